Source: an optimization exercise on an open RTL-to-GDS flow (aim: small area and a short achievable clock period). Production flows keep margins and buffers that such runs may drop. Where RTL was checked, it was by simulation tests only, not by an equivalence proof against the original. Order is by start time. A run may have started before the one above it ended, and the first run may already hold edits. Not every run is shown, and edits may drop behaviour that the tests do not exercise. For runs 1 to 4, 8, 9, 13, 19 to 22, 24 to 27, 30, 31 and 35 to 40, only the layout was checked, not whether the RTL still works. Power and IR drop assume default switching activity.

`config.mk`:
```
export PLATFORM = sky130hd
export DESIGN_NAME = fpm
export DESIGN_NICKNAME = fpm
export VERILOG_FILES = /design/flow/design.v
export SDC_FILE = /design/flow/constraint.sdc
export NUM_CORES = 4
export LEC_CHECK = 0
export CAP_MARGIN = 20
export CORE_MARGIN = 2
export CORE_UTILIZATION = 35
export SLEW_MARGIN = 20
```
`run.sh`:
```
#!/bin/bash
# synth_recipe.tcl (not shown) runs the flow's synth.tcl, then flattens the netlist and writes it again
# the make line also repeats each setting of config.mk as NAME=value (left out here)
make -C /OpenROAD-flow-scripts/flow DESIGN_CONFIG=/design/flow/config.mk WORK_HOME=/design/flow/orfs CLKGATE_MAP_FILE= SYNTH_SCRIPT=/design/flow/synth_recipe.tcl finish
```
`constraint.sdc`:
```
create_clock -name core_clock -period 5.0 [get_ports {clk}]
set_input_delay 1.0000 -clock core_clock [delete_from_list [all_inputs] [get_ports {clk}]]
set_output_delay 1.0000 -clock core_clock [all_outputs]
set_load 0.01 [all_outputs]
```
`design.v`:
```
module fpm(
    input [32:1] a,
    input [32:1] b,
    input clk,
    input rst,
    input in_valid,
    output [32:1] c,
    output out_valid
    );
reg [2:0] vld;
always @(posedge clk)
    if (!rst)
        vld <= 0;
    else
        vld <= {vld[1:0], in_valid};
assign out_valid = vld[2];
wire one1;
wire two2;
wire neg3;
wire bp4;
wire bp5;
wire bp6;
wire bp7;
wire bp8;
wire bp9;
wire bp10;
wire bp11;
wire bp12;
wire bp13;
wire bp14;
wire bp15;
wire bp16;
wire bp17;
wire bp18;
wire bp19;
wire bp20;
wire bp21;
wire bp22;
wire bp23;
wire bp24;
wire bp25;
wire bp26;
wire bp27;
wire bp28;
wire nn29;
wire one30;
wire two31;
wire neg32;
wire bp33;
wire bp34;
wire bp35;
wire bp36;
wire bp37;
wire bp38;
wire bp39;
wire bp40;
wire bp41;
wire bp42;
wire bp43;
wire bp44;
wire bp45;
wire bp46;
wire bp47;
wire bp48;
wire bp49;
wire bp50;
wire bp51;
wire bp52;
wire bp53;
wire bp54;
wire bp55;
wire bp56;
wire bp57;
wire nn58;
wire one59;
wire two60;
wire neg61;
wire bp62;
wire bp63;
wire bp64;
wire bp65;
wire bp66;
wire bp67;
wire bp68;
wire bp69;
wire bp70;
wire bp71;
wire bp72;
wire bp73;
wire bp74;
wire bp75;
wire bp76;
wire bp77;
wire bp78;
wire bp79;
wire bp80;
wire bp81;
wire bp82;
wire bp83;
wire bp84;
wire bp85;
wire bp86;
wire nn87;
wire one88;
wire two89;
wire neg90;
wire bp91;
wire bp92;
wire bp93;
wire bp94;
wire bp95;
wire bp96;
wire bp97;
wire bp98;
wire bp99;
wire bp100;
wire bp101;
wire bp102;
wire bp103;
wire bp104;
wire bp105;
wire bp106;
wire bp107;
wire bp108;
wire bp109;
wire bp110;
wire bp111;
wire bp112;
wire bp113;
wire bp114;
wire bp115;
wire nn116;
wire one117;
wire two118;
wire neg119;
wire bp120;
wire bp121;
wire bp122;
wire bp123;
wire bp124;
wire bp125;
wire bp126;
wire bp127;
wire bp128;
wire bp129;
wire bp130;
wire bp131;
wire bp132;
wire bp133;
wire bp134;
wire bp135;
wire bp136;
wire bp137;
wire bp138;
wire bp139;
wire bp140;
wire bp141;
wire bp142;
wire bp143;
wire bp144;
wire nn145;
wire one146;
wire two147;
wire neg148;
wire bp149;
wire bp150;
wire bp151;
wire bp152;
wire bp153;
wire bp154;
wire bp155;
wire bp156;
wire bp157;
wire bp158;
wire bp159;
wire bp160;
wire bp161;
wire bp162;
wire bp163;
wire bp164;
wire bp165;
wire bp166;
wire bp167;
wire bp168;
wire bp169;
wire bp170;
wire bp171;
wire bp172;
wire bp173;
wire nn174;
wire one175;
wire two176;
wire neg177;
wire bp178;
wire bp179;
wire bp180;
wire bp181;
wire bp182;
wire bp183;
wire bp184;
wire bp185;
wire bp186;
wire bp187;
wire bp188;
wire bp189;
wire bp190;
wire bp191;
wire bp192;
wire bp193;
wire bp194;
wire bp195;
wire bp196;
wire bp197;
wire bp198;
wire bp199;
wire bp200;
wire bp201;
wire bp202;
wire nn203;
wire one204;
wire two205;
wire neg206;
wire bp207;
wire bp208;
wire bp209;
wire bp210;
wire bp211;
wire bp212;
wire bp213;
wire bp214;
wire bp215;
wire bp216;
wire bp217;
wire bp218;
wire bp219;
wire bp220;
wire bp221;
wire bp222;
wire bp223;
wire bp224;
wire bp225;
wire bp226;
wire bp227;
wire bp228;
wire bp229;
wire bp230;
wire bp231;
wire nn232;
wire one233;
wire two234;
wire neg235;
wire bp236;
wire bp237;
wire bp238;
wire bp239;
wire bp240;
wire bp241;
wire bp242;
wire bp243;
wire bp244;
wire bp245;
wire bp246;
wire bp247;
wire bp248;
wire bp249;
wire bp250;
wire bp251;
wire bp252;
wire bp253;
wire bp254;
wire bp255;
wire bp256;
wire bp257;
wire bp258;
wire bp259;
wire bp260;
wire nn261;
wire one262;
wire two263;
wire neg264;
wire bp265;
wire bp266;
wire bp267;
wire bp268;
wire bp269;
wire bp270;
wire bp271;
wire bp272;
wire bp273;
wire bp274;
wire bp275;
wire bp276;
wire bp277;
wire bp278;
wire bp279;
wire bp280;
wire bp281;
wire bp282;
wire bp283;
wire bp284;
wire bp285;
wire bp286;
wire bp287;
wire bp288;
wire bp289;
wire nn290;
wire one291;
wire two292;
wire neg293;
wire bp294;
wire bp295;
wire bp296;
wire bp297;
wire bp298;
wire bp299;
wire bp300;
wire bp301;
wire bp302;
wire bp303;
wire bp304;
wire bp305;
wire bp306;
wire bp307;
wire bp308;
wire bp309;
wire bp310;
wire bp311;
wire bp312;
wire bp313;
wire bp314;
wire bp315;
wire bp316;
wire bp317;
wire bp318;
wire nn319;
wire one320;
wire two321;
wire neg322;
wire bp323;
wire bp324;
wire bp325;
wire bp326;
wire bp327;
wire bp328;
wire bp329;
wire bp330;
wire bp331;
wire bp332;
wire bp333;
wire bp334;
wire bp335;
wire bp336;
wire bp337;
wire bp338;
wire bp339;
wire bp340;
wire bp341;
wire bp342;
wire bp343;
wire bp344;
wire bp345;
wire bp346;
wire bp347;
wire nn348;
wire s349;
wire c350;
wire s351;
wire c352;
wire s353;
wire c354;
wire s355;
wire c356;
wire s357;
wire c358;
wire s359;
wire c360;
wire s361;
wire c362;
wire s363;
wire c364;
wire s365;
wire c366;
wire s367;
wire c368;
wire s369;
wire c370;
wire s371;
wire c372;
wire s373;
wire c374;
wire s375;
wire c376;
wire s377;
wire c378;
wire s379;
wire c380;
wire s381;
wire c382;
wire s383;
wire c384;
wire s385;
wire c386;
wire s387;
wire c388;
wire s389;
wire c390;
wire s391;
wire c392;
wire s393;
wire c394;
wire s395;
wire c396;
wire s397;
wire c398;
wire s399;
wire c400;
wire s401;
wire c402;
wire s403;
wire c404;
wire s405;
wire c406;
wire s407;
wire c408;
wire s409;
wire c410;
wire s411;
wire c412;
wire s413;
wire c414;
wire s415;
wire c416;
wire s417;
wire c418;
wire s419;
wire c420;
wire s421;
wire c422;
wire s423;
wire c424;
wire s425;
wire c426;
wire s427;
wire c428;
wire s429;
wire c430;
wire s431;
wire c432;
wire s433;
wire c434;
wire s435;
wire c436;
wire s437;
wire c438;
wire s439;
wire c440;
wire s441;
wire c442;
wire s443;
wire c444;
wire s445;
wire c446;
wire s447;
wire c448;
wire s449;
wire c450;
wire s451;
wire c452;
wire s453;
wire c454;
wire s455;
wire c456;
wire s457;
wire c458;
wire s459;
wire c460;
wire s461;
wire c462;
wire s463;
wire c464;
wire s465;
wire c466;
wire s467;
wire c468;
wire s469;
wire c470;
wire s471;
wire c472;
wire s473;
wire c474;
wire s475;
wire c476;
wire s477;
wire c478;
wire s479;
wire c480;
wire s481;
wire c482;
wire s483;
wire c484;
wire s485;
wire c486;
wire s487;
wire c488;
wire s489;
wire c490;
wire s491;
wire c492;
wire s493;
wire c494;
wire s495;
wire c496;
wire s497;
wire c498;
wire s499;
wire c500;
wire s501;
wire c502;
wire s503;
wire c504;
wire s505;
wire c506;
wire s507;
wire c508;
wire s509;
wire c510;
wire s511;
wire c512;
wire s513;
wire c514;
wire s515;
wire c516;
wire s517;
wire c518;
wire s519;
wire c520;
wire s521;
wire c522;
wire s523;
wire c524;
wire s525;
wire c526;
wire s527;
wire c528;
wire s529;
wire c530;
wire s531;
wire c532;
wire s533;
wire c534;
wire s535;
wire c536;
wire s537;
wire c538;
wire s539;
wire c540;
wire s541;
wire c542;
wire s543;
wire c544;
wire s545;
wire c546;
wire s547;
wire c548;
wire s549;
wire c550;
wire s551;
wire c552;
wire s553;
wire c554;
wire s555;
wire c556;
wire s557;
wire c558;
wire s559;
wire c560;
wire s561;
wire c562;
wire s563;
wire c564;
wire s565;
wire c566;
wire s567;
wire c568;
wire s569;
wire c570;
wire s571;
wire c572;
wire s573;
wire c574;
wire s575;
wire c576;
wire s577;
wire c578;
wire s579;
wire c580;
wire s581;
wire c582;
wire s583;
wire c584;
wire s585;
wire c586;
wire s587;
wire c588;
wire s589;
wire c590;
wire s591;
wire c592;
wire s593;
wire c594;
wire s595;
wire c596;
wire s597;
wire c598;
wire s599;
wire c600;
wire s601;
wire c602;
wire s603;
wire c604;
wire s605;
wire c606;
wire s607;
wire c608;
wire s609;
wire c610;
wire s611;
wire c612;
wire s613;
wire c614;
wire s615;
wire c616;
wire s617;
wire c618;
wire s619;
wire c620;
wire s621;
wire c622;
wire s623;
wire c624;
wire s625;
wire c626;
wire s627;
wire c628;
wire s629;
wire c630;
wire s631;
wire c632;
wire s633;
wire c634;
wire x635;
wire o636;
wire s637;
wire c638;
wire s639;
wire c640;
wire s641;
wire c642;
wire s643;
wire c644;
wire s645;
wire c646;
wire s647;
wire c648;
wire s649;
wire c650;
wire s651;
wire c652;
wire s653;
wire c654;
wire s655;
wire c656;
wire s657;
wire c658;
wire x659;
wire o660;
wire s661;
wire c662;
wire s663;
wire c664;
wire s665;
wire c666;
wire s667;
wire c668;
wire s669;
wire c670;
wire s671;
wire c672;
wire s673;
wire c674;
wire s675;
wire c676;
wire s677;
wire c678;
wire s679;
wire c680;
wire s681;
wire c682;
wire s683;
wire c684;
wire s685;
wire c686;
wire s687;
wire c688;
wire s689;
wire c690;
wire s691;
wire c692;
wire s693;
wire c694;
wire s695;
wire c696;
wire s697;
wire c698;
wire s699;
wire c700;
wire s701;
wire c702;
wire s703;
wire c704;
wire x705;
wire o706;
wire s707;
wire c708;
wire s709;
wire c710;
wire s711;
wire c712;
wire s713;
wire c714;
wire s715;
wire c716;
wire s717;
wire c718;
wire s719;
wire c720;
wire s721;
wire c722;
wire s723;
wire c724;
wire s725;
wire c726;
wire s727;
wire c728;
wire s729;
wire c730;
wire s731;
wire c732;
wire s733;
wire c734;
wire s735;
wire c736;
wire s737;
wire c738;
wire s739;
wire c740;
wire s741;
wire c742;
wire s743;
wire c744;
wire s745;
wire c746;
wire x747;
wire o748;
wire s749;
wire c750;
wire s751;
wire c752;
wire s753;
wire c754;
wire s755;
wire c756;
wire s757;
wire c758;
wire s759;
wire c760;
wire s761;
wire c762;
wire s763;
wire c764;
wire s765;
wire c766;
wire s767;
wire c768;
wire s769;
wire c770;
wire s771;
wire c772;
wire s773;
wire c774;
wire s775;
wire c776;
wire s777;
wire c778;
wire s779;
wire c780;
wire s781;
wire c782;
wire s783;
wire c784;
wire x785;
wire o786;
wire s787;
wire c788;
wire s789;
wire c790;
wire s791;
wire c792;
wire s793;
wire c794;
wire s795;
wire c796;
wire s797;
wire c798;
wire s799;
wire c800;
wire s801;
wire c802;
wire s803;
wire c804;
wire s805;
wire c806;
wire s807;
wire c808;
wire s809;
wire c810;
wire s811;
wire c812;
wire s813;
wire c814;
wire s815;
wire c816;
wire s817;
wire c818;
wire x819;
wire o820;
wire s821;
wire c822;
wire s823;
wire c824;
wire s825;
wire c826;
wire s827;
wire c828;
wire s829;
wire c830;
wire s831;
wire c832;
wire s833;
wire c834;
wire s835;
wire c836;
wire s837;
wire c838;
wire s839;
wire c840;
wire s841;
wire c842;
wire s843;
wire c844;
wire s845;
wire c846;
wire s847;
wire c848;
wire x849;
wire o850;
wire s851;
wire c852;
wire s853;
wire c854;
wire s855;
wire c856;
wire s857;
wire c858;
wire s859;
wire c860;
wire s861;
wire c862;
wire s863;
wire c864;
wire s865;
wire c866;
wire s867;
wire c868;
wire s869;
wire c870;
wire s871;
wire c872;
wire s873;
wire c874;
wire x875;
wire o876;
wire s877;
wire c878;
wire s879;
wire c880;
wire s881;
wire c882;
wire s883;
wire c884;
wire s885;
wire c886;
wire s887;
wire c888;
wire s889;
wire c890;
wire s891;
wire c892;
wire s893;
wire c894;
wire s895;
wire c896;
wire x897;
wire o898;
wire s899;
wire c900;
wire s901;
wire c902;
wire s903;
wire c904;
wire s905;
wire c906;
wire s907;
wire c908;
wire s909;
wire c910;
wire s911;
wire c912;
wire s913;
wire c914;
wire x915;
wire o916;
wire s917;
wire c918;
wire s919;
wire c920;
wire s921;
wire c922;
wire s923;
wire c924;
wire s925;
wire c926;
wire s927;
wire c928;
wire x929;
wire o930;
wire s931;
wire c932;
wire s933;
wire c934;
wire s935;
wire c936;
wire s937;
wire c938;
wire x939;
wire o940;
wire s941;
wire c942;
wire x943;
wire o944;
wire g945;
wire pp946;
wire g947;
wire pp948;
wire g949;
wire pp950;
wire g951;
wire pp952;
wire g953;
wire pp954;
wire g955;
wire pp956;
wire g957;
wire pp958;
wire g959;
wire pp960;
wire g961;
wire pp962;
wire g963;
wire pp964;
wire g965;
wire pp966;
wire g967;
wire pp968;
wire g969;
wire pp970;
wire g971;
wire pp972;
wire g973;
wire pp974;
wire g975;
wire pp976;
wire g977;
wire pp978;
wire g979;
wire pp980;
wire g981;
wire pp982;
wire g983;
wire pp984;
wire g985;
wire pp986;
wire g987;
wire pp988;
wire g989;
wire pp990;
wire g991;
wire pp992;
wire g993;
wire pp994;
wire g995;
wire pp996;
wire g997;
wire pp998;
wire g999;
wire pp1000;
wire g1001;
wire pp1002;
wire g1003;
wire pp1004;
wire g1005;
wire pp1006;
wire g1007;
wire pp1008;
wire g1009;
wire pp1010;
wire g1011;
wire pp1012;
wire g1013;
wire pp1014;
wire g1015;
wire pp1016;
wire g1017;
wire pp1018;
wire g1019;
wire pp1020;
wire g1021;
wire pp1022;
wire g1023;
wire pp1024;
wire g1025;
wire pp1026;
wire g1027;
wire pp1028;
wire g1029;
wire pp1030;
wire g1031;
wire pp1032;
wire g1033;
wire pp1034;
wire g1035;
wire pp1036;
wire g1037;
wire pp1038;
wire G1039;
wire P1040;
wire G1041;
wire P1042;
wire G1043;
wire P1044;
wire G1045;
wire P1046;
wire G1047;
wire P1048;
wire G1049;
wire P1050;
wire G1051;
wire P1052;
wire G1053;
wire P1054;
wire G1055;
wire P1056;
wire G1057;
wire P1058;
wire G1059;
wire P1060;
wire G1061;
wire P1062;
wire G1063;
wire P1064;
wire G1065;
wire P1066;
wire G1067;
wire P1068;
wire G1069;
wire P1070;
wire G1071;
wire P1072;
wire G1073;
wire P1074;
wire G1075;
wire P1076;
wire G1077;
wire P1078;
wire G1079;
wire P1080;
wire G1081;
wire P1082;
wire G1083;
wire P1084;
wire G1085;
wire P1086;
wire G1087;
wire P1088;
wire G1089;
wire P1090;
wire G1091;
wire P1092;
wire G1093;
wire P1094;
wire G1095;
wire P1096;
wire G1097;
wire P1098;
wire G1099;
wire P1100;
wire G1101;
wire P1102;
wire G1103;
wire P1104;
wire G1105;
wire P1106;
wire G1107;
wire P1108;
wire G1109;
wire P1110;
wire G1111;
wire P1112;
wire G1113;
wire P1114;
wire G1115;
wire P1116;
wire G1117;
wire P1118;
wire G1119;
wire P1120;
wire G1121;
wire P1122;
wire G1123;
wire P1124;
wire G1125;
wire P1126;
wire G1127;
wire P1128;
wire G1129;
wire P1130;
wire G1131;
wire P1132;
wire G1133;
wire P1134;
wire G1135;
wire P1136;
wire G1137;
wire P1138;
wire G1139;
wire P1140;
wire G1141;
wire P1142;
wire G1143;
wire P1144;
wire G1145;
wire P1146;
wire G1147;
wire P1148;
wire G1149;
wire P1150;
wire G1151;
wire P1152;
wire G1153;
wire P1154;
wire G1155;
wire P1156;
wire G1157;
wire P1158;
wire G1159;
wire P1160;
wire G1161;
wire P1162;
wire G1163;
wire P1164;
wire G1165;
wire P1166;
wire G1167;
wire P1168;
wire G1169;
wire P1170;
wire G1171;
wire P1172;
wire G1173;
wire P1174;
wire G1175;
wire P1176;
wire G1177;
wire P1178;
wire G1179;
wire P1180;
wire G1181;
wire P1182;
wire G1183;
wire P1184;
wire G1185;
wire P1186;
wire G1187;
wire P1188;
wire G1189;
wire P1190;
wire G1191;
wire P1192;
wire G1193;
wire P1194;
wire G1195;
wire P1196;
wire G1197;
wire P1198;
wire G1199;
wire P1200;
wire G1201;
wire P1202;
wire G1203;
wire P1204;
wire G1205;
wire P1206;
wire G1207;
wire P1208;
wire G1209;
wire P1210;
wire G1211;
wire P1212;
wire G1213;
wire P1214;
wire G1215;
wire P1216;
wire G1217;
wire P1218;
wire G1219;
wire P1220;
wire G1221;
wire P1222;
wire G1223;
wire P1224;
wire G1225;
wire P1226;
wire G1227;
wire P1228;
wire G1229;
wire P1230;
wire G1231;
wire P1232;
wire G1233;
wire P1234;
wire G1235;
wire P1236;
wire G1237;
wire P1238;
wire G1239;
wire P1240;
wire G1241;
wire P1242;
wire G1243;
wire P1244;
wire G1245;
wire P1246;
wire G1247;
wire P1248;
wire G1249;
wire P1250;
wire G1251;
wire P1252;
wire G1253;
wire P1254;
wire G1255;
wire P1256;
wire G1257;
wire P1258;
wire G1259;
wire P1260;
wire G1261;
wire P1262;
wire G1263;
wire P1264;
wire G1265;
wire P1266;
wire G1267;
wire P1268;
wire G1269;
wire P1270;
wire G1271;
wire P1272;
wire G1273;
wire P1274;
wire G1275;
wire P1276;
wire G1277;
wire P1278;
wire G1279;
wire P1280;
wire G1281;
wire P1282;
wire G1283;
wire P1284;
wire G1285;
wire P1286;
wire G1287;
wire P1288;
wire G1289;
wire P1290;
wire G1291;
wire P1292;
wire G1293;
wire P1294;
wire P1295;
wire P1296;
wire P1297;
wire P1298;
wire P1299;
wire P1300;
wire P1301;
wire P1302;
wire P1303;
wire P1304;
wire P1305;
wire P1306;
wire P1307;
wire P1308;
wire P1309;
wire P1310;
wire P1311;
wire P1312;
wire P1313;
wire P1314;
wire P1315;
wire P1316;
wire P1317;
wire P1318;
wire P1319;
wire w_sgn;
wire w_fz;
wire w_e255;
wire [8:0] w_S0;
reg q1_a_1;
reg q1_a_2;
reg q1_a_3;
reg q1_a_4;
reg q1_a_5;
reg q1_a_6;
reg q1_a_7;
reg q1_a_8;
reg q1_a_9;
reg q1_a_10;
reg q1_a_11;
reg q1_a_12;
reg q1_a_13;
reg q1_a_14;
reg q1_a_15;
reg q1_a_16;
reg q1_a_17;
reg q1_a_18;
reg q1_a_19;
reg q1_a_20;
reg q1_a_21;
reg q1_a_22;
reg q1_a_23;
reg q1_b_1;
reg q1_b_2;
reg q1_b_3;
reg q1_b_4;
reg q1_b_5;
reg q1_b_6;
reg q1_b_7;
reg q1_b_8;
reg q1_b_9;
reg q1_b_10;
reg q1_b_11;
reg q1_b_12;
reg q1_b_13;
reg q1_b_14;
reg q1_b_15;
reg q1_b_16;
reg q1_b_17;
reg q1_b_18;
reg q1_b_19;
reg q1_b_20;
reg q1_b_21;
reg q1_b_22;
reg q1_b_23;
reg q2_c490;
reg q2_s507;
reg q2_c508;
reg q2_s525;
reg q2_c526;
reg q2_s545;
reg q2_c546;
reg q2_s565;
reg q2_c566;
reg q2_s587;
reg q2_c588;
reg q2_s609;
reg q2_s629;
reg q2_c610;
reg q2_s631;
reg q2_c632;
reg q2_s655;
reg q2_c656;
reg q2_s679;
reg q2_s699;
reg q2_c680;
reg q2_s701;
reg q2_c702;
reg q2_s723;
reg q2_s741;
reg q2_c724;
reg q2_s743;
reg q2_c744;
reg q2_s763;
reg q2_c762;
reg q2_s781;
reg q2_c764;
reg q2_c782;
reg q2_s799;
reg q2_c798;
reg q2_s815;
reg q2_c800;
reg q2_c432;
reg q2_s445;
reg q2_c446;
reg q2_s459;
reg q2_c460;
reg q2_s475;
reg q2_c476;
reg q2_s491;
reg q2_c492;
reg q2_s833;
reg q2_c834;
reg q2_s847;
reg q2_c848;
reg q2_s861;
reg q2_c862;
reg q2_s873;
reg q2_c874;
reg q2_s885;
reg q2_c886;
reg q2_s895;
reg q2_g969;
reg q2_pp970;
reg q2_g967;
reg q2_pp968;
reg q2_g1025;
reg q2_pp1026;
reg q2_g1023;
reg q2_pp1024;
reg q2_G1049;
reg q2_P1050;
reg q2_G1047;
reg q2_P1048;
reg q2_g1027;
reg q2_pp1028;
reg q2_G1081;
reg q2_P1082;
reg q2_g1031;
reg q2_pp1032;
reg q2_G1083;
reg q2_P1084;
reg q2_G1131;
reg q2_P1132;
reg q2_G1133;
reg q2_P1134;
reg q2_g959;
reg q2_pp960;
reg q2_G1141;
reg q2_G1095;
reg q2_P1096;
reg q2_P1142;
reg q2_pp1030;
reg q2_pp1034;
reg q2_pp1036;
reg q2_pp1038;
reg q1_w_S0_0;
reg q2_w_S0_0;
reg q1_w_S0_1;
reg q2_w_S0_1;
reg q1_w_S0_2;
reg q2_w_S0_2;
reg q1_w_S0_3;
reg q2_w_S0_3;
reg q1_w_S0_4;
reg q2_w_S0_4;
reg q1_w_S0_5;
reg q2_w_S0_5;
reg q1_w_S0_6;
reg q2_w_S0_6;
reg q1_w_S0_7;
reg q2_w_S0_7;
reg q1_w_S0_8;
reg q2_w_S0_8;
reg q1_w_fz;
reg q2_w_fz;
reg q1_w_e255;
reg q2_w_e255;
reg q1_w_sgn;
reg q2_w_sgn;
reg [31:0] q_c;
assign one1 = q1_b_1 ^ 1'b0;
assign two2 = (q1_b_2 & ~q1_b_1 & ~1'b0) | (~q1_b_2 & q1_b_1 & 1'b0);
assign neg3 = q1_b_2;
assign bp4 = ((one1 & q1_a_1) | (two2 & 1'b0)) ^ neg3;
assign bp5 = ((one1 & q1_a_2) | (two2 & q1_a_1)) ^ neg3;
assign bp6 = ((one1 & q1_a_3) | (two2 & q1_a_2)) ^ neg3;
assign bp7 = ((one1 & q1_a_4) | (two2 & q1_a_3)) ^ neg3;
assign bp8 = ((one1 & q1_a_5) | (two2 & q1_a_4)) ^ neg3;
assign bp9 = ((one1 & q1_a_6) | (two2 & q1_a_5)) ^ neg3;
assign bp10 = ((one1 & q1_a_7) | (two2 & q1_a_6)) ^ neg3;
assign bp11 = ((one1 & q1_a_8) | (two2 & q1_a_7)) ^ neg3;
assign bp12 = ((one1 & q1_a_9) | (two2 & q1_a_8)) ^ neg3;
assign bp13 = ((one1 & q1_a_10) | (two2 & q1_a_9)) ^ neg3;
assign bp14 = ((one1 & q1_a_11) | (two2 & q1_a_10)) ^ neg3;
assign bp15 = ((one1 & q1_a_12) | (two2 & q1_a_11)) ^ neg3;
assign bp16 = ((one1 & q1_a_13) | (two2 & q1_a_12)) ^ neg3;
assign bp17 = ((one1 & q1_a_14) | (two2 & q1_a_13)) ^ neg3;
assign bp18 = ((one1 & q1_a_15) | (two2 & q1_a_14)) ^ neg3;
assign bp19 = ((one1 & q1_a_16) | (two2 & q1_a_15)) ^ neg3;
assign bp20 = ((one1 & q1_a_17) | (two2 & q1_a_16)) ^ neg3;
assign bp21 = ((one1 & q1_a_18) | (two2 & q1_a_17)) ^ neg3;
assign bp22 = ((one1 & q1_a_19) | (two2 & q1_a_18)) ^ neg3;
assign bp23 = ((one1 & q1_a_20) | (two2 & q1_a_19)) ^ neg3;
assign bp24 = ((one1 & q1_a_21) | (two2 & q1_a_20)) ^ neg3;
assign bp25 = ((one1 & q1_a_22) | (two2 & q1_a_21)) ^ neg3;
assign bp26 = ((one1 & q1_a_23) | (two2 & q1_a_22)) ^ neg3;
assign bp27 = ((one1 & 1'b1) | (two2 & q1_a_23)) ^ neg3;
assign bp28 = ((one1 & 1'b0) | (two2 & 1'b1)) ^ neg3;
assign nn29 = ~neg3;
assign one30 = q1_b_3 ^ q1_b_2;
assign two31 = (q1_b_4 & ~q1_b_3 & ~q1_b_2) | (~q1_b_4 & q1_b_3 & q1_b_2);
assign neg32 = q1_b_4;
assign bp33 = ((one30 & q1_a_1) | (two31 & 1'b0)) ^ neg32;
assign bp34 = ((one30 & q1_a_2) | (two31 & q1_a_1)) ^ neg32;
assign bp35 = ((one30 & q1_a_3) | (two31 & q1_a_2)) ^ neg32;
assign bp36 = ((one30 & q1_a_4) | (two31 & q1_a_3)) ^ neg32;
assign bp37 = ((one30 & q1_a_5) | (two31 & q1_a_4)) ^ neg32;
assign bp38 = ((one30 & q1_a_6) | (two31 & q1_a_5)) ^ neg32;
assign bp39 = ((one30 & q1_a_7) | (two31 & q1_a_6)) ^ neg32;
assign bp40 = ((one30 & q1_a_8) | (two31 & q1_a_7)) ^ neg32;
assign bp41 = ((one30 & q1_a_9) | (two31 & q1_a_8)) ^ neg32;
assign bp42 = ((one30 & q1_a_10) | (two31 & q1_a_9)) ^ neg32;
assign bp43 = ((one30 & q1_a_11) | (two31 & q1_a_10)) ^ neg32;
assign bp44 = ((one30 & q1_a_12) | (two31 & q1_a_11)) ^ neg32;
assign bp45 = ((one30 & q1_a_13) | (two31 & q1_a_12)) ^ neg32;
assign bp46 = ((one30 & q1_a_14) | (two31 & q1_a_13)) ^ neg32;
assign bp47 = ((one30 & q1_a_15) | (two31 & q1_a_14)) ^ neg32;
assign bp48 = ((one30 & q1_a_16) | (two31 & q1_a_15)) ^ neg32;
assign bp49 = ((one30 & q1_a_17) | (two31 & q1_a_16)) ^ neg32;
assign bp50 = ((one30 & q1_a_18) | (two31 & q1_a_17)) ^ neg32;
assign bp51 = ((one30 & q1_a_19) | (two31 & q1_a_18)) ^ neg32;
assign bp52 = ((one30 & q1_a_20) | (two31 & q1_a_19)) ^ neg32;
assign bp53 = ((one30 & q1_a_21) | (two31 & q1_a_20)) ^ neg32;
assign bp54 = ((one30 & q1_a_22) | (two31 & q1_a_21)) ^ neg32;
assign bp55 = ((one30 & q1_a_23) | (two31 & q1_a_22)) ^ neg32;
assign bp56 = ((one30 & 1'b1) | (two31 & q1_a_23)) ^ neg32;
assign bp57 = ((one30 & 1'b0) | (two31 & 1'b1)) ^ neg32;
assign nn58 = ~neg32;
assign one59 = q1_b_5 ^ q1_b_4;
assign two60 = (q1_b_6 & ~q1_b_5 & ~q1_b_4) | (~q1_b_6 & q1_b_5 & q1_b_4);
assign neg61 = q1_b_6;
assign bp62 = ((one59 & q1_a_1) | (two60 & 1'b0)) ^ neg61;
assign bp63 = ((one59 & q1_a_2) | (two60 & q1_a_1)) ^ neg61;
assign bp64 = ((one59 & q1_a_3) | (two60 & q1_a_2)) ^ neg61;
assign bp65 = ((one59 & q1_a_4) | (two60 & q1_a_3)) ^ neg61;
assign bp66 = ((one59 & q1_a_5) | (two60 & q1_a_4)) ^ neg61;
assign bp67 = ((one59 & q1_a_6) | (two60 & q1_a_5)) ^ neg61;
assign bp68 = ((one59 & q1_a_7) | (two60 & q1_a_6)) ^ neg61;
assign bp69 = ((one59 & q1_a_8) | (two60 & q1_a_7)) ^ neg61;
assign bp70 = ((one59 & q1_a_9) | (two60 & q1_a_8)) ^ neg61;
assign bp71 = ((one59 & q1_a_10) | (two60 & q1_a_9)) ^ neg61;
assign bp72 = ((one59 & q1_a_11) | (two60 & q1_a_10)) ^ neg61;
assign bp73 = ((one59 & q1_a_12) | (two60 & q1_a_11)) ^ neg61;
assign bp74 = ((one59 & q1_a_13) | (two60 & q1_a_12)) ^ neg61;
assign bp75 = ((one59 & q1_a_14) | (two60 & q1_a_13)) ^ neg61;
assign bp76 = ((one59 & q1_a_15) | (two60 & q1_a_14)) ^ neg61;
assign bp77 = ((one59 & q1_a_16) | (two60 & q1_a_15)) ^ neg61;
assign bp78 = ((one59 & q1_a_17) | (two60 & q1_a_16)) ^ neg61;
assign bp79 = ((one59 & q1_a_18) | (two60 & q1_a_17)) ^ neg61;
assign bp80 = ((one59 & q1_a_19) | (two60 & q1_a_18)) ^ neg61;
assign bp81 = ((one59 & q1_a_20) | (two60 & q1_a_19)) ^ neg61;
assign bp82 = ((one59 & q1_a_21) | (two60 & q1_a_20)) ^ neg61;
assign bp83 = ((one59 & q1_a_22) | (two60 & q1_a_21)) ^ neg61;
assign bp84 = ((one59 & q1_a_23) | (two60 & q1_a_22)) ^ neg61;
assign bp85 = ((one59 & 1'b1) | (two60 & q1_a_23)) ^ neg61;
assign bp86 = ((one59 & 1'b0) | (two60 & 1'b1)) ^ neg61;
assign nn87 = ~neg61;
assign one88 = q1_b_7 ^ q1_b_6;
assign two89 = (q1_b_8 & ~q1_b_7 & ~q1_b_6) | (~q1_b_8 & q1_b_7 & q1_b_6);
assign neg90 = q1_b_8;
assign bp91 = ((one88 & q1_a_1) | (two89 & 1'b0)) ^ neg90;
assign bp92 = ((one88 & q1_a_2) | (two89 & q1_a_1)) ^ neg90;
assign bp93 = ((one88 & q1_a_3) | (two89 & q1_a_2)) ^ neg90;
assign bp94 = ((one88 & q1_a_4) | (two89 & q1_a_3)) ^ neg90;
assign bp95 = ((one88 & q1_a_5) | (two89 & q1_a_4)) ^ neg90;
assign bp96 = ((one88 & q1_a_6) | (two89 & q1_a_5)) ^ neg90;
assign bp97 = ((one88 & q1_a_7) | (two89 & q1_a_6)) ^ neg90;
assign bp98 = ((one88 & q1_a_8) | (two89 & q1_a_7)) ^ neg90;
assign bp99 = ((one88 & q1_a_9) | (two89 & q1_a_8)) ^ neg90;
assign bp100 = ((one88 & q1_a_10) | (two89 & q1_a_9)) ^ neg90;
assign bp101 = ((one88 & q1_a_11) | (two89 & q1_a_10)) ^ neg90;
assign bp102 = ((one88 & q1_a_12) | (two89 & q1_a_11)) ^ neg90;
assign bp103 = ((one88 & q1_a_13) | (two89 & q1_a_12)) ^ neg90;
assign bp104 = ((one88 & q1_a_14) | (two89 & q1_a_13)) ^ neg90;
assign bp105 = ((one88 & q1_a_15) | (two89 & q1_a_14)) ^ neg90;
assign bp106 = ((one88 & q1_a_16) | (two89 & q1_a_15)) ^ neg90;
assign bp107 = ((one88 & q1_a_17) | (two89 & q1_a_16)) ^ neg90;
assign bp108 = ((one88 & q1_a_18) | (two89 & q1_a_17)) ^ neg90;
assign bp109 = ((one88 & q1_a_19) | (two89 & q1_a_18)) ^ neg90;
assign bp110 = ((one88 & q1_a_20) | (two89 & q1_a_19)) ^ neg90;
assign bp111 = ((one88 & q1_a_21) | (two89 & q1_a_20)) ^ neg90;
assign bp112 = ((one88 & q1_a_22) | (two89 & q1_a_21)) ^ neg90;
assign bp113 = ((one88 & q1_a_23) | (two89 & q1_a_22)) ^ neg90;
assign bp114 = ((one88 & 1'b1) | (two89 & q1_a_23)) ^ neg90;
assign bp115 = ((one88 & 1'b0) | (two89 & 1'b1)) ^ neg90;
assign nn116 = ~neg90;
assign one117 = q1_b_9 ^ q1_b_8;
assign two118 = (q1_b_10 & ~q1_b_9 & ~q1_b_8) | (~q1_b_10 & q1_b_9 & q1_b_8);
assign neg119 = q1_b_10;
assign bp120 = ((one117 & q1_a_1) | (two118 & 1'b0)) ^ neg119;
assign bp121 = ((one117 & q1_a_2) | (two118 & q1_a_1)) ^ neg119;
assign bp122 = ((one117 & q1_a_3) | (two118 & q1_a_2)) ^ neg119;
assign bp123 = ((one117 & q1_a_4) | (two118 & q1_a_3)) ^ neg119;
assign bp124 = ((one117 & q1_a_5) | (two118 & q1_a_4)) ^ neg119;
assign bp125 = ((one117 & q1_a_6) | (two118 & q1_a_5)) ^ neg119;
assign bp126 = ((one117 & q1_a_7) | (two118 & q1_a_6)) ^ neg119;
assign bp127 = ((one117 & q1_a_8) | (two118 & q1_a_7)) ^ neg119;
assign bp128 = ((one117 & q1_a_9) | (two118 & q1_a_8)) ^ neg119;
assign bp129 = ((one117 & q1_a_10) | (two118 & q1_a_9)) ^ neg119;
assign bp130 = ((one117 & q1_a_11) | (two118 & q1_a_10)) ^ neg119;
assign bp131 = ((one117 & q1_a_12) | (two118 & q1_a_11)) ^ neg119;
assign bp132 = ((one117 & q1_a_13) | (two118 & q1_a_12)) ^ neg119;
assign bp133 = ((one117 & q1_a_14) | (two118 & q1_a_13)) ^ neg119;
assign bp134 = ((one117 & q1_a_15) | (two118 & q1_a_14)) ^ neg119;
assign bp135 = ((one117 & q1_a_16) | (two118 & q1_a_15)) ^ neg119;
assign bp136 = ((one117 & q1_a_17) | (two118 & q1_a_16)) ^ neg119;
assign bp137 = ((one117 & q1_a_18) | (two118 & q1_a_17)) ^ neg119;
assign bp138 = ((one117 & q1_a_19) | (two118 & q1_a_18)) ^ neg119;
assign bp139 = ((one117 & q1_a_20) | (two118 & q1_a_19)) ^ neg119;
assign bp140 = ((one117 & q1_a_21) | (two118 & q1_a_20)) ^ neg119;
assign bp141 = ((one117 & q1_a_22) | (two118 & q1_a_21)) ^ neg119;
assign bp142 = ((one117 & q1_a_23) | (two118 & q1_a_22)) ^ neg119;
assign bp143 = ((one117 & 1'b1) | (two118 & q1_a_23)) ^ neg119;
assign bp144 = ((one117 & 1'b0) | (two118 & 1'b1)) ^ neg119;
assign nn145 = ~neg119;
assign one146 = q1_b_11 ^ q1_b_10;
assign two147 = (q1_b_12 & ~q1_b_11 & ~q1_b_10) | (~q1_b_12 & q1_b_11 & q1_b_10);
assign neg148 = q1_b_12;
assign bp149 = ((one146 & q1_a_1) | (two147 & 1'b0)) ^ neg148;
assign bp150 = ((one146 & q1_a_2) | (two147 & q1_a_1)) ^ neg148;
assign bp151 = ((one146 & q1_a_3) | (two147 & q1_a_2)) ^ neg148;
assign bp152 = ((one146 & q1_a_4) | (two147 & q1_a_3)) ^ neg148;
assign bp153 = ((one146 & q1_a_5) | (two147 & q1_a_4)) ^ neg148;
assign bp154 = ((one146 & q1_a_6) | (two147 & q1_a_5)) ^ neg148;
assign bp155 = ((one146 & q1_a_7) | (two147 & q1_a_6)) ^ neg148;
assign bp156 = ((one146 & q1_a_8) | (two147 & q1_a_7)) ^ neg148;
assign bp157 = ((one146 & q1_a_9) | (two147 & q1_a_8)) ^ neg148;
assign bp158 = ((one146 & q1_a_10) | (two147 & q1_a_9)) ^ neg148;
assign bp159 = ((one146 & q1_a_11) | (two147 & q1_a_10)) ^ neg148;
assign bp160 = ((one146 & q1_a_12) | (two147 & q1_a_11)) ^ neg148;
assign bp161 = ((one146 & q1_a_13) | (two147 & q1_a_12)) ^ neg148;
assign bp162 = ((one146 & q1_a_14) | (two147 & q1_a_13)) ^ neg148;
assign bp163 = ((one146 & q1_a_15) | (two147 & q1_a_14)) ^ neg148;
assign bp164 = ((one146 & q1_a_16) | (two147 & q1_a_15)) ^ neg148;
assign bp165 = ((one146 & q1_a_17) | (two147 & q1_a_16)) ^ neg148;
assign bp166 = ((one146 & q1_a_18) | (two147 & q1_a_17)) ^ neg148;
assign bp167 = ((one146 & q1_a_19) | (two147 & q1_a_18)) ^ neg148;
assign bp168 = ((one146 & q1_a_20) | (two147 & q1_a_19)) ^ neg148;
assign bp169 = ((one146 & q1_a_21) | (two147 & q1_a_20)) ^ neg148;
assign bp170 = ((one146 & q1_a_22) | (two147 & q1_a_21)) ^ neg148;
assign bp171 = ((one146 & q1_a_23) | (two147 & q1_a_22)) ^ neg148;
assign bp172 = ((one146 & 1'b1) | (two147 & q1_a_23)) ^ neg148;
assign bp173 = ((one146 & 1'b0) | (two147 & 1'b1)) ^ neg148;
assign nn174 = ~neg148;
assign one175 = q1_b_13 ^ q1_b_12;
assign two176 = (q1_b_14 & ~q1_b_13 & ~q1_b_12) | (~q1_b_14 & q1_b_13 & q1_b_12);
assign neg177 = q1_b_14;
assign bp178 = ((one175 & q1_a_1) | (two176 & 1'b0)) ^ neg177;
assign bp179 = ((one175 & q1_a_2) | (two176 & q1_a_1)) ^ neg177;
assign bp180 = ((one175 & q1_a_3) | (two176 & q1_a_2)) ^ neg177;
assign bp181 = ((one175 & q1_a_4) | (two176 & q1_a_3)) ^ neg177;
assign bp182 = ((one175 & q1_a_5) | (two176 & q1_a_4)) ^ neg177;
assign bp183 = ((one175 & q1_a_6) | (two176 & q1_a_5)) ^ neg177;
assign bp184 = ((one175 & q1_a_7) | (two176 & q1_a_6)) ^ neg177;
assign bp185 = ((one175 & q1_a_8) | (two176 & q1_a_7)) ^ neg177;
assign bp186 = ((one175 & q1_a_9) | (two176 & q1_a_8)) ^ neg177;
assign bp187 = ((one175 & q1_a_10) | (two176 & q1_a_9)) ^ neg177;
assign bp188 = ((one175 & q1_a_11) | (two176 & q1_a_10)) ^ neg177;
assign bp189 = ((one175 & q1_a_12) | (two176 & q1_a_11)) ^ neg177;
assign bp190 = ((one175 & q1_a_13) | (two176 & q1_a_12)) ^ neg177;
assign bp191 = ((one175 & q1_a_14) | (two176 & q1_a_13)) ^ neg177;
assign bp192 = ((one175 & q1_a_15) | (two176 & q1_a_14)) ^ neg177;
assign bp193 = ((one175 & q1_a_16) | (two176 & q1_a_15)) ^ neg177;
assign bp194 = ((one175 & q1_a_17) | (two176 & q1_a_16)) ^ neg177;
assign bp195 = ((one175 & q1_a_18) | (two176 & q1_a_17)) ^ neg177;
assign bp196 = ((one175 & q1_a_19) | (two176 & q1_a_18)) ^ neg177;
assign bp197 = ((one175 & q1_a_20) | (two176 & q1_a_19)) ^ neg177;
assign bp198 = ((one175 & q1_a_21) | (two176 & q1_a_20)) ^ neg177;
assign bp199 = ((one175 & q1_a_22) | (two176 & q1_a_21)) ^ neg177;
assign bp200 = ((one175 & q1_a_23) | (two176 & q1_a_22)) ^ neg177;
assign bp201 = ((one175 & 1'b1) | (two176 & q1_a_23)) ^ neg177;
assign bp202 = ((one175 & 1'b0) | (two176 & 1'b1)) ^ neg177;
assign nn203 = ~neg177;
assign one204 = q1_b_15 ^ q1_b_14;
assign two205 = (q1_b_16 & ~q1_b_15 & ~q1_b_14) | (~q1_b_16 & q1_b_15 & q1_b_14);
assign neg206 = q1_b_16;
assign bp207 = ((one204 & q1_a_1) | (two205 & 1'b0)) ^ neg206;
assign bp208 = ((one204 & q1_a_2) | (two205 & q1_a_1)) ^ neg206;
assign bp209 = ((one204 & q1_a_3) | (two205 & q1_a_2)) ^ neg206;
assign bp210 = ((one204 & q1_a_4) | (two205 & q1_a_3)) ^ neg206;
assign bp211 = ((one204 & q1_a_5) | (two205 & q1_a_4)) ^ neg206;
assign bp212 = ((one204 & q1_a_6) | (two205 & q1_a_5)) ^ neg206;
assign bp213 = ((one204 & q1_a_7) | (two205 & q1_a_6)) ^ neg206;
assign bp214 = ((one204 & q1_a_8) | (two205 & q1_a_7)) ^ neg206;
assign bp215 = ((one204 & q1_a_9) | (two205 & q1_a_8)) ^ neg206;
assign bp216 = ((one204 & q1_a_10) | (two205 & q1_a_9)) ^ neg206;
assign bp217 = ((one204 & q1_a_11) | (two205 & q1_a_10)) ^ neg206;
assign bp218 = ((one204 & q1_a_12) | (two205 & q1_a_11)) ^ neg206;
assign bp219 = ((one204 & q1_a_13) | (two205 & q1_a_12)) ^ neg206;
assign bp220 = ((one204 & q1_a_14) | (two205 & q1_a_13)) ^ neg206;
assign bp221 = ((one204 & q1_a_15) | (two205 & q1_a_14)) ^ neg206;
assign bp222 = ((one204 & q1_a_16) | (two205 & q1_a_15)) ^ neg206;
assign bp223 = ((one204 & q1_a_17) | (two205 & q1_a_16)) ^ neg206;
assign bp224 = ((one204 & q1_a_18) | (two205 & q1_a_17)) ^ neg206;
assign bp225 = ((one204 & q1_a_19) | (two205 & q1_a_18)) ^ neg206;
assign bp226 = ((one204 & q1_a_20) | (two205 & q1_a_19)) ^ neg206;
assign bp227 = ((one204 & q1_a_21) | (two205 & q1_a_20)) ^ neg206;
assign bp228 = ((one204 & q1_a_22) | (two205 & q1_a_21)) ^ neg206;
assign bp229 = ((one204 & q1_a_23) | (two205 & q1_a_22)) ^ neg206;
assign bp230 = ((one204 & 1'b1) | (two205 & q1_a_23)) ^ neg206;
assign bp231 = ((one204 & 1'b0) | (two205 & 1'b1)) ^ neg206;
assign nn232 = ~neg206;
assign one233 = q1_b_17 ^ q1_b_16;
assign two234 = (q1_b_18 & ~q1_b_17 & ~q1_b_16) | (~q1_b_18 & q1_b_17 & q1_b_16);
assign neg235 = q1_b_18;
assign bp236 = ((one233 & q1_a_1) | (two234 & 1'b0)) ^ neg235;
assign bp237 = ((one233 & q1_a_2) | (two234 & q1_a_1)) ^ neg235;
assign bp238 = ((one233 & q1_a_3) | (two234 & q1_a_2)) ^ neg235;
assign bp239 = ((one233 & q1_a_4) | (two234 & q1_a_3)) ^ neg235;
assign bp240 = ((one233 & q1_a_5) | (two234 & q1_a_4)) ^ neg235;
assign bp241 = ((one233 & q1_a_6) | (two234 & q1_a_5)) ^ neg235;
assign bp242 = ((one233 & q1_a_7) | (two234 & q1_a_6)) ^ neg235;
assign bp243 = ((one233 & q1_a_8) | (two234 & q1_a_7)) ^ neg235;
assign bp244 = ((one233 & q1_a_9) | (two234 & q1_a_8)) ^ neg235;
assign bp245 = ((one233 & q1_a_10) | (two234 & q1_a_9)) ^ neg235;
assign bp246 = ((one233 & q1_a_11) | (two234 & q1_a_10)) ^ neg235;
assign bp247 = ((one233 & q1_a_12) | (two234 & q1_a_11)) ^ neg235;
assign bp248 = ((one233 & q1_a_13) | (two234 & q1_a_12)) ^ neg235;
assign bp249 = ((one233 & q1_a_14) | (two234 & q1_a_13)) ^ neg235;
assign bp250 = ((one233 & q1_a_15) | (two234 & q1_a_14)) ^ neg235;
assign bp251 = ((one233 & q1_a_16) | (two234 & q1_a_15)) ^ neg235;
assign bp252 = ((one233 & q1_a_17) | (two234 & q1_a_16)) ^ neg235;
assign bp253 = ((one233 & q1_a_18) | (two234 & q1_a_17)) ^ neg235;
assign bp254 = ((one233 & q1_a_19) | (two234 & q1_a_18)) ^ neg235;
assign bp255 = ((one233 & q1_a_20) | (two234 & q1_a_19)) ^ neg235;
assign bp256 = ((one233 & q1_a_21) | (two234 & q1_a_20)) ^ neg235;
assign bp257 = ((one233 & q1_a_22) | (two234 & q1_a_21)) ^ neg235;
assign bp258 = ((one233 & q1_a_23) | (two234 & q1_a_22)) ^ neg235;
assign bp259 = ((one233 & 1'b1) | (two234 & q1_a_23)) ^ neg235;
assign bp260 = ((one233 & 1'b0) | (two234 & 1'b1)) ^ neg235;
assign nn261 = ~neg235;
assign one262 = q1_b_19 ^ q1_b_18;
assign two263 = (q1_b_20 & ~q1_b_19 & ~q1_b_18) | (~q1_b_20 & q1_b_19 & q1_b_18);
assign neg264 = q1_b_20;
assign bp265 = ((one262 & q1_a_1) | (two263 & 1'b0)) ^ neg264;
assign bp266 = ((one262 & q1_a_2) | (two263 & q1_a_1)) ^ neg264;
assign bp267 = ((one262 & q1_a_3) | (two263 & q1_a_2)) ^ neg264;
assign bp268 = ((one262 & q1_a_4) | (two263 & q1_a_3)) ^ neg264;
assign bp269 = ((one262 & q1_a_5) | (two263 & q1_a_4)) ^ neg264;
assign bp270 = ((one262 & q1_a_6) | (two263 & q1_a_5)) ^ neg264;
assign bp271 = ((one262 & q1_a_7) | (two263 & q1_a_6)) ^ neg264;
assign bp272 = ((one262 & q1_a_8) | (two263 & q1_a_7)) ^ neg264;
assign bp273 = ((one262 & q1_a_9) | (two263 & q1_a_8)) ^ neg264;
assign bp274 = ((one262 & q1_a_10) | (two263 & q1_a_9)) ^ neg264;
assign bp275 = ((one262 & q1_a_11) | (two263 & q1_a_10)) ^ neg264;
assign bp276 = ((one262 & q1_a_12) | (two263 & q1_a_11)) ^ neg264;
assign bp277 = ((one262 & q1_a_13) | (two263 & q1_a_12)) ^ neg264;
assign bp278 = ((one262 & q1_a_14) | (two263 & q1_a_13)) ^ neg264;
assign bp279 = ((one262 & q1_a_15) | (two263 & q1_a_14)) ^ neg264;
assign bp280 = ((one262 & q1_a_16) | (two263 & q1_a_15)) ^ neg264;
assign bp281 = ((one262 & q1_a_17) | (two263 & q1_a_16)) ^ neg264;
assign bp282 = ((one262 & q1_a_18) | (two263 & q1_a_17)) ^ neg264;
assign bp283 = ((one262 & q1_a_19) | (two263 & q1_a_18)) ^ neg264;
assign bp284 = ((one262 & q1_a_20) | (two263 & q1_a_19)) ^ neg264;
assign bp285 = ((one262 & q1_a_21) | (two263 & q1_a_20)) ^ neg264;
assign bp286 = ((one262 & q1_a_22) | (two263 & q1_a_21)) ^ neg264;
assign bp287 = ((one262 & q1_a_23) | (two263 & q1_a_22)) ^ neg264;
assign bp288 = ((one262 & 1'b1) | (two263 & q1_a_23)) ^ neg264;
assign bp289 = ((one262 & 1'b0) | (two263 & 1'b1)) ^ neg264;
assign nn290 = ~neg264;
assign one291 = q1_b_21 ^ q1_b_20;
assign two292 = (q1_b_22 & ~q1_b_21 & ~q1_b_20) | (~q1_b_22 & q1_b_21 & q1_b_20);
assign neg293 = q1_b_22;
assign bp294 = ((one291 & q1_a_1) | (two292 & 1'b0)) ^ neg293;
assign bp295 = ((one291 & q1_a_2) | (two292 & q1_a_1)) ^ neg293;
assign bp296 = ((one291 & q1_a_3) | (two292 & q1_a_2)) ^ neg293;
assign bp297 = ((one291 & q1_a_4) | (two292 & q1_a_3)) ^ neg293;
assign bp298 = ((one291 & q1_a_5) | (two292 & q1_a_4)) ^ neg293;
assign bp299 = ((one291 & q1_a_6) | (two292 & q1_a_5)) ^ neg293;
assign bp300 = ((one291 & q1_a_7) | (two292 & q1_a_6)) ^ neg293;
assign bp301 = ((one291 & q1_a_8) | (two292 & q1_a_7)) ^ neg293;
assign bp302 = ((one291 & q1_a_9) | (two292 & q1_a_8)) ^ neg293;
assign bp303 = ((one291 & q1_a_10) | (two292 & q1_a_9)) ^ neg293;
assign bp304 = ((one291 & q1_a_11) | (two292 & q1_a_10)) ^ neg293;
assign bp305 = ((one291 & q1_a_12) | (two292 & q1_a_11)) ^ neg293;
assign bp306 = ((one291 & q1_a_13) | (two292 & q1_a_12)) ^ neg293;
assign bp307 = ((one291 & q1_a_14) | (two292 & q1_a_13)) ^ neg293;
assign bp308 = ((one291 & q1_a_15) | (two292 & q1_a_14)) ^ neg293;
assign bp309 = ((one291 & q1_a_16) | (two292 & q1_a_15)) ^ neg293;
assign bp310 = ((one291 & q1_a_17) | (two292 & q1_a_16)) ^ neg293;
assign bp311 = ((one291 & q1_a_18) | (two292 & q1_a_17)) ^ neg293;
assign bp312 = ((one291 & q1_a_19) | (two292 & q1_a_18)) ^ neg293;
assign bp313 = ((one291 & q1_a_20) | (two292 & q1_a_19)) ^ neg293;
assign bp314 = ((one291 & q1_a_21) | (two292 & q1_a_20)) ^ neg293;
assign bp315 = ((one291 & q1_a_22) | (two292 & q1_a_21)) ^ neg293;
assign bp316 = ((one291 & q1_a_23) | (two292 & q1_a_22)) ^ neg293;
assign bp317 = ((one291 & 1'b1) | (two292 & q1_a_23)) ^ neg293;
assign bp318 = ((one291 & 1'b0) | (two292 & 1'b1)) ^ neg293;
assign nn319 = ~neg293;
assign one320 = q1_b_23 ^ q1_b_22;
assign two321 = (1'b1 & ~q1_b_23 & ~q1_b_22) | (~1'b1 & q1_b_23 & q1_b_22);
assign neg322 = 1'b1;
assign bp323 = ((one320 & q1_a_1) | (two321 & 1'b0)) ^ neg322;
assign bp324 = ((one320 & q1_a_2) | (two321 & q1_a_1)) ^ neg322;
assign bp325 = ((one320 & q1_a_3) | (two321 & q1_a_2)) ^ neg322;
assign bp326 = ((one320 & q1_a_4) | (two321 & q1_a_3)) ^ neg322;
assign bp327 = ((one320 & q1_a_5) | (two321 & q1_a_4)) ^ neg322;
assign bp328 = ((one320 & q1_a_6) | (two321 & q1_a_5)) ^ neg322;
assign bp329 = ((one320 & q1_a_7) | (two321 & q1_a_6)) ^ neg322;
assign bp330 = ((one320 & q1_a_8) | (two321 & q1_a_7)) ^ neg322;
assign bp331 = ((one320 & q1_a_9) | (two321 & q1_a_8)) ^ neg322;
assign bp332 = ((one320 & q1_a_10) | (two321 & q1_a_9)) ^ neg322;
assign bp333 = ((one320 & q1_a_11) | (two321 & q1_a_10)) ^ neg322;
assign bp334 = ((one320 & q1_a_12) | (two321 & q1_a_11)) ^ neg322;
assign bp335 = ((one320 & q1_a_13) | (two321 & q1_a_12)) ^ neg322;
assign bp336 = ((one320 & q1_a_14) | (two321 & q1_a_13)) ^ neg322;
assign bp337 = ((one320 & q1_a_15) | (two321 & q1_a_14)) ^ neg322;
assign bp338 = ((one320 & q1_a_16) | (two321 & q1_a_15)) ^ neg322;
assign bp339 = ((one320 & q1_a_17) | (two321 & q1_a_16)) ^ neg322;
assign bp340 = ((one320 & q1_a_18) | (two321 & q1_a_17)) ^ neg322;
assign bp341 = ((one320 & q1_a_19) | (two321 & q1_a_18)) ^ neg322;
assign bp342 = ((one320 & q1_a_20) | (two321 & q1_a_19)) ^ neg322;
assign bp343 = ((one320 & q1_a_21) | (two321 & q1_a_20)) ^ neg322;
assign bp344 = ((one320 & q1_a_22) | (two321 & q1_a_21)) ^ neg322;
assign bp345 = ((one320 & q1_a_23) | (two321 & q1_a_22)) ^ neg322;
assign bp346 = ((one320 & 1'b1) | (two321 & q1_a_23)) ^ neg322;
assign bp347 = ((one320 & 1'b0) | (two321 & 1'b1)) ^ neg322;
assign nn348 = ~neg322;
assign s349 = neg32 ^ bp6;
assign c350 = neg32 & bp6;
assign s351 = bp7 ^ bp34;
assign c352 = bp7 & bp34;
assign s353 = neg61 ^ bp8 ^ bp35;
assign c354 = (neg61 & bp8) | (neg61 & bp35) | (bp8 & bp35);
assign s355 = bp62 ^ c352;
assign c356 = bp62 & c352;
assign s357 = bp9 ^ bp36 ^ bp63;
assign c358 = (bp9 & bp36) | (bp9 & bp63) | (bp36 & bp63);
assign s359 = c354 ^ c356;
assign c360 = c354 & c356;
assign s361 = neg90 ^ bp10 ^ bp37;
assign c362 = (neg90 & bp10) | (neg90 & bp37) | (bp10 & bp37);
assign s363 = bp64 ^ bp91 ^ c358;
assign c364 = (bp64 & bp91) | (bp64 & c358) | (bp91 & c358);
assign s365 = s361 ^ c360;
assign c366 = s361 & c360;
assign s367 = bp11 ^ bp38 ^ bp65;
assign c368 = (bp11 & bp38) | (bp11 & bp65) | (bp38 & bp65);
assign s369 = bp92 ^ c362 ^ s367;
assign c370 = (bp92 & c362) | (bp92 & s367) | (c362 & s367);
assign s371 = c364 ^ c366;
assign c372 = c364 & c366;
assign s373 = neg119 ^ bp12 ^ bp39;
assign c374 = (neg119 & bp12) | (neg119 & bp39) | (bp12 & bp39);
assign s375 = bp66 ^ bp93 ^ bp120;
assign c376 = (bp66 & bp93) | (bp66 & bp120) | (bp93 & bp120);
assign s377 = c368 ^ s373 ^ s375;
assign c378 = (c368 & s373) | (c368 & s375) | (s373 & s375);
assign s379 = c370 ^ s377;
assign c380 = c370 & s377;
assign s381 = bp13 ^ bp40 ^ bp67;
assign c382 = (bp13 & bp40) | (bp13 & bp67) | (bp40 & bp67);
assign s383 = bp94 ^ bp121 ^ c374;
assign c384 = (bp94 & bp121) | (bp94 & c374) | (bp121 & c374);
assign s385 = c376 ^ s381 ^ c378;
assign c386 = (c376 & s381) | (c376 & c378) | (s381 & c378);
assign s387 = s383 ^ c380;
assign c388 = s383 & c380;
assign s389 = neg148 ^ bp14 ^ bp41;
assign c390 = (neg148 & bp14) | (neg148 & bp41) | (bp14 & bp41);
assign s391 = bp68 ^ bp95 ^ bp122;
assign c392 = (bp68 & bp95) | (bp68 & bp122) | (bp95 & bp122);
assign s393 = bp149 ^ c382 ^ s389;
assign c394 = (bp149 & c382) | (bp149 & s389) | (c382 & s389);
assign s395 = s391 ^ c384 ^ s393;
assign c396 = (s391 & c384) | (s391 & s393) | (c384 & s393);
assign s397 = c386 ^ c388;
assign c398 = c386 & c388;
assign s399 = bp15 ^ bp42 ^ bp69;
assign c400 = (bp15 & bp42) | (bp15 & bp69) | (bp42 & bp69);
assign s401 = bp96 ^ bp123 ^ bp150;
assign c402 = (bp96 & bp123) | (bp96 & bp150) | (bp123 & bp150);
assign s403 = c390 ^ c392 ^ s399;
assign c404 = (c390 & c392) | (c390 & s399) | (c392 & s399);
assign s405 = s401 ^ c394 ^ s403;
assign c406 = (s401 & c394) | (s401 & s403) | (c394 & s403);
assign s407 = c396 ^ s405;
assign c408 = c396 & s405;
assign s409 = neg177 ^ bp16 ^ bp43;
assign c410 = (neg177 & bp16) | (neg177 & bp43) | (bp16 & bp43);
assign s411 = bp70 ^ bp97 ^ bp124;
assign c412 = (bp70 & bp97) | (bp70 & bp124) | (bp97 & bp124);
assign s413 = bp151 ^ bp178 ^ c400;
assign c414 = (bp151 & bp178) | (bp151 & c400) | (bp178 & c400);
assign s415 = c402 ^ s409 ^ s411;
assign c416 = (c402 & s409) | (c402 & s411) | (s409 & s411);
assign s417 = c404 ^ s413 ^ s415;
assign c418 = (c404 & s413) | (c404 & s415) | (s413 & s415);
assign s419 = c406 ^ s417;
assign c420 = c406 & s417;
assign s421 = bp17 ^ bp44 ^ bp71;
assign c422 = (bp17 & bp44) | (bp17 & bp71) | (bp44 & bp71);
assign s423 = bp98 ^ bp125 ^ bp152;
assign c424 = (bp98 & bp125) | (bp98 & bp152) | (bp125 & bp152);
assign s425 = bp179 ^ c410 ^ c412;
assign c426 = (bp179 & c410) | (bp179 & c412) | (c410 & c412);
assign s427 = s421 ^ s423 ^ c414;
assign c428 = (s421 & s423) | (s421 & c414) | (s423 & c414);
assign s429 = c416 ^ s425 ^ s427;
assign c430 = (c416 & s425) | (c416 & s427) | (s425 & s427);
assign s431 = c418 ^ c420;
assign c432 = c418 & c420;
assign s433 = neg206 ^ bp18 ^ bp45;
assign c434 = (neg206 & bp18) | (neg206 & bp45) | (bp18 & bp45);
assign s435 = bp72 ^ bp99 ^ bp126;
assign c436 = (bp72 & bp99) | (bp72 & bp126) | (bp99 & bp126);
assign s437 = bp153 ^ bp180 ^ bp207;
assign c438 = (bp153 & bp180) | (bp153 & bp207) | (bp180 & bp207);
assign s439 = c422 ^ c424 ^ s433;
assign c440 = (c422 & c424) | (c422 & s433) | (c424 & s433);
assign s441 = s435 ^ s437 ^ c426;
assign c442 = (s435 & s437) | (s435 & c426) | (s437 & c426);
assign s443 = s439 ^ c428 ^ s441;
assign c444 = (s439 & c428) | (s439 & s441) | (c428 & s441);
assign s445 = c430 ^ s443;
assign c446 = c430 & s443;
assign s447 = bp19 ^ bp46 ^ bp73;
assign c448 = (bp19 & bp46) | (bp19 & bp73) | (bp46 & bp73);
assign s449 = bp100 ^ bp127 ^ bp154;
assign c450 = (bp100 & bp127) | (bp100 & bp154) | (bp127 & bp154);
assign s451 = bp181 ^ bp208 ^ c434;
assign c452 = (bp181 & bp208) | (bp181 & c434) | (bp208 & c434);
assign s453 = c436 ^ c438 ^ s447;
assign c454 = (c436 & c438) | (c436 & s447) | (c438 & s447);
assign s455 = s449 ^ c440 ^ s451;
assign c456 = (s449 & c440) | (s449 & s451) | (c440 & s451);
assign s457 = s453 ^ c442 ^ s455;
assign c458 = (s453 & c442) | (s453 & s455) | (c442 & s455);
assign s459 = c444 ^ s457;
assign c460 = c444 & s457;
assign s461 = neg235 ^ bp20 ^ bp47;
assign c462 = (neg235 & bp20) | (neg235 & bp47) | (bp20 & bp47);
assign s463 = bp74 ^ bp101 ^ bp128;
assign c464 = (bp74 & bp101) | (bp74 & bp128) | (bp101 & bp128);
assign s465 = bp155 ^ bp182 ^ bp209;
assign c466 = (bp155 & bp182) | (bp155 & bp209) | (bp182 & bp209);
assign s467 = bp236 ^ c448 ^ c450;
assign c468 = (bp236 & c448) | (bp236 & c450) | (c448 & c450);
assign s469 = s461 ^ s463 ^ s465;
assign c470 = (s461 & s463) | (s461 & s465) | (s463 & s465);
assign s471 = c452 ^ c454 ^ s467;
assign c472 = (c452 & c454) | (c452 & s467) | (c454 & s467);
assign s473 = s469 ^ c456 ^ s471;
assign c474 = (s469 & c456) | (s469 & s471) | (c456 & s471);
assign s475 = c458 ^ s473;
assign c476 = c458 & s473;
assign s477 = bp21 ^ bp48 ^ bp75;
assign c478 = (bp21 & bp48) | (bp21 & bp75) | (bp48 & bp75);
assign s479 = bp102 ^ bp129 ^ bp156;
assign c480 = (bp102 & bp129) | (bp102 & bp156) | (bp129 & bp156);
assign s481 = bp183 ^ bp210 ^ bp237;
assign c482 = (bp183 & bp210) | (bp183 & bp237) | (bp210 & bp237);
assign s483 = c462 ^ c464 ^ c466;
assign c484 = (c462 & c464) | (c462 & c466) | (c464 & c466);
assign s485 = s477 ^ s479 ^ s481;
assign c486 = (s477 & s479) | (s477 & s481) | (s479 & s481);
assign s487 = c468 ^ c470 ^ s483;
assign c488 = (c468 & c470) | (c468 & s483) | (c470 & s483);
assign s489 = s485 ^ c472 ^ s487;
assign c490 = (s485 & c472) | (s485 & s487) | (c472 & s487);
assign s491 = c474 ^ s489;
assign c492 = c474 & s489;
assign s493 = neg264 ^ bp22 ^ bp49;
assign c494 = (neg264 & bp22) | (neg264 & bp49) | (bp22 & bp49);
assign s495 = bp76 ^ bp103 ^ bp130;
assign c496 = (bp76 & bp103) | (bp76 & bp130) | (bp103 & bp130);
assign s497 = bp157 ^ bp184 ^ bp211;
assign c498 = (bp157 & bp184) | (bp157 & bp211) | (bp184 & bp211);
assign s499 = bp238 ^ bp265 ^ c478;
assign c500 = (bp238 & bp265) | (bp238 & c478) | (bp265 & c478);
assign s501 = c480 ^ c482 ^ s493;
assign c502 = (c480 & c482) | (c480 & s493) | (c482 & s493);
assign s503 = s495 ^ s497 ^ c484;
assign c504 = (s495 & s497) | (s495 & c484) | (s497 & c484);
assign s505 = c486 ^ s499 ^ s501;
assign c506 = (c486 & s499) | (c486 & s501) | (s499 & s501);
assign s507 = c488 ^ s503 ^ s505;
assign c508 = (c488 & s503) | (c488 & s505) | (s503 & s505);
assign s509 = q2_c490 ^ q2_s507;
assign c510 = q2_c490 & q2_s507;
assign s511 = bp23 ^ bp50 ^ bp77;
assign c512 = (bp23 & bp50) | (bp23 & bp77) | (bp50 & bp77);
assign s513 = bp104 ^ bp131 ^ bp158;
assign c514 = (bp104 & bp131) | (bp104 & bp158) | (bp131 & bp158);
assign s515 = bp185 ^ bp212 ^ bp239;
assign c516 = (bp185 & bp212) | (bp185 & bp239) | (bp212 & bp239);
assign s517 = bp266 ^ c494 ^ c496;
assign c518 = (bp266 & c494) | (bp266 & c496) | (c494 & c496);
assign s519 = c498 ^ s511 ^ s513;
assign c520 = (c498 & s511) | (c498 & s513) | (s511 & s513);
assign s521 = s515 ^ c500 ^ c502;
assign c522 = (s515 & c500) | (s515 & c502) | (c500 & c502);
assign s523 = s517 ^ s519 ^ c504;
assign c524 = (s517 & s519) | (s517 & c504) | (s519 & c504);
assign s525 = c506 ^ s521 ^ s523;
assign c526 = (c506 & s521) | (c506 & s523) | (s521 & s523);
assign s527 = q2_c508 ^ q2_s525;
assign c528 = q2_c508 & q2_s525;
assign s529 = neg293 ^ bp24 ^ bp51;
assign c530 = (neg293 & bp24) | (neg293 & bp51) | (bp24 & bp51);
assign s531 = bp78 ^ bp105 ^ bp132;
assign c532 = (bp78 & bp105) | (bp78 & bp132) | (bp105 & bp132);
assign s533 = bp159 ^ bp186 ^ bp213;
assign c534 = (bp159 & bp186) | (bp159 & bp213) | (bp186 & bp213);
assign s535 = bp240 ^ bp267 ^ bp294;
assign c536 = (bp240 & bp267) | (bp240 & bp294) | (bp267 & bp294);
assign s537 = c512 ^ c514 ^ c516;
assign c538 = (c512 & c514) | (c512 & c516) | (c514 & c516);
assign s539 = s529 ^ s531 ^ s533;
assign c540 = (s529 & s531) | (s529 & s533) | (s531 & s533);
assign s541 = s535 ^ c518 ^ c520;
assign c542 = (s535 & c518) | (s535 & c520) | (c518 & c520);
assign s543 = s537 ^ s539 ^ c522;
assign c544 = (s537 & s539) | (s537 & c522) | (s539 & c522);
assign s545 = s541 ^ c524 ^ s543;
assign c546 = (s541 & c524) | (s541 & s543) | (c524 & s543);
assign s547 = q2_c526 ^ q2_s545;
assign c548 = q2_c526 & q2_s545;
assign s549 = bp25 ^ bp52 ^ bp79;
assign c550 = (bp25 & bp52) | (bp25 & bp79) | (bp52 & bp79);
assign s551 = bp106 ^ bp133 ^ bp160;
assign c552 = (bp106 & bp133) | (bp106 & bp160) | (bp133 & bp160);
assign s553 = bp187 ^ bp214 ^ bp241;
assign c554 = (bp187 & bp214) | (bp187 & bp241) | (bp214 & bp241);
assign s555 = bp268 ^ bp295 ^ c530;
assign c556 = (bp268 & bp295) | (bp268 & c530) | (bp295 & c530);
assign s557 = c532 ^ c534 ^ c536;
assign c558 = (c532 & c534) | (c532 & c536) | (c534 & c536);
assign s559 = s549 ^ s551 ^ s553;
assign c560 = (s549 & s551) | (s549 & s553) | (s551 & s553);
assign s561 = c538 ^ c540 ^ s555;
assign c562 = (c538 & c540) | (c538 & s555) | (c540 & s555);
assign s563 = s557 ^ s559 ^ c542;
assign c564 = (s557 & s559) | (s557 & c542) | (s559 & c542);
assign s565 = s561 ^ c544 ^ s563;
assign c566 = (s561 & c544) | (s561 & s563) | (c544 & s563);
assign s567 = q2_c546 ^ q2_s565;
assign c568 = q2_c546 & q2_s565;
assign s569 = neg322 ^ bp26 ^ bp53;
assign c570 = (neg322 & bp26) | (neg322 & bp53) | (bp26 & bp53);
assign s571 = bp80 ^ bp107 ^ bp134;
assign c572 = (bp80 & bp107) | (bp80 & bp134) | (bp107 & bp134);
assign s573 = bp161 ^ bp188 ^ bp215;
assign c574 = (bp161 & bp188) | (bp161 & bp215) | (bp188 & bp215);
assign s575 = bp242 ^ bp269 ^ bp296;
assign c576 = (bp242 & bp269) | (bp242 & bp296) | (bp269 & bp296);
assign s577 = bp323 ^ c550 ^ c552;
assign c578 = (bp323 & c550) | (bp323 & c552) | (c550 & c552);
assign s579 = c554 ^ s569 ^ s571;
assign c580 = (c554 & s569) | (c554 & s571) | (s569 & s571);
assign s581 = s573 ^ s575 ^ c556;
assign c582 = (s573 & s575) | (s573 & c556) | (s575 & c556);
assign s583 = c558 ^ c560 ^ s577;
assign c584 = (c558 & c560) | (c558 & s577) | (c560 & s577);
assign s585 = s579 ^ c562 ^ s581;
assign c586 = (s579 & c562) | (s579 & s581) | (c562 & s581);
assign s587 = s583 ^ c564 ^ s585;
assign c588 = (s583 & c564) | (s583 & s585) | (c564 & s585);
assign s589 = q2_c566 ^ q2_s587;
assign c590 = q2_c566 & q2_s587;
assign s591 = bp27 ^ bp54 ^ bp81;
assign c592 = (bp27 & bp54) | (bp27 & bp81) | (bp54 & bp81);
assign s593 = bp108 ^ bp135 ^ bp162;
assign c594 = (bp108 & bp135) | (bp108 & bp162) | (bp135 & bp162);
assign s595 = bp189 ^ bp216 ^ bp243;
assign c596 = (bp189 & bp216) | (bp189 & bp243) | (bp216 & bp243);
assign s597 = bp270 ^ bp297 ^ bp324;
assign c598 = (bp270 & bp297) | (bp270 & bp324) | (bp297 & bp324);
assign s599 = c570 ^ c572 ^ c574;
assign c600 = (c570 & c572) | (c570 & c574) | (c572 & c574);
assign s601 = c576 ^ s591 ^ s593;
assign c602 = (c576 & s591) | (c576 & s593) | (s591 & s593);
assign s603 = s595 ^ s597 ^ c578;
assign c604 = (s595 & s597) | (s595 & c578) | (s597 & c578);
assign s605 = c580 ^ s599 ^ s601;
assign c606 = (c580 & s599) | (c580 & s601) | (s599 & s601);
assign s607 = c582 ^ c584 ^ s603;
assign c608 = (c582 & c584) | (c582 & s603) | (c584 & s603);
assign s609 = s605 ^ c586 ^ s607;
assign c610 = (s605 & c586) | (s605 & s607) | (c586 & s607);
assign s611 = q2_c588 ^ q2_s609;
assign c612 = q2_c588 & q2_s609;
assign s613 = q1_a_1 ^ bp28 ^ bp55;
assign c614 = (q1_a_1 & bp28) | (q1_a_1 & bp55) | (bp28 & bp55);
assign s615 = bp82 ^ bp109 ^ bp136;
assign c616 = (bp82 & bp109) | (bp82 & bp136) | (bp109 & bp136);
assign s617 = bp163 ^ bp190 ^ bp217;
assign c618 = (bp163 & bp190) | (bp163 & bp217) | (bp190 & bp217);
assign s619 = bp244 ^ bp271 ^ bp298;
assign c620 = (bp244 & bp271) | (bp244 & bp298) | (bp271 & bp298);
assign s621 = bp325 ^ c592 ^ c594;
assign c622 = (bp325 & c592) | (bp325 & c594) | (c592 & c594);
assign s623 = c596 ^ c598 ^ s613;
assign c624 = (c596 & c598) | (c596 & s613) | (c598 & s613);
assign s625 = s615 ^ s617 ^ s619;
assign c626 = (s615 & s617) | (s615 & s619) | (s617 & s619);
assign s627 = c600 ^ c602 ^ s621;
assign c628 = (c600 & c602) | (c600 & s621) | (c602 & s621);
assign s629 = s623 ^ s625 ^ c604;
assign c630 = (s623 & s625) | (s623 & c604) | (s625 & c604);
assign s631 = c606 ^ s627 ^ c608;
assign c632 = (c606 & s627) | (c606 & c608) | (s627 & c608);
assign s633 = q2_s629 ^ q2_c610 ^ q2_s631;
assign c634 = (q2_s629 & q2_c610) | (q2_s629 & q2_s631) | (q2_c610 & q2_s631);
assign x635 = ~(q1_a_2 ^ nn29);
assign o636 = q1_a_2 | nn29;
assign s637 = x635 ^ bp56 ^ bp83;
assign c638 = (x635 & bp56) | (x635 & bp83) | (bp56 & bp83);
assign s639 = bp110 ^ bp137 ^ bp164;
assign c640 = (bp110 & bp137) | (bp110 & bp164) | (bp137 & bp164);
assign s641 = bp191 ^ bp218 ^ bp245;
assign c642 = (bp191 & bp218) | (bp191 & bp245) | (bp218 & bp245);
assign s643 = bp272 ^ bp299 ^ bp326;
assign c644 = (bp272 & bp299) | (bp272 & bp326) | (bp299 & bp326);
assign s645 = c614 ^ c616 ^ c618;
assign c646 = (c614 & c616) | (c614 & c618) | (c616 & c618);
assign s647 = c620 ^ s637 ^ s639;
assign c648 = (c620 & s637) | (c620 & s639) | (s637 & s639);
assign s649 = s641 ^ s643 ^ c622;
assign c650 = (s641 & s643) | (s641 & c622) | (s643 & c622);
assign s651 = c624 ^ c626 ^ s645;
assign c652 = (c624 & c626) | (c624 & s645) | (c626 & s645);
assign s653 = s647 ^ c628 ^ s649;
assign c654 = (s647 & c628) | (s647 & s649) | (c628 & s649);
assign s655 = s651 ^ c630 ^ s653;
assign c656 = (s651 & c630) | (s651 & s653) | (c630 & s653);
assign s657 = q2_c632 ^ q2_s655;
assign c658 = q2_c632 & q2_s655;
assign x659 = ~(q1_a_3 ^ o636);
assign o660 = q1_a_3 | o636;
assign s661 = bp57 ^ bp84 ^ bp111;
assign c662 = (bp57 & bp84) | (bp57 & bp111) | (bp84 & bp111);
assign s663 = bp138 ^ bp165 ^ bp192;
assign c664 = (bp138 & bp165) | (bp138 & bp192) | (bp165 & bp192);
assign s665 = bp219 ^ bp246 ^ bp273;
assign c666 = (bp219 & bp246) | (bp219 & bp273) | (bp246 & bp273);
assign s667 = bp300 ^ bp327 ^ x659;
assign c668 = (bp300 & bp327) | (bp300 & x659) | (bp327 & x659);
assign s669 = c638 ^ c640 ^ c642;
assign c670 = (c638 & c640) | (c638 & c642) | (c640 & c642);
assign s671 = c644 ^ s661 ^ s663;
assign c672 = (c644 & s661) | (c644 & s663) | (s661 & s663);
assign s673 = s665 ^ s667 ^ c646;
assign c674 = (s665 & s667) | (s665 & c646) | (s667 & c646);
assign s675 = c648 ^ s669 ^ s671;
assign c676 = (c648 & s669) | (c648 & s671) | (s669 & s671);
assign s677 = c650 ^ c652 ^ s673;
assign c678 = (c650 & c652) | (c650 & s673) | (c652 & s673);
assign s679 = s675 ^ c654 ^ s677;
assign c680 = (s675 & c654) | (s675 & s677) | (c654 & s677);
assign s681 = q2_c656 ^ q2_s679;
assign c682 = q2_c656 & q2_s679;
assign s683 = q1_a_4 ^ nn58 ^ bp85;
assign c684 = (q1_a_4 & nn58) | (q1_a_4 & bp85) | (nn58 & bp85);
assign s685 = bp112 ^ bp139 ^ bp166;
assign c686 = (bp112 & bp139) | (bp112 & bp166) | (bp139 & bp166);
assign s687 = bp193 ^ bp220 ^ bp247;
assign c688 = (bp193 & bp220) | (bp193 & bp247) | (bp220 & bp247);
assign s689 = bp274 ^ bp301 ^ bp328;
assign c690 = (bp274 & bp301) | (bp274 & bp328) | (bp301 & bp328);
assign s691 = o660 ^ c662 ^ c664;
assign c692 = (o660 & c662) | (o660 & c664) | (c662 & c664);
assign s693 = c666 ^ c668 ^ s683;
assign c694 = (c666 & c668) | (c666 & s683) | (c668 & s683);
assign s695 = s685 ^ s687 ^ s689;
assign c696 = (s685 & s687) | (s685 & s689) | (s687 & s689);
assign s697 = c670 ^ c672 ^ s691;
assign c698 = (c670 & c672) | (c670 & s691) | (c672 & s691);
assign s699 = s693 ^ s695 ^ c674;
assign c700 = (s693 & s695) | (s693 & c674) | (s695 & c674);
assign s701 = c676 ^ s697 ^ c678;
assign c702 = (c676 & s697) | (c676 & c678) | (s697 & c678);
assign s703 = q2_s699 ^ q2_c680 ^ q2_s701;
assign c704 = (q2_s699 & q2_c680) | (q2_s699 & q2_s701) | (q2_c680 & q2_s701);
assign x705 = ~(q1_a_5 ^ bp86);
assign o706 = q1_a_5 | bp86;
assign s707 = bp113 ^ bp140 ^ bp167;
assign c708 = (bp113 & bp140) | (bp113 & bp167) | (bp140 & bp167);
assign s709 = bp194 ^ bp221 ^ bp248;
assign c710 = (bp194 & bp221) | (bp194 & bp248) | (bp221 & bp248);
assign s711 = bp275 ^ bp302 ^ bp329;
assign c712 = (bp275 & bp302) | (bp275 & bp329) | (bp302 & bp329);
assign s713 = x705 ^ c684 ^ c686;
assign c714 = (x705 & c684) | (x705 & c686) | (c684 & c686);
assign s715 = c688 ^ c690 ^ s707;
assign c716 = (c688 & c690) | (c688 & s707) | (c690 & s707);
assign s717 = s709 ^ s711 ^ c692;
assign c718 = (s709 & s711) | (s709 & c692) | (s711 & c692);
assign s719 = c694 ^ c696 ^ s713;
assign c720 = (c694 & c696) | (c694 & s713) | (c696 & s713);
assign s721 = s715 ^ c698 ^ s717;
assign c722 = (s715 & c698) | (s715 & s717) | (c698 & s717);
assign s723 = s719 ^ c700 ^ s721;
assign c724 = (s719 & c700) | (s719 & s721) | (c700 & s721);
assign s725 = q2_c702 ^ q2_s723;
assign c726 = q2_c702 & q2_s723;
assign s727 = q1_a_6 ^ nn87 ^ bp114;
assign c728 = (q1_a_6 & nn87) | (q1_a_6 & bp114) | (nn87 & bp114);
assign s729 = bp141 ^ bp168 ^ bp195;
assign c730 = (bp141 & bp168) | (bp141 & bp195) | (bp168 & bp195);
assign s731 = bp222 ^ bp249 ^ bp276;
assign c732 = (bp222 & bp249) | (bp222 & bp276) | (bp249 & bp276);
assign s733 = bp303 ^ bp330 ^ o706;
assign c734 = (bp303 & bp330) | (bp303 & o706) | (bp330 & o706);
assign s735 = c708 ^ c710 ^ c712;
assign c736 = (c708 & c710) | (c708 & c712) | (c710 & c712);
assign s737 = s727 ^ s729 ^ s731;
assign c738 = (s727 & s729) | (s727 & s731) | (s729 & s731);
assign s739 = s733 ^ c714 ^ c716;
assign c740 = (s733 & c714) | (s733 & c716) | (c714 & c716);
assign s741 = s735 ^ s737 ^ c718;
assign c742 = (s735 & s737) | (s735 & c718) | (s737 & c718);
assign s743 = c720 ^ s739 ^ c722;
assign c744 = (c720 & s739) | (c720 & c722) | (s739 & c722);
assign s745 = q2_s741 ^ q2_c724 ^ q2_s743;
assign c746 = (q2_s741 & q2_c724) | (q2_s741 & q2_s743) | (q2_c724 & q2_s743);
assign x747 = ~(q1_a_7 ^ bp115);
assign o748 = q1_a_7 | bp115;
assign s749 = bp142 ^ bp169 ^ bp196;
assign c750 = (bp142 & bp169) | (bp142 & bp196) | (bp169 & bp196);
assign s751 = bp223 ^ bp250 ^ bp277;
assign c752 = (bp223 & bp250) | (bp223 & bp277) | (bp250 & bp277);
assign s753 = bp304 ^ bp331 ^ x747;
assign c754 = (bp304 & bp331) | (bp304 & x747) | (bp331 & x747);
assign s755 = c728 ^ c730 ^ c732;
assign c756 = (c728 & c730) | (c728 & c732) | (c730 & c732);
assign s757 = s749 ^ s751 ^ c734;
assign c758 = (s749 & s751) | (s749 & c734) | (s751 & c734);
assign s759 = s753 ^ c736 ^ c738;
assign c760 = (s753 & c736) | (s753 & c738) | (c736 & c738);
assign s761 = s755 ^ s757 ^ c740;
assign c762 = (s755 & s757) | (s755 & c740) | (s757 & c740);
assign s763 = s759 ^ c742 ^ s761;
assign c764 = (s759 & c742) | (s759 & s761) | (c742 & s761);
assign s765 = q2_c744 ^ q2_s763;
assign c766 = q2_c744 & q2_s763;
assign s767 = q1_a_8 ^ nn116 ^ bp143;
assign c768 = (q1_a_8 & nn116) | (q1_a_8 & bp143) | (nn116 & bp143);
assign s769 = bp170 ^ bp197 ^ bp224;
assign c770 = (bp170 & bp197) | (bp170 & bp224) | (bp197 & bp224);
assign s771 = bp251 ^ bp278 ^ bp305;
assign c772 = (bp251 & bp278) | (bp251 & bp305) | (bp278 & bp305);
assign s773 = bp332 ^ o748 ^ c750;
assign c774 = (bp332 & o748) | (bp332 & c750) | (o748 & c750);
assign s775 = c752 ^ s767 ^ s769;
assign c776 = (c752 & s767) | (c752 & s769) | (s767 & s769);
assign s777 = s771 ^ c754 ^ c756;
assign c778 = (s771 & c754) | (s771 & c756) | (c754 & c756);
assign s779 = s773 ^ c758 ^ s775;
assign c780 = (s773 & c758) | (s773 & s775) | (c758 & s775);
assign s781 = c760 ^ s777 ^ s779;
assign c782 = (c760 & s777) | (c760 & s779) | (s777 & s779);
assign s783 = q2_c762 ^ q2_s781 ^ q2_c764;
assign c784 = (q2_c762 & q2_s781) | (q2_c762 & q2_c764) | (q2_s781 & q2_c764);
assign x785 = ~(q1_a_9 ^ bp144);
assign o786 = q1_a_9 | bp144;
assign s787 = bp171 ^ bp198 ^ bp225;
assign c788 = (bp171 & bp198) | (bp171 & bp225) | (bp198 & bp225);
assign s789 = bp252 ^ bp279 ^ bp306;
assign c790 = (bp252 & bp279) | (bp252 & bp306) | (bp279 & bp306);
assign s791 = bp333 ^ x785 ^ c768;
assign c792 = (bp333 & x785) | (bp333 & c768) | (x785 & c768);
assign s793 = c770 ^ c772 ^ s787;
assign c794 = (c770 & c772) | (c770 & s787) | (c772 & s787);
assign s795 = s789 ^ c774 ^ c776;
assign c796 = (s789 & c774) | (s789 & c776) | (c774 & c776);
assign s797 = s791 ^ s793 ^ c778;
assign c798 = (s791 & s793) | (s791 & c778) | (s793 & c778);
assign s799 = c780 ^ s795 ^ s797;
assign c800 = (c780 & s795) | (c780 & s797) | (s795 & s797);
assign s801 = q2_c782 ^ q2_s799;
assign c802 = q2_c782 & q2_s799;
assign s803 = q1_a_10 ^ nn145 ^ bp172;
assign c804 = (q1_a_10 & nn145) | (q1_a_10 & bp172) | (nn145 & bp172);
assign s805 = bp199 ^ bp226 ^ bp253;
assign c806 = (bp199 & bp226) | (bp199 & bp253) | (bp226 & bp253);
assign s807 = bp280 ^ bp307 ^ bp334;
assign c808 = (bp280 & bp307) | (bp280 & bp334) | (bp307 & bp334);
assign s809 = o786 ^ c788 ^ c790;
assign c810 = (o786 & c788) | (o786 & c790) | (c788 & c790);
assign s811 = s803 ^ s805 ^ s807;
assign c812 = (s803 & s805) | (s803 & s807) | (s805 & s807);
assign s813 = c792 ^ c794 ^ s809;
assign c814 = (c792 & c794) | (c792 & s809) | (c794 & s809);
assign s815 = s811 ^ c796 ^ s813;
assign c816 = (s811 & c796) | (s811 & s813) | (c796 & s813);
assign s817 = q2_c798 ^ q2_s815 ^ q2_c800;
assign c818 = (q2_c798 & q2_s815) | (q2_c798 & q2_c800) | (q2_s815 & q2_c800);
assign x819 = ~(q1_a_11 ^ bp173);
assign o820 = q1_a_11 | bp173;
assign s821 = bp200 ^ bp227 ^ bp254;
assign c822 = (bp200 & bp227) | (bp200 & bp254) | (bp227 & bp254);
assign s823 = bp281 ^ bp308 ^ bp335;
assign c824 = (bp281 & bp308) | (bp281 & bp335) | (bp308 & bp335);
assign s825 = x819 ^ c804 ^ c806;
assign c826 = (x819 & c804) | (x819 & c806) | (c804 & c806);
assign s827 = c808 ^ s821 ^ s823;
assign c828 = (c808 & s821) | (c808 & s823) | (s821 & s823);
assign s829 = c810 ^ c812 ^ s825;
assign c830 = (c810 & c812) | (c810 & s825) | (c812 & s825);
assign s831 = s827 ^ c814 ^ s829;
assign c832 = (s827 & c814) | (s827 & s829) | (c814 & s829);
assign s833 = c816 ^ s831;
assign c834 = c816 & s831;
assign s835 = q1_a_12 ^ nn174 ^ bp201;
assign c836 = (q1_a_12 & nn174) | (q1_a_12 & bp201) | (nn174 & bp201);
assign s837 = bp228 ^ bp255 ^ bp282;
assign c838 = (bp228 & bp255) | (bp228 & bp282) | (bp255 & bp282);
assign s839 = bp309 ^ bp336 ^ o820;
assign c840 = (bp309 & bp336) | (bp309 & o820) | (bp336 & o820);
assign s841 = c822 ^ c824 ^ s835;
assign c842 = (c822 & c824) | (c822 & s835) | (c824 & s835);
assign s843 = s837 ^ s839 ^ c826;
assign c844 = (s837 & s839) | (s837 & c826) | (s839 & c826);
assign s845 = c828 ^ s841 ^ c830;
assign c846 = (c828 & s841) | (c828 & c830) | (s841 & c830);
assign s847 = s843 ^ c832 ^ s845;
assign c848 = (s843 & c832) | (s843 & s845) | (c832 & s845);
assign x849 = ~(q1_a_13 ^ bp202);
assign o850 = q1_a_13 | bp202;
assign s851 = bp229 ^ bp256 ^ bp283;
assign c852 = (bp229 & bp256) | (bp229 & bp283) | (bp256 & bp283);
assign s853 = bp310 ^ bp337 ^ x849;
assign c854 = (bp310 & bp337) | (bp310 & x849) | (bp337 & x849);
assign s855 = c836 ^ c838 ^ s851;
assign c856 = (c836 & c838) | (c836 & s851) | (c838 & s851);
assign s857 = c840 ^ s853 ^ c842;
assign c858 = (c840 & s853) | (c840 & c842) | (s853 & c842);
assign s859 = s855 ^ c844 ^ s857;
assign c860 = (s855 & c844) | (s855 & s857) | (c844 & s857);
assign s861 = c846 ^ s859;
assign c862 = c846 & s859;
assign s863 = q1_a_14 ^ nn203 ^ bp230;
assign c864 = (q1_a_14 & nn203) | (q1_a_14 & bp230) | (nn203 & bp230);
assign s865 = bp257 ^ bp284 ^ bp311;
assign c866 = (bp257 & bp284) | (bp257 & bp311) | (bp284 & bp311);
assign s867 = bp338 ^ o850 ^ c852;
assign c868 = (bp338 & o850) | (bp338 & c852) | (o850 & c852);
assign s869 = s863 ^ s865 ^ c854;
assign c870 = (s863 & s865) | (s863 & c854) | (s865 & c854);
assign s871 = c856 ^ s867 ^ s869;
assign c872 = (c856 & s867) | (c856 & s869) | (s867 & s869);
assign s873 = c858 ^ s871 ^ c860;
assign c874 = (c858 & s871) | (c858 & c860) | (s871 & c860);
assign x875 = ~(q1_a_15 ^ bp231);
assign o876 = q1_a_15 | bp231;
assign s877 = bp258 ^ bp285 ^ bp312;
assign c878 = (bp258 & bp285) | (bp258 & bp312) | (bp285 & bp312);
assign s879 = bp339 ^ x875 ^ c864;
assign c880 = (bp339 & x875) | (bp339 & c864) | (x875 & c864);
assign s881 = c866 ^ s877 ^ c868;
assign c882 = (c866 & s877) | (c866 & c868) | (s877 & c868);
assign s883 = s879 ^ c870 ^ s881;
assign c884 = (s879 & c870) | (s879 & s881) | (c870 & s881);
assign s885 = c872 ^ s883;
assign c886 = c872 & s883;
assign s887 = q1_a_16 ^ nn232 ^ bp259;
assign c888 = (q1_a_16 & nn232) | (q1_a_16 & bp259) | (nn232 & bp259);
assign s889 = bp286 ^ bp313 ^ bp340;
assign c890 = (bp286 & bp313) | (bp286 & bp340) | (bp313 & bp340);
assign s891 = o876 ^ c878 ^ s887;
assign c892 = (o876 & c878) | (o876 & s887) | (c878 & s887);
assign s893 = s889 ^ c880 ^ s891;
assign c894 = (s889 & c880) | (s889 & s891) | (c880 & s891);
assign s895 = c882 ^ s893 ^ c884;
assign c896 = (c882 & s893) | (c882 & c884) | (s893 & c884);
assign x897 = ~(q1_a_17 ^ bp260);
assign o898 = q1_a_17 | bp260;
assign s899 = bp287 ^ bp314 ^ bp341;
assign c900 = (bp287 & bp314) | (bp287 & bp341) | (bp314 & bp341);
assign s901 = x897 ^ c888 ^ c890;
assign c902 = (x897 & c888) | (x897 & c890) | (c888 & c890);
assign s903 = s899 ^ c892 ^ s901;
assign c904 = (s899 & c892) | (s899 & s901) | (c892 & s901);
assign s905 = c894 ^ s903;
assign c906 = c894 & s903;
assign s907 = q1_a_18 ^ nn261 ^ bp288;
assign c908 = (q1_a_18 & nn261) | (q1_a_18 & bp288) | (nn261 & bp288);
assign s909 = bp315 ^ bp342 ^ o898;
assign c910 = (bp315 & bp342) | (bp315 & o898) | (bp342 & o898);
assign s911 = c900 ^ s907 ^ s909;
assign c912 = (c900 & s907) | (c900 & s909) | (s907 & s909);
assign s913 = c902 ^ s911 ^ c904;
assign c914 = (c902 & s911) | (c902 & c904) | (s911 & c904);
assign x915 = ~(q1_a_19 ^ bp289);
assign o916 = q1_a_19 | bp289;
assign s917 = bp316 ^ bp343 ^ x915;
assign c918 = (bp316 & bp343) | (bp316 & x915) | (bp343 & x915);
assign s919 = c908 ^ c910 ^ s917;
assign c920 = (c908 & c910) | (c908 & s917) | (c910 & s917);
assign s921 = c912 ^ s919;
assign c922 = c912 & s919;
assign s923 = q1_a_20 ^ nn290 ^ bp317;
assign c924 = (q1_a_20 & nn290) | (q1_a_20 & bp317) | (nn290 & bp317);
assign s925 = bp344 ^ o916 ^ s923;
assign c926 = (bp344 & o916) | (bp344 & s923) | (o916 & s923);
assign s927 = c918 ^ s925 ^ c920;
assign c928 = (c918 & s925) | (c918 & c920) | (s925 & c920);
assign x929 = ~(q1_a_21 ^ bp318);
assign o930 = q1_a_21 | bp318;
assign s931 = bp345 ^ x929 ^ c924;
assign c932 = (bp345 & x929) | (bp345 & c924) | (x929 & c924);
assign s933 = c926 ^ s931;
assign c934 = c926 & s931;
assign s935 = q1_a_22 ^ nn319 ^ bp346;
assign c936 = (q1_a_22 & nn319) | (q1_a_22 & bp346) | (nn319 & bp346);
assign s937 = o930 ^ s935 ^ c932;
assign c938 = (o930 & s935) | (o930 & c932) | (s935 & c932);
assign x939 = ~(q1_a_23 ^ bp347);
assign o940 = q1_a_23 | bp347;
assign s941 = x939 ^ c936;
assign c942 = x939 & c936;
assign x943 = ~(nn348 ^ o940);
assign o944 = nn348 | o940;
assign g945 = bp4 & neg3;
assign pp946 = bp4 ^ neg3;
assign g947 = bp33 & s349;
assign pp948 = bp33 ^ s349;
assign g949 = c350 & s351;
assign pp950 = c350 ^ s351;
assign g951 = s353 & s355;
assign pp952 = s353 ^ s355;
assign g953 = s357 & s359;
assign pp954 = s357 ^ s359;
assign g955 = s363 & s365;
assign pp956 = s363 ^ s365;
assign g957 = s369 & s371;
assign pp958 = s369 ^ s371;
assign g959 = c372 & s379;
assign pp960 = c372 ^ s379;
assign g961 = s385 & s387;
assign pp962 = s385 ^ s387;
assign g963 = s395 & s397;
assign pp964 = s395 ^ s397;
assign g965 = c398 & s407;
assign pp966 = c398 ^ s407;
assign g967 = c408 & s419;
assign pp968 = c408 ^ s419;
assign g969 = s429 & s431;
assign pp970 = s429 ^ s431;
assign g971 = q2_c432 & q2_s445;
assign pp972 = q2_c432 ^ q2_s445;
assign g973 = q2_c446 & q2_s459;
assign pp974 = q2_c446 ^ q2_s459;
assign g975 = q2_c460 & q2_s475;
assign pp976 = q2_c460 ^ q2_s475;
assign g977 = q2_c476 & q2_s491;
assign pp978 = q2_c476 ^ q2_s491;
assign g979 = q2_c492 & s509;
assign pp980 = q2_c492 ^ s509;
assign g981 = c510 & s527;
assign pp982 = c510 ^ s527;
assign g983 = c528 & s547;
assign pp984 = c528 ^ s547;
assign g985 = c548 & s567;
assign pp986 = c548 ^ s567;
assign g987 = c568 & s589;
assign pp988 = c568 ^ s589;
assign g989 = c590 & s611;
assign pp990 = c590 ^ s611;
assign g991 = c612 & s633;
assign pp992 = c612 ^ s633;
assign g993 = c634 & s657;
assign pp994 = c634 ^ s657;
assign g995 = c658 & s681;
assign pp996 = c658 ^ s681;
assign g997 = c682 & s703;
assign pp998 = c682 ^ s703;
assign g999 = c704 & s725;
assign pp1000 = c704 ^ s725;
assign g1001 = c726 & s745;
assign pp1002 = c726 ^ s745;
assign g1003 = c746 & s765;
assign pp1004 = c746 ^ s765;
assign g1005 = c766 & s783;
assign pp1006 = c766 ^ s783;
assign g1007 = c784 & s801;
assign pp1008 = c784 ^ s801;
assign g1009 = c802 & s817;
assign pp1010 = c802 ^ s817;
assign g1011 = c818 & q2_s833;
assign pp1012 = c818 ^ q2_s833;
assign g1013 = q2_c834 & q2_s847;
assign pp1014 = q2_c834 ^ q2_s847;
assign g1015 = q2_c848 & q2_s861;
assign pp1016 = q2_c848 ^ q2_s861;
assign g1017 = q2_c862 & q2_s873;
assign pp1018 = q2_c862 ^ q2_s873;
assign g1019 = q2_c874 & q2_s885;
assign pp1020 = q2_c874 ^ q2_s885;
assign g1021 = q2_c886 & q2_s895;
assign pp1022 = q2_c886 ^ q2_s895;
assign g1023 = c896 & s905;
assign pp1024 = c896 ^ s905;
assign g1025 = c906 & s913;
assign pp1026 = c906 ^ s913;
assign g1027 = c914 & s921;
assign pp1028 = c914 ^ s921;
assign g1029 = c922 & s927;
assign pp1030 = c922 ^ s927;
assign g1031 = c928 & s933;
assign pp1032 = c928 ^ s933;
assign g1033 = c934 & s937;
assign pp1034 = c934 ^ s937;
assign g1035 = c938 & s941;
assign pp1036 = c938 ^ s941;
assign g1037 = c942 & x943;
assign pp1038 = c942 ^ x943;
assign G1039 = 1'b0 | (bp5 & g945);
assign P1040 = bp5 & pp946;
assign G1041 = g949 | (pp950 & g947);
assign P1042 = pp950 & pp948;
assign G1043 = g953 | (pp954 & g951);
assign P1044 = pp954 & pp952;
assign G1045 = g957 | (pp958 & g955);
assign P1046 = pp958 & pp956;
assign G1047 = g961 | (pp962 & g959);
assign P1048 = pp962 & pp960;
assign G1049 = g965 | (pp966 & g963);
assign P1050 = pp966 & pp964;
assign G1051 = q2_g969 | (q2_pp970 & q2_g967);
assign P1052 = q2_pp970 & q2_pp968;
assign G1053 = g973 | (pp974 & g971);
assign P1054 = pp974 & pp972;
assign G1055 = g977 | (pp978 & g975);
assign P1056 = pp978 & pp976;
assign G1057 = g981 | (pp982 & g979);
assign P1058 = pp982 & pp980;
assign G1059 = g985 | (pp986 & g983);
assign P1060 = pp986 & pp984;
assign G1061 = g989 | (pp990 & g987);
assign P1062 = pp990 & pp988;
assign G1063 = g993 | (pp994 & g991);
assign P1064 = pp994 & pp992;
assign G1065 = g997 | (pp998 & g995);
assign P1066 = pp998 & pp996;
assign G1067 = g1001 | (pp1002 & g999);
assign P1068 = pp1002 & pp1000;
assign G1069 = g1005 | (pp1006 & g1003);
assign P1070 = pp1006 & pp1004;
assign G1071 = g1009 | (pp1010 & g1007);
assign P1072 = pp1010 & pp1008;
assign G1073 = g1013 | (pp1014 & g1011);
assign P1074 = pp1014 & pp1012;
assign G1075 = g1017 | (pp1018 & g1015);
assign P1076 = pp1018 & pp1016;
assign G1077 = g1021 | (pp1022 & g1019);
assign P1078 = pp1022 & pp1020;
assign G1079 = q2_g1025 | (q2_pp1026 & q2_g1023);
assign P1080 = q2_pp1026 & q2_pp1024;
assign G1081 = g1029 | (pp1030 & g1027);
assign P1082 = pp1030 & pp1028;
assign G1083 = g1033 | (pp1034 & g1031);
assign P1084 = pp1034 & pp1032;
assign G1085 = g1037 | (pp1038 & g1035);
assign P1086 = pp1038 & pp1036;
assign G1087 = g947 | (pp948 & G1039);
assign P1088 = pp948 & P1040;
assign G1089 = G1041 | (P1042 & G1039);
assign P1090 = P1042 & P1040;
assign G1091 = g955 | (pp956 & G1043);
assign P1092 = pp956 & P1044;
assign G1093 = G1045 | (P1046 & G1043);
assign P1094 = P1046 & P1044;
assign G1095 = g963 | (pp964 & G1047);
assign P1096 = pp964 & P1048;
assign G1097 = q2_G1049 | (q2_P1050 & q2_G1047);
assign P1098 = q2_P1050 & q2_P1048;
assign G1099 = g971 | (pp972 & G1051);
assign P1100 = pp972 & P1052;
assign G1101 = G1053 | (P1054 & G1051);
assign P1102 = P1054 & P1052;
assign G1103 = g979 | (pp980 & G1055);
assign P1104 = pp980 & P1056;
assign G1105 = G1057 | (P1058 & G1055);
assign P1106 = P1058 & P1056;
assign G1107 = g987 | (pp988 & G1059);
assign P1108 = pp988 & P1060;
assign G1109 = G1061 | (P1062 & G1059);
assign P1110 = P1062 & P1060;
assign G1111 = g995 | (pp996 & G1063);
assign P1112 = pp996 & P1064;
assign G1113 = G1065 | (P1066 & G1063);
assign P1114 = P1066 & P1064;
assign G1115 = g1003 | (pp1004 & G1067);
assign P1116 = pp1004 & P1068;
assign G1117 = G1069 | (P1070 & G1067);
assign P1118 = P1070 & P1068;
assign G1119 = g1011 | (pp1012 & G1071);
assign P1120 = pp1012 & P1072;
assign G1121 = G1073 | (P1074 & G1071);
assign P1122 = P1074 & P1072;
assign G1123 = g1019 | (pp1020 & G1075);
assign P1124 = pp1020 & P1076;
assign G1125 = G1077 | (P1078 & G1075);
assign P1126 = P1078 & P1076;
assign G1127 = q2_g1027 | (q2_pp1028 & G1079);
assign P1128 = q2_pp1028 & P1080;
assign G1129 = q2_G1081 | (q2_P1082 & G1079);
assign P1130 = q2_P1082 & P1080;
assign G1131 = g1035 | (pp1036 & G1083);
assign P1132 = pp1036 & P1084;
assign G1133 = G1085 | (P1086 & G1083);
assign P1134 = P1086 & P1084;
assign G1135 = g951 | (pp952 & G1089);
assign P1136 = pp952 & P1090;
assign G1137 = G1043 | (P1044 & G1089);
assign P1138 = P1044 & P1090;
assign G1139 = G1091 | (P1092 & G1089);
assign P1140 = P1092 & P1090;
assign G1141 = G1093 | (P1094 & G1089);
assign P1142 = P1094 & P1090;
assign G1143 = q2_g967 | (q2_pp968 & G1097);
assign P1144 = q2_pp968 & P1098;
assign G1145 = G1051 | (P1052 & G1097);
assign P1146 = P1052 & P1098;
assign G1147 = G1099 | (P1100 & G1097);
assign P1148 = P1100 & P1098;
assign G1149 = G1101 | (P1102 & G1097);
assign P1150 = P1102 & P1098;
assign G1151 = g983 | (pp984 & G1105);
assign P1152 = pp984 & P1106;
assign G1153 = G1059 | (P1060 & G1105);
assign P1154 = P1060 & P1106;
assign G1155 = G1107 | (P1108 & G1105);
assign P1156 = P1108 & P1106;
assign G1157 = G1109 | (P1110 & G1105);
assign P1158 = P1110 & P1106;
assign G1159 = g999 | (pp1000 & G1113);
assign P1160 = pp1000 & P1114;
assign G1161 = G1067 | (P1068 & G1113);
assign P1162 = P1068 & P1114;
assign G1163 = G1115 | (P1116 & G1113);
assign P1164 = P1116 & P1114;
assign G1165 = G1117 | (P1118 & G1113);
assign P1166 = P1118 & P1114;
assign G1167 = g1015 | (pp1016 & G1121);
assign P1168 = pp1016 & P1122;
assign G1169 = G1075 | (P1076 & G1121);
assign P1170 = P1076 & P1122;
assign G1171 = G1123 | (P1124 & G1121);
assign P1172 = P1124 & P1122;
assign G1173 = G1125 | (P1126 & G1121);
assign P1174 = P1126 & P1122;
assign G1175 = q2_g1031 | (q2_pp1032 & G1129);
assign P1176 = q2_pp1032 & P1130;
assign G1177 = q2_G1083 | (q2_P1084 & G1129);
assign P1178 = q2_P1084 & P1130;
assign G1179 = q2_G1131 | (q2_P1132 & G1129);
assign P1180 = q2_P1132 & P1130;
assign G1181 = q2_G1133 | (q2_P1134 & G1129);
assign P1182 = q2_P1134 & P1130;
assign G1183 = q2_g959 | (q2_pp960 & q2_G1141);
assign P1184 = pp960 & P1142;
assign G1185 = q2_G1047 | (q2_P1048 & q2_G1141);
assign P1186 = P1048 & P1142;
assign G1187 = q2_G1095 | (q2_P1096 & q2_G1141);
assign P1188 = q2_P1096 & q2_P1142;
assign G1189 = G1097 | (P1098 & q2_G1141);
assign P1190 = P1098 & q2_P1142;
assign G1191 = G1143 | (P1144 & q2_G1141);
assign P1192 = P1144 & q2_P1142;
assign G1193 = G1145 | (P1146 & q2_G1141);
assign P1194 = P1146 & q2_P1142;
assign G1195 = G1147 | (P1148 & q2_G1141);
assign P1196 = P1148 & q2_P1142;
assign G1197 = G1149 | (P1150 & q2_G1141);
assign P1198 = P1150 & q2_P1142;
assign G1199 = g991 | (pp992 & G1157);
assign P1200 = pp992 & P1158;
assign G1201 = G1063 | (P1064 & G1157);
assign P1202 = P1064 & P1158;
assign G1203 = G1111 | (P1112 & G1157);
assign P1204 = P1112 & P1158;
assign G1205 = G1113 | (P1114 & G1157);
assign P1206 = P1114 & P1158;
assign G1207 = G1159 | (P1160 & G1157);
assign P1208 = P1160 & P1158;
assign G1209 = G1161 | (P1162 & G1157);
assign P1210 = P1162 & P1158;
assign G1211 = G1163 | (P1164 & G1157);
assign P1212 = P1164 & P1158;
assign G1213 = G1165 | (P1166 & G1157);
assign P1214 = P1166 & P1158;
assign G1215 = q2_g1023 | (q2_pp1024 & G1173);
assign P1216 = q2_pp1024 & P1174;
assign G1217 = G1079 | (P1080 & G1173);
assign P1218 = P1080 & P1174;
assign G1219 = G1127 | (P1128 & G1173);
assign P1220 = P1128 & P1174;
assign G1221 = G1129 | (P1130 & G1173);
assign P1222 = P1130 & P1174;
assign G1223 = G1175 | (P1176 & G1173);
assign P1224 = P1176 & P1174;
assign G1225 = G1177 | (P1178 & G1173);
assign P1226 = P1178 & P1174;
assign G1227 = G1179 | (P1180 & G1173);
assign P1228 = P1180 & P1174;
assign G1229 = G1181 | (P1182 & G1173);
assign P1230 = P1182 & P1174;
assign G1231 = g975 | (pp976 & G1197);
assign P1232 = pp976 & P1198;
assign G1233 = G1055 | (P1056 & G1197);
assign P1234 = P1056 & P1198;
assign G1235 = G1103 | (P1104 & G1197);
assign P1236 = P1104 & P1198;
assign G1237 = G1105 | (P1106 & G1197);
assign P1238 = P1106 & P1198;
assign G1239 = G1151 | (P1152 & G1197);
assign P1240 = P1152 & P1198;
assign G1241 = G1153 | (P1154 & G1197);
assign P1242 = P1154 & P1198;
assign G1243 = G1155 | (P1156 & G1197);
assign P1244 = P1156 & P1198;
assign G1245 = G1157 | (P1158 & G1197);
assign P1246 = P1158 & P1198;
assign G1247 = G1199 | (P1200 & G1197);
assign P1248 = P1200 & P1198;
assign G1249 = G1201 | (P1202 & G1197);
assign P1250 = P1202 & P1198;
assign G1251 = G1203 | (P1204 & G1197);
assign P1252 = P1204 & P1198;
assign G1253 = G1205 | (P1206 & G1197);
assign P1254 = P1206 & P1198;
assign G1255 = G1207 | (P1208 & G1197);
assign P1256 = P1208 & P1198;
assign G1257 = G1209 | (P1210 & G1197);
assign P1258 = P1210 & P1198;
assign G1259 = G1211 | (P1212 & G1197);
assign P1260 = P1212 & P1198;
assign G1261 = G1213 | (P1214 & G1197);
assign P1262 = P1214 & P1198;
assign G1263 = g1007 | (pp1008 & G1261);
assign P1264 = pp1008 & P1262;
assign G1265 = G1071 | (P1072 & G1261);
assign P1266 = P1072 & P1262;
assign G1267 = G1119 | (P1120 & G1261);
assign P1268 = P1120 & P1262;
assign G1269 = G1121 | (P1122 & G1261);
assign P1270 = P1122 & P1262;
assign G1271 = G1167 | (P1168 & G1261);
assign P1272 = P1168 & P1262;
assign G1273 = G1169 | (P1170 & G1261);
assign P1274 = P1170 & P1262;
assign G1275 = G1171 | (P1172 & G1261);
assign P1276 = P1172 & P1262;
assign G1277 = G1173 | (P1174 & G1261);
assign P1278 = P1174 & P1262;
assign G1279 = G1215 | (P1216 & G1261);
assign P1280 = P1216 & P1262;
assign G1281 = G1217 | (P1218 & G1261);
assign P1282 = P1218 & P1262;
assign G1283 = G1219 | (P1220 & G1261);
assign P1284 = P1220 & P1262;
assign G1285 = G1221 | (P1222 & G1261);
assign P1286 = P1222 & P1262;
assign G1287 = G1223 | (P1224 & G1261);
assign P1288 = P1224 & P1262;
assign G1289 = G1225 | (P1226 & G1261);
assign P1290 = P1226 & P1262;
assign G1291 = G1227 | (P1228 & G1261);
assign P1292 = P1228 & P1262;
assign G1293 = G1229 | (P1230 & G1261);
assign P1294 = P1230 & P1262;
assign P1295 = pp990 ^ G1243;
assign P1296 = pp992 ^ G1245;
assign P1297 = pp994 ^ G1247;
assign P1298 = pp996 ^ G1249;
assign P1299 = pp998 ^ G1251;
assign P1300 = pp1000 ^ G1253;
assign P1301 = pp1002 ^ G1255;
assign P1302 = pp1004 ^ G1257;
assign P1303 = pp1006 ^ G1259;
assign P1304 = pp1008 ^ G1261;
assign P1305 = pp1010 ^ G1263;
assign P1306 = pp1012 ^ G1265;
assign P1307 = pp1014 ^ G1267;
assign P1308 = pp1016 ^ G1269;
assign P1309 = pp1018 ^ G1271;
assign P1310 = pp1020 ^ G1273;
assign P1311 = pp1022 ^ G1275;
assign P1312 = q2_pp1024 ^ G1277;
assign P1313 = q2_pp1026 ^ G1279;
assign P1314 = q2_pp1028 ^ G1281;
assign P1315 = q2_pp1030 ^ G1283;
assign P1316 = q2_pp1032 ^ G1285;
assign P1317 = q2_pp1034 ^ G1287;
assign P1318 = q2_pp1036 ^ G1289;
assign P1319 = q2_pp1038 ^ G1291;
assign w_sgn = a[32] ^ b[32];
assign w_fz = (a[31:1] == 31'd0) | (b[31:1] == 31'd0) | (((a[31:24] == 8'hff) | (b[31:24] == 8'hff)) & (a[23:1] == 23'd0) & (b[23:1] == 23'd0));
assign w_e255 = ((a[31:24] == 8'hff) | (b[31:24] == 8'hff)) & (a[31:1] != 31'd0) & (b[31:1] != 31'd0);
assign w_S0 = {1'b0, a[31:24]} + {1'b0, b[31:24]} + 9'd385;
wire [8:0] o_S0 = {q2_w_S0_8, q2_w_S0_7, q2_w_S0_6, q2_w_S0_5, q2_w_S0_4, q2_w_S0_3, q2_w_S0_2, q2_w_S0_1, q2_w_S0_0};
wire [8:0] o_E = o_S0 + {8'd0, P1319};
wire [22:0] o_F = P1319 ? {P1318, P1317, P1316, P1315, P1314, P1313, P1312, P1311, P1310, P1309, P1308, P1307, P1306, P1305, P1304, P1303, P1302, P1301, P1300, P1299, P1298, P1297, P1296} : {P1317, P1316, P1315, P1314, P1313, P1312, P1311, P1310, P1309, P1308, P1307, P1306, P1305, P1304, P1303, P1302, P1301, P1300, P1299, P1298, P1297, P1296, P1295};
wire [22:0] o_frac = q2_w_fz ? 23'd0 : q2_w_e255 ? (P1319 ? 23'h001000 : 23'h002000) : o_F;
wire [7:0] o_exp = (q2_w_fz & ~q2_w_e255) ? 8'h00 : ((q2_w_e255 | o_E[8]) ? 8'hff : o_E[7:0]);
wire [31:0] o_c = {q2_w_sgn, o_exp, o_frac};
always @(posedge clk) begin
    q1_a_1 <= a[1];
    q1_a_2 <= a[2];
    q1_a_3 <= a[3];
    q1_a_4 <= a[4];
    q1_a_5 <= a[5];
    q1_a_6 <= a[6];
    q1_a_7 <= a[7];
    q1_a_8 <= a[8];
    q1_a_9 <= a[9];
    q1_a_10 <= a[10];
    q1_a_11 <= a[11];
    q1_a_12 <= a[12];
    q1_a_13 <= a[13];
    q1_a_14 <= a[14];
    q1_a_15 <= a[15];
    q1_a_16 <= a[16];
    q1_a_17 <= a[17];
    q1_a_18 <= a[18];
    q1_a_19 <= a[19];
    q1_a_20 <= a[20];
    q1_a_21 <= a[21];
    q1_a_22 <= a[22];
    q1_a_23 <= a[23];
    q1_b_1 <= b[1];
    q1_b_2 <= b[2];
    q1_b_3 <= b[3];
    q1_b_4 <= b[4];
    q1_b_5 <= b[5];
    q1_b_6 <= b[6];
    q1_b_7 <= b[7];
    q1_b_8 <= b[8];
    q1_b_9 <= b[9];
    q1_b_10 <= b[10];
    q1_b_11 <= b[11];
    q1_b_12 <= b[12];
    q1_b_13 <= b[13];
    q1_b_14 <= b[14];
    q1_b_15 <= b[15];
    q1_b_16 <= b[16];
    q1_b_17 <= b[17];
    q1_b_18 <= b[18];
    q1_b_19 <= b[19];
    q1_b_20 <= b[20];
    q1_b_21 <= b[21];
    q1_b_22 <= b[22];
    q1_b_23 <= b[23];
    q2_c490 <= c490;
    q2_s507 <= s507;
    q2_c508 <= c508;
    q2_s525 <= s525;
    q2_c526 <= c526;
    q2_s545 <= s545;
    q2_c546 <= c546;
    q2_s565 <= s565;
    q2_c566 <= c566;
    q2_s587 <= s587;
    q2_c588 <= c588;
    q2_s609 <= s609;
    q2_s629 <= s629;
    q2_c610 <= c610;
    q2_s631 <= s631;
    q2_c632 <= c632;
    q2_s655 <= s655;
    q2_c656 <= c656;
    q2_s679 <= s679;
    q2_s699 <= s699;
    q2_c680 <= c680;
    q2_s701 <= s701;
    q2_c702 <= c702;
    q2_s723 <= s723;
    q2_s741 <= s741;
    q2_c724 <= c724;
    q2_s743 <= s743;
    q2_c744 <= c744;
    q2_s763 <= s763;
    q2_c762 <= c762;
    q2_s781 <= s781;
    q2_c764 <= c764;
    q2_c782 <= c782;
    q2_s799 <= s799;
    q2_c798 <= c798;
    q2_s815 <= s815;
    q2_c800 <= c800;
    q2_c432 <= c432;
    q2_s445 <= s445;
    q2_c446 <= c446;
    q2_s459 <= s459;
    q2_c460 <= c460;
    q2_s475 <= s475;
    q2_c476 <= c476;
    q2_s491 <= s491;
    q2_c492 <= c492;
    q2_s833 <= s833;
    q2_c834 <= c834;
    q2_s847 <= s847;
    q2_c848 <= c848;
    q2_s861 <= s861;
    q2_c862 <= c862;
    q2_s873 <= s873;
    q2_c874 <= c874;
    q2_s885 <= s885;
    q2_c886 <= c886;
    q2_s895 <= s895;
    q2_g969 <= g969;
    q2_pp970 <= pp970;
    q2_g967 <= g967;
    q2_pp968 <= pp968;
    q2_g1025 <= g1025;
    q2_pp1026 <= pp1026;
    q2_g1023 <= g1023;
    q2_pp1024 <= pp1024;
    q2_G1049 <= G1049;
    q2_P1050 <= P1050;
    q2_G1047 <= G1047;
    q2_P1048 <= P1048;
    q2_g1027 <= g1027;
    q2_pp1028 <= pp1028;
    q2_G1081 <= G1081;
    q2_P1082 <= P1082;
    q2_g1031 <= g1031;
    q2_pp1032 <= pp1032;
    q2_G1083 <= G1083;
    q2_P1084 <= P1084;
    q2_G1131 <= G1131;
    q2_P1132 <= P1132;
    q2_G1133 <= G1133;
    q2_P1134 <= P1134;
    q2_g959 <= g959;
    q2_pp960 <= pp960;
    q2_G1141 <= G1141;
    q2_G1095 <= G1095;
    q2_P1096 <= P1096;
    q2_P1142 <= P1142;
    q2_pp1030 <= pp1030;
    q2_pp1034 <= pp1034;
    q2_pp1036 <= pp1036;
    q2_pp1038 <= pp1038;
    q1_w_S0_0 <= w_S0[0];
    q2_w_S0_0 <= q1_w_S0_0;
    q1_w_S0_1 <= w_S0[1];
    q2_w_S0_1 <= q1_w_S0_1;
    q1_w_S0_2 <= w_S0[2];
    q2_w_S0_2 <= q1_w_S0_2;
    q1_w_S0_3 <= w_S0[3];
    q2_w_S0_3 <= q1_w_S0_3;
    q1_w_S0_4 <= w_S0[4];
    q2_w_S0_4 <= q1_w_S0_4;
    q1_w_S0_5 <= w_S0[5];
    q2_w_S0_5 <= q1_w_S0_5;
    q1_w_S0_6 <= w_S0[6];
    q2_w_S0_6 <= q1_w_S0_6;
    q1_w_S0_7 <= w_S0[7];
    q2_w_S0_7 <= q1_w_S0_7;
    q1_w_S0_8 <= w_S0[8];
    q2_w_S0_8 <= q1_w_S0_8;
    q1_w_fz <= w_fz;
    q2_w_fz <= q1_w_fz;
    q1_w_e255 <= w_e255;
    q2_w_e255 <= q1_w_e255;
    q1_w_sgn <= w_sgn;
    q2_w_sgn <= q1_w_sgn;
    q_c <= o_c;
end
assign c = q_c;
endmodule
```
==> results of run 1 <==
[through the flow]
stage	instance area, sq um	setup slack [ns]	cells	util, %	hold WS, ns
floorplan	22500	0.824	2844	-	0.310
global placement	24400	0.603	3603	38.5	0.311
detailed placement	24400	0.581	3603	38.5	0.313
CTS	25000	0.578	3634	39.5	0.332
global route	25000	0.231	3634	39.5	0.336
finish	25000	0.489	3634	39.5	0.330
[power by group through the flow]
stage               clock, W  combinational (W)  sequential [W]
floorplan                  0            0.00583         0.00243
global placement           0            0.00799         0.00251
detailed placement         0            0.00821         0.00252
CTS                  0.00151            0.00825         0.00249
global route         0.00156            0.00937         0.00254
finish               0.00148            0.00823         0.00249
[layer usage]
layer  GRT usage, %  vias up
met4           8.49        0
met5              0        -
met1           34.8    10429
met2           35.3     1174
li1               -     9681
met3           6.69      123
[cells in the mapped netlist (53+ instances only)]
library cell	count	share of area (%)
dfxtp_1	189	17
ha_1	111	6.2
maj3_1	53	2.4
o22ai_1	107	3.0
fa_1	252	22
a211oi_1	53	1.8
nor2_1	219	3.7
a21oi_1	264	5.9
nand2_1	177	3.0
o21ai_0	249	5.5
a22oi_1	91	3.0
clkbuf_1	275	4.6
a221oi_1	77	3.0
inv_1	297	5.0
[worst paths after layout]
check / end / slack (ns) / depth (start not counted)
setup reg to reg: q2_s679 / 0.49 / 12
hold / removal: q2_w_S0_1 / 0.33 / 0
setup / recovery: q2_s679 / 0.49 / 12
hold reg to reg: q2_w_S0_1 / 0.33 / 0
[layout make-up]
cell class	count	area share, %
clock buffers	17	1.70
clock inverters	14	0.765
inverters	303	4.55
multi-input cells	2030	65.3
flip-flops and latches	189	15.2
well taps	846	4.23
repair buffers	235	8.29
[kinds of logic after synthesis]
family	after synthesis	share of synthesized area, %
mux	15	0.724
xor+xnor	51	2.02
buf+inv	625	10.6
simple gates	555	10.9
flops	189	16.8
compound gates	993	27.9
fa+ha+maj	416	31.0
[critical path, delay by kind of cell (launching register included)]
kind | cells | cell delay, ns
DFF | 1 | 0.72
and+or+nand+nor | 2 | 0.23
adders and majority gates | 5 | 2.21
buffers and inverters | 3 | 0.44
AOI/OAI and AO/OA | 2 | 0.80
==> summary.md, run 1 <==
100 I/O pins were placed. The synthesis warning total came out at 1. The total setup violations reported at the end of the flow came out at 0.

Walking the worst path, the cells encountered are buf_4 > nand2_1 > a211oi_1 > nor2_1 > a221oi_1 > fa_1 > inv_1 > fa_1 > fa_1 > fa_1 > inv_1 > fa_1. The initial antenna violation count is 0. The data arrival time of the critical path came out at 4.92 ns. The later pin in the worst-skew pair is clocked with a latency of 0.53 ns.

Counting flops with an async set or reset pin after synthesis yields a share of 0%. The tools report the startpoint of the most critical register-to-register path as q1_b_7. Wire segments on met3 add up to 9.40 mm in the final route. Element type at the critical path start: a flop. The number of gates resized after CTS was 0. The run gives 0.0163 sq mm as the total area of multi-input combinational cells. Counting stages on the worst path, the most repeated cell is fa_1.

The run gives 24.5% as the total global-route track usage. The power per cell area works out to 487 mW/mm^2. Startpoint of the lowest-slack hold path: q1_w_S0_1. After floorplanning, the core was sized to cover 0.0633 sq mm. Buffers inserted during clock tree synthesis total 17. Summed over all failing endpoints, the final setup total negative slack is 0 ns.

After clock tree synthesis, the flow added hold-fix buffers numbering 0. STA classifies the critical path endpoint as a flop. The sequential-to-total area share from yosys stat came out at 16.8%. In the layout the commonest cells are 297 x inv_1, 264 x a21oi_1, 252 x fa_1. The critical setup path kind was reg2reg. Post-CTS timing repair inserted 0 buffers for setup.

Counting along the longest clock path gives a buffer depth of 2. The routed layout has 21,407 vias. The sum of routed wire length over all layers was 81.9 mm; the pin count of the biggest net entering global routing was 136.

The cell internal power dissipation is 0.00645 W. Horizontal die dimension: 257 um. The tools report the count of TritonRoute iterations in the first routing pass as 7. The die covers 0.0663 sq mm. Max-slew violation count: 0. The final antenna-violating net count was 0; the routed via count divided by cell count was 5.89.

The CTS sink count was 189; the post-detailed-route wirelength per cell was 22.6 um. The maximum level of the CTS H-tree is 4, and the net switching power of the design is 0.00574 W. The half-perimeter wire length after detailed placement was 62.1 mm; the biggest fanout along the worst timing path was 17.

The clock transition time at the flip-flop clock pins of the worst setup and hold paths was 0.10 ns; the largest incremental delay on the critical path was 0.72 ns. The net switching share of the total power was 47.1%. The logs give 92 for the total number of placement rows and 0.222 GHz for the peak clock frequency supported by timing.

At the end of routability-driven placement, the weighted congestion stood at 0.960. Synthesis inferred 189 register bits. The leftover overflow at the end of global routing is 0. The relative slew slack came out at 27.2%. The average instance in the mapped netlist occupies 7.90 sq um. In the routed design, unresolved DRC markers number 0. After the last flow step, the layout net total stands at 3,206. In this run the cell area of the synthesized design comes to 0.0225 sq mm. The peak supply drop is 298 uV. The starting density of the core is 35.5%. Relative to the synthesized area, the layout overhead comes to 11.3%. Power comes to 0.0122 W.

The number of buffers inserted by port buffering is 99, and the minimum clock period is 4.51 ns. Wire length of the first global-routing pass: 124 mm. Combinational logic is responsible for 67.5% of the overall power. The routed metal-1 wire length is 35.4 mm.

For the pin with the worst max-slew slack, the measured transition is 1.09 ns. The first routing iteration left 2,749 violations. The share of the cycle needed by the critical path after routing came out at 90.2%. CTS placed an instance of clkbuf_16 at the clock tree root. In the final layout, the registers with the most flip-flops are q_c: 32 flops, vld: 3 flops. The tools report the routed length on met2 as 34.6 mm. The number of flops mapped to enable cells by yosys came out at 0. STA puts the critical path data required time at 5.41 ns.

Leaving out fill and tap cells, the most frequent cell in the layout is inv_1. Uppermost signal routing layer after detailed routing: met4. The number of standard cells after synthesis is 2,844. The synthesized netlist contains 71 unique library cells.

The fraction of final layout cells sized beyond drive strength 1 was 7.75%. On the critical path, the stage with the largest delay is an instance of dfxtp_1. Setup repair after global routing left no endpoint under its margin. The clock network power share is 12.1%. Tracing the worst setup path back leads to its startpoint at q1_b_7.

The number of global-route vias before repair was 19,979; the overall die height was 257 um. For the leakage power summed over all cells, the log shows 10.3 nW. The number of fill cells in the layout is 6,412. The number of failing hold endpoints at the final stage is 0. The worst min-delay path class is reg2reg.

In the synthesized netlist the dominant register cell turns out to be dfxtp_1. The sequential cells in the finished layout cover a total of 0.00380 sq mm. The tool flagged a number of max-cap violations equal to 0. The repair_antennas step left the layout with diodes totalling 0.

Counting flops per register, the top entry is q_c. TritonCTS built the clock tree. The run finished with no timing, DRC or antenna violations. In this run, flip-flops and latches consume 20.4% of the power. The register with the most flip-flops in the layout has 32 of them. Between clock sinks in the finished design, the worst skew comes to 0.0340 ns.
## Run 2: large edit since run 1, in outline
design.v: 2996 -> 3452 lines; modules unchanged: 0
  fpm: edited, 2996 -> 3452 lines, not shown
==> summary.md, run 2 <==
The H-tree generated during clock tree synthesis spans 2 levels. For the synthesis warning total, the log shows 1. The run finished with no timing, DRC or antenna violations.

The library cell with the highest instance count after synthesis was dfxtp_1. The area of the placeable core is 0.0773 sq mm. The number of global-route vias before repair is 21,197. The final critical path takes up 73.6% of the cycle. In this run, CTS created clock tree buffers numbering 48.

By area the synthesized netlist is led by dfxtp_1 30%, fa_1 18%, a21oi_1 5.9%. For the total placed cells including tap cells, the log shows 4,035. For the final database, setup skew stands at 0.0399 ns. The fraction of final layout cells sized beyond drive strength 1 was 6.13%; the leakage power summed over all cells was 12.5 nW.

The tools report the CTS sink count as 410. At the pin with the least slew margin, the transition time is 1.17 ns. The count of buffers added on input and output ports is 99. The async set-reset flop share out of synthesis works out to 0%.

After the first detailed-routing iteration, the DRC count stood at 3,291. The cell area after synthesis is 0.0273 sq mm. Post-CTS timing repair inserted 0 buffers for setup. After clock tree synthesis, the clock-pin slew on the worst setup and hold paths is 0.06 ns. The power per cell area was 521 mW/mm^2; the horizontal die dimension was 283 um.

The run gives 0 as the max-slew violation count. Setup repair after global routing left no endpoint under its margin. Clock tree synthesis selected as its root buffer the cell clkbuf_16.

The area share of the leading cell type in the synthesized netlist was 30.1%; the I/O pin count was 100. For the count of TritonRoute iterations in the first routing pass, the log shows 6. The most used flip-flop cell after synthesis is dfxtp_1.

VDD sags by at most 325 uV. Each instance of the synthesized netlist takes up on average 8.67 sq um. The floorplan has 102 rows.

Synthesis instantiated 57 different standard cells from the library. The run gives 59.6 mm as the half-perimeter wire length after detailed placement. The top cell type by total area after synthesis is dfxtp_1. At the end of the flow, the number of nets in the layout was 3,475. Global routing used 21.3% of the available tracks. The layout has 7,808 filler cells. Summing over every cut layer, the via total after detailed routing is 23,024. The largest registers in the layout are q_c: 32 flops, vld: 5 flops.

Sorting the synthesized cells by how often they occur yields 410 x dfxtp_1, 320 x a21oi_1, 281 x nor2_1. The post-layout total power is 0.0159 W, and the area of the die is 0.0802 sq mm. STA puts the critical path data arrival time at 4.15 ns. In the layout the commonest cells are 394 x dfxtp_1, 320 x a21oi_1, 279 x nor2_1.

Ranked by flip-flop count, first place goes to q_c. Measured against its own limit, the worst slew margin works out to 21.8%. The post-synthesis sequential element count was 410.

The congestion estimate from routability-driven global placement came to 0.920. Clock latency on the worst-skew pair, taken at its later pin, is 0.63 ns. STA classifies the critical path startpoint as a flop.

Number of failing hold endpoints at the final stage: 0. The routed via count divided by cell count was 5.58; the core occupancy in the finished layout was 39.5%. The run gives 0 as the post-cts gate resize count.

The number of standard cells after synthesis was 3,146. The critical setup path kind was reg2reg. The overall die height came out at 283 um. Leaving out fill and tap cells, the most frequent cell in the layout is dfxtp_1. For the worst setup path, the data required time is 5.47 ns. Setup total negative slack on the finished layout was measured at 0 ns.

The detail route stage leaves a number of antenna-violating nets equal to 0. The pin count of the biggest net entering global routing was 73. Max-cap violations in this run came to 0. In this run the worst path has a maximum fanout of 26. The worst path in the final design needs a cycle of 3.68 ns, including I/O delays and setup.

The sum of routed wire length over all layers was 87.6 mm; the peak clock frequency supported by timing was 0.272 GHz. The worst min-delay path class is reg2reg. The share of the Yosys chip area taken by registers is 30.1%. The tools report the wire length of the first global-routing pass as 133 mm. TritonCTS built the clock tree. The logs give 0 for the leftover overflow at the end of global routing and 3 for the initial antenna violation count. The tools report the starting density of the core as 35.3%.

The post-detailed-route wirelength per cell is 21.2 um. Across all hold checks on the routed design, the worst slack comes to 0.322 ns. STA classifies the critical path endpoint as a flop.

Setup violations remaining at the end of the flow were counted as 0. In this run, synthesis inferred 0 flip-flops with an integrated enable. The number of flip-flops in the largest register was 32.

In the routed design, unresolved DRC markers number 0. The layout overhead on the synthesized area was 11.9%; the deepest clock path buffer count was 3. After the flow finishes, the layout carries non-filler instances totaling 4,124. The number of hold buffers added after CTS was 0.
-- run 2: cell count changes after synthesis, moves of 13 or more --
cell	previous run	this run
buf_1	40	67
nand2_1	177	196
inv_1	297	275
clkbuf_1	275	256
mux2i_1	11	24
nor2_1	219	281
a22oi_1	91	75
o21ai_0	249	176
a211oi_1	53	90
dfxtp_1	189	410
xor2_1	21	38
a21oi_1	264	320
-- run 2: cell type report --
class,count,area [sq um],area share (%)
Clock buffer,67,1340,4.40
Clock inverter,21,245,0.804
Timing Repair Buffer,173,1550,5.07
Inverter,287,1080,3.53
Antenna cell,1,2.50,0.00820
Tap cell,1040,1300,4.26
Multi-Input combinational cell,2125,16800,54.9
Sequential cell,410,8230,27.0
-- run 2: report_power, final --
part / leakage, nW / total [W] / switching (W) / internal (W)
clock: 0.773 / 0.00350 / 0.00149 / 0.00201
combinational: 8.31 / 0.00718 / 0.00396 / 0.00323
sequential: 3.45 / 0.00521 / 0.000620 / 0.00459
-- run 2: cells by family after synthesis --
group / synth area share (%)
and+or+nand+nor: 9.78
buffers and inverters: 8.44
adders and majority gates: 25.4
xor gates and xnor gates: 2.54
DFF: 30.1
AOI/OAI and AO/OA: 22.9
muxes: 0.881
-- run 2: critical path: stages (launching register included) --
cell	delay, ns
dfxtp_1	0.92
nand2_1	0.84
o21ai_0	0.39
a21oi_1	0.06
o21ai_0	0.31
fa_1	0.45
inv_1	0.12
fa_1	0.42
-- run 2: final timing paths --
| path | startpoint | to | slack [ns] | cells past startpoint |
|---|---|---|---|---|
| worst min-delay path | q3_w_e255 | q4_w_e255 | 0.32 | 0 |
| worst min register to register | q3_w_e255 | q4_w_e255 | 0.32 | 0 |
| worst max-delay path | q1_b_11 | q2_s539 | 1.32 | 7 |
| worst max register to register | q1_b_11 | q2_s539 | 1.32 | 7 |
-- run 2: per-layer routing --
| layer | wire length, um | up-vias | share of wire [%] | global-route usage, % |
|---|---|---|---|---|
| li1 | - | 10590 | - | - |
| met1 | 37600 | 10859 | 43 | 30.5 |
| met2 | 35700 | 1297 | 41 | 30.4 |
| met3 | 10000 | 274 | 11 | 5.03 |
| met4 | 4290 | 4 | 4.9 | 9.46 |
| met5 | 34 | - | 0.039 | 0 |
-- run 2: through the flow --
step | setup WS, ns | area [sq um]
detailed placement | 1.46 | 28900
finish | 1.32 | 30500
global route | 1.11 | 30500
CTS | 1.46 | 30500
floorplan | 2.17 | 27300
global placement | 1.53 | 28900
## Run 3: large edit since run 2, in outline
design.v: 3452 -> 3024 lines; modules unchanged: 0
  fpm: edited, 3452 -> 3013 lines, shown in part
  fadd: new, 4 lines
  bsel: new, 3 lines
  hadd: new, 4 lines
==> module fpm, changes in run 3, first 24 of 3041 lines <==
@@ -8,11 +8,11 @@
     output out_valid
     );
-reg [4:0] vld;
+reg [2:0] vld;
 always @(posedge clk)
     if (!rst)
         vld <= 0;
     else
-        vld <= {vld[3:0], in_valid};
-assign out_valid = vld[4];
+        vld <= {vld[1:0], in_valid};
+assign out_valid = vld[2];
 wire one1;
 wire two2;
@@ -1384,271 +1384,232 @@
 reg q1_b_22;
 reg q1_b_23;
-reg q2_c364;
-reg q2_c366;
-reg q2_c370;
-reg q2_s377;
-reg q2_c376;
-reg q2_s381;
==> module fadd as of run 3 <==
module fadd(input x, input y, input z, output s, output co);
assign s = x ^ y ^ z;
assign co = (x & y) | (x & z) | (y & z);
endmodule
==> module bsel as of run 3 <==
module bsel(input one, input two, input neg, input x1, input x0, output p);
assign p = ((one & x1) | (two & x0)) ^ neg;
endmodule
==> module hadd as of run 3 <==
module hadd(input x, input y, output s, output co);
assign s = x ^ y;
assign co = x & y;
endmodule
--- a/config.mk
+++ b/config.mk
@@ -9,3 +9,6 @@
 export CORE_MARGIN = 2
 export CORE_UTILIZATION = 35
+export SETUP_SLACK_MARGIN = 1.9
 export SLEW_MARGIN = 20
+export SYNTH_HIERARCHICAL = 1
+export SYNTH_MINIMUM_KEEP_SIZE = 0
==> summary.md, run 3 <==
The clock tree synthesis step divided the H-tree into 2 levels. OpenSTA, run right after detailed placement, puts the worst setup slack at 0.891 ns. Across the routed clock network, the largest skew measured is 0.0236 ns. The number of failing hold endpoints at the final stage was 0. After detailed routing, the total wire length is 63.8 mm. The tools report the cts-stage hold buffer count as 0. The per-instance average area after synthesis works out to 12.3 sq um. STA classifies the critical path startpoint as a flop. The wire length of the first global-routing pass came out at 97.5 mm.

For the synthesis warning total, the log shows 7. The die covers 0.0625 sq mm. CTS saw 308 sinks.

The critical setup path kind was reg2out. The flow ran to the end and the layout has no timing, DRC or antenna violations. The final critical path takes up 81.6% of the cycle. The run gives 33.3% as the met2 global-route usage. Counting instances in the post-synthesis netlist gives the leading cell types as 308 x dfxtp_1, 305 x xnor2_1, 264 x a22oi_2.

The library cell with the highest instance count after synthesis was dfxtp_1. The number of clock buffers added by TritonCTS is 35. The biggest area contributor in the post-synthesis netlist is dfxtp_1. Summing all non-filler instances in the final layout gives an area of 0.0275 sq mm. The clock network accounts for 14.3% of the total power. In the global route stage, met3 resource usage came out at 3.94%. TritonCTS built the clock tree. The number of global-route vias before repair came out at 16,077. The tools report the peak clock frequency supported by timing as 0.245 GHz.

Worst-case register-to-register setup slack: 1.96 ns. The endpoint of the worst hold-timing path was q2_w_S0_5. STA classifies the critical path endpoint as a primary output. Setup repair after global routing could not meet its margin everywhere. The cell area reported after detailed placement was 0.0244 sq mm. For the last weighted congestion value of the routability-driven placer, the log shows 0.810. IR analysis of the VDD net gives a maximum drop of 548 uV. The clock reaches the later pin of the worst-skew pair after 0.56 ns. The leakage power summed over all cells was 10.3 nW. The tools report the initial antenna violation count as 0.

For the number of DRC violations after detailed-routing iteration 0, the log shows 944. For the number of antenna cells inserted, the log shows 0. The required time of the worst setup path came out at 4.00 ns. The data arrival time of the critical path is 3.08 ns, and the biggest fanout along the worst timing path is 4. 100 I/O pins were placed.

The routed via count is 14,930. After synthesis the netlist holds a flip-flop and latch count of 308. The half-perimeter wire length after detailed placement was 42.7 mm; the final antenna-violating net count was 0.

The count of buffers added on input and output ports is 99. In this run, the combinational gates consume 63.1% of the power. From synthesis to final layout, the design area changed by 29.8%. The worst min-delay path class was reg2reg.

After synthesis the cells add up to 0.0212 sq mm. Global routing consumed, on the met1 layer, 26.8% of the routing resources. Yosys mapped the design onto 47 distinct sky130hd cell types. Counting along the longest clock path gives a buffer depth of 3. The horizontal die dimension came out at 250 um.

The layer flagged by global routing as most heavily used is met2. For the pin with the worst max-slew slack, the measured transition is 1.19 ns. The endpoint of the lowest-slack register-to-register path was q2_s779.

For this run, the total global-route usage over all layers was measured as 20.3%. The first TritonRoute pass finished after 5 iterations. At the end of the flow, the number of nets in the layout was 2,477. Max-cap violations in this run came to 0. In this run the most critical hold path is launched from q1_w_S0_5.

The total number of placement rows is 90, and the cell internal power dissipation is 0.0105 W. The number of flops mapped to enable cells by yosys is 0. The tools report the library cell used as clock root buffer as clkbuf_16. In this run the biggest area consumer among cell types represents 29.1% of the synthesized area. Number of flip-flops in the largest register: 3. The die is 250 um tall. The net switching power of the design was 0.00752 W. Fill cells in the final layout number 5,441. The register with the most flip-flops in the final layout is vld. For this configuration, the core starts out at a cell density of 35.2%.

The most common cell after layout, fill and taps aside was xnor2_1. After clock tree synthesis, the clock-pin slew on the worst setup and hold paths is 0.06 ns. In the synthesized netlist the async set-or-reset flop fraction comes to 0%. The top cell types in the final layout, fill and taps aside, are 279 x xnor2_1, 273 x dfxtp_1, 264 x a22oi_2. The total overflow left after global routing is 0.

In this run the critical register-to-register path is launched from q1_b_15. After synthesis, the cell types taking the most area are dfxtp_1 29%, fa_1 24%, a22oi_2 16%. The minimum clock period is 4.08 ns. The cell count of the worst hold path is 0.

The primary flip-flop cell chosen by synthesis mapping was dfxtp_1. After layout, the worst setup slack is 0.919 ns. Number of standard cells after synthesis: 1,729. After detailed routing, the number of remaining DRC violations is 0. Setup total negative slack on the finished layout was measured at 0 ns. The area of the placeable core came out at 0.0601 sq mm.

Setup violations remaining at the end of the flow were counted as 0. Of the total power, the share spent switching nets is 41.8%. The sequential-to-total area share from yosys stat came out at 29.1%. The power per cell area works out to 655 mW/mm^2.

The post-layout total power is 0.0180 W, and the max-slew violation count is 0. For the pin count of the biggest net entering global routing, the log shows 28. In the final layout, the share of cells above drive strength 1 is 39.4%.

The relative slew slack is 19.9%, and the post-detailed-route wirelength per cell is 22.4 um. After detailed routing, the number of vias per cell comes to 5.24. Measured in cells, the most critical reg-to-reg path has a length of 8. Of the total power, registers draw 22.7%.
## run 3: cells by family after synthesis
group	share of synthesized area (%)
AOI/OAI and AO/OA	20.1
xor gates and xnor gates	13.3
adders and majority gates	30.4
buffers and inverters	1.69
DFF	29.1
muxes	0.0472
other	0.0177
and+or+nand+nor	5.30
## run 3: layout make-up
| class | instances | area (sq um) | area share (%) |
|---|---|---|---|
| clock inverter | 11 | 151 | 0.551 |
| timing repair buffer | 282 | 2770 | 10.1 |
| timing repair inverter | 1 | 5.00 | 0.0182 |
| inverter | 60 | 231 | 0.842 |
| sequential | 308 | 6240 | 22.7 |
| clock buffer | 48 | 1010 | 3.69 |
| multi-input combinational | 1359 | 16100 | 58.5 |
| tap | 782 | 978 | 3.56 |
## run 3: per-layer routing
layer  share of wire [%]  up-vias
li1                    -     6732
met2                  47      502
met1                  44     7575
met3                 6.2      121
met5                   0        -
met4                 3.2        0
## run 3: critical path, stage by stage, from the launching register on
cell,delay [ns]
dfxtp_4,0.35
a221o_1,0.41
a221oi_4,0.30
xor2_2,0.24
inv_4,0.09
ha_4,0.18
ha_4,0.16
nand3_4,0.07
nor3_4,0.05
xor2_2,0.15
nor2_4,0.18
buf_4,0.15
a21oi_2,0.04
buf_2,0.17
## run 3: what timing repair did
action | 4_1_cts | 5_1_grt
buffers inserted | 121 | 8
pin swaps | 36 | 33
endpoints found under the setup margin | 165 | 65
gates cloned | 5 | 2
gates resized for setup | 192 | 98
## run 3: worst max path at each step
stage	start	slack [ns]	depth (start not counted)	to
global route	q3_G1157	0.79	13	c[31]
CTS	q3_G1157	0.85	13	c[27]
floorplan	q3_G1197	1.39	13	c[24]
global placement	q3_G1197	0.98	12	c[29]
finish	q3_G1157	0.92	13	c[25]
detailed placement	q3_G1197	0.89	12	c[25]
## run 3: power groups by stage
stage | Sequential (W) | Combinational [W] | Clock (W)
2_1_floorplan | 0.00405 | 0.00684 | 0
3_3_place_gp | 0.00417 | 0.00991 | 0
3_5_place_dp | 0.00420 | 0.0100 | 0
4_1_cts | 0.00408 | 0.0109 | 0.00264
5_1_grt | 0.00417 | 0.0127 | 0.00274
6_report | 0.00408 | 0.0114 | 0.00257
## run 3: through the flow
step / utilization (%) / hold WS (ns) / instances
2_1_floorplan: - / 0.310 / 1751
3_3_place_gp: 40.5 / 0.310 / 2656
3_5_place_dp: 40.5 / 0.312 / 2656
4_1_cts: 44.9 / 0.325 / 2841
5_1_grt: 45.7 / 0.333 / 2851
6_report: 45.7 / 0.324 / 2851
--- run 4: outline of the changes from run 3 ---
design.v: 3024 -> 3320 lines; modules unchanged: 3
  fpm: edited, 3013 -> 3309 lines, not shown
--- a/config.mk
+++ b/config.mk
@@ -9,5 +9,5 @@
 export CORE_MARGIN = 2
 export CORE_UTILIZATION = 35
-export SETUP_SLACK_MARGIN = 1.9
+export SETUP_SLACK_MARGIN = 2.5
 export SLEW_MARGIN = 20
 export SYNTH_HIERARCHICAL = 1
==> summary.md, run 4 <==
For this run, asynchronously set or reset flops after synthesis account for 0%. The biggest fanout along the worst timing path is 8, and the count of TritonRoute iterations in the first routing pass is 5. For this design, the CTS-stage hold fixing added 0 buffers.

Summing all multi-input logic gate instances after layout gives 0.0168 sq mm. The largest register by flop count is vld. DRC violation count after routing: 0. Setup violations remaining at the end of the flow were counted as 0. The total overflow left after global routing is 0. The initial antenna violation count came out at 0.

For the peak supply drop, the log shows 305 uV. The top cell type by total area after synthesis is dfxtp_1. The detailed router placed 17,549 vias in this run. The clock arrives with 0.0533 ns of skew. The min-delay analysis places its worst path in the category reg2reg.

Measured along the y axis, the die boundary spans 267 um. The deepest clock path buffer count is 3. The clock tree synthesis step divided the H-tree into 2 levels. The element type at the critical path start is a flop. The synthesized design contains 451 register bits.

The most common cell after layout, fill and taps aside is dfxtp_1. Setup repair after global routing could not meet its margin everywhere. The power per cell area was 558 mW/mm^2; the area of the placeable core was 0.0686 sq mm. Of the total power, registers draw 31.6%. The worst setup path is of the reg2out kind.

The run gives 0.0242 sq mm as the cell area after synthesis. The tools report the total number of placement rows as 96. met2 is the most crowded layer. The transition time of the tightest slew-check pin was 0.822 ns. Number of buffers inserted by port buffering: 99. For the area of the die, the log shows 0.0713 sq mm. In the final layout, the share of cells above drive strength 1 is 40.1%. Entering global routing, the biggest net connects 26 pins. 100 I/O pins were placed.

The tools report the number of DRC violations after detailed-routing iteration 0 as 1,523. By area the synthesized netlist is led by dfxtp_1 37%, fa_1 21%, a22oi_2 14%. Across the run, the number of max-cap violations was 0. After clock tree synthesis, the clock-pin slew on the worst setup and hold paths is 0.06 ns. The die is 267 um wide.

The cell sitting at the root of the clock tree is a clkbuf_16. Per-instance average area after synthesis: 12.9 sq um. The run gives 0 as the max-slew violation count.

Summed over all failing endpoints, the final setup total negative slack is 0 ns. The tools report the total global-route track usage as 22.4%. The tools report the number of standard cells after synthesis as 1,880. Data on the critical path arrives at its endpoint at 2.16 ns. Primary flip-flop cell chosen by synthesis mapping: dfxtp_1. The cell area reported after detailed placement is 0.0272 sq mm, and the minimum clock period is 3.16 ns. The HPWL after detailed placement is 44.5 mm. The flow ran to the end and the layout has no timing, DRC or antenna violations. Wires add up to 80.9 mm. The Yosys step of the flow raised 7 warnings. Required time of the worst setup path: 4.00 ns. The run gives 0.317 GHz as the peak clock frequency supported by timing.

After the last flow step, the layout net total stands at 2,758. For this configuration, the core starts out at a cell density of 35.3%. The tools report the number of fill cells in the layout as 5,888. The analysis attributes to net switching a power of 0.00682 W. The routing usage on met3 was 4.66%. The leakage power summed over all cells is 12.9 nW. The capturing element type of the critical path is a primary output. The clock reaches the later pin of the worst-skew pair after 0.63 ns. The area share of the leading cell type in the synthesized netlist was 37.3%; the number of failing hold endpoints at the final stage was 0. The number of clock buffers added by TritonCTS is 49.

Global routing used 35.9% of the available met2 tracks. The number of cells on the worst reg-to-reg path came out at 9. TritonCTS built the clock tree. The global routing usage on met1 was 28.6%. The core occupancy in the finished layout is 48.5%, and the relative slew slack is 45.0%.

Counting distinct cell types in the post-synthesis netlist gives 62. The register with the most flip-flops in the layout has 5 of them. Registers take 0.00913 sq mm. The repair_antennas step left the layout with diodes totalling 0. The detail route stage leaves a number of antenna-violating nets equal to 0.

The internal portion of the total power is 0.0117 W. The routed via count divided by cell count is 5.32, and the layout overhead on the synthesized area is 37.4%. Ranked by instance count, the synthesized netlist is headed by 451 x dfxtp_1, 297 x xnor2_1, 264 x a22oi_2.

The net switching share of the total power was 36.7%; the finished layout cell area was 0.0333 sq mm. The library cell with the highest instance count after synthesis was dfxtp_1. In the layout the commonest cells are 419 x dfxtp_1, 264 x a22oi_2, 224 x xnor2_1.

The run gives 118 mm as the wire length of the first global-routing pass. The cell count of the worst hold path works out to 0. The final critical path takes up 63.2% of the cycle. The CTS sink count is 451, and the last weighted congestion value of the routability-driven placer is 0.815. The clock network accounts for 21.5% of the total power. In the final routed layout, each cell accounts on average for 24.5 um. Number of flops mapped to enable cells by yosys: 0. Hold is met by 0.322 ns. In this run, the combinational gates consume 46.8% of the power. The number of global-route vias before repair was 18,360. Summing the sequential cell areas from Yosys gives 37.3% of the chip area.
==> run 4: power by group through the flow <==
stage,Combinational [W],Clock (W),Sequential (W)
after global routing,0.00978,0.00422,0.00601
after CTS,0.00850,0.00407,0.00588
after detailed placement,0.00793,0,0.00601
after floorplan,0.00535,0,0.00581
final,0.00870,0.00400,0.00587
after global placement,0.00771,0,0.00598
==> run 4: through the flow <==
step / setup WS, ns / instances / total power (W)
finish: 1.84 / 3299 / 0.0186
global route: 1.75 / 3299 / 0.0200
floorplan: 2.18 / 1902 / 0.0112
global placement: 1.57 / 2937 / 0.0137
CTS: 1.80 / 3239 / 0.0184
detailed placement: 1.50 / 2938 / 0.0139
==> run 4: cell type report <==
cell class	count	share of cell area, %
clock buffers	65	4.14
clock inverters	26	1.28
inverters	62	0.813
multi-input cells	1385	50.5
flip-flops and latches	451	27.5
well taps	931	3.50
repair buffers	379	12.3
==> run 4: final timing paths <==
path / startpoint / end / slack [ns]
max: q5_P1319 / c[26] / 1.84
min: q2_w_e255 / q3_w_e255 / 0.32
max reg2reg: q1_b_2 / q2_s485 / 2.38
min reg2reg: q2_w_e255 / q3_w_e255 / 0.32
==> run 4: kinds of logic (layout without fill, tap and decap cells) <==
group | count (synthesis) | after routing | synth area share (%)
flip-flops | 451 | 451 | 37.3
AO/OA/AOI/OAI | 411 | 421 | 17.6
adder cells (fa/ha/maj) | 364 | 364 | 26.6
XOR/XNOR | 318 | 326 | 11.5
AND/OR/NAND/NOR | 226 | 229 | 4.59
buffers and inverters | 87 | 532 | 1.42
multiplexers | 22 | 22 | 0.910
other | 1 | 23 | 0.0155
==> run 4: per-module statistics from Yosys, one instance, submodules excluded <==
module / flops+latches / times used
fadd: 0 / 251
fpm: 451 / 1
hadd: 0 / 34
bsel: 0 / 264
==> run 4: per-layer routing <==
layer	routed length, um	part of all wire (%)
met3	7000	8.7
met2	37100	46
met1	32300	40
met5	0	0
met4	4430	5.5
==> run 4: worst max-delay path: stages (launching register included) <==
cell	delay (ns)
dfxtp_4	0.35
ha_4	0.14
ha_4	0.14
nand2_4	0.06
nor3_4	0.19
xor2_2	0.21
nor2_4	0.05
buf_12	0.15
a21oi_2	0.12
buf_2	0.14
==> run 4: what timing repair did <==
action                                  4_1_cts  5_1_grt
gates cloned                                 25        2
gates resized for setup                     244      159
endpoints found under the setup margin      208      101
setup buffers                               185       58
pin swaps                                    96      112
--- run 5: outline of the changes from run 4 ---
design.v: 3320 -> 3035 lines; modules unchanged: 2
  fpm: edited, 3309 -> 3019 lines, not shown
  bsel: edited, 3 -> 5 lines
  ao22: new, 3 lines
==> module bsel as of run 5 <==
module bsel(input one, input two, input neg, input x1, input x0, output p);
wire t;
ao22 u_ao(one, x1, two, x0, t);
assign p = t ^ neg;
endmodule
==> module ao22 as of run 5 <==
module ao22(input a1, input a2, input b1, input b2, output y);
assign y = (a1 & a2) | (b1 & b2);
endmodule
--- a/config.mk
+++ b/config.mk
@@ -9,5 +9,4 @@
 export CORE_MARGIN = 2
 export CORE_UTILIZATION = 35
-export SETUP_SLACK_MARGIN = 2.5
 export SLEW_MARGIN = 20
 export SYNTH_HIERARCHICAL = 1
==> summary.md, run 5 <==
Sequential cells burn 27.9% of the power. After synthesis, the largest family of logic cells by area is adder cells. The number of cells on the worst reg-to-reg path is 9. The sequential-to-total area share from yosys stat came out at 32.6%.

The slowest stage of the critical path belongs to the cell dfxtp_2. For the number of fill cells in the layout, the log shows 5,568. The largest registers in the layout are q_c: 32 flops, vld: 4 flops.

The signal on the critical path passes through inv_1 > nand3_1 > o21ai_1 > buf_4 > a22o_1 > xor2_1 > fa_1 > fa_1 > fa_1. The setup path with the least slack is of type reg2reg. The die covers 0.0617 sq mm.

Once detail routing completed, the nets flagged for antenna violations numbered 0. The first detailed-routing pass took 5 iterations. For the number of failing hold endpoints at the final stage, the log shows 0. The setup check on the worst reg-to-reg path leaves a slack of 1.19 ns. For the half-perimeter wire length after detailed placement, the log shows 41.8 mm. The leakage power summed over all cells was 10.6 nW; the number of standard cells after synthesis was 1,741. Initial antenna violation count: 1. The max-slew violation count is 0, and the complex-gate fraction of the synthesized area is 15.4%. In this run, CTS created clock tree buffers numbering 39. The cell area after synthesis is 0.0209 sq mm. For the post-cts gate resize count, the log shows 0. Of all flip-flops after synthesis, the portion carrying an async set or reset was 0%.

The per-instance average area after synthesis is 12.0 sq um. The register with the most flip-flops in the layout has 32 of them. For this configuration, the core starts out at a cell density of 35.4%. The number of DRC violations after detailed-routing iteration 0 is 984, and the clock network power share is 17.3%. The routed via count divided by cell count was 5.21. The post-synthesis adder-cell area fraction works out to 30.8%. The endpoint of the lowest-slack register-to-register path is q2_s561. The transition time of the tightest slew-check pin came out at 1.21 ns.

In the final timing run, aggregate negative setup slack is 0 ns. The clock skew was 0.0308 ns. In this run the clock root is driven by a clkbuf_16. Dividing total power by cell area gives a power density of 668 mW/mm^2.

The first global-routing pass estimated 91.3 mm of wire. The largest incremental delay on the critical path was 1.02 ns. The largest total area in the synthesized netlist belongs to dfxtp_1. The synthesized-area fraction occupied by and/or/nand/nor cells was 5.43%; the last weighted congestion value of the routability-driven placer was 0.875. Setup repair after global routing left no endpoint under its margin.

The library cell with the highest instance count after synthesis was dfxtp_1. For this block, the via count after detailed routing is 14,291. The I/O pin count is 100. Along the worst path, the maximum fanout reaches 34.

The tools report the max-capacitance violation count as 0. The flow ran to the end and the layout has no timing, DRC or antenna violations. Dividing the detail-routed wire length by the instance count gives 21.0 um. The worst setup slack after placement is 1.19 ns, and the total number of placement rows is 89. The H-tree was split into 2 levels. Relative to the synthesized area, the layout overhead comes to 17.9%. The largest part of the power goes to combinational cells.

TritonCTS built the clock tree. The total setup violations reported at the end of the flow is 0. The number of distinct library cells after synthesis is 46. The net count of the finished layout is 2,372. Post-synthesis sequential element count: 340. Timing would allow up to 0.262 GHz.

In this run the critical register-to-register path is launched from q1_b_8. The setup slack after layout is 1.19 ns. Entering global routing, the biggest net connects 35 pins. The minimum clock period was 3.81 ns.

The tools report the area of the placeable core as 0.0590 sq mm. Total global-route track usage: 19.3%. The tools report the core occupancy in the finished layout as 41.7%. After detailed routing, the total wire length is 57.6 mm.

The net switching power of the design is 0.00651 W. The critical path ends at q2_s561. The overall die height is 248 um, and the horizontal die dimension is 248 um. In this run the post-CTS setup repair buffer count came out at 0. Headroom to the max-slew limit came out at 19.3%. The run gives 54.8% as the combinational cell fraction of total power. During synthesis, Yosys emitted a total of 7 warnings. The clock passes through at most 3 buffers. The cts-stage hold buffer count is 0. Number of global-route vias before repair: 15,371. In the final layout, the multi-input gates occupy 0.0139 sq mm. For the final cell count without fillers, the log shows 2,743.

The most common cell after layout, fill and taps aside is dfxtp_1. The net switching share of the total power came out at 39.6%. STA puts the critical path data arrival time at 4.24 ns. The tools report the leftover overflow at the end of global routing as 0. Share of the cycle needed by the critical path after routing: 76.3%. Sorting the synthesized cells by how often they occur yields 340 x dfxtp_1, 280 x xor2_1, 264 x a22o_1. Of the post-synthesis cell area, the dominant cell type holds 32.6%.

After clock tree synthesis, the clock-pin slew on the worst setup and hold paths is 0.06 ns. Sequential cells consume a total of 0.00458 W. The number of flops mapped to enable cells by yosys is 0.

By area the synthesized netlist is led by dfxtp_1 33%, fa_1 24%, xor2_1 12%. At the worst endpoint, the required time is 5.43 ns. The worst hold path belongs to the class reg2reg.

The element type at the critical path start is a flop. VDD sags by at most 427 uV. The clock group total power is 0.00284 W, and the fraction of final layout cells sized beyond drive strength 1 is 7.21%. The worst setup path is captured at a flop.

In this run the worst setup path begins at q1_b_8. The sequential cells in the finished layout cover a total of 0.00682 sq mm.
run 5: cell types whose count changed in the layout (fill, tap and decap cells not counted), sizes merged, moves of 15 or more:
cell / previous run / this run
o21ai: 48 / 33
a22oi: 265 / 0
xor2: 29 / 280
clkbuf: 69 / 50
clkdlybuf4s50: 62 / 99
dfxtp: 451 / 340
buf: 307 / 59
a22o: 0 / 264
xnor2: 297 / 36
run 5: cell families after synthesis:
group,after synthesis
other cells,1
xor+xnor,316
buf+inv,78
fa+ha+maj,364
simple gates,224
flops,340
mux,19
compound gates,399
run 5: worst min-delay path by stage:
stage,startpoint,end,slack [ns],cells after the start
after global placement,q2_w_e255,q3_w_e255,0.31,0
after CTS,q1_w_S0_4,q2_w_S0_4,0.32,0
final,q3_w_sgn,q_c[31],0.32,0
after detailed placement,q1_w_S0_7,q2_w_S0_7,0.31,0
after floorplan,q1_w_S0_0,q2_w_S0_0,0.31,0
after global routing,q2_w_S0_8,q3_w_S0_8,0.33,0
run 5: metrics by stage:
step	area (sq um)	hold WS (ns)	power, W
finish	24600	0.325	0.0164
global route	24600	0.329	0.0182
CTS	24600	0.325	0.0167
detailed placement	23300	0.312	0.0137
global placement	23300	0.311	0.0135
floorplan	21000	0.310	0.0107
run 5: worst max-delay path: cells and delay by family (launching register included):
| kind | cells | cell delay, ns |
|---|---|---|
| and+or+nand+nor | 1 | 0.15 |
| AOI/OAI and AO/OA | 2 | 0.32 |
| buffers and inverters | 2 | 0.51 |
| adders and majority gates | 3 | 1.53 |
| xor gates and xnor gates | 1 | 0.16 |
| DFF | 1 | 1.02 |
run 5: routing by layer:
metal / track usage [%] / wire length [um] / vias to the layer above
met5: 0 / 0 / -
met4: 6.07 / 1270 / 0
met3: 4.06 / 4280 / 85
met2: 31.0 / 26400 / 574
met1: 26.1 / 25600 / 7104
li1: - / - / 6528
run 5: cell type report:
cell class              instances  share of cell area (%)
multi-input cells            1345                    56.4
flip-flops and latches        340                    27.7
repair buffers                158                    5.82
clock buffers                  50                    4.33
well taps                     773                    3.93
clock inverters                19                   0.955
inverters                      58                   0.884
run 5: modules after synthesis, one instance, submodules excluded:
module | cells | flip-flops and latches | area (sq um)
hadd | 1 | 0 | 12.5
fpm | 928 | 340 | 10800
fadd | 1 | 0 | 20.0
bsel | 1 | 0 | 8.76
ao22 | 1 | 0 | 8.76
==> run 6, diff against run 5 <==
--- a/config.mk
+++ b/config.mk
@@ -9,5 +9,7 @@
 export CORE_MARGIN = 2
 export CORE_UTILIZATION = 35
+export SETUP_SLACK_MARGIN = 2.5
 export SLEW_MARGIN = 20
 export SYNTH_HIERARCHICAL = 1
 export SYNTH_MINIMUM_KEEP_SIZE = 0
+export TNS_END_PERCENT = 0
==> summary.md, run 6 <==
The flow ran to the end and the layout has no timing, DRC or antenna violations. The H-tree generated during clock tree synthesis spans 2 levels. By instance count, the cell type seen most on the critical path is fa_1. At the later pin of the worst-skew pair, clock insertion delay measures 0.58 ns. The floorplan step defined a core boundary enclosing 0.0590 sq mm. The setup check on the worst reg-to-reg path leaves a slack of 2.08 ns. For met3 alone, demand over resource in global routing was 6.45%.

For this block, the via count after detailed routing is 16,073. During I/O placement, the number of pins put on the boundary was 100. Entering global routing, the biggest net connects 28 pins. In this run the horizontal extent of the chip is 248 um. The initial antenna violation count came out at 0. The primary flip-flop cell chosen by synthesis mapping is dfxtp_1. The DRC violation count after routing came out at 0.

Number of global-route vias before repair: 17,193. By area the synthesized netlist is led by dfxtp_1 33%, fa_1 24%, xor2_1 12%. Yosys mapped a number of flops with a built-in enable equal to 0. The logs give 35.4% for the starting density of the core and 3 for the deepest clock path buffer count.

The mux share of post-synthesis cell area works out to 0.928%. The post-synthesis sequential element count was 340; the final antenna-violating net count was 0. Clock-pin slew was measured on the worst setup and hold paths at 0.06 ns. The slowest cell on the critical path was fa_1. The power per cell area was 615 mW/mm^2. Layout overhead on the synthesized area: 31.8%. Max-cap violations in this run came to 0. The tools report the peak supply drop as 415 uV. met2 is the most crowded layer.

The element type at the critical path start was a flop. TritonCTS created 39 clock buffers. The wire-length estimate of the detail-placed layout is 40.3 mm.

The area share of the leading cell type in the synthesized netlist is 32.6%. Ranked by instance count, the synthesized netlist is headed by 340 x dfxtp_1, 280 x xor2_1, 264 x a22o_1. The synthesized netlist devotes 30.8% of its cell area to adder and majority cells. Relative slew slack: 32.3%. Library cell with the highest instance count after synthesis: dfxtp_1. Data arrival time of the critical path: 3.37 ns. Traced cell by cell, the critical path runs through buf_8 > xor2_4 > buf_12 > buf_4 > a22o_1 > xor2_2 > fa_1 > fa_2 > fa_1. The number of cells on the worst reg-to-reg path is 9.

In the detailed route, the total length drawn on met3 is 7.72 mm. The die covers 0.0617 sq mm. The CTS sink count was 340; the leftover overflow at the end of global routing was 0. The routed via count divided by cell count is 5.58.

The library cells used most frequently in the layout, excluding fill and tap cells, are 299 x dfxtp_1, 264 x a22o_1, 255 x xor2_1. Wire segments on met2 add up to 30.6 mm in the final route. The net count of the finished layout is 2,509. The critical setup path kind is reg2reg.

The die is 248 um tall. The worst path needs 2.92 ns of the cycle, external delays included. The number of DRC violations after detailed-routing iteration 0 is 1,665, and the synthesized-area fraction occupied by and/or/nand/nor cells is 5.43%.

The sum of routed wire length over all layers was 69.9 mm; the peak clock frequency supported by timing was 0.342 GHz. The most critical setup path has its endpoint at q2_s385. Top cell type by total area after synthesis: dfxtp_1. In this run the worst setup path begins at q1_b_4. In this design, the largest share of critical-path delay is due to adder cells.

The path length in cells of the critical path works out to 9. The max-slew violation count was 0. Leaving out fill and tap cells, the most frequent cell in the layout is dfxtp_1.

Row generation in the floorplan step produced 89 rows. At the end of routability-driven placement, the weighted congestion stood at 0.855. Number of flip-flops in the largest register: 32.

Counting both buffers and inverters, the worst setup path holds a total of 3. The largest registers in the layout are q_c: 32 flops, vld: 4 flops. The sequential-to-total area share from yosys stat came out at 32.6%.

The detailed router used layers up to and including met4. At the pin with the least slew margin, the transition time is 1.01 ns. Summed over all cells, the static leakage comes to 11.6 nW. The startpoint identified for the worst register-to-register timing path is q1_b_4. The number of hold buffers added after CTS was 0.

The min-delay analysis places its worst path in the category reg2reg. The run gives 46 as the number of distinct library cells after synthesis. The biggest fanout along the worst timing path works out to 10. TritonCTS built the clock tree. Cell area reported after detailed placement: 0.0234 sq mm.

Synthesis produced a netlist whose cell count is 1,741. STA classifies the critical path endpoint as a flop. The detailed router put a total of 27.0 mm of wire on met1. The synthesis warning total was 7. Measured on the finished design, the core utilization comes to 46.7%. Input and output buffers added on the ports amount to 99. Of the available clock period, the critical path in the final layout requires 58.5%.

The per-instance average area after synthesis was 12.0 sq um. In the global route stage, overall resource usage came out at 23.0%. Minimum hold slack: 0.321 ns. The post-route netlist has 20.2% of its cells at a drive strength greater than 1. Global routing used 28.9% of the available met1 tracks.

The tools report the number of failing hold endpoints at the final stage as 0. The run gives 35.4% as the met2 global-route usage. The count of TritonRoute iterations in the first routing pass is 8, and the accumulated negative setup slack is 0 ns. After detailed routing, the average wire length per cell comes to 24.2 um.

Between clock sinks in the finished design, the worst skew comes to 0.0331 ns. After synthesis, the largest family of logic cells by area is adder cells. At the worst endpoint, the required time is 5.44 ns.

Setup violations remaining at the end of the flow were counted as 0. Summing the areas of all xor and xnor instances in the mapped netlist gives 13.2% of the synthesized area. The finished cells cover 0.0275 sq mm. The largest register by flop count was q_c. The largest incremental delay on the critical path was 0.50 ns; the cell area after synthesis was 0.0209 sq mm. The wire length of the first global-routing pass is 106 mm, and the complex-gate fraction of the synthesized area is 15.4%. The tools report the endpoint of the lowest-slack register-to-register path as q2_s385. Of all flip-flops after synthesis, the portion carrying an async set or reset was 0%.

The cell sitting at the root of the clock tree is a clkbuf_16. Setup repair after global routing could not meet its margin everywhere.
-- run 6: worst reg2reg max path, stage by stage (launching register included) --
cell and delay, ns:
dfxtp_4 0.39, buf_8 0.17, xor2_4 0.16, buf_12 0.16, buf_4 0.15, a22o_1 0.27, xor2_2 0.18, fa_1 0.51
fa_2 0.36, fa_1 0.47
-- run 6: final cells by class --
class,instances,area (sq um)
sequential,340,6910
inverter,58,248
antenna,1,2.50
tap,773,967
clock buffer,48,1040
multi-input combinational,1370,15100
clock inverter,23,245
timing repair buffer,270,3000
fill,5281,31500
-- run 6: per-module statistics from Yosys (local to each module, per instance) --
module,cell area (sq um),flops+latches,cells
ao22,8.76,0,1
bsel,8.76,0,1
fadd,20.0,0,1
fpm,10800,340,928
hadd,12.5,0,1
-- run 6: power breakdown --
group / leakage, nW / internal, W / switching [W]
logic: 8.13 / 0.00451 / 0.00496
registers: 2.86 / 0.00401 / 0.000625
clock network: 0.632 / 0.00162 / 0.00121
total: 11.6 / 0.0101 / 0.00680
-- run 6: repair_timing --
item | in CTS | in global routing
buffers inserted | 141 | 14
setup endpoints to repair | 173 | 161
cloned | 25 | 1
pin swaps | 44 | 12
resized for setup | 124 | 20
-- run 6: worst min path at each step --
stage / slack [ns] / endpoint / cells past startpoint / start
after floorplan: 0.31 / q2_w_S0_0 / 0 / q1_w_S0_0
after global placement: 0.31 / q3_w_S0_2 / 0 / q2_w_S0_2
after detailed placement: 0.31 / q2_w_S0_7 / 0 / q1_w_S0_7
after CTS: 0.32 / q3_pp1038 / 0 / q2_pp1038
after global routing: 0.33 / q3_pp1038 / 0 / q2_pp1038
final: 0.32 / q3_pp1038 / 0 / q2_pp1038
-- run 6: cells by family (layout without fill, tap and decap cells) --
family / count (synthesis) / in the layout
AOI/OAI and AO/OA: 399 / 412
adders and majority gates: 364 / 364
DFF: 340 / 340
xor gates and xnor gates: 316 / 326
and+or+nand+nor: 224 / 226
buffers and inverters: 78 / 399
muxes: 19 / 19
other: 1 / 24
-- run 6: stage by stage --
stage | power (W) | cells | setup slack, ns
3_5_place_dp | 0.0137 | 2630 | 1.30
6_report | 0.0169 | 2883 | 2.08
2_1_floorplan | 0.0108 | 1763 | 1.99
5_1_grt | 0.0186 | 2882 | 2.05
4_1_cts | 0.0170 | 2867 | 2.17
3_3_place_gp | 0.0135 | 2630 | 1.35
==> run 7, diff against run 6 <==
--- a/config.mk
+++ b/config.mk
@@ -6,9 +6,9 @@
 export NUM_CORES = 4
 export LEC_CHECK = 0
-export CAP_MARGIN = 20
+export CAP_MARGIN = 50
 export CORE_MARGIN = 2
-export CORE_UTILIZATION = 35
+export CORE_UTILIZATION = 60
 export SETUP_SLACK_MARGIN = 2.5
-export SLEW_MARGIN = 20
+export SLEW_MARGIN = 70
 export SYNTH_HIERARCHICAL = 1
 export SYNTH_MINIMUM_KEEP_SIZE = 0
==> summary.md, run 7 <==
For this run, design rule violations remaining after detail routing come to 0. For the worst setup path, the data arrival time is 3.47 ns. Routability-driven placement finished with a final weighted congestion of 0.908. After legalization and detailed placement, the total HPWL measured 40.7 mm. The tools report the CTS sink count as 340. Global routing consumed, on the met3 layer, 8.23% of the routing resources.

Across the routed clock network, the largest skew measured is 0.0310 ns. In the post-synthesis netlist, the biggest area contributors are dfxtp_1 33%, fa_1 24%, xor2_1 12%. The run gives 7 as the synthesis warning total. The flow ran to the end and the layout has no timing, DRC or antenna violations. The total area of multi-input combinational cells came out at 0.0145 sq mm.

The global routing usage on met1 was 43.9%. The number of flip-flops in the largest register is 32. The primary flip-flop cell chosen by synthesis mapping is dfxtp_1. The number of failing hold endpoints at the final stage came out at 0.

Summed over all nets, the switching power comes to 0.00651 W. Setup repair after global routing could not meet its margin everywhere. Sequential cells account for 28.0% of the total power. The layout overhead on the synthesized area came out at 24.8%.

The tightest min-delay check is of the reg2reg type. The number of clock buffers added by TritonCTS is 37. For the routed via count, the log shows 15,281. In the final layout, the registers with the most flip-flops are q_c: 32 flops, vld: 4 flops. Global routing finished with a remaining overflow of 0. The run gives 0.0363 sq mm as the area of the die. STA classifies the critical path endpoint as a flop.

Internal power comes to 0.00998 W. Measured along the y axis, the die boundary spans 191 um. The net switching share of the total power was 39.5%.

The logs give 0.327 GHz for the peak clock frequency supported by timing and 75.7% for the core occupancy in the finished layout. The count of TritonRoute iterations in the first routing pass came out at 5. The clock reaches the later pin of the worst-skew pair after 0.56 ns. The area of the placeable core was 0.0345 sq mm. By count the netlist is led by 340 x dfxtp_1, 280 x xor2_1, 264 x a22o_1. Combinational logic burns 55.9% of the power.

TritonCTS built the clock tree. The deepest clock path buffer count is 3, and the number of standard cells after synthesis is 1,741. Most used routing layer: met2. The worst path uses 61.2% of the clock period. The max-slew violation count was 0; the leakage power summed over all cells was 11.3 nW.

In this run, synthesis inferred 0 flip-flops with an integrated enable. Of all nets on the critical path, the largest fanout is 9. Clock-pin slew was measured on the worst setup and hold paths at 0.06 ns. The tools report the element type at the critical path start as a flop. The sum of routed wire length over all layers came out at 57.4 mm. The sequential cells in the finished layout cover a total of 0.00692 sq mm. For the required time of the worst setup path, the log shows 5.42 ns. The count of buffers added on input and output ports is 99. Per report_power, the clock group accounts for 16.1% of the total. For the sequential-to-total area share from yosys stat, the log shows 32.6%. The tools report the net count of the finished layout as 2,466.

The minimum clock period came out at 3.06 ns. The top cell types in the final layout, fill and taps aside, are 301 x dfxtp_1, 263 x a22o_1, 256 x xor2_1. The synthesized design contains 340 register bits. Ranked by flip-flop count, first place goes to q_c. The total setup violations reported at the end of the flow was 0; the number of distinct library cells after synthesis was 46. The cts-stage hold buffer count was 0. The tools report the met2 global-route usage as 49.6%. The tools report the accumulated negative setup slack as 0 ns. After detailed routing, the number of vias per cell comes to 6.07. The area share of the leading cell type in the synthesized netlist was 32.6%; the total number of placement rows was 68. The number of DRC violations after detailed-routing iteration 0 is 1,447. Among all cell types in the netlist, the one instantiated most often is dfxtp_1. Entering global routing, the biggest net connects 27 pins. Each instance of the synthesized netlist takes up on average 12.0 sq um.

In the final routed layout, each cell accounts on average for 22.8 um. Once the floorplan was initialized, standard cells occupied 60.6% of the core. In the global route stage, overall resource usage came out at 32.2%. The run gives 0 as the max-capacitance violation count. The tools report the library cell used as clock root buffer as clkbuf_16. Across the VDD grid, the largest voltage drop is 640 uV. Power per cell area: 632 mW/mm^2. The first global-routing pass estimated 89.0 mm of wire.

Top cell type by total area after synthesis: dfxtp_1. The run gives 2 as the maximum level of the CTS H-tree. After filler insertion, the fill cell instance count of the layout stands at 2,308. The critical path is of the reg2reg type. For the initial antenna violation count, the log shows 2. The final antenna-violating net count was 0; the horizontal die dimension was 191 um. The I/O pin count is 100.

The number of global-route vias before repair was 15,805. The library cell used most frequently in the layout, excluding fill and tap cells, is dfxtp_1. Counting flops with an async set or reset pin after synthesis yields a share of 0%. The cell area after synthesis was 0.0209 sq mm. The number of antenna cells inserted was 0; the fraction of final layout cells sized beyond drive strength 1 was 17.4%.
[run 7: cell types whose count changed in the layout (fill, tap and decap cells not counted), sizes merged, moves of 2 or more]
cell,delta
buf,-17
clkbuf,+3
clkinv,-4
clkinvlp,-2
inv,-4
o21ai,-13
xor2,-10
[run 7: final timing paths]
check	cells past startpoint	from	endpoint	slack [ns]
min	0	q2_w_S0_1	q3_w_S0_1	0.32
min reg2reg	0	q2_w_S0_1	q3_w_S0_1	0.32
max	11	q1_b_6	q2_s651	1.94
max reg2reg	11	q1_b_6	q2_s651	1.94
[run 7: layout make-up]
type	count	share of cell area [%]
inverter	58	0.945
multi-input combinational	1346	55.8
timing repair buffer	253	10.1
clock buffer	51	3.91
sequential	340	26.5
clock inverter	13	0.528
tap	455	2.18
[run 7: critical path, stage by stage, from the launching register on]
cell     delay (ns)
dfxtp_4        0.36
buf_16         0.15
buf_4          0.14
nand3_2        0.07
o21ai_4        0.08
buf_6          0.14
buf_6          0.14
a22o_1         0.23
xor2_2         0.19
fa_2           0.54
fa_2           0.42
fa_1           0.44
[run 7: cell families (layout without fill, tap and decap cells)]
kind of cell,after synthesis,in the layout,share of synthesized area [%]
fa+ha+maj,364,364,30.8
other cells,1,23,0.0179
flops,340,340,32.6
compound gates,399,399,15.4
mux,19,19,0.928
buf+inv,78,375,1.53
simple gates,224,225,5.43
xor+xnor,316,316,13.2
[run 7: stage by stage]
step / cells / power [W] / area [sq um] / hold WS (ns) / worst slack (ns)
after global placement: 2318 / 0.0133 / 23100 / 0.310 / 1.48
after global routing: 2516 / 0.0181 / 26100 / 0.323 / 1.92
after CTS: 2497 / 0.0166 / 25800 / 0.323 / 2.01
after floorplan: 1763 / 0.0108 / 21700 / 0.310 / 1.99
after detailed placement: 2385 / 0.0137 / 24100 / 0.312 / 1.64
final: 2516 / 0.0165 / 26100 / 0.324 / 1.94
[run 7: timing repair]
item                                    CTS  global route
setup buffers                            46            17
pin swaps                                30            19
gates cloned                              2             2
resized for setup                        47            18
endpoints found under the setup margin  157           168
[run 7: power by group through the flow]
stage	clock network [W]	registers, W	logic, W
finish	0.00265	0.00462	0.00922
global route	0.00280	0.00473	0.0105
CTS	0.00269	0.00462	0.00927
detailed placement	0	0.00468	0.00902
global placement	0	0.00471	0.00857
floorplan	0	0.00460	0.00622
[run 7: per-layer routing]
layer	routed length (um)	part of all wire (%)
met3	6120	11
met4	2010	3.5
met2	25500	44
met5	13	0.023
met1	23800	41
## Run 8: large edit since run 7, in outline
design.v: 3035 -> 2919 lines; modules unchanged: 4
  fpm: edited, 3019 -> 2903 lines, shown in part
==> module fpm as of run 8, first 56 of 2903 lines <==
module fpm(
    input [32:1] a,
    input [32:1] b,
    input clk,
    input rst,
    input in_valid,
    output [32:1] c,
    output out_valid
    );
reg [2:0] vld;
always @(posedge clk)
    if (!rst)
        vld <= 0;
    else
        vld <= {vld[1:0], in_valid};
assign out_valid = vld[2];
wire one1;
wire two2;
wire neg3;
wire bp4;
wire bp5;
wire bp6;
wire bp7;
wire bp8;
wire bp9;
wire bp10;
wire bp11;
wire bp12;
wire bp13;
wire bp14;
wire bp15;
wire bp16;
wire bp17;
wire bp18;
wire bp19;
wire bp20;
wire bp21;
wire bp22;
wire bp23;
wire bp24;
wire bp25;
wire bp26;
wire bp27;
wire bp28;
wire nn29;
wire one30;
wire two31;
wire neg32;
wire bp33;
wire bp34;
wire bp35;
wire bp36;
wire bp37;
wire bp38;
wire bp39;
wire bp40;
--- a/config.mk
+++ b/config.mk
@@ -6,9 +6,9 @@
 export NUM_CORES = 4
 export LEC_CHECK = 0
-export CAP_MARGIN = 50
+export CAP_MARGIN = 20
 export CORE_MARGIN = 2
-export CORE_UTILIZATION = 60
+export CORE_UTILIZATION = 35
 export SETUP_SLACK_MARGIN = 2.5
-export SLEW_MARGIN = 70
+export SLEW_MARGIN = 20
 export SYNTH_HIERARCHICAL = 1
 export SYNTH_MINIMUM_KEEP_SIZE = 0
==> summary.md, run 8 <==
The die is 241 um tall. The horizontal die dimension is 241 um. The analysis attributes to cell leakage a power of 11.3 nW.

A synthesized cell averages 11.7 sq um. In this run the worst path has a maximum fanout of 6. The top cell type by area accounts for 28.5% of the synthesized area. Among all flip-flop cells after synthesis, the most frequent one is dfxtp_1. Yosys attributes the largest share of cell area to dfxtp_1 29%, fa_1 26%, xor2_1 12%. For the max-slew violation count, the log shows 0. At the worst endpoint, the required time is 5.48 ns.

Using the TritonRoute via totals, the vias-per-cell ratio works out to 5.57. By instance count, the leading cell after synthesis is dfxtp_1. Across the run, the number of max-cap violations was 0. The post-layout total power came out at 0.0160 W. For the net count of the finished layout, the log shows 2,422. For this run, design rule violations remaining after detail routing come to 0. The tools report the insertion delay of the later-clocked pin in the worst-skew pair as 0.61 ns.

Counting flops per register, the top entry is q_c. The post-synthesis sequential element count works out to 281. The largest registers in the layout are q_c: 32 flops, vld: 3 flops.

The top cell types in the final layout, fill and taps aside, are 279 x dfxtp_1, 260 x a22o_1, 249 x xor2_1. After detailed routing, the total wire length is 68.8 mm. The count of buffers added on input and output ports is 99. The cell area that synthesis handed to floorplanning was 0.0197 sq mm.

In the final timing run, aggregate negative setup slack is 0 ns. The logs give 55.9% for the relative slew slack and 47 for the number of distinct library cells after synthesis. Most common cell after layout, fill and taps aside: dfxtp_1. Once the floorplan was initialized, standard cells occupied 35.2% of the core.

The min-delay analysis places its worst path in the category reg2reg. The top cell type by total area after synthesis was dfxtp_1. The first detailed-routing pass ran for 5 iterations. Between clock sinks in the finished design, the worst skew comes to 0.0342 ns.

Element type at the critical path start: an input port. In this run the clock root is driven by a clkbuf_16. The worst setup path is of the in2reg kind. The number of standard cells after synthesis was 1,683; the cell area reported after detailed placement was 0.0225 sq mm. TritonCTS built the clock tree.

Setup repair after global routing could not meet its margin everywhere. The run finished with no timing, DRC or antenna violations. Across every metal layer, demand over resource in global routing totals 23.6%. Ranked by instance count, the synthesized netlist is headed by 281 x dfxtp_1, 279 x xor2_1, 264 x a22o_1. In the final routed layout, each cell accounts on average for 24.8 um. Hold repair after CTS inserted 0 buffers. The minimum clock period is 3.04 ns, and the total setup violations reported at the end of the flow is 0.

The power per cell area was 608 mW/mm^2. The layout overhead on the synthesized area was 33.1%. The routed via count was 15,440; the transition time of the tightest slew-check pin was 0.657 ns. Before CTS, the worst setup slack after placement is 0.501 ns.

The area of the die is 0.0583 sq mm. Detailed placement finished with a half-perimeter wire length of 40.6 mm. 100 I/O pins were placed. Number of flops mapped to enable cells by yosys: 0. Summing the sequential cell areas from Yosys gives 28.5% of the chip area.

At the end of the flow the core is filled with cells to 46.8%. The first global-routing pass estimated 102 mm of wire. In this run, CTS created clock tree buffers numbering 31. Data on the critical path arrives at its endpoint at 3.52 ns. Counting flops with an async set or reset pin after synthesis yields a share of 0%. The final antenna-violating net count is 0, and the share of the cycle needed by the critical path after routing is 60.8%.

Clock-pin slew was measured on the worst setup and hold paths at 0.06 ns. Fraction of final layout cells sized beyond drive strength 1: 21.3%. The area of the placeable core is 0.0561 sq mm, and the leftover overflow at the end of global routing is 0. Last weighted congestion value of the routability-driven placer: 0.901.

The synthesis warning total was 7. For this run, the top clock speed supported by timing is 0.329 GHz. After layout, the worst setup slack is 1.96 ns. The clock drives 281 sinks. The number of global-route vias before repair is 15,965, and the number of failing hold endpoints at the final stage is 0. The initial antenna violation count came out at 1.

Across the VDD grid, the largest voltage drop is 388 uV. Finished layout cell area: 0.0263 sq mm. The clock passes through at most 3 buffers. Capturing element type of the critical path: a flop.

The number of flip-flops in the largest register is 32. Maximum level of the CTS H-tree: 1. Entering global routing, the biggest net connects 29 pins. Row generation in the floorplan step produced 87 rows. The run gives 1,731 as the number of DRC violations after detailed-routing iteration 0.
## run 8: repair_timing
action                     CTS  global route
gates resized for setup    338            42
setup endpoints to repair  176           173
setup buffers               67            11
pin swaps                   55            21
cloned                      29             2
## run 8: per-module statistics from Yosys, one instance, submodules excluded
module / flops+latches / cell area (sq um)
fpm: 281 / 9650
fadd: 0 / 20.0
hadd: 0 / 12.5
ao22: 0 / 8.76
bsel: 0 / 8.76
## run 8: cell type report
class | instances | area (sq um)
clock inverters | 19 | 239
well taps | 756 | 946
fillers | 4951 | 29800
diodes | 1 | 2.50
flip-flops and latches | 281 | 5630
repair buffers | 270 | 3490
multi-input cells | 1350 | 14900
inverters | 58 | 243
clock buffers | 39 | 836
## run 8: kinds of logic after synthesis
group	Yosys count	synth area share, %
AND/OR/NAND/NOR	220	5.74
buffers and inverters	84	1.72
other	1	0.0190
XOR/XNOR	316	14.0
flip-flops	281	28.5
AO/OA/AOI/OAI	398	16.3
adder cells (fa/ha/maj)	364	32.7
multiplexers	19	0.983
## run 8: layer usage
| layer | vias up | share of wire (%) | track usage (%) |
|---|---|---|---|
| met5 | - | 0 | 0 |
| met1 | 7658 | 38 | 29.6 |
| met4 | 0 | 6.5 | 12.9 |
| li1 | 6578 | - | - |
| met2 | 935 | 44 | 36.3 |
| met3 | 269 | 11 | 7.30 |
## run 8: stage by stage
stage	cells	hold slack [ns]
after CTS	2760	0.326
after global routing	2773	0.329
final	2774	0.325
after floorplan	1705	0.310
after global placement	2606	0.311
after detailed placement	2606	0.312
## run 8: worst paths after layout
check | depth (start not counted) | end | slack, ns | start
worst max-delay path | 9 | q1_s739 | 1.96 | b[11]
worst min register to register | 0 | q2_w_S0_0 | 0.32 | q1_w_S0_0
worst max register to register | 7 | q2_P1174 | 2.09 | q1_c740
worst min-delay path | 0 | q2_w_S0_0 | 0.32 | q1_w_S0_0
## run 8: critical path, stage by stage
cell	delay [ns]
buf_12	0.12
nand2b_4	0.16
o21ai_4	0.26
buf_12	0.17
a22o_1	0.22
xor2_2	0.23
fa_2	0.50
fa_2	0.38
fa_1	0.47
## run 8: power breakdown
group	total, W	internal, W	switching (W)
clock network	0.00238	0.00141	0.000974
logic	0.00958	0.00454	0.00503
registers	0.00402	0.00350	0.000514
==> run 9, diff against run 8 <==
--- a/design.v
+++ b/design.v
@@ -1470,67 +1470,75 @@
 reg q1_s379;
 reg q1_s385;
+reg q2_c590;
+reg q2_s611;
+reg q2_c612;
+reg q2_s633;
+reg q2_c634;
+reg q2_s657;
+reg q2_c658;
+reg q2_s681;
+reg q2_c682;
+reg q2_s703;
+reg q2_c704;
+reg q2_s725;
+reg q2_c726;
+reg q2_s745;
+reg q2_c746;
+reg q2_s765;
+reg q2_c766;
+reg q2_s783;
+reg q2_c784;
+reg q2_s801;
+reg q2_c802;
+reg q2_s817;
+reg q2_c818;
+reg q2_s833;
+reg q2_c834;
+reg q2_s847;
+reg q2_c848;
+reg q2_s861;
+reg q2_c862;
+reg q2_s873;
+reg q2_c874;
+reg q2_s885;
+reg q2_c886;
+reg q2_s895;
+reg q2_c896;
+reg q2_s905;
+reg q2_c906;
+reg q2_s913;
+reg q2_c914;
+reg q2_s921;
+reg q2_c922;
+reg q2_s927;
+reg q2_c928;
 reg q1_s933;
+reg q2_s933;
 reg q1_c934;
+reg q2_c934;
 reg q1_s937;
+reg q2_s937;
 reg q1_c938;
+reg q2_c938;
 reg q1_s941;
+reg q2_s941;
+reg q1_c942;
+reg q2_c942;
+reg q1_x943;
+reg q2_x943;
 reg q1_g955;
 reg q1_pp956;
-reg q1_g1037;
-reg q1_pp1038;
+reg q2_g987;
+reg q2_pp988;
 reg q1_G1043;
 reg q1_P1044;
+reg q2_G1059;
+reg q2_P1060;
 reg q1_G1091;
 reg q1_P1092;
 reg q1_G1089;
 reg q1_P1090;
-reg q2_g999;
-reg q2_pp1000;
-reg q2_G1113;
-reg q2_G1067;
-reg q2_P1068;
-reg q2_G1115;
-reg q2_P1116;
-reg q2_G1117;
-reg q2_P1118;
-reg q2_g1015;
-reg q2_pp1016;
-reg q2_G1121;
-reg q2_G1075;
-reg q2_P1076;
-reg q2_G1123;
-reg q2_P1124;
-reg q2_G1125;
-reg q2_P1126;
-reg q2_g991;
-reg q2_pp992;
-reg q2_G1157;
-reg q2_P1158;
-reg q2_G1063;
-reg q2_P1064;
-reg q2_G1111;
-reg q2_P1112;
-reg q2_P1114;
-reg q2_P1160;
-reg q2_P1162;
-reg q2_P1164;
-reg q2_P1166;
-reg q2_g1023;
-reg q2_pp1024;
-reg q2_P1174;
-reg q2_G1079;
-reg q2_P1080;
-reg q2_G1127;
-reg q2_P1128;
-reg q2_G1129;
-reg q2_P1130;
-reg q2_G1175;
-reg q2_P1176;
-reg q2_G1177;
-reg q2_P1178;
-reg q2_G1179;
-reg q2_P1180;
-reg q2_G1181;
-reg q2_P1182;
+reg q2_G1105;
+reg q2_P1106;
 reg q2_G1151;
 reg q2_P1152;
@@ -1541,34 +1549,4 @@
 reg q2_P1156;
 reg q2_P1198;
-reg q2_g1007;
-reg q2_pp1008;
-reg q2_G1071;
-reg q2_P1072;
-reg q2_G1119;
-reg q2_P1120;
-reg q2_P1122;
-reg q2_P1168;
-reg q2_P1170;
-reg q2_P1172;
-reg q2_pp990;
-reg q2_pp994;
-reg q2_pp996;
-reg q2_pp998;
-reg q2_pp1002;
-reg q2_pp1004;
-reg q2_pp1006;
-reg q2_pp1010;
-reg q2_pp1012;
-reg q2_pp1014;
-reg q2_pp1018;
-reg q2_pp1020;
-reg q2_pp1022;
-reg q2_pp1026;
-reg q2_pp1028;
-reg q2_pp1030;
-reg q2_pp1032;
-reg q2_pp1034;
-reg q2_pp1036;
-reg q2_pp1038;
 reg q1_w_S0_0;
 reg q2_w_S0_0;
@@ -2299,54 +2277,54 @@
 assign g987 = c568 & s589;
 assign pp988 = c568 ^ s589;
-assign g989 = c590 & s611;
-assign pp990 = c590 ^ s611;
-assign g991 = c612 & s633;
-assign pp992 = c612 ^ s633;
-assign g993 = c634 & s657;
-assign pp994 = c634 ^ s657;
-assign g995 = c658 & s681;
-assign pp996 = c658 ^ s681;
-assign g997 = c682 & s703;
-assign pp998 = c682 ^ s703;
-assign g999 = c704 & s725;
-assign pp1000 = c704 ^ s725;
-assign g1001 = c726 & s745;
-assign pp1002 = c726 ^ s745;
-assign g1003 = c746 & s765;
-assign pp1004 = c746 ^ s765;
-assign g1005 = c766 & s783;
-assign pp1006 = c766 ^ s783;
-assign g1007 = c784 & s801;
-assign pp1008 = c784 ^ s801;
-assign g1009 = c802 & s817;
-assign pp1010 = c802 ^ s817;
-assign g1011 = c818 & s833;
-assign pp1012 = c818 ^ s833;
-assign g1013 = c834 & s847;
-assign pp1014 = c834 ^ s847;
-assign g1015 = c848 & s861;
-assign pp1016 = c848 ^ s861;
-assign g1017 = c862 & s873;
-assign pp1018 = c862 ^ s873;
-assign g1019 = c874 & s885;
-assign pp1020 = c874 ^ s885;
-assign g1021 = c886 & s895;
-assign pp1022 = c886 ^ s895;
-assign g1023 = c896 & s905;
-assign pp1024 = c896 ^ s905;
-assign g1025 = c906 & s913;
-assign pp1026 = c906 ^ s913;
-assign g1027 = c914 & s921;
-assign pp1028 = c914 ^ s921;
-assign g1029 = c922 & s927;
-assign pp1030 = c922 ^ s927;
-assign g1031 = c928 & q1_s933;
-assign pp1032 = c928 ^ q1_s933;
-assign g1033 = q1_c934 & q1_s937;
-assign pp1034 = q1_c934 ^ q1_s937;
-assign g1035 = q1_c938 & q1_s941;
-assign pp1036 = q1_c938 ^ q1_s941;
-assign g1037 = c942 & x943;
-assign pp1038 = c942 ^ x943;
+assign g989 = q2_c590 & q2_s611;
+assign pp990 = q2_c590 ^ q2_s611;
+assign g991 = q2_c612 & q2_s633;
+assign pp992 = q2_c612 ^ q2_s633;
+assign g993 = q2_c634 & q2_s657;
+assign pp994 = q2_c634 ^ q2_s657;
+assign g995 = q2_c658 & q2_s681;
+assign pp996 = q2_c658 ^ q2_s681;
+assign g997 = q2_c682 & q2_s703;
+assign pp998 = q2_c682 ^ q2_s703;
+assign g999 = q2_c704 & q2_s725;
+assign pp1000 = q2_c704 ^ q2_s725;
+assign g1001 = q2_c726 & q2_s745;
+assign pp1002 = q2_c726 ^ q2_s745;
+assign g1003 = q2_c746 & q2_s765;
+assign pp1004 = q2_c746 ^ q2_s765;
+assign g1005 = q2_c766 & q2_s783;
+assign pp1006 = q2_c766 ^ q2_s783;
+assign g1007 = q2_c784 & q2_s801;
+assign pp1008 = q2_c784 ^ q2_s801;
+assign g1009 = q2_c802 & q2_s817;
+assign pp1010 = q2_c802 ^ q2_s817;
+assign g1011 = q2_c818 & q2_s833;
+assign pp1012 = q2_c818 ^ q2_s833;
+assign g1013 = q2_c834 & q2_s847;
+assign pp1014 = q2_c834 ^ q2_s847;
+assign g1015 = q2_c848 & q2_s861;
+assign pp1016 = q2_c848 ^ q2_s861;
+assign g1017 = q2_c862 & q2_s873;
+assign pp1018 = q2_c862 ^ q2_s873;
+assign g1019 = q2_c874 & q2_s885;
+assign pp1020 = q2_c874 ^ q2_s885;
+assign g1021 = q2_c886 & q2_s895;
+assign pp1022 = q2_c886 ^ q2_s895;
+assign g1023 = q2_c896 & q2_s905;
+assign pp1024 = q2_c896 ^ q2_s905;
+assign g1025 = q2_c906 & q2_s913;
+assign pp1026 = q2_c906 ^ q2_s913;
+assign g1027 = q2_c914 & q2_s921;
+assign pp1028 = q2_c914 ^ q2_s921;
+assign g1029 = q2_c922 & q2_s927;
+assign pp1030 = q2_c922 ^ q2_s927;
+assign g1031 = q2_c928 & q2_s933;
+assign pp1032 = q2_c928 ^ q2_s933;
+assign g1033 = q2_c934 & q2_s937;
+assign pp1034 = q2_c934 ^ q2_s937;
+assign g1035 = q2_c938 & q2_s941;
+assign pp1036 = q2_c938 ^ q2_s941;
+assign g1037 = q2_c942 & q2_x943;
+assign pp1038 = q2_c942 ^ q2_x943;
 assign G1039 = 1'b0 | (bp5 & g945);
 assign P1040 = bp5 & pp946;
@@ -2371,6 +2349,6 @@
 assign G1059 = g985 | (pp986 & g983);
 assign P1060 = pp986 & pp984;
-assign G1061 = g989 | (pp990 & g987);
-assign P1062 = pp990 & pp988;
+assign G1061 = g989 | (pp990 & q2_g987);
+assign P1062 = pp990 & q2_pp988;
 assign G1063 = g993 | (pp994 & g991);
 assign P1064 = pp994 & pp992;
@@ -2395,6 +2373,6 @@
 assign G1083 = g1033 | (pp1034 & g1031);
 assign P1084 = pp1034 & pp1032;
-assign G1085 = q1_g1037 | (q1_pp1038 & g1035);
-assign P1086 = q1_pp1038 & pp1036;
+assign G1085 = g1037 | (pp1038 & g1035);
+assign P1086 = pp1038 & pp1036;
 assign G1087 = g947 | (pp948 & G1039);
 assign P1088 = pp948 & P1040;
@@ -2419,6 +2397,6 @@
 assign G1107 = g987 | (pp988 & G1059);
 assign P1108 = pp988 & P1060;
-assign G1109 = G1061 | (P1062 & G1059);
-assign P1110 = P1062 & P1060;
+assign G1109 = G1061 | (P1062 & q2_G1059);
+assign P1110 = P1062 & q2_P1060;
 assign G1111 = g995 | (pp996 & G1063);
 assign P1112 = pp996 & P1064;
@@ -2467,21 +2445,21 @@
 assign G1155 = G1107 | (P1108 & G1105);
 assign P1156 = P1108 & P1106;
-assign G1157 = G1109 | (P1110 & G1105);
-assign P1158 = P1110 & P1106;
-assign G1159 = q2_g999 | (q2_pp1000 & q2_G1113);
+assign G1157 = G1109 | (P1110 & q2_G1105);
+assign P1158 = P1110 & q2_P1106;
+assign G1159 = g999 | (pp1000 & G1113);
 assign P1160 = pp1000 & P1114;
-assign G1161 = q2_G1067 | (q2_P1068 & q2_G1113);
+assign G1161 = G1067 | (P1068 & G1113);
 assign P1162 = P1068 & P1114;
-assign G1163 = q2_G1115 | (q2_P1116 & q2_G1113);
+assign G1163 = G1115 | (P1116 & G1113);
 assign P1164 = P1116 & P1114;
-assign G1165 = q2_G1117 | (q2_P1118 & q2_G1113);
+assign G1165 = G1117 | (P1118 & G1113);
 assign P1166 = P1118 & P1114;
-assign G1167 = q2_g1015 | (q2_pp1016 & q2_G1121);
+assign G1167 = g1015 | (pp1016 & G1121);
 assign P1168 = pp1016 & P1122;
-assign G1169 = q2_G1075 | (q2_P1076 & q2_G1121);
+assign G1169 = G1075 | (P1076 & G1121);
 assign P1170 = P1076 & P1122;
-assign G1171 = q2_G1123 | (q2_P1124 & q2_G1121);
+assign G1171 = G1123 | (P1124 & G1121);
 assign P1172 = P1124 & P1122;
-assign G1173 = q2_G1125 | (q2_P1126 & q2_G1121);
+assign G1173 = G1125 | (P1126 & G1121);
 assign P1174 = P1126 & P1122;
 assign G1175 = g1031 | (pp1032 & G1129);
@@ -2509,36 +2487,36 @@
 assign G1197 = G1149 | (P1150 & G1141);
 assign P1198 = P1150 & P1142;
-assign G1199 = q2_g991 | (q2_pp992 & q2_G1157);
-assign P1200 = q2_pp992 & q2_P1158;
-assign G1201 = q2_G1063 | (q2_P1064 & q2_G1157);
-assign P1202 = q2_P1064 & q2_P1158;
-assign G1203 = q2_G1111 | (q2_P1112 & q2_G1157);
-assign P1204 = q2_P1112 & q2_P1158;
-assign G1205 = q2_G1113 | (q2_P1114 & q2_G1157);
-assign P1206 = q2_P1114 & q2_P1158;
-assign G1207 = G1159 | (q2_P1160 & q2_G1157);
-assign P1208 = q2_P1160 & q2_P1158;
-assign G1209 = G1161 | (q2_P1162 & q2_G1157);
-assign P1210 = q2_P1162 & q2_P1158;
-assign G1211 = G1163 | (q2_P1164 & q2_G1157);
-assign P1212 = q2_P1164 & q2_P1158;
-assign G1213 = G1165 | (q2_P1166 & q2_G1157);
-assign P1214 = q2_P1166 & q2_P1158;
-assign G1215 = q2_g1023 | (q2_pp1024 & G1173);
-assign P1216 = q2_pp1024 & q2_P1174;
-assign G1217 = q2_G1079 | (q2_P1080 & G1173);
-assign P1218 = q2_P1080 & q2_P1174;
-assign G1219 = q2_G1127 | (q2_P1128 & G1173);
-assign P1220 = q2_P1128 & q2_P1174;
-assign G1221 = q2_G1129 | (q2_P1130 & G1173);
-assign P1222 = q2_P1130 & q2_P1174;
-assign G1223 = q2_G1175 | (q2_P1176 & G1173);
-assign P1224 = q2_P1176 & q2_P1174;
-assign G1225 = q2_G1177 | (q2_P1178 & G1173);
-assign P1226 = q2_P1178 & q2_P1174;
-assign G1227 = q2_G1179 | (q2_P1180 & G1173);
-assign P1228 = q2_P1180 & q2_P1174;
-assign G1229 = q2_G1181 | (q2_P1182 & G1173);
-assign P1230 = q2_P1182 & q2_P1174;
+assign G1199 = g991 | (pp992 & G1157);
+assign P1200 = pp992 & P1158;
+assign G1201 = G1063 | (P1064 & G1157);
+assign P1202 = P1064 & P1158;
+assign G1203 = G1111 | (P1112 & G1157);
+assign P1204 = P1112 & P1158;
+assign G1205 = G1113 | (P1114 & G1157);
+assign P1206 = P1114 & P1158;
+assign G1207 = G1159 | (P1160 & G1157);
+assign P1208 = P1160 & P1158;
+assign G1209 = G1161 | (P1162 & G1157);
+assign P1210 = P1162 & P1158;
+assign G1211 = G1163 | (P1164 & G1157);
+assign P1212 = P1164 & P1158;
+assign G1213 = G1165 | (P1166 & G1157);
+assign P1214 = P1166 & P1158;
+assign G1215 = g1023 | (pp1024 & G1173);
+assign P1216 = pp1024 & P1174;
+assign G1217 = G1079 | (P1080 & G1173);
+assign P1218 = P1080 & P1174;
+assign G1219 = G1127 | (P1128 & G1173);
+assign P1220 = P1128 & P1174;
+assign G1221 = G1129 | (P1130 & G1173);
+assign P1222 = P1130 & P1174;
+assign G1223 = G1175 | (P1176 & G1173);
+assign P1224 = P1176 & P1174;
+assign G1225 = G1177 | (P1178 & G1173);
+assign P1226 = P1178 & P1174;
+assign G1227 = G1179 | (P1180 & G1173);
+assign P1228 = P1180 & P1174;
+assign G1229 = G1181 | (P1182 & G1173);
+assign P1230 = P1182 & P1174;
 assign G1231 = g975 | (pp976 & G1197);
 assign P1232 = pp976 & P1198;
@@ -2555,6 +2533,6 @@
 assign G1243 = q2_G1155 | (q2_P1156 & q2_G1197);
 assign P1244 = q2_P1156 & q2_P1198;
-assign G1245 = q2_G1157 | (q2_P1158 & q2_G1197);
-assign P1246 = q2_P1158 & q2_P1198;
+assign G1245 = G1157 | (P1158 & q2_G1197);
+assign P1246 = P1158 & q2_P1198;
 assign G1247 = G1199 | (P1200 & q2_G1197);
 assign P1248 = P1200 & q2_P1198;
@@ -2573,20 +2551,20 @@
 assign G1261 = G1213 | (P1214 & q2_G1197);
 assign P1262 = P1214 & q2_P1198;
-assign G1263 = q2_g1007 | (q2_pp1008 & G1261);
-assign P1264 = q2_pp1008 & P1262;
-assign G1265 = q2_G1071 | (q2_P1072 & G1261);
-assign P1266 = q2_P1072 & P1262;
-assign G1267 = q2_G1119 | (q2_P1120 & G1261);
-assign P1268 = q2_P1120 & P1262;
-assign G1269 = q2_G1121 | (q2_P1122 & G1261);
-assign P1270 = q2_P1122 & P1262;
-assign G1271 = G1167 | (q2_P1168 & G1261);
-assign P1272 = q2_P1168 & P1262;
-assign G1273 = G1169 | (q2_P1170 & G1261);
-assign P1274 = q2_P1170 & P1262;
-assign G1275 = G1171 | (q2_P1172 & G1261);
-assign P1276 = q2_P1172 & P1262;
-assign G1277 = G1173 | (q2_P1174 & G1261);
-assign P1278 = q2_P1174 & P1262;
+assign G1263 = g1007 | (pp1008 & G1261);
+assign P1264 = pp1008 & P1262;
+assign G1265 = G1071 | (P1072 & G1261);
+assign P1266 = P1072 & P1262;
+assign G1267 = G1119 | (P1120 & G1261);
+assign P1268 = P1120 & P1262;
+assign G1269 = G1121 | (P1122 & G1261);
+assign P1270 = P1122 & P1262;
+assign G1271 = G1167 | (P1168 & G1261);
+assign P1272 = P1168 & P1262;
+assign G1273 = G1169 | (P1170 & G1261);
+assign P1274 = P1170 & P1262;
+assign G1275 = G1171 | (P1172 & G1261);
+assign P1276 = P1172 & P1262;
+assign G1277 = G1173 | (P1174 & G1261);
+assign P1278 = P1174 & P1262;
 assign G1279 = G1215 | (P1216 & G1261);
 assign P1280 = P1216 & P1262;
@@ -2605,29 +2583,29 @@
 assign G1293 = G1229 | (P1230 & G1261);
 assign P1294 = P1230 & P1262;
-assign P1295 = q2_pp990 ^ G1243;
-assign P1296 = q2_pp992 ^ G1245;
-assign P1297 = q2_pp994 ^ G1247;
-assign P1298 = q2_pp996 ^ G1249;
-assign P1299 = q2_pp998 ^ G1251;
-assign P1300 = q2_pp1000 ^ G1253;
-assign P1301 = q2_pp1002 ^ G1255;
-assign P1302 = q2_pp1004 ^ G1257;
-assign P1303 = q2_pp1006 ^ G1259;
-assign P1304 = q2_pp1008 ^ G1261;
-assign P1305 = q2_pp1010 ^ G1263;
-assign P1306 = q2_pp1012 ^ G1265;
-assign P1307 = q2_pp1014 ^ G1267;
-assign P1308 = q2_pp1016 ^ G1269;
-assign P1309 = q2_pp1018 ^ G1271;
-assign P1310 = q2_pp1020 ^ G1273;
-assign P1311 = q2_pp1022 ^ G1275;
-assign P1312 = q2_pp1024 ^ G1277;
-assign P1313 = q2_pp1026 ^ G1279;
-assign P1314 = q2_pp1028 ^ G1281;
-assign P1315 = q2_pp1030 ^ G1283;
-assign P1316 = q2_pp1032 ^ G1285;
-assign P1317 = q2_pp1034 ^ G1287;
-assign P1318 = q2_pp1036 ^ G1289;
-assign P1319 = q2_pp1038 ^ G1291;
+assign P1295 = pp990 ^ G1243;
+assign P1296 = pp992 ^ G1245;
+assign P1297 = pp994 ^ G1247;
+assign P1298 = pp996 ^ G1249;
+assign P1299 = pp998 ^ G1251;
+assign P1300 = pp1000 ^ G1253;
+assign P1301 = pp1002 ^ G1255;
+assign P1302 = pp1004 ^ G1257;
+assign P1303 = pp1006 ^ G1259;
+assign P1304 = pp1008 ^ G1261;
+assign P1305 = pp1010 ^ G1263;
+assign P1306 = pp1012 ^ G1265;
+assign P1307 = pp1014 ^ G1267;
+assign P1308 = pp1016 ^ G1269;
+assign P1309 = pp1018 ^ G1271;
+assign P1310 = pp1020 ^ G1273;
+assign P1311 = pp1022 ^ G1275;
+assign P1312 = pp1024 ^ G1277;
+assign P1313 = pp1026 ^ G1279;
+assign P1314 = pp1028 ^ G1281;
+assign P1315 = pp1030 ^ G1283;
+assign P1316 = pp1032 ^ G1285;
+assign P1317 = pp1034 ^ G1287;
+assign P1318 = pp1036 ^ G1289;
+assign P1319 = pp1038 ^ G1291;
 assign w_sgn = a[32] ^ b[32];
 assign w_fz = (a[31:1] == 31'd0) | (b[31:1] == 31'd0) | (((a[31:24] == 8'hff) | (b[31:24] == 8'hff)) & (a[23:1] == 23'd0) & (b[23:1] == 23'd0));
@@ -2773,67 +2751,75 @@
     q1_s379 <= s379;
     q1_s385 <= s385;
+    q2_c590 <= c590;
+    q2_s611 <= s611;
+    q2_c612 <= c612;
+    q2_s633 <= s633;
+    q2_c634 <= c634;
+    q2_s657 <= s657;
+    q2_c658 <= c658;
+    q2_s681 <= s681;
+    q2_c682 <= c682;
+    q2_s703 <= s703;
+    q2_c704 <= c704;
+    q2_s725 <= s725;
+    q2_c726 <= c726;
+    q2_s745 <= s745;
+    q2_c746 <= c746;
+    q2_s765 <= s765;
+    q2_c766 <= c766;
+    q2_s783 <= s783;
+    q2_c784 <= c784;
+    q2_s801 <= s801;
+    q2_c802 <= c802;
+    q2_s817 <= s817;
+    q2_c818 <= c818;
+    q2_s833 <= s833;
+    q2_c834 <= c834;
+    q2_s847 <= s847;
+    q2_c848 <= c848;
+    q2_s861 <= s861;
+    q2_c862 <= c862;
+    q2_s873 <= s873;
+    q2_c874 <= c874;
+    q2_s885 <= s885;
+    q2_c886 <= c886;
+    q2_s895 <= s895;
+    q2_c896 <= c896;
+    q2_s905 <= s905;
+    q2_c906 <= c906;
+    q2_s913 <= s913;
+    q2_c914 <= c914;
+    q2_s921 <= s921;
+    q2_c922 <= c922;
+    q2_s927 <= s927;
+    q2_c928 <= c928;
     q1_s933 <= s933;
+    q2_s933 <= q1_s933;
     q1_c934 <= c934;
+    q2_c934 <= q1_c934;
     q1_s937 <= s937;
+    q2_s937 <= q1_s937;
     q1_c938 <= c938;
+    q2_c938 <= q1_c938;
     q1_s941 <= s941;
+    q2_s941 <= q1_s941;
+    q1_c942 <= c942;
+    q2_c942 <= q1_c942;
+    q1_x943 <= x943;
+    q2_x943 <= q1_x943;
     q1_g955 <= g955;
     q1_pp956 <= pp956;
-    q1_g1037 <= g1037;
-    q1_pp1038 <= pp1038;
+    q2_g987 <= g987;
+    q2_pp988 <= pp988;
     q1_G1043 <= G1043;
     q1_P1044 <= P1044;
+    q2_G1059 <= G1059;
+    q2_P1060 <= P1060;
     q1_G1091 <= G1091;
     q1_P1092 <= P1092;
     q1_G1089 <= G1089;
     q1_P1090 <= P1090;
-    q2_g999 <= g999;
-    q2_pp1000 <= pp1000;
-    q2_G1113 <= G1113;
-    q2_G1067 <= G1067;
-    q2_P1068 <= P1068;
-    q2_G1115 <= G1115;
-    q2_P1116 <= P1116;
-    q2_G1117 <= G1117;
-    q2_P1118 <= P1118;
-    q2_g1015 <= g1015;
-    q2_pp1016 <= pp1016;
-    q2_G1121 <= G1121;
-    q2_G1075 <= G1075;
-    q2_P1076 <= P1076;
-    q2_G1123 <= G1123;
-    q2_P1124 <= P1124;
-    q2_G1125 <= G1125;
-    q2_P1126 <= P1126;
-    q2_g991 <= g991;
-    q2_pp992 <= pp992;
-    q2_G1157 <= G1157;
-    q2_P1158 <= P1158;
-    q2_G1063 <= G1063;
-    q2_P1064 <= P1064;
-    q2_G1111 <= G1111;
-    q2_P1112 <= P1112;
-    q2_P1114 <= P1114;
-    q2_P1160 <= P1160;
-    q2_P1162 <= P1162;
-    q2_P1164 <= P1164;
-    q2_P1166 <= P1166;
-    q2_g1023 <= g1023;
-    q2_pp1024 <= pp1024;
-    q2_P1174 <= P1174;
-    q2_G1079 <= G1079;
-    q2_P1080 <= P1080;
-    q2_G1127 <= G1127;
-    q2_P1128 <= P1128;
-    q2_G1129 <= G1129;
-    q2_P1130 <= P1130;
-    q2_G1175 <= G1175;
-    q2_P1176 <= P1176;
-    q2_G1177 <= G1177;
-    q2_P1178 <= P1178;
-    q2_G1179 <= G1179;
-    q2_P1180 <= P1180;
-    q2_G1181 <= G1181;
-    q2_P1182 <= P1182;
+    q2_G1105 <= G1105;
+    q2_P1106 <= P1106;
     q2_G1151 <= G1151;
     q2_P1152 <= P1152;
@@ -2844,34 +2830,4 @@
     q2_P1156 <= P1156;
     q2_P1198 <= P1198;
-    q2_g1007 <= g1007;
-    q2_pp1008 <= pp1008;
-    q2_G1071 <= G1071;
-    q2_P1072 <= P1072;
-    q2_G1119 <= G1119;
-    q2_P1120 <= P1120;
-    q2_P1122 <= P1122;
-    q2_P1168 <= P1168;
-    q2_P1170 <= P1170;
-    q2_P1172 <= P1172;
-    q2_pp990 <= pp990;
-    q2_pp994 <= pp994;
-    q2_pp996 <= pp996;
-    q2_pp998 <= pp998;
-    q2_pp1002 <= pp1002;
-    q2_pp1004 <= pp1004;
-    q2_pp1006 <= pp1006;
-    q2_pp1010 <= pp1010;
-    q2_pp1012 <= pp1012;
-    q2_pp1014 <= pp1014;
-    q2_pp1018 <= pp1018;
-    q2_pp1020 <= pp1020;
-    q2_pp1022 <= pp1022;
-    q2_pp1026 <= pp1026;
-    q2_pp1028 <= pp1028;
-    q2_pp1030 <= pp1030;
-    q2_pp1032 <= pp1032;
-    q2_pp1034 <= pp1034;
-    q2_pp1036 <= pp1036;
-    q2_pp1038 <= q1_pp1038;
     q1_w_S0_0 <= w_S0[0];
     q2_w_S0_0 <= q1_w_S0_0;
--- a/config.mk
+++ b/config.mk
@@ -9,4 +9,5 @@
 export CORE_MARGIN = 2
 export CORE_UTILIZATION = 35
+export CTS_BUF_LIST = sky130_fd_sc_hd__clkbuf_4 sky130_fd_sc_hd__clkbuf_8
 export SETUP_SLACK_MARGIN = 2.5
 export SLEW_MARGIN = 20
==> summary.md, run 9 <==
In this design, the critical path's most frequently occurring cell is fa_1. For this run, the slowest stage of the critical path takes 0.85 ns. The synthesized design contains 0 enable-type register cells. Per report_power, the sequential group accounts for 25.8% of the total. The cell area after synthesis came out at 0.0196 sq mm. Max-capacitance violation count: 0. For the pin count of the biggest net entering global routing, the log shows 30. The share of total power dissipated in combinational logic is 58.2%. The tools report the total global-route track usage as 22.0%. Summed over all layers, the routed wires come to 63.3 mm. The register with the most flip-flops in the final layout is q_c. The required time of the worst setup path is 5.49 ns, and the count of TritonRoute iterations in the first routing pass is 5. The minimum hold slack was 0.319 ns. The commonest cells after synthesis are 279 x xor2_1, 265 x a22o_1, 262 x dfxtp_1. Total area of multi-input combinational cells: 0.0148 sq mm.

For this run the aggregate overflow at the end of global routing stands at 0. The horizontal die dimension was 240 um. For the peak supply drop, the log shows 257 uV.

Walking the worst path, the cells encountered are dlygate4sd2_1 > buf_4 > a22o_1 > xor2_1 > fa_1 > fa_1 > fa_1. Summed over all combinational cells, the power is 0.00834 W. In the post-synthesis netlist, the biggest area contributors are dfxtp_1 27%, fa_1 26%, xor2_1 12%. Setup repair after global routing could not meet its margin everywhere.

In the synthesized netlist the async set-or-reset flop fraction comes to 0%. Power spread over the standard cell area amounts to 597 mW/mm^2. STA puts the critical path data arrival time at 3.94 ns. In the final layout, flip-flops and latches occupy 0.00525 sq mm. In this run the static leakage power is 10.1 nW. The number of global-route vias before repair came out at 15,859.

The max-slew violation count is 0. The largest registers in the layout are q_c: 32 flops, vld: 3 flops. The slowest cell on the critical path is dlygate4sd2_1.

The tree is rooted in a clkbuf_8. The tightest min-delay check is of the reg2reg type. Biggest fanout along the worst timing path: 13. The number of buffers created by CTS is 47, and the wire length of the first global-routing pass is 95.8 mm. The layout overhead on the synthesized area came out at 22.7%. The logs give 0 for the number of failing hold endpoints at the final stage and 0.0578 sq mm for the area of the die. The critical setup path kind was in2reg. The longest clock path from root to sink contains 3 buffers.

The buffer and inverter count on the worst path was 2. The tools report the last weighted congestion value of the routability-driven placer as 0.891. The group with the largest share of power is combinational cells. In this run, the number of DRC markers left after iteration 0 of detailed routing was 1,344.

For the clock network power share, the log shows 16.0%. TritonCTS built the clock tree. The post-detailed-route wirelength per cell is 23.1 um, and the number of buffers inserted by port buffering is 99. A synthesized cell averages 11.4 sq um. The clock transition time at the flip-flop clock pins of the worst setup and hold paths works out to 0.07 ns. Leaving out fill and tap cells, the most frequent cells in the layout are 269 x xor2_1, 265 x a22o_1, 259 x dfxtp_1. The run gives 0.0221 ns as the clock skew. The run gives 67 as the number of distinct library cells after synthesis. The initial antenna violation count was 7. In the final layout, the share of cells above drive strength 1 is 14.5%. The filler cells instantiated in the layout total 5,154.

The logs give 26.8% for the sequential-to-total area share from yosys stat and 0 for the final antenna-violating net count. The peak clock frequency supported by timing was 0.290 GHz; the net switching share of the total power was 40.8%. The run finished with no timing, DRC or antenna violations. Per report_power, the Sequential row totals 0.00370 W. For this configuration, the core starts out at a cell density of 35.4%. At the pin with the least slew margin, the transition time is 0.981 ns. The minimum clock period is 3.45 ns, and the total setup violations reported at the end of the flow is 0. CTS sink count: 262.

The detailed router placed 15,177 vias in this run. For the post-CTS setup buffer count, the log shows 18. The most common cell after layout, fill and taps aside is xor2_1.

The synthesized design devotes to its leading area cell type 26.8% of total area. The accumulated negative setup slack is 0 ns, and the cell internal power dissipation is 0.00849 W. After synthesis the netlist holds a flip-flop and latch count of 262.

The initialized floorplan defines 86 standard-cell rows. The logs give 2,386 for the net count of the finished layout and 0.00229 W for the clock group total power. After technology mapping, the gate count stands at 1,721. Family with the most delay on the worst path: adder cells. The die is 240 um tall.

Yosys printed 7 warnings. In the finished design, the share of the clock period the worst path needs comes to 69.0%. dfxtp_1 takes more of the synthesized area than any other cell. After legalization and detailed placement, the total HPWL measured 41.1 mm. For this run, design rule violations remaining after detail routing come to 0. For the worst-skew pair, the clock arrives at the later sink with an insertion delay of 0.63 ns. In this run the number of H-tree levels came out at 2.

For the cts-stage hold buffer count, the log shows 0. For this design the top-level I/O count stands at 100. The register with the most flip-flops in the layout has 32 of them. Primary flip-flop cell chosen by synthesis mapping: dfxtp_1. The area of the placeable core came out at 0.0552 sq mm. The tools report the capturing element type of the critical path as a flop.

The net switching power of the design is 0.00584 W, and the routed via count divided by cell count is 5.53. The tools report the post-cts gate resize count as 76. The library cell with the highest instance count after synthesis is xor2_1.

STA classifies the critical path startpoint as an input port. Measured against its own limit, the worst slew margin works out to 34.6%.
==> run 9: changes by cell type after synthesis, moves of 8 or more <==
cell | previous run | this run
a21oi_1 | 39 | 59
dfxtp_1 | 281 | 262
a21o_1 | 33 | 16
nand2_1 | 29 | 45
mux2i_1 | 18 | 5
inv_1 | 58 | 70
nand3_1 | 36 | 26
a221oi_1 | 10 | 1
and3_1 | 17 | 8
nor2b_1 | 14 | 5
a211oi_1 | 0 | 8
==> run 9: cells by family (layout without fill, tap and decap cells) <==
group | count (synthesis) | in the layout | synth area share, %
flip-flops | 262 | 262 | 26.8
buffers and inverters | 102 | 342 | 2.08
AND/OR/NAND/NOR | 222 | 222 | 5.63
adder cells (fa/ha/maj) | 364 | 364 | 33.0
multiplexers | 5 | 5 | 0.256
other | 1 | 29 | 0.0192
XOR/XNOR | 309 | 312 | 13.8
AO/OA/AOI/OAI | 456 | 459 | 18.4
==> run 9: per-stage QoR <==
step / total power [W] / cells / cell area, sq um / setup WS, ns / utilization, %
6_report: 0.0143 / 2743 / 24000 / 1.55 / 43.5
5_1_grt: 0.0158 / 2741 / 24000 / 1.50 / 43.5
4_1_cts: 0.0144 / 2735 / 24000 / 1.67 / 43.4
3_5_place_dp: 0.0117 / 2628 / 22400 / 0.495 / 40.5
3_3_place_gp: 0.0114 / 2628 / 22400 / 0.577 / 40.5
2_1_floorplan: 0.00918 / 1743 / 20200 / 1.46 / -
==> run 9: area by class of cell <==
cell class                 instances  area share (%)
multi-input combinational       1385            61.5
sequential                       262            21.9
timing repair buffer             188            7.05
tap                              748            3.90
clock buffer                      66            3.58
inverter                          71            1.14
clock inverter                    16           0.938
antenna                            6          0.0625
timing repair inverter             1          0.0156
==> run 9: final timing paths <==
path	depth (start not counted)	startpoint	slack (ns)	end
max	7	a[19]	1.55	q1_s795
min	0	q1_s933	0.32	q2_s933
max reg2reg	17	q2_s681	1.67	q_c[27]
min reg2reg	0	q1_s933	0.32	q2_s933
==> run 9: modules after synthesis, one instance, submodules excluded <==
module,times used,flip-flops and latches
bsel,264,0
hadd,34,0
fpm,1,262
fadd,251,0
ao22,264,0
==> run 9: routing by layer <==
| layer | up-vias | global-route usage [%] | share of wire [%] |
|---|---|---|---|
| met5 | - | 0 | 0 |
| met3 | 221 | 5.75 | 10 |
| li1 | 6619 | - | - |
| met1 | 7503 | 28.6 | 42 |
| met4 | 0 | 11.2 | 5.0 |
| met2 | 834 | 33.8 | 43 |
--- run 10: outline of the changes from run 9 ---
design.v: 2875 -> 3137 lines; modules unchanged: 4
  fpm: edited, 2859 -> 3121 lines, shown in part
==> module fpm, changes in run 10, first 11 of 1945 lines <==
@@ -8,11 +8,11 @@
     output out_valid
     );
-reg [2:0] vld;
+reg [3:0] vld;
 always @(posedge clk)
     if (!rst)
         vld <= 0;
     else
-        vld <= {vld[1:0], in_valid};
-assign out_valid = vld[2];
removed: run.sh
==> flow/run.sh (new file) <==
#!/bin/bash
set -euo pipefail
export BUFFER_PORTS_ARGS="-buffer_cell sky130_fd_sc_hd__buf_2"
bash standard.sh > standard.log 2>&1
==> standard.sh (new file) <==
#!/bin/bash
# synth_recipe.tcl (not shown) runs the flow's synth.tcl, then flattens the netlist and writes it again
# the make line also repeats each setting of config.mk as NAME=value (left out here)
make -C /OpenROAD-flow-scripts/flow DESIGN_CONFIG=/design/flow/config.mk WORK_HOME=/design/flow/orfs CLKGATE_MAP_FILE= SYNTH_SCRIPT=/design/flow/synth_recipe.tcl "${@:-finish}"
==> config.mk (replaced) <==
export PLATFORM = sky130hd
export DESIGN_NAME = fpm
export DESIGN_NICKNAME = fpm
export VERILOG_FILES = /design/flow/design.v
export SDC_FILE = /design/flow/constraint.sdc
export NUM_CORES = 4
export LEC_CHECK = 0
export CAP_MARGIN = 50
export CORE_MARGIN = 2
export CORE_UTILIZATION = 60
export SETUP_SLACK_MARGIN = 2.7
export SLEW_MARGIN = 70
export SYNTH_HIERARCHICAL = 1
export SYNTH_MINIMUM_KEEP_SIZE = 0
export TNS_END_PERCENT = 0
==> summary.md, run 10 <==
The count of buffers added on input and output ports is 99. The logs give 0 for the max-capacitance violation count and 95.1 mm for the wire length of the first global-routing pass. In the synthesized netlist the dominant register cell turns out to be dfxtp_1.

For the leakage power summed over all cells, the log shows 11.7 nW. The number of flops mapped to enable cells by yosys works out to 0. A synthesized cell averages 12.0 sq um. More flip-flops sit in one register than any other, and that register is q_c. The logs give 28 for the pin count of the biggest net entering global routing and 0 ns for the accumulated negative setup slack. The filler cells instantiated in the layout total 2,449. The initial antenna violation count was 1.

The number of flip-flops in the largest register was 32. For the number of DRC violations after detailed-routing iteration 0, the log shows 1,362. The worst-case register-to-register setup slack came out at 2.51 ns. The count of nets left with antenna violations once routing finished came out at 0. Counting flops with an async set or reset pin after synthesis yields a share of 0%. The die is 194 um wide. The run gives 0.0264 sq mm as the finished layout cell area. The die covers 0.0376 sq mm. TritonCTS built the clock tree. Once layout is complete, the cells apart from fillers number 2,571. Data arrives at the worst endpoint at 3.08 ns. The worst path needs 2.62 ns of the cycle, external delays included. The run finished with no timing, DRC or antenna violations. The number of global-route vias before repair was 16,441; the leftover overflow at the end of global routing was 0. Sorting the synthesized cells by area gives the leading types as dfxtp_1 36%, fa_1 23%, xor2_1 12%. The total setup violations reported at the end of the flow is 0, and the overall die height is 194 um. The share of the cycle needed by the critical path after routing was 52.5%.

The run gives 0 as the number of antenna cells inserted. The peak clock frequency supported by timing is 0.381 GHz. The worst hold path belongs to the class reg2reg. The number of cells on the worst reg-to-reg path works out to 9.

The top cell type by total area after synthesis is dfxtp_1. The cell area after synthesis is 0.0216 sq mm. The library cell with the highest instance count after synthesis was dfxtp_1. The clock passes through at most 3 buffers. The I/O pin count was 100; the required time of the worst setup path was 5.45 ns.

The run gives 33.0% as the total global-route track usage. The routed via count came out at 15,699. The tree built by TritonCTS fans out to 387 sinks. The number of failing hold endpoints at the final stage was 0; the starting density of the core was 60.9%. The half-perimeter wire length after detailed placement came out at 41.4 mm. STA classifies the critical path startpoint as an input port. After detailed placement, the design holds a cell count of 2,425. At the later pin of the worst-skew pair, clock insertion delay measures 0.59 ns.

The area of the placeable core is 0.0356 sq mm, and the maximum level of the CTS H-tree is 2. Clock-pin slew was measured on the worst setup and hold paths at 0.07 ns. The minimum hold slack is 0.322 ns. The critical path in this run is classified as in2reg. The power per cell area is 591 mW/mm^2, and the clock skew is 0.0360 ns.

The cell area reported after detailed placement is 0.0237 sq mm, and the last weighted congestion value of the routability-driven placer is 0.872. The synthesized netlist contains 46 unique library cells. The peak supply drop is 476 uV. The cell count after synthesis came out at 1,802. Counting instances, the worst hold path has a depth of 0.

In the final layout, the registers with the most flip-flops are q_c: 32 flops, vld: 4 flops. By count the netlist is led by 387 x dfxtp_1, 285 x xor2_1, 264 x a22o_1. The top cell types in the final layout, fill and taps aside, are 387 x dfxtp_1, 264 x a22o_1, 259 x xor2_1. The post-layout total power was 0.0156 W; the post-detailed-route wirelength per cell was 23.8 um.

For this run, the number of Yosys warnings is 7. Most common cell after layout, fill and taps aside: dfxtp_1. For the count of TritonRoute iterations in the first routing pass, the log shows 5.

Wires add up to 61.1 mm. Cells with a size suffix above 1 make up 18.9% of the layout. For this run, the register share of the synthesized area comes to 35.8%. The logs give 0 for the max-slew violation count and 2,509 for the net count of the finished layout. Number of buffers created by CTS: 41. The cts-stage hold buffer count was 0; the total number of placement rows was 69.

The routed via count divided by cell count is 6.11, and the layout overhead on the synthesized area is 22.2%. The worst setup path is captured at a flop. In this run the clock root is driven by a clkbuf_16. In this run the biggest area consumer among cell types represents 35.8% of the synthesized area. After detailed routing, the number of remaining DRC violations is 0. Synthesis inferred 387 register bits.

In this run the worst path has a maximum fanout of 8. Setup repair after global routing could not meet its margin everywhere.
-- run 10: final timing paths --
path / start / endpoint
max: b[13] / q1_s625
min reg2reg: q2_pp1026 / q3_pp1026
max reg2reg: q2_s815 / q3_G1171
min: q2_pp1026 / q3_pp1026
-- run 10: cell families after synthesis --
| group | synth area share (%) |
|---|---|
| buffers and inverters | 1.53 |
| flip-flops | 35.8 |
| AND/OR/NAND/NOR | 5.20 |
| AO/OA/AOI/OAI | 14.8 |
| other | 0.0173 |
| adder cells (fa/ha/maj) | 29.7 |
| XOR/XNOR | 13.0 |
-- run 10: Yosys stat by module (local to each module, per instance) --
module	times used	flops+latches	cells
fpm	1	387	989
hadd	34	0	1
ao22	264	0	1
bsel	264	0	1
fadd	251	0	1
-- run 10: what timing repair did --
item | CTS | global route
pin swaps | 46 | 8
gates resized for setup | 134 | 18
setup buffers | 57 | 7
endpoints found under the setup margin | 180 | 154
hold endpoints to repair | 0 | 0
gates cloned | 8 | 0
-- run 10: area by class of cell --
class | instances | area, sq um | area share (%)
Multi-Input combinational cell | 1349 | 14300 | 54.2
Timing Repair inverter | 1 | 6.26 | 0.0237
Inverter | 65 | 278 | 1.05
Sequential cell | 387 | 7750 | 29.3
Clock inverter | 25 | 312 | 1.18
Timing Repair Buffer | 234 | 2130 | 8.06
Tap cell | 461 | 577 | 2.18
Clock buffer | 49 | 1070 | 4.03
-- run 10: report_power, final --
part	switching [W]	leakage (nW)	internal [W]	total [W]
clock	0.00131	0.661	0.00177	0.00308
combinational	0.00387	7.81	0.00346	0.00733
sequential	0.000638	3.25	0.00458	0.00522
total	0.00581	11.7	0.00981	0.0156
-- run 10: metal layers --
metal  track usage [%]  vias up  wire length (um)
met3              7.97      219              5650
met1              43.2     7810             24200
met2              51.5      846             27900
li1                  -     6822                 -
met5                 0        -                10
met4              17.0        2              3350
-- run 10: critical path: stages --
cell	delay, ns
buf_8	0.12
nand2b_4	0.15
o21ai_4	0.29
buf_6	0.19
a22o_1	0.15
xor2_1	0.21
fa_1	0.48
fa_1	0.47
-- run 10: through the flow --
step	utilization (%)	setup slack, ns
detailed placement	66.8	1.19
global placement	65.4	1.09
floorplan	-	1.97
global route	74.4	2.35
CTS	73.9	2.45
finish	74.4	2.38
==> run 11, diff against run 10 <==
==> run.sh (new file) <==
#!/bin/bash
# synth_recipe.tcl (not shown) runs the flow's synth.tcl, then flattens the netlist and writes it again
# the make line also repeats each setting of config.mk as NAME=value (left out here)
make -C /OpenROAD-flow-scripts/flow DESIGN_CONFIG=/design/flow/config.mk WORK_HOME=/design/flow/orfs CLKGATE_MAP_FILE= SYNTH_SCRIPT=/design/flow/synth_recipe.tcl finish
removed: flow/run.sh
removed: standard.sh
==> summary.md, run 11 <==
The number of global-route vias before repair is 16,343. The tools report the peak supply drop as 620 uV. The sequential-to-total area share from yosys stat was 35.8%. For this run, the leading register cell type out of synthesis is dfxtp_1. The leftover overflow at the end of global routing is 0, and the accumulated negative setup slack is 0 ns. The net count of the finished layout was 2,539; the pin count of the biggest net entering global routing was 29. Most used cell along the critical path: buf_6. By instance count, the leading cell after synthesis is dfxtp_1.

Total global-route track usage: 33.0%. Summing every instance area after synthesis gives 0.0216 sq mm. The first routing iteration left 1,361 violations.

Hold timing on the final database bottoms out at a slack of 0.324 ns. From left edge to right edge, the die measures 194 um. Element type at the critical path start: an input port. CTS saw 387 sinks. By area the synthesized netlist is led by dfxtp_1 36%, fa_1 23%, xor2_1 12%. The worst setup path is of the in2reg kind. The tools report the total setup violations reported at the end of the flow as 0.

The area share of the leading cell type in the synthesized netlist came out at 35.8%. The family with the most delay on the worst path was adder cells. Among all stages on the critical path, the largest delay is contributed by fa_1. Minimum clock period: 2.64 ns. The post-detailed-route wirelength per cell was 23.9 um; the last weighted congestion value of the routability-driven placer was 0.874.

After routing the design area is 0.0271 sq mm. The critical path contains buffers and inverters numbering 3 combined. Clock tree synthesis selected as its root buffer the cell clkbuf_16. Number of antenna cells inserted: 0. Before antenna repair, the detailed router went through 5 iterations.

The tools report the number of standard cells after synthesis as 1,802. For the cell area reported after detailed placement, the log shows 0.0244 sq mm. Synthesis inferred 387 register bits. The top cell types in the final layout, fill and taps aside, are 387 x dfxtp_1, 264 x a22o_1, 251 x xor2_1. The signal on the critical path passes through buf_6 > nand2b_4 > o21ai_4 > buf_6 > buf_8 > a22o_1 > xor2_2 > fa_1 > fa_2. The number of buffers inserted by port buffering is 99.

The number of flops mapped to enable cells by yosys came out at 0. The multi-input combinational cells in the finished layout cover a total of 0.0144 sq mm. The run finished with no timing, DRC or antenna violations. The largest registers in the layout are q_c: 32 flops, vld: 4 flops. The leakage power summed over all cells came out at 11.9 nW. The run gives 0 as the max-slew violation count. Ranked by instance count, the synthesized netlist is headed by 387 x dfxtp_1, 285 x xor2_1, 264 x a22o_1. The first global-routing pass estimated 94.8 mm of wire. The area used by sequential logic in the layout came out at 0.00775 sq mm. Along the worst path, the maximum fanout reaches 7. Counting flops with an async set or reset pin after synthesis yields a share of 0%. Setup slack on the critical path of the routed design comes to 2.36 ns.

The tools report the clock skew as 0.0124 ns. The max-capacitance violation count was 0; the I/O pin count was 100. After clock tree synthesis, the clock-pin slew on the worst setup and hold paths is 0.06 ns.

TritonCTS built the clock tree. The largest incremental delay on the critical path is 0.61 ns, and the routed via count is 15,920. Fraction of final layout cells sized beyond drive strength 1: 18.1%. The biggest area contributor in the post-synthesis netlist is dfxtp_1. The most common cell after layout, fill and taps aside is dfxtp_1. Clock tree synthesis inserted a total of 41 buffers. The sum of routed wire length over all layers was 62.0 mm; the maximum level of the CTS H-tree was 2. The per-instance average area after synthesis is 12.0 sq um. The power per cell area is 579 mW/mm^2, and the final cell count without fillers is 2,600. For the worst setup path, the data arrival time is 3.09 ns.

The share of the cycle needed by the critical path after routing was 52.7%. After detailed routing, the number of vias per cell comes to 6.12. In the routed design, unresolved DRC markers number 0. The worst min-delay path class was reg2reg.

The total placed cells including tap cells was 2,462; the number of flip-flops in the largest register was 32. Compared with the post-synthesis result, the final layout area differs by 25.2%. For this run, the number of Yosys warnings is 7.

Setup repair after global routing could not meet its margin everywhere. The worst setup slack after placement came out at 0.985 ns. Number of distinct library cells after synthesis: 46.

The largest register by flop count is q_c. Final antenna-violating net count: 0. The area of the placeable core is 0.0356 sq mm. For the worst setup path, the data required time is 5.45 ns. The capturing element type of the critical path was a flop. Fill cells in the final layout number 2,386. For the half-perimeter wire length after detailed placement, the log shows 42.1 mm.

The floorplan has 69 rows. The run gives 0.0376 sq mm as the area of the die. Based on the critical path, the design can be clocked at up to 0.380 GHz. Number of failing hold endpoints at the final stage: 0.

Once the floorplan was initialized, standard cells occupied 60.9% of the core. The die is 194 um tall. The clock reaches the later pin of the worst-skew pair after 0.57 ns.

The deepest clock path buffer count is 3. The run gives 1 as the initial antenna violation count.
-- run 11: cell counts after synthesis --
No cell type changed its count.
-- run 11: power breakdown --
part	total (W)	internal, W	switching [W]
Sequential	0.00522	0.00458	0.000637
Combinational	0.00754	0.00364	0.00390
Clock	0.00292	0.00169	0.00123
Total	0.0157	0.00991	0.00577
-- run 11: cell type report --
class | count | share of cell area, %
clock inverter | 11 | 0.369
timing repair buffer | 265 | 10.2
tap | 461 | 2.13
multi-input combinational | 1349 | 53.2
sequential | 387 | 28.6
inverter | 65 | 0.988
clock buffer | 62 | 4.49
-- run 11: cell families after synthesis --
kind of cell | Yosys count | synth area share, %
other | 1 | 0.0173
and+or+nand+nor | 234 | 5.20
adders and majority gates | 363 | 29.7
AOI/OAI and AO/OA | 408 | 14.8
xor gates and xnor gates | 321 | 13.0
buffers and inverters | 88 | 1.53
DFF | 387 | 35.8
-- run 11: per-layer routing --
| metal | vias to the layer above | routed length [um] | global-route usage (%) |
|---|---|---|---|
| met2 | 932 | 28400 | 51.3 |
| met5 | - | 0 | 0 |
| met4 | 0 | 3240 | 15.7 |
| li1 | 6871 | - | - |
| met3 | 204 | 6240 | 8.58 |
| met1 | 7913 | 24100 | 43.5 |
-- run 11: path summary, 6_finish.rpt --
kind	start	to	slack [ns]	cells after the start
worst max-delay path	b[7]	q1_s695	2.36	9
worst min-delay path	q2_w_S0_3	q3_w_S0_3	0.32	0
worst max register to register	q2_s815	q3_G1171	2.50	9
worst min register to register	q2_w_S0_3	q3_w_S0_3	0.32	0
-- run 11: per-module statistics from Yosys, one instance, submodules excluded --
module,cell area (sq um),cells
fpm,11600,989
bsel,8.76,1
hadd,12.5,1
ao22,8.76,1
fadd,20.0,1
-- run 11: what timing repair did --
| item | 4_1_cts | 5_1_grt |
|---|---|---|
| gates cloned | 8 | 1 |
| setup endpoints to repair | 232 | 213 |
| hold buffers | 0 | 0 |
| setup buffers | 44 | 12 |
| pin swaps | 58 | 23 |
| gates resized for setup | 228 | 41 |
-- run 11: through the flow --
step	util [%]	total power, W
final	76.2	0.0157
after global routing	76.2	0.0171
after CTS	75.4	0.0158
after detailed placement	68.5	0.0126
after global placement	67.5	0.0122
after floorplan	-	0.00996
==> run 12: too many edits to list; what changed since run 11 <==
design.v: 3137 -> 2921 lines; modules unchanged: 4
  fpm: edited, 3121 -> 2905 lines, not shown
removed: run.sh
==> flow/run.sh (new file) <==
#!/bin/bash
set -euo pipefail
export BUFFER_PORTS_ARGS="-buffer_cell sky130_fd_sc_hd__buf_2"
bash standard.sh > standard.log 2>&1
==> standard.sh (new file) <==
#!/bin/bash
# synth_recipe.tcl (not shown) runs the flow's synth.tcl, then flattens the netlist and writes it again
# the make line also repeats each setting of config.mk as NAME=value (left out here)
make -C /OpenROAD-flow-scripts/flow DESIGN_CONFIG=/design/flow/config.mk WORK_HOME=/design/flow/orfs CLKGATE_MAP_FILE= SYNTH_SCRIPT=/design/flow/synth_recipe.tcl "${@:-finish}"
==> summary.md, run 12 <==
The relative contribution of sequential cells to total power was 25.8%. The tools report the capturing element type of the critical path as a flop. The clock drives 283 sinks. The share of the cycle needed by the critical path after routing came out at 55.6%. By area the synthesized netlist is led by dfxtp_1 29%, fa_1 26%, xor2_1 13%.

The tools report the accumulated negative setup slack as 0 ns. After global routing, the most crowded layer is met2. The logs give 2,433 for the final cell count without fillers and 2,291 for the total placed cells including tap cells.

The run gives 0 as the cts-stage hold buffer count. For the combinational cell fraction of total power, the log shows 56.9%. For this block, the routed nets add up to 59.2 mm of wire. The internal portion of the total power is 0.00911 W. For the maximum level of the CTS H-tree, the log shows 1. The total global-route track usage is 34.9%, and the initial antenna violation count is 0.

Of the synthesized area, sequential elements account for 28.8%. Between clock sinks in the finished design, the worst skew comes to 0.0154 ns. For the leakage power summed over all cells, the log shows 10.7 nW. The area of the die was 0.0343 sq mm; the cell count of the worst hold path was 0.

The top cell type by area accounts for 28.8% of the synthesized area. The detailed router put a total of 23.4 mm of wire on met1. The run gives 0 as the final antenna-violating net count. Across all hold checks on the routed design, the worst slack comes to 0.327 ns. In this run the tool buffered the top-level ports with 99 buffer cells. The logs give 7 for the synthesis warning total and 1,609 for the number of DRC violations after detailed-routing iteration 0. Once the floorplan was initialized, standard cells occupied 60.7% of the core. In the global route stage, met1 resource usage came out at 46.8%. Counting flops and latches in the post-synthesis netlist gives 283. The power per cell area came out at 627 mW/mm^2.

The peak clock frequency supported by timing came out at 0.360 GHz. TritonCTS built the clock tree. The completed layout was analyzed and its total power is 0.0153 W.

Entering global routing, the biggest net connects 28 pins. In the final design database the tool counted 2,395 nets. The tools report the insertion delay of the later-clocked pin in the worst-skew pair as 0.60 ns.

The final route contains 15,131 vias. The number of different library cells used by synthesis comes to 57. Setup repair after global routing could not meet its margin everywhere. Of the total power, the share spent switching nets is 40.6%. In the detailed route, the total length drawn on met2 is 27.4 mm. The horizontal die dimension was 185 um.

Top cell type by total area after synthesis: dfxtp_1. In the layout the commonest cells are 279 x dfxtp_1, 266 x xor2_1, 264 x a22o_1. Minimum clock period: 2.78 ns. The run gives 0.0325 sq mm as the area of the placeable core. The biggest fanout along the worst timing path works out to 7. Dividing the detail-routed wire length by the instance count gives 24.3 um. Setup violations remaining at the end of the flow were counted as 0. The setup slack after layout is 2.22 ns, and the core occupancy in the finished layout is 75.3%. The register with the most flip-flops in the layout has 32 of them.

Summing every instance area after synthesis gives 0.0197 sq mm. The element type at the critical path start was an input port. For the total number of placement rows, the log shows 66. The number of cells on the worst reg-to-reg path is 10, and the fraction of final layout cells sized beyond drive strength 1 is 22.5%. The number of failing hold endpoints at the final stage is 0. Global routing used 8.22% of the available met3 tracks. The number of global-route vias before repair is 15,170. Counting the fill cells in the layout gives 2,248. At the worst endpoint, the arrival time is 3.22 ns.

The routed via count divided by cell count came out at 6.22. The tools report the worst setup slack after placement as 1.18 ns. Signal routing reaches up to met5. The max-slew violation count is 0, and the net switching power of the design is 0.00622 W. The library cell used most frequently in the layout, excluding fill and tap cells, is dfxtp_1. The flow ran to the end and the layout has no timing, DRC or antenna violations.

For this run, global-route usage on met2 was measured as 54.3%. After legalization and detailed placement, the total HPWL measured 39.8 mm. After clock tree synthesis, the clock-pin slew on the worst setup and hold paths is 0.06 ns.

The leftover overflow at the end of global routing is 0, and the DRC violation count after routing is 0. For this run, asynchronously set or reset flops after synthesis account for 0%. The peak supply drop was 486 uV. By count the netlist is led by 285 x xor2_1, 283 x dfxtp_1, 264 x a22o_1. Primary flip-flop cell chosen by synthesis mapping: dfxtp_1. The library cell used as clock root buffer was clkbuf_16. The overall die height is 185 um.

The longest clock path from root to sink contains 3 buffers. The I/O pin count is 100, and the routed length on met3 is 5.85 mm. The largest register by flop count is q_c. By instance count, the leading cell after synthesis is xor2_1. Across the run, the number of max-cap violations was 0. The number of antenna diodes in the final layout is 0. The finished layout cell area was 0.0244 sq mm. The cell area reported after detailed placement is 0.0217 sq mm, and the last weighted congestion value of the routability-driven placer is 0.933. The synthesized design contains 0 enable-type register cells. The worst hold path belongs to the class reg2reg.

The number of buffers created by CTS was 31; the wire length of the first global-routing pass was 89.5 mm. The critical setup path kind is in2reg. Before antenna repair, the detailed router went through 8 iterations. The per-instance average area after synthesis is 11.6 sq um. For the clock network power share, the log shows 17.3%. Required time of the worst setup path: 5.44 ns. In the final layout, the registers with the most flip-flops are q_c: 32 flops, vld: 3 flops. Relative to the synthesized area, the layout overhead comes to 24.1%. Synthesis produced 1,694 cells.
[run 12: cell count changes in the layout (fill, tap and decap cells not counted), moves of 11 or more]
cell / change
clkdlybuf4s50_1: -47
xor2_1: +15
o21ai_0: +12
buf_2: +53
xor2_2: -15
fa_1: -12
fa_2: +13
a21oi_1: -15
clkbuf_1: -11
nand2_1: -14
dlygate4sd2_1: -11
a21o_1: -15
dfxtp_1: -108
[run 12: what timing repair did]
action / in CTS / in global routing
resized for setup: 152 / 32
endpoints found under the setup margin: 201 / 189
pin swaps: 54 / 36
cloned: 7 / 1
buffers inserted: 65 / 11
[run 12: modules after synthesis (local to each module, per instance)]
module / flip-flops and latches / cells inside / copies in the design / area (sq um)
fpm: 283 / 881 / 1 / 9610
fadd: 0 / 1 / 251 / 20.0
hadd: 0 / 1 / 34 / 12.5
ao22: 0 / 1 / 264 / 8.76
bsel: 0 / 1 / 264 / 8.76
[run 12: worst paths after layout]
check	end	slack (ns)	from
worst max-delay path	q1_c454	2.22	b[3]
worst min-delay path	q2_w_S0_3	0.33	q1_w_S0_3
worst max register to register	q_c[8]	2.23	q2_s611
worst min register to register	q2_w_S0_3	0.33	q1_w_S0_3
[run 12: power by group through the flow]
stage | Sequential [W] | Combinational (W) | Clock, W
after floorplan | 0.00391 | 0.00542 | 0
after global placement | 0.00395 | 0.00756 | 0
after detailed placement | 0.00398 | 0.00791 | 0
after CTS | 0.00397 | 0.00863 | 0.00269
after global routing | 0.00406 | 0.00984 | 0.00278
final | 0.00396 | 0.00872 | 0.00265
[run 12: cell type report]
cell class / count / area [sq um] / area share [%]
flip-flops and latches: 283 / 5670 / 23.2
clock buffers: 36 / 845 / 3.46
inverters: 62 / 240 / 0.983
clock inverters: 22 / 358 / 1.46
well taps: 442 / 553 / 2.26
multi-input cells: 1351 / 14700 / 60.1
repair buffers: 237 / 2080 / 8.50
[run 12: critical path: stages]
cell	delay, ns
buf_6	0.12
nand2b_4	0.15
o21ai_4	0.22
buf_4	0.16
buf_2	0.15
buf_4	0.13
a22o_1	0.17
xor2_2	0.08
fa_1	0.53
fa_1	0.49
[run 12: cell families after synthesis]
group                    share of synthesized area (%)
AO/OA/AOI/OAI                                     16.9
XOR/XNOR                                          13.9
adder cells (fa/ha/maj)                           32.7
multiplexers                                     0.153
buffers and inverters                             1.70
flip-flops                                        28.8
AND/OR/NAND/NOR                                   5.82
other                                           0.0191
==> run 13: too many edits to list; what changed since run 12 <==
design.v: 2921 -> 2963 lines; modules unchanged: 4
  fpm: edited, 2905 -> 2947 lines, not shown
==> summary.md, run 13 <==
The run finished with no timing, DRC or antenna violations. After floorplanning, the core was sized to cover 0.0335 sq mm. For this run, the total global-route usage over all layers was measured as 35.4%. Number of failing hold endpoints at the final stage: 0. Summed over all layers, the global routing overflow is 0. Measured along the x axis, the die boundary spans 189 um. Worst min-delay path class: reg2reg. Summed over all nets, wire length on met2 after detailed routing comes to 28.4 mm.

For the finished layout, the period the worst path requires is 2.81 ns. Post-synthesis sequential element count: 305. The worst pin sits at a relative slew slack of 65.6%.

The library cell used as clock root buffer is clkbuf_16. Clock transition time at the flip-flop clock pins of the worst setup and hold paths: 0.06 ns. The detailed router finished its first iteration with 1,502 violations.

The tools report the total number of placement rows as 67. The largest register by flop count is q_c. Setup repair after global routing could not meet its margin everywhere.

The register with the most flip-flops in the layout has 32 of them. The largest registers in the layout are q_c: 32 flops, vld: 3 flops. The pin count of the biggest net entering global routing is 28, and the count of TritonRoute iterations in the first routing pass is 9. At the pin with the least slew margin, the transition time is 0.515 ns. The floorplan step defined a die boundary enclosing 0.0356 sq mm.

By area, the combinational part of the netlist is dominated by adder cells. In this run the remaining antenna-violating nets after routing total 0. The number of buffers inserted by port buffering works out to 99.

The peak clock frequency supported by timing was 0.356 GHz; the biggest fanout along the worst timing path was 7. Startpoint of the most critical register-to-register path: q2_c746. The first global-routing pass estimated 95.7 mm of wire. The routed metal-1 wire length was 24.0 mm.

For the I/O pin count, the log shows 100. Walking the worst path, the cells encountered are buf_2 > nand2b_4 > o21ai_4 > buf_4 > a22o_1 > xor2_1 > fa_1 > fa_1. In the post-synthesis netlist, the cell with the most instances is dfxtp_1.

Endpoint of the worst setup timing path: q1_s539. In this run the critical register-to-register path is captured at q_c[19]. The layout overhead on the synthesized area is 22.6%, and the synthesized-area fraction occupied by and/or/nand/nor cells is 6.26%. The total placed cells including tap cells was 2,374; the leakage power summed over all cells was 10.9 nW. Peak supply drop: 501 uV. The run gives 5 as the initial antenna violation count. The fraction of final layout cells sized beyond drive strength 1 works out to 20.4%.

The synthesized netlist occupies a cell area of 0.0205 sq mm. By instance count, the cell type seen most on the critical path is fa_1. Setup violations remaining at the end of the flow were counted as 0. The CTS sink count is 305, and the number of flops mapped to enable cells by yosys is 0. In the final routed layout, each cell accounts on average for 24.7 um. Summed over all nets, wire length on met3 after detailed routing comes to 6.53 mm.

Tracing the worst setup path back leads to its startpoint at b[7]. The synthesized netlist devotes 16.9% of its cell area to compound gates. Slowest cell on the critical path: fa_1. The last weighted congestion value of the routability-driven placer came out at 0.892.

The largest incremental delay on the critical path came out at 0.51 ns. After the flow finishes, the layout carries non-filler instances totaling 2,503. The number of clock buffers added by TritonCTS is 35. In the synthesized netlist, mux cells make up 0.202% of the area.

In this run, post-CTS hold repair placed 0 buffers. TritonCTS built the clock tree. Max-slew violation count: 0. For this run, the number of Yosys warnings is 7. For the finished layout cell area, the log shows 0.0251 sq mm. STA puts the critical path data required time at 5.39 ns. The detailed router used layers up to and including met5. The critical path is of the in2reg type. For this run, the register share of the synthesized area comes to 29.8%. In the final design database the tool counted 2,457 nets. After Yosys synthesis, full adders, half adders and majority gates account for 31.5% of the synthesized area. The library cells used most frequently in the layout, excluding fill and tap cells, are 300 x dfxtp_1, 264 x a22o_1, 263 x xor2_1. By area the synthesized netlist is led by dfxtp_1 30%, fa_1 25%, xor2_1 12%. STA puts the critical path data arrival time at 3.20 ns. For flop-to-flop paths, the worst setup slack is 2.21 ns. The run gives 0.0195 ns as the clock skew. The power per cell area was 675 mW/mm^2. The top cell type by total area after synthesis was dfxtp_1.

The average instance in the mapped netlist occupies 11.6 sq um. After Yosys synthesis, XOR and XNOR cells account for 13.5% of the synthesized area. The number of cells on the worst reg-to-reg path came out at 11.

In the finished design, the share of the clock period the worst path needs comes to 56.2%. Summed over its instances, the top area cell type makes up 29.8% of the synthesized netlist area. Before CTS, the worst setup slack after placement is 1.17 ns.

After legalization and detailed placement, the total HPWL measured 42.3 mm. The deepest clock path buffer count is 3. The cell count after synthesis came out at 1,766. The insertion delay of the later-clocked pin in the worst-skew pair came out at 0.53 ns.

For the final routed database, the setup TNS stands at 0 ns. The routed layout has 15,776 vias. Setup slack after layout: 2.19 ns. For this configuration, the core starts out at a cell density of 61.0%. The run gives 0.0226 sq mm as the cell area reported after detailed placement. Of all flip-flops after synthesis, the portion carrying an async set or reset was 0%.

The worst setup path is captured at a flop. Measured along the y axis, the die boundary spans 189 um. Element type at the critical path start: an input port. Primary flip-flop cell chosen by synthesis mapping: dfxtp_1.

Final hold analysis gives a worst-case slack of 0.320 ns. After detailed routing, the total wire length is 61.9 mm. In the routed layout, each cell is associated on average with a via count of 6.30. By count the netlist is led by 305 x dfxtp_1, 281 x xor2_1, 264 x a22o_1. DRC violation count after routing: 0. Across the run, the number of max-cap violations was 0.

For the number of global-route vias before repair, the log shows 16,526. The most common cell after layout, fill and taps aside was dfxtp_1. In this run, distinct cell masters in the synthesized netlist total 66. The H-tree generated during clock tree synthesis spans 2 levels.
[run 13: cells by family (layout without fill, tap and decap cells)]
| group | count (synthesis) | count (layout) |
|---|---|---|
| DFF | 305 | 305 |
| xor gates and xnor gates | 313 | 313 |
| adders and majority gates | 363 | 363 |
| AOI/OAI and AO/OA | 433 | 433 |
| muxes | 4 | 4 |
| other | 1 | 24 |
| and+or+nand+nor | 255 | 255 |
| buffers and inverters | 92 | 358 |
[run 13: worst min path at each step]
stage | end | depth (start not counted) | from
2_1_floorplan | q2_c942 | 0 | q1_c942
3_3_place_gp | q_c[31] | 0 | q2_w_sgn
3_5_place_dp | q2_w_S0_5 | 0 | q1_w_S0_5
4_1_cts | q2_w_S0_6 | 0 | q1_w_S0_6
5_1_grt | q2_w_S0_6 | 0 | q1_w_S0_6
6_report | q2_w_S0_8 | 0 | q1_w_S0_8
[run 13: where the power goes]
group          switching, W  internal [W]  total [W]
combinational       0.00538       0.00469     0.0101
clock               0.00105       0.00159    0.00264
sequential         0.000533       0.00367    0.00421
[run 13: stage by stage]
step | util [%] | power, W
floorplan | - | 0.00999
global placement | 65.4 | 0.0128
detailed placement | 67.3 | 0.0132
CTS | 74.1 | 0.0166
global route | 74.8 | 0.0184
finish | 74.8 | 0.0169
[run 13: worst max-delay path: cells and delay by family]
kind	cells	cell delay (ns)
simple gates	1	0.17
xor+xnor	1	0.19
buf+inv	2	0.40
fa+ha+maj	2	1.00
compound gates	2	0.43
[run 13: modules after synthesis (local to each module, per instance)]
module / area, sq um / times used / flip-flops and latches
fadd: 20.0 / 251 / 0
bsel: 8.76 / 264 / 0
ao22: 8.76 / 264 / 0
hadd: 12.5 / 34 / 0
fpm: 10400 / 1 / 305
[run 13: layout make-up]
cell class              instances  area, sq um
multi-input cells            1391        15000
clock buffers                  46          967
inverters                      61          236
well taps                     448          561
fillers                      2309         8450
diodes                          1         2.50
repair buffers                234         2010
flip-flops and latches        305         6110
clock inverters                17          226
[run 13: repair_timing]
| action | in CTS | in global routing |
|---|---|---|
| resized for setup | 132 | 22 |
| pin swaps | 39 | 17 |
| setup endpoints to repair | 230 | 214 |
| setup buffers | 50 | 9 |
| cloned | 6 | 0 |
[run 13: routing by layer]
layer,global-route usage [%],vias up
li1,-,6795
met1,46.4,7757
met2,56.4,976
met3,8.20,244
met4,15.4,4
met5,0,-
==> run 14, diff against run 13 <==
==> design.v: back to that of run 12 <==
--- a/config.mk
+++ b/config.mk
@@ -9,5 +9,5 @@
 export CORE_MARGIN = 2
 export CORE_UTILIZATION = 60
-export SETUP_SLACK_MARGIN = 2.7
+export SETUP_SLACK_MARGIN = 3.0
 export SLEW_MARGIN = 70
 export SYNTH_HIERARCHICAL = 1
==> summary.md, run 14 <==
Dividing the detail-routed via count by the number of cells gives 6.22. The tools report the initial antenna violation count as 0. The deepest clock path buffer count came out at 3. Leaving out fill and tap cells, the most frequent cell in the layout is dfxtp_1. The pre-antenna-repair detailed-routing pass consisted of 8 iterations.

The initial utilization of the core area, before any placement, comes to 60.7%. The tools report the number of failing hold endpoints at the final stage as 0. The wire length of the first global-routing pass was 89.5 mm.

Library cell used as clock root buffer: clkbuf_16. Data on the critical path arrives at its endpoint at 3.22 ns. After technology mapping, the gate count stands at 1,694. Relative to the synthesized area, the layout overhead comes to 24.1%. The die is 185 um wide. In the final layout, the registers with the most flip-flops are q_c: 32 flops, vld: 3 flops. Minimum hold slack: 0.327 ns. In the post-synthesis netlist, the cell with the most instances is xor2_1. In the routed design, unresolved DRC markers number 0.

The worst min-delay path class was reg2reg. The required time of the worst setup path is 5.44 ns, and the max-capacitance violation count is 0. The CTS sink count is 283, and the area of the die is 0.0343 sq mm. The synthesized netlist devotes 13.9% of its cell area to XOR and XNOR gates. The leftover overflow at the end of global routing came out at 0. Dividing the synthesized area by the synthesized cell count gives 11.6 sq um. Yosys attributes the largest share of cell area to dfxtp_1 29%, fa_1 26%, xor2_1 13%. On the critical path the largest part of the delay comes from adder cells.

The run gives 0.60 ns as the insertion delay of the later-clocked pin in the worst-skew pair. Row generation in the floorplan step produced 66 rows. The synthesis warning total was 7.

The mux share of post-synthesis cell area was 0.153%. The power per cell area was 627 mW/mm^2. The post-synthesis sequential element count is 283, and the area of the placeable core is 0.0325 sq mm. Buffers inserted during clock tree synthesis total 31. The largest incremental delay on the critical path came out at 0.53 ns.

The cell area after synthesis was 0.0197 sq mm; the clock transition time at the flip-flop clock pins of the worst setup and hold paths was 0.06 ns. 100 I/O pins were placed. The flow ran to the end and the layout has no timing, DRC or antenna violations.

The worst setup path is launched from an input port. Summed over its instances, the top area cell type makes up 28.8% of the synthesized netlist area. Yosys mapped the design onto 57 distinct sky130hd cell types. 0 antenna diodes ended up in the layout. The synthesized design spends more area on one cell type than any other, namely dfxtp_1. Once detail routing completed, the nets flagged for antenna violations numbered 0. The share of the Yosys chip area taken by registers is 28.8%.

Along the worst path, the maximum fanout reaches 7. The die is 185 um tall. Clock skew on the completed layout was measured at 0.0154 ns.

For this run, the top clock speed supported by timing is 0.360 GHz. Fraction of final layout cells sized beyond drive strength 1: 22.5%. For this block, the via count after detailed routing is 15,131. STA classifies the critical path endpoint as a flop.

The leakage power summed over all cells was 10.7 nW; the total setup violations reported at the end of the flow was 0. The synthesized netlist devotes 16.9% of its cell area to compound gates. The logs give 15,170 for the number of global-route vias before repair and 1 for the maximum level of the CTS H-tree. The net count of the finished layout is 2,395, and the sum of routed wire length over all layers is 59.2 mm. The slowest cell on the critical path is fa_1. IR analysis of the VDD net gives a maximum drop of 486 uV. The worst setup path is of the in2reg kind.

The async set-reset flop share out of synthesis is 0%, and the total global-route track usage is 34.9%. Together, buffers and inverters on the worst path number 4. In the layout the commonest cells are 279 x dfxtp_1, 266 x xor2_1, 264 x a22o_1.

Among all flip-flop cells after synthesis, the most frequent one is dfxtp_1. The run gives 0.933 as the last weighted congestion value of the routability-driven placer. Summed over all failing endpoints, the final setup total negative slack is 0 ns. The HPWL after detailed placement is 39.8 mm. The post-detailed-route wirelength per cell is 24.3 um, and the number of DRC violations after detailed-routing iteration 0 is 1,609. The number of flops mapped to enable cells by yosys was 0.

Ranked by instance count, the synthesized netlist is headed by 285 x xor2_1, 283 x dfxtp_1, 264 x a22o_1. TritonCTS built the clock tree. Summing the areas of all fa, ha and maj instances in the mapped netlist gives 32.7% of the synthesized area. The signal on the critical path passes through buf_6 > nand2b_4 > o21ai_4 > buf_4 > buf_2 > buf_4 > a22o_1 > xor2_2 > fa_1 > fa_1. The synthesized-area fraction occupied by and/or/nand/nor cells was 5.82%. The minimum clock period is 2.78 ns.

In the finished design, the share of the clock period the worst path needs comes to 55.6%. The max-slew violation count came out at 0. Main combinational cell family by area after synthesis: adder cells. Setup repair after global routing could not meet its margin everywhere.

q_c holds more flip-flops than any other register. The number of buffers inserted by port buffering was 99. The number of flip-flops in the largest register is 32. For the core occupancy in the finished layout, the log shows 75.3%. The tools report the pin count of the biggest net entering global routing as 28.
==> run 14: cell types whose count changed in the layout (fill, tap and decap cells not counted), sizes merged, moves of 5 or more <==
cell    change
dfxtp      -22
nor3       -12
clkbuf      -8
nor2        -6
o31ai       -5
==> run 14: where the power goes <==
part	internal (W)	leakage, nW	switching [W]
Combinational	0.00402	7.68	0.00470
Sequential	0.00346	2.38	0.000504
Clock	0.00164	0.585	0.00101
Total	0.00911	10.7	0.00622
==> run 14: Yosys stat by module, one instance, submodules excluded <==
module | cell area (sq um) | copies in the design
bsel | 8.76 | 264
fadd | 20.0 | 251
hadd | 12.5 | 34
fpm | 9610 | 1
ao22 | 8.76 | 264
==> run 14: final cells by class <==
class	count	area, sq um
tap	442	553
timing repair buffer	237	2080
multi-input combinational	1351	14700
sequential	283	5670
fill	2248	8030
inverter	62	240
clock inverter	22	358
clock buffer	36	845
==> run 14: repair_timing <==
| item | 4_1_cts | 5_1_grt |
|---|---|---|
| setup buffers | 65 | 11 |
| resized for setup | 152 | 32 |
| cloned | 7 | 1 |
| setup endpoints to repair | 260 | 259 |
| hold buffers | 0 | 0 |
| pin swaps | 54 | 36 |
==> run 14: per-layer routing <==
metal | up-vias | wire length [um] | global-route usage (%)
li1 | 6546 | - | -
met3 | 165 | 5850 | 8.22
met4 | 2 | 2490 | 14.5
met1 | 7533 | 23400 | 46.8
met2 | 885 | 27400 | 54.3
met5 | - | 124 | 2.81
==> run 14: path summary, 6_finish.rpt <==
kind              slack [ns]  depth (start not counted)       from         to
setup / recovery        2.22                         10       b[3]    q1_c454
hold / removal          0.33                          0  q1_w_S0_3  q2_w_S0_3
setup reg to reg        2.23                         10    q2_s611     q_c[8]
hold reg to reg         0.33                          0  q1_w_S0_3  q2_w_S0_3
==> run 14: kinds of logic (layout without fill, tap and decap cells) <==
logic type      count (synthesis)  count (layout)
mux                             3               3
compound gates                417             417
other cells                     1              23
flops                         283             283
buf+inv                        86             357
fa+ha+maj                     362             362
simple gates                  229             233
xor+xnor                      313             313
==> run 14: through the flow <==
step           cells  cell area, sq um  power [W]  setup WS [ns]
2_1_floorplan   1716             20400    0.00933           1.76
4_1_cts         2421             24100     0.0153           2.31
6_report        2433             24400     0.0153           2.22
3_5_place_dp    2291             21700     0.0119           1.18
5_1_grt         2433             24400     0.0167           2.17
3_3_place_gp    2268             21400     0.0115           1.13
==> run 15, diff against run 14 <==
--- a/config.mk
+++ b/config.mk
@@ -9,5 +9,8 @@
 export CORE_MARGIN = 2
 export CORE_UTILIZATION = 60
-export SETUP_SLACK_MARGIN = 3.0
+export CTS_BUF_LIST = sky130_fd_sc_hd__clkbuf_16
+export CTS_CLUSTER_DIAMETER = 80
+export CTS_CLUSTER_SIZE = 40
+export SETUP_SLACK_MARGIN = 2.7
 export SLEW_MARGIN = 70
 export SYNTH_HIERARCHICAL = 1
==> summary.md, run 15 <==
Sum of routed wire length over all layers: 57.0 mm. The repair_antennas step left the layout with diodes totalling 0. In the final layout, the registers with the most flip-flops are q_c: 32 flops, vld: 3 flops. The run gives 66 as the total number of placement rows.

The tools report the cell internal power dissipation as 0.00799 W. The number of failing hold endpoints at the final stage is 0. By instance count, the leading cell after synthesis is xor2_1. Setup violations remaining at the end of the flow were counted as 0. Across the whole layout, storage elements make up 24.1% of the cell area.

In this run, synthesis produced a sequential element count of 283. For this run, the number of Yosys warnings is 7. dfxtp_1 takes more of the synthesized area than any other cell.

Setup repair after global routing could not meet its margin everywhere. The leftover overflow at the end of global routing came out at 0. The fraction of final layout cells sized beyond drive strength 1 was 19.5%; the I/O pin count was 100. For the final database, setup skew stands at 0.0404 ns. The first global-routing pass estimated 86.6 mm of wire. In this run the remaining antenna-violating nets after routing total 0. The count of non-CTS buffers in the layout is 221. Port buffering added 99 buffers. The fraction of final cell area spent on clock buffers and inverters in this run is 2.87%.

The count of TritonRoute iterations in the first routing pass is 5, and the post-detailed-route wirelength per cell is 23.9 um. The cell area after synthesis was 0.0197 sq mm. Of all nets on the critical path, the largest fanout is 8. The worst setup path is launched from an input port. Leaving out fill and tap cells, the most frequent cell in the layout is dfxtp_1. The count of inverters other than clock inverters in the layout was 62; the number of fill cells in the layout was 2,379. The logs give 2,364 for the net count of the finished layout and 0.0325 sq mm for the area of the placeable core.

From synthesis to final layout, the design area changed by 19.4%. The clock net in this run drives a total of 283 sinks. Primary flip-flop cell chosen by synthesis mapping: dfxtp_1. The routed design could run at a clock period as short as 2.85 ns. The critical setup path kind was in2reg. The number of distinct library cells after synthesis came out at 57. The share of synthesized area in the top cell type comes to 28.8%. There are 283 flip-flops and latches. The floorplan step defined a die boundary enclosing 0.0343 sq mm. The async set-reset flop share out of synthesis came out at 0%. The register with the most flip-flops in the final layout is q_c. The tools report the number of multi-input logic gates as 1,350. In this run the most critical hold path is launched from q1_w_S0_1. The clock network is responsible for 12.1% of the overall power. The half-perimeter wire length after detailed placement is 39.8 mm, and the area used by sequential logic in the layout is 0.00567 sq mm.

After synthesis, the mean cell area works out to 11.6 sq um. The max-slew violation count came out at 0. The pin count of the biggest net entering global routing came out at 40. For this configuration, the core starts out at a cell density of 60.7%.

The leakage power summed over all cells was 10.3 nW. After detailed routing, the number of vias per cell comes to 6.16. Setup total negative slack on the finished layout was measured at 0 ns. Setup slack on the critical path of the routed design comes to 2.15 ns. The tools report the number of global-route vias before repair as 14,930.

Maximum level of the CTS H-tree: 1. The net switching share of the total power came out at 42.8%. The run gives 0 as the DRC violation count after routing. The total global-route track usage was 33.6%.

The multi-input combinational area share came out at 61.8%. In this run, the combinational gates consume 59.8% of the power. Timing would allow up to 0.351 GHz. Summing internal, switching and leakage power gives 0.0140 W. The startpoint identified for the worst register-to-register timing path is q2_c726. Summing over every cut layer, the via total after detailed routing is 14,703. Across all hold checks on the routed design, the worst slack comes to 0.339 ns.

The initial antenna violation count was 1; the overall die height was 185 um. Of the synthesized area, sequential elements account for 28.8%. Summed over all nets, the switching power comes to 0.00598 W. At the worst endpoint, the required time is 5.40 ns. By area the synthesized netlist is led by dfxtp_1 29%, fa_1 26%, xor2_1 13%.

Before CTS, the worst setup slack after placement is 1.18 ns. The final critical path takes up 57.0% of the cycle. At the end of routability-driven placement, the weighted congestion stood at 0.933.

Counting the buffers created by CTS gives 17. For this block, the initial DRC count from the detailed router was 1,452. The peak supply drop was 465 uV; the deepest clock path buffer count was 3. The horizontal die dimension is 185 um. The synthesized design contains 0 enable-type register cells. Per report_power, the sequential group accounts for 28.1% of the total. STA classifies the critical path endpoint as a flop. Most area-hungry cell class in the final design: multi-input gates. The commonest cells after synthesis are 285 x xor2_1, 283 x dfxtp_1, 264 x a22o_1. The clock transition time at the flip-flop clock pins of the worst setup and hold paths is 0.11 ns.

Power spread over the standard cell area amounts to 594 mW/mm^2. The register with the most flip-flops in the layout has 32 of them. TritonCTS built the clock tree. In the finished layout, the clock tree contains a buffer count of 17.

In the final layout, the multi-input gates occupy 0.0145 sq mm. The flow ran to the end and the layout has no timing, DRC or antenna violations. For the insertion delay of the later-clocked pin in the worst-skew pair, the log shows 0.55 ns. Leaving out fill and tap cells, the most frequent cells in the layout are 281 x dfxtp_1, 272 x xor2_1, 264 x a22o_1. Startpoint of the most critical setup path: b[7]. The tightest min-delay check is of the reg2reg type. The run gives 3.25 ns as the data arrival time of the critical path. The buffering overhead came out at 7.88%. The cell sitting at the root of the clock tree is a clkbuf_16. The design received a total of 442 well taps at floorplan. The tools report the number of standard cells after synthesis as 1,694. The max-capacitance violation count is 0.
[run 15: what timing repair did]
action | 4_1_cts | 5_1_grt
setup endpoints to repair | 205 | 193
hold buffers | 0 | 0
hold endpoints to repair | 0 | 0
gates resized for setup | 126 | 20
setup buffers | 55 | 6
pin swaps | 44 | 16
gates cloned | 3 | 3
[run 15: power by group through the flow]
stage	clock [W]	combinational, W	sequential [W]
5_1_grt	0.00180	0.00949	0.00403
4_1_cts	0.00173	0.00832	0.00394
3_5_place_dp	0	0.00791	0.00398
3_3_place_gp	0	0.00756	0.00395
2_1_floorplan	0	0.00542	0.00391
6_report	0.00169	0.00835	0.00393
[run 15: path summary, 6_finish.rpt]
kind               end  slack, ns  cells past startpoint
max reg2reg    q_c[25]       2.17                     10
max            q1_s603       2.15                     10
min          q2_w_S0_1       0.34                      0
min reg2reg  q2_w_S0_1       0.34                      0
[run 15: cell families after synthesis]
| logic type | share of synthesized area (%) |
|---|---|
| compound gates | 16.9 |
| other cells | 0.0191 |
| fa+ha+maj | 32.7 |
| flops | 28.8 |
| simple gates | 5.82 |
| xor+xnor | 13.9 |
| buf+inv | 1.70 |
| mux | 0.153 |
[run 15: layer usage]
metal  global-route usage (%)  vias to the layer above  routed length [um]
met2                     53.1                      776               26300
met5                     1.33                        -                  72
met4                     13.1                        4                2350
met1                     45.4                     7315               22900
li1                         -                     6462                   -
met3                     7.02                      146                5310
[run 15: worst max-delay path, stage by stage]
cell	delay, ns
buf_8	0.11
nand2b_4	0.15
o21ai_4	0.08
buf_8	0.14
buf_4	0.12
a22o_1	0.20
xor2_1	0.16
fa_2	0.41
fa_2	0.41
fa_1	0.45
[run 15: through the flow]
| step | area, sq um | util, % | instances |
|---|---|---|---|
| 6_report | 23500 | 72.4 | 2388 |
| 3_5_place_dp | 21700 | 66.9 | 2291 |
| 4_1_cts | 23300 | 71.9 | 2379 |
| 2_1_floorplan | 20400 | - | 1716 |
| 3_3_place_gp | 21400 | 66.0 | 2268 |
| 5_1_grt | 23500 | 72.4 | 2388 |
[run 15: per-module statistics from Yosys, one instance, submodules excluded]
module | flip-flops and latches | copies in the design | cell area [sq um] | cells
ao22 | 0 | 264 | 8.76 | 1
bsel | 0 | 264 | 8.76 | 1
fadd | 0 | 251 | 20.0 | 1
fpm | 283 | 1 | 9610 | 881
hadd | 0 | 34 | 12.5 | 1
==> run 16, diff against run 15 <==
--- a/config.mk
+++ b/config.mk
@@ -9,7 +9,7 @@
 export CORE_MARGIN = 2
 export CORE_UTILIZATION = 60
-export CTS_BUF_LIST = sky130_fd_sc_hd__clkbuf_16
-export CTS_CLUSTER_DIAMETER = 80
-export CTS_CLUSTER_SIZE = 40
+export CTS_BUF_LIST = sky130_fd_sc_hd__clkbuf_8 sky130_fd_sc_hd__clkbuf_16
+export CTS_CLUSTER_DIAMETER = 60
+export CTS_CLUSTER_SIZE = 25
 export SETUP_SLACK_MARGIN = 2.7
 export SLEW_MARGIN = 70
==> summary.md, run 16 <==
The net count of the finished layout is 2,380. The worst setup path is captured at a flop. For the sum of routed wire length over all layers, the log shows 57.9 mm.

The half-perimeter wire length after detailed placement is 39.8 mm. Counting flops per register, the top entry is q_c. The cell count after synthesis came out at 1,694.

In the synthesized netlist the dominant register cell turns out to be dfxtp_1. The library cell with the highest instance count after synthesis is xor2_1. By area the synthesized netlist is led by dfxtp_1 29%, fa_1 26%, xor2_1 13%. The library cell used most frequently in the layout, excluding fill and tap cells, is dfxtp_1.

In this run, distinct cell masters in the synthesized netlist total 57. The library cell used as clock root buffer was clkbuf_16. Of all cell types, the one taking the most synthesized area is dfxtp_1. At the worst endpoint, the required time is 5.44 ns. The tools report the cell area after synthesis as 0.0197 sq mm. On the critical path, the stage with the largest delay is an instance of o311a_4. The synthesized design contains 283 register bits. Across the run, the number of max-cap violations was 0.

The worst min-delay path class was reg2reg. The first TritonRoute pass finished after 5 iterations. The tools report the number of global-route vias before repair as 15,233. The worst setup path is launched from a flop.

The accumulated negative setup slack was 0 ns; the number of buffers created by CTS was 26. The count of nets left with antenna violations once routing finished came out at 0. Initial antenna violation count: 2.

For flop-to-flop paths, the worst setup slack is 2.20 ns. Yosys printed 7 warnings. At the end of the flow the core is filled with cells to 73.7%. The congestion estimate from routability-driven global placement came to 0.933. The total setup violations reported at the end of the flow is 0. The cell area reported after detailed placement was 0.0217 sq mm. The share of the Yosys chip area taken by registers is 28.8%. In the final routed layout, each cell accounts on average for 24.0 um.

The logs give 3 for the deepest clock path buffer count and 2,325 for the number of fill cells in the layout. For the number of failing hold endpoints at the final stage, the log shows 0. The buffer and inverter count on the worst path works out to 1. Subtracting the final worst setup slack from the clock period gives 2.80 ns. Per-instance average area after synthesis: 11.6 sq um. The flow ran to the end and the layout has no timing, DRC or antenna violations.

The signal on the critical path passes through ha_4 > a21o_1 > a211oi_2 > o2bb2ai_2 > a31oi_4 > o22ai_4 > o311a_4 > and2_4 > buf_4 > nor2_1 > a211oi_4. The total global-route track usage was 34.4%. Cells with a size suffix above 1 make up 20.3% of the layout.

The run gives 409 uV as the peak supply drop. The area share of the leading cell type in the synthesized netlist works out to 28.8%. For the number of DRC violations after detailed-routing iteration 0, the log shows 1,333.

In the layout the commonest cells are 281 x dfxtp_1, 274 x xor2_1, 264 x a22o_1. The routed via count divided by cell count is 6.17, and the leakage power summed over all cells is 10.5 nW. On the critical path the largest part of the delay comes from compound AO/OA/AOI/OAI gates.

The max-slew violation count is 0. After floorplanning, the core was divided into 66 placement rows. Setup repair after global routing could not meet its margin everywhere. The largest incremental delay on the critical path was 0.43 ns; the layout overhead on the synthesized area was 21.6%. 100 I/O pins were placed. In this run the horizontal extent of the chip is 185 um. The core region is 0.0325 sq mm. The largest registers in the layout are q_c: 32 flops, vld: 3 flops. The first global-routing pass estimated 88.3 mm of wire. The logs give 0 for the leftover overflow at the end of global routing and 0 for the DRC violation count after routing. The tree built by TritonCTS fans out to 283 sinks.

The clock transition time at the flip-flop clock pins of the worst setup and hold paths came out at 0.08 ns. The number of antenna cells inserted came out at 0. Derived from the worst setup path, the maximum achievable clock frequency is 0.357 GHz. Input and output buffers added on the ports amount to 99. The critical setup path kind is reg2reg. From bottom edge to top edge, the die measures 185 um. For this block, the via count after detailed routing is 14,897. At the worst endpoint, the arrival time is 3.24 ns. The async set-reset flop share out of synthesis works out to 0%.

The power per cell area is 614 mW/mm^2. Once layout is done, the placed cells without fillers occupy 0.0239 sq mm. Minimum hold slack: 0.330 ns.

For this configuration, the core starts out at a cell density of 60.7%. Entering global routing, the biggest net connects 28 pins. In the finished design, the share of the clock period the worst path needs comes to 56.0%. In this run the worst path has a maximum fanout of 7. The number of flops mapped to enable cells by yosys is 0. The area used by sequential logic in the layout came out at 0.00567 sq mm. On the final layout, the worst clock skew is 0.0172 ns. Counting instances in the post-synthesis netlist gives the leading cell types as 285 x xor2_1, 283 x dfxtp_1, 264 x a22o_1. The number of flip-flops in the largest register came out at 32. Maximum level of the CTS H-tree: 1. TritonCTS built the clock tree. For the insertion delay of the later-clocked pin in the worst-skew pair, the log shows 0.58 ns. The die covers 0.0343 sq mm.

Buffers inserted to repair hold after CTS numbered 0. The multi-input combinational cells in the finished layout cover a total of 0.0145 sq mm.
[run 16: cell counts after synthesis]
No cell type changed its count.
[run 16: modules after synthesis (local to each module, per instance)]
| module | area, sq um | cells | flops+latches |
|---|---|---|---|
| bsel | 8.76 | 1 | 0 |
| fpm | 9610 | 881 | 283 |
| ao22 | 8.76 | 1 | 0 |
| fadd | 20.0 | 1 | 0 |
| hadd | 12.5 | 1 | 0 |
[run 16: cell families (layout without fill, tap and decap cells)]
logic type,after synthesis,in the layout,synth area share [%]
other,1,23,0.0191
AO/OA/AOI/OAI,417,417,16.9
buffers and inverters,86,338,1.70
multiplexers,3,3,0.153
flip-flops,283,283,28.8
AND/OR/NAND/NOR,229,232,5.82
XOR/XNOR,313,313,13.9
adder cells (fa/ha/maj),362,362,32.7
[run 16: what timing repair did]
action                     in CTS  in global routing
setup buffers                  64                  2
hold endpoints to repair        0                  0
pin swaps                      55                  2
setup endpoints to repair     203                191
resized for setup             142                  2
gates cloned                    8                  0
[run 16: worst paths after layout]
check           from      end  cells past startpoint
min reg2reg  q1_s941  q2_s941                      0
min          q1_s941  q2_s941                      0
max reg2reg  q2_c726   q_c[8]                     11
max          q2_c726   q_c[8]                     11
[run 16: area by class of cell]
type / instances / area share [%]
clock buffers: 27 / 2.82
clock inverters: 21 / 1.35
inverters: 62 / 0.993
multi-input cells: 1350 / 60.7
flip-flops and latches: 283 / 23.7
well taps: 442 / 2.31
repair buffers: 228 / 8.18
[run 16: metal layers]
layer	routed length [um]	GRT usage, %	share of wire [%]
met5	87	1.33	0.15
met3	5690	9.04	9.8
met4	3140	16.6	5.4
met1	22700	45.1	39
met2	26200	52.9	45
[run 16: where the power goes]
group	internal [W]	total (W)	switching, W	leakage (nW)
Clock	0.00116	0.00228	0.00112	0.489
Sequential	0.00345	0.00394	0.000486	2.38
Combinational	0.00389	0.00847	0.00458	7.61
Total	0.00850	0.0147	0.00619	10.5
[run 16: per-stage QoR]
stage                     setup slack, ns  instances  power, W
final                                2.20       2413    0.0147
after floorplan                      1.76       1716   0.00933
after global placement               1.13       2268    0.0115
after detailed placement             1.18       2291    0.0119
after global routing                 2.14       2413    0.0161
after CTS                            2.27       2411    0.0148
==> run 17, diff against run 16 <==
--- a/config.mk
+++ b/config.mk
@@ -9,7 +9,7 @@
 export CORE_MARGIN = 2
 export CORE_UTILIZATION = 60
-export CTS_BUF_LIST = sky130_fd_sc_hd__clkbuf_8 sky130_fd_sc_hd__clkbuf_16
-export CTS_CLUSTER_DIAMETER = 60
-export CTS_CLUSTER_SIZE = 25
+export CTS_BUF_LIST = sky130_fd_sc_hd__clkbuf_8
+export CTS_CLUSTER_DIAMETER = 50
+export CTS_CLUSTER_SIZE = 18
 export SETUP_SLACK_MARGIN = 2.7
 export SLEW_MARGIN = 70
==> summary.md, run 17 <==
The run gives 27.5% as the relative contribution of sequential cells to total power. The tools report the wire length of the first global-routing pass as 85.6 mm. Fill cells in the final layout number 2,396. The biggest fanout along the worst timing path came out at 7. The initialized floorplan defines 66 standard-cell rows. The sequential-to-total area share from yosys stat was 28.8%; the total global-route track usage was 33.2%. Top cell type by total area after synthesis: dfxtp_1. From left edge to right edge, the die measures 185 um.

Of the total synthesized cell area, the portion taken by XOR and XNOR cells is 13.9%. Clock transition time at the flip-flop clock pins of the worst setup and hold paths: 0.10 ns. Summed over all cells, the static leakage comes to 10.1 nW.

The number of failing hold endpoints at the final stage is 0, and the area of the die is 0.0343 sq mm. Primary flip-flop cell chosen by synthesis mapping: dfxtp_1. The run finished with no timing, DRC or antenna violations. Number of distinct library cells after synthesis: 57.

The wire-length estimate of the detail-placed layout is 39.8 mm. By area, the combinational part of the netlist is dominated by adder cells. In the routed design, unresolved DRC markers number 0. By area the synthesized netlist is led by dfxtp_1 29%, fa_1 26%, xor2_1 13%. No sink is reached through more buffers than the 3 on the longest clock path. The required time of the worst setup path was 5.50 ns. In the layout the commonest cells are 279 x dfxtp_1, 274 x xor2_1, 264 x a22o_1.

The max-slew violation count came out at 0. Counting flops per register, the top entry is q_c. By instance count, the leading cell after synthesis is xor2_1.

IR analysis of the VDD net gives a maximum drop of 431 uV. Mux share of post-synthesis cell area: 0.153%. The routed via count divided by cell count was 6.15; the cell internal power dissipation was 0.00824 W.

The per-instance average area after synthesis came out at 11.6 sq um. For this design the total switching power over the nets is 0.00608 W. In this run the vertical extent of the chip is 185 um. The logs give 283 for the CTS sink count and 0 ns for the accumulated negative setup slack.

Setup repair after global routing could not meet its margin everywhere. Counting flops and latches in the post-synthesis netlist gives 283. In this run the standard cell core region covers 0.0325 sq mm.

In this run, the clock network consumes 13.5% of the power. The total overflow left after global routing is 0. For the routed via count, the log shows 14,665. Ranked by instance count, the synthesized netlist is headed by 285 x xor2_1, 283 x dfxtp_1, 264 x a22o_1. Clock tree synthesis selected as its root buffer the cell clkbuf_8. For the number of DRC violations after detailed-routing iteration 0, the log shows 1,417.

The power per cell area was 614 mW/mm^2; the final antenna-violating net count was 0. Element type at the critical path start: an input port. The data arrival time of the critical path was 3.30 ns; the net switching share of the total power was 42.5%. OpenSTA, run right after detailed placement, puts the worst setup slack at 1.18 ns. After the last flow step, the layout net total stands at 2,347. The cts-stage hold buffer count was 0. The peak clock frequency supported by timing came out at 0.357 GHz. The logs give 0 for the max-capacitance violation count and 0.933 for the last weighted congestion value of the routability-driven placer. The total placed cells including tap cells was 2,291. The finished layout holds 2,385 standard cells, fillers aside. Combinational cells account for 59.1% of the total power. For this run, the share of the core covered by cells in the final layout is 71.9%. Dividing the detail-routed wire length by the instance count gives 23.6 um.

The number of global-route vias before repair is 14,923. The share of the cycle needed by the critical path after routing is 56.0%, and the clock skew is 0.0439 ns. The number of buffers inserted by port buffering is 99, and the total setup violations reported at the end of the flow is 0. Before antenna repair, the detailed router went through 5 iterations. The pin count of the biggest net entering global routing came out at 28. The async set-reset flop share out of synthesis is 0%, and the insertion delay of the later-clocked pin in the worst-skew pair is 0.66 ns.

For the setup slack after layout, the log shows 2.20 ns. TritonCTS built the clock tree. For the maximum level of the CTS H-tree, the log shows 1.

STA classifies the critical path endpoint as a flop. The Yosys step of the flow raised 7 warnings. Critical setup path kind: in2reg. The area share of the leading cell type in the synthesized netlist works out to 28.8%.

The routed design has 56.2 mm of wire. Compared with the post-synthesis result, the final layout area differs by 18.5%. The minimum clock period works out to 2.80 ns.

The complex-gate fraction of the synthesized area was 16.9%. For the number of antenna cells inserted, the log shows 0. Summing the areas of all and, or, nand and nor instances in the mapped netlist gives 5.82% of the synthesized area.

The initial antenna violation count was 3. Of the total synthesized cell area, the portion taken by full adders, half adders and majority gates is 32.7%. The largest registers in the layout are q_c: 32 flops, vld: 3 flops.

The worst min-delay path class was reg2reg. The number of flip-flops in the largest register works out to 32. For the number of buffers created by CTS, the log shows 31. The tools report the cell area after synthesis as 0.0197 sq mm. The most common cell after layout, fill and taps aside was dfxtp_1.

The initial utilization of the core area, before any placement, comes to 60.7%. In the final layout, the share of cells above drive strength 1 is 19.3%. The synthesized design contains 0 enable-type register cells. The I/O pin count is 100. Number of standard cells after synthesis: 1,694.
## run 17: cell counts after synthesis
Identical to the previous run, type by type.
## run 17: logic make-up after synthesis
logic type / Yosys count
buffers and inverters: 86
DFF: 283
other: 1
muxes: 3
and+or+nand+nor: 229
AOI/OAI and AO/OA: 417
adders and majority gates: 362
xor gates and xnor gates: 313
## run 17: final timing paths
| path | depth (start not counted) | endpoint | slack (ns) | startpoint |
|---|---|---|---|---|
| setup / recovery | 9 | q1_s503 | 2.20 | b[11] |
| hold / removal | 0 | q2_w_S0_3 | 0.32 | q1_w_S0_3 |
| setup reg to reg | 11 | q_c[8] | 2.26 | q2_c802 |
| hold reg to reg | 0 | q2_w_S0_3 | 0.32 | q1_w_S0_3 |
## run 17: cell type report
class / count / area [sq um] / area share (%)
Clock buffer: 32 / 440 / 1.89
Tap cell: 442 / 553 / 2.37
Sequential cell: 283 / 5670 / 24.3
Inverter: 62 / 236 / 1.01
Clock inverter: 26 / 387 / 1.66
Timing Repair Buffer: 189 / 1490 / 6.40
Multi-Input combinational cell: 1351 / 14500 / 62.4
## run 17: timing repair
item | in CTS | in global routing
gates resized for setup | 94 | 16
gates cloned | 3 | 2
setup buffers | 27 | 4
endpoints found under the setup margin | 193 | 192
pin swaps | 31 | 6
## run 17: per-layer routing
metal | global-route usage [%] | part of all wire (%) | vias to the layer above
met5 | 0 | 0.075 | -
met3 | 8.55 | 9.6 | 180
met4 | 14.8 | 5.0 | 6
met2 | 51.1 | 45 | 819
met1 | 44.3 | 40 | 7207
li1 | - | - | 6453
## run 17: through the flow
step | hold WS [ns] | cell area, sq um | power (W)
after CTS | 0.320 | 23200 | 0.0144
final | 0.319 | 23300 | 0.0143
after detailed placement | 0.312 | 21700 | 0.0119
after floorplan | 0.310 | 20400 | 0.00933
after global placement | 0.311 | 21400 | 0.0115
after global routing | 0.312 | 23300 | 0.0157
## run 17: critical path: stages
cell	delay [ns]
buf_4	0.16
nand2b_4	0.16
o21ai_4	0.22
buf_4	0.22
a22o_1	0.15
xor2_1	0.09
fa_2	0.39
fa_2	0.41
fa_1	0.48
## run 17: power groups by stage
stage / Sequential (W) / Clock [W] / Combinational (W)
6_report: 0.00393 / 0.00193 / 0.00846
5_1_grt: 0.00404 / 0.00206 / 0.00961
4_1_cts: 0.00395 / 0.00198 / 0.00846
3_5_place_dp: 0.00398 / 0 / 0.00791
3_3_place_gp: 0.00395 / 0 / 0.00756
2_1_floorplan: 0.00391 / 0 / 0.00542
==> run 18, diff against run 17 <==
==> flow/run.sh (replaced) <==
#!/bin/bash
set -euo pipefail
export BUFFER_PORTS_ARGS="-buffer_cell sky130_fd_sc_hd__buf_2"
export CTS_ARGS="-sink_clustering_enable -repair_clock_nets -buf_list sky130_fd_sc_hd__clkbuf_8 -sink_clustering_size 18 -sink_clustering_max_diameter 50 -dont_use_dummy_load"
bash standard.sh > standard.log 2>&1
==> summary.md, run 18 <==
The number of hold buffers added after CTS was 0. The element type at the critical path start is a flop. For the cell area after synthesis, the log shows 0.0197 sq mm.

The share of total power dissipated in sequential elements is 28.8%. The critical path starts at q2_c726. The worst path in the final design needs a cycle of 2.81 ns, including I/O delays and setup.

The number of flip-flops in the largest register works out to 32. The tools report the total setup violations reported at the end of the flow as 0. The cell count of the worst hold path was 0. In the final design database the tool counted 2,370 nets. The post-route netlist has 19.9% of its cells at a drive strength greater than 1.

Combinational cells account for 61.9% of the total power. Clock tree synthesis found a total of 283 sinks. Internal power comes to 0.00792 W.

Clock-pin slew was measured on the worst setup and hold paths at 0.10 ns. The required time of the worst setup path came out at 5.48 ns. For this run, the leading register cell type out of synthesis is dfxtp_1. In this run the horizontal extent of the chip is 185 um.

On the critical path, the stage with the largest delay is an instance of o311a_4. The run gives 14,999 as the number of global-route vias before repair. Yosys attributes the largest share of cell area to dfxtp_1 29%, fa_1 26%, xor2_1 13%. The run gives 0.00583 W as the net switching power of the design. Once layout is complete, the cells apart from fillers number 2,382. The routed via count divided by cell count works out to 6.16.

In this run the worst path has a maximum fanout of 7. Critical setup path kind: reg2reg. The number of standard cells after synthesis was 1,694. After layout, the worst path uses 56.2% of the clock period.

After detailed routing, the number of remaining DRC violations is 0. The largest registers in the layout are q_c: 32 flops, vld: 3 flops. Derived from the worst setup path, the maximum achievable clock frequency is 0.356 GHz. Entering global routing, the biggest net connects 28 pins. For this configuration, the core starts out at a cell density of 60.7%. For this run, the detailed router's first-pass iteration total came to 5. Once detail routing completed, the nets flagged for antenna violations numbered 0. Buffer and inverter count on the worst path: 0. The initial antenna violation count was 3. The maximum level of the CTS H-tree is 1. After synthesis, the most frequently instantiated cells are 285 x xor2_1, 283 x dfxtp_1, 264 x a22o_1.

In this design, the largest share of critical-path delay is due to compound AO/OA/AOI/OAI gates. After the first detailed-routing iteration, the DRC count stood at 1,294. Gates resized during post-CTS repair numbered 112. For this run, the slowest stage of the critical path takes 0.47 ns.

The area of the die is 0.0343 sq mm, and the number of buffers created by CTS is 31. The finished layout cell area is 0.0233 sq mm. CTS placed an instance of clkbuf_8 at the clock tree root. The run gives 57 as the number of distinct library cells after synthesis. Counting flops with a built-in enable in the synthesized netlist gives 0. The max-slew violation count came out at 0. The share of the Yosys chip area taken by registers is 28.8%.

TritonCTS built the clock tree. Half-perimeter wire length after detailed placement: 39.8 mm. Wire length of the first global-routing pass: 86.4 mm.

The tools report the insertion delay of the later-clocked pin in the worst-skew pair as 0.63 ns. In this run the tool buffered the top-level ports with 99 buffer cells. For the deepest clock path buffer count, the log shows 3. The overall die height was 185 um; the total placed cells including tap cells was 2,291. The most common cell in the synthesized netlist is xor2_1. In the layout the commonest cells are 276 x dfxtp_1, 269 x xor2_1, 264 x a22o_1. The flow ran to the end and the layout has no timing, DRC or antenna violations. The run gives 14,679 as the routed via count. The capturing element type of the critical path is a flop. The logs give 0 ns for the accumulated negative setup slack and 7 for the synthesis warning total. After synthesis, the share of flip-flops with an asynchronous set or reset is 0%.

Global routing finished with a remaining overflow of 0. After detailed routing, the total wire length is 57.1 mm. Summed over all instances, the cell type with the most area after synthesis is dfxtp_1. The area of the placeable core is 0.0325 sq mm.

Traced cell by cell, the critical path runs through ha_4 > a21o_1 > a211oi_2 > o2bb2ai_2 > a31oi_4 > o22ai_4 > o311a_4 > and2_2 > a211oi_2. Worst min-delay path class: reg2reg. After filler insertion, the fill cell instance count of the layout stands at 2,402.

Hold timing on the final database bottoms out at a slack of 0.278 ns. At the worst endpoint, the arrival time is 3.29 ns. The I/O pin count is 100. The startpoint of the most critical register-to-register path was q2_c726. The area share of the leading cell type in the synthesized netlist was 28.8%. The cell area reported after detailed placement is 0.0217 sq mm. The run gives 33.6% as the total global-route track usage.

Setup repair after global routing could not meet its margin everywhere. The per-instance average area after synthesis works out to 11.6 sq um. The tools report the peak supply drop as 422 uV. For the total number of placement rows, the log shows 66. Compared with the post-synthesis result, the final layout area differs by 18.4%. The post-CTS setup buffer count was 39; the net switching share of the total power was 42.4%. The startpoint of the lowest-slack hold path is q1_w_S0_3. After detailed routing, the average wire length per cell comes to 24.0 um. The most used cell along the critical path is a211oi_2. The power per cell area works out to 590 mW/mm^2. Across the run, the number of max-cap violations was 0. The clock network accounts for 9.3% of the total power.

At the end of routability-driven placement, the weighted congestion stood at 0.933. Largest register by flop count: q_c. Synthesis inferred 283 register bits. The number of failing hold endpoints at the final stage was 0. The analysis attributes to cell leakage a power of 10.1 nW. The run gives 0.0627 ns as the clock skew.

Leaving out fill and tap cells, the most frequent cell in the layout is dfxtp_1. Path length in cells of the critical path: 9. The number of cells on the worst reg-to-reg path is 9.
[run 18: cell types whose count changed in the layout (fill, tap and decap cells not counted), moves of 4 or more]
cell and change:
buf_4 +7, buf_6 +10, buf_8 +5, bufinv_16 -4, clkinv_8 -6, ha_4 +4, inv_12 -4, inv_6 -5
xor2_1 -5, xor2_2 +5
[run 18: layer usage]
| layer | global-route usage, % | routed length (um) | vias up |
|---|---|---|---|
| met2 | 52.1 | 26100 | 786 |
| li1 | - | - | 6457 |
| met5 | 0 | 40 | - |
| met3 | 9.50 | 5710 | 179 |
| met1 | 44.3 | 22700 | 7251 |
| met4 | 14.5 | 2640 | 6 |
[run 18: final cells by class]
class                      count  area, sq um  share of cell area (%)
multi-input combinational   1351        14600                    62.9
sequential                   283         5670                    24.3
inverter                      62          235                    1.01
clock buffer                  31          427                    1.83
timing repair buffer         212         1770                    7.58
antenna                        1         2.50                  0.0107
tap                          442          553                    2.37
[run 18: worst paths after layout]
path | to | slack (ns)
max reg2reg | q_c[8] | 2.19
min reg2reg | q2_w_S0_3 | 0.28
min | q2_w_S0_3 | 0.28
max | q_c[8] | 2.19
[run 18: worst reg2reg max path, delay by kind of cell (launching register included)]
kind	cells	cell delay, ns
adders and majority gates	1	0.25
DFF	1	0.33
and+or+nand+nor	1	0.30
AOI/OAI and AO/OA	7	1.81
[run 18: stage by stage]
step | setup slack [ns] | total power (W) | utilization [%]
after floorplan | 1.76 | 0.00933 | -
after global placement | 1.13 | 0.0115 | 66.0
after detailed placement | 1.18 | 0.0119 | 66.9
after CTS | 2.27 | 0.0137 | 70.7
after global routing | 2.20 | 0.0151 | 71.8
final | 2.19 | 0.0138 | 71.8
[run 18: kinds of logic after synthesis]
logic type               share of synthesized area, %
buffers and inverters                            1.70
AO/OA/AOI/OAI                                    16.9
multiplexers                                    0.153
other                                          0.0191
flip-flops                                       28.8
XOR/XNOR                                         13.9
adder cells (fa/ha/maj)                          32.7
AND/OR/NAND/NOR                                  5.82
[run 18: power groups by stage]
stage | clock network (W) | logic (W) | registers, W
floorplan | 0 | 0.00542 | 0.00391
global placement | 0 | 0.00756 | 0.00395
detailed placement | 0 | 0.00791 | 0.00398
CTS | 0.00132 | 0.00838 | 0.00395
global route | 0.00142 | 0.00965 | 0.00406
finish | 0.00128 | 0.00851 | 0.00396
## Run 19: large edit since run 18, in outline
design.v: 2921 -> 3133 lines; modules unchanged: 4
  fpm: edited, 2905 -> 3117 lines, not shown
==> flow/run.sh (replaced) <==
#!/bin/bash
set -euo pipefail
export BUFFER_PORTS_ARGS="-buffer_cell sky130_fd_sc_hd__buf_2"
bash standard.sh > standard.log 2>&1
==> summary.md, run 19 <==
The tools report the maximum level of the CTS H-tree as 2. Counting the fill cells in the layout gives 2,573. The count of nets left with antenna violations once routing finished came out at 0.

The critical path in this run is classified as reg2reg. The data arrival time of the critical path is 3.42 ns, and the max-capacitance violation count is 0. The tools report the leftover overflow at the end of global routing as 0. In this run, synthesis inferred 0 flip-flops with an integrated enable. The net count of the finished layout came out at 2,409. The half-perimeter wire length after detailed placement came out at 41.2 mm. In the final layout, the share of cells above drive strength 1 is 17.8%. The number of failing hold endpoints at the final stage came out at 0.

Core occupancy in the finished layout: 70.9%. The main combinational cell family by area after synthesis was adder cells. The overall die height works out to 192 um. In the synthesized netlist the dominant register cell turns out to be dfxtp_1.

Global routing used 52.2% of the available met2 tracks. The top cell type by total area after synthesis is dfxtp_1. Clock-pin slew was measured on the worst setup and hold paths at 0.10 ns. The wire length of the first global-routing pass came out at 90.2 mm. The tools report the element type at the critical path start as a flop. The commonest cells after synthesis are 355 x dfxtp_1, 283 x xor2_1, 264 x a22o_1.

Summing the areas of all and, or, nand and nor instances in the mapped netlist gives 4.77% of the synthesized area. For met1 alone, demand over resource in global routing was 43.3%. The most used routing layer was met2.

In the synthesized netlist, the number of instances is 1,774. After detailed routing, the number of remaining DRC violations is 0. The max-slew violation count came out at 0. The tools report the number of global-route vias before repair as 15,681.

After synthesis the netlist holds a flip-flop and latch count of 355. The run gives 58.2 mm as the sum of routed wire length over all layers. Of the total synthesized cell area, the portion taken by XOR and XNOR cells is 13.1%. From left edge to right edge, the die measures 192 um. By area the synthesized netlist is led by dfxtp_1 34%, fa_1 24%, xor2_1 12%. For this block, the via count after detailed routing is 14,966. Setup repair after global routing could not meet its margin everywhere. Global routing used 7.16% of the available met3 tracks. After synthesis, the share of flip-flops with an asynchronous set or reset is 0%. VDD sags by at most 790 uV.

The synthesized netlist occupies a cell area of 0.0212 sq mm. The number of buffers inserted by port buffering was 99. Along the worst path, the maximum fanout reaches 4. The run gives 7 as the initial antenna violation count.

Between clock sinks in the finished design, the worst skew comes to 0.0336 ns. Of the post-synthesis cell area, the part taken by muxes is 1.42%. Dividing the final minimum period by the clock period gives 58.3%. The library cell with the highest instance count after synthesis was dfxtp_1. The run gives 0.0347 sq mm as the area of the placeable core. The synthesis warning total was 7; the sequential-to-total area share from yosys stat was 33.5%. The run gives 61.1% as the starting density of the core. The tools report the library cell used as clock root buffer as clkbuf_8. For this block, the initial DRC count from the detailed router was 1,343. Post-synthesis adder-cell area fraction: 30.4%. The register with the most flip-flops in the layout has 3 of them. For this design the top-level I/O count stands at 100.

The worst path in the final design needs a cycle of 2.91 ns, including I/O delays and setup. In this run the core area contains 68 standard-cell rows. The post-detailed-route wirelength per cell is 23.6 um. The largest register by flop count is vld. For the cts-stage hold buffer count, the log shows 0.

Routed via count divided by cell count: 6.07. The tools report the total global-route track usage as 32.8%. The library cell used most frequently in the layout, excluding fill and tap cells, is dfxtp_1. The area of the die is 0.0369 sq mm. At the worst endpoint, the required time is 5.51 ns. The run gives 0.854 as the last weighted congestion value of the routability-driven placer. The insertion delay of the later-clocked pin in the worst-skew pair is 0.59 ns, and the accumulated negative setup slack is 0 ns. TritonCTS built the clock tree. The first detailed-routing pass ran for 5 iterations.

For the number of buffers created by CTS, the log shows 40. The total setup violations reported at the end of the flow was 0. Compared with the post-synthesis result, the final layout area differs by 15.9%. The worst setup path is captured at a flop. Summing the areas of all compound-gate instances in the mapped netlist gives 15.0% of the synthesized area. The number of different library cells used by synthesis comes to 54.

Summed over all cells, the static leakage comes to 10.7 nW. Static timing analysis puts the maximum clock frequency at 0.343 GHz. The clock net in this run drives a total of 355 sinks. The power per cell area is 634 mW/mm^2, and the area share of the leading cell type in the synthesized netlist is 33.5%. The worst min-delay path class is reg2reg. The pin count of the biggest net entering global routing is 35.

The run finished with no timing, DRC or antenna violations. In the layout the commonest cells are 351 x dfxtp_1, 273 x xor2_1, 264 x a22o_1. Each instance of the synthesized netlist takes up on average 12.0 sq um.

The deepest clock path buffer count is 3.
==> run 19: changes by cell type in the layout (fill, tap and decap cells not counted), sizes merged, moves of 9 or more <==
| cell | delta |
|---|---|
| inv | +24 |
| mux2i | +18 |
| buf | -37 |
| nor2 | +24 |
| clkbuf | +12 |
| a211oi | -9 |
| dfxtp | +72 |
| nand2 | -29 |
==> run 19: path summary, 6_finish.rpt <==
path	depth (start not counted)	start	to	slack, ns
hold reg to reg	0	q1_w_S0_5	q2_w_S0_5	0.32
setup reg to reg	10	q2_c722	q3_P1318	2.09
hold / removal	0	q1_w_S0_5	q2_w_S0_5	0.32
setup / recovery	10	q2_c722	q3_P1318	2.09
==> run 19: per-layer routing <==
metal  wire length [um]  share of wire [%]
met1              23600                 41
met2              26700                 46
met3               5240                9.0
met4               2600                4.5
met5                 71               0.12
==> run 19: critical path, stage by stage (launching register included) <==
cell      delay [ns]
dfxtp_2         0.33
fa_1            0.51
ha_4            0.31
and4_4          0.25
nand4_4         0.11
nor3_2          0.18
o21a_4          0.23
nor4_4          0.07
or4_4           0.48
a311o_1         0.29
o311ai_1        0.08
==> run 19: through the flow <==
step	hold WS, ns	total power (W)	cell area, sq um	instances	worst slack, ns
2_1_floorplan	0.310	0.0103	21900	1796	2.10
3_3_place_gp	0.310	0.0127	22900	2340	1.16
6_report	0.323	0.0156	24600	2465	2.09
4_1_cts	0.321	0.0158	24500	2464	2.09
5_1_grt	0.311	0.0172	24600	2464	2.02
3_5_place_dp	0.312	0.0131	23400	2388	1.40
==> run 19: power breakdown <==
part,total (W),internal (W),switching [W]
sequential,0.00475,0.00413,0.000615
combinational,0.00850,0.00403,0.00447
clock,0.00234,0.00111,0.00123
==> run 19: cell type report <==
type                    instances  area [sq um]  area share, %
well taps                     455           569           2.31
clock buffers                  44           606           2.46
clock inverters                27           364           1.48
repair buffers                173          1230           5.00
diodes                          1          2.50         0.0102
flip-flops and latches        355          7110           28.9
multi-input cells            1338         14400           58.7
inverters                      72           270           1.10
==> run 19: cells by family (layout without fill, tap and decap cells) <==
kind of cell               Yosys count  count (layout)
AOI/OAI and AO/OA                  403             403
adders and majority gates          363             363
DFF                                355             355
xor gates and xnor gates           317             317
and+or+nand+nor                    203             203
buffers and inverters              103             316
muxes                               29              29
other                                1              24
==> run 19: repair_timing <==
item | CTS | global route
gates resized for setup | 16 | 4
pin swaps | 10 | 1
setup endpoints to repair | 251 | 280
endpoints found under the hold margin | 0 | 0
buffers inserted | 5 | 0
==> run 20: too many edits to list; what changed since run 19 <==
design.v: 3133 -> 2945 lines; modules unchanged: 4
  fpm: edited, 3117 -> 2925 lines, shown in part
  benc: new, 4 lines
==> module fpm, changes in run 20, first 69 of 3870 lines <==
@@ -15,7 +15,7 @@
         vld <= {vld[1:0], in_valid};
 assign out_valid = vld[2];
-wire one1;
-wire two2;
-wire neg3;
+wire neg1;
+wire one2;
+wire two3;
 wire bp4;
 wire bp5;
@@ -44,9 +44,9 @@
 wire bp28;
 wire nn29;
-wire one30;
-wire two31;
-wire neg32;
-wire bp33;
-wire bp34;
+wire neg30;
+wire one31;
+wire two32;
+wire one33;
+wire two34;
 wire bp35;
 wire bp36;
@@ -72,12 +72,12 @@
 wire bp56;
 wire bp57;
-wire nn58;
-wire one59;
-wire two60;
+wire bp58;
+wire bp59;
+wire nn60;
 wire neg61;
-wire bp62;
-wire bp63;
-wire bp64;
-wire bp65;
+wire one62;
+wire two63;
+wire one64;
+wire two65;
 wire bp66;
 wire bp67;
@@ -101,14 +101,14 @@
 wire bp85;
 wire bp86;
-wire nn87;
-wire one88;
-wire two89;
-wire neg90;
-wire bp91;
-wire bp92;
-wire bp93;
-wire bp94;
-wire bp95;
-wire bp96;
+wire bp87;
+wire bp88;
+wire bp89;
+wire bp90;
+wire nn91;
+wire neg92;
+wire one93;
+wire two94;
+wire one95;
+wire two96;
==> module benc as of run 20 <==
module benc(input y2, input y1, input y0, output one, output two);
assign one = y1 ^ y0;
assign two = (y2 & ~y1 & ~y0) | (~y2 & y1 & y0);
endmodule
==> summary.md, run 20 <==
The average instance in the mapped netlist occupies 11.6 sq um. Between clock sinks in the finished design, the worst skew comes to 0.0579 ns. The final antenna-violating net count is 0, and the number of buffers created by CTS is 29. For this run, design rule violations remaining after detail routing come to 0. In this run the power density over the cells is 596 mW/mm^2. Across the run, the number of max-cap violations was 0. The tree is rooted in a clkbuf_8. The routed design has 60.7 mm of wire.

For the required time of the worst setup path, the log shows 5.51 ns. The worst setup path is launched from an input port. Yosys mapped the design onto 61 distinct sky130hd cell types. In this run, synthesis produced a sequential element count of 283. The largest register by flop count is q_c. Counting every sink on the clock net gives 283. The peak clock frequency supported by timing was 0.372 GHz. In this run the static leakage power is 10.7 nW. 100 I/O pins were placed. The floorplan step defined a die boundary enclosing 0.0352 sq mm. The half-perimeter wire length after detailed placement is 39.9 mm. Sequential cells burn 27.0% of the power. The routed layout has 15,664 vias. After synthesis, the share of flip-flops with an asynchronous set or reset is 0%. The post-CTS setup buffer count was 100; the starting density of the core was 60.6%. The post-cts gate resize count was 165; the fraction of final layout cells sized beyond drive strength 1 was 23.3%.

Combinational cell fraction of total power: 61.2%. For the max-slew violation count, the log shows 0. Internal power comes to 0.00858 W.

For the core occupancy in the finished layout, the log shows 75.0%. For the number of antenna cells inserted, the log shows 0. For the final routed database, the setup TNS stands at 0 ns. Synthesis produced a netlist whose cell count is 1,750. Cts-stage hold buffer count: 0. Net count of the finished layout: 2,450. Clock-pin slew was measured on the worst setup and hold paths at 0.10 ns.

The routed design could run at a clock period as short as 2.69 ns. The most common cell after layout, fill and taps aside is xor2_1. Yosys mapped a number of flops with a built-in enable equal to 0. Setup repair after global routing could not meet its margin everywhere. The floorplan step set the die height to 188 um.

The top cell type by total area after synthesis is dfxtp_1. The library cell with the highest instance count after synthesis is xor2_1. For this design the total switching power over the nets is 0.00635 W.

The total setup violations reported at the end of the flow is 0. The number of global-route vias before repair was 16,143; the deepest clock path buffer count was 3. The biggest fanout along the worst timing path was 7. For the sequential-to-total area share from yosys stat, the log shows 28.0%. Data arrival time of the critical path: 3.20 ns. Net switching share of the total power: 42.5%.

The run gives 1 as the maximum level of the CTS H-tree. The first global-routing pass estimated 94.1 mm of wire. The die is 188 um wide. The most used flip-flop cell after synthesis is dfxtp_1. The floorplan has 67 rows. TritonCTS built the clock tree.

The run gives 1 as the initial antenna violation count. Global routing finished with a remaining overflow of 0. The area of the placeable core came out at 0.0334 sq mm. The tools report the pin count of the biggest net entering global routing as 29. The largest registers in the layout are q_c: 32 flops, vld: 3 flops. The count of TritonRoute iterations in the first routing pass was 5; the last weighted congestion value of the routability-driven placer was 0.910. The share of the cycle needed by the critical path after routing came out at 53.7%.

The flow ran to the end and the layout has no timing, DRC or antenna violations. Clock latency on the worst-skew pair, taken at its later pin, is 0.67 ns. After filler insertion, the fill cell instance count of the layout stands at 2,319. The total global-route track usage was 34.8%. The peak supply drop came out at 579 uV.

The tightest min-delay check is of the reg2reg type. The tools report the number of failing hold endpoints at the final stage as 0. In the layout the commonest cells are 272 x xor2_1, 268 x dfxtp_1, 264 x a22o_1.

The clock network power share came out at 11.7%. The first routing iteration left 1,554 violations. Buffers placed on the I/O ports in this run total 99. The Yosys step of the flow raised 7 warnings. After synthesis, the cell types taking the most area are dfxtp_1 28%, fa_1 25%, xor2_1 13%.

The layout overhead on the synthesized area is 23.7%. The area share of the leading cell type in the synthesized netlist was 28.0%. The worst setup path is captured at a flop. Dividing the detail-routed wire length by the instance count gives 24.4 um. The run gives 0.0202 sq mm as the cell area after synthesis. Sorting the synthesized cells by how often they occur yields 294 x xor2_1, 283 x dfxtp_1, 264 x a22o_1. Using the TritonRoute via totals, the vias-per-cell ratio works out to 6.29.

The register with the most flip-flops in the layout has 32 of them. The worst setup path is of the in2reg kind.
## run 20: power by group through the flow
stage	clock network, W	registers (W)	logic [W]
after detailed placement	0	0.00400	0.00815
after global routing	0.00188	0.00413	0.0104
after global placement	0	0.00397	0.00780
after floorplan	0	0.00394	0.00557
final	0.00175	0.00403	0.00914
after CTS	0.00178	0.00402	0.00893
## run 20: per-stage QoR
stage	cells	total power, W	instance area (sq um)	hold WS [ns]	setup WS [ns]
after floorplan	1772	0.00950	20700	0.310	1.94
after global placement	2318	0.0118	21800	0.310	0.965
after detailed placement	2329	0.0122	22300	0.312	1.16
after CTS	2488	0.0147	24900	0.325	2.40
after global routing	2491	0.0164	25000	0.334	2.27
final	2491	0.0149	25000	0.326	2.31
## run 20: per-module statistics from Yosys (local to each module, per instance)
module  cell area [sq um]  copies in the design  cells
hadd                 12.5                    34      1
bsel                 8.76                   264      1
fpm                  9530                     1    857
ao22                 8.76                   264      1
fadd                 20.0                   251      1
benc                 31.3                    20      4
## run 20: critical path, cell delays in order
cell and delay [ns]:
buf_4 0.17, nand2b_4 0.16, o22ai_4 0.28, buf_4 0.19, a22o_1 0.15, xor2_1 0.23
fa_1 0.50, fa_1 0.51
## run 20: final cells by class
class	count	area [sq um]	share of cell area (%)
clock buffers	29	399	1.60
inverters	68	259	1.04
clock inverters	24	322	1.29
flip-flops and latches	283	5680	22.7
repair buffers	242	2290	9.15
multi-input cells	1397	15500	62.0
well taps	448	561	2.24
## run 20: cells by family (layout without fill, tap and decap cells)
group	Yosys count	count (layout)	share of synthesized area, %
AOI/OAI and AO/OA	431	432	17.4
adders and majority gates	362	362	31.8
xor gates and xnor gates	340	340	14.7
DFF	283	283	28.0
and+or+nand+nor	237	237	5.98
buffers and inverters	93	363	1.90
muxes	3	3	0.148
other	1	23	0.0185
## run 20: worst paths after layout
check                               start         to  slack, ns  depth (start not counted)
worst max-delay path                b[17]    q1_s777       2.31                          8
worst min-delay path            q1_w_S0_7  q2_w_S0_7       0.33                          0
worst max register to register    q2_c766     q_c[2]       2.32                         11
worst min register to register  q1_w_S0_7  q2_w_S0_7       0.33                          0
## run 20: metal layers
layer | GRT usage (%) | vias to the layer above | routed length (um)
met5 | 0 | - | 7
met4 | 12.5 | 2 | 2170
met3 | 6.64 | 189 | 6150
met2 | 54.6 | 921 | 27700
met1 | 48.5 | 7806 | 24700
li1 | - | 6746 | -
==> run 21, diff against run 20 <==
--- a/config.mk
+++ b/config.mk
@@ -12,4 +12,5 @@
 export CTS_CLUSTER_DIAMETER = 50
 export CTS_CLUSTER_SIZE = 18
+export PLACE_DENSITY = 0.75
 export SETUP_SLACK_MARGIN = 2.7
 export SLEW_MARGIN = 70
==> summary.md, run 21 <==
The insertion delay of the later-clocked pin in the worst-skew pair was 0.64 ns; the mux share of post-synthesis cell area was 0.148%. After layout, the worst setup slack is 2.30 ns. Number of global-route vias before repair: 16,857. For this run, the detailed router's first-pass iteration total came to 5. The routed via count was 15,926. The worst setup path is launched from an input port.

Row generation in the floorplan step produced 67 rows. Max-cap violations in this run came to 0. The number of DRC violations after detailed-routing iteration 0 came out at 1,505. The final layout contains 2,448 nets. The number of buffers created by CTS was 29; the async set-reset flop share out of synthesis was 0%. The biggest fanout along the worst timing path is 12. Once placement completed, the tool counted placed cells totaling 2,328. By startpoint and endpoint, the worst setup path is classified as in2reg. The deepest clock path buffer count is 3. The synthesis warning total is 7. Data on the critical path is required at its endpoint by 5.50 ns. Dividing the detail-routed wire length by the instance count gives 24.0 um. During I/O placement, the number of pins put on the boundary was 100.

The data arrival time of the critical path was 3.20 ns; the worst setup slack after placement was 1.15 ns. The CTS sink count was 283. The worst-case register-to-register setup slack came out at 2.39 ns. The flow ran to the end and the layout has no timing, DRC or antenna violations. For the total setup violations reported at the end of the flow, the log shows 0. In the final layout, the registers with the most flip-flops are q_c: 32 flops, vld: 3 flops. During placement, the flow inserted port buffers numbering 99. The worst-case IR drop observed on VDD is 366 uV. The logs give 0.0352 sq mm for the area of the die and 0 for the max-slew violation count. The number of antenna diodes in the final layout is 0. The share of the cycle needed by the critical path after routing came out at 54.1%.

The leakage power summed over all cells is 10.6 nW. In the final layout, the multi-input gates occupy 0.0154 sq mm. The tree is rooted in a clkbuf_8.

Setup repair after global routing could not meet its margin everywhere. Leaving out fill and tap cells, the most frequent cell in the layout is dfxtp_1. For the starting density of the core, the log shows 60.6%. Counting every instance in the synthesized netlist gives 1,750. The clock transition time at the flip-flop clock pins of the worst setup and hold paths is 0.09 ns, and the layout overhead on the synthesized area is 22.6%. Across the whole layout, storage elements account for 0.00568 sq mm. After Yosys synthesis, and, or, nand and nor cells account for 5.98% of the synthesized area. Entering global routing, the biggest net connects 29 pins. Detailed placement ended at an HPWL of 39.5 mm. The number of flip-flops in the largest register came out at 32.

The clock skew was 0.0322 ns. The run gives 2 as the initial antenna violation count. TritonCTS built the clock tree. The floorplan step defined a core boundary enclosing 0.0334 sq mm. The synthesized netlist devotes 17.4% of its cell area to compound gates.

The synthesized netlist occupies a cell area of 0.0202 sq mm. Power spread over the standard cell area amounts to 597 mW/mm^2. STA classifies the critical path endpoint as a flop. A synthesized cell averages 11.6 sq um. Global routing used 34.1% of the available tracks. After synthesis, the cell types taking the most area are dfxtp_1 28%, fa_1 25%, xor2_1 13%.

The worst min-delay path class is reg2reg. Of the cells placed in the final design, the portion with a size suffix greater than 1 is 22.6%. For the number of distinct library cells after synthesis, the log shows 61. In this run, synthesis inferred 0 flip-flops with an integrated enable. In the synthesized netlist the dominant register cell turns out to be dfxtp_1. For the number of failing hold endpoints at the final stage, the log shows 0. For the last weighted congestion value of the routability-driven placer, the log shows 0.889. Cts-stage hold buffer count: 0.

The worst path needs 2.70 ns of the cycle, external delays included. The minimum hold slack is 0.330 ns. The core occupancy in the finished layout is 74.3%, and the accumulated negative setup slack is 0 ns. In the layout the commonest cells are 273 x dfxtp_1, 269 x xor2_1, 264 x a22o_1.

After filler insertion, the fill cell instance count of the layout stands at 2,231. The post-synthesis adder-cell area fraction is 31.8%. The sequential-to-total area share from yosys stat came out at 28.0%. By area, the combinational part of the netlist is dominated by adder cells. The post-synthesis sequential element count came out at 283. Wires add up to 59.7 mm. Summed over all layers, the global routing overflow is 0.

The run gives 1 as the maximum level of the CTS H-tree. Library cell with the highest instance count after synthesis: xor2_1. By count the netlist is led by 294 x xor2_1, 283 x dfxtp_1, 264 x a22o_1. The horizontal die dimension came out at 188 um.

The overall die height came out at 188 um. Summed over its instances, the top area cell type makes up 28.0% of the synthesized netlist area. The wire length of the first global-routing pass was 93.6 mm.

The share of the synthesized netlist area taken by xor and xnor gates was 14.7%; the DRC violation count after routing was 0. The largest register by flop count was q_c. Dividing the detail-routed via count by the number of cells gives 6.40. The tools report the final antenna-violating net count as 0. After the flow finishes, the layout carries non-filler instances totaling 2,489. The top cell type by total area after synthesis was dfxtp_1. The peak clock frequency supported by timing is 0.370 GHz.
[run 21: cell counts after synthesis]
No cell type changed its count.
[run 21: area by class of cell]
| cell class | count | share of cell area [%] |
|---|---|---|
| clock buffer | 30 | 1.67 |
| clock inverter | 23 | 1.17 |
| inverter | 68 | 1.04 |
| multi-input combinational | 1400 | 62.2 |
| sequential | 283 | 22.9 |
| tap | 448 | 2.26 |
| timing repair buffer | 237 | 8.72 |
[run 21: path summary, 6_finish.rpt]
| path | startpoint | end | cells past startpoint |
|---|---|---|---|
| max reg2reg | q2_c766 | q_c[13] | 9 |
| min | q1_w_e255 | q2_w_e255 | 0 |
| min reg2reg | q1_w_e255 | q2_w_e255 | 0 |
| max | b[6] | q1_s737 | 10 |
[run 21: per-layer routing]
| metal | vias to the layer above | wire (um) | share of wire, % | global-route usage [%] |
|---|---|---|---|---|
| li1 | 6747 | - | - | - |
| met1 | 7895 | 23300 | 39 | 44.2 |
| met2 | 1055 | 27200 | 46 | 54.0 |
| met3 | 227 | 6640 | 11 | 9.02 |
| met4 | 2 | 2500 | 4.2 | 15.1 |
| met5 | - | 12 | 0.020 | 0 |
[run 21: what timing repair did]
action / 4_1_cts / 5_1_grt
setup endpoints to repair: 191 / 188
pin swaps: 57 / 22
buffers inserted: 87 / 11
gates resized for setup: 138 / 24
cloned: 8 / 0
[run 21: worst max-delay path: stages]
cell and delay (ns):
buf_16 0.15, buf_12 0.13, nand2b_4 0.05, o22ai_4 0.26, buf_12 0.15, a22o_1 0.13, xor2_1 0.08, fa_2 0.39
fa_2 0.38, fa_1 0.46
[run 21: cells by family (layout without fill, tap and decap cells)]
logic type,after synthesis,after routing
adders and majority gates,362,362
xor gates and xnor gates,340,340
AOI/OAI and AO/OA,431,434
other,1,23
and+or+nand+nor,237,238
DFF,283,283
muxes,3,3
buffers and inverters,93,358
[run 21: metrics by stage]
step           power [W]  area (sq um)
4_1_cts           0.0145         24500
2_1_floorplan    0.00950         20700
3_3_place_gp      0.0117         21800
5_1_grt           0.0161         24800
6_report          0.0148         24800
3_5_place_dp      0.0122         22200
[run 21: power breakdown]
| part | total [W] | internal (W) | switching (W) |
|---|---|---|---|
| logic | 0.00903 | 0.00423 | 0.00480 |
| registers | 0.00403 | 0.00347 | 0.000562 |
| clock network | 0.00173 | 0.000746 | 0.000984 |
==> run 22, diff against run 21 <==
--- a/config.mk
+++ b/config.mk
@@ -12,6 +12,5 @@
 export CTS_CLUSTER_DIAMETER = 50
 export CTS_CLUSTER_SIZE = 18
-export PLACE_DENSITY = 0.75
-export SETUP_SLACK_MARGIN = 2.7
+export SETUP_SLACK_MARGIN = 2.35
 export SLEW_MARGIN = 70
 export SYNTH_HIERARCHICAL = 1
==> summary.md, run 22 <==
The synthesized design contains 0 enable-type register cells. For the worst setup path, the data arrival time is 3.30 ns. For this design the static power due to leakage is 10.5 nW. Counting flops with an async set or reset pin after synthesis yields a share of 0%. The routed via count is 15,354.

For the total setup violations reported at the end of the flow, the log shows 0. The total placed cells including tap cells came out at 2,329. The synthesis warning total was 7.

For the insertion delay of the later-clocked pin in the worst-skew pair, the log shows 0.66 ns. In this run the core area contains 67 standard-cell rows. Counting instances in the post-synthesis netlist gives the leading cell types as 294 x xor2_1, 283 x dfxtp_1, 264 x a22o_1. Area of the die: 0.0352 sq mm.

In the synthesized netlist the dominant register cell turns out to be dfxtp_1. The first detailed-routing pass took 6 iterations. The design draws 0.0147 W. During placement, the flow inserted port buffers numbering 99. The logs give 29 for the pin count of the biggest net entering global routing and 2,431 for the net count of the finished layout.

The min-delay analysis places its worst path in the category reg2reg. Of the post-synthesis cell area, the dominant cell type holds 28.0%. The tools report the required time of the worst setup path as 5.51 ns. Leaving out fill and tap cells, the most frequent cell in the layout is dfxtp_1. Setup repair after global routing could not meet its margin everywhere. Clock tree synthesis found a total of 283 sinks. In the post-synthesis netlist, the biggest area contributors are dfxtp_1 28%, fa_1 25%, xor2_1 13%. The number of standard cells after synthesis was 1,750; the biggest fanout along the worst timing path was 8. The minimum clock period works out to 2.79 ns. The first global-routing pass estimated 89.9 mm of wire.

The tools report the capturing element type of the critical path as a flop. The finished layout holds 2,473 standard cells, fillers aside. STA classifies the critical path startpoint as an input port. Walking the worst path, the cells encountered are buf_4 > nand2b_1 > o22ai_4 > a22o_1 > xor2_1 > fa_2 > fa_2 > fa_1.

The tools report the total global-route track usage as 33.5%. The share of the cycle needed by the critical path after routing is 55.7%. In this run the remaining antenna-violating nets after routing total 0.

The power per cell area is 598 mW/mm^2, and the per-instance average area after synthesis is 11.6 sq um. Clock skew: 0.0496 ns. Library cell used as clock root buffer: clkbuf_8. The logs give 29 for the number of buffers created by CTS and 0 for the number of failing hold endpoints at the final stage. The largest registers in the layout are q_c: 32 flops, vld: 3 flops. In the routed layout, each cell is associated on average with a via count of 6.21.

The flow ran to the end and the layout has no timing, DRC or antenna violations. The last weighted congestion value of the routability-driven placer is 0.910, and the number of DRC violations after detailed-routing iteration 0 is 1,445. The tools report the half-perimeter wire length after detailed placement as 39.9 mm. The peak supply drop was 580 uV; the fraction of final layout cells sized beyond drive strength 1 was 21.6%.

The peak clock frequency supported by timing was 0.359 GHz. The library cell with the highest instance count after synthesis was xor2_1. The I/O pin count was 100. The run gives 1 as the maximum level of the CTS H-tree. The horizontal die dimension was 188 um. The setup path with the least slack is of type in2reg. The largest individual stage delay along the critical path comes from the cell fa_1. The largest incremental delay on the critical path is 0.47 ns.

The floorplan step set the die height to 188 um. Max-slew violation count: 0. On the final layout, the worst hold slack is 0.327 ns.

The post-detailed-route wirelength per cell was 23.9 um; the sequential-to-total area share from yosys stat was 28.0%. Accumulated negative setup slack: 0 ns. Top cell type by total area after synthesis: dfxtp_1. For this run, design rule violations remaining after detail routing come to 0.

The finished cells cover 0.0246 sq mm. The buffer and inverter count on the worst path was 1; the post-synthesis sequential element count was 283. The initial antenna violation count came out at 1. Family with the most delay on the worst path: adder cells.

The logs give 0.0334 sq mm for the area of the placeable core and 61 for the number of distinct library cells after synthesis. The clock transition time at the flip-flop clock pins of the worst setup and hold paths was 0.10 ns. The number of global-route vias before repair is 15,613.

Relative to the synthesized area, the layout overhead comes to 21.6%. Counting stages on the worst path, the most repeated cell is fa_2. In the layout the commonest cells are 278 x dfxtp_1, 269 x xor2_1, 264 x a22o_1. Counting along the longest clock path gives a buffer depth of 3. The tools report the cell area after synthesis as 0.0202 sq mm.

Wires add up to 59.1 mm. The largest register by flop count was q_c. TritonCTS built the clock tree. Max-capacitance violation count: 0. After global routing the overflow that remains totals 0. Summing all placed instances gives a cell area of 0.0223 sq mm.

The starting density of the core was 60.6%; the number of flip-flops in the largest register was 32.
## run 22: cell count changes in the layout (fill, tap and decap cells not counted), sizes merged
cell	before	now
or2	6	5
inv	80	76
diode	0	1
clkinv	5	8
bufinv	2	3
clkbuf	30	33
clkinvlp	4	5
bufbuf	4	1
buf	233	218
o22ai	26	24
## run 22: cell families after synthesis
group / share of synthesized area (%)
AOI/OAI and AO/OA: 17.4
adders and majority gates: 31.8
xor gates and xnor gates: 14.7
DFF: 28.0
and+or+nand+nor: 5.98
buffers and inverters: 1.90
muxes: 0.148
other: 0.0185
## run 22: modules after synthesis (local to each module, per instance)
module  area (sq um)  flops+latches  cells
ao22            8.76              0      1
benc            31.3              0      4
bsel            8.76              0      1
fadd            20.0              0      1
fpm             9530            283    857
hadd            12.5              0      1
## run 22: path summary, 6_finish.rpt
path	startpoint	to	slack, ns	cells after the start
setup / recovery	b[9]	q1_s797	2.21	8
hold / removal	q1_w_S0_7	q2_w_S0_7	0.33	0
setup reg to reg	q2_s765	q_c[16]	2.29	11
hold reg to reg	q1_w_S0_7	q2_w_S0_7	0.33	0
## run 22: layout make-up
type / count / area [sq um]
diodes: 1 / 2.50
repair buffers: 223 / 1940
well taps: 448 / 561
inverters: 68 / 259
clock inverters: 24 / 322
multi-input cells: 1397 / 15400
flip-flops and latches: 283 / 5670
fillers: 2413 / 8770
clock buffers: 29 / 399
## run 22: worst register-to-register path: stages (launching register included)
cell and delay (ns):
dfxtp_2 0.34, ha_4 0.29, and4_4 0.22, and4_4 0.24, o21ai_4 0.10, a211o_4 0.39
a21oi_4 0.17, buf_6 0.12, nor2_4 0.05, buf_4 0.17, or3_4 0.39, a21oi_2 0.13
## run 22: stage by stage
stage | utilization [%] | setup WS [ns]
finish | 73.7 | 2.21
global route | 73.7 | 2.24
CTS | 71.9 | 2.30
detailed placement | 66.7 | 1.16
global placement | 65.4 | 0.965
floorplan | - | 1.94
## run 22: where the power goes
group	internal (W)	total, W	switching (W)
sequential	0.00346	0.00402	0.000554
combinational	0.00421	0.00893	0.00472
clock	0.000778	0.00175	0.000974
## run 22: timing repair
item,in CTS,in global routing
pin swaps,37,29
cloned,1,1
endpoints found under the hold margin,0,0
hold buffers,0,0
gates resized for setup,90,53
endpoints found under the setup margin,156,97
setup buffers,58,22
## run 22: metal layers
metal	wire length (um)	share of wire, %	track usage, %	up-vias
li1	-	-	-	6702
met1	24300	41	45.6	7654
met2	26900	46	51.7	854
met3	5950	10	8.14	144
met4	1950	3.3	13.2	0
met5	0	0	0	-
==> run 23, diff against run 22 <==
==> design.v: back to that of run 12 <==
--- a/config.mk
+++ b/config.mk
@@ -12,5 +12,5 @@
 export CTS_CLUSTER_DIAMETER = 50
 export CTS_CLUSTER_SIZE = 18
-export SETUP_SLACK_MARGIN = 2.35
+export SETUP_SLACK_MARGIN = 2.25
 export SLEW_MARGIN = 70
 export SYNTH_HIERARCHICAL = 1
==> summary.md, run 23 <==
The flow ran to the end and the layout has no timing, DRC or antenna violations. Half-perimeter wire length after detailed placement: 39.8 mm. Of the total power, the share spent switching nets is 42.4%. The run gives 0.67 ns as the insertion delay of the later-clocked pin in the worst-skew pair. The post-route netlist has 17.7% of its cells at a drive strength greater than 1. The synthesized design contains 0 enable-type register cells. The initial utilization of the core area, before any placement, comes to 60.7%. After detailed routing, the met2 layer carries 25.3 mm of wire.

The die covers 0.0343 sq mm. The largest registers in the layout are q_c: 32 flops, vld: 3 flops. Of the total power, combinational logic draws 58.8%. Sorting the synthesized cells by how often they occur yields 285 x xor2_1, 283 x dfxtp_1, 264 x a22o_1. The run gives 8.18% as the routing usage on met3.

The max-capacitance violation count is 0. Once detail routing completed, the nets flagged for antenna violations numbered 0. Summing the areas of all xor and xnor instances in the mapped netlist gives 13.9% of the synthesized area. Number of DRC violations after detailed-routing iteration 0: 1,364.

After detailed routing, the average wire length per cell comes to 23.4 um. The relative contribution of sequential cells to total power was 27.6%. For the count of TritonRoute iterations in the first routing pass, the log shows 5. The primary flip-flop cell chosen by synthesis mapping was dfxtp_1. Averaged over all synthesized cells, the footprint is 11.6 sq um. No sink is reached through more buffers than the 3 on the longest clock path.

The complex-gate fraction of the synthesized area works out to 16.9%. The element type at the critical path start was an input port. Global routing usage on met1: 44.3%. The horizontal die dimension was 185 um. The tools report the worst setup slack after placement as 1.18 ns. The library cell with the highest instance count after synthesis was xor2_1.

The initial antenna violation count was 4; the clock network power share was 13.6%. The congestion estimate from routability-driven global placement came to 0.933. In the synthesized netlist the async set-or-reset flop fraction comes to 0%. After Yosys synthesis, and, or, nand and nor cells account for 5.82% of the synthesized area.

In the layout the commonest cells are 282 x dfxtp_1, 275 x xor2_1, 264 x a22o_1. The number of global-route vias before repair was 14,721. In this run the static leakage power is 10.1 nW. The synthesized design devotes to its leading area cell type 28.8% of total area. In this run the power density over the cells is 616 mW/mm^2. The synthesis warning total was 7; the net switching power of the design was 0.00602 W. Setup repair after global routing could not meet its margin everywhere. The top cell type by total area after synthesis was dfxtp_1. The most common cell after layout, fill and taps aside is dfxtp_1. After detailed routing, the number of vias per cell comes to 6.17. Across all hold checks on the routed design, the worst slack comes to 0.320 ns.

The peak clock frequency supported by timing came out at 0.349 GHz. The library cell used as clock root buffer was clkbuf_8. The setup path with the least slack is of type in2reg. The run gives 3.38 ns as the data arrival time of the critical path. For met2 alone, demand over resource in global routing was 50.6%. The wire length of the first global-routing pass came out at 85.0 mm. The core occupancy in the finished layout is 71.0%. The mux share of post-synthesis cell area is 0.153%. For the total number of placement rows, the log shows 66.

The logs give 2.13 ns for the setup slack after layout and 0 for the number of antenna cells inserted. The minimum clock period works out to 2.87 ns. The biggest fanout along the worst timing path was 9; the number of distinct library cells after synthesis was 57. Yosys attributes the largest share of cell area to dfxtp_1 29%, fa_1 26%, xor2_1 13%.

The overall die height works out to 185 um. The accumulated negative setup slack is 0 ns, and the number of buffers inserted by port buffering is 99. Entering global routing, the biggest net connects 28 pins.

The total global-route track usage was 32.9%. The largest register by flop count is q_c. The area of the placeable core is 0.0325 sq mm, and the final cell count without fillers is 2,374.

The cell area reported after detailed placement was 0.0217 sq mm; the clock transition time at the flip-flop clock pins of the worst setup and hold paths was 0.10 ns. The post-synthesis adder-cell area fraction was 32.7%; the CTS sink count was 283. The I/O pin count came out at 100.

met2 is the most crowded layer. The routed via count is 14,650. The min-delay analysis places its worst path in the category reg2reg. Sequential cells were found to cover 28.8% of the synthesized design area.

TritonCTS built the clock tree. At the end of the flow, the number of nets in the layout was 2,336. Buffers inserted to repair hold after CTS numbered 0. Setup violations remaining at the end of the flow were counted as 0. The tools report the finished layout cell area as 0.0230 sq mm. Wires add up to 55.6 mm. The worst-case IR drop observed on VDD is 425 uV. The layout overhead on the synthesized area came out at 17.0%.

Summing internal, switching and leakage power gives 0.0142 W. The register with the most flip-flops in the layout has 32 of them. For the required time of the worst setup path, the log shows 5.51 ns. Main combinational cell family by area after synthesis: adder cells. The capturing element type of the critical path is a flop. The total overflow left after global routing is 0. Counting tap cells, the placed design contains a total of 2,291 instances.

In this run, synthesis produced a sequential element count of 283. The tools report the routed metal-1 wire length as 22.5 mm. The maximum level of the CTS H-tree is 1, and the share of the cycle needed by the critical path after routing is 57.4%.

After detailed routing, no signal wire sits above met5. For the max-slew violation count, the log shows 0. The cell area that synthesis handed to floorplanning was 0.0197 sq mm. TritonCTS created 31 clock buffers. Number of failing hold endpoints at the final stage: 0. After detailed routing, the number of remaining DRC violations is 0.

In the synthesized netlist, the number of instances is 1,694. Internal power comes to 0.00817 W. The logs give 0.0486 ns for the clock skew and 5.10 mm for the routed length on met3.
-- run 23: cell count changes in the layout (fill, tap and decap cells not counted), moves of 11 or more --
cell / previous run / this run
buf_4: 120 / 93
ha_1: 88 / 105
ha_4: 19 / 3
o21ai_0: 16 / 28
xnor2_1: 45 / 28
o22ai_4: 22 / 1
nor2_1: 29 / 49
nand3_1: 15 / 26
nand2_1: 71 / 52
-- run 23: cell families (layout without fill, tap and decap cells) --
kind of cell / count (synthesis) / after routing
adder cells (fa/ha/maj): 362 / 362
flip-flops: 283 / 283
XOR/XNOR: 313 / 313
multiplexers: 3 / 3
other: 1 / 23
AO/OA/AOI/OAI: 417 / 417
buffers and inverters: 86 / 299
AND/OR/NAND/NOR: 229 / 232
-- run 23: timing repair --
action | 4_1_cts | 5_1_grt
cloned | 2 | 1
setup buffers | 18 | 4
resized for setup | 55 | 9
endpoints found under the setup margin | 119 | 72
pin swaps | 14 | 6
-- run 23: area by class of cell --
cell class / count / area [sq um]
inverters: 62 / 233
multi-input cells: 1350 / 14400
fillers: 2446 / 9420
clock inverters: 26 / 387
well taps: 442 / 553
flip-flops and latches: 283 / 5670
repair buffers: 179 / 1320
clock buffers: 32 / 440
-- run 23: path summary, 6_finish.rpt --
check                  from        end  slack, ns  cells past startpoint
setup / recovery       b[8]    q1_s503       2.13                      9
hold / removal    q1_w_S0_3  q2_w_S0_3       0.32                      0
setup reg to reg    q2_c612    q_c[25]       2.15                      9
hold reg to reg   q1_w_S0_3  q2_w_S0_3       0.32                      0
-- run 23: worst max-delay path, stage by stage --
cell and delay [ns]:
buf_2 0.16, buf_12 0.16, xor2_4 0.19, buf_6 0.16, a22o_1 0.24, xor2_1 0.16
fa_2 0.39, fa_2 0.42, fa_1 0.48
-- run 23: Yosys stat by module, one instance, submodules excluded --
module	cells inside	copies in the design	cell area, sq um	flops+latches
fpm	881	1	9610	283
bsel	1	264	8.76	0
ao22	1	264	8.76	0
hadd	1	34	12.5	0
fadd	1	251	20.0	0
-- run 23: power by group through the flow --
stage / combinational, W / clock (W) / sequential (W)
2_1_floorplan: 0.00542 / 0 / 0.00391
3_3_place_gp: 0.00756 / 0 / 0.00395
3_5_place_dp: 0.00791 / 0 / 0.00398
4_1_cts: 0.00830 / 0.00198 / 0.00394
5_1_grt: 0.00949 / 0.00206 / 0.00402
6_report: 0.00834 / 0.00193 / 0.00392
--- run 24: outline of the changes from run 23 ---
design.v: 2921 -> 3009 lines; modules unchanged: 4
  fpm: edited, 2905 -> 2989 lines, shown in part
  benc: new, 4 lines
==> module fpm, changes in run 24, first 44 of 2695 lines <==
@@ -8,14 +8,14 @@
     output out_valid
     );
-reg [2:0] vld;
+reg [3:0] vld;
 always @(posedge clk)
     if (!rst)
         vld <= 0;
     else
-        vld <= {vld[1:0], in_valid};
-assign out_valid = vld[2];
-wire one1;
-wire two2;
-wire neg3;
+        vld <= {vld[2:0], in_valid};
+assign out_valid = vld[3];
+wire neg1;
+wire one2;
+wire two3;
 wire bp4;
 wire bp5;
@@ -44,7 +44,7 @@
 wire bp28;
 wire nn29;
-wire one30;
-wire two31;
-wire neg32;
+wire neg30;
+wire one31;
+wire two32;
 wire bp33;
 wire bp34;
@@ -73,7 +73,7 @@
 wire bp57;
 wire nn58;
-wire one59;
-wire two60;
-wire neg61;
+wire neg59;
+wire one60;
+wire two61;
 wire bp62;
 wire bp63;
@@ -102,7 +102,7 @@
==> module benc as of run 24 <==
module benc(input y2, input y1, input y0, output one, output two);
assign one = y1 ^ y0;
assign two = (y2 & ~y1 & ~y0) | (~y2 & y1 & y0);
endmodule
--- a/config.mk
+++ b/config.mk
@@ -12,5 +12,5 @@
 export CTS_CLUSTER_DIAMETER = 50
 export CTS_CLUSTER_SIZE = 18
-export SETUP_SLACK_MARGIN = 2.25
+export SETUP_SLACK_MARGIN = 2.7
 export SLEW_MARGIN = 70
 export SYNTH_HIERARCHICAL = 1
==> summary.md, run 24 <==
The logs give 1.91 ns for the worst setup slack after placement and 16,211 for the routed via count. The post-detailed-route wirelength per cell was 26.6 um; the sum of routed wire length over all layers was 67.7 mm. The logs give 16,516 for the number of global-route vias before repair and 0 for the max-capacitance violation count. The area share of the leading cell type in the synthesized netlist is 31.9%. The overall die height was 190 um.

Of all cell types, the one taking the most synthesized area is dfxtp_1. In this run the cell area of the synthesized design comes to 0.0208 sq mm. The path with the worst hold slack has its endpoint at q3_x943.

Setup repair after global routing could not meet its margin everywhere. The leakage power summed over all cells was 11.1 nW; the fraction of final layout cells sized beyond drive strength 1 was 24.0%. The half-perimeter wire length after detailed placement was 37.5 mm; the accumulated negative setup slack was 0 ns.

The horizontal die dimension is 190 um, and the routed metal-1 wire length is 25.3 mm. In the finished design, the share of the clock period the worst path needs comes to 56.5%. The insertion delay of the later-clocked pin in the worst-skew pair was 0.63 ns; the relative slew slack was 60.0%. The tools report the initial antenna violation count as 1.

Total placed cells including tap cells: 2,327. In this run the critical register-to-register path is captured at q2_P1094. The worst-case register-to-register setup slack was 2.18 ns; the number of standard cells after synthesis was 1,741. In this run the most critical hold path is launched from q2_x943. Synthesis warning total: 7. The first detailed-routing pass ran for 6 iterations.

In this run, the number of DRC markers left after iteration 0 of detailed routing was 1,891. Max-slew violation count: 0. Library cell used as clock root buffer: clkbuf_8. Signal routing reaches up to met5. Pin count of the biggest net entering global routing: 26. The longest clock path from root to sink contains 3 buffers. The element type at the critical path start is a flop.

The largest registers in the layout are q_c: 32 flops, vld: 4 flops. The completed layout was analyzed and its total power is 0.0150 W. The per-instance average area after synthesis was 11.9 sq um; the net count of the finished layout was 2,489. The detail route stage leaves a number of antenna-violating nets equal to 0.

TritonCTS built the clock tree. Leaving out fill and tap cells, the most frequent cells in the layout are 277 x xor2_1, 266 x dfxtp_1, 264 x a22o_1. Clock-pin slew was measured on the worst setup and hold paths at 0.10 ns.

The finished layout cell area came out at 0.0253 sq mm. Starting density of the core: 60.6%. The most common cell after layout, fill and taps aside is xor2_1. The filler cells instantiated in the layout total 2,378.

The leftover overflow at the end of global routing was 0. The number of cells on the worst reg-to-reg path is 8. Wire length of the first global-routing pass: 101 mm.

The power per cell area came out at 594 mW/mm^2. The peak clock frequency supported by timing came out at 0.354 GHz. The clock net in this run drives a total of 331 sinks.

After floorplanning, the core was divided into 68 placement rows. The run gives 61 as the number of distinct library cells after synthesis. The floorplan step defined a die boundary enclosing 0.0361 sq mm. 100 I/O pins were placed. After synthesis the netlist holds a flip-flop and latch count of 331. The finished layout holds 2,541 standard cells, fillers aside. Counting flops with a built-in enable in the synthesized netlist gives 0. The last weighted congestion value of the routability-driven placer is 0.867, and the area of the placeable core is 0.0343 sq mm. Ranked by flip-flop count, first place goes to q_c. Capturing element type of the critical path: a flop. The routed length on met2 was 28.6 mm; the cts-stage hold buffer count was 0.

The commonest cells after synthesis are 331 x dfxtp_1, 282 x xor2_1, 264 x a22o_1. The tools report the minimum hold slack as 0.315 ns. Once routing completed, OpenROAD measured the worst setup slack at 2.18 ns. The startpoint of the most critical register-to-register path was q1_one60.

The total global-route track usage was 38.1%; the number of buffers created by CTS was 35. The run gives 73.9% as the core occupancy in the finished layout. The register with the most flip-flops in the layout has 32 of them. The DRC violation count after routing was 0; the transition time of the tightest slew-check pin was 0.600 ns.

The layout overhead on the synthesized area came out at 21.9%. The biggest fanout along the worst timing path came out at 6. The library cell with the highest instance count after synthesis was dfxtp_1. Primary flip-flop cell chosen by synthesis mapping: dfxtp_1.

The minimum clock period works out to 2.82 ns. In this run the number of H-tree levels came out at 2. The cell count of the worst hold path is 0.

The run finished with no timing, DRC or antenna violations. The logs give 0 for the number of failing hold endpoints at the final stage and 5.50 ns for the required time of the worst setup path. Data arrival time of the critical path: 3.33 ns. By area the synthesized netlist is led by dfxtp_1 32%, fa_1 24%, xor2_1 12%. The critical setup path kind is reg2reg. The tools report the routed length on met3 as 9.25 mm.

The peak supply drop came out at 469 uV. Buffers placed on the I/O ports in this run total 99. The clock skew was 0.0404 ns. Of all flip-flops after synthesis, the portion carrying an async set or reset was 0%. Cell area reported after detailed placement: 0.0226 sq mm. Worst min-delay path class: reg2reg. The sequential-to-total area share from yosys stat was 31.9%; the routed via count divided by cell count was 6.38.

Setup violations remaining at the end of the flow were counted as 0.
-- run 24: changes by cell type in the layout (fill, tap and decap cells not counted), moves of 9 or more --
cell / before / now
nor2_1: 49 / 32
xnor2_1: 28 / 45
xor2_4: 10 / 1
a32o_1: 9 / 0
buf_2: 63 / 102
buf_16: 0 / 12
o21ai_4: 10 / 0
inv_1: 59 / 72
buf_8: 2 / 24
dfxtp_4: 0 / 58
nor3_1: 8 / 19
dfxtp_1: 282 / 266
-- run 24: timing repair --
| item | 4_1_cts | 5_1_grt |
|---|---|---|
| setup buffers | 138 | 10 |
| gates cloned | 0 | 3 |
| gates resized for setup | 61 | 38 |
| setup endpoints to repair | 127 | 143 |
| pin swaps | 35 | 16 |
-- run 24: layout make-up --
type,instances,area [sq um],area share (%)
Timing Repair Buffer,275,2510,9.89
Multi-Input combinational cell,1346,14300,56.5
Tap cell,455,569,2.25
Inverter,71,267,1.05
Clock inverter,25,304,1.20
Sequential cell,331,6850,27.1
Antenna cell,1,2.50,0.00988
Clock buffer,37,509,2.01
-- run 24: logic make-up (layout without fill, tap and decap cells) --
| logic type | Yosys count | after routing | synth area share [%] |
|---|---|---|---|
| AOI/OAI and AO/OA | 420 | 420 | 16.1 |
| xor gates and xnor gates | 330 | 330 | 14.0 |
| adders and majority gates | 362 | 362 | 30.9 |
| buffers and inverters | 86 | 408 | 1.73 |
| DFF | 331 | 331 | 31.9 |
| muxes | 6 | 6 | 0.307 |
| other | 1 | 24 | 0.0180 |
| and+or+nand+nor | 205 | 205 | 5.03 |
-- run 24: critical path, stage by stage, from the launching register on --
cell     delay [ns]
dfxtp_4        0.42
buf_8          0.17
a22o_1         0.26
xor2_1         0.22
fa_2           0.50
fa_2           0.58
ha_4           0.21
and2_1         0.17
and3_1         0.18
-- run 24: routing by layer --
layer  GRT usage (%)  up-vias
met5               0        -
met4            21.5        2
met1            48.2     7862
li1                -     6793
met3            14.1      330
met2            56.5     1224
-- run 24: where the power goes --
| part | internal, W | switching [W] |
|---|---|---|
| clock network | 0.000843 | 0.00114 |
| registers | 0.00377 | 0.000587 |
| logic | 0.00409 | 0.00461 |
-- run 24: worst max path at each step --
stage	from	end	slack, ns	cells past startpoint
global route	q3_s633	q_c[25]	2.13	13
finish	q1_one60	q2_P1094	2.18	8
detailed placement	q3_c834	q_c[26]	1.91	12
CTS	q1_one118	q2_s605	2.29	6
global placement	q3_c726	q_c[27]	1.53	8
floorplan	q3_c658	q_c[1]	2.35	11
--- run 25: outline of the changes from run 24 ---
design.v: 3009 -> 2963 lines; modules unchanged: 5
  fpm: edited, 2989 -> 2943 lines, not shown
==> summary.md, run 25 <==
The run finished with no timing, DRC or antenna violations. Critical setup path kind: reg2reg. The share of the cycle needed by the critical path after routing was 60.5%.

Wires add up to 63.0 mm. The sequential-to-total area share from yosys stat is 30.5%, and the overall die height is 187 um. For the worst setup path, the data arrival time is 3.59 ns. The design draws 0.0136 W. The biggest fanout along the worst timing path works out to 12. The routed via count divided by cell count was 6.36. Post-detailed-route wirelength per cell: 26.2 um. After global routing the overflow that remains totals 0. The number of flops mapped to enable cells by yosys was 0. The average instance in the mapped netlist occupies 12.0 sq um. The logs give 15,467 for the number of global-route vias before repair and 1.98 ns for the setup slack after layout. IR analysis of the VDD net gives a maximum drop of 397 uV.

Clock-pin slew was measured on the worst setup and hold paths at 0.10 ns. For this run, design rule violations remaining after detail routing come to 0. TritonCTS built the clock tree.

After synthesis, the largest area contributor takes up 30.5% of total cell area. The die is 187 um wide. The logs give 0.0201 sq mm for the cell area after synthesis and 0 ns for the accumulated negative setup slack. The tools report the area of the placeable core as 0.0327 sq mm. The later pin in the worst-skew pair is clocked with a latency of 0.65 ns.

The worst setup slack after placement is 1.69 ns, and the total setup violations reported at the end of the flow is 0. The minimum clock period is 3.02 ns. The count of cells in the finished layout, fillers not included, comes to 2,402. The tools report the element type at the critical path start as a flop. The tool flagged a number of max-cap violations equal to 0. Measured on the finished design, the core utilization comes to 73.3%. Clock skew on the completed layout was measured at 0.0324 ns. The number of standard cells after synthesis is 1,676, and the number of buffers inserted by port buffering is 99.

The count of TritonRoute iterations in the first routing pass is 8, and the number of buffers created by CTS is 30. In the final layout, the registers with the most flip-flops are q_c: 32 flops, vld: 4 flops. Maximum level of the CTS H-tree: 1. In the layout the commonest cells are 280 x xor2_1, 264 x a22o_1, 248 x dfxtp_1. The register with the most flip-flops in the layout has 32 of them. The run gives 306 as the CTS sink count. The most common cell after layout, fill and taps aside was xor2_1.

The post-synthesis sequential element count came out at 306. The run gives 0 as the final antenna-violating net count. For this design the top-level I/O count stands at 100.

For this run, the leading register cell type out of synthesis is dfxtp_1. The starting density of the core came out at 61.4%. Detailed placement finished with a half-perimeter wire length of 36.6 mm. The run gives 0 as the max-slew violation count.

The tools report the synthesis warning total as 7. For the routed via count, the log shows 15,281. Library cell with the highest instance count after synthesis: dfxtp_1. The clock passes through at most 3 buffers. The power per cell area was 567 mW/mm^2.

The analysis attributes to cell leakage a power of 10.4 nW. The run gives 2,367 as the net count of the finished layout. The tools report the required time of the worst setup path as 5.57 ns. Ranked by instance count, the synthesized netlist is headed by 306 x dfxtp_1, 285 x xor2_1, 264 x a22o_1.

On the final layout, the worst hold slack is 0.328 ns. After routing the design area is 0.0240 sq mm. q_c holds more flip-flops than any other register.

The first global-routing pass estimated 92.3 mm of wire. The worst hold path belongs to the class reg2reg. Number of failing hold endpoints at the final stage: 0. Ranked by total cell area, the synthesized netlist is headed by dfxtp_1 31%, fa_1 25%, xor2_1 12%.

The tools report the area of the die as 0.0349 sq mm. Top cell type by total area after synthesis: dfxtp_1. In the final layout, the share of cells above drive strength 1 is 20.8%.

Setup repair after global routing could not meet its margin everywhere. In this run the clock root is driven by a clkbuf_8. Entering global routing, the biggest net connects 26 pins.

At the end of routability-driven placement, the weighted congestion stood at 0.903. The logs give 2 for the initial antenna violation count and 66 for the total number of placement rows. The first routing iteration left 1,858 violations. Counting flops with an async set or reset pin after synthesis yields a share of 0%.

The run gives 59 as the number of distinct library cells after synthesis. Global routing used 34.9% of the available tracks across all layers. The worst setup path is captured at a flop. The cell area reported after detailed placement was 0.0220 sq mm. Peak clock frequency supported by timing: 0.331 GHz. The total placed cells including tap cells is 2,251. Layout overhead on the synthesized area: 19.5%.
## run 25: changes by cell type in the layout (fill, tap and decap cells not counted), sizes merged, moves of 6 or more
| cell | delta |
|---|---|
| and3 | -6 |
| buf | -56 |
| clkbuf | -8 |
| clkinv | -9 |
| dfxtp | -25 |
| nand2b | +7 |
| nor3 | -12 |
| o21ai | -6 |
| o31ai | -6 |
## run 25: per-module statistics from Yosys, one instance, submodules excluded
module / cell area, sq um / times used / flops+latches
bsel: 8.76 / 264 / 0
ao22: 8.76 / 264 / 0
fadd: 20.0 / 251 / 0
hadd: 12.5 / 34 / 0
fpm: 9990 / 1 / 306
## run 25: cell type report
class                           instances  area (sq um)
Multi-Input combinational cell       1316         14000
Fill cell                            2331          8720
Sequential cell                       306          6340
Timing Repair Buffer                  217          2120
Tap cell                              442           553
Clock buffer                           31           427
Inverter                               67           251
Clock inverter                         22           246
Antenna cell                            1          2.50
## run 25: kinds of logic (layout without fill, tap and decap cells)
family                   after synthesis  count (layout)  share of synthesized area, %
AO/OA/AOI/OAI                        404             404                          16.1
XOR/XNOR                             335             335                          14.8
adder cells (fa/ha/maj)              362             362                          32.0
buffers and inverters                 76             337                          1.55
flip-flops                           306             306                          30.5
multiplexers                           4               4                         0.212
other                                  1              24                        0.0187
AND/OR/NAND/NOR                      188             188                          4.80
## run 25: worst paths after layout
check | from | endpoint | slack (ns) | depth (start not counted)
hold reg to reg | q1_w_S0_6 | q2_w_S0_6 | 0.33 | 0
setup / recovery | q1_a_16 | q2_s721 | 1.98 | 7
setup reg to reg | q1_a_16 | q2_s721 | 1.98 | 7
hold / removal | q1_w_S0_6 | q2_w_S0_6 | 0.33 | 0
## run 25: where the power goes
part	internal [W]	switching [W]	leakage (nW)	total, W
Clock	0.000711	0.000998	0.357	0.00171
Sequential	0.00347	0.000572	2.60	0.00405
Combinational	0.00373	0.00411	7.45	0.00783
Total	0.00791	0.00568	10.4	0.0136
## run 25: critical path: stages, from the launching register on
cell	delay, ns
dfxtp_4	0.43
buf_6	0.19
a22o_1	0.24
xor2_1	0.16
fa_1	0.44
fa_1	0.51
fa_1	0.42
fa_2	0.54
## run 25: layer usage
metal	wire [um]	global-route usage (%)
met5	84	0
met4	3660	17.4
met3	8360	11.2
met2	26700	52.2
met1	24200	45.8
## run 25: repair_timing
item,CTS,global route
hold buffers,0,0
endpoints found under the setup margin,128,135
buffers inserted,61,35
gates resized for setup,22,18
pin swaps,11,6
## Run 26: large edit since run 25, in outline
design.v: 2963 -> 2928 lines; modules unchanged: 5
  fpm: edited, 2943 -> 2905 lines, shown in part
  gcomb: new, 3 lines
==> module fpm as of run 26, first 79 of 2905 lines <==
module fpm(
    input [32:1] a,
    input [32:1] b,
    input clk,
    input rst,
    input in_valid,
    output [32:1] c,
    output out_valid
    );
reg [2:0] vld;
always @(posedge clk)
    if (!rst)
        vld <= 0;
    else
        vld <= {vld[1:0], in_valid};
assign out_valid = vld[2];
wire neg1;
wire one2;
wire two3;
wire bp4;
wire bp5;
wire bp6;
wire bp7;
wire bp8;
wire bp9;
wire bp10;
wire bp11;
wire bp12;
wire bp13;
wire bp14;
wire bp15;
wire bp16;
wire bp17;
wire bp18;
wire bp19;
wire bp20;
wire bp21;
wire bp22;
wire bp23;
wire bp24;
wire bp25;
wire bp26;
wire bp27;
wire bp28;
wire nn29;
wire neg30;
wire one31;
wire two32;
wire bp33;
wire bp34;
wire bp35;
wire bp36;
wire bp37;
wire bp38;
wire bp39;
wire bp40;
wire bp41;
wire bp42;
wire bp43;
wire bp44;
wire bp45;
wire bp46;
wire bp47;
wire bp48;
wire bp49;
wire bp50;
wire bp51;
wire bp52;
wire bp53;
wire bp54;
wire bp55;
wire bp56;
wire bp57;
wire nn58;
wire neg59;
wire one60;
wire two61;
wire bp62;
wire bp63;
==> module gcomb as of run 26 <==
module gcomb(input g, input p, input c, output y);
assign y = g | (p & c);
endmodule
==> summary.md, run 26 <==
The flow ran to the end and the layout has no timing, DRC or antenna violations. For this design, the slowest cell found on the critical path is fa_1. The initial antenna violation count was 1; the net count of the finished layout was 2,381.

The capturing element type of the critical path is a flop. The floorplan step defined a die boundary enclosing 0.0351 sq mm. Setup violations remaining at the end of the flow were counted as 0. The peak clock frequency supported by timing came out at 0.322 GHz. The post-synthesis sequential element count is 283, and the number of DRC violations after detailed-routing iteration 0 is 1,235. The async set-reset flop share out of synthesis is 0%, and the final antenna-violating net count is 0.

Measured along the x axis, the die boundary spans 187 um. 100 I/O pins were placed. The last weighted congestion value of the routability-driven placer was 0.881. Signal routing reaches up to met5.

The required time of the worst setup path was 5.49 ns. The first global-routing pass estimated 89.8 mm of wire. Detailed placement ended at an HPWL of 41.1 mm. Summed over all cells, the static leakage comes to 10.8 nW. Together, buffers and inverters on the worst path number 4. The total overflow left after global routing is 0. The top cell type by total area after synthesis is dfxtp_1. The tools report the peak supply drop as 475 uV. The floorplan step set the die height to 187 um. The share of the cycle needed by the critical path after routing is 62.2%, and the area of the placeable core is 0.0333 sq mm. The worst setup path is of the in2reg kind. In this run, synthesis inferred 0 flip-flops with an integrated enable. Fill cells in the final layout number 2,524.

Subtracting the final worst setup slack from the clock period gives 3.11 ns. Setup repair after global routing could not meet its margin everywhere. The starting density of the core is 60.6%.

0 antenna diodes ended up in the layout. The finished layout holds 2,426 standard cells, fillers aside. Ranked by instance count, the synthesized netlist is headed by 283 x dfxtp_1, 279 x xor2_1, 265 x a22o_1.

The insertion delay of the later-clocked pin in the worst-skew pair was 0.59 ns. Synthesis instantiated 47 different standard cells from the library. The tools report the number of global-route vias before repair as 15,539. The layout overhead on the synthesized area is 16.3%. The biggest fanout along the worst timing path was 22; the total number of placement rows was 67. The max-slew violation count was 0. For the final database, setup skew stands at 0.0341 ns. The largest registers in the layout are q_c: 32 flops, vld: 3 flops. The post-layout total power was 0.0146 W. During synthesis, Yosys emitted a total of 7 warnings. The clock passes through at most 3 buffers.

After clock tree synthesis, the flow added hold-fix buffers numbering 0. The number of failing hold endpoints at the final stage came out at 0. The post-detailed-route wirelength per cell is 24.0 um, and the relative slew slack is 66.3%.

The tools report the maximum level of the CTS H-tree as 2. The worst min-delay path class is reg2reg. The final layout contains routed wiring with a total length of 58.3 mm. Entering global routing, the biggest net connects 29 pins. After routing the design area is 0.0234 sq mm.

Cells with a size suffix above 1 make up 17.9% of the layout. The detailed router placed 15,055 vias in this run. Once placement completed, the tool counted placed cells totaling 2,346. In this run the tool buffered the top-level ports with 99 buffer cells. Of the post-synthesis cell area, the dominant cell type holds 28.1%. Data on the critical path arrives at its endpoint at 3.60 ns. The run gives 5 as the count of TritonRoute iterations in the first routing pass.

The detailed router put a total of 23.6 mm of wire on met1. The transition time of the tightest slew-check pin was 0.500 ns. The routed length on met3 is 5.96 mm. TritonCTS built the clock tree. STA classifies the critical path startpoint as an input port. DRC violation count after routing: 0.

The register with the most flip-flops in the layout has 32 of them. Ranked by flip-flop count, first place goes to q_c. Adding up every negative setup slack in the final design gives 0 ns. Library cell used as clock root buffer: clkbuf_8. After layout, the worst setup slack is 1.89 ns. Summing every instance area after synthesis gives 0.0202 sq mm. Before CTS, the worst setup slack after placement is 1.09 ns. The routed design uses 26.7 mm of met2 wire.

The library cell with the highest instance count after synthesis is dfxtp_1. Max-capacitance violation count: 0. The largest single stage delay on the critical path is 0.57 ns.

Walking the worst path, the cells encountered are buf_12 > inv_2 > nand3_1 > o21ai_4 > buf_4 > buf_4 > a22o_1 > xor2_1 > fa_1 > fa_1 > ha_1. The total global-route track usage came out at 33.5%. The logs give 28.1% for the sequential-to-total area share from yosys stat and 35 for the number of buffers created by CTS. Clock-pin slew was measured on the worst setup and hold paths at 0.09 ns. Most common cell after layout, fill and taps aside: dfxtp_1. The power per cell area works out to 623 mW/mm^2.

Ranked by total cell area, the synthesized netlist is headed by dfxtp_1 28%, fa_1 25%, xor2_1 12%. Dividing the detail-routed via count by the number of cells gives 6.21. The run gives 0.0222 sq mm as the cell area reported after detailed placement. The top cell types in the final layout, fill and taps aside, are 272 x dfxtp_1, 269 x xor2_1, 265 x a22o_1. Primary flip-flop cell chosen by synthesis mapping: dfxtp_1. The family with the most delay on the worst path was adder cells.

The clock net in this run drives a total of 283 sinks. Per-instance average area after synthesis: 11.6 sq um. Counting every instance in the synthesized netlist gives 1,739.
-- run 26: layout make-up --
type / count / area (sq um) / area share, %
Multi-Input combinational cell: 1384 / 14900 / 63.4
Sequential cell: 283 / 5680 / 24.2
Timing Repair Buffer: 184 / 1340 / 5.72
Tap cell: 448 / 561 / 2.39
Clock buffer: 36 / 495 / 2.11
Clock inverter: 26 / 270 / 1.15
Inverter: 65 / 244 / 1.04
-- run 26: metrics by stage --
| stage | hold slack, ns | util [%] |
|---|---|---|
| final | 0.326 | 70.5 |
| after global routing | 0.331 | 70.5 |
| after CTS | 0.322 | 69.7 |
| after detailed placement | 0.312 | 66.8 |
| after global placement | 0.311 | 65.8 |
| after floorplan | 0.310 | - |
-- run 26: cell families after synthesis --
family                     count (synthesis)  share of synthesized area [%]
xor gates and xnor gates                 315                           13.8
buffers and inverters                     94                           1.81
muxes                                     18                          0.894
AOI/OAI and AO/OA                        438                           17.5
DFF                                      283                           28.1
adders and majority gates                362                           31.8
and+or+nand+nor                          228                           6.12
other                                      1                         0.0186
-- run 26: layer usage --
metal | track usage (%) | vias to the layer above
met2 | 52.4 | 812
met1 | 44.5 | 7538
met4 | 13.0 | 2
met3 | 9.06 | 139
li1 | - | 6564
met5 | 0 | -
-- run 26: power by group --
part           leakage [nW]  internal (W)  total (W)  switching [W]
sequential             2.38       0.00347    0.00398       0.000514
clock                 0.377      0.000763    0.00180        0.00104
combinational          8.08       0.00433    0.00882        0.00449
-- run 26: timing repair --
item                       in CTS  in global routing
setup endpoints to repair     197                206
gates cloned                    1                  0
setup buffers                   4                 12
pin swaps                       4                 17
gates resized for setup        25                 22
-- run 26: Yosys stat by module, one instance, submodules excluded --
module	flops+latches	times used	cell area (sq um)
ao22	0	264	8.76
bsel	0	264	8.76
fadd	0	251	20.0
fpm	283	1	9360
gcomb	0	96	7.51
hadd	0	34	12.5
-- run 26: worst paths after layout --
kind,end,startpoint,cells after the start,slack (ns)
setup / recovery,q1_s379,b[6],11,1.89
setup reg to reg,q_c[0],q2_s657,12,1.93
hold / removal,q2_w_S0_1,q1_w_S0_1,0,0.33
hold reg to reg,q2_w_S0_1,q1_w_S0_1,0,0.33
-- run 26: worst reg2reg max path, delay by kind of cell (launching register included) --
kind / cells / cell delay, ns
compound gates: 7 / 1.33
xor+xnor: 1 / 0.45
buf+inv: 2 / 0.35
flops: 1 / 0.34
simple gates: 1 / 0.27
fa+ha+maj: 1 / 0.25
## Run 27: large edit since run 26, in outline
design.v: 2928 -> 2948 lines; modules unchanged: 6
  fpm: edited, 2905 -> 2925 lines, shown in part
==> module fpm, changes in run 27, first 66 of 3484 lines <==
@@ -47,6 +47,6 @@
 wire one31;
 wire two32;
-wire bp33;
-wire bp34;
+wire one33;
+wire two34;
 wire bp35;
 wire bp36;
@@ -72,12 +72,12 @@
 wire bp56;
 wire bp57;
-wire nn58;
-wire neg59;
-wire one60;
-wire two61;
-wire bp62;
-wire bp63;
-wire bp64;
-wire bp65;
+wire bp58;
+wire bp59;
+wire nn60;
+wire neg61;
+wire one62;
+wire two63;
+wire one64;
+wire two65;
 wire bp66;
 wire bp67;
@@ -101,14 +101,14 @@
 wire bp85;
 wire bp86;
-wire nn87;
-wire neg88;
-wire one89;
-wire two90;
-wire bp91;
-wire bp92;
-wire bp93;
-wire bp94;
-wire bp95;
-wire bp96;
+wire bp87;
+wire bp88;
+wire bp89;
+wire bp90;
+wire nn91;
+wire neg92;
+wire one93;
+wire two94;
+wire one95;
+wire two96;
 wire bp97;
 wire bp98;
@@ -130,16 +130,16 @@
 wire bp114;
 wire bp115;
-wire nn116;
-wire neg117;
-wire one118;
-wire two119;
+wire bp116;
+wire bp117;
+wire bp118;
+wire bp119;
--- a/config.mk
+++ b/config.mk
@@ -12,5 +12,5 @@
 export CTS_CLUSTER_DIAMETER = 50
 export CTS_CLUSTER_SIZE = 18
-export SETUP_SLACK_MARGIN = 2.7
+export SETUP_SLACK_MARGIN = 2.4
 export SLEW_MARGIN = 70
 export SYNTH_HIERARCHICAL = 1
==> summary.md, run 27 <==
The run finished with no timing, DRC or antenna violations. The clock arrives with 0.0221 ns of skew. The congestion estimate from routability-driven global placement came to 0.878. Setup repair after global routing could not meet its margin everywhere. The number of buffers and inverters on the critical path is 0. Family with the most delay on the worst path: simple AND/OR/NAND/NOR gates. The critical path goes through ha_4 > and2_1 > a21o_1 > a21o_1 > a21o_1 > a21o_4 > a21o_1 > xnor3_2 > or2_4 > or4b_1 > nor3b_2. The filler cells instantiated in the layout total 2,462. The peak supply drop was 474 uV; the clock transition time at the flip-flop clock pins of the worst setup and hold paths was 0.10 ns. The number of standard cells after synthesis is 1,734. In the post-synthesis netlist, the cell with the most instances is xor2_1. After synthesis the cells add up to 0.0204 sq mm. The final critical path takes up 60.7% of the cycle. Counting stages on the worst path, the most repeated cell is a21o_1. The post-synthesis sequential element count works out to 283. Global routing used 51.4% of the available met2 tracks.

In this run, CTS created clock tree buffers numbering 35. Primary flip-flop cell chosen by synthesis mapping: dfxtp_1. The required time of the worst setup path came out at 5.47 ns. For the leakage power summed over all cells, the log shows 10.9 nW. The fraction of final layout cells sized beyond drive strength 1 works out to 18.2%.

For the worst flop-to-flop path, the logic depth is 11. In this run the critical register-to-register path is launched from q2_c766. The pin count of the biggest net entering global routing was 30. Initial antenna violation count: 1.

The endpoint of the lowest-slack register-to-register path was q_c[30]. For the final routed database, the setup TNS stands at 0 ns. The biggest fanout along the worst timing path came out at 6. Sorting the synthesized cells by area gives the leading types as dfxtp_1 28%, fa_1 25%, xor2_1 12%. Power spread over the standard cell area amounts to 634 mW/mm^2. The global routing stage identified its most utilized layer as met2.

From left edge to right edge, the die measures 188 um. The count of buffers added on input and output ports is 99. Once layout is complete, the utilization of the core stands at 71.4%.

The finished layout holds 2,418 standard cells, fillers aside. In this run the worst setup path terminates at q_c[30]. Counting every sink on the clock net gives 283. The tools report the routed length on met3 as 5.52 mm. The detail route stage leaves a number of antenna-violating nets equal to 0. Critical setup path kind: reg2reg. For this run the aggregate overflow at the end of global routing stands at 0. Overall die height: 188 um.

The run gives 100 as the I/O pin count. The longest clock path from root to sink contains 3 buffers. The total placed cells including tap cells was 2,316; the max-slew violation count was 0. The H-tree generated during clock tree synthesis spans 2 levels. The per-instance average area after synthesis was 11.8 sq um. The tools report the total global-route track usage as 31.8%.

Power comes to 0.0152 W. In the layout the commonest cells are 271 x dfxtp_1, 269 x xor2_1, 265 x a22o_1. For this block, the routed nets add up to 56.1 mm of wire. STA classifies the critical path endpoint as a flop. The largest incremental delay on the critical path was 0.52 ns.

Once the floorplan was initialized, standard cells occupied 60.9% of the core. Signal routing reaches up to met4. For the peak clock frequency supported by timing, the log shows 0.329 GHz. Wire segments on met2 add up to 25.9 mm in the final route. The top cell type by area accounts for 27.7% of the synthesized area. dfxtp_1 takes more of the synthesized area than any other cell. Hold repair after CTS inserted 0 buffers. The routed via count divided by cell count is 6.14. The minimum clock period is 3.04 ns, and the worst-case register-to-register setup slack is 1.96 ns. The die covers 0.0355 sq mm. By count the netlist is led by 289 x xor2_1, 283 x dfxtp_1, 265 x a22o_1.

The tools report the global routing usage on met1 as 43.5%. TritonCTS built the clock tree. The clock reaches the later pin of the worst-skew pair after 0.59 ns. Data on the critical path arrives at its endpoint at 3.50 ns. For the DRC violation count after routing, the log shows 0. The async set-reset flop share out of synthesis was 0%; the post-detailed-route wirelength per cell was 23.2 um.

In the final layout, the registers with the most flip-flops are q_c: 32 flops, vld: 3 flops. The pre-antenna-repair detailed-routing pass consisted of 5 iterations. The region available for standard cell placement spans 0.0335 sq mm. The layout overhead on the synthesized area was 17.3%; the number of global-route vias before repair was 15,148. The final layout contains 2,371 nets. The most common cell after layout, fill and taps aside is dfxtp_1. More flip-flops sit in one register than any other, and that register is q_c.

The slowest stage of the critical path belongs to the cell or4b_1. The first global-routing pass estimated 87.0 mm of wire. The path length in cells of the critical path was 11; the synthesis warning total was 7. The run gives 67 as the total number of placement rows.

For the half-perimeter wire length after detailed placement, the log shows 39.6 mm. Element type at the critical path start: a flop. Number of distinct library cells after synthesis: 46. The worst min-delay path class was reg2reg. The tools report the total setup violations reported at the end of the flow as 0. For the number of failing hold endpoints at the final stage, the log shows 0.

The library cell used as clock root buffer is clkbuf_8. The number of flip-flops in the largest register is 32. The routed via count came out at 14,843. In the final routing, the length of wire on met1 measures 23.1 mm.

The sequential-to-total area share from yosys stat is 27.7%, and the number of DRC violations after detailed-routing iteration 0 is 1,078. The number of flops mapped to enable cells by yosys was 0. The routing usage on met3 came out at 6.39%.

The critical path starts at q2_c766. The max-capacitance violation count came out at 0.
[run 27: cell count changes after synthesis, moves of 12 or more]
cell     before  now
nand3_1      29    4
nor2_1       39   16
o22ai_2       0   20
xnor2_1      35   54
inv_1        53   68
nand2_1      25   39
o21ai_1      14    0
o21ai_0      19    6
inv_2        12    0
[run 27: metrics by stage]
| stage | hold slack, ns | setup WS, ns | area [sq um] |
|---|---|---|---|
| floorplan | 0.310 | 1.94 | 20900 |
| global placement | 0.310 | 1.06 | 22100 |
| detailed placement | 0.312 | 1.03 | 22500 |
| CTS | 0.321 | 2.00 | 23600 |
| global route | 0.320 | 1.91 | 24000 |
| finish | 0.318 | 1.96 | 24000 |
[run 27: per-module statistics from Yosys, one instance, submodules excluded, a selection]
module	area [sq um]	copies in the design
hadd	12.5	34
bsel	8.76	264
benc	31.3	20
fpm	9000	1
gcomb	7.51	96
fadd	20.0	251
[run 27: repair_timing]
item	in CTS	in global routing
hold endpoints to repair	0	0
endpoints found under the setup margin	176	173
pin swaps	10	16
resized for setup	32	31
setup buffers	16	11
[run 27: power breakdown]
| group | internal [W] | switching [W] | total [W] |
|---|---|---|---|
| clock | 0.000956 | 0.00103 | 0.00199 |
| combinational | 0.00445 | 0.00475 | 0.00920 |
| sequential | 0.00348 | 0.000520 | 0.00400 |
| total | 0.00889 | 0.00630 | 0.0152 |
[run 27: worst min-delay path by stage]
| stage | start | endpoint | cells after the start |
|---|---|---|---|
| floorplan | q1_c954 | q2_c954 | 0 |
| global placement | q1_w_S0_2 | q2_w_S0_2 | 0 |
| detailed placement | q1_c954 | q2_c954 | 0 |
| CTS | q1_w_S0_3 | q2_w_S0_3 | 0 |
| global route | q1_w_S0_8 | q2_w_S0_8 | 0 |
| finish | q1_w_S0_3 | q2_w_S0_3 | 0 |
[run 27: logic make-up after synthesis]
logic type | after synthesis | synth area share, %
adder cells (fa/ha/maj) | 361 | 31.4
AND/OR/NAND/NOR | 216 | 6.02
AO/OA/AOI/OAI | 426 | 17.6
XOR/XNOR | 344 | 14.8
buffers and inverters | 86 | 1.61
multiplexers | 17 | 0.833
other | 1 | 0.0184
flip-flops | 283 | 27.7
[run 27: final cells by class]
type / instances / area [sq um] / area share, %
multi-input cells: 1387 / 15400 / 64.3
inverters: 68 / 258 / 1.08
clock buffers: 39 / 537 / 2.24
diodes: 1 / 2.50 / 0.0104
well taps: 448 / 561 / 2.34
repair buffers: 168 / 1190 / 4.97
flip-flops and latches: 283 / 5690 / 23.7
clock inverters: 24 / 315 / 1.32
==> run 28, diff against run 27 <==
==> design.v: back to that of run 12 <==
--- a/config.mk
+++ b/config.mk
@@ -6,5 +6,5 @@
 export NUM_CORES = 4
 export LEC_CHECK = 0
-export CAP_MARGIN = 50
+export CAP_MARGIN = 20
 export CORE_MARGIN = 2
 export CORE_UTILIZATION = 60
@@ -12,6 +12,6 @@
 export CTS_CLUSTER_DIAMETER = 50
 export CTS_CLUSTER_SIZE = 18
-export SETUP_SLACK_MARGIN = 2.4
-export SLEW_MARGIN = 70
+export SETUP_SLACK_MARGIN = 2.7
+export SLEW_MARGIN = 30
 export SYNTH_HIERARCHICAL = 1
 export SYNTH_MINIMUM_KEEP_SIZE = 0
==> summary.md, run 28 <==
The path class of the tightest hold or removal check is reg2reg. Walking the worst path, the cells encountered are buf_2 > nand2b_4 > o21ai_4 > a22o_1 > xor2_1 > fa_1 > fa_1. In this run, the combinational gates consume 59.5% of the power. The tools report the clock network power share as 12.8%.

Detailed routing inserted a total of 15,057 vias. Once detail routing completed, the nets flagged for antenna violations numbered 0. During synthesis, Yosys emitted a total of 7 warnings. The DRC violation count after routing was 0. The tools report the capturing element type of the critical path as a flop. In the final routed layout, each cell accounts on average for 24.6 um. Largest register by flop count: q_c.

The minimum clock period works out to 2.83 ns. The most common cell after layout, fill and taps aside was dfxtp_1. Of the synthesized area, sequential elements account for 28.8%.

The number of DRC violations after detailed-routing iteration 0 is 1,904. Yosys mapped the design onto 57 distinct sky130hd cell types. After synthesis, the most frequently instantiated cells are 285 x xor2_1, 283 x dfxtp_1, 264 x a22o_1.

The analysis attributes to net switching a power of 0.00614 W. The top cell type by total area after synthesis was dfxtp_1. The library cell with the highest instance count after synthesis is xor2_1.

Most used cell along the critical path: fa_1. Entering global routing, the biggest net connects 29 pins. The largest incremental delay on the critical path is 0.50 ns, and the number of buffers inserted by port buffering is 99. The data arrival time of the critical path was 3.28 ns. The run finished with no timing, DRC or antenna violations. In this run, synthesis produced a sequential element count of 283. Net switching is 43.0% of the power. The max-slew violation count was 0. The relative contribution of sequential cells to total power was 27.6%. At the pin with the least slew margin, the transition time is 0.784 ns.

In this run the standard cell core region covers 0.0325 sq mm. Number of failing hold endpoints at the final stage: 0. Deepest clock path buffer count: 3. Summed over all cells, the static leakage comes to 10.3 nW. The first global-routing pass estimated 90.8 mm of wire. The maximum level of the CTS H-tree came out at 2. Yosys attributes the largest share of cell area to dfxtp_1 29%, fa_1 26%, xor2_1 13%. After layout, the design draws a total of 0.0143 W. Broken down by cell family, the worst path's largest delay share belongs to adder cells. The required time of the worst setup path was 5.46 ns. The later pin in the worst-skew pair is clocked with a latency of 0.59 ns. The primary flip-flop cell chosen by synthesis mapping was dfxtp_1. The run gives 0 as the total setup violations reported at the end of the flow. Pin placement for this block handled 100 I/O pins. The synthesized design devotes to its leading area cell type 28.8% of total area. For the starting density of the core, the log shows 60.7%.

The fraction of final layout cells sized beyond drive strength 1 came out at 20.6%. In the layout the commonest cells are 281 x dfxtp_1, 271 x xor2_1, 263 x a22o_1. At the end of the flow the core is filled with cells to 73.1%. Setup repair after global routing could not meet its margin everywhere. The last weighted congestion value of the routability-driven placer came out at 0.933. Wires add up to 59.5 mm.

The cell sitting at the root of the clock tree is a clkbuf_8. The tools report the area of the die as 0.0343 sq mm. The cell internal power dissipation is 0.00815 W. In this run the tightest slew margin relative to its limit is 47.8%. The repair_antennas step left the layout with diodes totalling 0. The run gives 435 uV as the peak supply drop. The leftover overflow at the end of global routing is 0.

The number of clock buffers added by TritonCTS is 35. The run gives 15,345 as the number of global-route vias before repair. The slowest stage of the critical path is the fa_1 cell. The largest registers in the layout are q_c: 32 flops, vld: 3 flops. Across the routed clock network, the largest skew measured is 0.0272 ns.

Of all flip-flops after synthesis, the portion carrying an async set or reset was 0%. TritonCTS built the clock tree. For the total number of placement rows, the log shows 66. Derived from the worst setup path, the maximum achievable clock frequency is 0.354 GHz. The overall die height was 185 um.

The tools report the initial antenna violation count as 2. For the accumulated negative setup slack, the log shows 0 ns. The layout overhead on the synthesized area is 20.6%.

The buffer and inverter count on the worst path was 1. The worst setup path is launched from an input port. In this run the power density over the cells is 602 mW/mm^2. The tools report the number of standard cells after synthesis as 1,694. For this run, the post-layout net count is 2,377. The register with the most flip-flops in the layout has 32 of them. The share of the cycle needed by the critical path after routing was 56.5%; the CTS sink count was 283.

The per-instance average area after synthesis is 11.6 sq um, and the biggest fanout along the worst timing path is 11. The count of TritonRoute iterations in the first routing pass is 6, and the max-capacitance violation count is 0. Yosys mapped a number of flops with a built-in enable equal to 0. By startpoint and endpoint, the worst setup path is classified as in2reg. Detailed placement ended at an HPWL of 38.9 mm. The cell area after synthesis came out at 0.0197 sq mm. The routed via count divided by cell count works out to 6.23. From left edge to right edge, the die measures 185 um.

Global routing used 35.5% of the available tracks. Clock-pin slew was measured on the worst setup and hold paths at 0.09 ns.
==> run 28: path summary, 6_finish.rpt <==
check / from / to / slack, ns / depth (start not counted)
max: b[19] / q1_s777 / 2.17 / 7
min: q1_w_S0_3 / q2_w_S0_3 / 0.32 / 0
max reg2reg: q2_c590 / q_c[25] / 2.19 / 10
min reg2reg: q1_w_S0_3 / q2_w_S0_3 / 0.32 / 0
==> run 28: timing repair <==
action / in CTS / in global routing
pin swaps: 56 / 2
cloned: 13 / 0
setup endpoints to repair: 204 / 191
gates resized for setup: 155 / 1
hold buffers: 0 / 0
buffers inserted: 71 / 1
==> run 28: area by class of cell <==
type	instances	area (sq um)
Clock buffer	37	509
Clock inverter	26	273
Fill cell	2354	8720
Inverter	62	248
Multi-Input combinational cell	1358	14700
Sequential cell	283	5670
Tap cell	442	553
Timing Repair Buffer	208	1750
==> run 28: metrics by stage <==
step                worst slack [ns]  area, sq um  cells  hold slack [ns]
floorplan                       1.76        20400   1716            0.310
global placement                1.13        21400   2268            0.311
detailed placement              1.09        21400   2268            0.312
CTS                             2.28        23700   2415            0.317
global route                    2.11        23700   2416            0.319
finish                          2.17        23700   2416            0.322
==> run 28: routing by layer <==
layer | track usage (%) | wire length, um
met3 | 9.56 | 6410
met1 | 47.2 | 23300
met2 | 55.0 | 27200
met4 | 15.2 | 2690
met5 | 0 | 27
==> run 28: power groups by stage <==
stage	clock, W	combinational, W	sequential (W)
6_report	0.00183	0.00850	0.00394
5_1_grt	0.00197	0.00961	0.00405
2_1_floorplan	0	0.00542	0.00391
4_1_cts	0.00188	0.00851	0.00395
3_5_place_dp	0	0.00786	0.00398
3_3_place_gp	0	0.00756	0.00395
==> run 28: kinds of logic after synthesis <==
family | after synthesis | share of synthesized area (%)
AOI/OAI and AO/OA | 417 | 16.9
adders and majority gates | 362 | 32.7
xor gates and xnor gates | 313 | 13.9
DFF | 283 | 28.8
and+or+nand+nor | 229 | 5.82
buffers and inverters | 86 | 1.70
muxes | 3 | 0.153
other | 1 | 0.0191
==> run 28: modules after synthesis (local to each module, per instance) <==
module	flip-flops and latches	area, sq um
ao22	0	8.76
hadd	0	12.5
bsel	0	8.76
fadd	0	20.0
fpm	283	9610
==> run 29, diff against run 28 <==
--- a/config.mk
+++ b/config.mk
@@ -6,5 +6,5 @@
 export NUM_CORES = 4
 export LEC_CHECK = 0
-export CAP_MARGIN = 20
+export CAP_MARGIN = 50
 export CORE_MARGIN = 2
 export CORE_UTILIZATION = 60
@@ -12,6 +12,6 @@
 export CTS_CLUSTER_DIAMETER = 50
 export CTS_CLUSTER_SIZE = 18
-export SETUP_SLACK_MARGIN = 2.7
-export SLEW_MARGIN = 30
+export SETUP_SLACK_MARGIN = 2.4
+export SLEW_MARGIN = 70
 export SYNTH_HIERARCHICAL = 1
 export SYNTH_MINIMUM_KEEP_SIZE = 0
==> summary.md, run 29 <==
The critical path contains buffers and inverters numbering 2 combined. After synthesis, the share of flip-flops with an asynchronous set or reset is 0%. The area share of the leading cell type in the synthesized netlist works out to 28.8%. The run gives 56.2 mm as the sum of routed wire length over all layers. The worst path uses 56.0% of the clock period. In this run the worst hold path is classified as reg2reg.

The die is 185 um wide. The power per cell area is 614 mW/mm^2, and the layout overhead on the synthesized area is 18.5%. Yosys mapped a number of flops with a built-in enable equal to 0. Ranked by total cell area, the synthesized netlist is headed by dfxtp_1 29%, fa_1 26%, xor2_1 13%. In this run the most critical hold path is launched from q1_w_S0_3. Sequential cells burn 27.5% of the power. Net count of the finished layout: 2,347. The startpoint of the most critical register-to-register path was q2_c802. The wire length of the first global-routing pass came out at 85.6 mm.

0 antenna diodes ended up in the layout. In the synthesized netlist, the cells that appear most often are 285 x xor2_1, 283 x dfxtp_1, 264 x a22o_1. Peak clock frequency supported by timing: 0.357 GHz. Clock-pin slew was measured on the worst setup and hold paths at 0.10 ns. The biggest fanout along the worst timing path was 7. Primary flip-flop cell chosen by synthesis mapping: dfxtp_1.

The post-synthesis sequential element count was 283; the clock skew was 0.0439 ns. The final antenna-violating net count is 0, and the leftover overflow at the end of global routing is 0. The internal portion of the total power is 0.00824 W. The number of failing hold endpoints at the final stage was 0.

Ranked by power, first place goes to combinational cells. Hold repair after CTS inserted 0 buffers. At the worst endpoint, the arrival time is 3.30 ns.

The critical path in this run is classified as in2reg. For the clock network power share, the log shows 13.5%. Global routing used 33.2% of the available tracks across all layers. For the cell area after synthesis, the log shows 0.0197 sq mm.

The tree is rooted in a clkbuf_8. After floorplanning, the core was sized to cover 0.0325 sq mm. Summed over all nets, the switching power comes to 0.00608 W. For the number of distinct library cells after synthesis, the log shows 57. The floorplan step defined a die boundary enclosing 0.0343 sq mm.

A synthesized cell averages 11.6 sq um. Once placement finished, the instance area stood at 0.0217 sq mm. Setup repair after global routing could not meet its margin everywhere.

The tools report the synthesis warning total as 7. In the final layout, the registers with the most flip-flops are q_c: 32 flops, vld: 3 flops. The pin count of the biggest net entering global routing was 28. The tools report the max-slew violation count as 0. Element type at the critical path start: an input port. Cells with a size suffix above 1 make up 19.3% of the layout. The maximum level of the CTS H-tree is 1, and the net switching share of the total power is 42.5%.

The number of DRC violations after detailed-routing iteration 0 is 1,417, and the total setup violations reported at the end of the flow is 0. Summed over all failing endpoints, the final setup total negative slack is 0 ns. The number of flip-flops in the largest register was 32; the minimum hold slack was 0.319 ns.

Largest register by flop count: q_c. The worst setup path is captured at a flop. By instance count, the leading cell after synthesis is xor2_1. The deepest clock path buffer count was 3; the required time of the worst setup path was 5.50 ns.

Number of global-route vias before repair: 14,923. Largest incremental delay on the critical path: 0.48 ns. The post-detailed-route wirelength per cell is 23.6 um, and the I/O pin count is 100.

After technology mapping, the gate count stands at 1,694. The share of total power dissipated in combinational logic is 59.1%. The count of buffers added on input and output ports is 99. The number of buffers created by CTS was 31. The minimum clock period came out at 2.80 ns. The number of fill cells in the layout was 2,396. The logs give 10.1 nW for the leakage power summed over all cells and 283 for the CTS sink count. Before antenna repair, the detailed router went through 5 iterations. Combinational cells consume a total of 0.00846 W.

Routability-driven placement finished with a final weighted congestion of 0.933. Once the floorplan was initialized, standard cells occupied 60.7% of the core. Across the run, the number of max-cap violations was 0. The critical path goes through buf_4 > nand2b_4 > o21ai_4 > buf_4 > a22o_1 > xor2_1 > fa_2 > fa_2 > fa_1. For the half-perimeter wire length after detailed placement, the log shows 39.8 mm. Leaving out fill and tap cells, the most frequent cell in the layout is dfxtp_1.

Among all stages on the critical path, the largest delay is contributed by fa_1. The flow ran to the end and the layout has no timing, DRC or antenna violations. For the routed via count, the log shows 14,665.

After synthesis, flip-flops and latches occupy 28.8% of the total area. After detailed routing, the number of vias per cell comes to 6.15. The family with the most delay on the worst path is adder cells.

After routing the design area is 0.0233 sq mm. In this run, power in flip-flops and latches comes to 0.00393 W. TritonCTS built the clock tree. The startpoint of the most critical setup path is b[11]. The insertion delay of the later-clocked pin in the worst-skew pair is 0.66 ns.

Of all cell types, the one taking the most synthesized area is dfxtp_1. The clock group total power came out at 0.00193 W. The tools report the total number of placement rows as 66. Leaving out fill and tap cells, the most frequent cells in the layout are 279 x dfxtp_1, 274 x xor2_1, 264 x a22o_1. For this run, design rule violations remaining after detail routing come to 0. From bottom edge to top edge, the die measures 185 um.

IR analysis of the VDD net gives a maximum drop of 431 uV. The initial antenna violation count was 3.
==> run 29: cell types whose count changed in the layout (fill, tap and decap cells not counted), moves of 4 or more <==
cell        change
buf_2          -18
buf_4           +7
buf_12          -6
buf_16          -5
clkbuf_8        -5
clkinvlp_4      -4
o21ai_4         -4
==> run 29: worst paths after layout <==
check	slack, ns	endpoint	cells after the start
setup / recovery	2.20	q1_s503	9
hold / removal	0.32	q2_w_S0_3	0
setup reg to reg	2.26	q_c[8]	11
hold reg to reg	0.32	q2_w_S0_3	0
==> run 29: per-stage QoR <==
stage               util [%]  instances  power, W  worst slack, ns
floorplan                  -       1716   0.00933             1.76
finish                  71.9       2385    0.0143             2.20
global placement        66.0       2268    0.0115             1.13
CTS                     71.4       2379    0.0144             2.28
global route            71.9       2385    0.0157             2.14
detailed placement      66.9       2291    0.0119             1.18
==> run 29: timing repair <==
action,in CTS,in global routing
setup buffers,27,4
cloned,3,2
pin swaps,31,6
setup endpoints to repair,161,113
gates resized for setup,94,16
==> run 29: worst reg2reg max path, cell delays in order, from the launching register on <==
cell and delay (ns):
dfxtp_1 0.34, ha_2 0.32, a21oi_1 0.23, o21ai_2 0.15, a221oi_4 0.35, o22ai_4 0.14, a211oi_4 0.25, buf_6 0.19
and2_4 0.24, buf_4 0.15, nor2_2 0.05, a211oi_4 0.21
==> run 29: final cells by class <==
class	instances	area (sq um)	area share [%]
tap	442	553	2.37
multi-input combinational	1351	14500	62.4
inverter	62	236	1.01
clock inverter	26	387	1.66
sequential	283	5670	24.3
clock buffer	32	440	1.89
timing repair buffer	189	1490	6.40
==> run 29: cell families (layout without fill, tap and decap cells) <==
family                     after synthesis  count (layout)  share of synthesized area (%)
AOI/OAI and AO/OA                      417             417                           16.9
buffers and inverters                   86             309                           1.70
muxes                                    3               3                          0.153
DFF                                    283             283                           28.8
adders and majority gates              362             362                           32.7
other                                    1              23                         0.0191
xor gates and xnor gates               313             313                           13.9
and+or+nand+nor                        229             233                           5.82
==> run 29: per-layer routing <==
metal | part of all wire [%] | up-vias | global-route usage (%)
met5 | 0.075 | - | 0
met1 | 40 | 7207 | 44.3
li1 | - | 6453 | -
met3 | 9.6 | 180 | 8.55
met2 | 45 | 819 | 51.1
met4 | 5.0 | 6 | 14.8
==> run 29: per-module statistics from Yosys, one instance, submodules excluded <==
module	copies in the design	flops+latches	cells inside	area (sq um)
fadd	251	0	1	20.0
fpm	1	283	881	9610
bsel	264	0	1	8.76
hadd	34	0	1	12.5
ao22	264	0	1	8.76
--- run 30: outline of the changes from run 29 ---
design.v: 2921 -> 3101 lines; modules unchanged: 4
  fpm: edited, 2905 -> 3075 lines, not shown
  benc: new, 4 lines
  gcomb: new, 3 lines
  xr: new, 3 lines
==> module benc as of run 30 <==
module benc(input y2, input y1, input y0, output one, output two);
assign one = y1 ^ y0;
assign two = (y2 & ~y1 & ~y0) | (~y2 & y1 & y0);
endmodule
==> module gcomb as of run 30 <==
module gcomb(input g, input p, input c, output y);
assign y = g | (p & c);
endmodule
==> module xr as of run 30 <==
module xr(input a, input b, output y);
assign y = a ^ b;
endmodule
--- a/config.mk
+++ b/config.mk
@@ -12,5 +12,5 @@
 export CTS_CLUSTER_DIAMETER = 50
 export CTS_CLUSTER_SIZE = 18
-export SETUP_SLACK_MARGIN = 2.4
+export SETUP_SLACK_MARGIN = 2.7
 export SLEW_MARGIN = 70
 export SYNTH_HIERARCHICAL = 1
==> summary.md, run 30 <==
Ranked by total cell area, the synthesized netlist is headed by dfxtp_1 31%, fa_1 25%, xor2_1 12%. The floorplan step defined a die boundary enclosing 0.0356 sq mm. The post-route netlist has 18.8% of its cells at a drive strength greater than 1. For the worst-skew pair, the clock arrives at the later sink with an insertion delay of 0.62 ns. The commonest cells after synthesis are 319 x dfxtp_1, 289 x xor2_1, 264 x a22o_1. Sequential cells account for 31.8% of the total power.

More flip-flops sit in one register than any other, and that register is vld. The tools report the total setup violations reported at the end of the flow as 0. The pin count of the biggest net entering global routing was 28; the relative slew slack was 66.6%.

In this run the horizontal extent of the chip is 189 um. The clock network accounts for 13.2% of the total power. The tree built by TritonCTS fans out to 319 sinks. The worst path in the final design needs a cycle of 2.70 ns, including I/O delays and setup. The library cell with the highest instance count after synthesis is dfxtp_1. The number of flip-flops in the largest register works out to 3. Clock tree synthesis inserted a total of 34 buffers. The top cell types in the final layout, fill and taps aside, are 313 x dfxtp_1, 264 x a22o_1, 263 x xor2_1.

The cell area after synthesis was 0.0204 sq mm; the leakage power summed over all cells was 10.6 nW. The logs give 0 for the max-slew violation count and 0 for the DRC violation count after routing. The first TritonRoute pass finished after 6 iterations.

Per report_power, the Sequential row totals 0.00445 W. The floorplan has 67 rows. In this run, synthesis inferred 0 flip-flops with an integrated enable.

Data arrival time of the critical path: 3.20 ns. The initial antenna violation count is 2. The tools report the startpoint of the most critical register-to-register path as q2_c848.

Post-synthesis sequential element count: 319. The logs give 0.00184 W for the clock group total power and 0.370 GHz for the peak clock frequency supported by timing. The layout overhead on the synthesized area was 18.1%; the number of fill cells in the layout was 2,471. The deepest clock path buffer count is 3, and the share of the cycle needed by the critical path after routing is 54.1%. The starting density of the core was 61.0%.

The capturing element type of the critical path was a flop. The number of standard cells after synthesis was 1,723. The synthesis warning total is 7, and the combinational cell fraction of total power is 55.0%.

The path class of the tightest hold or removal check is reg2reg. The final antenna-violating net count is 0. Across the run, the number of max-cap violations was 0.

The cts-stage hold buffer count was 0. Finished layout cell area: 0.0241 sq mm. The worst hold path begins at q1_w_fz.

Power per cell area: 579 mW/mm^2. The tools report the leftover overflow at the end of global routing as 0. In this run, distinct cell masters in the synthesized netlist total 50.

The library cell used most frequently in the layout, excluding fill and tap cells, is dfxtp_1. The most used flip-flop cell after synthesis is dfxtp_1. The sequential-to-total area share from yosys stat was 31.2%. Of all cell types, the one taking the most synthesized area is dfxtp_1. The net count of the finished layout came out at 2,384. The first routing iteration left 1,531 violations. The tools report the number of failing hold endpoints at the final stage as 0.

The group with the largest share of power was combinational cells. In this run the mean area of a mapped cell was 11.9 sq um. The die is 189 um tall. For the total global-route track usage, the log shows 33.9%. The worst-case IR drop observed on VDD is 441 uV. Net switching is 41.0% of the power. Of all flip-flops after synthesis, the portion carrying an async set or reset was 0%. In this run the worst setup path begins at b[17]. Dividing the detail-routed via count by the number of cells gives 6.20. The I/O pin count is 100. The flow ran to the end and the layout has no timing, DRC or antenna violations. Clock skew on the completed layout was measured at 0.0353 ns. The worst setup path is launched from an input port.

TritonCTS built the clock tree. For the worst setup path, the data required time is 5.49 ns. For the wire length of the first global-routing pass, the log shows 91.0 mm. The transition time of the tightest slew-check pin is 0.501 ns.

In this run the cell area measured after placement is 0.0225 sq mm. The last weighted congestion value of the routability-driven placer is 0.857, and the post-detailed-route wirelength per cell is 24.4 um. Summed over all nets, the switching power comes to 0.00573 W. The area share of the leading cell type in the synthesized netlist works out to 31.2%.

The sum of routed wire length over all layers was 59.2 mm; the biggest fanout along the worst timing path was 9. Clock transition time at the flip-flop clock pins of the worst setup and hold paths: 0.10 ns. The combinational logic power came out at 0.00768 W.

After legalization and detailed placement, the total HPWL measured 40.2 mm. The number of buffers inserted by port buffering is 99, and the area of the placeable core is 0.0335 sq mm. The library cell used as clock root buffer is clkbuf_8.

Setup repair after global routing could not meet its margin everywhere. The accumulated negative setup slack was 0 ns. Maximum level of the CTS H-tree: 2. Cell internal power was estimated by the tool at 0.00824 W. The run gives 15,655 as the number of global-route vias before repair. The tools report the routed via count as 15,049. The worst setup path is of the in2reg kind.
run 30: worst max-delay path: stages:
cell and delay, ns:
buf_2 0.16, nand2b_4 0.17, o21ai_4 0.24, buf_6 0.17, buf_6 0.16, a22o_1 0.19
xor2_2 0.09, fa_1 0.58, fa_1 0.42
run 30: worst paths after layout:
kind / cells past startpoint / slack, ns / end
setup / recovery: 9 / 2.30 / q1_s625
hold / removal: 0 / 0.33 / q2_w_fz
setup reg to reg: 10 / 2.36 / q3_P1319
hold reg to reg: 0 / 0.33 / q2_w_fz
run 30: area by class of cell:
cell class                 instances  area, sq um  area share (%)
sequential                       319         6400            26.5
multi-input combinational       1334        14500            60.1
clock inverter                    22          226           0.938
clock buffer                      37          509            2.11
tap                              448          561            2.32
antenna                            1         2.50          0.0104
timing repair buffer             202         1680            6.97
inverter                          64          251            1.04
run 30: per-stage QoR:
stage | std cells | setup slack, ns | util [%] | hold WS (ns) | total power, W
2_1_floorplan | 1745 | 1.93 | - | 0.310 | 0.00947
3_3_place_gp | 2277 | 1.10 | 65.5 | 0.310 | 0.0115
3_5_place_dp | 2326 | 1.20 | 67.0 | 0.312 | 0.0119
4_1_cts | 2408 | 2.33 | 70.6 | 0.330 | 0.0139
5_1_grt | 2427 | 2.27 | 72.0 | 0.321 | 0.0155
6_report | 2427 | 2.30 | 72.0 | 0.327 | 0.0140
run 30: per-module statistics from Yosys (local to each module, per instance):
module  flops+latches  times used  cells
fpm               319           1    908
ao22                0         264      1
bsel                0         264      1
fadd                0         251      1
xr                  0           2      1
hadd                0          34      1
run 30: kinds of logic after synthesis:
family	Yosys count	share of synthesized area, %
compound gates	397	15.6
fa+ha+maj	363	31.5
xor+xnor	321	13.7
flops	319	31.2
simple gates	199	4.74
mux	29	1.47
buf+inv	94	1.74
other cells	1	0.0183
run 30: timing repair:
| action | CTS | global route |
|---|---|---|
| pin swaps | 16 | 22 |
| buffers inserted | 20 | 16 |
| gates resized for setup | 59 | 56 |
| endpoints found under the setup margin | 216 | 210 |
| cloned | 3 | 2 |
run 30: per-layer routing:
layer / vias to the layer above / track usage [%] / part of all wire, %
met4: 2 / 13.9 / 3.8
met2: 899 / 52.1 / 44
met1: 7478 / 46.2 / 40
met3: 184 / 8.29 / 11
li1: 6486 / - / -
met5: - / 0 / 0.024
## Run 31: large edit since run 30, in outline
design.v: 3101 -> 3059 lines; modules unchanged: 7
  fpm: edited, 3075 -> 3033 lines, not shown
==> summary.md, run 31 <==
The library cells used most frequently in the layout, excluding fill and tap cells, are 292 x dfxtp_1, 271 x xor2_1, 265 x a22o_1. The flow ran to the end and the layout has no timing, DRC or antenna violations. Using the TritonRoute via totals, the vias-per-cell ratio works out to 6.06. The post-synthesis adder-cell area fraction was 32.2%. The clock arrives with 0.0210 ns of skew. The run gives 1,505 as the number of DRC violations after detailed-routing iteration 0.

The sum of routed wire length over all layers was 55.5 mm; the finished layout cell area was 0.0238 sq mm. The number of flops mapped to enable cells by yosys is 0. Setup violations remaining at the end of the flow were counted as 0. The number of fill cells in the layout came out at 2,363.

For the cell area after synthesis, the log shows 0.0200 sq mm. The post-route netlist has 20.0% of its cells at a drive strength greater than 1. The main combinational cell family by area after synthesis is adder cells. The logs give 61.1% for the starting density of the core and 5.45 ns for the required time of the worst setup path. The leakage power summed over all cells came out at 10.4 nW. The per-instance average area after synthesis was 11.8 sq um; the total global-route track usage was 32.5%.

At the end of routability-driven placement, the weighted congestion stood at 0.900. The run gives 297 as the CTS sink count. Yosys attributes the largest share of cell area to dfxtp_1 30%, fa_1 25%, xor2_1 13%. Of the total synthesized cell area, the portion taken by XOR and XNOR cells is 14.1%. For this run, the number of Yosys warnings is 7. The leftover overflow at the end of global routing was 0. The accumulated negative setup slack is 0 ns. The total number of placement rows was 66; the insertion delay of the later-clocked pin in the worst-skew pair was 0.58 ns.

The top cell type by area accounts for 29.7% of the synthesized area. For the worst setup slack after placement, the log shows 1.03 ns. The most common cell after layout, fill and taps aside is dfxtp_1. In the synthesized netlist, the cells that appear most often are 297 x dfxtp_1, 287 x xor2_1, 265 x a22o_1.

Data arrives at the worst endpoint at 3.31 ns. The routed via count is 14,569, and the complex-gate fraction of the synthesized area is 16.0%. Summing all multi-input logic gate instances after layout gives 0.0144 sq mm. The logs give 5 for the count of TritonRoute iterations in the first routing pass and 573 uV for the peak supply drop.

Setup repair after global routing could not meet its margin everywhere. The biggest fanout along the worst timing path came out at 9. The synthesized design spends more area on one cell type than any other, namely dfxtp_1. The worst path uses 57.1% of the clock period.

The tools report the max-slew violation count as 0. During placement, the flow inserted port buffers numbering 99. Number of global-route vias before repair: 15,338. The logs give 2,406 for the final cell count without fillers and 3 for the deepest clock path buffer count. vld holds more flip-flops than any other register.

The tools report the capturing element type of the critical path as a flop. Cells fill 72.9% of the core in the end. In the synthesized netlist the async set-or-reset flop fraction comes to 0%.

The synthesized netlist devotes 4.79% of its cell area to simple gates. For the cts-stage hold buffer count, the log shows 0. Among all flip-flop cells after synthesis, the most frequent one is dfxtp_1. The mux share of post-synthesis cell area was 1.55%; the number of buffers created by CTS was 34.

For the worst flop-to-flop path, the logic depth is 10. The core region is 0.0327 sq mm. The area of the die came out at 0.0348 sq mm.

The power per cell area came out at 579 mW/mm^2. For this design the top-level I/O count stands at 100. The area growth from synthesis to layout is 19.3%.

The half-perimeter wire length after detailed placement is 38.8 mm. The setup path with the least slack is of type in2reg. Across all hold checks on the routed design, the worst slack comes to 0.316 ns. The maximum level of the CTS H-tree is 2. Total power for the finished layout comes to 0.0138 W.

TritonCTS built the clock tree. The run gives 0.0220 sq mm as the cell area reported after detailed placement. The worst hold path passes through 0 cells. For the DRC violation count after routing, the log shows 0. Setup slack closes at 2.14 ns.

The initial antenna violation count came out at 1. Sequential-to-total area share from yosys stat: 29.7%. Counting every instance in the synthesized netlist gives 1,693. The run gives 0 as the number of failing hold endpoints at the final stage.

The logs give 87.3 mm for the wire length of the first global-routing pass and 2,368 for the net count of the finished layout. The tree is rooted in a clkbuf_8. Derived from the worst setup path, the maximum achievable clock frequency is 0.350 GHz. The register with the most flip-flops in the layout has 3 of them.

In the final layout, flip-flops and latches occupy 0.00595 sq mm. The horizontal die dimension is 187 um. The post-synthesis sequential element count works out to 297.

The smallest clock period supported by the final layout is computed as 2.86 ns. After detailed routing, the average wire length per cell comes to 23.1 um. The clock transition time at the flip-flop clock pins of the worst setup and hold paths came out at 0.09 ns. In this run the worst hold path is classified as reg2reg. The count of nets left with antenna violations once routing finished came out at 0. The tools report the max-capacitance violation count as 0.

The number of placed instances, taps included, is 2,287. The element type at the critical path start was an input port. The library cell with the highest instance count after synthesis was dfxtp_1. The overall die height works out to 187 um.

Synthesis instantiated 55 different standard cells from the library. Pin count of the biggest net entering global routing: 29.
## run 31: layout make-up
| type | instances | area share (%) |
|---|---|---|
| inverters | 63 | 1.07 |
| diodes | 1 | 0.0105 |
| well taps | 442 | 2.32 |
| clock inverters | 23 | 1.29 |
| repair buffers | 213 | 7.84 |
| multi-input cells | 1330 | 60.4 |
| flip-flops and latches | 297 | 25.0 |
| clock buffers | 37 | 2.14 |
## run 31: worst paths after layout
path / start / end / slack (ns)
hold / removal: q1_c942 / q2_c942 / 0.32
setup reg to reg: q2_s745 / q3_hd1320 / 2.35
setup / recovery: b[5] / q1_s379 / 2.14
hold reg to reg: q1_c942 / q2_c942 / 0.32
## run 31: worst max-delay path: stages
cell	delay, ns
buf_6	0.13
xor2_4	0.21
buf_6	0.15
buf_6	0.13
a22o_1	0.23
xor2_1	0.18
fa_1	0.57
fa_1	0.42
ha_1	0.29
## run 31: logic make-up after synthesis
kind of cell	Yosys count
mux	30
simple gates	196
xor+xnor	321
flops	297
compound gates	398
other cells	1
buf+inv	88
fa+ha+maj	362
## run 31: what timing repair did
action | CTS | global route
setup endpoints to repair | 212 | 214
pin swaps | 30 | 18
gates resized for setup | 98 | 19
setup buffers | 45 | 5
gates cloned | 5 | 1
endpoints found under the hold margin | 0 | 0
## run 31: modules after synthesis, one instance, submodules excluded
| module | cells | area [sq um] | copies in the design |
|---|---|---|---|
| fpm | 878 | 9900 | 1 |
| fadd | 1 | 20.0 | 251 |
| hadd | 1 | 12.5 | 34 |
| ao22 | 1 | 8.76 | 264 |
| bsel | 1 | 8.76 | 264 |
| xr | 1 | 8.76 | 2 |
## run 31: per-layer routing
metal	global-route usage (%)	up-vias	routed length, um
met1	44.1	7244	22700
met4	11.2	0	1850
li1	-	6454	-
met3	8.48	117	5670
met2	50.9	754	25300
met5	0	-	0
## run 31: report_power, final
part,internal [W],leakage (nW),total (W),switching [W]
clock,0.000917,0.401,0.00192,0.00101
combinational,0.00362,7.54,0.00770,0.00408
sequential,0.00359,2.50,0.00418,0.000589
==> run 32, diff against run 31 <==
==> design.v: back to that of run 12 <==
--- a/config.mk
+++ b/config.mk
@@ -12,7 +12,7 @@
 export CTS_CLUSTER_DIAMETER = 50
 export CTS_CLUSTER_SIZE = 18
-export SETUP_SLACK_MARGIN = 2.7
+export SETUP_SLACK_MARGIN = 2.4
 export SLEW_MARGIN = 70
 export SYNTH_HIERARCHICAL = 1
 export SYNTH_MINIMUM_KEEP_SIZE = 0
-export TNS_END_PERCENT = 0
+export TNS_END_PERCENT = 15
==> summary.md, run 32 <==
For the routed length on met2, the log shows 28.4 mm. In this run the critical register-to-register path is captured at q_c[8]. The area of the die is 0.0343 sq mm.

Setup repair after global routing could not meet its margin everywhere. The completed layout was analyzed and its total power is 0.0147 W. At the end of the flow the core is filled with cells to 76.1%. For this design the static power due to leakage is 10.7 nW. Area of the placeable core: 0.0325 sq mm. The cell sitting at the root of the clock tree is a clkbuf_8. The tools report the startpoint of the lowest-slack hold path as q1_s933. During placement, the flow inserted port buffers numbering 99. The area share of the leading cell type in the synthesized netlist came out at 28.8%. For this run, global-route usage on met3 was measured as 8.83%.

The internal power of the cells totals 0.00839 W. For this configuration, the core starts out at a cell density of 60.7%. Minimum clock period: 2.75 ns. CTS saw 283 sinks. For this design the total switching power over the nets is 0.00627 W.

The tool flagged a number of max-cap violations equal to 0. The routed metal-1 wire length was 23.2 mm; the power per cell area was 593 mW/mm^2. Once detailed placement completed, the half-perimeter wirelength came to 40.0 mm.

The worst hold path passes through 0 cells. The clock transition time at the flip-flop clock pins of the worst setup and hold paths is 0.10 ns. The number of global-route vias before repair is 15,852, and the cell area reported after detailed placement is 0.0218 sq mm.

Per report_power, the sequential group accounts for 27.0% of the total. The worst hold path terminates at q2_s933. After detailed routing, the average wire length per cell comes to 24.4 um. For the net count of the finished layout, the log shows 2,428. The synthesized netlist occupies a cell area of 0.0197 sq mm. Leaving out fill and tap cells, the most frequent cells in the layout are 274 x dfxtp_1, 262 x a22o_1, 256 x xor2_1. After detailed routing, no signal wire sits above met5. The maximum level of the CTS H-tree is 1. Across the routed clock network, the largest skew measured is 0.0210 ns. The worst register-to-register path begins at q2_s611. The area growth from synthesis to layout is 25.5%. Leaving out fill and tap cells, the most frequent cell in the layout is dfxtp_1. During synthesis, Yosys emitted a total of 7 warnings. In this run the mean area of a mapped cell was 11.6 sq um. Dividing the detail-routed via count by the number of cells gives 6.28. TritonCTS built the clock tree. By area the synthesized netlist is led by dfxtp_1 29%, fa_1 26%, xor2_1 13%. The most used routing layer is met2.

The number of DRC violations after detailed-routing iteration 0 is 1,542, and the number of flip-flops in the largest register is 32. Critical setup path kind: in2reg. The async set-reset flop share out of synthesis was 0%. For met2 alone, demand over resource in global routing was 56.4%.

For the worst-skew pair, the clock arrives at the later sink with an insertion delay of 0.64 ns. The total number of placement rows came out at 66. The count of TritonRoute iterations in the first routing pass is 8. The commonest cells after synthesis are 285 x xor2_1, 283 x dfxtp_1, 264 x a22o_1. The number of cells on the worst reg-to-reg path was 12. The net switching share of the total power is 42.8%. More flip-flops sit in one register than any other, and that register is q_c. The data arrival time of the critical path was 3.34 ns. In the final layout, the registers with the most flip-flops are q_c: 32 flops, vld: 3 flops. In this run, CTS created clock tree buffers numbering 31. The horizontal die dimension is 185 um. The DRC violation count after routing came out at 0. Summed over all instances, the cell type with the most area after synthesis is dfxtp_1. The run gives 5.59 ns as the required time of the worst setup path. Wire segments on met3 add up to 6.41 mm in the final route. STA classifies the critical path startpoint as an input port.

The run gives 57 as the number of distinct library cells after synthesis. Cells with a size suffix above 1 make up 25.8% of the layout. The run gives 555 uV as the peak supply drop.

Sequential-to-total area share from yosys stat: 28.8%. The number of flops mapped to enable cells by yosys is 0, and the biggest fanout along the worst timing path is 24. Primary flip-flop cell chosen by synthesis mapping: dfxtp_1.

Once layout is done, the placed cells without fillers occupy 0.0247 sq mm. The peak clock frequency supported by timing came out at 0.364 GHz. The most common cell in the synthesized netlist is xor2_1. After layout, the worst path uses 54.9% of the clock period.

STA classifies the critical path endpoint as a flop. Clock network power share: 11.9%. The filler cells instantiated in the layout total 2,254. During I/O placement, the number of pins put on the boundary was 100. Entering global routing, the biggest net connects 28 pins. For this run, the total global-route usage over all layers was measured as 35.0%.

The run finished with no timing, DRC or antenna violations. For met1 alone, demand over resource in global routing was 45.2%. The first global-routing pass estimated 90.2 mm of wire. The minimum hold slack was 0.320 ns.

The worst-case register-to-register setup slack came out at 2.28 ns. Global routing finished with a remaining overflow of 0. For the initial antenna violation count, the log shows 1.

Adding up every negative setup slack in the final design gives 0 ns. The run gives 0 as the number of failing hold endpoints at the final stage. Of the total power, combinational logic draws 61.2%. The final layout contains routed wiring with a total length of 60.3 mm. In this run the deepest clock path goes through 3 buffers.

In this run the remaining antenna-violating nets after routing total 0. Synthesis produced 1,694 cells. Setup violations remaining at the end of the flow were counted as 0.

Overall die height: 185 um. The post-synthesis sequential element count was 283. Worst min-delay path class: reg2reg. Routability-driven placement finished with a final weighted congestion of 0.859.

The max-slew violation count is 0. For the routed via count, the log shows 15,486.
[run 32: modules after synthesis, one instance, submodules excluded]
module / cell area, sq um / copies in the design / flops+latches / cells inside
hadd: 12.5 / 34 / 0 / 1
bsel: 8.76 / 264 / 0 / 1
fpm: 9610 / 1 / 283 / 881
fadd: 20.0 / 251 / 0 / 1
ao22: 8.76 / 264 / 0 / 1
[run 32: worst max-delay path by stage]
stage	startpoint	to	slack, ns	cells past startpoint
5_1_grt	q2_s611	q_c[29]	2.22	12
4_1_cts	b[15]	q1_s777	2.29	9
3_3_place_gp	b[10]	q1_s777	1.07	8
3_5_place_dp	b[4]	q1_pp956	1.15	11
2_1_floorplan	b[6]	q1_s379	1.76	8
6_report	a[23]	q1_s843	2.25	7
[run 32: layout make-up]
class                           instances  area [sq um]  share of cell area (%)
Sequential cell                       283          5680                    23.0
Antenna cell                            1          2.50                  0.0101
Timing Repair Buffer                  269          2570                    10.4
Clock buffer                           32           440                    1.78
Multi-Input combinational cell       1352         14900                    60.3
Clock inverter                         26           297                    1.20
Tap cell                              442           553                    2.24
Inverter                               62           255                    1.03
[run 32: kinds of logic after synthesis]
logic type,Yosys count,synth area share (%)
flip-flops,283,28.8
adder cells (fa/ha/maj),362,32.7
multiplexers,3,0.153
AND/OR/NAND/NOR,229,5.82
other,1,0.0191
buffers and inverters,86,1.70
XOR/XNOR,313,13.9
AO/OA/AOI/OAI,417,16.9
[run 32: timing repair]
item / CTS / global route
resized for setup: 187 / 74
pin swaps: 73 / 46
buffers inserted: 75 / 22
gates cloned: 8 / 3
endpoints found under the setup margin: 167 / 102
hold buffers: 0 / 0
[run 32: power by group through the flow]
stage / registers [W] / logic [W] / clock network (W)
3_3_place_gp: 0.00395 / 0.00753 / 0
2_1_floorplan: 0.00391 / 0.00544 / 0
6_report: 0.00395 / 0.00897 / 0.00174
3_5_place_dp: 0.00398 / 0.00786 / 0
5_1_grt: 0.00405 / 0.0101 / 0.00186
4_1_cts: 0.00395 / 0.00861 / 0.00178
[run 32: worst max-delay path, cell delays in order]
cell	delay (ns)
buf_4	0.23
inv_4	0.22
nand3_1	0.15
a32o_1	0.34
fa_1	0.47
fa_2	0.41
fa_2	0.52
[run 32: per-stage QoR]
stage,cells,worst slack [ns]
global placement,2266,1.07
detailed placement,2299,1.15
CTS,2440,2.29
finish,2467,2.25
global route,2466,2.22
floorplan,1716,1.76
==> run 33, diff against run 32 <==
--- a/config.mk
+++ b/config.mk
@@ -12,7 +12,7 @@
 export CTS_CLUSTER_DIAMETER = 50
 export CTS_CLUSTER_SIZE = 18
-export SETUP_SLACK_MARGIN = 2.4
+export SETUP_SLACK_MARGIN = 2.5
 export SLEW_MARGIN = 70
 export SYNTH_HIERARCHICAL = 1
 export SYNTH_MINIMUM_KEEP_SIZE = 0
-export TNS_END_PERCENT = 15
+export TNS_END_PERCENT = 40
==> summary.md, run 33 <==
The flow ran to the end and the layout has no timing, DRC or antenna violations. In this design, the largest share of critical-path delay is due to adder cells. The tools report the CTS sink count as 283. Entering global routing, the biggest net connects 29 pins.

In the global route stage, overall resource usage came out at 36.4%. In the final routed layout, each cell accounts on average for 25.3 um. In the final layout, the registers with the most flip-flops are q_c: 32 flops, vld: 3 flops. The startpoint of the lowest-slack hold path was q1_w_S0_5. Synthesized-area fraction occupied by and/or/nand/nor cells: 5.82%. Primary flip-flop cell chosen by synthesis mapping: dfxtp_1. The cts-stage hold buffer count was 0; the sequential-to-total area share from yosys stat was 28.8%. The logs give 1 for the number of antenna cells inserted and 0.0219 sq mm for the cell area reported after detailed placement.

The first global-routing pass estimated 93.4 mm of wire. The library cell with the highest instance count after synthesis is xor2_1. After synthesis, the netlist uses 57 different library cells.

After synthesis, the mean cell area works out to 11.6 sq um. The horizontal die dimension works out to 185 um. The register with the most flip-flops in the final layout is q_c.

After layout, the worst path uses 56.3% of the clock period. The first detailed-routing pass took 9 iterations. The tools report the starting density of the core as 60.7%. The clock transition time at the flip-flop clock pins of the worst setup and hold paths was 0.09 ns; the complex-gate fraction of the synthesized area was 16.9%. The number of clock buffers added by TritonCTS is 35. The number of failing hold endpoints at the final stage was 0; the multi-input combinational area share was 59.7%. Post-synthesis adder-cell area fraction: 32.7%. In this run the cell area of the synthesized design comes to 0.0197 sq mm. Counting both buffers and inverters, the worst setup path holds a total of 4. The die covers 0.0343 sq mm. Setup repair after global routing could not meet its margin everywhere. The layout overhead on the synthesized area was 31.9%; the number of flops mapped to enable cells by yosys was 0. Among all stages on the critical path, the largest delay is contributed by fa_2. Data arrives at the worst endpoint at 3.30 ns. The startpoint of the most critical register-to-register path is q2_c726.

The deepest clock path buffer count was 3. The library cell used as clock root buffer was clkbuf_8. Across the whole layout, storage elements make up 21.9% of the cell area. At the worst endpoint, the required time is 5.49 ns. The register with the most flip-flops in the layout has 32 of them. By area, the combinational part of the netlist is dominated by adder cells. The buffering overhead is 12.2%, and the number of standard cells after synthesis is 1,694. The run gives 0.00568 sq mm as the area used by sequential logic in the layout. The max-slew violation count came out at 0. The later pin in the worst-skew pair is clocked with a latency of 0.58 ns.

The DRC violation count after routing is 0. Most area-hungry cell class in the final design: multi-input gates. The post-synthesis sequential element count came out at 283.

The detailed router finished its first iteration with 1,467 violations. In the finished design the tool counted flip-flops and latches totalling 283. The last weighted congestion value of the routability-driven placer came out at 0.878. In this run the tool buffered the top-level ports with 99 buffer cells. For this design the ratio of total power to cell area is 596 mW/mm^2. Critical setup path kind: in2reg.

Across the VDD grid, the largest voltage drop is 428 uV. The capturing element type of the critical path was a flop. Maximum level of the CTS H-tree: 2. Traced cell by cell, the critical path runs through buf_12 > inv_4 > nand3_2 > o21ai_4 > buf_6 > buf_6 > a22o_4 > xor2_2 > fa_2 > fa_2 > fa_2. The run gives 0.0155 sq mm as the total area of multi-input combinational cells.

The worst min-delay path class is reg2reg. For this block, the routed nets add up to 63.6 mm of wire. TritonCTS built the clock tree.

The biggest fanout along the worst timing path came out at 5. Number of fill cells in the layout: 1,946. For this design the static power due to leakage is 11.1 nW. The net count of the finished layout is 2,483. The total number of placement rows came out at 66. Summed over all instances, the cell type with the most area after synthesis is dfxtp_1. The largest single stage delay on the critical path is 0.53 ns. Leaving out fill and tap cells, the most frequent cell in the layout is dfxtp_1. By area the synthesized netlist is led by dfxtp_1 29%, fa_1 26%, xor2_1 13%. The run gives 15,875 as the routed via count. The tapcell count was 442; the routed via count divided by cell count was 6.30. The initial antenna violation count is 1. Counting instances in the post-synthesis netlist gives the leading cell types as 285 x xor2_1, 283 x dfxtp_1, 264 x a22o_1.

Static timing analysis puts the maximum clock frequency at 0.355 GHz. The total setup violations reported at the end of the flow is 0, and the number of multi-input logic gates is 1,351. Summed over all nets, the half-perimeter wirelength after detailed placement is 40.0 mm.

After layout, the clock buffer instance count stands at 35. The top cell types in the final layout, fill and taps aside, are 275 x dfxtp_1, 255 x a22o_1, 236 x xor2_1. The count of non-CTS buffers in the layout was 321. In this run the remaining antenna-violating nets after routing total 0.

The die is 185 um tall. The clock skew was 0.0393 ns; the minimum clock period was 2.82 ns. The async set-reset flop share out of synthesis came out at 0%. The clock buffer and inverter area fraction after layout works out to 3.06%. The logs give 0.0260 sq mm for the finished layout cell area and 7 for the synthesis warning total. The number of global-route vias before repair was 16,284; the leftover overflow at the end of global routing was 0. After routing, the total negative slack on setup checks comes to 0 ns. After synthesis, the share of cell area in mux cells is 0.153%. The tools report the startpoint of the most critical setup path as b[4].

The max-capacitance violation count came out at 0. The fraction of final layout cells sized beyond drive strength 1 came out at 32.9%. The element type at the critical path start is an input port.

The run gives 0.0325 sq mm as the area of the placeable core. 100 I/O pins were placed. Area share of the leading cell type in the synthesized netlist: 28.8%. The share of the synthesized netlist area taken by xor and xnor gates works out to 13.9%.

Among the stages of the critical path, the cell type that occurs most often is fa_2. Count of inverters other than clock inverters in the layout: 62.
run 33: cell count changes in the layout (fill, tap and decap cells not counted), moves of 10 or more:
cell / delta
fa_1: -47
fa_2: +47
buf_4: +29
xor2_1: -20
xor2_2: +20
buf_6: +17
a21oi_1: -10
a21oi_2: +10
run 33: layer usage:
layer	GRT usage [%]	vias up	wire, um
met3	9.95	308	6950
met2	57.3	1046	29100
met4	16.6	2	3410
li1	-	6705	-
met1	47.1	7814	24100
met5	0	-	56
run 33: worst reg2reg max path: stages (launching register included):
cell and delay (ns):
dfxtp_2 0.34, ha_4 0.24, a21o_1 0.18, a211oi_2 0.26, o2bb2ai_4 0.10, a31oi_4 0.28, o22ai_4 0.15, a211oi_4 0.26
buf_6 0.19, and2_4 0.28, o21ai_0 0.15, a211oi_2 0.28
run 33: path summary, 6_finish.rpt:
path                    end  slack [ns]  depth (start not counted)
hold reg to reg   q2_w_S0_5        0.33                          0
hold / removal    q2_w_S0_5        0.33                          0
setup reg to reg     q_c[0]        2.23                         11
setup / recovery    q1_s441        2.18                         11
run 33: per-stage QoR:
| step | hold WS, ns | setup slack [ns] | util (%) | cells | total power [W] |
|---|---|---|---|---|---|
| after floorplan | 0.310 | 1.76 | - | 1716 | 0.00939 |
| after global placement | 0.311 | 0.970 | 66.3 | 2259 | 0.0116 |
| after detailed placement | 0.312 | 1.08 | 67.6 | 2296 | 0.0119 |
| after CTS | 0.326 | 2.23 | 76.9 | 2475 | 0.0149 |
| after global routing | 0.330 | 2.15 | 80.0 | 2518 | 0.0169 |
| final | 0.325 | 2.18 | 80.0 | 2519 | 0.0155 |
run 33: power by group:
group,switching [W],leakage (nW),total [W],internal [W]
Sequential,0.000520,2.38,0.00397,0.00345
Combinational,0.00504,8.36,0.00960,0.00456
Clock,0.00100,0.400,0.00189,0.000891
run 33: cell families (layout without fill, tap and decap cells):
logic type / Yosys count / after routing
compound gates: 417 / 417
fa+ha+maj: 362 / 362
xor+xnor: 313 / 313
flops: 283 / 283
simple gates: 229 / 233
buf+inv: 86 / 442
mux: 3 / 3
other cells: 1 / 24
run 33: what timing repair did:
item                       in CTS  in global routing
setup buffers                 109                 41
cloned                         11                  2
gates resized for setup       254                124
pin swaps                     122                 69
setup endpoints to repair     178                153
run 33: Yosys stat by module, one instance, submodules excluded:
module,cells inside,flip-flops and latches
bsel,1,0
fpm,881,283
fadd,1,0
ao22,1,0
hadd,1,0
==> run 34, diff against run 33 <==
--- a/config.mk
+++ b/config.mk
@@ -8,11 +8,11 @@
 export CAP_MARGIN = 50
 export CORE_MARGIN = 2
-export CORE_UTILIZATION = 60
+export CORE_UTILIZATION = 45
 export CTS_BUF_LIST = sky130_fd_sc_hd__clkbuf_8
 export CTS_CLUSTER_DIAMETER = 50
 export CTS_CLUSTER_SIZE = 18
-export SETUP_SLACK_MARGIN = 2.5
+export SETUP_SLACK_MARGIN = 2.7
 export SLEW_MARGIN = 70
 export SYNTH_HIERARCHICAL = 1
 export SYNTH_MINIMUM_KEEP_SIZE = 0
-export TNS_END_PERCENT = 40
+export TNS_END_PERCENT = 0
==> summary.md, run 34 <==
The register with the most flip-flops in the layout has 32 of them. 1,351 cells are multi-input combinational gates. The half-perimeter wire length after detailed placement was 42.1 mm. The tools report the pin count of the biggest net entering global routing as 28.

The number of buffers inserted by port buffering was 99; the number of flops mapped to enable cells by yosys was 0. For the sum of routed wire length over all layers, the log shows 60.3 mm. Setup repair after global routing could not meet its margin everywhere. The post-route netlist has 21.3% of its cells at a drive strength greater than 1. The peak clock frequency supported by timing was 0.353 GHz.

The first detailed-routing pass took 5 iterations. The clock transition time at the flip-flop clock pins of the worst setup and hold paths is 0.09 ns. The cell area reported after detailed placement was 0.0220 sq mm. The cell count of the worst hold path came out at 0.

The clock buffer and inverter area fraction after layout was 3.43%; the wire length of the first global-routing pass was 91.7 mm. The post-detailed-route wirelength per cell is 23.5 um. For this design, the CTS-stage hold fixing added 0 buffers.

The tools report the element type at the critical path start as an input port. In this run, synthesis produced a sequential element count of 283. In this run the number of H-tree levels came out at 2.

Leaving out the clock tree, the finished layout contains a buffer count of 220. After synthesis, the most frequently instantiated cells are 285 x xor2_1, 283 x dfxtp_1, 264 x a22o_1. Across the whole layout, storage elements make up 23.8% of the cell area. The worst register-to-register path begins at q2_c590. The async set-reset flop share out of synthesis works out to 0%.

Among all cell types in the netlist, the one instantiated most often is xor2_1. The share of the cycle needed by the critical path after routing is 56.7%, and the net count of the finished layout is 2,382. The logs give 0.00567 sq mm for the area used by sequential logic in the layout and 0 for the final antenna-violating net count. The number of failing hold endpoints at the final stage came out at 0. On the worst path, the slowest cell contributes a delay of 0.52 ns.

The slowest stage of the critical path belongs to the cell fa_1. Most common cell after layout, fill and taps aside: dfxtp_1. The signal on the critical path passes through buf_16 > clkinvlp_4 > nand3_2 > o21ai_4 > buf_4 > buf_4 > a22o_1 > xor2_1 > fa_1 > fa_1. After layout, the minimum clock period comes to 2.83 ns. The run gives 275 uV as the peak supply drop. At the worst endpoint, the required time is 5.48 ns. The area of the die is 0.0454 sq mm.

The largest register by flop count was q_c. Clock tree synthesis found a total of 283 sinks. The primary flip-flop cell chosen by synthesis mapping was dfxtp_1. Counting cells, the worst reg-to-reg path comes to 10. The tools report the last weighted congestion value of the routability-driven placer as 0.870. The synthesis warning total was 7; the leakage power summed over all cells was 10.3 nW.

STA puts the critical path data arrival time at 3.31 ns. The area of the placeable core was 0.0432 sq mm; the buffering overhead was 7.54%. In the routed design, unresolved DRC markers number 0.

Global routing finished with a remaining overflow of 0. The total global-route track usage came out at 27.1%. dfxtp_1 takes more of the synthesized area than any other cell. The capturing element type of the critical path was a flop. For the number of fill cells in the layout, the log shows 3,797. The multi-input combinational cells in the finished layout cover a total of 0.0146 sq mm. By area, multi-input gates come first. The run finished with no timing, DRC or antenna violations.

The number of antenna diodes in the final layout is 0. After routing, the total negative slack on setup checks comes to 0 ns. After layout, the clock buffer instance count stands at 38. The tools report the tapcell count as 585.

The deepest clock path buffer count was 3; the power per cell area was 603 mW/mm^2. The area share of the leading cell type in the synthesized netlist is 28.8%. The tools report the endpoint of the worst hold-timing path as q2_w_S0_2. In this run the most critical hold path is launched from q1_w_S0_2.

The multi-input combinational area share came out at 61.1%. The critical path in this run is classified as in2reg. The clock skew was 0.0273 ns. TritonCTS built the clock tree. The horizontal die dimension was 213 um.

The number of global-route vias before repair is 15,380. The insertion delay of the later-clocked pin in the worst-skew pair is 0.62 ns, and the flip-flop and latch count is 283. The worst hold path belongs to the class reg2reg.

The root buffer cell chosen for the clock tree is clkbuf_8. Along the worst path, the maximum fanout reaches 20. The endpoint identified for the worst register-to-register timing path is q_c[25]. The run gives 28.8% as the sequential-to-total area share from yosys stat.

The initial antenna violation count came out at 0. The max-slew violation count came out at 0. For the I/O pin count, the log shows 100.

In this run, the number of DRC markers left after iteration 0 of detailed routing was 1,474. After synthesis the cells add up to 0.0197 sq mm. Leaving out fill and tap cells, the most frequent cells in the layout are 279 x dfxtp_1, 269 x xor2_1, 264 x a22o_1. Setup violations remaining at the end of the flow were counted as 0. The overall die height was 213 um; the number of standard cells after synthesis was 1,694. The starting density of the core came out at 45.6%.

After synthesis, the mean cell area works out to 11.6 sq um. Non-clock inverters in the final layout number 62. The largest registers in the layout are q_c: 32 flops, vld: 3 flops. The routed layout has 14,890 vias.

The max-capacitance violation count is 0. Yosys attributes the largest share of cell area to dfxtp_1 29%, fa_1 26%, xor2_1 13%. The tools report the number of buffers created by CTS as 35. Routed via count divided by cell count: 5.81. The finished cells cover 0.0238 sq mm. After floorplanning, the core was divided into 76 placement rows.

The number of distinct library cells after synthesis is 57, and the worst-case register-to-register setup slack is 2.20 ns. The layout overhead on the synthesized area was 21.2%.
[run 34: cell counts after synthesis]
No cell type changed its count.
[run 34: per-layer routing]
layer | GRT usage (%) | part of all wire, % | wire length [um]
met5 | 0 | 0 | 0
met2 | 41.4 | 45 | 26800
met1 | 38.4 | 43 | 26000
met4 | 10.3 | 3.3 | 2010
met3 | 4.79 | 9.0 | 5410
[run 34: cells by family after synthesis]
logic type | count (synthesis) | synth area share, %
AOI/OAI and AO/OA | 417 | 16.9
adders and majority gates | 362 | 32.7
xor gates and xnor gates | 313 | 13.9
DFF | 283 | 28.8
and+or+nand+nor | 229 | 5.82
buffers and inverters | 86 | 1.70
muxes | 3 | 0.153
other | 1 | 0.0191
[run 34: critical path: cells and delay by family]
kind	cells	cell delay, ns
AO/OA/AOI/OAI	2	0.29
buffers and inverters	4	0.58
adder cells (fa/ha/maj)	2	1.01
XOR/XNOR	1	0.31
AND/OR/NAND/NOR	1	0.10
[run 34: power by group]
group / internal [W] / total, W / switching [W] / leakage [nW]
Combinational: 0.00388 / 0.00850 / 0.00462 / 7.52
Sequential: 0.00345 / 0.00394 / 0.000492 / 2.38
Clock: 0.000897 / 0.00194 / 0.00104 / 0.416
Total: 0.00823 / 0.0144 / 0.00615 / 10.3
[run 34: worst max path at each step]
stage / from / to / depth (start not counted)
floorplan: b[6] / q1_s379 / 8
global placement: b[6] / q1_s427 / 10
detailed placement: b[10] / q1_s441 / 11
CTS: b[4] / q1_s673 / 11
global route: b[1] / q1_s379 / 9
finish: b[6] / q1_s539 / 10
[run 34: through the flow]
stage	total power, W	utilization, %	setup slack [ns]	std cells	hold WS [ns]
after floorplan	0.00933	-	1.76	1716	0.310
after global placement	0.0116	50.1	1.05	2414	0.309
after detailed placement	0.0119	51.0	0.910	2442	0.312
after CTS	0.0145	55.0	2.25	2563	0.323
after global routing	0.0159	55.2	2.11	2565	0.336
final	0.0144	55.2	2.17	2565	0.328
[run 34: modules after synthesis (local to each module, per instance)]
module,cells inside,flip-flops and latches,area [sq um],copies in the design
ao22,1,0,8.76,264
fpm,881,283,9610,1
fadd,1,0,20.0,251
hadd,1,0,12.5,34
bsel,1,0,8.76,264
[run 34: timing repair]
action / CTS / global route
endpoints found under the setup margin: 200 / 195
setup buffers: 52 / 1
gates cloned: 5 / 0
gates resized for setup: 117 / 10
pin swaps: 49 / 4
--- run 35: outline of the changes from run 34 ---
design.v: 2921 -> 2887 lines; modules unchanged: 4
  fpm: edited, 2905 -> 2861 lines, not shown
  benc: new, 4 lines
  gcomb: new, 3 lines
  xr: new, 3 lines
==> module benc as of run 35 <==
module benc(input y2, input y1, input y0, output one, output two);
assign one = y1 ^ y0;
assign two = (y2 & ~y1 & ~y0) | (~y2 & y1 & y0);
endmodule
==> module gcomb as of run 35 <==
module gcomb(input g, input p, input c, output y);
assign y = g | (p & c);
endmodule
==> module xr as of run 35 <==
module xr(input a, input b, output y);
assign y = a ^ b;
endmodule
--- a/config.mk
+++ b/config.mk
@@ -8,5 +8,5 @@
 export CAP_MARGIN = 50
 export CORE_MARGIN = 2
-export CORE_UTILIZATION = 45
+export CORE_UTILIZATION = 60
 export CTS_BUF_LIST = sky130_fd_sc_hd__clkbuf_8
 export CTS_CLUSTER_DIAMETER = 50
==> summary.md, run 35 <==
The run finished with no timing, DRC or antenna violations. In this run the static leakage power is 9.90 nW. Once layout is complete, the utilization of the core stands at 71.4%.

The tools report the capturing element type of the critical path as a flop. The top cell type by total area after synthesis was dfxtp_1. The run gives 0 as the leftover overflow at the end of global routing. For the pin with the worst max-slew slack, the measured transition is 0.543 ns. By instance count, the leading cell after synthesis is xor2_1.

The floorplan has 65 rows. For the worst setup path, the data required time is 5.50 ns. Clock skew: 0.0335 ns. The multi-input combinational cells in the finished layout cover a total of 0.0145 sq mm. The logs give 5 for the initial antenna violation count and 1,694 for the number of standard cells after synthesis.

The final critical path takes up 63.9% of the cycle. The worst setup path is of the in2reg kind. For the number of global-route vias before repair, the log shows 15,095. For this design the top-level I/O count stands at 100. The minimum clock period works out to 3.20 ns. The cell area reported after detailed placement was 0.0215 sq mm.

Synthesis warning total: 7. The run gives 0.0338 sq mm as the area of the die. Summing all non-filler instances in the final layout gives an area of 0.0226 sq mm.

The layout overhead on the synthesized area works out to 16.8%. The library cells used most frequently in the layout, excluding fill and tap cells, are 269 x xor2_1, 264 x a22o_1, 257 x dfxtp_1. The post-synthesis sequential element count was 262. Ranked by instance count, the synthesized netlist is headed by 281 x xor2_1, 264 x a22o_1, 262 x dfxtp_1.

The run gives 3 as the deepest clock path buffer count. Setup slack on the critical path of the routed design comes to 1.80 ns. Buffers inserted to repair hold after CTS numbered 0. In the final routed layout, each cell accounts on average for 24.2 um. For the number of fill cells in the layout, the log shows 2,416. The run gives 87.8 mm as the wire length of the first global-routing pass. Based on the critical path, the design can be clocked at up to 0.313 GHz. Of all nets on the critical path, the largest fanout is 9. For this configuration, the core starts out at a cell density of 61.1%. Clock-pin slew was measured on the worst setup and hold paths at 0.09 ns. The logs give 0.872 for the last weighted congestion value of the routability-driven placer and 0 for the total setup violations reported at the end of the flow. Entering global routing, the biggest net connects 29 pins.

In the synthesized netlist the async set-or-reset flop fraction comes to 0%. The relative contribution of sequential cells to total power is 26.3%, and the number of flops mapped to enable cells by yosys is 0. After synthesis, flip-flops and latches occupy 27.1% of the total area. Relative slew slack: 63.4%. The routed via count divided by cell count works out to 6.25.

The register with the most flip-flops in the layout has 32 of them. After synthesis, the largest area contributor takes up 27.1% of total cell area. The max-capacitance violation count is 0, and the worst-case register-to-register setup slack is 1.85 ns. The tree is rooted in a clkbuf_8. The finished layout holds 2,341 standard cells, fillers aside. The sequential cells in the finished layout cover a total of 0.00525 sq mm. Net switching power of the design: 0.00608 W. In the synthesized netlist the dominant register cell turns out to be dfxtp_1.

Hold is met by 0.335 ns. For the worst-skew pair, the clock arrives at the later sink with an insertion delay of 0.65 ns. For the number of buffers created by CTS, the log shows 31.

The tools report the post-layout total power as 0.0141 W. Setup repair after global routing could not meet its margin everywhere. For the total global-route track usage, the log shows 34.4%. The worst setup path is launched from an input port.

The maximum level of the CTS H-tree is 1, and the per-instance average area after synthesis is 11.4 sq um. The number of different library cells used by synthesis comes to 58. Measured along the y axis, the die boundary spans 184 um. Number of failing hold endpoints at the final stage: 0. The region available for standard cell placement spans 0.0317 sq mm. The synthesized netlist occupies a cell area of 0.0194 sq mm. After synthesis, the cell types taking the most area are dfxtp_1 27%, fa_1 26%, xor2_1 13%. In the final layout, the registers with the most flip-flops are q_c: 32 flops, vld: 3 flops.

The fraction of final layout cells sized beyond drive strength 1 works out to 18.3%. Net switching is 43.2% of the power. After legalization and detailed placement, the total HPWL measured 41.1 mm. The count of TritonRoute iterations in the first routing pass came out at 5. The routed via count was 14,639; the power per cell area was 622 mW/mm^2. In the routed design, unresolved DRC markers number 0.

The number of buffers inserted by port buffering came out at 99. For the sum of routed wire length over all layers, the log shows 56.7 mm. The logs give 0 for the max-slew violation count and 262 for the CTS sink count. TritonCTS built the clock tree. In this run the remaining antenna-violating nets after routing total 0.

For the total placed cells including tap cells, the log shows 2,257. The data arrival time of the critical path was 3.70 ns. The cell internal power dissipation came out at 0.00799 W.

The logs give 2,341 for the net count of the finished layout and 12.1% for the clock network power share. OpenSTA, run right after detailed placement, puts the worst setup slack at 0.776 ns. The horizontal die dimension works out to 184 um. After routing, the total negative slack on setup checks comes to 0 ns. The number of DRC violations after detailed-routing iteration 0 came out at 1,191. The path class of the tightest hold or removal check is reg2reg. Combinational logic burns 61.5% of the power. VDD sags by at most 557 uV. The register with the most flip-flops in the final layout is q_c.

The library cell used most frequently in the layout, excluding fill and tap cells, is xor2_1.
run 35: path summary, 6_finish.rpt:
path                   from         to  cells past startpoint
setup reg to reg    q2_c634    q_c[14]                     12
setup / recovery       b[3]    q1_c472                     10
hold reg to reg   q1_w_S0_7  q2_w_S0_7                      0
hold / removal    q1_w_S0_7  q2_w_S0_7                      0
run 35: power by group through the flow:
| stage | logic [W] | clock network (W) | registers (W) |
|---|---|---|---|
| 2_1_floorplan | 0.00534 | 0 | 0.00366 |
| 3_3_place_gp | 0.00775 | 0 | 0.00372 |
| 3_5_place_dp | 0.00814 | 0 | 0.00374 |
| 4_1_cts | 0.00854 | 0.00174 | 0.00371 |
| 5_1_grt | 0.00976 | 0.00183 | 0.00380 |
| 6_report | 0.00866 | 0.00171 | 0.00370 |
run 35: cell type report:
class,instances,share of cell area (%)
Multi-Input combinational cell,1362,64.0
Sequential cell,262,23.2
Timing Repair Buffer,191,6.38
Tap cell,402,2.22
Clock buffer,32,1.94
Clock inverter,25,1.20
Inverter,64,1.08
Antenna cell,3,0.0331
run 35: what timing repair did:
action	in CTS	in global routing
endpoints found under the setup margin	173	176
buffers inserted	14	10
pin swaps	10	10
gates cloned	0	0
gates resized for setup	28	25
endpoints found under the hold margin	0	0
run 35: routing by layer:
| layer | track usage [%] | vias up | part of all wire (%) |
|---|---|---|---|
| met3 | 7.65 | 134 | 10 |
| met1 | 47.7 | 7262 | 41 |
| li1 | - | 6440 | - |
| met2 | 53.3 | 803 | 45 |
| met5 | 0 | - | 0 |
| met4 | 12.7 | 0 | 3.6 |
run 35: cells by family (layout without fill, tap and decap cells):
group | count (synthesis) | after routing | share of synthesized area, %
xor gates and xnor gates | 312 | 312 | 14.3
AOI/OAI and AO/OA | 422 | 422 | 17.3
muxes | 2 | 2 | 0.103
and+or+nand+nor | 240 | 240 | 6.15
buffers and inverters | 92 | 312 | 1.88
adders and majority gates | 363 | 363 | 33.2
DFF | 262 | 262 | 27.1
other | 1 | 26 | 0.0193
run 35: worst max-delay path: stages:
cell and delay, ns:
buf_2 0.17, nand2b_4 0.18, o21ai_4 0.33, buf_6 0.20
buf_6 0.14, a22o_1 0.14, xor2_1 0.23, fa_2 0.48
fa_2 0.37, fa_1 0.46
run 35: Yosys stat by module (local to each module, per instance):
module | cells | cell area, sq um | flip-flops and latches
hadd | 1 | 12.5 | 0
bsel | 1 | 8.76 | 0
ao22 | 1 | 8.76 | 0
fpm | 881 | 9310 | 262
fadd | 1 | 20.0 | 0
--- run 36: outline of the changes from run 35 ---
design.v: 2887 -> 3121 lines; modules unchanged: 7
  fpm: edited, 2861 -> 3095 lines, shown in part
==> module fpm, changes in run 36, first 83 of 3724 lines <==
@@ -47,6 +47,6 @@
 wire one31;
 wire two32;
-wire bp33;
-wire bp34;
+wire one33;
+wire two34;
 wire bp35;
 wire bp36;
@@ -72,12 +72,12 @@
 wire bp56;
 wire bp57;
-wire nn58;
-wire neg59;
-wire one60;
-wire two61;
-wire bp62;
-wire bp63;
-wire bp64;
-wire bp65;
+wire bp58;
+wire bp59;
+wire nn60;
+wire neg61;
+wire one62;
+wire two63;
+wire one64;
+wire two65;
 wire bp66;
 wire bp67;
@@ -101,14 +101,14 @@
 wire bp85;
 wire bp86;
-wire nn87;
-wire neg88;
-wire one89;
-wire two90;
-wire bp91;
-wire bp92;
-wire bp93;
-wire bp94;
-wire bp95;
-wire bp96;
+wire bp87;
+wire bp88;
+wire bp89;
+wire bp90;
+wire nn91;
+wire neg92;
+wire one93;
+wire two94;
+wire one95;
+wire two96;
 wire bp97;
 wire bp98;
@@ -130,16 +130,16 @@
 wire bp114;
 wire bp115;
-wire nn116;
-wire neg117;
-wire one118;
-wire two119;
+wire bp116;
+wire bp117;
+wire bp118;
+wire bp119;
 wire bp120;
 wire bp121;
-wire bp122;
-wire bp123;
-wire bp124;
-wire bp125;
-wire bp126;
-wire bp127;
+wire nn122;
+wire neg123;
+wire one124;
+wire two125;
+wire one126;
+wire two127;
 wire bp128;
 wire bp129;
@@ -159,18 +159,18 @@
==> summary.md, run 36 <==
For the maximum level of the CTS H-tree, the log shows 2. The area share of the leading cell type in the synthesized netlist was 30.8%; the total number of placement rows was 68. The area of the die is 0.0361 sq mm. Routed via count divided by cell count: 6.14.

Initial antenna violation count: 0. The tools report the capturing element type of the critical path as a flop. For the finished layout, the period the worst path requires is 2.67 ns. The sequential-to-total area share from yosys stat was 30.8%. STA puts the critical path data arrival time at 3.11 ns.

The tools report the peak clock frequency supported by timing as 0.375 GHz. Summing every instance area after synthesis gives 0.0207 sq mm. The library cell used most frequently in the layout, excluding fill and tap cells, is dfxtp_1.

The first detailed-routing pass ran for 5 iterations. A synthesized cell averages 11.9 sq um. Dividing the detail-routed wire length by the instance count gives 23.7 um. In the synthesized netlist, the number of instances is 1,735. The DRC violation count after routing was 0; the last weighted congestion value of the routability-driven placer was 0.857. The run gives 1,338 as the number of DRC violations after detailed-routing iteration 0.

TritonCTS built the clock tree. The startpoint identified for the worst hold timing path is q1_w_S0_6. The logs give 0 for the max-slew violation count and 0.57 ns for the insertion delay of the later-clocked pin in the worst-skew pair.

The startpoint of the most critical setup path was b[3]. Entering global routing, the biggest net connects 29 pins. Between clock sinks in the finished design, the worst skew comes to 0.0147 ns. The logs give 5.44 ns for the required time of the worst setup path and 0.0250 sq mm for the finished layout cell area. The worst setup path is launched from an input port. The library cells used most frequently in the layout, excluding fill and tap cells, are 313 x dfxtp_1, 263 x a22o_1, 252 x xor2_1.

The synthesis warning total came out at 7. In the synthesized netlist the dominant register cell turns out to be dfxtp_1. For the half-perimeter wire length after detailed placement, the log shows 39.2 mm. By area the synthesized netlist is led by dfxtp_1 31%, fa_1 24%, xor2_1 13%.

For the peak supply drop, the log shows 368 uV. The number of flops mapped to enable cells by yosys works out to 0. The tools report the number of buffers created by CTS as 34.

Setup violations remaining at the end of the flow were counted as 0. The post-synthesis sequential element count was 319; the CTS sink count was 319. The tree is rooted in a clkbuf_8.

Ranked by instance count, the synthesized netlist is headed by 319 x dfxtp_1, 302 x xor2_1, 264 x a22o_1. The share of the cycle needed by the critical path after routing is 53.4%. The accumulated negative setup slack is 0 ns. The worst min-delay path class is reg2reg. dfxtp_1 takes more of the synthesized area than any other cell.

The max-capacitance violation count came out at 0. The placed instances occupy a cell area of 0.0228 sq mm. After clock tree synthesis, the clock-pin slew on the worst setup and hold paths is 0.10 ns. The async set-reset flop share out of synthesis is 0%, and the number of buffers inserted by port buffering is 99. The deepest clock path buffer count was 3.

The number of global-route vias before repair was 15,272; the net count of the finished layout was 2,410. The power per cell area works out to 576 mW/mm^2. Setup repair after global routing could not meet its margin everywhere. The number of failing hold endpoints at the final stage was 0; the final antenna-violating net count was 0. Prior to clock tree synthesis, the placed netlist has a worst setup slack of 1.43 ns. 100 I/O pins were placed.

The wire length of the first global-routing pass is 89.7 mm, and the sum of routed wire length over all layers is 58.4 mm. The filler cells instantiated in the layout total 2,469. For the starting density of the core, the log shows 60.5%. The register with the most flip-flops in the final layout is vld. The synthesized netlist contains 46 unique library cells.

The worst path meets setup with 2.33 ns of slack. The number of flip-flops in the largest register came out at 3. Of the cells placed in the final design, the portion with a size suffix greater than 1 is 19.9%.

Yosys instantiated no cell more often than dfxtp_1. The total area inside the core boundary comes to 0.0343 sq mm. Biggest fanout along the worst timing path: 7. The worst setup path is of the in2reg kind. The tools report the startpoint of the most critical register-to-register path as q2_c702. Total power for the finished layout comes to 0.0144 W. The horizontal die dimension works out to 190 um. Detailed routing inserted a total of 15,112 vias.

The flow ran to the end and the layout has no timing, DRC or antenna violations. The leftover overflow at the end of global routing was 0. Across every metal layer, demand over resource in global routing totals 32.7%.

The analysis attributes to cell leakage a power of 10.9 nW. Relative to the synthesized area, the layout overhead comes to 20.8%. The die is 190 um tall.
[run 36: timing repair]
item / CTS / global route
pin swaps: 36 / 37
resized for setup: 74 / 58
hold buffers: 0 / 0
endpoints found under the setup margin: 219 / 210
cloned: 12 / 3
buffers inserted: 47 / 22
[run 36: per-layer routing]
metal	up-vias	share of wire [%]	GRT usage, %
li1	6567	-	-
met1	7567	42	46.0
met2	851	45	50.7
met3	127	10	7.86
met4	0	2.9	9.72
met5	-	0	0
[run 36: where the power goes]
group / total [W] / leakage, nW / internal, W / switching, W
clock network: 0.00180 / 0.373 / 0.000801 / 0.000999
logic: 0.00823 / 7.81 / 0.00386 / 0.00436
registers: 0.00441 / 2.69 / 0.00383 / 0.000586
[run 36: worst paths after layout]
| kind | end | slack [ns] | cells past startpoint |
|---|---|---|---|
| max reg2reg | q3_P1336 | 2.53 | 9 |
| min reg2reg | q2_w_S0_6 | 0.32 | 0 |
| min | q2_w_S0_6 | 0.32 | 0 |
| max | q1_s579 | 2.33 | 8 |
[run 36: kinds of logic (layout without fill, tap and decap cells)]
group	Yosys count	count (layout)	synth area share [%]
compound gates	388	394	15.5
fa+ha+maj	362	362	31.0
mux	29	29	1.45
xor+xnor	353	353	14.9
flops	319	319	30.8
buf+inv	87	327	1.59
simple gates	196	197	4.70
other cells	1	24	0.0181
[run 36: through the flow]
step,hold slack [ns],cells,utilization (%)
after detailed placement,0.312,2313,66.5
after global routing,0.334,2459,73.0
after floorplan,0.310,1757,-
after CTS,0.327,2431,71.2
final,0.324,2460,73.1
after global placement,0.311,2302,65.1
[run 36: final cells by class]
| type | instances | area, sq um | share of cell area, % |
|---|---|---|---|
| diodes | 1 | 2.50 | 0.00999 |
| multi-input cells | 1358 | 15200 | 60.7 |
| clock inverters | 21 | 190 | 0.759 |
| clock buffers | 38 | 523 | 2.09 |
| repair buffers | 204 | 1910 | 7.64 |
| inverters | 64 | 240 | 0.959 |
| flip-flops and latches | 319 | 6400 | 25.6 |
| well taps | 455 | 569 | 2.27 |
[run 36: worst max-delay path, stage by stage]
cell and delay (ns):
buf_4 0.17, nand2b_4 0.16, o22ai_4 0.24, buf_4 0.18
a22o_1 0.14, xor2_1 0.23, fa_2 0.52, fa_1 0.45
--- run 37: outline of the changes from run 36 ---
design.v: 3121 -> 3608 lines; modules unchanged: 7
  fpm: edited, 3095 -> 3567 lines, not shown
  aoi21: new, 3 lines
  oai21: new, 3 lines
  nand2m: new, 3 lines
  nor2m: new, 3 lines
  inv1: new, 3 lines
==> module aoi21 as of run 37 <==
module aoi21(input a, input b, input c, output y);
assign y = ~(a | (b & c));
endmodule
==> module oai21 as of run 37 <==
module oai21(input a, input b, input c, output y);
assign y = ~(a & (b | c));
endmodule
==> module nand2m as of run 37 <==
module nand2m(input a, input b, output y);
assign y = ~(a & b);
endmodule
==> module nor2m as of run 37 <==
module nor2m(input a, input b, output y);
assign y = ~(a | b);
endmodule
==> module inv1 as of run 37 <==
module inv1(input a, output y);
assign y = ~a;
endmodule
==> summary.md, run 37 <==
The run gives 0.318 ns as the minimum hold slack. The minimum clock period came out at 2.76 ns. The first detailed-routing pass took 5 iterations. The top cell type by total area after synthesis is dfxtp_1. The clock buffer and inverter area fraction after layout was 3.35%; the clock transition time at the flip-flop clock pins of the worst setup and hold paths was 0.10 ns. Net switching is 43.9% of the power.

The library cell with the highest instance count after synthesis was xor2_1. The post-detailed-route wirelength per cell is 23.5 um. In this run, post-CTS hold repair placed 0 buffers. The half-perimeter wire length after detailed placement is 40.3 mm, and the fraction of final layout cells sized beyond drive strength 1 is 23.6%. The primary flip-flop cell chosen by synthesis mapping was dfxtp_1.

The pin count of the biggest net entering global routing was 31; the number of failing hold endpoints at the final stage was 0. The tool flagged a number of max-cap violations equal to 0. The net count of the finished layout came out at 2,456. Setup repair after global routing could not meet its margin everywhere. In the synthesized netlist the async set-or-reset flop fraction comes to 0%. The synthesized design contains 0 enable-type register cells.

The library cell used as clock root buffer was clkbuf_8. Peak clock frequency supported by timing: 0.363 GHz. Of the total power, combinational logic draws 61.7%. The clock skew was 0.0235 ns.

The floorplan has 67 rows. The synthesis warning total was 7. The layout has 39 clock buffers. For the sequential-to-total area share from yosys stat, the log shows 28.0%.

The setup path with the least slack is of type in2reg. In the final layout, multi-input gates take up 62.0% of the cell area. The worst setup path is captured at a flop.

For the peak supply drop, the log shows 566 uV. The run gives 0 as the total setup violations reported at the end of the flow. The number of buffers created by CTS was 36. The flow ran to the end and the layout has no timing, DRC or antenna violations.

The area of the die was 0.0354 sq mm; the cell internal power dissipation was 0.00879 W. Biggest fanout along the worst timing path: 5. The run gives 15,389 as the routed via count.

Counting every sink on the clock net gives 284. The overall die height was 188 um. The register with the most flip-flops in the layout has 32 of them. The number of distinct library cells after synthesis is 46, and the leftover overflow at the end of global routing is 0. The congestion estimate from routability-driven global placement came to 0.896.

Multi-input combinational cells in the finished layout were counted as 1,402. The accumulated negative setup slack is 0 ns, and the count of non-CTS buffers in the layout is 216. The H-tree was split into 2 levels.

There are 284 flip-flops and latches. STA puts the critical path data required time at 5.56 ns. The run gives 448 as the tapcell count. Worst min-delay path class: reg2reg.

The worst setup path is launched from an input port. The starting density of the core was 60.8%. For this design the ratio of total power to cell area is 631 mW/mm^2.

TritonCTS built the clock tree. For this design the total switching power over the nets is 0.00688 W. The tools report the sum of routed wire length over all layers as 58.8 mm. The tools report the initial antenna violation count as 1. The tools report the insertion delay of the later-clocked pin in the worst-skew pair as 0.61 ns. The area of the placeable core came out at 0.0334 sq mm. In the post-synthesis netlist, the biggest area contributors are dfxtp_1 28%, fa_1 25%, xor2_1 13%.

In the final layout, the multi-input gates occupy 0.0154 sq mm. For the total global-route track usage, the log shows 34.1%. Relative to the synthesized area, the layout overhead comes to 22.1%.

Counting flops per register, the top entry is q_c. The logs give 0 for the number of antenna cells inserted and 1,312 for the number of DRC violations after detailed-routing iteration 0. The most area-hungry cell class in the final design was multi-input gates. In the routed design, unresolved DRC markers number 0. After layout, the inverter instance count without clock inverters stands at 88. The routed via count divided by cell count was 6.15.

Synthesis produced 1,768 cells. The proportion of cell area occupied by registers is 22.9%, and the final antenna-violating net count is 0. After filler insertion, the fill cell instance count of the layout stands at 2,360. The tools report the relative contribution of sequential cells to total power as 25.8%.

The cell area after synthesis came out at 0.0203 sq mm. In the layout the commonest cells are 283 x dfxtp_1, 269 x xor2_1, 263 x a22o_1. The horizontal die dimension came out at 188 um. In the final layout, the registers with the most flip-flops are q_c: 32 flops, vld: 3 flops. Sorting the synthesized cells by how often they occur yields 291 x xor2_1, 284 x dfxtp_1, 264 x a22o_1. Summed over its instances, the top area cell type makes up 28.0% of the synthesized netlist area. The number of buffers inserted by port buffering works out to 99. The wire length of the first global-routing pass was 91.7 mm.

The most common cell after layout, fill and taps aside was dfxtp_1. The fraction of final cell area spent on non-clock buffers in this run is 8.13%. The max-slew violation count was 0. Pin placement for this block handled 100 I/O pins. The tools report the deepest clock path buffer count as 3. Dividing the synthesized area by the synthesized cell count gives 11.5 sq um.

The area used by sequential logic in the layout came out at 0.00569 sq mm. The share of the cycle needed by the critical path after routing is 55.2%. The clock network power share is 12.5%. In this run, synthesis produced a sequential element count of 284.

The logs give 15,899 for the number of global-route vias before repair and 3.32 ns for the data arrival time of the critical path. In this run the static leakage power is 10.6 nW.
-- run 37: cells by family after synthesis --
logic type | Yosys count | synth area share [%]
compound gates | 439 | 18.0
xor+xnor | 344 | 14.9
fa+ha+maj | 361 | 31.5
buf+inv | 105 | 1.96
flops | 284 | 28.0
mux | 8 | 0.394
other cells | 1 | 0.0185
simple gates | 226 | 5.25
-- run 37: metrics by stage --
step / instance area (sq um) / setup slack, ns / std cells / power (W) / utilization (%)
2_1_floorplan: 20800 / 1.94 / 1790 / 0.0101 / -
3_3_place_gp: 22000 / 0.859 / 2345 / 0.0126 / 65.7
3_5_place_dp: 22400 / 1.01 / 2354 / 0.0131 / 67.0
4_1_cts: 24700 / 2.32 / 2500 / 0.0157 / 73.9
5_1_grt: 24800 / 2.21 / 2502 / 0.0171 / 74.2
6_report: 24800 / 2.24 / 2502 / 0.0157 / 74.2
-- run 37: worst max-delay path: stages --
cell and delay (ns):
buf_16 0.13, buf_12 0.13, buf_4 0.14, o22ai_4 0.12, buf_4 0.16, a22o_1 0.13
xor2_1 0.38, fa_2 0.56, fa_1 0.54
-- run 37: repair_timing --
item | CTS | global route
resized for setup | 136 | 14
pin swaps | 49 | 6
gates cloned | 6 | 0
endpoints found under the setup margin | 202 | 195
buffers inserted | 76 | 2
-- run 37: power by group through the flow --
stage               Sequential (W)  Clock [W]  Combinational (W)
CTS                        0.00404    0.00201            0.00963
global placement           0.00401          0            0.00863
floorplan                  0.00397          0            0.00609
detailed placement         0.00404          0            0.00903
global route               0.00413    0.00209             0.0109
finish                     0.00404    0.00197            0.00967
-- run 37: routing by layer --
| metal | vias up | GRT usage, % | part of all wire, % |
|---|---|---|---|
| li1 | 6722 | - | - |
| met1 | 7734 | 47.7 | 42 |
| met2 | 801 | 52.9 | 45 |
| met3 | 130 | 7.64 | 10 |
| met4 | 2 | 10.5 | 2.7 |
| met5 | - | 0 | 0.025 |
-- run 37: final timing paths --
kind	startpoint	to	slack [ns]	cells after the start
worst max register to register	q2_c724	q_c[25]	2.33	11
worst min-delay path	q1_w_S0_5	q2_w_S0_5	0.32	0
worst max-delay path	b[12]	q1_s645	2.24	9
worst min register to register	q1_w_S0_5	q2_w_S0_5	0.32	0
--- run 38: outline of the changes from run 37 ---
design.v: 3608 -> 3588 lines; modules unchanged: 12
  fpm: edited, 3567 -> 3547 lines, shown in part
==> module fpm, changes in run 38, first 83 of 4580 lines <==
@@ -47,6 +47,6 @@
 wire one31;
 wire two32;
-wire one33;
-wire two34;
+wire bp33;
+wire bp34;
 wire bp35;
 wire bp36;
@@ -72,12 +72,12 @@
 wire bp56;
 wire bp57;
-wire bp58;
-wire bp59;
-wire nn60;
-wire neg61;
-wire one62;
-wire two63;
-wire one64;
-wire two65;
+wire nn58;
+wire neg59;
+wire one60;
+wire two61;
+wire bp62;
+wire bp63;
+wire bp64;
+wire bp65;
 wire bp66;
 wire bp67;
@@ -101,14 +101,14 @@
 wire bp85;
 wire bp86;
-wire bp87;
-wire bp88;
-wire bp89;
-wire bp90;
-wire nn91;
-wire neg92;
-wire one93;
-wire two94;
-wire one95;
-wire two96;
+wire nn87;
+wire neg88;
+wire one89;
+wire two90;
+wire bp91;
+wire bp92;
+wire bp93;
+wire bp94;
+wire bp95;
+wire bp96;
 wire bp97;
 wire bp98;
@@ -130,16 +130,16 @@
 wire bp114;
 wire bp115;
-wire bp116;
-wire bp117;
-wire bp118;
-wire bp119;
+wire nn116;
+wire neg117;
+wire one118;
+wire two119;
 wire bp120;
 wire bp121;
-wire nn122;
-wire neg123;
-wire one124;
-wire two125;
-wire one126;
-wire two127;
+wire bp122;
+wire bp123;
+wire bp124;
+wire bp125;
+wire bp126;
+wire bp127;
 wire bp128;
 wire bp129;
@@ -159,18 +159,18 @@
==> summary.md, run 38 <==
The flow ran to the end and the layout has no timing, DRC or antenna violations. Summed over all instances, the cell type with the most area after synthesis is dfxtp_1. Setup violations remaining at the end of the flow were counted as 0.

The share of the synthesized netlist area taken by xor and xnor gates was 13.8%; the maximum level of the CTS H-tree was 2. The startpoint of the most critical register-to-register path was q2_c682. The clock period could shrink to 2.75 ns.

The worst hold path passes through 0 cells. The floorplan step set the die height to 188 um. The first routing iteration left 1,568 violations. The floorplan step defined a die boundary enclosing 0.0352 sq mm.

Before antenna repair, the detailed router went through 5 iterations. The register with the most flip-flops in the layout has 32 of them. Entering global routing, the biggest net connects 37 pins. In this run the clock root is driven by a clkbuf_8. Routability-driven placement finished with a final weighted congestion of 0.882.

Yosys printed 7 warnings. The I/O pin count was 100; the number of antenna cells inserted was 0. Per-instance average area after synthesis: 11.3 sq um.

The critical path is of the in2reg type. Of all flip-flops after synthesis, the portion carrying an async set or reset was 0%. At the worst endpoint, the required time is 5.48 ns. The biggest fanout along the worst timing path works out to 10.

The number of global-route vias before repair was 16,162; the leftover overflow at the end of global routing was 0. In this run the horizontal extent of the chip is 188 um. Once the floorplan was initialized, standard cells occupied 60.7% of the core.

The number of flops mapped to enable cells by yosys was 0. The routed layout has 15,876 vias. The routed design has 61.5 mm of wire. The critical path starts at b[10]. The endpoint identified for the worst register-to-register timing path is q_c[28]. The synthesized netlist devotes 31.7% of its cell area to adder and majority cells. For the net count of the finished layout, the log shows 2,490. Counting every sink on the clock net gives 284. The tools report the minimum hold slack as 0.317 ns.

The final cell count without fillers came out at 2,539. The tools report the setup slack after layout as 2.25 ns. Setup repair after global routing could not meet its margin everywhere. After synthesis, flip-flops and latches occupy 28.1% of the total area. The number of distinct library cells after synthesis came out at 55.

The initial antenna violation count was 3. The library cells used most frequently in the layout, excluding fill and tap cells, are 272 x dfxtp_1, 264 x a22o_1, 259 x xor2_1. The number of failing hold endpoints at the final stage was 0.

By area the synthesized netlist is led by dfxtp_1 28%, fa_1 25%, xor2_1 12%. Leaving out fill and tap cells, the most frequent cell in the layout is dfxtp_1. By area, the combinational part of the netlist is dominated by adder cells. The worst min-delay path class is reg2reg. The total global-route track usage was 34.8%; the cts-stage hold buffer count was 0. In the synthesized netlist, the number of instances is 1,790. The peak supply drop came out at 473 uV. In this run the deepest clock path goes through 3 buffers.

Between clock sinks in the finished design, the worst skew comes to 0.0311 ns. STA classifies the critical path startpoint as an input port. Counting flops per register, the top entry is q_c. The cell area that synthesis handed to floorplanning was 0.0202 sq mm. The post-cts gate resize count was 169; the routed via count divided by cell count was 6.25.

After detailed routing, the number of remaining DRC violations is 0. Dividing the detail-routed wire length by the instance count gives 24.2 um. In this run the register-to-register setup slack is 2.33 ns. The area share of the leading cell type in the synthesized netlist came out at 28.1%.

For the number of buffers created by CTS, the log shows 37. Once detail routing completed, the nets flagged for antenna violations numbered 0. The library cell with the highest instance count after synthesis was dfxtp_1.

The leakage power summed over all cells came out at 10.7 nW. The largest registers in the layout are q_c: 32 flops, vld: 3 flops. Among all flip-flop cells after synthesis, the most frequent one is dfxtp_1. Data arrives at the worst endpoint at 3.23 ns. The tools report the max-capacitance violation count as 0. The finished cells cover 0.0250 sq mm. The core occupancy in the finished layout was 74.9%. After synthesis, the most frequently instantiated cells are 284 x dfxtp_1, 279 x xor2_1, 264 x a22o_1. STA classifies the critical path endpoint as a flop. Number of buffers inserted by port buffering: 99. The run gives 0.364 GHz as the peak clock frequency supported by timing.

Multiplexer cells account for 0% of the synthesized area. Measured in cells, the most critical reg-to-reg path has a length of 12. The critical path ends at q1_s673.

The layout overhead on the synthesized area is 23.5%. Once placement finished, the instance area stood at 0.0222 sq mm. The region available for standard cell placement spans 0.0334 sq mm. TritonCTS built the clock tree.

The worst path uses 55.0% of the clock period. The clock transition time at the flip-flop clock pins of the worst setup and hold paths is 0.10 ns, and the transition time of the tightest slew-check pin is 0.497 ns. In this run the core area contains 67 standard-cell rows. The post-CTS setup buffer count came out at 64.

The later pin in the worst-skew pair is clocked with a latency of 0.62 ns. The tools report the accumulated negative setup slack as 0 ns. The tools report the wire length of the first global-routing pass as 94.0 mm. The synthesized netlist devotes 6.08% of its cell area to simple gates. Power spread over the standard cell area amounts to 628 mW/mm^2. The synthesized design contains 284 register bits. Summing the areas of all compound-gate instances in the mapped netlist gives 17.8% of the synthesized area.

At the placement stage, the worst setup path has a slack of 1.07 ns. For the total placed cells including tap cells, the log shows 2,389. The max-slew violation count was 0; the post-layout total power was 0.0157 W. The worst pin sits at a relative slew slack of 66.7%. Of the cells placed in the final design, the portion with a size suffix greater than 1 is 25.7%. Once detailed placement completed, the half-perimeter wirelength came to 41.4 mm.
[run 38: changes by cell type after synthesis, moves of 8 or more]
cell	before	now
o21ai_1	39	55
inv_2	0	9
nand3_1	3	22
xnor2_1	52	34
nor2_1	61	70
o22ai_2	20	0
nand2b_1	21	10
mux2i_1	8	0
a32o_1	0	9
xor2_1	291	279
[run 38: cell families after synthesis]
| kind of cell | Yosys count |
|---|---|
| AO/OA/AOI/OAI | 451 |
| adder cells (fa/ha/maj) | 361 |
| XOR/XNOR | 315 |
| flip-flops | 284 |
| AND/OR/NAND/NOR | 257 |
| buffers and inverters | 121 |
| other | 1 |
[run 38: worst min-delay path by stage]
stage                         start   endpoint
after floorplan             q1_c934    q2_c934
after global placement     q2_w_sgn    q_c[31]
after detailed placement    q1_s941    q2_s941
after CTS                   q1_c942    q2_c942
after global routing        q1_c942    q2_c942
final                     q1_w_S0_5  q2_w_S0_5
[run 38: layout make-up]
class | instances | area (sq um)
multi-input cells | 1407 | 15200
fillers | 2324 | 8380
inverters | 91 | 369
clock buffers | 39 | 537
well taps | 448 | 561
repair buffers | 241 | 2220
clock inverters | 29 | 352
flip-flops and latches | 284 | 5700
[run 38: modules after synthesis (local to each module, per instance)]
module / cell area (sq um) / cells inside / times used / flip-flops and latches
oai21: 5.00 / 1 / 39 / 0
fpm: 9100 / 784 / 1 / 284
inv1: 3.75 / 1 / 29 / 0
bsel: 8.76 / 1 / 264 / 0
nand2m: 3.75 / 1 / 44 / 0
aoi21: 8.76 / 1 / 57 / 0
nor2m: 3.75 / 1 / 24 / 0
hadd: 12.5 / 1 / 34 / 0
ao22: 8.76 / 1 / 264 / 0
fadd: 20.0 / 1 / 251 / 0
[run 38: per-layer routing]
| layer | GRT usage, % | part of all wire, % |
|---|---|---|
| met5 | 0 | 0.049 |
| met4 | 13.0 | 3.6 |
| met2 | 53.2 | 44 |
| met1 | 47.6 | 40 |
| met3 | 9.60 | 12 |
[run 38: critical path: stages]
cell and delay [ns]:
buf_16 0.13, inv_2 0.07, nand3_2 0.09, o21ai_4 0.07
buf_12 0.14, buf_4 0.13, a22o_1 0.20, xor2_1 0.20
fa_2 0.39, fa_2 0.35, fa_1 0.43
[run 38: report_power, final]
group          total [W]  internal [W]  switching, W  leakage (nW)
Sequential       0.00408       0.00348      0.000604          2.39
Clock            0.00204      0.000901       0.00114         0.454
Combinational    0.00957       0.00437       0.00519          7.87
Total             0.0157       0.00875       0.00693          10.7
==> run 39, diff against run 38 <==
==> design.v: back to that of run 36 <==
--- a/config.mk
+++ b/config.mk
@@ -12,5 +12,5 @@
 export CTS_CLUSTER_DIAMETER = 50
 export CTS_CLUSTER_SIZE = 18
-export SETUP_SLACK_MARGIN = 2.7
+export SETUP_SLACK_MARGIN = 2.3
 export SLEW_MARGIN = 70
 export SYNTH_HIERARCHICAL = 1
==> summary.md, run 39 <==
The tools report the peak clock frequency supported by timing as 0.356 GHz. The maximum level of the CTS H-tree was 2. For the initial antenna violation count, the log shows 0. The number of fill cells in the layout is 2,613, and the minimum clock period is 2.81 ns. In the final timing run, aggregate negative setup slack is 0 ns. The net count of the finished layout came out at 2,354. The number of flip-flops in the largest register was 3; the total setup violations reported at the end of the flow was 0.

After synthesis, flip-flops and latches occupy 30.8% of the total area. The tools report the DRC violation count after routing as 0. Across the whole layout, storage elements account for 0.00639 sq mm.

After legalization and detailed placement, the total HPWL measured 39.2 mm. Cells fill 69.9% of the core in the end. The biggest fanout along the worst timing path was 26. The post-synthesis sequential element count works out to 319. The run gives 1,735 as the number of standard cells after synthesis. STA classifies the critical path endpoint as a flop. Horizontal die dimension: 190 um. For the final database, setup skew stands at 0.0151 ns. The routed via count divided by cell count works out to 6.05. In this run the remaining antenna-violating nets after routing total 0. After synthesis, the most frequently instantiated cells are 319 x dfxtp_1, 302 x xor2_1, 264 x a22o_1. The library cell used as clock root buffer was clkbuf_8.

The run gives 319 as the CTS sink count. The min-delay analysis places its worst path in the category reg2reg. Per-instance average area after synthesis: 11.9 sq um. The biggest area contributor in the post-synthesis netlist is dfxtp_1. Starting density of the core: 60.5%.

vld holds more flip-flops than any other register. The tools report the sum of routed wire length over all layers as 55.6 mm. The synthesized netlist devotes 15.5% of its cell area to compound gates.

The multi-input combinational cells in the finished layout cover a total of 0.0148 sq mm. After clock tree synthesis, the clock-pin slew on the worst setup and hold paths is 0.10 ns. Number of antenna cells inserted: 0.

For the worst setup path, the data arrival time is 3.24 ns. In this run, CTS created clock tree buffers numbering 34. The worst setup path is launched from an input port. Relative to the synthesized area, the layout overhead comes to 15.6%. The library cell used most frequently in the layout, excluding fill and tap cells, is dfxtp_1. The run finished with no timing, DRC or antenna violations. Area of the die: 0.0361 sq mm. The setup path with the least slack is of type in2reg.

For this run, the leading register cell type out of synthesis is dfxtp_1. Input and output buffers added on the ports amount to 99. 100 I/O pins were placed. Across the run, the number of max-cap violations was 0.

After synthesis, the share of flip-flops with an asynchronous set or reset is 0%. The worst-case register-to-register setup slack came out at 2.37 ns. The routed via count is 14,546, and the area share of the leading cell type in the synthesized netlist is 30.8%.

Yosys instantiated no cell more often than dfxtp_1. The run gives 14,897 as the number of global-route vias before repair. The peak supply drop was 367 uV. Of the cells placed in the final design, the portion with a size suffix greater than 1 is 15.3%. At the later pin of the worst-skew pair, clock insertion delay measures 0.57 ns. The power per cell area is 593 mW/mm^2. Summing the areas of all xor and xnor instances in the mapped netlist gives 14.9% of the synthesized area.

Leaving out fill and tap cells, the most frequent cells in the layout are 315 x dfxtp_1, 279 x xor2_1, 264 x a22o_1. The leakage power summed over all cells was 10.4 nW; the cell area reported after detailed placement was 0.0228 sq mm. The portion of synthesized area spent on multiplexers is 1.45%.

The synthesized-area fraction occupied by and/or/nand/nor cells works out to 4.70%. The run gives 0.857 as the last weighted congestion value of the routability-driven placer. The tools report the pin count of the biggest net entering global routing as 30.

The post-synthesis adder-cell area fraction was 31.0%; the area of the placeable core was 0.0343 sq mm. The tools report the number of distinct library cells after synthesis as 46. After synthesis the cells add up to 0.0207 sq mm. The count of TritonRoute iterations in the first routing pass was 5. Counting along the longest clock path gives a buffer depth of 3. At the placement stage, the worst setup path has a slack of 1.43 ns. The die is 190 um tall. After global routing the overflow that remains totals 0. The number of failing hold endpoints at the final stage is 0. The wire length of the first global-routing pass is 86.3 mm, and the total global-route track usage is 31.4%. Hold repair after CTS inserted 0 buffers. The tools report the number of DRC violations after detailed-routing iteration 0 as 1,117. Setup repair after global routing could not meet its margin everywhere.

The worst path meets setup with 2.19 ns of slack. Share of the cycle needed by the critical path after routing: 56.2%. Dividing the detail-routed wire length by the instance count gives 23.1 um.

The main combinational cell family by area after synthesis is adder cells. After routing the design area is 0.0240 sq mm. For the worst setup path, the data required time is 5.43 ns.

The initialized floorplan defines 68 standard-cell rows. The tools report the max-slew violation count as 0. TritonCTS built the clock tree. The synthesized design contains 0 enable-type register cells.

In the post-synthesis netlist, the biggest area contributors are dfxtp_1 31%, fa_1 24%, xor2_1 13%. For the synthesis warning total, the log shows 7.
run 39: cell count changes in the layout (fill, tap and decap cells not counted), moves of 22 or more:
cell     previous run  this run
dfxtp_1           272       315
nand2_1            70        48
fa_2               31         2
buf_4             116        68
a21oi_2            50         0
buf_6              36         6
o21ai_1            37         1
fa_1              221       251
run 39: final timing paths:
path,to,depth (start not counted),start
worst max-delay path,q1_s599,8,b[6]
worst min-delay path,q2_w_S0_6,0,q1_w_S0_6
worst max register to register,q3_hd1341,9,q2_c610
worst min register to register,q2_w_S0_6,0,q1_w_S0_6
run 39: repair_timing:
| item | CTS | global route |
|---|---|---|
| endpoints found under the setup margin | 122 | 118 |
| pin swaps | 5 | 5 |
| setup buffers | 11 | 8 |
| gates resized for setup | 16 | 25 |
| gates cloned | 0 | 2 |
run 39: layer usage:
layer	global-route usage, %	wire length, um	up-vias
met3	7.97	5520	99
met2	48.1	24800	695
met5	0	0	-
li1	-	-	6457
met4	9.63	1330	0
met1	44.2	23900	7295
run 39: worst max-delay path: stages:
cell,delay [ns]
buf_12,0.22
buf_6,0.26
o22ai_4,0.11
buf_4,0.18
a22o_1,0.21
xor2_1,0.16
fa_1,0.63
fa_1,0.46
run 39: per-stage QoR:
| step | instances | hold WS (ns) | power [W] |
|---|---|---|---|
| 6_report | 2403 | 0.322 | 0.0142 |
| 5_1_grt | 2403 | 0.332 | 0.0157 |
| 4_1_cts | 2383 | 0.327 | 0.0143 |
| 3_5_place_dp | 2313 | 0.312 | 0.0125 |
| 3_3_place_gp | 2302 | 0.311 | 0.0121 |
| 2_1_floorplan | 1757 | 0.310 | 0.00964 |
run 39: layout make-up:
cell class	instances	area share, %
flip-flops and latches	319	26.7
inverters	64	1.00
well taps	455	2.38
clock inverters	21	0.794
clock buffers	38	2.18
repair buffers	153	5.02
multi-input cells	1353	62.0
run 39: where the power goes:
part	internal, W	total (W)	switching (W)	leakage (nW)
sequential	0.00382	0.00442	0.000596	2.68
clock	0.000801	0.00180	0.000996	0.373
combinational	0.00373	0.00799	0.00427	7.34
total	0.00835	0.0142	0.00586	10.4
run 39: kinds of logic (layout without fill, tap and decap cells):
| group | after synthesis | count (layout) |
|---|---|---|
| xor+xnor | 353 | 353 |
| simple gates | 196 | 196 |
| compound gates | 388 | 390 |
| other cells | 1 | 23 |
| fa+ha+maj | 362 | 362 |
| flops | 319 | 319 |
| mux | 29 | 29 |
| buf+inv | 87 | 276 |
==> run 40, diff against run 39 <==
--- a/config.mk
+++ b/config.mk
@@ -12,5 +12,5 @@
 export CTS_CLUSTER_DIAMETER = 50
 export CTS_CLUSTER_SIZE = 18
-export SETUP_SLACK_MARGIN = 2.3
+export SETUP_SLACK_MARGIN = 2.45
 export SLEW_MARGIN = 70
 export SYNTH_HIERARCHICAL = 1
==> summary.md, run 40 <==
The top cell type by total area after synthesis was dfxtp_1. Of the total power, combinational logic draws 57.0%. The root buffer cell chosen for the clock tree is clkbuf_8. The power consumed by sequential cells came out at 0.00441 W.

By count the netlist is led by 319 x dfxtp_1, 302 x xor2_1, 264 x a22o_1. The cell area after synthesis is 0.0207 sq mm. After detailed routing, the average wire length per cell comes to 23.9 um.

Power per cell area: 576 mW/mm^2. The library cell with the highest instance count after synthesis is dfxtp_1. The group with the largest share of power was combinational cells. Data arrives at the worst endpoint at 3.11 ns.

Clock latency on the worst-skew pair, taken at its later pin, is 0.57 ns. The floorplan step defined a die boundary enclosing 0.0361 sq mm. In the final layout, flip-flops and latches occupy 0.00640 sq mm.

From bottom edge to top edge, the die measures 190 um. Setup violations remaining at the end of the flow were counted as 0. The net count of the finished layout came out at 2,408. Setup repair after global routing could not meet its margin everywhere. Ranked by flip-flop count, first place goes to vld. For the number of DRC violations after detailed-routing iteration 0, the log shows 1,386.

In the layout the commonest cells are 314 x dfxtp_1, 263 x a22o_1, 254 x xor2_1. The primary flip-flop cell chosen by synthesis mapping is dfxtp_1. The worst register-to-register path has a setup slack of 2.52 ns.

The synthesized design contains 319 register bits. Summing over every cut layer, the via total after detailed routing is 15,046. The path class of the tightest hold or removal check is reg2reg. Yosys mapped the design onto 46 distinct sky130hd cell types. The critical setup path kind was in2reg. Across the run, the number of max-cap violations was 0.

The minimum clock period works out to 2.67 ns. The sequential-to-total area share from yosys stat was 30.8%; the share of the cycle needed by the critical path after routing was 53.4%. The clock tree synthesis step divided the H-tree into 2 levels. TritonCTS built the clock tree.

After global routing the overflow that remains totals 0. Once the floorplan was initialized, standard cells occupied 60.5% of the core. Clock-pin slew was measured on the worst setup and hold paths at 0.10 ns. The tools report the clock group total power as 0.00180 W. The total area of multi-input combinational cells is 0.0152 sq mm, and the CTS sink count is 319. Clock skew: 0.0126 ns.

The logs give 0.0343 sq mm for the area of the placeable core and 0 for the DRC violation count after routing. The deepest clock path buffer count was 3. The net switching power of the design came out at 0.00594 W. The peak clock frequency supported by timing came out at 0.374 GHz. STA classifies the critical path startpoint as an input port. Counting the buffers created by CTS gives 34.

STA puts the critical path data required time at 5.44 ns. The routed design has 58.6 mm of wire. Synthesis handed over a netlist of 1,735 instances. The fraction of final layout cells sized beyond drive strength 1 is 19.5%.

Of the total power, the share spent switching nets is 41.2%. The flow ran to the end and the layout has no timing, DRC or antenna violations. The relative contribution of sequential cells to total power is 30.6%.

Hold repair after CTS inserted 0 buffers. The biggest fanout along the worst timing path is 7. Using the TritonRoute via totals, the vias-per-cell ratio works out to 6.12. In this run, synthesis inferred 0 flip-flops with an integrated enable. IR analysis of the VDD net gives a maximum drop of 368 uV.

The area share of the leading cell type in the synthesized netlist is 30.8%. The number of global-route vias before repair is 15,356, and the number of failing hold endpoints at the final stage is 0. The die is 190 um wide. A synthesized cell averages 11.9 sq um. The first global-routing pass estimated 89.4 mm of wire. For the total number of placement rows, the log shows 68. The library cell used most frequently in the layout, excluding fill and tap cells, is dfxtp_1.

On the final layout, the worst hold slack is 0.319 ns. Ranked by total cell area, the synthesized netlist is headed by dfxtp_1 31%, fa_1 24%, xor2_1 13%. Relative to the synthesized area, the layout overhead comes to 20.8%. The tools report the half-perimeter wire length after detailed placement as 39.2 mm. Pin placement for this block handled 100 I/O pins.

The congestion estimate from routability-driven global placement came to 0.857. The internal portion of the total power is 0.00849 W. The run gives 0.00822 W as the combinational logic power. Summed over all cells, the static leakage comes to 10.9 nW.

In this run the remaining antenna-violating nets after routing total 0. The register with the most flip-flops in the layout has 3 of them. The accumulated negative setup slack was 0 ns; the synthesis warning total was 7. The clock network power share was 12.5%; the number of buffers inserted by port buffering was 99. The initial antenna violation count was 0; the max-slew violation count was 0. The number of fill cells in the layout is 2,459.

The async set-reset flop share out of synthesis was 0%; the total global-route track usage was 32.6%. The worst setup path is captured at a flop. The count of TritonRoute iterations in the first routing pass is 7. The pin count of the biggest net entering global routing is 29.
run 40: cell count changes in the layout (fill, tap and decap cells not counted), moves of 5 or more:
cell,change
buf_16,+6
clkbuf_4,-9
clkbuf_16,+5
buf_12,+5
buf_4,+30
buf_6,+10
xor2_1,-25
xor2_2,+25
run 40: layout make-up:
type	count	share of cell area, %
Multi-Input combinational cell	1358	60.6
Tap cell	455	2.27
Inverter	64	0.959
Clock buffer	38	2.09
Sequential cell	319	25.6
Antenna cell	1	0.00999
Clock inverter	21	0.759
Timing Repair Buffer	202	7.74
run 40: final timing paths:
kind                            startpoint        end  cells after the start
worst max register to register     q2_c702   q3_P1336                      9
worst min register to register   q1_w_S0_6  q2_w_S0_6                      0
worst min-delay path             q1_w_S0_6  q2_w_S0_6                      0
worst max-delay path                  b[7]    q1_s691                      7
run 40: metal layers:
layer / global-route usage, % / vias up / share of wire [%]
li1: - / 6566 / -
met1: 45.4 / 7510 / 42
met2: 50.6 / 836 / 45
met3: 7.90 / 134 / 9.7
met4: 10.5 / 0 / 3.2
met5: 0 / - / 0
run 40: modules after synthesis (local to each module, per instance):
module	area, sq um	times used	cells	flops+latches
fpm	10000	1	840	319
benc	31.3	20	4	0
fadd	20.0	251	1	0
hadd	12.5	34	1	0
ao22	8.76	264	1	0
bsel	8.76	264	1	0
xr	8.76	2	1	0
run 40: logic make-up after synthesis:
kind of cell	share of synthesized area [%]
AOI/OAI and AO/OA	15.5
adders and majority gates	31.0
xor gates and xnor gates	14.9
DFF	30.8
and+or+nand+nor	4.70
buffers and inverters	1.59
muxes	1.45
other	0.0181
run 40: critical path: stages:
cell      delay [ns]
buf_6           0.14
nand2b_4        0.18
o22ai_4         0.29
a22o_1          0.19
xor2_1          0.26
fa_2            0.56
fa_1            0.49
run 40: stage by stage:
| step | cell area (sq um) | setup WS [ns] | total power, W | utilization (%) | cells |
|---|---|---|---|---|---|
| floorplan | 21200 | 2.16 | 0.00964 | - | 1757 |
| global placement | 22300 | 1.02 | 0.0121 | 65.1 | 2302 |
| detailed placement | 22800 | 1.43 | 0.0125 | 66.5 | 2313 |
| CTS | 24400 | 2.39 | 0.0145 | 71.1 | 2429 |
| global route | 25100 | 2.34 | 0.0159 | 73.1 | 2457 |
| finish | 25100 | 2.33 | 0.0144 | 73.1 | 2458 |
run 40: timing repair:
action                     CTS  global route
pin swaps                   29            45
resized for setup           70            61
setup endpoints to repair  159           126
buffers inserted            46            20
cloned                      11             5
==> run 41, diff against run 40 <==
==> design.v: back to that of run 12 <==
--- a/config.mk
+++ b/config.mk
@@ -12,5 +12,6 @@
 export CTS_CLUSTER_DIAMETER = 50
 export CTS_CLUSTER_SIZE = 18
-export SETUP_SLACK_MARGIN = 2.45
+export GPL_ROUTABILITY_DRIVEN = 0
+export SETUP_SLACK_MARGIN = 2.7
 export SLEW_MARGIN = 70
 export SYNTH_HIERARCHICAL = 1
==> summary.md, run 41 <==
Routing usage on met3: 8.22%. The horizontal die dimension is 185 um. The run finished with no timing, DRC or antenna violations. The fraction of final layout cells sized beyond drive strength 1 works out to 21.2%. Hold timing on the final database bottoms out at a slack of 0.323 ns. The number of cells on the worst reg-to-reg path is 9, and the area share of the leading cell type in the synthesized netlist is 28.8%. The net count of the finished layout was 2,370. The cell family contributing the most delay on the critical path is compound AO/OA/AOI/OAI gates. In this run the worst setup path begins at q2_c612. At the later pin of the worst-skew pair, clock insertion delay measures 0.58 ns. Max-capacitance violation count: 0. The tree built by TritonCTS fans out to 283 sinks. The synthesized netlist contains 57 unique library cells. Peak clock frequency supported by timing: 0.358 GHz. Compared with the post-synthesis result, the final layout area differs by 21.4%.

In this run the most critical hold path is launched from q1_w_S0_2. The biggest area contributor in the post-synthesis netlist is dfxtp_1. Startpoint of the most critical register-to-register path: q2_c612.

In the routed layout, each cell is associated on average with a via count of 6.34. The tools report the final antenna-violating net count as 0. Setup repair after global routing could not meet its margin everywhere. Counting flops per register, the top entry is q_c.

The DRC violation count after routing is 0, and the maximum level of the CTS H-tree is 2. For flop-to-flop paths, the worst setup slack is 2.21 ns. The smallest clock period supported by the final layout is computed as 2.79 ns. The power per cell area is 608 mW/mm^2. For this block, wires on met1 add up to 22.9 mm.

Global routing used 56.5% of the available met2 tracks. The most used flip-flop cell after synthesis is dfxtp_1. In the layout the commonest cells are 278 x dfxtp_1, 266 x xor2_1, 263 x a22o_1.

The largest registers in the layout are q_c: 32 flops, vld: 3 flops. Number of buffers created by CTS: 35. The first detailed-routing pass took 5 iterations. Summed over all cells, the static leakage comes to 10.4 nW.

The leftover overflow at the end of global routing is 0, and the post-detailed-route wirelength per cell is 24.7 um. Sorting the synthesized cells by how often they occur yields 285 x xor2_1, 283 x dfxtp_1, 264 x a22o_1. The number of DRC violations after detailed-routing iteration 0 was 1,465; the cell internal power dissipation was 0.00838 W.

The tree is rooted in a clkbuf_8. The logs give 27.7 mm for the routed length on met2 and 0 for the max-slew violation count. The number of global-route vias before repair was 15,394. The worst setup path is launched from a flop.

Global routing usage on met1: 45.1%. In this run the count of I/O pins placed on the die edge is 100. The worst hold path passes through 0 cells.

For hold timing, the worst endpoint is q2_w_S0_2. Along the worst path, the maximum fanout reaches 7. The logs give 34.8% for the total global-route track usage and 479 uV for the peak supply drop. The synthesis warning total came out at 7. Counting flops and latches in the post-synthesis netlist gives 283.

The tools report the area of the placeable core as 0.0325 sq mm. The number of antenna cells inserted was 0; the required time of the worst setup path was 5.46 ns. Summing every instance area after synthesis gives 0.0197 sq mm. In the post-synthesis netlist, the biggest area contributors are dfxtp_1 29%, fa_1 26%, xor2_1 13%. The overall die height works out to 185 um.

The signal on the critical path passes through ha_1 > nor2b_1 > a41o_4 > a31oi_4 > o22ai_4 > o311a_4 > and2_4 > a2111oi_4 > a311oi_1. The per-instance average area after synthesis is 11.6 sq um, and the clock network power share is 13.9%. Buffer and inverter count on the worst path: 0. The total number of placement rows came out at 66. Most used routing layer: met2. Data arrives at the worst endpoint at 3.25 ns. The tools report the net switching power of the design as 0.00613 W. The logs give 60.7% for the starting density of the core and 5.98 mm for the routed length on met3.

Initial antenna violation count: 0. The min-delay analysis places its worst path in the category reg2reg. The area of the die is 0.0343 sq mm, and the pin count of the biggest net entering global routing is 28.

In this run, flip-flops and latches consume 27.2% of the power. STA classifies the critical path endpoint as a flop. Net switching is 42.3% of the power.

The number of fill cells in the layout came out at 2,368. Critical setup path kind: reg2reg. Hold repair after CTS inserted 0 buffers. The first global-routing pass estimated 89.1 mm of wire.

The register with the most flip-flops in the layout has 32 of them. The critical path runs through a total of 9 cells. Across the routed clock network, the largest skew measured is 0.0231 ns.

The largest incremental delay on the critical path works out to 0.45 ns. The accumulated negative setup slack was 0 ns; the sum of routed wire length over all layers was 59.4 mm. The tools report the endpoint of the lowest-slack register-to-register path as q_c[25].

During placement, the flow inserted port buffers numbering 99. Setup violations remaining at the end of the flow were counted as 0. Per report_power, the combinational group accounts for 58.9% of the total. After synthesis, the share of flip-flops with an asynchronous set or reset is 0%. The share of the cycle needed by the critical path after routing is 55.8%, and the clock transition time at the flip-flop clock pins of the worst setup and hold paths is 0.09 ns. Sequential-to-total area share from yosys stat: 28.8%.

The most critical setup path has its endpoint at q_c[25]. TritonCTS built the clock tree. The most common cell after layout, fill and taps aside was dfxtp_1. The number of flops mapped to enable cells by yosys is 0.

The uppermost signal routing layer after detailed routing was met4. The number of failing hold endpoints at the final stage is 0, and the deepest clock path buffer count is 3. The slowest stage of the critical path belongs to the cell o311a_4.

The logs give 15,280 for the routed via count and 1,694 for the number of standard cells after synthesis. Detailed placement ended at an HPWL of 40.4 mm. xor2_1 is the most common cell in the netlist.
==> run 41: cell types whose count changed after synthesis, moves of 17 or more <==
cell and delta:
xnor2_1 -23, nand3_1 +23, xor2_1 -17, o22ai_2 -19, dfxtp_1 -36, o21ai_0 +25, mux2i_1 -18
==> run 41: stage by stage <==
stage	std cells	total power (W)	worst slack (ns)	utilization, %	area, sq um
2_1_floorplan	1716	0.00933	1.76	-	20400
3_3_place_gp	2262	0.0115	0.976	65.9	21400
3_5_place_dp	2286	0.0118	1.17	66.8	21700
4_1_cts	2392	0.0144	2.28	72.3	23500
5_1_grt	2409	0.0159	2.17	73.6	23900
6_report	2409	0.0145	2.21	73.6	23900
==> run 41: worst register-to-register path, stage by stage, from the launching register on <==
cell	delay, ns
dfxtp_1	0.31
ha_1	0.34
nor2b_1	0.16
a41o_4	0.28
a31oi_4	0.24
o22ai_4	0.15
o311a_4	0.45
and2_4	0.24
a2111oi_4	0.38
a311oi_1	0.10
==> run 41: final cells by class <==
type / count / area (sq um) / share of cell area (%)
clock buffer: 38 / 523 / 2.19
clock inverter: 25 / 340 / 1.42
inverter: 62 / 249 / 1.04
multi-input combinational: 1351 / 14700 / 61.4
sequential: 283 / 5670 / 23.7
tap: 442 / 553 / 2.32
timing repair buffer: 208 / 1890 / 7.90
==> run 41: cells by family after synthesis <==
group | after synthesis | share of synthesized area, %
AO/OA/AOI/OAI | 417 | 16.9
XOR/XNOR | 313 | 13.9
adder cells (fa/ha/maj) | 362 | 32.7
buffers and inverters | 86 | 1.70
flip-flops | 283 | 28.8
multiplexers | 3 | 0.153
other | 1 | 0.0191
AND/OR/NAND/NOR | 229 | 5.82
==> run 41: per-module statistics from Yosys (local to each module, per instance) <==
module | cell area (sq um) | cells | flip-flops and latches
ao22 | 8.76 | 1 | 0
bsel | 8.76 | 1 | 0
fadd | 20.0 | 1 | 0
fpm | 9610 | 881 | 283
hadd | 12.5 | 1 | 0
==> run 41: power by group through the flow <==
stage / clock network [W] / logic [W] / registers (W)
after floorplan: 0 / 0.00542 / 0.00391
after global placement: 0 / 0.00754 / 0.00396
after detailed placement: 0 / 0.00785 / 0.00399
after CTS: 0.00205 / 0.00837 / 0.00396
after global routing: 0.00214 / 0.00969 / 0.00405
final: 0.00202 / 0.00854 / 0.00395
==> run 41: timing repair <==
item                                    4_1_cts  5_1_grt
gates cloned                                  5        3
resized for setup                           130       34
pin swaps                                    47       19
setup buffers                                38       13
endpoints found under the setup margin      202      193
==> run 42, diff against run 41 <==
--- a/config.mk
+++ b/config.mk
@@ -12,5 +12,5 @@
 export CTS_CLUSTER_DIAMETER = 50
 export CTS_CLUSTER_SIZE = 18
-export GPL_ROUTABILITY_DRIVEN = 0
+export PLACE_DENSITY_LB_ADDON = 0.2
 export SETUP_SLACK_MARGIN = 2.7
 export SLEW_MARGIN = 70
==> summary.md, run 42 <==
After synthesis, the largest family of logic cells by area is adder cells. Counting flops with an async set or reset pin after synthesis yields a share of 0%. In this run the remaining antenna-violating nets after routing total 0. The top cell type by total area after synthesis was dfxtp_1. The run gives 0.0343 sq mm as the area of the die. Along the worst hold path, the cell count comes to 0. Clock-pin slew was measured on the worst setup and hold paths at 0.09 ns.

The highest layer touched by signal routing is met4. In the post-route analysis, the smallest setup slack over all paths is 2.10 ns. For the required time of the worst setup path, the log shows 5.44 ns.

The mapped netlist covers 0.0197 sq mm. Number of global-route vias before repair: 15,906. Global routing consumed, on the met2 layer, 53.4% of the routing resources. The DRC violation count after routing was 0; the number of failing hold endpoints at the final stage was 0. The first TritonRoute pass finished after 8 iterations. In the post-synthesis netlist, the biggest area contributors are dfxtp_1 29%, fa_1 26%, xor2_1 13%. The tool flagged a number of max-cap violations equal to 0.

Routability-driven placement finished with a final weighted congestion of 0.901. The initial antenna violation count was 2. Summing over every cut layer, the via total after detailed routing is 15,424. At the later pin of the worst-skew pair, clock insertion delay measures 0.57 ns. Total number of placement rows: 66. Leaving out fill and tap cells, the most frequent cells in the layout are 279 x dfxtp_1, 270 x xor2_1, 264 x a22o_1.

For this run, the number of Yosys warnings is 7. The share of the Yosys chip area taken by registers is 28.8%. In this run, post-CTS hold repair placed 0 buffers. The flow ran to the end and the layout has no timing, DRC or antenna violations. The synthesized-area fraction occupied by and/or/nand/nor cells works out to 5.82%. Number of distinct library cells after synthesis: 57. CTS saw 283 sinks.

Summed over all nets, wire length on met2 after detailed routing comes to 26.6 mm. In this run the count of I/O pins placed on the die edge is 100. The longest clock path from root to sink contains 3 buffers. q_c holds more flip-flops than any other register.

The detailed router put a total of 21.6 mm of wire on met1. The tools report the total setup violations reported at the end of the flow as 0. The smallest clock period supported by the final layout is computed as 2.90 ns.

The leftover overflow at the end of global routing came out at 0. TritonCTS built the clock tree. The critical setup path kind was in2reg. For this run, the post-layout net count is 2,368.

The path class of the tightest hold or removal check is reg2reg. Of the cells placed in the final design, the portion with a size suffix greater than 1 is 20.3%. Summed over all nets, the half-perimeter wirelength after detailed placement is 39.3 mm. The logs give 2 for the maximum level of the CTS H-tree and 0 ns for the accumulated negative setup slack. Counting flops with a built-in enable in the synthesized netlist gives 0. The element type at the critical path start was an input port.

Timing would allow up to 0.345 GHz. Multiplexer cells account for 0.153% of the synthesized area. The number of standard cells after synthesis is 1,694. The run gives 60.7% as the starting density of the core. The worst setup path is captured at a flop. Most common cell after layout, fill and taps aside: dfxtp_1. In the global route stage, met3 resource usage came out at 10.0%. In this run the mean area of a mapped cell was 11.6 sq um. Timing analysis after detailed placement gives a worst setup slack of 1.09 ns.

The complex-gate fraction of the synthesized area is 16.9%. The pin count of the biggest net entering global routing was 29; the sum of routed wire length over all layers was 58.3 mm. The number of buffers created by CTS is 36.

Setup repair after global routing could not meet its margin everywhere. The post-detailed-route wirelength per cell is 24.2 um, and the area of the placeable core is 0.0325 sq mm. The top cell type by area accounts for 28.8% of the synthesized area.

The power per cell area came out at 608 mW/mm^2. Summing the areas of all xor and xnor instances in the mapped netlist gives 13.9% of the synthesized area. Clock tree synthesis selected as its root buffer the cell clkbuf_8.

The leakage power summed over all cells is 10.3 nW. The max-slew violation count was 0. The area used by sequential logic in the layout was 0.00567 sq mm. In the post-synthesis netlist, the cell with the most instances is xor2_1. The post-synthesis sequential element count is 283, and the layout overhead on the synthesized area is 20.1%. On the final layout, the worst clock skew is 0.0490 ns. Across all register-to-register paths, the minimum setup slack is 2.20 ns. In this run the tool buffered the top-level ports with 99 buffer cells. The worst-case IR drop observed on VDD is 412 uV. The total area of multi-input combinational cells was 0.0145 sq mm.

After global routing, the most crowded layer is met2. The largest registers in the layout are q_c: 32 flops, vld: 3 flops. Global routing used 34.4% of the available tracks.

The routed length on met3 is 7.02 mm. The global routing usage on met1 is 44.3%. Among all flip-flop cells after synthesis, the most frequent one is dfxtp_1. The first global-routing pass estimated 89.0 mm of wire. The register with the most flip-flops in the layout has 32 of them. The layout has 2,318 filler cells.

Horizontal die dimension: 185 um. The synthesized netlist devotes 32.7% of its cell area to adder and majority cells. Data arrival time of the critical path: 3.34 ns. Dividing the detail-routed via count by the number of cells gives 6.40.

After the first detailed-routing iteration, the DRC count stood at 1,925. In this run the worst path has a maximum fanout of 7. Measured in cells, the most critical reg-to-reg path has a length of 11.

From bottom edge to top edge, the die measures 185 um. By count the netlist is led by 285 x xor2_1, 283 x dfxtp_1, 264 x a22o_1. The share of the cycle needed by the critical path after routing is 58.0%.
-- run 42: changes by cell type in the layout (fill, tap and decap cells not counted), sizes merged --
cell	previous run	this run
buf	203	202
bufbuf	2	1
bufinv	4	3
clkbuf	41	44
clkinv	6	10
clkinvlp	2	7
diode	0	2
inv	75	65
-- run 42: worst max-delay path, stage by stage --
cell and delay [ns]:
buf_4 0.15, nand2b_1 0.20, o21ai_4 0.24, buf_4 0.23
a22o_1 0.16, xor2_1 0.09, fa_2 0.43, fa_2 0.38
fa_1 0.46
-- run 42: stage by stage --
stage	hold WS (ns)	instance area, sq um	instances	utilization (%)	power [W]
after floorplan	0.310	20400	1716	-	0.00933
after global placement	0.311	21400	2262	65.9	0.0113
after detailed placement	0.312	21700	2285	66.8	0.0118
after CTS	0.325	23200	2388	71.5	0.0141
after global routing	0.334	23600	2409	72.8	0.0158
final	0.329	23600	2410	72.9	0.0144
-- run 42: cells by family (layout without fill, tap and decap cells) --
family	Yosys count	after routing
AOI/OAI and AO/OA	417	417
adders and majority gates	362	362
other	1	25
muxes	3	3
buffers and inverters	86	332
xor gates and xnor gates	313	313
and+or+nand+nor	229	233
DFF	283	283
-- run 42: worst paths after layout --
path,start,end
worst max register to register,q2_c726,q_c[29]
worst max-delay path,b[15],q1_s777
worst min-delay path,q1_w_S0_8,q2_w_S0_8
worst min register to register,q1_w_S0_8,q2_w_S0_8
-- run 42: per-module statistics from Yosys (local to each module, per instance) --
| module | flops+latches | cell area (sq um) | times used |
|---|---|---|---|
| ao22 | 0 | 8.76 | 264 |
| bsel | 0 | 8.76 | 264 |
| fadd | 0 | 20.0 | 251 |
| fpm | 283 | 9610 | 1 |
| hadd | 0 | 12.5 | 34 |
-- run 42: area by class of cell --
cell class              count  share of cell area [%]
diodes                      2                  0.0212
clock buffers              42                    2.44
clock inverters            23                    1.21
inverters                  62                    1.03
multi-input cells        1351                    61.5
flip-flops and latches    283                    24.0
well taps                 442                    2.34
repair buffers            205                    7.51
-- run 42: repair_timing --
| item | CTS | global route |
|---|---|---|
| pin swaps | 28 | 23 |
| cloned | 5 | 2 |
| gates resized for setup | 84 | 49 |
| setup buffers | 33 | 16 |
| setup endpoints to repair | 201 | 200 |
-- run 42: power by group --
group	switching (W)	internal (W)
Sequential	0.000485	0.00345
Clock	0.000994	0.000983
Combinational	0.00456	0.00390
Total	0.00604	0.00834

## what the ideal ports hide
The results above use ideal ports. As a check the final layouts listed here were re-extracted and re-timed, cells and wires unchanged. Step 1 sets driving cells, clkbuf_16 on the clock port and buf_2 on the other inputs (assumed; they add their load-dependent delay and slew). Step 2 moves the port delays by t, midway between the first and last clock arrival at a register: inputs arrive t later, outputs are due t later. That takes back most of the time a late clock gives input paths. Slacks: ideal / step 1 / step 2; pairs: ideal / step 1.
run	t, ns	setup slack, ns	latest minus earliest clock arrival (ns)	pins driven straight from the clock port
run 1	0.570	0.489 / 0.489 / 0.489	0.034 / 0.034	1
run 2	0.674	1.321 / 1.321 / 1.321	0.044 / 0.044	1
run 3	0.599	0.919 / 0.864 / 1.463	0.024 / 0.023	1
run 4	0.670	1.841 / 1.773 / 1.976	0.053 / 0.054	1
run 5	0.607	1.186 / 1.186 / 1.186	0.031 / 0.031	1
run 6	0.625	2.075 / 2.075 / 1.632	0.035 / 0.035	1
run 7	0.601	1.941 / 1.941 / 1.668	0.031 / 0.031	1
run 8	0.645	1.958 / 1.851 / 1.205	0.035 / 0.035	1
run 9	0.674	1.548 / 1.537 / 0.862	0.027 / 0.027	1
run 10	0.625	2.376 / 2.283 / 1.658	0.039 / 0.039	1
run 11	0.621	2.365 / 2.286 / 1.666	0.015 / 0.015	1
run 12	0.647	2.220 / 2.143 / 1.496	0.018 / 0.018	1
run 13	0.579	2.190 / 2.112 / 1.533	0.019 / 0.020	1
run 14	0.647	2.220 / 2.143 / 1.496	0.018 / 0.018	1
run 15	0.581	2.148 / 2.068 / 1.487	0.042 / 0.042	1
run 16	0.621	2.198 / 2.097 / 1.476	0.022 / 0.022	1
run 17	0.691	2.200 / 2.096 / 1.406	0.047 / 0.047	1
run 18	0.656	2.189 / 2.137 / 1.481	0.072 / 0.072	1
run 19	0.629	2.087 / 1.983 / 1.354	0.035 / 0.035	1
run 20	0.689	2.313 / 2.283 / 1.594	0.057 / 0.058	1
run 21	0.681	2.297 / 2.197 / 1.516	0.035 / 0.035	1
run 22	0.692	2.213 / 2.235 / 1.543	0.050 / 0.049	1
run 23	0.694	2.132 / 2.065 / 1.371	0.050 / 0.050	1
run 24	0.661	2.177 / 2.177 / 2.056	0.041 / 0.041	1
run 25	0.686	1.977 / 1.977 / 1.938	0.033 / 0.032	1
run 26	0.627	1.890 / 1.878 / 1.251	0.036 / 0.036	1
run 27	0.624	1.964 / 1.964 / 1.376	0.031 / 0.030	1
run 28	0.625	2.173 / 2.114 / 1.490	0.031 / 0.031	1
run 29	0.691	2.200 / 2.096 / 1.406	0.047 / 0.047	1
run 30	0.649	2.297 / 2.156 / 1.507	0.046 / 0.046	1
run 31	0.615	2.145 / 1.997 / 1.382	0.031 / 0.031	1
run 32	0.688	2.254 / 2.169 / 1.482	0.022 / 0.021	1
run 33	0.609	2.183 / 2.075 / 1.465	0.045 / 0.045	1
run 34	0.659	2.165 / 2.096 / 1.438	0.029 / 0.029	1
run 35	0.681	1.805 / 1.705 / 1.024	0.035 / 0.035	1
run 36	0.614	2.332 / 2.245 / 1.631	0.020 / 0.020	1
run 37	0.649	2.242 / 2.129 / 1.480	0.030 / 0.030	1
run 38	0.659	2.251 / 2.131 / 1.472	0.034 / 0.034	1
run 39	0.610	2.188 / 2.175 / 1.565	0.020 / 0.020	1
run 40	0.611	2.329 / 2.215 / 1.605	0.017 / 0.017	1
run 41	0.621	2.208 / 2.118 / 1.497	0.031 / 0.030	1
run 42	0.596	2.101 / 1.988 / 1.392	0.051 / 0.052	1
After both steps setup and hold are still met in every run listed.
